This is an optimization exercise on Yosys and OpenROAD, whose aim is small area, a short achievable clock period and few clock cycles per item, not a production implementation.
At most, simulation tests tie the RTL to the original design; equivalence was not proved.
The runs stand in the order in which they began. Some may have run side by side, so a run need not build on the results above it, and the first need not be the original design.
Not every run is shown, and edits may drop behaviour that the tests do not exercise.
For runs 2 to 9, 15, 16 and 20, only the layout was checked, not whether the RTL still works.

[flow/design.v]
typedef enum logic [1:0] {
	S_IDLE,
                S_M1,
                S_M2,
	S_UART_RX
} top_state_type;
typedef enum logic [1:0] {
	S_RXC_IDLE,
	S_RXC_SYNC,
	S_RXC_ASSEMBLE_DATA,
	S_RXC_STOP_BIT
} RX_Controller_state_type;
typedef enum logic [2:0] {
	S_US_IDLE,
	S_US_STRIP_FILE_HEADER_1,
	S_US_STRIP_FILE_HEADER_2,
	S_US_START_FIRST_BYTE_RECEIVE,
	S_US_WRITE_FIRST_BYTE,
	S_US_START_SECOND_BYTE_RECEIVE,
	S_US_WRITE_SECOND_BYTE
} UART_SRAM_state_type;
typedef enum logic [3:0] {
	S_VS_WAIT_NEW_PIXEL_ROW,
	S_VS_NEW_PIXEL_ROW_DELAY_1,
	S_VS_NEW_PIXEL_ROW_DELAY_2,
	S_VS_NEW_PIXEL_ROW_DELAY_3,
	S_VS_NEW_PIXEL_ROW_DELAY_4,
	S_VS_NEW_PIXEL_ROW_DELAY_5,
	S_VS_FETCH_PIXEL_DATA_0,
	S_VS_FETCH_PIXEL_DATA_1,
	S_VS_FETCH_PIXEL_DATA_2,
	S_VS_FETCH_PIXEL_DATA_3
} VGA_SRAM_state_type;
typedef enum logic [31:0] {
	S_M1_IDLE,
	S_LI_0,
	S_LI_1,
	S_LI_2,
	S_LI_3,
	S_LI_4,
	S_LI_5,
	S_LI_6,
	S_LI_7,
	S_LI_8,
	S_LI_9,
	S_LI_10,
	S_LI_11,
	S_LI_12,
	S_LI_13,
	S_LI_14,
	S_LI_15,
	S_LI_16,
	S_LI_17,
	S_LI_18,
	S_LI_19,
	S_LI_20,
	S_LI_21,
	S_LI_22,
	S_LI_23,
	S_LI_24,
	S_CC_0,
	S_CC_1,
	S_CC_2,
	S_CC_3,
	S_CC_4,
	S_CC_5,
	S_CC_6,
	S_CC_7,
	S_CC_8,
	S_CC_7_withbuff,
	S_CC_8_withbuff,
               S_LO_0,
	S_LO_1,
	S_LO_2,
	S_LO_3,
	S_LO_4,
	S_LO_5,
	S_LO_6,
	S_LO_7,
	S_LO_8,
                S_LO_9,
	S_LO_10,
	S_LO_11,
	S_LO_12,
	S_LO_13,
	S_LO_14,
	S_LO_15,
	S_LO_16,
	S_LO_17,
                S_LO_18,
	S_LO_19,
	S_LO_20,
	S_LO_21,
	S_LO_22,
	S_LO_23,
	S_LO_24,
	S_LO_25,
	S_LO_26,
                S_LO_27,
	S_LO_28,
	S_LO_29,
	S_LO_30,
	S_LO_31,
	S_LO_32,
	S_LO_33,
	S_LO_34,
	S_LO_35,
                S_LO_36,
	S_LO_37,
	S_LO_38,
                S_Done
} M1_state_type;
typedef enum logic [31:0] {
         S_M2_IDLE,
         LI_FS_0, 
         LI_FS_1,
         LI_FS_2,
         LI_FS_3,
         LI_FS_4,
         LI_FS_5,
         LI_FS_6,
         LI_CT_0,
         LI_CT_1,
         LI_CT_2,
         LI_CT_3,
         LI_CT_4,
         LI_CT_5,
	      LI_CT_6,
	      LI_CT_7,
         CC_CS_FS_0,
	      CC_CS_FS_0_1,
         CC_CS_FS_1,
	      CC_CS_FS_1_1,
         CC_CS_FS_2,
			CC_CS_FS_2_1,
         CC_CS_FS_3,
			CC_CS_FS_3_1,
			CC_CS_FS_3_noFS,
         CC_CS_FS_4,
			CC_CS_FS_4_1,
         CC_CS_FS_5,
			CC_CS_FS_5_1,
         CC_CS_FS_6,
			CC_CS_FS_6_1,
         CC_CS_FS_7,
			CC_CS_FS_8,
			CC_WS_CT_buff,
         CC_WS_CT_0,
			CC_WS_CT_0_1,
         CC_WS_CT_1,
			CC_WS_CT_1_1,
         CC_WS_CT_2,
			CC_WS_CT_2_1,
         CC_WS_CT_3,
         CC_WS_CT_4,
			CC_WS_CT_5_1,
			CC_WS_CT_3_1,
			CC_WS_CT_5_a,
         CC_WS_CT_5,
         CC_WS_CT_6,
         CC_WS_CT_7,
			CC_WS_CT_8,
         CC_WS_CT_last0,
         CC_WS_CT_last1,
         CC_WS_CT_end,
         LO_CS_0,
         LO_CS_1,
         LO_CS_2,
         LO_CS_3,
			LO_CS_0_1,
         LO_CS_1_1,
         LO_CS_2_1,
         LO_CS_3_1,
         LO_CS_4,
         LO_CS_5,
         LO_CS_6,
         LO_CS_7,
			LO_CS_8,
         LO_WS_0,
         LO_WS_1,
         LO_WS_2,
         LO_WS_3,
			LO_WS_1_1,
			LO_WS_2_last_1,
         LO_WS_last0,
         LO_WS_last1,
         M2_Done,
         M2_Done_all,
			S_test
} M2_state_type;
parameter 
   VIEW_AREA_LEFT = 160,
   VIEW_AREA_RIGHT = 480,
   VIEW_AREA_TOP = 120,
   VIEW_AREA_BOTTOM = 360;
`timescale 1ns/100ps
`default_nettype none
module milestone1 (
    input logic CLOCK_50_I,                   
    input logic resetn,                      
    input logic M1_start,
    input logic [15:0] SRAM_read_data,
    output logic [15:0] SRAM_write_data,
    output logic [17:0] SRAM_address,
    output logic SRAM_we_n,
	 output logic M1_done 
);
M1_state_type M1_state;
parameter 
          RGB_Y = 18'd76284,
          R_V = 18'd104595,
          G_U = 18'd25624,
			 G_V = 18'd53281,
          B_U = 18'd132251,
			 U_5 = 8'd21,
			 V_5 = 8'd21,
          U_3 = 8'd52,
			 V_3 = 8'd52,
          U_1 = 8'd159,
			 V_1 = 8'd159,
			 UV_plus = 8'd128,
			 Y_start = 18'd0,
          U_start = 18'd38400,
          V_start = 18'd57600,
			 Y_RGB_minus = 8'd16,
			 U_RGB_minus = 8'd128,
			 V_RGB_minus = 8'd128,
          RGB_start = 18'd146944,	 
			 RGB_base_address = 18'd146944;
logic [15:0] Y_value; 
logic [31:0] U_even_value;  
logic [31:0] U_odd_value;  
logic [7:0] U_buff;  
logic [31:0] V_even_value;  
logic [31:0] V_odd_value; 
logic [7:0] V_buff;  
logic [7:0] U_plus5;
logic [7:0] U_plus3;
logic [7:0] U_plus1;
logic [7:0] U_minus1;
logic [7:0] U_minus3;
logic [7:0] U_minus5;
logic [7:0] V_plus5;
logic [7:0] V_plus3;
logic [7:0] V_plus1;
logic [7:0] V_minus1;
logic [7:0] V_minus3;
logic [7:0] V_minus5;
logic [17:0] counter_Y, counter_U, counter_V, counter_RGB; 
logic [31:0] R_even, R_odd, G_even, G_odd, B_even, B_odd; 
logic [31:0] op1, op2, op3, op4;
logic [31:0] mult1, mult2; 
logic [1:0] state_pin;
logic [7:0] count_pos;
logic [7:0] count_row;
always @(posedge CLOCK_50_I or negedge resetn) begin
    if (~resetn) begin
        M1_state <= S_M1_IDLE;
        M1_done <= 1'b0;
        counter_Y <= 18'd0;
        counter_U <= 18'd0;
		  counter_V <= 18'd0;
        counter_RGB <= 18'd0;
        Y_value <= 16'd0;
        U_even_value <= 32'd0;
		  U_odd_value <= 32'd0;
		  U_buff <= 8'd0;
        V_even_value <= 32'd0;
		  V_odd_value <=32'd0;
		  V_buff <= 8'd0;
		  U_plus5 <= 8'd0;
        U_plus3 <= 8'd0;
        U_plus1 <= 8'd0;
        U_minus1 <= 8'd0;
        U_minus3 <= 8'd0;
        U_minus5 <= 8'd0;
        V_plus5 <= 8'd0;
        V_plus3 <= 8'd0;
        V_plus1 <= 8'd0;
        V_minus1 <= 8'd0;
        V_minus3 <= 8'd0;
        V_minus5 <= 8'd0;
        R_odd <=32'd0;
        G_odd <= 32'd0;
        B_odd <= 32'd0;
		  R_even <= 32'd0;
        G_even <= 32'd0;
        B_even <= 32'd0;
		  count_row <= 8'd0;
		  count_pos <= 8'd0;
		  state_pin <= 2'b0;
		  op1 <= 32'b0;
		  op2 <= 32'b0;
		  op3 <= 32'b0;
        op4 <= 32'b0;
        SRAM_address <= 18'd0;
        SRAM_write_data <= 16'd0;
        SRAM_we_n <= 1'b1;
		 end else begin
        case (M1_state)
        S_M1_IDLE: begin
		      M1_done <= 1'b0;
            if(M1_start) begin
				    counter_Y <= 18'd0;
                counter_U <= 18'd0;
		          counter_V <= 18'd0;
                counter_RGB <= 18'd0;
			 	    Y_value <= 16'd0;
                U_even_value <= 32'd0;
		          U_odd_value <= 32'd0;
		          U_buff <= 8'd0;
                V_even_value <= 32'd0;
		          V_odd_value <= 32'd0;
		          V_buff <= 8'd0;
		          U_plus5 <= 8'd0;
                U_plus3 <= 8'd0;
                U_plus1 <= 8'd0;
                U_minus1 <= 8'd0;
                U_minus3 <= 8'd0;
                U_minus5 <= 8'd0;
                V_plus5 <= 8'd0;
                V_plus3 <= 8'd0;
                V_plus1 <= 8'd0;
                V_minus1 <= 8'd0;
                V_minus3 <= 8'd0;
                V_minus5 <= 8'd0;
                R_odd <= 32'd0;
                G_odd <= 32'd0;
                B_odd <= 32'd0;
		          R_even <= 32'd0;
                G_even <= 32'd0;
                B_even <= 32'd0;
		         state_pin <= 2'b0;
					count_pos <= 8'd2;
					count_row <= 8'd0;
		         op1 <= 32'b0;
		         op2 <= 32'b0;
		         op3 <= 32'b0;
               op4 <= 32'b0;
               SRAM_we_n <= 1'b1;
               SRAM_address <= 18'd0;
               SRAM_write_data <= 16'd0;
               M1_state <= S_LI_0;
            end
        end
		  S_LI_0: begin
		      count_row <= count_row + 8'd1;
		      SRAM_we_n <= 1'b1;
		      SRAM_address <= Y_start + counter_Y;
				counter_Y <= counter_Y + 18'd1;  
            M1_state <= S_LI_1;
				end
		  S_LI_1: begin
		      SRAM_address <= U_start + counter_U;
				counter_U <= counter_U + 18'd1;  
				M1_state <= S_LI_2;
				end
		  S_LI_2: begin
				SRAM_address <= V_start + counter_V;
				counter_V <= counter_V + 18'd1;  
				M1_state <= S_LI_3;
				end
        S_LI_3: begin
		      SRAM_address <= U_start + counter_U;  
				counter_U <= counter_U + 18'd1;
				Y_value <= SRAM_read_data;
				M1_state <= S_LI_4;
			end
        S_LI_4: begin
		      SRAM_address <= V_start + counter_V;  
				counter_V <= counter_V + 18'd1;
		      U_even_value <= SRAM_read_data[15:8];  
				U_minus5 <= SRAM_read_data[15:8];  
				U_minus3 <= SRAM_read_data[15:8];  
				U_minus1 <= SRAM_read_data[15:8];  
				U_plus1 <= SRAM_read_data[7:0];  
            M1_state <= S_LI_5;
        end
       S_LI_5: begin
		      V_even_value <= SRAM_read_data[15:8];  
				V_minus5 <= SRAM_read_data[15:8];  
				V_minus3 <= SRAM_read_data[15:8];  
				V_minus1 <= SRAM_read_data[15:8];  
				V_plus1 <= SRAM_read_data[7:0];  
            M1_state <= S_LI_6;
			end
       S_LI_6: begin
		      U_plus3 <= SRAM_read_data[15:8];  
		      U_plus5 <= SRAM_read_data[7:0];  
				op1 <= Y_value[15:8] - Y_RGB_minus; 
				op2 <= RGB_Y;  
				op3 <= Y_value[7:0] - Y_RGB_minus; 
				op4 <= RGB_Y;  
				M1_state <= S_LI_7;
			end
       S_LI_7: begin
		      SRAM_address <= Y_start + counter_Y;  
				counter_Y <= counter_Y + 18'd1;
				V_plus3 <= SRAM_read_data[15:8];  
		      V_plus5 <= SRAM_read_data[7:0];  
				R_even <= mult1; 
				R_odd <= mult2;
				G_even <= mult1; 
				G_odd <= mult2;
				B_even <= mult1; 
				B_odd <= mult2;
				M1_state <= S_LI_8;
			end
       S_LI_8: begin
				SRAM_address <= U_start + counter_U;  
				counter_U <= counter_U + 18'd1;
				op1 <= U_plus5 + U_minus5;
				op2 <= U_5;
				op3 <= V_plus5 + V_minus5;
				op4 <= V_5;
				M1_state <= S_LI_9;
			end
       S_LI_9: begin
		     SRAM_address <= V_start + counter_V;  
			  counter_V <= counter_V + 18'd1;
		     U_odd_value <= mult1; 
			  V_odd_value <= mult2; 
		     op1 <= U_plus3 + U_minus3;
			  op2 <= U_3; 
			  op3 <= V_plus3 + V_minus3;
			  op4 <= V_3; 
			  M1_state <= S_LI_10;
			 end
       S_LI_10: begin
		     Y_value <= SRAM_read_data;  
		     U_odd_value <= U_odd_value - mult1; 
			  V_odd_value <= V_odd_value - mult2; 
		     op1 <= U_plus1 + U_minus1;
			  op2 <= U_1;
			  op3 <= V_plus1 + V_minus1;
			  op4 <= V_1;	
			  M1_state <= S_LI_11;
		end
       S_LI_11: begin
		     U_odd_value <= (U_odd_value + mult1 + UV_plus) >>> 8; 
			  V_odd_value <= (V_odd_value + mult2 + UV_plus) >>> 8; 
			  U_buff <= SRAM_read_data[7:0];  
			  U_minus5 <= U_minus3;  
			  U_minus3 <= U_minus1;  
			  U_minus1 <= U_plus1;  
			  U_plus1 <= U_plus3;  
			  U_plus3 <= U_plus5;  
			  U_plus5 <= SRAM_read_data[15:8];  
			  M1_state <= S_LI_12;
	   end
       S_LI_12: begin
		     V_buff <= SRAM_read_data[7:0];  
			  V_minus5 <= V_minus3;  
			  V_minus3 <= V_minus1;  
			  V_minus1 <= V_plus1;  
			  V_plus1 <= V_plus3;  
			  V_plus3 <= V_plus5;  
			  V_plus5 <= SRAM_read_data[15:8];  
		     op1 <= U_even_value - U_RGB_minus;
			  op2 <= G_U; 
			  op3 <= U_odd_value - U_RGB_minus;
		     op4 <= G_U; 
			  M1_state <= S_LI_13;
			end
       S_LI_13: begin
		     G_even <= G_even - mult1; 
			  G_odd <= G_odd - mult2; 
			  op1 <= U_even_value - U_RGB_minus;
			  op2 <= B_U;
			  op3 <= U_odd_value - U_RGB_minus;
			  op4 <= B_U;	
			  M1_state <= S_LI_14;
			end
       S_LI_14: begin
		     B_even <= B_even + mult1; 
			  B_odd <= B_odd + mult2;
			  op1 <= V_even_value - V_RGB_minus;
			  op2 <= R_V;
			  op3 <= V_odd_value - V_RGB_minus;
			  op4 <= R_V;		
			  M1_state <= S_LI_15;
			end
       S_LI_15: begin
		     R_even <= R_even + mult1; 
			  R_odd <= R_odd + mult2;
			  op1 <= V_even_value - V_RGB_minus;
			  op2 <= G_V; 
			  op3 <= V_odd_value - V_RGB_minus;
			  op4 <= G_V;	 
			  M1_state <= S_LI_16;
			end
       S_LI_16: begin
		     G_even <= G_even - mult1; 
			  G_odd <= G_odd - mult2; 
			  U_even_value <= U_minus1;  
			  V_even_value <= V_minus1;  
			  op1 <= U_plus5 + U_minus5;
			  op2 <= U_5;
			  op3 <= V_plus5 + V_minus5;
			  op4 <= V_5;
			  M1_state <= S_LI_17;
			end
       S_LI_17: begin
		     SRAM_address <= RGB_start + counter_RGB;
		     counter_RGB <= counter_RGB + 18'd1;
	        SRAM_we_n <= 1'b0; 
		     SRAM_write_data[15:8] <= (R_even[31] == 1'b1)?8'b0:((|R_even[30:24])?8'd255:R_even[23:16]);  
           SRAM_write_data[7:0] <= (G_even[31] == 1'b1)?8'b0:((|G_even[30:24])?8'd255:G_even[23:16]);  
			  U_odd_value <= mult1; 
			  V_odd_value <= mult2; 
		     op1 <= U_plus3 + U_minus3;
			  op2 <= U_3; 
			  op3 <= V_plus3 + V_minus3;
			  op4 <= V_3;	 
			  M1_state <= S_LI_18;
			end
       S_LI_18: begin
		     SRAM_address <= RGB_start + counter_RGB;
		     counter_RGB <= counter_RGB + 18'd1;
		     SRAM_write_data[15:8] <= (B_even[31] == 1'b1)?8'b0:((|B_even[30:24])?8'd255:B_even[23:16]);  
           SRAM_write_data[7:0] <= (R_odd[31] == 1'b1)?8'b0:((|R_odd[30:24])?8'd255:R_odd[23:16]);  
			  U_odd_value <= U_odd_value - mult1; 
			  V_odd_value <= V_odd_value - mult2; 
		     op1 <= U_plus1 + U_minus1;
			  op2 <= U_1;
			  op3 <= V_plus1 + V_minus1;
			  op4 <= V_1;
			  M1_state <= S_LI_19;
			end
       S_LI_19: begin
		     SRAM_address <= RGB_start + counter_RGB;
		     counter_RGB <= counter_RGB + 18'd1;
		     SRAM_write_data[15:8] <= (G_odd[31] == 1'b1)?8'b0:((|G_odd[30:24])?8'd255:G_odd[23:16]);  
           SRAM_write_data[7:0] <= (B_odd[31] == 1'b1)?8'b0:((|B_odd[30:24])?8'd255:B_odd[23:16]);  
			  U_odd_value <= (U_odd_value + mult1 + UV_plus) >>> 8; 
			  V_odd_value <= (V_odd_value + mult2 + UV_plus) >>> 8; 
		     op1 <= Y_value[15:8] - Y_RGB_minus;
			  op2 <= RGB_Y;  
			  op3 <= Y_value[7:0] - Y_RGB_minus;
			  op4 <= RGB_Y;  
			  M1_state <= S_LI_20;
			end
       S_LI_20: begin
		     SRAM_we_n <= 1'b1; 
		     SRAM_address <= Y_start + counter_Y;  
			  counter_Y <= counter_Y + 18'd1;	
	         R_even <= mult1; 
				R_odd <= mult2;
				G_even <= mult1; 
				G_odd <= mult2;
				B_even <= mult1; 
				B_odd <= mult2;
				op1 <= U_even_value - U_RGB_minus;
				op2 <= G_U; 
				op3 <= U_odd_value - U_RGB_minus;
				op4 <= G_U; 
			  M1_state <= S_LI_21;
			end
       S_LI_21: begin
	         G_even <= G_even - mult1; 
				G_odd <= G_odd - mult2; 
				op1 <= U_even_value - U_RGB_minus;
				op2 <= B_U;
				op3 <= U_odd_value - U_RGB_minus;
				op4 <= B_U;	
			  M1_state <= S_LI_22;
			end
       S_LI_22: begin
	         B_even <= B_even + mult1; 
				B_odd <= B_odd + mult2;  
				op1 <= V_even_value - V_RGB_minus;
				op2 <= R_V;
				op3 <= V_odd_value - V_RGB_minus;
				op4 <= R_V;	
			  M1_state <= S_LI_23;
			end
       S_LI_23: begin 
		      Y_value <= SRAM_read_data;  
	         R_even <= R_even + mult1; 
				R_odd <= R_odd + mult2;  
				op1 <= V_even_value - V_RGB_minus;
				op2 <= G_V; 
				op3 <= V_odd_value - V_RGB_minus;
				op4 <= G_V;	 
				U_minus5 <= U_minus3;  
				U_minus3 <= U_minus1;  
				U_minus1 <= U_plus1;  
				U_plus1 <= U_plus3;  
				U_plus3 <= U_plus5;  
				U_plus5 <= U_buff;  
			  M1_state <= S_LI_24;
			end
       S_LI_24: begin
	         G_even <= G_even - mult1; 
				G_odd <= G_odd - mult2;  
				V_minus5 <= V_minus3;  
				V_minus3 <= V_minus1;  
				V_minus1 <= V_plus1;  
				V_plus1 <= V_plus3;  
				V_plus3 <= V_plus5;  
				V_plus5 <= V_buff;  
			  M1_state <= S_CC_0;
			end
        S_CC_0: begin
		      count_pos <= count_pos + 8'd1;
		      SRAM_address <= RGB_start + counter_RGB;
		      counter_RGB <= counter_RGB + 18'd1;                                                                           
	         SRAM_we_n <= 1'b0; 
				SRAM_write_data[15:8] <= (R_even[31] == 1'b1)?8'b0:((|R_even[30:24])?8'd255:R_even[23:16]);  
            SRAM_write_data[7:0] <= (G_even[31] == 1'b1)?8'b0:((|G_even[30:24])?8'd255:G_even[23:16]);  
				op1 <= U_plus5 + U_minus5;
				op2 <= U_5;
				op3 <= V_plus5 + V_minus5;
				op4 <= V_5;
				M1_state <= S_CC_1;
			end
        S_CC_1: begin
		      SRAM_address <= RGB_start + counter_RGB;
				counter_RGB <= counter_RGB + 18'd1;
            SRAM_write_data[15:8] <= (B_even[31] == 1'b1)?8'b0:((|B_even[30:24])?8'd255:B_even[23:16]);  
            SRAM_write_data[7:0] <= (R_odd[31] == 1'b1)?8'b0:((|R_odd[30:24])?8'd255:R_odd[23:16]);  
				U_even_value <= U_minus1; 
				U_odd_value <= mult1; 
				V_odd_value <= mult2; 
			   op1 <= U_plus3 + U_minus3;
				op2 <= U_3;
				op3 <= V_plus3 + V_minus3;
				op4 <= V_3;	
				M1_state <= S_CC_2;
			end
        S_CC_2: begin
		      SRAM_address <= RGB_start + counter_RGB;
				counter_RGB <= counter_RGB + 18'd1;
            SRAM_write_data[15:8] <= (G_odd[31] == 1'b1)?8'b0:((|G_odd[30:24])?8'd255:G_odd[23:16]);  
            SRAM_write_data[7:0] <= (B_odd[31] == 1'b1)?8'b0:((|B_odd[30:24])?8'd255:B_odd[23:16]);  
				V_even_value <= V_minus1; 
				U_odd_value <= U_odd_value - mult1; 
				V_odd_value <= V_odd_value - mult2; 
				op1 <= U_plus1 + U_minus1;
				op2 <= U_1;
				op3 <= V_plus1 + V_minus1;
				op4 <= V_1;	
				M1_state <= S_CC_3;
			end
        S_CC_3: begin
		      SRAM_we_n <= 1'b1; 
	         SRAM_address <= Y_start + counter_Y;
				counter_Y <= counter_Y + 18'd1;
		      U_odd_value <= (U_odd_value + mult1 + UV_plus) >>> 8; 
				V_odd_value <= (V_odd_value + mult2 + UV_plus) >>> 8; 
				op1 <= Y_value[15:8] - Y_RGB_minus;  
				op2 <= RGB_Y;  
				op3 <= Y_value[7:0] - Y_RGB_minus;  
				op4 <= RGB_Y;  
				M1_state <= S_CC_4;
			end
        S_CC_4: begin
		      if(state_pin == 2'b0) begin 
				   SRAM_address <= U_start + counter_U;
				   counter_U <= counter_U + 18'd1;
				end
		      R_even <= mult1; 
				R_odd <= mult2;
				G_even <= mult1; 
				G_odd <= mult2;
				B_even <= mult1; 
				B_odd <= mult2;
				op1 <= U_even_value - U_RGB_minus;
				op2 <= G_U;
				op3 <= U_odd_value - U_RGB_minus;
				op4 <= G_U;	
				M1_state <= S_CC_5;
			end
        S_CC_5: begin
		      if(state_pin == 2'b0) begin 
	            SRAM_address <= V_start + counter_V;
				   counter_V = counter_V + 18'd1;
				end
				G_even <= G_even - mult1; 
				G_odd <= G_odd - mult2;
				op1 <= U_even_value - U_RGB_minus;
				op2 <= B_U;
				op3 <= U_odd_value - U_RGB_minus;
				op4 <= B_U;	
				M1_state <= S_CC_6;
			end
        S_CC_6: begin 	
		      Y_value <= SRAM_read_data;
				B_even <= B_even + mult1; 
				B_odd <= B_odd + mult2;
				op1 <= V_even_value - V_RGB_minus;
				op2 <= R_V;
				op3 <= V_odd_value - V_RGB_minus;
				op4 <= R_V;	
				if(state_pin == 2'b0) begin 
				   M1_state <= S_CC_7;
					end
				else begin
				   M1_state <= S_CC_7_withbuff;
			   end
			end
        S_CC_7: begin 	
				R_even <= R_even + mult1; 
				R_odd <= R_odd + mult2;
				op1 <= V_even_value - V_RGB_minus;
				op2 <= G_V;
				op3 <= V_odd_value - V_RGB_minus;
				op4 <= G_V;	
				U_buff <= SRAM_read_data[7:0];  
				U_minus5 <= U_minus3;  
				U_minus3 <= U_minus1;  
				U_minus1 <= U_plus1;  
				U_plus1 <= U_plus3;  
				U_plus3 <= U_plus5;  
				U_plus5 <= SRAM_read_data[15:8];  
				M1_state <= S_CC_8;
			end
        S_CC_8: begin 	
				G_even <= G_even - mult1; 
				G_odd <= G_odd - mult2;
				V_buff <= SRAM_read_data[7:0];  
				V_minus5 <= V_minus3;  
				V_minus3 <= V_minus1;  
				V_minus1 <= V_plus1;  
				V_plus1 <= V_plus3;  
				V_plus3 <= V_plus5;  
				V_plus5 <= SRAM_read_data[15:8];  
				state_pin <= 2'b1;
				M1_state <= S_CC_0;
			end
        S_CC_7_withbuff: begin 	
				R_even <= R_even + mult1; 
				R_odd <= R_odd + mult2;
				op1 <= V_even_value - V_RGB_minus;
				op2 <= G_V;
				op3 <= V_odd_value - V_RGB_minus;
				op4 <= G_V;	
				U_minus5 <= U_minus3;  
				U_minus3 <= U_minus1;  
				U_minus1 <= U_plus1;  
				U_plus1 <= U_plus3;  
				U_plus3 <= U_plus5;  
				U_plus5 <= U_buff;  
				  U_buff <= 8'b0;
				M1_state <= S_CC_8_withbuff;
			end
        S_CC_8_withbuff: begin 	
				G_even <= G_even - mult1; 
				G_odd <= G_odd - mult2;
				V_minus5 <= V_minus3;  
				V_minus3 <= V_minus1;  
				V_minus1 <= V_plus1;  
				V_plus1 <= V_plus3;  
				V_plus3 <= V_plus5;  
				V_plus5 <= V_buff;  
				state_pin <= 2'b0;
				if(count_pos == 8'd156) begin  
				   M1_state <= S_LO_0;
				end
				else begin
				   M1_state <= S_CC_0;
				end
			end
        S_LO_0: begin
		      SRAM_address <= RGB_start + counter_RGB;  
		      counter_RGB <= counter_RGB + 18'd1;
	         SRAM_we_n <= 1'b0; 
				SRAM_write_data[15:8] <= (R_even[31] == 1'b1)?8'b0:((|R_even[30:24])?8'd255:R_even[23:16]);  
           SRAM_write_data[7:0] <= (G_even[31] == 1'b1)?8'b0:((|G_even[30:24])?8'd255:G_even[23:16]);  
				op1 <= U_plus5 + U_minus5; 
				op2 <= U_5;
				op3 <= V_plus5 + V_minus5;
				op4 <= V_5;
				M1_state <= S_LO_1;
			end
		  S_LO_1: begin
				SRAM_address <= RGB_start + counter_RGB;  
				counter_RGB <= counter_RGB + 18'd1;
            SRAM_write_data[15:8] <= (B_even[31] == 1'b1)?8'b0:((|B_even[30:24])?8'd255:B_even[23:16]);  
            SRAM_write_data[7:0] <= (R_odd[31] == 1'b1)?8'b0:((|R_odd[30:24])?8'd255:R_odd[23:16]);  
				U_even_value <= U_minus1; 
				U_odd_value <= mult1; 
				V_odd_value <= mult2; 
			   op1 <= U_plus3 + U_minus3;
				op2 <= U_3;
				op3 <= V_plus3 + V_minus3;
				op4 <= V_3;	
				M1_state <= S_LO_2;
				end
        S_LO_2: begin
		      SRAM_address <= RGB_start + counter_RGB;
				counter_RGB <= counter_RGB + 18'd1;
            SRAM_write_data[15:8] <= (G_odd[31] == 1'b1)?8'b0:((|G_odd[30:24])?8'd255:G_odd[23:16]);  
            SRAM_write_data[7:0] <= (B_odd[31] == 1'b1)?8'b0:((|B_odd[30:24])?8'd255:B_odd[23:16]);  
				V_even_value <= V_minus1; 
				U_odd_value <= U_odd_value - mult1; 
				V_odd_value <= V_odd_value - mult2; 
				op1 <= U_plus1 + U_minus1;
				op2 <= U_1;
				op3 <= V_plus1 + V_minus1;
				op4 <= V_1;	
				M1_state <= S_LO_3;
			end
        S_LO_3: begin
		     SRAM_we_n <= 1'b1; 
		    SRAM_address <= Y_start + counter_Y; 
				counter_Y <= counter_Y + 18'd1;  
		      U_odd_value <= (U_odd_value + mult1 + UV_plus) >>> 8; 
				V_odd_value <= (V_odd_value + mult2 + UV_plus) >>> 8; 
				op1 <= Y_value[15:8] - Y_RGB_minus;  
				op2 <= RGB_Y;  
				op3 <= Y_value[7:0] - Y_RGB_minus;
				op4 <= RGB_Y;  
            M1_state <= S_LO_4;
        end
       S_LO_4: begin
		      R_even <= mult1; 
				R_odd <= mult2; 
				G_even <= mult1; 
				G_odd <= mult2;  
				B_even <= mult1; 
				B_odd <= mult2;  
				op1 <= U_even_value - U_RGB_minus;
				op2 <= G_U;
				op3 <= U_odd_value - U_RGB_minus;
				op4 <= G_U;	
            M1_state <= S_LO_5;
			end
       S_LO_5: begin
				G_even <= G_even - mult1; 
				G_odd <= G_odd - mult2;
				op1 <= U_even_value - U_RGB_minus;
				op2 <= B_U;
				op3 <= U_odd_value - U_RGB_minus;
				op4 <= B_U;	
				M1_state <= S_LO_6;
			end
       S_LO_6: begin
		      Y_value <= SRAM_read_data;  
				B_even <= B_even + mult1; 
				B_odd <= B_odd + mult2;  
				op1 <= V_even_value - V_RGB_minus;
				op2 <= R_V;
				op3 <= V_odd_value - V_RGB_minus;
				op4 <= R_V;	
				M1_state <= S_LO_7;
			end
       S_LO_7: begin
				R_even <= R_even + mult1; 
				R_odd <= R_odd + mult2;  
				op1 <= V_even_value - V_RGB_minus;
				op2 <= G_V;
				op3 <= V_odd_value - V_RGB_minus;
				op4 <= G_V;	
				U_minus5 <= U_minus3;  
				U_minus3 <= U_minus1;  
				U_minus1 <= U_plus1;  
				U_plus1 <= U_plus3;  
				U_plus3 <= U_plus5;  
				M1_state <= S_LO_8;
			end
       S_LO_8: begin
		     G_even <= G_even - mult1; 
			  G_odd <= G_odd - mult2;
			  V_minus5 <= V_minus3;  
			  V_minus3 <= V_minus1;  
			  V_minus1 <= V_plus1;  
			  V_plus1 <= V_plus3;  
			  V_plus3 <= V_plus5;  
			  M1_state <= S_LO_9;
			 end
       S_LO_9: begin
		    SRAM_address <= RGB_start + counter_RGB;
		    counter_RGB <= counter_RGB + 18'd1;
	       SRAM_we_n <= 1'b0; 
		    SRAM_write_data[15:8] <= (R_even[31] == 1'b1)?8'b0:((|R_even[30:24])?8'd255:R_even[23:16]);  
           SRAM_write_data[7:0] <= (G_even[31] == 1'b1)?8'b0:((|G_even[30:24])?8'd255:G_even[23:16]);  
		    op1 <= U_plus5 + U_minus5;
			 op2 <= U_5;
			 op3 <= V_plus5 + V_minus5;
			 op4 <= V_5;
			 M1_state <= S_LO_10;
		end
       S_LO_10: begin
		     SRAM_address <= RGB_start + counter_RGB;
		     counter_RGB <= counter_RGB + 18'd1;
           SRAM_write_data[15:8] <= (B_even[31] == 1'b1)?8'b0:((|B_even[30:24])?8'd255:B_even[23:16]);  
           SRAM_write_data[7:0] <= (R_odd[31] == 1'b1)?8'b0:((|R_odd[30:24])?8'd255:R_odd[23:16]);  
			  U_even_value <= U_minus1; 
			  U_odd_value <= mult1; 
		     V_odd_value <= mult2; 
			  op1 <= U_plus3 + U_minus3;
			  op2 <= U_3;
			  op3 <= V_plus3 + V_minus3;
			  op4 <= V_3;	
			  M1_state <= S_LO_11;
	   end
       S_LO_11: begin
		     SRAM_address <= RGB_start + counter_RGB;
		  	  counter_RGB <= counter_RGB + 18'd1;
           SRAM_write_data[15:8] <= (G_odd[31] == 1'b1)?8'b0:((|G_odd[30:24])?8'd255:G_odd[23:16]);  
           SRAM_write_data[7:0] <= (B_odd[31] == 1'b1)?8'b0:((|B_odd[30:24])?8'd255:B_odd[23:16]);  
			  V_even_value <= V_minus1; 
			  U_odd_value <= U_odd_value - mult1; 
			  V_odd_value <= V_odd_value - mult2; 
			  op1 <= U_plus1 + U_minus1;
			  op2 <= U_1;
			  op3 <= V_plus1 + V_minus1;
			  op4 <= V_1;	
			  M1_state <= S_LO_12;
			end
       S_LO_12: begin
		     SRAM_we_n <= 1'b1; 
		     SRAM_address <= Y_start + counter_Y; 
			  counter_Y <= counter_Y + 18'd1;
		     U_odd_value <= (U_odd_value + mult1 + UV_plus) >>> 8; 
		     V_odd_value <= (V_odd_value + mult2 + UV_plus) >>> 8; 
			  op1 <= Y_value[15:8] - Y_RGB_minus;  
			  op2 <= RGB_Y;  
			  op3 <= Y_value[7:0] - Y_RGB_minus;
			  op4 <= RGB_Y;  
			  M1_state <= S_LO_13;
			end
       S_LO_13: begin
		     R_even <= mult1; 
		     R_odd <= mult2; 
			  G_even <= mult1; 
			  G_odd <= mult2;  
			  B_even <= mult1; 
			  B_odd <= mult2;  
			  op1 <= U_even_value - U_RGB_minus;
			  op2 <= G_U;
			  op3 <= U_odd_value - U_RGB_minus;
			  op4 <= G_U;	
			  M1_state <= S_LO_14;
			end
       S_LO_14: begin
		    G_even <= G_even - mult1; 
		    G_odd <= G_odd - mult2;
			 op1 <= U_even_value - U_RGB_minus;
			 op2 <= B_U;
			 op3 <= U_odd_value - U_RGB_minus;
			 op4 <= B_U;	
			  M1_state <= S_LO_15;
			end
       S_LO_15: begin
           Y_value <= SRAM_read_data;  
			  B_even <= B_even + mult1; 
			  B_odd <= B_odd + mult2;  
			  op1 <= V_even_value - V_RGB_minus;
			  op2 <= R_V;
			  op3 <= V_odd_value - V_RGB_minus;
			  op4 <= R_V;	
			  M1_state <= S_LO_16;
			end
       S_LO_16: begin
		     R_even <= R_even + mult1; 
			  R_odd <= R_odd + mult2;  
			  op1 <= V_even_value - V_RGB_minus;
			  op2 <= G_V;
			  op3 <= V_odd_value - V_RGB_minus;
			  op4 <= G_V;	
			  U_minus5 <= U_minus3;  
			  U_minus3 <= U_minus1;  
			   U_minus1 <= U_plus1;  
			  U_plus1 <= U_plus3;  
			  M1_state <= S_LO_17;
			end
       S_LO_17: begin
		     G_even <= G_even - mult1; 
			  G_odd <= G_odd - mult2;
			  V_minus5 <= V_minus3;  
			  V_minus3 <= V_minus1;  
			  V_minus1 <= V_plus1;  
			  V_plus1 <= V_plus3;  
			  M1_state <= S_LO_18;
			end
       S_LO_18: begin
		    SRAM_address <= RGB_start + counter_RGB;
		    counter_RGB <= counter_RGB + 18'd1;
	       SRAM_we_n <= 1'b0; 
		    SRAM_write_data[15:8] <= (R_even[31] == 1'b1)?8'b0:((|R_even[30:24])?8'd255:R_even[23:16]);  
           SRAM_write_data[7:0] <= (G_even[31] == 1'b1)?8'b0:((|G_even[30:24])?8'd255:G_even[23:16]);  
		    op1 <= U_plus5 + U_minus5;
			 op2 <= U_5;
			 op3 <= V_plus5 + V_minus5;
			 op4 <= V_5;
			  M1_state <= S_LO_19;
			end
       S_LO_19: begin
		     SRAM_address <= RGB_start + counter_RGB;
		     counter_RGB <= counter_RGB + 18'd1;
           SRAM_write_data[15:8] <= (B_even[31] == 1'b1)?8'b0:((|B_even[30:24])?8'd255:B_even[23:16]);  
           SRAM_write_data[7:0] <= (R_odd[31] == 1'b1)?8'b0:((|R_odd[30:24])?8'd255:R_odd[23:16]);  
			  U_even_value <= U_minus1; 
			  U_odd_value <= mult1; 
		     V_odd_value <= mult2; 
			  op1 <= U_plus3 + U_minus3;
			  op2 <= U_3;
			  op3 <= V_plus3 + V_minus3;
			  op4 <= V_3;			
			  M1_state <= S_LO_20;
			end
       S_LO_20: begin
		     SRAM_address <= RGB_start + counter_RGB;
		  	  counter_RGB <= counter_RGB + 18'd1;
           SRAM_write_data[15:8] <= (G_odd[31] == 1'b1)?8'b0:((|G_odd[30:24])?8'd255:G_odd[23:16]);  
           SRAM_write_data[7:0] <= (B_odd[31] == 1'b1)?8'b0:((|B_odd[30:24])?8'd255:B_odd[23:16]);  
			  V_even_value <= V_minus1; 
			  U_odd_value <= U_odd_value - mult1; 
			  V_odd_value <= V_odd_value - mult2; 
			  op1 <= U_plus1 + U_minus1;
			  op2 <= U_1;
			  op3 <= V_plus1 + V_minus1;
			  op4 <= V_1;	
			  M1_state <= S_LO_21;
			end
       S_LO_21: begin
		     SRAM_we_n <= 1'b1; 
	        SRAM_address <= Y_start + counter_Y; 
			  counter_Y <= counter_Y + 18'd1;
		     U_odd_value <= (U_odd_value + mult1 + UV_plus) >>> 8; 
		     V_odd_value <= (V_odd_value + mult2 + UV_plus) >>> 8; 
			  op1 <= Y_value[15:8] - Y_RGB_minus;  
			  op2 <= RGB_Y;  
			  op3 <= Y_value[7:0] - Y_RGB_minus;
			  op4 <= RGB_Y;  
			  M1_state <= S_LO_22;
			end
       S_LO_22: begin
		     R_even <= mult1; 
		     R_odd <= mult2; 
			  G_even <= mult1; 
			  G_odd <= mult2;  
			  B_even <= mult1; 
			  B_odd <= mult2;  
			  op1 <= U_even_value - U_RGB_minus;
			  op2 <= G_U;
			  op3 <= U_odd_value - U_RGB_minus;
			  op4 <= G_U;	
			  M1_state <= S_LO_23;
			end
       S_LO_23: begin
	        G_even <= G_even - mult1; 
		     G_odd <= G_odd - mult2;
			  op1 <= U_even_value - U_RGB_minus;
			  op2 <= B_U;
			  op3 <= U_odd_value - U_RGB_minus;
			  op4 <= B_U;	
			  M1_state <= S_LO_24;
			end
       S_LO_24: begin
           Y_value <= SRAM_read_data;  
			  B_even <= B_even + mult1; 
			  B_odd <= B_odd + mult2;  
			  op1 <= V_even_value - V_RGB_minus;
			  op2 <= R_V;
			  op3 <= V_odd_value - V_RGB_minus;
			  op4 <= R_V;	
			  M1_state <= S_LO_25;
			end
       S_LO_25: begin
		     R_even <= R_even + mult1; 
			  R_odd <= R_odd + mult2;  
			  op1 <= V_even_value - V_RGB_minus;
			  op2 <= G_V;
			  op3 <= V_odd_value - V_RGB_minus;
			  op4 <= G_V;	
			  U_minus5 <= U_minus3;  
			  U_minus3 <= U_minus1;  
			  U_minus1 <= U_plus1;  
			  M1_state <= S_LO_26;
			end
       S_LO_26: begin
		     G_even <= G_even - mult1; 
			  G_odd <= G_odd - mult2;
			  V_minus5 <= V_minus3;  
			  V_minus3 <= V_minus1;  
			   V_minus1 <= V_plus1;  
			  M1_state <= S_LO_27;
			end			
       S_LO_27: begin
		    SRAM_address <= RGB_start + counter_RGB;
		    counter_RGB <= counter_RGB + 18'd1;
	       SRAM_we_n <= 1'b0; 
		   SRAM_write_data[15:8] <= (R_even[31] == 1'b1)?8'b0:((|R_even[30:24])?8'd255:R_even[23:16]);  
           SRAM_write_data[7:0] <= (G_even[31] == 1'b1)?8'b0:((|G_even[30:24])?8'd255:G_even[23:16]);  
		    op1 <= U_plus5 + U_minus5;
			 op2 <= U_5;
			 op3 <= V_plus5 + V_minus5;
			 op4 <= V_5;
			  M1_state <= S_LO_28;
			end
       S_LO_28: begin
		     SRAM_address <= RGB_start + counter_RGB;
		     counter_RGB <= counter_RGB + 18'd1;
           SRAM_write_data[15:8] <= (B_even[31] == 1'b1)?8'b0:((|B_even[30:24])?8'd255:B_even[23:16]);  
           SRAM_write_data[7:0] <= (R_odd[31] == 1'b1)?8'b0:((|R_odd[30:24])?8'd255:R_odd[23:16]);  
			  U_even_value <= U_minus1; 
			  U_odd_value <= mult1; 
		     V_odd_value <= mult2; 
			  op1 <= U_plus3 + U_minus3;
			  op2 <= U_3;
			  op3 <= V_plus3 + V_minus3;
			  op4 <= V_3;			
			  M1_state <= S_LO_29;
			end			
       S_LO_29: begin
		     SRAM_address <= RGB_start + counter_RGB;
		  	  counter_RGB <= counter_RGB + 18'd1;
           SRAM_write_data[15:8] <= (G_odd[31] == 1'b1)?8'b0:((|G_odd[30:24])?8'd255:G_odd[23:16]);  
           SRAM_write_data[7:0] <= (B_odd[31] == 1'b1)?8'b0:((|B_odd[30:24])?8'd255:B_odd[23:16]);  
			  V_even_value <= V_minus1; 
			  U_odd_value <= U_odd_value - mult1; 
			  V_odd_value <= V_odd_value - mult2; 
			  op1 <= U_plus1 + U_minus1;
			  op2 <= U_1;
			  op3 <= V_plus1 + V_minus1;
			  op4 <= V_1;	
			  M1_state <= S_LO_30;
			end
       S_LO_30: begin
			  SRAM_we_n <= 1'b1; 
		     U_odd_value <= (U_odd_value + mult1 + UV_plus) >>> 8; 
		     V_odd_value <= (V_odd_value + mult2 + UV_plus) >>> 8; 
			  op1 <= Y_value[15:8] - Y_RGB_minus;  
			  op2 <= RGB_Y;  
			  op3 <= Y_value[7:0] - Y_RGB_minus;
			  op4 <= RGB_Y;  
			  M1_state <= S_LO_31;
			end
       S_LO_31: begin
		     R_even <= mult1; 
		     R_odd <= mult2; 
			  G_even <= mult1; 
			  G_odd <= mult2;  
			  B_even <= mult1; 
			  B_odd <= mult2;  
			  op1 <= U_even_value - U_RGB_minus;
			  op2 <= G_U;
			  op3 <= U_odd_value - U_RGB_minus;
			  op4 <= G_U;	
			  M1_state <= S_LO_32;
			end			
       S_LO_32: begin
	        G_even <= G_even - mult1; 
		     G_odd <= G_odd - mult2;
			  op1 <= U_even_value - U_RGB_minus;
			  op2 <= B_U;
			  op3 <= U_odd_value - U_RGB_minus;
			  op4 <= B_U;	
			  M1_state <= S_LO_33;
			end
       S_LO_33: begin
			  B_even <= B_even + mult1; 
			  B_odd <= B_odd + mult2;  
			  op1 <= V_even_value - V_RGB_minus;
			  op2 <= R_V;
			  op3 <= V_odd_value - V_RGB_minus;
			  op4 <= R_V;	
			  M1_state <= S_LO_34;
			end
       S_LO_34: begin
		     R_even <= R_even + mult1; 
			  R_odd <= R_odd + mult2;  
			  op1 <= V_even_value - V_RGB_minus;
			  op2 <= G_V;
			  op3 <= V_odd_value - V_RGB_minus;
			  op4 <= G_V;	
			  M1_state <= S_LO_35;
			end			
       S_LO_35: begin
		     G_even <= G_even - mult1; 
			  G_odd <= G_odd - mult2;
			  M1_state <= S_LO_36;
			end	
       S_LO_36: begin
		     SRAM_address <= RGB_start + counter_RGB;
		     counter_RGB <= counter_RGB + 18'd1;
	        SRAM_we_n <= 1'b0; 
		     SRAM_write_data[15:8] <= (R_even[31] == 1'b1)?8'b0:((|R_even[30:24])?8'd255:R_even[23:16]);  
           SRAM_write_data[7:0] <= (G_even[31] == 1'b1)?8'b0:((|G_even[30:24])?8'd255:G_even[23:16]);  
			  M1_state <= S_LO_37;
			end
       S_LO_37: begin
		     SRAM_address <= RGB_start + counter_RGB;
		     counter_RGB <= counter_RGB + 18'd1;
           SRAM_write_data[15:8] <= (B_even[31] == 1'b1)?8'b0:((|B_even[30:24])?8'd255:B_even[23:16]);  
           SRAM_write_data[7:0] <= (R_odd[31] == 1'b1)?8'b0:((|R_odd[30:24])?8'd255:R_odd[23:16]);  
			  M1_state <= S_LO_38;
			end			
       S_LO_38: begin
		     SRAM_address <= RGB_start + counter_RGB;
		  	  counter_RGB <= counter_RGB + 18'd1;
           SRAM_write_data[15:8] <= (G_odd[31] == 1'b1)?8'b0:((|G_odd[30:24])?8'd255:G_odd[23:16]);  
           SRAM_write_data[7:0] <= (B_odd[31] == 1'b1)?8'b0:((|B_odd[30:24])?8'd255:B_odd[23:16]);  
			  if(count_row == 8'd240) begin
			     M1_state <= S_Done;
				 end
			  else begin
			     state_pin <= 2'b0;
				  count_pos <= 8'd2;
				  M1_state <= S_LI_0;
			end
		end	
       S_Done: begin
	       M1_done <= 1'b1;
		   end
			default: M1_state <= S_M1_IDLE;
         endcase
	 end
end
assign mult1 = op1 * op2; 
assign mult2 = op3 * op4;
endmodule
[flow/run.sh]
#!/bin/bash
# synth_recipe.tcl (not shown) runs the flow's synth.tcl, then flattens the netlist and writes it again
# the make line also repeats each setting of config.mk as NAME=value (left out here)
make -C /OpenROAD-flow-scripts/flow DESIGN_CONFIG=/design/flow/config.mk WORK_HOME=/design/flow/orfs CLKGATE_MAP_FILE= SYNTH_SCRIPT=/design/flow/synth_recipe.tcl finish
[flow/config.mk]
export PLATFORM = sky130hd
export DESIGN_NAME = milestone1
export DESIGN_NICKNAME = milestone1
export VERILOG_FILES = /design/flow/design.v
export SDC_FILE = /design/flow/constraint.sdc
export NUM_CORES = 4
export LEC_CHECK = 0
export CAP_MARGIN = 20
export CORE_MARGIN = 2
export CORE_UTILIZATION = 40
export SLEW_MARGIN = 20
[flow/constraint.sdc]
create_clock -name core_clock -period 10.5 [get_ports {CLOCK_50_I}]
set_input_delay 2.1000 -clock core_clock [delete_from_list [all_inputs] [get_ports {CLOCK_50_I}]]
set_output_delay 2.1000 -clock core_clock [all_outputs]
set_load 0.01 [all_outputs]
==> out/qor.yml, run 1 <==
outcome: "finished clean"
maxSlewViolCount: 0
synth-seq-cells: 588
grt-ovfl-total: 0
clock.fmax_mhz: 99.8
drc: 0
worstSetupPathType: "reg -> reg"
cp_max_fo: 11
ys_warn_count: 1
end_kind: "register"
antenna_found_initial: 8
max_slew_margin: 0.227
die_area_um2: 166000
critPathRequiredTime_ps: 11050
cts_tree: "yes"
arrival_ps: 10570
detail-route-antenna-nets: 0
cpPeakStageDelay_ps: 560
clkTransAtPathRegs_ps: 70
yosys_most_used_dff: "dfrtp_1"
reg2regPathDepth: 32
post-dp-hpwl_um: 162000
ff2ff_setup_slack_ps: 480
clock-sinks: 588
rows: 147
vias: 54402
wirelength_um: 210000
timing.final.crit_share: 0.954
skew_ps: 56.7
min_delay_path_depth: 2
cts.htree.levels: 3
clk_root_buffer_cell: "clkbuf_16"
pin_count: 55
dr.pass1.iters: 9
syn-instance-count: 7177
gp_congestion: 0.936
tns_ps: 0
die_w_um: 407
place_area_um2: 68400
grt_pass1_vias: 55433
worst_path_max_delay_cell: "fa_1"
drt-wirelength-per-cell_um: 22.4
preCtsSetupSlack_ps: 352
grt_pass1_wl_um: 327000
initial_utilization: 0.404
postLayoutCellArea_um2: 71100
start_kind: "register"
grt_usage: 0.250
tightest_slew_ps: 1150
clock_latency_ps: 710
hold_viol: 0
crit_top_cell: "fa_1"
viasPerCell: 5.79
min_path_type: "reg -> reg"
dpl.cell_count: 9254
portBuffers: 54
core_region_area_um2: 161000
drt_iter0_markers: 4665
fin_ws_ps: 482
die_y_um: 407
clk_path_buf_depth: 3
fin_cells: 9388
async_flop_share: 1.00
drv_cap: 0
avgSynthCellArea_um2: 9.06
synth-edff-count: 0
synthDistinctLibCells: 102
area_growth_pct: 9.22
numCtsBuffers: 75
ys_seq_area_frac: 0.226
ctsHoldBuffers: 0
layout-drive-gt1-share: 0.0475
finalNetCount: 8449
grt_max_degree: 158
syn-cell-area_um2: 65100
setup_violations: 0
fin_crit_ps: 10020
-- final timing paths --
kind                                 from         endpoint
worst max-delay path               op2[3]  U_odd_value[31]
worst min-delay path            SRAM_we_n        SRAM_we_n
worst max register to register     op2[3]  U_odd_value[31]
worst min register to register  SRAM_we_n        SRAM_we_n
max in group asynchronous          resetn       B_even[22]
min in group asynchronous          resetn      U_minus5[4]
-- cells by family (layout without fill, tap and decap cells) --
kind of cell,Yosys count,in the layout,share of synthesized area
flops,588,588,0.226
buf+inv,1101,1151,0.0652
other cells,0,1,0
compound gates,1820,1820,0.194
simple gates,1885,1885,0.141
fa+ha+maj,1258,1258,0.302
mux,25,25,0.00400
xor+xnor,500,500,0.0677
-- worst max-delay path, delay by kind of cell, from the launching register on --
family	cells	cell delay, ps
adders and majority gates	10	4810
AOI/OAI and AO/OA	8	2000
and+or+nand+nor	6	1260
buffers and inverters	6	870
DFF	1	490
xor gates and xnor gates	2	420
-- cells in the final DEF (no fill, tap or decap), types with 44 or more instances in the layout --
cell,count
nor3_1,84
xor2_1,194
clkdlybuf4s50_1,53
nand3_1,89
and3_1,48
a22oi_1,63
a221o_1,137
ha_1,742
nand2_1,608
o21ai_0,383
inv_1,814
dfrtp_1,584
nor2_1,407
fa_1,516
a21oi_1,404
o21a_1,55
nand2b_1,72
xnor2_1,301
a21o_1,154
a22o_1,47
nand4_1,44
o211ai_1,54
o21bai_1,52
clkbuf_16,76
or3_1,44
buf_4,143
a222oi_1,107
nor2b_1,63
and2_1,319
-- layout make-up --
cell class | instances | area, µm²
multi-input combinational | 5488 | 46300
timing repair buffer | 203 | 1720
inverter | 816 | 3060
sequential | 588 | 14700
clock buffer | 107 | 2100
fill | 15890 | 90100
clock inverter | 25 | 475
tap | 2160 | 2700
antenna | 1 | 2.50
-- sequential cells by signal, summed over array words and instances (netlist names), 16 cells and up --
signal           cells
B_even              32
B_odd               32
G_even              32
G_odd               32
R_even              32
R_odd               32
SRAM_address        18
SRAM_write_data     16
U_odd_value         32
V_odd_value         32
Y_value             16
counter_RGB         18
counter_U           18
counter_V           18
counter_Y           18
op3                 32
-- cells in the mapped netlist, types with 63 or more instances --
cell type | instances | area share
a21oi_1 | 405 | 0.031
nand2_1 | 609 | 0.035
xnor2_1 | 303 | 0.041
nor3_1 | 86 | 0.0066
fa_1 | 516 | 0.16
inv_1 | 814 | 0.047
a222oi_1 | 107 | 0.016
nor2b_1 | 63 | 0.0061
nand3_1 | 91 | 0.0070
nand2b_1 | 72 | 0.0069
clkbuf_1 | 215 | 0.012
nor2_1 | 409 | 0.024
a221o_1 | 137 | 0.021
dfrtp_1 | 587 | 0.23
xor2_1 | 195 | 0.026
o21ai_0 | 385 | 0.030
a21o_1 | 154 | 0.018
ha_1 | 742 | 0.14
a22oi_1 | 63 | 0.0073
and2_1 | 321 | 0.031
-- per-layer routing --
layer | track usage | up-vias | routed length (µm)
met1 | 0.329 | 27208 | 89500
met3 | 0.0353 | 400 | 12400
li1 | - | 24992 | -
met4 | 0.0907 | 2 | 8050
met5 | 0 | - | 13
met2 | 0.418 | 1800 | 100000
-- stage by stage --
stage | hold WS (ps) | utilization
finish | 465 | 0.441
global route | 493 | 0.441
CTS | 471 | 0.441
detailed placement | 458 | 0.425
global placement | 450 | 0.425
floorplan | 445 | -
-- timing repair --
action                                  CTS  global route
buffers inserted                          0             1
resized for setup                         0            10
endpoints found under the setup margin    0             6
Testbench counts, summed over its fixed seeds: cycles 2,088,018, pixels 460,800.
Power of run 1 is not shown: default switching activity piles up to over one toggle a cycle in this logic, so the estimate is an artifact.
==> inputs of run 2 (changes only) <==
==> flow/design.v (replaced) <==
`timescale 1ns/100ps
`default_nettype none
module milestone1 (
    input  logic        CLOCK_50_I,
    input  logic        resetn,
    input  logic        M1_start,
    input  logic [15:0] SRAM_read_data,
    output logic [15:0] SRAM_write_data,
    output logic [17:0] SRAM_address,
    output logic        SRAM_we_n,
    output logic        M1_done
);
localparam logic [17:0] U_BASE   = 18'd38400;
localparam logic [17:0] V_BASE   = 18'd57600;
localparam logic [17:0] RGB_BASE = 18'd146944;
logic [1:0]  st;           
logic [2:0]  ph;           
logic [2:0]  pro;          
logic        first;        
logic [7:0]  jc;           
logic [14:0] cw;           
logic [17:0] yc;           
logic [17:0] wa;           
localparam logic [1:0] ST_IDLE = 2'd0, ST_PRO = 2'd1, ST_RUN = 2'd2, ST_DONE = 2'd3;
wire running = (st == ST_PRO) || (st == ST_RUN);
wire odd_slot = jc[0];
logic [15:0] uw0, uw1, uw2, uw3;    
logic [15:0] vw0, vw1, vw2, vw3;    
logic [15:0] yw;                    
always_ff @(posedge CLOCK_50_I) begin
    if (running && ph == 3'd2) begin
        if (odd_slot) begin
            uw0 <= uw1; uw1 <= uw2; uw2 <= uw3; uw3 <= SRAM_read_data;
        end else begin
            vw0 <= vw1; vw1 <= vw2; vw2 <= vw3; vw3 <= SRAM_read_data;
        end
    end
    if (ph == 3'd1) yw <= SRAM_read_data;
end
wire use_v = (ph == 3'd3);
wire [63:0] sw = use_v ? {vw0, vw1, vw2, vw3} : {uw0, uw1, uw2, uw3};
wire [7:0] S0 = sw[63:56], S1 = sw[55:48], S2 = sw[47:40], S3 = sw[39:32];
wire [7:0] S4 = sw[31:24], S5 = sw[23:16], S6 = sw[15:8];
logic [7:0] x0, x1, x2, x3, x4, x5;
always_comb begin
    case (jc)
        8'd0:   begin x0 = S2; x1 = S2; x2 = S2; x3 = S3; x4 = S4; x5 = S5; end
        8'd1:   begin x0 = S2; x1 = S2; x2 = S3; x3 = S4; x4 = S5; x5 = S6; end
        8'd157: begin x0 = S1; x1 = S2; x2 = S3; x3 = S4; x4 = S5; x5 = S5; end
        8'd158: begin x0 = S0; x1 = S1; x2 = S2; x3 = S3; x4 = S3; x5 = S3; end
        8'd159: begin x0 = S1; x1 = S2; x2 = S3; x3 = S3; x4 = S3; x5 = S3; end
        default: begin
            if (jc[0]) begin x0 = S1; x1 = S2; x2 = S3; x3 = S4; x4 = S5; x5 = S6; end
            else       begin x0 = S0; x1 = S1; x2 = S2; x3 = S3; x4 = S4; x5 = S5; end
        end
    endcase
end
wire [8:0] a1 = x0 + x5;
wire [8:0] a2 = x1 + x4;
wire [8:0] a3 = x2 + x3;
wire [16:0] fsum = 17'(21 * a1) - 17'(52 * a2) + 17'(159 * a3) + 17'd32896;
wire [8:0] fw = fsum[16:8];         
logic [8:0] uo, vo;                 
always_ff @(posedge CLOCK_50_I) begin
    if (ph == 3'd2) uo <= fw;
    if (ph == 3'd3) vo <= fw;
end
wire even_px = (ph == 3'd2);
wire [7:0] ue = odd_slot ? uw1[7:0] : uw1[15:8];    
wire [7:0] ve = odd_slot ? vw1[7:0] : vw2[15:8];    
wire [7:0] py = even_px ? yw[15:8] : yw[7:0];
wire [8:0] pu = even_px ? {ue[7], ~ue[7], ue[6:0]} : uo;    
wire [8:0] pv = even_px ? {ve[7], ~ve[7], ve[6:0]} : vo;    
wire ku = ~pu[8] & ~pu[7];
wire kv = ~pv[8] & ~pv[7];
wire [26:0] tr = 27'(76284 * py) + 27'(104595 * pv) + 27'(67108864 - 1220544 - 104595*256);
wire [26:0] tg = 27'(76284 * py) - 27'(25624 * pu) - 27'(53281 * pv)
               + 27'(67108864 - 1220544 + 25624*256 + 53281*256);
wire [26:0] tb = 27'(76284 * py) + 27'(132251 * pu) + 27'(67108864 - 1220544 - 132251*256);
function automatic [7:0] clip(input [26:0] t, input kill);
    if (kill || !t[26]) clip = 8'd0;
    else if (t[25] || t[24]) clip = 8'd255;
    else clip = t[23:16];
endfunction
wire [7:0] cr = clip(tr, kv);
wire [7:0] cg = clip(tg, ku | kv);
wire [7:0] cb = clip(tb, ku);
logic [7:0] b0;
always_ff @(posedge CLOCK_50_I) begin
    if (ph == 3'd2) b0 <= cb;
    case (ph)
        3'd2: SRAM_write_data <= {cr, cg};
        3'd0: SRAM_write_data <= {b0, cr};
        3'd1: SRAM_write_data <= {cg, cb};
        default: ;
    endcase
end
always_ff @(posedge CLOCK_50_I or negedge resetn) begin
    if (!resetn) begin
        st <= ST_IDLE;
        ph <= 3'd0;
        pro <= 3'd0;
        first <= 1'b0;
        jc <= 8'd0;
        cw <= 15'd0;
        yc <= 18'd0;
        wa <= 18'd0;
        SRAM_address <= 18'd0;
        SRAM_we_n <= 1'b1;
        M1_done <= 1'b0;
    end else begin
        case (st)
        ST_IDLE: begin
            if (M1_start) begin
                st <= ST_PRO;
                ph <= 3'd0;
                pro <= 3'd4;
                first <= 1'b1;
                jc <= 8'd155;
                cw <= 15'd0;
                yc <= 18'd262140;      
                wa <= RGB_BASE;
                SRAM_address <= U_BASE;
                SRAM_we_n <= 1'b1;
            end
        end
        ST_PRO, ST_RUN: begin
            ph <= (ph == 3'd4) ? 3'd0 : ph + 3'd1;
            case (ph)
            3'd0: begin                            
                SRAM_address <= wa;
                SRAM_we_n <= !(st == ST_RUN && !first);
                if (st == ST_RUN && !first) wa <= wa + 18'd1;
            end
            3'd1: begin                            
                SRAM_address <= wa;
                SRAM_we_n <= !(st == ST_RUN && !first);
                if (st == ST_RUN && !first) wa <= wa + 18'd1;
            end
            3'd2: begin                            
                SRAM_address <= wa;
                if (st == ST_RUN && !first && wa == 18'd0) begin
                    st <= ST_DONE;
                    M1_done <= 1'b1;
                    SRAM_we_n <= 1'b1;
                end else begin
                    SRAM_we_n <= !(st == ST_RUN);
                    if (st == ST_RUN) wa <= wa + 18'd1;
                end
            end
            3'd3: begin                            
                SRAM_address <= yc;
                SRAM_we_n <= 1'b1;
                yc <= yc + 18'd1;
            end
            default: begin                         
                SRAM_we_n <= 1'b1;
                jc <= (jc == 8'd159) ? 8'd0 : jc + 8'd1;
                if (!jc[0]) begin                  
                    SRAM_address <= U_BASE + {3'd0, cw};
                end else begin                     
                    SRAM_address <= V_BASE + {3'd0, cw};
                    cw <= cw + 15'd1;
                end
                if (st == ST_PRO) begin
                    if (pro == 3'd0) st <= ST_RUN;
                    else pro <= pro - 3'd1;
                end else begin
                    first <= 1'b0;
                end
            end
            endcase
        end
        default: begin
            SRAM_we_n <= 1'b1;
            M1_done <= 1'b1;
        end
        endcase
    end
end
endmodule
==> out/qor.yml, run 2 <==
pin_count: 55  # unchanged
antenna_found_initial: 2  # -6
viasPerCell: 5.21  # -10%
layout_common_cells: "inv_1 (547), ha_1 (489), buf_4 (245)"
gp_congestion: 0.921  # -1.6%
critPathRequiredTime_ps: 10820  # -230 ps
min_path_type: "reg -> reg"
outcome: "finished clean"
fin_ws_ps: 330  # -152 ps
num-fill-cells: 6831  # -57%
cts.htree.levels: 1  # -2
yosysMostFrequentCell: "inv_1"
vias: 22098  # -59%
preCtsSetupSlack_ps: 37.2  # -315 ps
portBuffers: 54  # unchanged
fin_cells: 4240  # -55%
numCtsBuffers: 30  # -60%
worst_path_max_delay_cell: "or4_4"
fin_crit_ps: 10170  # +152 ps
tns_ps: 0  # unchanged
rows: 99  # -33%
synth-edff-count: 186  # +186
grt_pass1_wl_um: 120000  # -63%
synthDistinctLibCells: 92  # -9.8%
cts_tree: "yes"
ys_warn_count: 1  # unchanged
ff2ff_setup_slack_ps: 330  # -150 ps
fin_util: 0.470  # +0.0286
ys_seq_area_frac: 0.264  # +0.0382
finalNetCount: 3995  # -53%
area_growth_pct: 16.3
avgSynthCellArea_um2: 9.90  # +9.2%
start_kind: "register"
dr.pass1.iters: 5  # -4
grt_pass1_vias: 21659  # -61%
grt_usage: 0.204  # -0.0462
arrival_ps: 10490  # -80 ps
drt_iter0_markers: 1425  # -69%
clk_root_buffer_cell: "clkbuf_16"
grt-ovfl-total: 0  # unchanged
drv_cap: 0  # unchanged
worstReg2RegStart: "jc[5]"
syn-instance-count: 2975  # -59%
crit_top_cell: "fa_1"
synth-seq-cells: 274  # -53%
cp_max_fo: 3  # -8
synth_top_cell_by_area: "ha_1"
ctsHoldBuffers: 0  # unchanged
max_slew_margin: 0.252  # +0.0250
die_area_um2: 75800  # -54%
dpl.cell_count: 4176  # -55%
die_y_um: 275  # -32%
initial_utilization: 0.404  # about the same
clock-sinks: 274  # -53%
synth_commonest_cells: "inv_1 (552), ha_1 (497), fa_1 (222)"
yosys_most_used_dff: "edfxtp_1"
maxSlewViolCount: 0  # unchanged
clock.fmax_mhz: 98.3  # -1.5%
timing.final.crit_share: 0.969  # +0.0145
layout-drive-gt1-share: 0.134  # +0.0864
cpPeakStageDelay_ps: 550  # about the same
synth_top_area_frac: 0.211  # -0.0147
detail-route-antenna-nets: 0  # unchanged
core_region_area_um2: 73000  # -55%
drt-wirelength-per-cell_um: 18.1  # -19%
top_regs: "SRAM_address (18), wa (18), yc (18)"
crit_start: "jc[5]"
skew_ps: 14.1  # -42.6 ps
async_flop_share: 0.321  # -0.679
setup_violations: 0  # unchanged
clock_latency_ps: 580  # -130 ps
yosys-top-cells-area: "ha_1 (21%), edfxtp_1 (19%), fa_1 (15%), dfrtp_1 (7.4%), inv_1 (7.0%)"
tightest_slew_ps: 1110  # -36.2 ps
syn-cell-area_um2: 29500  # -55%
mostFrequentLayoutCell: "inv_1"
post-dp-hpwl_um: 63500  # -61%
clk_path_buf_depth: 3  # unchanged
worstSetupPathType: "reg -> reg"
drc: 0  # unchanged
wirelength_um: 76600  # -64%
die_w_um: 275  # -32%
hold_viol: 0  # unchanged
end_kind: "register"
clkTransAtPathRegs_ps: 60  # about the same
hp-start: "vw3[2]"
grt_max_degree: 71  # -55%
[run 2: changes by cell type after synthesis, sizes merged, moves of 126 or more]
cell and delta:
a21oi -270, a221o -136, and2 -312, clkbuf -171
dfrtp -500, edfxtp +186, fa -294, ha -245
inv -263, nand2 -400, nor2 -272, o21ai -312
xnor2 -213, xor2 -126
[run 2: final timing paths]
path | to | depth (start not counted)
worst max-delay path | uo[4] | 43
max in group asynchronous | jc[0] | 2
worst max register to register | uo[4] | 43
worst min-delay path | vw2[2] | 0
min in group asynchronous | SRAM_address[11] | 1
worst min register to register | vw2[2] | 0
[run 2: timing repair]
action | CTS | global route
pin swaps | 0 | 44
resized for setup | 2 | 81
buffers inserted | 0 | 8
hold endpoints to repair | 0 | 0
setup endpoints to repair | 2 | 34
[run 2: area by class of cell]
type	instances	area (µm²)	area share
multi-input combinational	2094	19800	0.577
sequential	274	7790	0.227
timing repair buffer	304	2450	0.0716
inverter	553	2080	0.0607
tap	959	1200	0.0350
clock buffer	35	769	0.0225
clock inverter	20	188	0.00548
antenna	1	2.50	0.0000730
[run 2: kinds of logic after synthesis]
| kind of cell | synth area share |
|---|---|
| compound gates | 0.125 |
| xor+xnor | 0.0479 |
| fa+ha+maj | 0.362 |
| buf+inv | 0.0779 |
| flops | 0.264 |
| mux | 0.0275 |
| simple gates | 0.0956 |
[run 2: metrics by stage]
step	cell area [µm²]	hold slack [ps]
floorplan	29500	400
global placement	32900	401
detailed placement	32900	405
CTS	33800	419
global route	34300	424
finish	34300	418
[run 2: critical path, delay by kind of cell (launching register included)]
family	cells	cell delay, ps
compound gates	5	830
simple gates	8	1430
buf+inv	12	860
xor+xnor	3	440
fa+ha+maj	15	5950
flops	1	390
[run 2: per-layer routing]
layer  GRT usage  wire [µm]
met5     0.00940        115
met4      0.0684       2670
met3      0.0309       4190
met2       0.308      33500
met1       0.298      36100
Power of run 2 is left out for the same reason.
==> inputs of run 3 (changes only) <==
--- a/flow/design.v
+++ b/flow/design.v
@@ -58,7 +58,8 @@
 wire [8:0] a1 = x0 + x5;
 wire [8:0] a2 = x1 + x4;
 wire [8:0] a3 = x2 + x3;
-wire [16:0] fsum = 17'(21 * a1) - 17'(52 * a2) + 17'(159 * a3) + 17'd32896;
+wire [16:0] fsum;
+m1_filter u_filter (.a1(a1), .a2(a2), .a3(a3), .fs(fsum));
 wire [8:0] fw = fsum[16:8];         
 logic [8:0] uo, vo;                 
 always_ff @(posedge CLOCK_50_I) begin
@@ -73,10 +74,8 @@
 wire [8:0] pv = even_px ? {ve[7], ~ve[7], ve[6:0]} : vo;    
 wire ku = ~pu[8] & ~pu[7];
 wire kv = ~pv[8] & ~pv[7];
-wire [26:0] tr = 27'(76284 * py) + 27'(104595 * pv) + 27'(67108864 - 1220544 - 104595*256);
-wire [26:0] tg = 27'(76284 * py) - 27'(25624 * pu) - 27'(53281 * pv)
-               + 27'(67108864 - 1220544 + 25624*256 + 53281*256);
-wire [26:0] tb = 27'(76284 * py) + 27'(132251 * pu) + 27'(67108864 - 1220544 - 132251*256);
+wire [26:0] tr, tg, tb;
+m1_engine u_engine (.py(py), .pu(pu), .pv(pv), .tr(tr), .tg(tg), .tb(tb));
 function automatic [7:0] clip(input [26:0] t, input kill);
     if (kill || !t[26]) clip = 8'd0;
     else if (t[25] || t[24]) clip = 8'd255;
@@ -179,3 +178,683 @@
     end
 end
 endmodule
+module m1_engine (
+    input  wire [7:0] py,
+    input  wire [8:0] pu,
+    input  wire [8:0] pv,
+    output wire [26:0] tr,
+    output wire [26:0] tg,
+    output wire [26:0] tb
+);
+wire e_n0 = ~(pv[2] ^ pv[1]);
+wire e_n1 = pv[2] | pv[1];
+wire e_n2 = pv[3] ^ pv[2] ^ ~py[1];
+wire e_n3 = (pv[3] & pv[2]) | (pv[3] & ~py[1]) | (pv[2] & ~py[1]);
+wire e_n4 = pv[4] ^ pv[3] ^ pv[0];
+wire e_n5 = (pv[4] & pv[3]) | (pv[4] & pv[0]) | (pv[3] & pv[0]);
+wire e_n6 = ~py[2] ^ e_n3 ^ e_n4;
+wire e_n7 = (~py[2] & e_n3) | (~py[2] & e_n4) | (e_n3 & e_n4);
+wire e_n8 = pv[5] ^ pv[4] ^ pv[1];
+wire e_n9 = (pv[5] & pv[4]) | (pv[5] & pv[1]) | (pv[4] & pv[1]);
+wire e_n10 = ~py[3] ^ e_n5 ^ e_n8;
+wire e_n11 = (~py[3] & e_n5) | (~py[3] & e_n8) | (e_n5 & e_n8);
+wire e_n12 = ~(pv[6] ^ pv[5]);
+wire e_n13 = pv[6] | pv[5];
+wire e_n14 = pv[2] ^ ~py[4] ^ e_n12;
+wire e_n15 = (pv[2] & ~py[4]) | (pv[2] & e_n12) | (~py[4] & e_n12);
+wire e_n16 = e_n9 ^ e_n14 ^ e_n11;
+wire e_n17 = (e_n9 & e_n14) | (e_n9 & e_n11) | (e_n14 & e_n11);
+wire e_n18 = pv[7] ^ pv[6] ^ pv[3];
+wire e_n19 = (pv[7] & pv[6]) | (pv[7] & pv[3]) | (pv[6] & pv[3]);
+wire e_n20 = pv[0] ^ ~py[5] ^ e_n13;
+wire e_n21 = (pv[0] & ~py[5]) | (pv[0] & e_n13) | (~py[5] & e_n13);
+wire e_n22 = e_n18 ^ e_n15 ^ e_n20;
+wire e_n23 = (e_n18 & e_n15) | (e_n18 & e_n20) | (e_n15 & e_n20);
+wire e_n24 = ~(pv[8] ^ pv[7]);
+wire e_n25 = pv[8] | pv[7];
+wire e_n26 = pv[4] ^ pv[1] ^ ~py[6];
+wire e_n27 = (pv[4] & pv[1]) | (pv[4] & ~py[6]) | (pv[1] & ~py[6]);
+wire e_n28 = e_n24 ^ e_n19 ^ e_n21;
+wire e_n29 = (e_n24 & e_n19) | (e_n24 & e_n21) | (e_n19 & e_n21);
+wire e_n30 = e_n26 ^ e_n23 ^ e_n28;
+wire e_n31 = (e_n26 & e_n23) | (e_n26 & e_n28) | (e_n23 & e_n28);
+wire e_n32 = py[0] ^ pv[8] ^ pv[5];
+wire e_n33 = (py[0] & pv[8]) | (py[0] & pv[5]) | (pv[8] & pv[5]);
+wire e_n34 = pv[2] ^ ~py[7] ^ e_n25;
+wire e_n35 = (pv[2] & ~py[7]) | (pv[2] & e_n25) | (~py[7] & e_n25);
+wire e_n36 = e_n27 ^ e_n32 ^ e_n34;
+wire e_n37 = (e_n27 & e_n32) | (e_n27 & e_n34) | (e_n32 & e_n34);
+wire e_n38 = e_n29 ^ e_n36 ^ e_n31;
+wire e_n39 = (e_n29 & e_n36) | (e_n29 & e_n31) | (e_n36 & e_n31);
+wire e_n40 = py[1] ^ pv[6] ^ pv[3];
+wire e_n41 = (py[1] & pv[6]) | (py[1] & pv[3]) | (pv[6] & pv[3]);
+wire e_n42 = e_n33 ^ e_n40 ^ e_n35;
+wire e_n43 = (e_n33 & e_n40) | (e_n33 & e_n35) | (e_n40 & e_n35);
+wire e_n44 = e_n37 ^ e_n42 ^ e_n39;
+wire e_n45 = (e_n37 & e_n42) | (e_n37 & e_n39) | (e_n42 & e_n39);
+wire e_n46 = ~(py[2] ^ py[0]);
+wire e_n47 = py[2] | py[0];
+wire e_n48 = pv[7] ^ pv[4] ^ pv[0];
+wire e_n49 = (pv[7] & pv[4]) | (pv[7] & pv[0]) | (pv[4] & pv[0]);
+wire e_n50 = e_n46 ^ e_n41 ^ e_n48;
+wire e_n51 = (e_n46 & e_n41) | (e_n46 & e_n48) | (e_n41 & e_n48);
+wire e_n52 = e_n43 ^ e_n50 ^ e_n45;
+wire e_n53 = (e_n43 & e_n50) | (e_n43 & e_n45) | (e_n50 & e_n45);
+wire e_n54 = py[3] ^ py[1] ^ pv[8];
+wire e_n55 = (py[3] & py[1]) | (py[3] & pv[8]) | (py[1] & pv[8]);
+wire e_n56 = pv[5] ^ pv[1] ^ pv[0];
+wire e_n57 = (pv[5] & pv[1]) | (pv[5] & pv[0]) | (pv[1] & pv[0]);
+wire e_n58 = e_n47 ^ e_n49 ^ e_n54;
+wire e_n59 = (e_n47 & e_n49) | (e_n47 & e_n54) | (e_n49 & e_n54);
+wire e_n60 = e_n56 ^ e_n51 ^ e_n58;
+wire e_n61 = (e_n56 & e_n51) | (e_n56 & e_n58) | (e_n51 & e_n58);
+wire e_n62 = py[4] ^ py[2] ^ py[0];
+wire e_n63 = (py[4] & py[2]) | (py[4] & py[0]) | (py[2] & py[0]);
+wire e_n64 = pv[6] ^ pv[2] ^ pv[1];
+wire e_n65 = (pv[6] & pv[2]) | (pv[6] & pv[1]) | (pv[2] & pv[1]);
+wire e_n66 = e_n55 ^ e_n57 ^ e_n62;
+wire e_n67 = (e_n55 & e_n57) | (e_n55 & e_n62) | (e_n57 & e_n62);
+wire e_n68 = e_n64 ^ e_n59 ^ e_n66;
+wire e_n69 = (e_n64 & e_n59) | (e_n64 & e_n66) | (e_n59 & e_n66);
+wire e_n70 = ~(py[5] ^ py[3]);
+wire e_n71 = py[5] | py[3];
+wire e_n72 = py[1] ^ pv[7] ^ pv[3];
+wire e_n73 = (py[1] & pv[7]) | (py[1] & pv[3]) | (pv[7] & pv[3]);
+wire e_n74 = pv[2] ^ e_n70 ^ e_n63;
+wire e_n75 = (pv[2] & e_n70) | (pv[2] & e_n63) | (e_n70 & e_n63);
+wire e_n76 = e_n65 ^ e_n72 ^ e_n67;
+wire e_n77 = (e_n65 & e_n72) | (e_n65 & e_n67) | (e_n72 & e_n67);
+wire e_n78 = e_n74 ^ e_n69 ^ e_n76;
+wire e_n79 = (e_n74 & e_n69) | (e_n74 & e_n76) | (e_n69 & e_n76);
+wire e_n80 = ~(py[6] ^ py[4]);
+wire e_n81 = py[6] | py[4];
+wire e_n82 = py[2] ^ pv[8] ^ pv[4];
+wire e_n83 = (py[2] & pv[8]) | (py[2] & pv[4]) | (pv[8] & pv[4]);
+wire e_n84 = pv[3] ^ pv[0] ^ e_n71;
+wire e_n85 = (pv[3] & pv[0]) | (pv[3] & e_n71) | (pv[0] & e_n71);
+wire e_n86 = e_n80 ^ e_n73 ^ e_n82;
+wire e_n87 = (e_n80 & e_n73) | (e_n80 & e_n82) | (e_n73 & e_n82);
+wire e_n88 = e_n84 ^ e_n75 ^ e_n86;
+wire e_n89 = (e_n84 & e_n75) | (e_n84 & e_n86) | (e_n75 & e_n86);
+wire e_n90 = e_n77 ^ e_n88 ^ e_n79;
+wire e_n91 = (e_n77 & e_n88) | (e_n77 & e_n79) | (e_n88 & e_n79);
+wire e_n92 = py[7] ^ py[5] ^ py[3];
+wire e_n93 = (py[7] & py[5]) | (py[7] & py[3]) | (py[5] & py[3]);
+wire e_n94 = py[0] ^ pv[5] ^ pv[4];
+wire e_n95 = (py[0] & pv[5]) | (py[0] & pv[4]) | (pv[5] & pv[4]);
+wire e_n96 = pv[1] ^ pv[0] ^ e_n81;
+wire e_n97 = (pv[1] & pv[0]) | (pv[1] & e_n81) | (pv[0] & e_n81);
+wire e_n98 = e_n83 ^ e_n92 ^ e_n94;
+wire e_n99 = (e_n83 & e_n92) | (e_n83 & e_n94) | (e_n92 & e_n94);
+wire e_n100 = e_n85 ^ e_n96 ^ e_n87;
+wire e_n101 = (e_n85 & e_n96) | (e_n85 & e_n87) | (e_n96 & e_n87);
+wire e_n102 = e_n98 ^ e_n89 ^ e_n100;
+wire e_n103 = (e_n98 & e_n89) | (e_n98 & e_n100) | (e_n89 & e_n100);
+wire e_n104 = py[6] ^ py[4] ^ py[1];
+wire e_n105 = (py[6] & py[4]) | (py[6] & py[1]) | (py[4] & py[1]);
+wire e_n106 = pv[6] ^ pv[5] ^ pv[2];
+wire e_n107 = (pv[6] & pv[5]) | (pv[6] & pv[2]) | (pv[5] & pv[2]);
+wire e_n108 = pv[1] ^ e_n93 ^ e_n95;
+wire e_n109 = (pv[1] & e_n93) | (pv[1] & e_n95) | (e_n93 & e_n95);
+wire e_n110 = e_n104 ^ e_n106 ^ e_n97;
+wire e_n111 = (e_n104 & e_n106) | (e_n104 & e_n97) | (e_n106 & e_n97);
+wire e_n112 = e_n99 ^ e_n108 ^ e_n110;
+wire e_n113 = (e_n99 & e_n108) | (e_n99 & e_n110) | (e_n108 & e_n110);
+wire e_n114 = e_n101 ^ e_n112 ^ e_n103;
+wire e_n115 = (e_n101 & e_n112) | (e_n101 & e_n103) | (e_n112 & e_n103);
+wire e_n116 = ~(py[7] ^ py[5]);
+wire e_n117 = py[7] | py[5];
+wire e_n118 = py[2] ^ pv[7] ^ pv[6];
+wire e_n119 = (py[2] & pv[7]) | (py[2] & pv[6]) | (pv[7] & pv[6]);
+wire e_n120 = pv[3] ^ pv[2] ^ e_n116;
+wire e_n121 = (pv[3] & pv[2]) | (pv[3] & e_n116) | (pv[2] & e_n116);
+wire e_n122 = e_n105 ^ e_n107 ^ e_n118;
+wire e_n123 = (e_n105 & e_n107) | (e_n105 & e_n118) | (e_n107 & e_n118);
+wire e_n124 = e_n120 ^ e_n109 ^ e_n111;
+wire e_n125 = (e_n120 & e_n109) | (e_n120 & e_n111) | (e_n109 & e_n111);
+wire e_n126 = e_n122 ^ e_n113 ^ e_n124;
+wire e_n127 = (e_n122 & e_n113) | (e_n122 & e_n124) | (e_n113 & e_n124);
+wire e_n128 = py[6] ^ py[3] ^ pv[8];
+wire e_n129 = (py[6] & py[3]) | (py[6] & pv[8]) | (py[3] & pv[8]);
+wire e_n130 = pv[7] ^ pv[4] ^ pv[3];
+wire e_n131 = (pv[7] & pv[4]) | (pv[7] & pv[3]) | (pv[4] & pv[3]);
+wire e_n132 = e_n117 ^ e_n119 ^ e_n128;
+wire e_n133 = (e_n117 & e_n119) | (e_n117 & e_n128) | (e_n119 & e_n128);
+wire e_n134 = e_n130 ^ e_n121 ^ e_n123;
+wire e_n135 = (e_n130 & e_n121) | (e_n130 & e_n123) | (e_n121 & e_n123);
+wire e_n136 = e_n132 ^ e_n125 ^ e_n134;
+wire e_n137 = (e_n132 & e_n125) | (e_n132 & e_n134) | (e_n125 & e_n134);
+wire e_n138 = ~(py[7] ^ py[4]);
+wire e_n139 = py[7] | py[4];
+wire e_n140 = pv[8] ^ pv[5] ^ pv[4];
+wire e_n141 = (pv[8] & pv[5]) | (pv[8] & pv[4]) | (pv[5] & pv[4]);
+wire e_n142 = e_n138 ^ e_n129 ^ e_n131;
+wire e_n143 = (e_n138 & e_n129) | (e_n138 & e_n131) | (e_n129 & e_n131);
+wire e_n144 = e_n140 ^ e_n133 ^ e_n142;
+wire e_n145 = (e_n140 & e_n133) | (e_n140 & e_n142) | (e_n133 & e_n142);
+wire e_n146 = e_n135 ^ e_n144 ^ e_n137;
+wire e_n147 = (e_n135 & e_n144) | (e_n135 & e_n137) | (e_n144 & e_n137);
+wire e_n148 = py[5] ^ pv[6] ^ pv[5];
+wire e_n149 = (py[5] & pv[6]) | (py[5] & pv[5]) | (pv[6] & pv[5]);
+wire e_n150 = e_n139 ^ e_n141 ^ e_n148;
+wire e_n151 = (e_n139 & e_n141) | (e_n139 & e_n148) | (e_n141 & e_n148);
+wire e_n152 = e_n143 ^ e_n150 ^ e_n145;
+wire e_n153 = (e_n143 & e_n150) | (e_n143 & e_n145) | (e_n150 & e_n145);
+wire e_n154 = ~(py[6] ^ pv[7]);
+wire e_n155 = py[6] | pv[7];
+wire e_n156 = pv[6] ^ e_n154 ^ e_n149;
+wire e_n157 = (pv[6] & e_n154) | (pv[6] & e_n149) | (e_n154 & e_n149);
+wire e_n158 = e_n151 ^ e_n156 ^ e_n153;
+wire e_n159 = (e_n151 & e_n156) | (e_n151 & e_n153) | (e_n156 & e_n153);
+wire e_n160 = py[7] ^ pv[8] ^ pv[7];
+wire e_n161 = (py[7] & pv[8]) | (py[7] & pv[7]) | (pv[8] & pv[7]);
+wire e_n162 = e_n155 ^ e_n160 ^ e_n157;
+wire e_n163 = (e_n155 & e_n160) | (e_n155 & e_n157) | (e_n160 & e_n157);
+wire e_n164 = pv[8] ^ e_n161 ^ e_n163;
+wire e_n165 = (pv[8] & e_n161) | (pv[8] & e_n163) | (e_n161 & e_n163);
+wire [26:0] tr_a = {1'b0, 1'b1, e_n164, e_n162, e_n158, e_n152, e_n146, e_n127, e_n126, e_n114, e_n102, e_n90, e_n78, e_n61, e_n60, e_n52, e_n44, e_n38, e_n30, e_n22, e_n16, e_n7, e_n6, e_n1, ~py[0], pv[1], pv[0]};
+wire [26:0] tr_b = {1'b0, e_n165, 1'b0, e_n159, 1'b0, e_n147, 1'b0, e_n136, e_n115, 1'b0, e_n91, 1'b0, 1'b0, e_n68, e_n53, 1'b0, 1'b0, 1'b0, 1'b0, e_n17, 1'b0, e_n10, 1'b0, e_n2, e_n0, pv[0], 1'b0};
+assign tr = tr_a + tr_b;
+wire e_n166 = ~(~py[0] ^ ~pv[2]);
+wire e_n167 = ~py[0] | ~pv[2];
+wire e_n168 = pu[0] ^ ~py[1] ^ ~pv[3];
+wire e_n169 = (pu[0] & ~py[1]) | (pu[0] & ~pv[3]) | (~py[1] & ~pv[3]);
+wire e_n170 = pu[1] ^ ~py[2] ^ ~pv[4];
+wire e_n171 = (pu[1] & ~py[2]) | (pu[1] & ~pv[4]) | (~py[2] & ~pv[4]);
+wire e_n172 = pu[2] ^ ~py[3] ^ ~pu[0];
+wire e_n173 = (pu[2] & ~py[3]) | (pu[2] & ~pu[0]) | (~py[3] & ~pu[0]);
+wire e_n174 = ~pv[5] ^ ~pv[0] ^ e_n171;
+wire e_n175 = (~pv[5] & ~pv[0]) | (~pv[5] & e_n171) | (~pv[0] & e_n171);
+wire e_n176 = pu[3] ^ ~py[4] ^ ~pu[1];
+wire e_n177 = (pu[3] & ~py[4]) | (pu[3] & ~pu[1]) | (~py[4] & ~pu[1]);
+wire e_n178 = ~pv[6] ^ ~pv[1] ^ e_n173;
+wire e_n179 = (~pv[6] & ~pv[1]) | (~pv[6] & e_n173) | (~pv[1] & e_n173);
+wire e_n180 = e_n176 ^ e_n175 ^ e_n178;
+wire e_n181 = (e_n176 & e_n175) | (e_n176 & e_n178) | (e_n175 & e_n178);
+wire e_n182 = ~(pu[4] ^ ~py[5]);
+wire e_n183 = pu[4] | ~py[5];
+wire e_n184 = ~pu[2] ^ ~pv[7] ^ ~pv[2];
+wire e_n185 = (~pu[2] & ~pv[7]) | (~pu[2] & ~pv[2]) | (~pv[7] & ~pv[2]);
+wire e_n186 = e_n182 ^ e_n177 ^ e_n184;
+wire e_n187 = (e_n182 & e_n177) | (e_n182 & e_n184) | (e_n177 & e_n184);
+wire e_n188 = e_n179 ^ e_n186 ^ e_n181;
+wire e_n189 = (e_n179 & e_n186) | (e_n179 & e_n181) | (e_n186 & e_n181);
+wire e_n190 = ~(pu[5] ^ ~py[6]);
+wire e_n191 = pu[5] | ~py[6];
+wire e_n192 = ~pu[3] ^ ~pv[8] ^ ~pv[3];
+wire e_n193 = (~pu[3] & ~pv[8]) | (~pu[3] & ~pv[3]) | (~pv[8] & ~pv[3]);
+wire e_n194 = e_n183 ^ e_n190 ^ e_n185;
+wire e_n195 = (e_n183 & e_n190) | (e_n183 & e_n185) | (e_n190 & e_n185);
+wire e_n196 = e_n192 ^ e_n194 ^ e_n187;
+wire e_n197 = (e_n192 & e_n194) | (e_n192 & e_n187) | (e_n194 & e_n187);
+wire e_n198 = ~(py[0] ^ pu[6]);
+wire e_n199 = py[0] | pu[6];
+wire e_n200 = ~py[7] ^ ~pu[4] ^ ~pv[4];
+wire e_n201 = (~py[7] & ~pu[4]) | (~py[7] & ~pv[4]) | (~pu[4] & ~pv[4]);
+wire e_n202 = e_n191 ^ e_n198 ^ e_n193;
+wire e_n203 = (e_n191 & e_n198) | (e_n191 & e_n193) | (e_n198 & e_n193);
+wire e_n204 = e_n200 ^ e_n195 ^ e_n202;
+wire e_n205 = (e_n200 & e_n195) | (e_n200 & e_n202) | (e_n195 & e_n202);
+wire e_n206 = ~(py[1] ^ pu[7]);
+wire e_n207 = py[1] | pu[7];
+wire e_n208 = ~pu[5] ^ ~pu[0] ^ ~pv[5];
+wire e_n209 = (~pu[5] & ~pu[0]) | (~pu[5] & ~pv[5]) | (~pu[0] & ~pv[5]);
+wire e_n210 = e_n199 ^ e_n206 ^ e_n201;
+wire e_n211 = (e_n199 & e_n206) | (e_n199 & e_n201) | (e_n206 & e_n201);
+wire e_n212 = e_n208 ^ e_n203 ^ e_n210;
+wire e_n213 = (e_n208 & e_n203) | (e_n208 & e_n210) | (e_n203 & e_n210);
+wire e_n214 = py[2] ^ py[0] ^ pu[8];
+wire e_n215 = (py[2] & py[0]) | (py[2] & pu[8]) | (py[0] & pu[8]);
+wire e_n216 = ~pu[6] ^ ~pu[1] ^ ~pv[6];
+wire e_n217 = (~pu[6] & ~pu[1]) | (~pu[6] & ~pv[6]) | (~pu[1] & ~pv[6]);
+wire e_n218 = e_n207 ^ e_n209 ^ e_n214;
+wire e_n219 = (e_n207 & e_n209) | (e_n207 & e_n214) | (e_n209 & e_n214);
+wire e_n220 = e_n216 ^ e_n211 ^ e_n218;
+wire e_n221 = (e_n216 & e_n211) | (e_n216 & e_n218) | (e_n211 & e_n218);
+wire e_n222 = py[3] ^ py[1] ^ ~pu[7];
+wire e_n223 = (py[3] & py[1]) | (py[3] & ~pu[7]) | (py[1] & ~pu[7]);
+wire e_n224 = ~pu[2] ^ ~pv[7] ^ ~pv[0];
+wire e_n225 = (~pu[2] & ~pv[7]) | (~pu[2] & ~pv[0]) | (~pv[7] & ~pv[0]);
+wire e_n226 = e_n215 ^ e_n217 ^ e_n222;
+wire e_n227 = (e_n215 & e_n217) | (e_n215 & e_n222) | (e_n217 & e_n222);
+wire e_n228 = e_n224 ^ e_n219 ^ e_n226;
+wire e_n229 = (e_n224 & e_n219) | (e_n224 & e_n226) | (e_n219 & e_n226);
+wire e_n230 = ~(py[4] ^ py[2]);
+wire e_n231 = py[4] | py[2];
+wire e_n232 = py[0] ^ pu[0] ^ ~pu[8];
+wire e_n233 = (py[0] & pu[0]) | (py[0] & ~pu[8]) | (pu[0] & ~pu[8]);
+wire e_n234 = ~pu[3] ^ ~pv[8] ^ ~pv[1];
+wire e_n235 = (~pu[3] & ~pv[8]) | (~pu[3] & ~pv[1]) | (~pv[8] & ~pv[1]);
+wire e_n236 = e_n230 ^ e_n223 ^ e_n225;
+wire e_n237 = (e_n230 & e_n223) | (e_n230 & e_n225) | (e_n223 & e_n225);
+wire e_n238 = e_n232 ^ e_n234 ^ e_n236;
+wire e_n239 = (e_n232 & e_n234) | (e_n232 & e_n236) | (e_n234 & e_n236);
+wire e_n240 = e_n227 ^ e_n238 ^ e_n229;
+wire e_n241 = (e_n227 & e_n238) | (e_n227 & e_n229) | (e_n238 & e_n229);
+wire e_n242 = py[5] ^ py[3] ^ py[1];
+wire e_n243 = (py[5] & py[3]) | (py[5] & py[1]) | (py[3] & py[1]);
+wire e_n244 = pu[1] ^ pv[0] ^ ~pu[4];
+wire e_n245 = (pu[1] & pv[0]) | (pu[1] & ~pu[4]) | (pv[0] & ~pu[4]);
+wire e_n246 = ~pv[2] ^ e_n231 ^ e_n233;
+wire e_n247 = (~pv[2] & e_n231) | (~pv[2] & e_n233) | (e_n231 & e_n233);
+wire e_n248 = e_n235 ^ e_n242 ^ e_n244;
+wire e_n249 = (e_n235 & e_n242) | (e_n235 & e_n244) | (e_n242 & e_n244);
+wire e_n250 = e_n237 ^ e_n246 ^ e_n248;
+wire e_n251 = (e_n237 & e_n246) | (e_n237 & e_n248) | (e_n246 & e_n248);
+wire e_n252 = e_n239 ^ e_n250 ^ e_n241;
+wire e_n253 = (e_n239 & e_n250) | (e_n239 & e_n241) | (e_n250 & e_n241);
+wire e_n254 = ~(py[6] ^ py[4]);
+wire e_n255 = py[6] | py[4];
+wire e_n256 = py[2] ^ pu[2] ^ pv[1];
+wire e_n257 = (py[2] & pu[2]) | (py[2] & pv[1]) | (pu[2] & pv[1]);
+wire e_n258 = ~pu[5] ^ ~pu[0] ^ ~pv[3];
+wire e_n259 = (~pu[5] & ~pu[0]) | (~pu[5] & ~pv[3]) | (~pu[0] & ~pv[3]);
+wire e_n260 = e_n254 ^ e_n243 ^ e_n245;
+wire e_n261 = (e_n254 & e_n243) | (e_n254 & e_n245) | (e_n243 & e_n245);
+wire e_n262 = e_n256 ^ e_n258 ^ e_n247;
+wire e_n263 = (e_n256 & e_n258) | (e_n256 & e_n247) | (e_n258 & e_n247);
+wire e_n264 = e_n260 ^ e_n249 ^ e_n262;
+wire e_n265 = (e_n260 & e_n249) | (e_n260 & e_n262) | (e_n249 & e_n262);
+wire e_n266 = e_n251 ^ e_n264 ^ e_n253;
+wire e_n267 = (e_n251 & e_n264) | (e_n251 & e_n253) | (e_n264 & e_n253);
+wire e_n268 = py[7] ^ py[5] ^ py[3];
+wire e_n269 = (py[7] & py[5]) | (py[7] & py[3]) | (py[5] & py[3]);
+wire e_n270 = py[0] ^ pu[3] ^ pv[2];
+wire e_n271 = (py[0] & pu[3]) | (py[0] & pv[2]) | (pu[3] & pv[2]);
+wire e_n272 = ~pu[6] ^ ~pu[1] ^ ~pv[4];
+wire e_n273 = (~pu[6] & ~pu[1]) | (~pu[6] & ~pv[4]) | (~pu[1] & ~pv[4]);
+wire e_n274 = ~pv[0] ^ e_n255 ^ e_n257;
+wire e_n275 = (~pv[0] & e_n255) | (~pv[0] & e_n257) | (e_n255 & e_n257);
+wire e_n276 = e_n259 ^ e_n268 ^ e_n270;
+wire e_n277 = (e_n259 & e_n268) | (e_n259 & e_n270) | (e_n268 & e_n270);
+wire e_n278 = e_n272 ^ e_n261 ^ e_n274;
+wire e_n279 = (e_n272 & e_n261) | (e_n272 & e_n274) | (e_n261 & e_n274);
+wire e_n280 = e_n276 ^ e_n263 ^ e_n278;
+wire e_n281 = (e_n276 & e_n263) | (e_n276 & e_n278) | (e_n263 & e_n278);
+wire e_n282 = e_n265 ^ e_n280 ^ e_n267;
+wire e_n283 = (e_n265 & e_n280) | (e_n265 & e_n267) | (e_n280 & e_n267);
+wire e_n284 = ~(py[6] ^ py[4]);
+wire e_n285 = py[6] | py[4];
+wire e_n286 = py[1] ^ pu[4] ^ pv[3];
+wire e_n287 = (py[1] & pu[4]) | (py[1] & pv[3]) | (pu[4] & pv[3]);
+wire e_n288 = ~pu[7] ^ ~pu[2] ^ ~pv[5];
+wire e_n289 = (~pu[7] & ~pu[2]) | (~pu[7] & ~pv[5]) | (~pu[2] & ~pv[5]);
+wire e_n290 = ~pv[1] ^ e_n284 ^ e_n269;
+wire e_n291 = (~pv[1] & e_n284) | (~pv[1] & e_n269) | (e_n284 & e_n269);
+wire e_n292 = e_n271 ^ e_n273 ^ e_n286;
+wire e_n293 = (e_n271 & e_n273) | (e_n271 & e_n286) | (e_n273 & e_n286);
+wire e_n294 = e_n288 ^ e_n275 ^ e_n277;
+wire e_n295 = (e_n288 & e_n275) | (e_n288 & e_n277) | (e_n275 & e_n277);
+wire e_n296 = e_n290 ^ e_n292 ^ e_n279;
+wire e_n297 = (e_n290 & e_n292) | (e_n290 & e_n279) | (e_n292 & e_n279);
+wire e_n298 = e_n294 ^ e_n281 ^ e_n296;
+wire e_n299 = (e_n294 & e_n281) | (e_n294 & e_n296) | (e_n281 & e_n296);
+wire e_n300 = py[7] ^ py[5] ^ py[2];
+wire e_n301 = (py[7] & py[5]) | (py[7] & py[2]) | (py[5] & py[2]);
+wire e_n302 = pu[5] ^ pv[4] ^ ~pu[8];
+wire e_n303 = (pu[5] & pv[4]) | (pu[5] & ~pu[8]) | (pv[4] & ~pu[8]);
+wire e_n304 = ~pu[3] ^ ~pv[6] ^ ~pv[2];
+wire e_n305 = (~pu[3] & ~pv[6]) | (~pu[3] & ~pv[2]) | (~pv[6] & ~pv[2]);
+wire e_n306 = e_n285 ^ e_n287 ^ e_n289;
+wire e_n307 = (e_n285 & e_n287) | (e_n285 & e_n289) | (e_n287 & e_n289);
+wire e_n308 = e_n300 ^ e_n302 ^ e_n304;
+wire e_n309 = (e_n300 & e_n302) | (e_n300 & e_n304) | (e_n302 & e_n304);
+wire e_n310 = e_n291 ^ e_n293 ^ e_n306;
+wire e_n311 = (e_n291 & e_n293) | (e_n291 & e_n306) | (e_n293 & e_n306);
+wire e_n312 = e_n308 ^ e_n295 ^ e_n310;
+wire e_n313 = (e_n308 & e_n295) | (e_n308 & e_n310) | (e_n295 & e_n310);
+wire e_n314 = e_n297 ^ e_n312 ^ e_n299;
+wire e_n315 = (e_n297 & e_n312) | (e_n297 & e_n299) | (e_n312 & e_n299);
+wire e_n316 = ~(py[6] ^ py[3]);
+wire e_n317 = py[6] | py[3];
+wire e_n318 = pu[6] ^ pv[5] ^ ~pu[4];
+wire e_n319 = (pu[6] & pv[5]) | (pu[6] & ~pu[4]) | (pv[5] & ~pu[4]);
+wire e_n320 = ~pv[7] ^ ~pv[3] ^ e_n316;
+wire e_n321 = (~pv[7] & ~pv[3]) | (~pv[7] & e_n316) | (~pv[3] & e_n316);
+wire e_n322 = e_n301 ^ e_n303 ^ e_n305;
+wire e_n323 = (e_n301 & e_n303) | (e_n301 & e_n305) | (e_n303 & e_n305);
+wire e_n324 = e_n318 ^ e_n320 ^ e_n307;
+wire e_n325 = (e_n318 & e_n320) | (e_n318 & e_n307) | (e_n320 & e_n307);
+wire e_n326 = e_n322 ^ e_n309 ^ e_n311;
+wire e_n327 = (e_n322 & e_n309) | (e_n322 & e_n311) | (e_n309 & e_n311);
+wire e_n328 = e_n324 ^ e_n313 ^ e_n326;
+wire e_n329 = (e_n324 & e_n313) | (e_n324 & e_n326) | (e_n313 & e_n326);
+wire e_n330 = ~(py[7] ^ py[4]);
+wire e_n331 = py[7] | py[4];
+wire e_n332 = pu[7] ^ pv[6] ^ ~pu[5];
+wire e_n333 = (pu[7] & pv[6]) | (pu[7] & ~pu[5]) | (pv[6] & ~pu[5]);
+wire e_n334 = ~pv[8] ^ ~pv[4] ^ e_n317;
+wire e_n335 = (~pv[8] & ~pv[4]) | (~pv[8] & e_n317) | (~pv[4] & e_n317);
+wire e_n336 = e_n330 ^ e_n319 ^ e_n332;
+wire e_n337 = (e_n330 & e_n319) | (e_n330 & e_n332) | (e_n319 & e_n332);
+wire e_n338 = e_n321 ^ e_n334 ^ e_n323;
+wire e_n339 = (e_n321 & e_n334) | (e_n321 & e_n323) | (e_n334 & e_n323);
+wire e_n340 = e_n336 ^ e_n325 ^ e_n338;
+wire e_n341 = (e_n336 & e_n325) | (e_n336 & e_n338) | (e_n325 & e_n338);
+wire e_n342 = e_n327 ^ e_n340 ^ e_n329;
+wire e_n343 = (e_n327 & e_n340) | (e_n327 & e_n329) | (e_n340 & e_n329);
+wire e_n344 = ~(py[5] ^ pu[8]);
+wire e_n345 = py[5] | pu[8];
+wire e_n346 = pv[7] ^ ~pu[6] ^ ~pv[5];
+wire e_n347 = (pv[7] & ~pu[6]) | (pv[7] & ~pv[5]) | (~pu[6] & ~pv[5]);
+wire e_n348 = e_n331 ^ e_n344 ^ e_n333;
+wire e_n349 = (e_n331 & e_n344) | (e_n331 & e_n333) | (e_n344 & e_n333);
+wire e_n350 = e_n335 ^ e_n346 ^ e_n348;
+wire e_n351 = (e_n335 & e_n346) | (e_n335 & e_n348) | (e_n346 & e_n348);
+wire e_n352 = e_n337 ^ e_n339 ^ e_n350;
+wire e_n353 = (e_n337 & e_n339) | (e_n337 & e_n350) | (e_n339 & e_n350);
+wire e_n354 = e_n341 ^ e_n352 ^ e_n343;
+wire e_n355 = (e_n341 & e_n352) | (e_n341 & e_n343) | (e_n352 & e_n343);
+wire e_n356 = ~(py[6] ^ pv[8]);
+wire e_n357 = py[6] | pv[8];
+wire e_n358 = ~pu[7] ^ ~pv[6] ^ e_n345;
+wire e_n359 = (~pu[7] & ~pv[6]) | (~pu[7] & e_n345) | (~pv[6] & e_n345);
+wire e_n360 = e_n356 ^ e_n347 ^ e_n358;
+wire e_n361 = (e_n356 & e_n347) | (e_n356 & e_n358) | (e_n347 & e_n358);
+wire e_n362 = e_n349 ^ e_n360 ^ e_n351;
+wire e_n363 = (e_n349 & e_n360) | (e_n349 & e_n351) | (e_n360 & e_n351);
+wire e_n364 = e_n353 ^ e_n362 ^ e_n355;
+wire e_n365 = (e_n353 & e_n362) | (e_n353 & e_n355) | (e_n362 & e_n355);
+wire e_n366 = ~(py[7] ^ ~pu[8]);
+wire e_n367 = py[7] | ~pu[8];
+wire e_n368 = ~pv[7] ^ e_n357 ^ e_n366;
+wire e_n369 = (~pv[7] & e_n357) | (~pv[7] & e_n366) | (e_n357 & e_n366);
+wire e_n370 = e_n359 ^ e_n368 ^ e_n361;
+wire e_n371 = (e_n359 & e_n368) | (e_n359 & e_n361) | (e_n368 & e_n361);
+wire e_n372 = e_n370 ^ e_n363 ^ e_n365;
+wire e_n373 = (e_n370 & e_n363) | (e_n370 & e_n365) | (e_n363 & e_n365);
+wire e_n374 = ~(~pv[8] ^ e_n367);
+wire e_n375 = ~pv[8] | e_n367;
+wire e_n376 = e_n374 ^ e_n369 ^ e_n371;
+wire e_n377 = (e_n374 & e_n369) | (e_n374 & e_n371) | (e_n369 & e_n371);
+wire [26:0] tg_a = {1'b0, e_n375, e_n376, e_n372, e_n364, e_n354, e_n342, e_n328, e_n314, e_n298, e_n282, e_n266, e_n252, e_n240, e_n221, e_n213, e_n205, e_n197, e_n196, e_n188, e_n180, e_n172, e_n169, e_n167, e_n166, ~pv[1], 1'b1};
+wire [26:0] tg_b = {1'b0, e_n377, e_n373, 1'b0, 1'b0, 1'b0, 1'b0, e_n315, 1'b0, e_n283, 1'b0, 1'b0, 1'b0, 1'b0, e_n228, e_n220, e_n212, e_n204, e_n189, 1'b0, 1'b0, e_n174, e_n170, e_n168, 1'b0, 1'b0, ~pv[0]};
+assign tg = tg_a + tg_b;
+wire e_n378 = ~py[0] ^ ~pu[2] ^ ~pu[0];
+wire e_n379 = (~py[0] & ~pu[2]) | (~py[0] & ~pu[0]) | (~pu[2] & ~pu[0]);
+wire e_n380 = ~(~py[1] ^ ~pu[3]);
+wire e_n381 = ~py[1] | ~pu[3];
+wire e_n382 = ~pu[1] ^ e_n380 ^ e_n379;
+wire e_n383 = (~pu[1] & e_n380) | (~pu[1] & e_n379) | (e_n380 & e_n379);
+wire e_n384 = ~py[2] ^ ~pu[4] ^ ~pu[2];
+wire e_n385 = (~py[2] & ~pu[4]) | (~py[2] & ~pu[2]) | (~pu[4] & ~pu[2]);
+wire e_n386 = e_n381 ^ e_n384 ^ e_n383;
+wire e_n387 = (e_n381 & e_n384) | (e_n381 & e_n383) | (e_n384 & e_n383);
+wire e_n388 = pu[0] ^ ~py[3] ^ ~pu[5];
+wire e_n389 = (pu[0] & ~py[3]) | (pu[0] & ~pu[5]) | (~py[3] & ~pu[5]);
+wire e_n390 = ~pu[3] ^ e_n385 ^ e_n388;
+wire e_n391 = (~pu[3] & e_n385) | (~pu[3] & e_n388) | (e_n385 & e_n388);
+wire e_n392 = ~(pu[1] ^ ~py[4]);
+wire e_n393 = pu[1] | ~py[4];
+wire e_n394 = ~pu[6] ^ ~pu[4] ^ e_n392;
+wire e_n395 = (~pu[6] & ~pu[4]) | (~pu[6] & e_n392) | (~pu[4] & e_n392);
+wire e_n396 = e_n389 ^ e_n394 ^ e_n391;
+wire e_n397 = (e_n389 & e_n394) | (e_n389 & e_n391) | (e_n394 & e_n391);
+wire e_n398 = pu[2] ^ pu[0] ^ ~py[5];
+wire e_n399 = (pu[2] & pu[0]) | (pu[2] & ~py[5]) | (pu[0] & ~py[5]);
+wire e_n400 = ~pu[7] ^ ~pu[5] ^ e_n393;
+wire e_n401 = (~pu[7] & ~pu[5]) | (~pu[7] & e_n393) | (~pu[5] & e_n393);
+wire e_n402 = e_n398 ^ e_n395 ^ e_n400;
+wire e_n403 = (e_n398 & e_n395) | (e_n398 & e_n400) | (e_n395 & e_n400);
+wire e_n404 = ~(pu[3] ^ pu[1]);
+wire e_n405 = pu[3] | pu[1];
+wire e_n406 = ~py[6] ^ ~pu[8] ^ ~pu[6];
+wire e_n407 = (~py[6] & ~pu[8]) | (~py[6] & ~pu[6]) | (~pu[8] & ~pu[6]);
+wire e_n408 = e_n404 ^ e_n399 ^ e_n406;
+wire e_n409 = (e_n404 & e_n399) | (e_n404 & e_n406) | (e_n399 & e_n406);
+wire e_n410 = e_n401 ^ e_n408 ^ e_n403;
+wire e_n411 = (e_n401 & e_n408) | (e_n401 & e_n403) | (e_n408 & e_n403);
+wire e_n412 = ~(py[0] ^ pu[4]);
+wire e_n413 = py[0] | pu[4];
+wire e_n414 = pu[2] ^ ~py[7] ^ ~pu[7];
+wire e_n415 = (pu[2] & ~py[7]) | (pu[2] & ~pu[7]) | (~py[7] & ~pu[7]);
+wire e_n416 = e_n405 ^ e_n412 ^ e_n407;
+wire e_n417 = (e_n405 & e_n412) | (e_n405 & e_n407) | (e_n412 & e_n407);
+wire e_n418 = e_n414 ^ e_n416 ^ e_n409;
+wire e_n419 = (e_n414 & e_n416) | (e_n414 & e_n409) | (e_n416 & e_n409);
+wire e_n420 = ~(py[1] ^ pu[5]);
+wire e_n421 = py[1] | pu[5];
+wire e_n422 = pu[3] ^ pu[0] ^ ~pu[8];
+wire e_n423 = (pu[3] & pu[0]) | (pu[3] & ~pu[8]) | (pu[0] & ~pu[8]);
+wire e_n424 = e_n413 ^ e_n420 ^ e_n415;
+wire e_n425 = (e_n413 & e_n420) | (e_n413 & e_n415) | (e_n420 & e_n415);
+wire e_n426 = e_n422 ^ e_n417 ^ e_n424;
+wire e_n427 = (e_n422 & e_n417) | (e_n422 & e_n424) | (e_n417 & e_n424);
+wire e_n428 = py[2] ^ py[0] ^ pu[6];
+wire e_n429 = (py[2] & py[0]) | (py[2] & pu[6]) | (py[0] & pu[6]);
+wire e_n430 = pu[4] ^ pu[1] ^ e_n421;
+wire e_n431 = (pu[4] & pu[1]) | (pu[4] & e_n421) | (pu[1] & e_n421);
+wire e_n432 = e_n423 ^ e_n428 ^ e_n430;
+wire e_n433 = (e_n423 & e_n428) | (e_n423 & e_n430) | (e_n428 & e_n430);
+wire e_n434 = e_n425 ^ e_n432 ^ e_n427;
+wire e_n435 = (e_n425 & e_n432) | (e_n425 & e_n427) | (e_n432 & e_n427);
+wire e_n436 = ~(py[3] ^ py[1]);
+wire e_n437 = py[3] | py[1];
+wire e_n438 = pu[7] ^ pu[5] ^ pu[2];
+wire e_n439 = (pu[7] & pu[5]) | (pu[7] & pu[2]) | (pu[5] & pu[2]);
+wire e_n440 = e_n436 ^ e_n429 ^ e_n438;
+wire e_n441 = (e_n436 & e_n429) | (e_n436 & e_n438) | (e_n429 & e_n438);
+wire e_n442 = e_n431 ^ e_n440 ^ e_n433;
+wire e_n443 = (e_n431 & e_n440) | (e_n431 & e_n433) | (e_n440 & e_n433);
+wire e_n444 = ~(py[4] ^ py[2]);
+wire e_n445 = py[4] | py[2];
+wire e_n446 = py[0] ^ pu[8] ^ pu[6];
+wire e_n447 = (py[0] & pu[8]) | (py[0] & pu[6]) | (pu[8] & pu[6]);
+wire e_n448 = pu[3] ^ e_n437 ^ e_n444;
+wire e_n449 = (pu[3] & e_n437) | (pu[3] & e_n444) | (e_n437 & e_n444);
+wire e_n450 = e_n439 ^ e_n446 ^ e_n448;
+wire e_n451 = (e_n439 & e_n446) | (e_n439 & e_n448) | (e_n446 & e_n448);
+wire e_n452 = e_n441 ^ e_n450 ^ e_n443;
+wire e_n453 = (e_n441 & e_n450) | (e_n441 & e_n443) | (e_n450 & e_n443);
+wire e_n454 = py[5] ^ py[3] ^ py[1];
+wire e_n455 = (py[5] & py[3]) | (py[5] & py[1]) | (py[3] & py[1]);
+wire e_n456 = pu[7] ^ pu[4] ^ e_n445;
+wire e_n457 = (pu[7] & pu[4]) | (pu[7] & e_n445) | (pu[4] & e_n445);
+wire e_n458 = e_n447 ^ e_n454 ^ e_n449;
+wire e_n459 = (e_n447 & e_n454) | (e_n447 & e_n449) | (e_n454 & e_n449);
+wire e_n460 = e_n456 ^ e_n451 ^ e_n458;
+wire e_n461 = (e_n456 & e_n451) | (e_n456 & e_n458) | (e_n451 & e_n458);
+wire e_n462 = ~(py[6] ^ py[4]);
+wire e_n463 = py[6] | py[4];
+wire e_n464 = py[2] ^ pu[8] ^ pu[5];
+wire e_n465 = (py[2] & pu[8]) | (py[2] & pu[5]) | (pu[8] & pu[5]);
+wire e_n466 = e_n462 ^ e_n455 ^ e_n464;
+wire e_n467 = (e_n462 & e_n455) | (e_n462 & e_n464) | (e_n455 & e_n464);
+wire e_n468 = e_n457 ^ e_n459 ^ e_n466;
+wire e_n469 = (e_n457 & e_n459) | (e_n457 & e_n466) | (e_n459 & e_n466);
+wire e_n470 = py[7] ^ py[5] ^ py[3];
+wire e_n471 = (py[7] & py[5]) | (py[7] & py[3]) | (py[5] & py[3]);
+wire e_n472 = py[0] ^ pu[6] ^ e_n463;
+wire e_n473 = (py[0] & pu[6]) | (py[0] & e_n463) | (pu[6] & e_n463);
+wire e_n474 = e_n465 ^ e_n470 ^ e_n472;
+wire e_n475 = (e_n465 & e_n470) | (e_n465 & e_n472) | (e_n470 & e_n472);
+wire e_n476 = e_n467 ^ e_n474 ^ e_n469;
+wire e_n477 = (e_n467 & e_n474) | (e_n467 & e_n469) | (e_n474 & e_n469);
+wire e_n478 = py[6] ^ py[4] ^ py[1];
+wire e_n479 = (py[6] & py[4]) | (py[6] & py[1]) | (py[4] & py[1]);
+wire e_n480 = pu[7] ^ pu[0] ^ e_n471;
+wire e_n481 = (pu[7] & pu[0]) | (pu[7] & e_n471) | (pu[0] & e_n471);
+wire e_n482 = e_n478 ^ e_n473 ^ e_n480;
+wire e_n483 = (e_n478 & e_n473) | (e_n478 & e_n480) | (e_n473 & e_n480);
+wire e_n484 = e_n475 ^ e_n482 ^ e_n477;
+wire e_n485 = (e_n475 & e_n482) | (e_n475 & e_n477) | (e_n482 & e_n477);
+wire e_n486 = py[7] ^ py[5] ^ py[2];
+wire e_n487 = (py[7] & py[5]) | (py[7] & py[2]) | (py[5] & py[2]);
+wire e_n488 = pu[8] ^ pu[1] ^ e_n479;
+wire e_n489 = (pu[8] & pu[1]) | (pu[8] & e_n479) | (pu[1] & e_n479);
+wire e_n490 = e_n486 ^ e_n481 ^ e_n488;
+wire e_n491 = (e_n486 & e_n481) | (e_n486 & e_n488) | (e_n481 & e_n488);
+wire e_n492 = e_n483 ^ e_n490 ^ e_n485;
+wire e_n493 = (e_n483 & e_n490) | (e_n483 & e_n485) | (e_n490 & e_n485);
+wire e_n494 = ~(py[6] ^ py[3]);
+wire e_n495 = py[6] | py[3];
+wire e_n496 = pu[2] ^ e_n494 ^ e_n487;
+wire e_n497 = (pu[2] & e_n494) | (pu[2] & e_n487) | (e_n494 & e_n487);
+wire e_n498 = e_n489 ^ e_n496 ^ e_n491;
+wire e_n499 = (e_n489 & e_n496) | (e_n489 & e_n491) | (e_n496 & e_n491);
+wire e_n500 = py[7] ^ py[4] ^ pu[3];
+wire e_n501 = (py[7] & py[4]) | (py[7] & pu[3]) | (py[4] & pu[3]);
+wire e_n502 = e_n495 ^ e_n500 ^ e_n497;
+wire e_n503 = (e_n495 & e_n500) | (e_n495 & e_n497) | (e_n500 & e_n497);
+wire e_n504 = ~(py[5] ^ pu[4]);
+wire e_n505 = py[5] | pu[4];
+wire e_n506 = e_n504 ^ e_n501 ^ e_n503;
+wire e_n507 = (e_n504 & e_n501) | (e_n504 & e_n503) | (e_n501 & e_n503);
+wire e_n508 = ~(py[6] ^ pu[5]);
+wire e_n509 = py[6] | pu[5];
+wire e_n510 = e_n505 ^ e_n508 ^ e_n507;
+wire e_n511 = (e_n505 & e_n508) | (e_n505 & e_n507) | (e_n508 & e_n507);
+wire e_n512 = ~(py[7] ^ pu[6]);
+wire e_n513 = py[7] | pu[6];
+wire e_n514 = e_n509 ^ e_n512 ^ e_n511;
+wire e_n515 = (e_n509 & e_n512) | (e_n509 & e_n511) | (e_n512 & e_n511);
+wire e_n516 = ~(pu[7] ^ e_n513);
+wire e_n517 = pu[7] | e_n513;
+wire [26:0] tb_a = {1'b0, pu[8], e_n516, e_n514, e_n510, e_n506, e_n502, e_n498, e_n492, e_n484, e_n476, e_n461, e_n460, e_n452, e_n442, e_n434, e_n419, e_n418, e_n410, e_n402, e_n396, e_n390, e_n386, e_n382, e_n378, ~pu[1], 1'b1};
+wire [26:0] tb_b = {1'b0, e_n517, e_n515, 1'b0, 1'b0, 1'b0, e_n499, e_n493, 1'b0, 1'b0, 1'b0, e_n468, e_n453, 1'b0, e_n435, 1'b0, e_n426, e_n411, 1'b0, e_n397, 1'b0, e_n387, 1'b0, 1'b0, 1'b0, 1'b0, ~pu[0]};
+assign tb = tb_a + tb_b;
+endmodule
+module m1_filter (
+    input  wire [8:0] a1,
+    input  wire [8:0] a2,
+    input  wire [8:0] a3,
+    output wire [16:0] fs
+);
+wire f_n0 = ~(a1[0] ^ ~a3[0]);
+wire f_n1 = a1[0] | ~a3[0];
+wire f_n2 = a1[1] ^ ~a3[1] ^ f_n1;
+wire f_n3 = (a1[1] & ~a3[1]) | (a1[1] & f_n1) | (~a3[1] & f_n1);
+wire f_n4 = ~(a1[2] ^ a1[0]);
+wire f_n5 = a1[2] | a1[0];
+wire f_n6 = ~a2[0] ^ ~a3[2] ^ f_n4;
+wire f_n7 = (~a2[0] & ~a3[2]) | (~a2[0] & f_n4) | (~a3[2] & f_n4);
+wire f_n8 = a1[3] ^ a1[1] ^ ~a2[1];
+wire f_n9 = (a1[3] & a1[1]) | (a1[3] & ~a2[1]) | (a1[1] & ~a2[1]);
+wire f_n10 = ~a3[3] ^ f_n5 ^ f_n8;
+wire f_n11 = (~a3[3] & f_n5) | (~a3[3] & f_n8) | (f_n5 & f_n8);
+wire f_n12 = a1[4] ^ a1[2] ^ a1[0];
+wire f_n13 = (a1[4] & a1[2]) | (a1[4] & a1[0]) | (a1[2] & a1[0]);
+wire f_n14 = a2[0] ^ ~a2[2] ^ ~a3[4];
+wire f_n15 = (a2[0] & ~a2[2]) | (a2[0] & ~a3[4]) | (~a2[2] & ~a3[4]);
+wire f_n16 = f_n9 ^ f_n12 ^ f_n14;
+wire f_n17 = (f_n9 & f_n12) | (f_n9 & f_n14) | (f_n12 & f_n14);
+wire f_n18 = a1[5] ^ a1[3] ^ a1[1];
+wire f_n19 = (a1[5] & a1[3]) | (a1[5] & a1[1]) | (a1[3] & a1[1]);
+wire f_n20 = a2[1] ^ a3[0] ^ ~a2[3];
+wire f_n21 = (a2[1] & a3[0]) | (a2[1] & ~a2[3]) | (a3[0] & ~a2[3]);
+wire f_n22 = ~a3[5] ^ f_n13 ^ f_n15;
+wire f_n23 = (~a3[5] & f_n13) | (~a3[5] & f_n15) | (f_n13 & f_n15);
+wire f_n24 = f_n18 ^ f_n20 ^ f_n22;
+wire f_n25 = (f_n18 & f_n20) | (f_n18 & f_n22) | (f_n20 & f_n22);
+wire f_n26 = ~(a1[6] ^ a1[4]);
+wire f_n27 = a1[6] | a1[4];
+wire f_n28 = a1[2] ^ a2[2] ^ a3[1];
+wire f_n29 = (a1[2] & a2[2]) | (a1[2] & a3[1]) | (a2[2] & a3[1]);
+wire f_n30 = ~a2[4] ^ ~a2[0] ^ ~a3[6];
+wire f_n31 = (~a2[4] & ~a2[0]) | (~a2[4] & ~a3[6]) | (~a2[0] & ~a3[6]);
+wire f_n32 = f_n26 ^ f_n19 ^ f_n21;
+wire f_n33 = (f_n26 & f_n19) | (f_n26 & f_n21) | (f_n19 & f_n21);
+wire f_n34 = f_n28 ^ f_n30 ^ f_n23;
+wire f_n35 = (f_n28 & f_n30) | (f_n28 & f_n23) | (f_n30 & f_n23);
+wire f_n36 = f_n32 ^ f_n25 ^ f_n34;
+wire f_n37 = (f_n32 & f_n25) | (f_n32 & f_n34) | (f_n25 & f_n34);
+wire f_n38 = ~(a1[7] ^ a1[5]);
+wire f_n39 = a1[7] | a1[5];
+wire f_n40 = a1[3] ^ a2[3] ^ a3[2];
+wire f_n41 = (a1[3] & a2[3]) | (a1[3] & a3[2]) | (a2[3] & a3[2]);
+wire f_n42 = a3[0] ^ ~a2[5] ^ ~a2[1];
+wire f_n43 = (a3[0] & ~a2[5]) | (a3[0] & ~a2[1]) | (~a2[5] & ~a2[1]);
+wire f_n44 = ~a3[7] ^ f_n27 ^ f_n38;
+wire f_n45 = (~a3[7] & f_n27) | (~a3[7] & f_n38) | (f_n27 & f_n38);
+wire f_n46 = f_n29 ^ f_n31 ^ f_n40;
+wire f_n47 = (f_n29 & f_n31) | (f_n29 & f_n40) | (f_n31 & f_n40);
+wire f_n48 = f_n42 ^ f_n44 ^ f_n33;
+wire f_n49 = (f_n42 & f_n44) | (f_n42 & f_n33) | (f_n44 & f_n33);
+wire f_n50 = f_n46 ^ f_n35 ^ f_n48;
+wire f_n51 = (f_n46 & f_n35) | (f_n46 & f_n48) | (f_n35 & f_n48);
+wire f_n52 = a1[8] ^ a1[6] ^ a1[4];
+wire f_n53 = (a1[8] & a1[6]) | (a1[8] & a1[4]) | (a1[6] & a1[4]);
+wire f_n54 = a2[4] ^ a3[3] ^ a3[1];
+wire f_n55 = (a2[4] & a3[3]) | (a2[4] & a3[1]) | (a3[3] & a3[1]);
+wire f_n56 = ~a2[6] ^ ~a2[2] ^ ~a3[8];
+wire f_n57 = (~a2[6] & ~a2[2]) | (~a2[6] & ~a3[8]) | (~a2[2] & ~a3[8]);
+wire f_n58 = f_n39 ^ f_n41 ^ f_n43;
+wire f_n59 = (f_n39 & f_n41) | (f_n39 & f_n43) | (f_n41 & f_n43);
+wire f_n60 = f_n52 ^ f_n54 ^ f_n56;
+wire f_n61 = (f_n52 & f_n54) | (f_n52 & f_n56) | (f_n54 & f_n56);
+wire f_n62 = f_n45 ^ f_n47 ^ f_n58;
+wire f_n63 = (f_n45 & f_n47) | (f_n45 & f_n58) | (f_n47 & f_n58);
+wire f_n64 = f_n60 ^ f_n49 ^ f_n62;
+wire f_n65 = (f_n60 & f_n49) | (f_n60 & f_n62) | (f_n49 & f_n62);
+wire f_n66 = ~(a1[7] ^ a1[5]);
+wire f_n67 = a1[7] | a1[5];
+wire f_n68 = a2[5] ^ a3[4] ^ a3[2];
+wire f_n69 = (a2[5] & a3[4]) | (a2[5] & a3[2]) | (a3[4] & a3[2]);
+wire f_n70 = ~a2[7] ^ ~a2[3] ^ f_n66;
+wire f_n71 = (~a2[7] & ~a2[3]) | (~a2[7] & f_n66) | (~a2[3] & f_n66);
+wire f_n72 = f_n53 ^ f_n55 ^ f_n57;
+wire f_n73 = (f_n53 & f_n55) | (f_n53 & f_n57) | (f_n55 & f_n57);
+wire f_n74 = f_n68 ^ f_n70 ^ f_n59;
+wire f_n75 = (f_n68 & f_n70) | (f_n68 & f_n59) | (f_n70 & f_n59);
+wire f_n76 = f_n72 ^ f_n61 ^ f_n63;
+wire f_n77 = (f_n72 & f_n61) | (f_n72 & f_n63) | (f_n61 & f_n63);
+wire f_n78 = f_n74 ^ f_n65 ^ f_n76;
+wire f_n79 = (f_n74 & f_n65) | (f_n74 & f_n76) | (f_n65 & f_n76);
+wire f_n80 = ~(a1[8] ^ a1[6]);
+wire f_n81 = a1[8] | a1[6];
+wire f_n82 = a2[6] ^ a3[5] ^ a3[3];
+wire f_n83 = (a2[6] & a3[5]) | (a2[6] & a3[3]) | (a3[5] & a3[3]);
+wire f_n84 = ~a2[8] ^ ~a2[4] ^ f_n67;
+wire f_n85 = (~a2[8] & ~a2[4]) | (~a2[8] & f_n67) | (~a2[4] & f_n67);
+wire f_n86 = f_n80 ^ f_n69 ^ f_n82;
+wire f_n87 = (f_n80 & f_n69) | (f_n80 & f_n82) | (f_n69 & f_n82);
+wire f_n88 = f_n71 ^ f_n84 ^ f_n73;
+wire f_n89 = (f_n71 & f_n84) | (f_n71 & f_n73) | (f_n84 & f_n73);
+wire f_n90 = f_n86 ^ f_n75 ^ f_n88;
+wire f_n91 = (f_n86 & f_n75) | (f_n86 & f_n88) | (f_n75 & f_n88);
+wire f_n92 = f_n77 ^ f_n90 ^ f_n79;
+wire f_n93 = (f_n77 & f_n90) | (f_n77 & f_n79) | (f_n90 & f_n79);
+wire f_n94 = a1[7] ^ a2[7] ^ a3[6];
+wire f_n95 = (a1[7] & a2[7]) | (a1[7] & a3[6]) | (a2[7] & a3[6]);
+wire f_n96 = a3[4] ^ ~a2[5] ^ f_n81;
+wire f_n97 = (a3[4] & ~a2[5]) | (a3[4] & f_n81) | (~a2[5] & f_n81);
+wire f_n98 = f_n83 ^ f_n94 ^ f_n85;
+wire f_n99 = (f_n83 & f_n94) | (f_n83 & f_n85) | (f_n94 & f_n85);
+wire f_n100 = f_n96 ^ f_n87 ^ f_n98;
+wire f_n101 = (f_n96 & f_n87) | (f_n96 & f_n98) | (f_n87 & f_n98);
+wire f_n102 = f_n89 ^ f_n100 ^ f_n91;
+wire f_n103 = (f_n89 & f_n100) | (f_n89 & f_n91) | (f_n100 & f_n91);
+wire f_n104 = ~(a1[8] ^ a2[8]);
+wire f_n105 = a1[8] | a2[8];
+wire f_n106 = a3[7] ^ a3[5] ^ ~a2[6];
+wire f_n107 = (a3[7] & a3[5]) | (a3[7] & ~a2[6]) | (a3[5] & ~a2[6]);
+wire f_n108 = f_n104 ^ f_n95 ^ f_n97;
+wire f_n109 = (f_n104 & f_n95) | (f_n104 & f_n97) | (f_n95 & f_n97);
+wire f_n110 = f_n106 ^ f_n99 ^ f_n108;
+wire f_n111 = (f_n106 & f_n99) | (f_n106 & f_n108) | (f_n99 & f_n108);
+wire f_n112 = f_n101 ^ f_n110 ^ f_n103;
+wire f_n113 = (f_n101 & f_n110) | (f_n101 & f_n103) | (f_n110 & f_n103);
+wire f_n114 = ~(a3[8] ^ a3[6]);
+wire f_n115 = a3[8] | a3[6];
+wire f_n116 = ~a2[7] ^ f_n105 ^ f_n114;
+wire f_n117 = (~a2[7] & f_n105) | (~a2[7] & f_n114) | (f_n105 & f_n114);
+wire f_n118 = f_n107 ^ f_n116 ^ f_n109;
+wire f_n119 = (f_n107 & f_n116) | (f_n107 & f_n109) | (f_n116 & f_n109);
+wire f_n120 = f_n111 ^ f_n118 ^ f_n113;
+wire f_n121 = (f_n111 & f_n118) | (f_n111 & f_n113) | (f_n118 & f_n113);
+wire f_n122 = ~(a3[7] ^ ~a2[8]);
+wire f_n123 = a3[7] | ~a2[8];
+wire f_n124 = f_n115 ^ f_n122 ^ f_n117;
+wire f_n125 = (f_n115 & f_n122) | (f_n115 & f_n117) | (f_n122 & f_n117);
+wire f_n126 = f_n124 ^ f_n119 ^ f_n121;
+wire f_n127 = (f_n124 & f_n119) | (f_n124 & f_n121) | (f_n119 & f_n121);
+wire f_n128 = ~(a3[8] ^ f_n123);
+wire f_n129 = a3[8] | f_n123;
+wire f_n130 = f_n128 ^ f_n125 ^ f_n127;
+wire f_n131 = (f_n128 & f_n125) | (f_n128 & f_n127) | (f_n125 & f_n127);
+wire f_n132 = ~(f_n129 ^ f_n131);
+wire f_n133 = f_n129 | f_n131;
+wire [16:0] fs_a = {f_n132, f_n130, f_n126, f_n120, f_n112, f_n102, f_n92, f_n78, f_n51, f_n37, f_n36, f_n17, f_n11, f_n7, f_n3, f_n2, f_n0};
+wire [16:0] fs_b = {1'b0, 1'b0, 1'b0, 1'b0, 1'b0, f_n93, 1'b0, 1'b0, f_n64, f_n50, 1'b0, f_n24, f_n16, f_n10, f_n6, 1'b0, 1'b0};
+assign fs = fs_a + fs_b;
+endmodule
==> out/qor.yml, run 3 <==
setup_violations: 0  # unchanged
outcome: "finished clean"
seq_area_um2: 7790  # unchanged
ff2ff_setup_slack_ps: 1030  # +700 ps
yosysMostFrequentCell: "inv_1"
fin_crit_ps: 9470  # -697 ps
clock-sinks: 274  # unchanged
finalNetCount: 2669  # -33%
die_w_um: 245  # -11%
fin_util: 0.449  # -0.0207
die_area_um2: 60100  # -21%
end_kind: "register"
syn-cell-area_um2: 23300  # -21%
initial_utilization: 0.404  # about the same
ys_seq_area_frac: 0.335  # +0.0705
worst_path_max_delay_cell: "dfrtp_2"
reg2reg_to: "uo[8]"
antenna_found_initial: 3  # +1
clock_latency_ps: 580  # about the same
crit_top_cell: "fa_1"
clk_root_buffer_cell: "clkbuf_16"
postLayoutCellArea_um2: 25800  # -25%
critPathRequiredTime_ps: 10820  # about the same
maxSlewViolCount: 0  # unchanged
synthDistinctLibCells: 85  # -7.6%
area_growth_pct: 11.1
ys_warn_count: 1  # unchanged
detail-route-antenna-nets: 0  # unchanged
drv_cap: 0  # unchanged
numCtsBuffers: 29  # -3.3%
ctsResizeCount: 0  # -2
async_flop_share: 0.321  # unchanged
tightest_slew_ps: 1030  # -84.6 ps
core_region_area_um2: 57600  # -21%
pin_count: 55  # unchanged
dr.pass1.iters: 6  # +1
critPathBufInv: 4  # -8
yosys_most_used_dff: "edfxtp_1"
layout-drive-gt1-share: 0.0610  # -0.0728
reg2regPathDepth: 30  # -30%
ctsHoldBuffers: 0  # unchanged
layout_common_cells: "inv_1 (411), fa_1 (273), edfxtp_1 (186)"
drt_iter0_markers: 1256  # -12%
synth_top_cell_by_area: "edfxtp_1"
hold_viol: 0  # unchanged
drc: 0  # unchanged
clock.fmax_mhz: 106  # +7.4%
worstSetupPathType: "reg -> reg"
timing.final.crit_share: 0.902  # -0.0664
syn-instance-count: 2176  # -27%
cts_tree: "yes"
grt_usage: 0.215  # +0.0109
synth-seq-cells: 274  # unchanged
vias: 16257  # -26%
tns_ps: 0  # unchanged
clk_path_buf_depth: 3  # unchanged
synth_commonest_cells: "inv_1 (411), fa_1 (273), edfxtp_1 (186)"
wirelength_um: 63400  # -17%
post-dp-hpwl_um: 49600  # -22%
crit_family: "adder cells"
grt_max_degree: 65  # -8.5%
die_y_um: 245  # -11%
avgSynthCellArea_um2: 10.7  # +8.0%
rsz0062_at_grt: "no"
cp_max_fo: 22  # +19
grt_pass1_wl_um: 99100  # -18%
hold_slack_ps: 418  # +0.376 ps
min_delay_path_depth: 0  # unchanged
num-fill-cells: 5378  # -21%
multi_input_area_um2: 13700  # -31%
grt-ovfl-total: 0  # unchanged
arrival_ps: 9790  # -700 ps
top_regs: "SRAM_address (18), wa (18), yc (18)"
min_path_type: "reg -> reg"
holdPathEnd: "vw2[6]"
yosys-top-cells-area: "edfxtp_1 (24%), fa_1 (23%), dfrtp_1 (9.4%), ha_1 (7.4%), inv_1 (6.6%)"
viasPerCell: 5.37  # +3.0%
mostFrequentLayoutCell: "inv_1"
place_area_um2: 24800  # -24%
grt_pass1_vias: 16737  # -23%
cts.htree.levels: 1  # unchanged
portBuffers: 54  # unchanged
drt-wirelength-per-cell_um: 21.0  # +16%
start_kind: "register"
worstReg2RegStart: "jc[0]"
cpPeakStageDelay_ps: 610  # +60 ps
synth-edff-count: 186  # unchanged
gp_congestion: 0.974  # +5.8%
hp-start: "vw3[6]"
clkTransAtPathRegs_ps: 60  # about the same
rows: 88  # -11%
max_slew_margin: 0.314  # +0.0621
postCtsSetupBuffers: 0  # unchanged
skew_ps: 35.9  # +21.7 ps
synth_top_area_frac: 0.240  # +0.0290
run 3: changes by cell type after synthesis, moves of 33 or more:
cell	before	now
ha_1	497	137
inv_1	552	411
nand2_1	209	134
a21oi_1	131	73
fa_1	222	273
xnor2_1	92	51
nor3_1	48	15
xor2_1	69	36
run 3: how the worst max path moves through the flow:
stage                     start  endpoint  slack [ps]  cells past startpoint
after global placement    jc[0]     uo[8]        1230                     30
after detailed placement  jc[0]     uo[8]        1050                     30
after CTS                 jc[0]     uo[8]        1050                     30
after global routing      jc[0]     uo[8]         370                     30
final                     jc[0]     uo[8]        1030                     30
after floorplan           jc[0]     uo[8]        1820                     36
run 3: cells by family after synthesis:
family          synth area share
compound gates             0.111
xor+xnor                  0.0328
fa+ha+maj                  0.309
buf+inv                   0.0769
flops                      0.335
mux                       0.0374
simple gates              0.0983
run 3: metrics by stage:
stage	worst slack, ps	instances
after floorplan	1820	2176
after global placement	1230	2974
after detailed placement	1050	2974
after CTS	1050	3027
after global routing	366	3027
final	1030	3028
run 3: final cells by class:
class,count,share of cell area
multi-input combinational,1432,0.531
sequential,274,0.301
inverter,413,0.0600
tap,765,0.0370
clock buffer,37,0.0321
timing repair buffer,90,0.0313
clock inverter,16,0.00697
antenna,1,0.0000968
run 3: per-layer routing:
metal,GRT usage,wire length (µm),up-vias
met1,0.305,28800,8248
met3,0.0336,3760,88
met5,0,13,-
met2,0.345,29400,495
met4,0.0531,1530,2
li1,-,-,7424
run 3: worst register-to-register path, delay by kind of cell, from the launching register on:
family                     cells  cell delay [ps]
AOI/OAI and AO/OA              8             1550
xor gates and xnor gates       2              390
adders and majority gates     11             4260
buffers and inverters          4              640
DFF                            1              610
and+or+nand+nor                5             1730
Power of run 3 is not shown: the default activity estimate is doubtful for this run.
## Run 4: large edit since run 3, in outline
flow/design.v: 860 -> 1309 lines; modules unchanged: 0
  milestone1: edited, 178 -> 171 lines, not shown
  m1_engine: edited, 536 -> 911 lines, shown in part
  m1_filter: edited, 144 -> 225 lines, not shown
==> module m1_engine as of run 4, first 51 of 911 lines <==
module m1_engine (
    input  wire [7:0] py,
    input  wire [8:0] pu,
    input  wire [8:0] pv,
    output wire [26:0] tr,
    output wire [26:0] tg,
    output wire [26:0] tb
);
wire e_n0 = 1'b1 ^ py[5];
wire e_n1 = 1'b1 & py[5];
wire e_n2 = ~(py[6] ^ py[4]);
wire e_n3 = py[6] | py[4];
wire e_n4 = py[2] ^ pv[8];
wire e_n5 = py[2] & pv[8];
wire e_n6 = py[7] ^ py[5] ^ py[3];
wire e_n7 = (py[7] & py[5]) | (py[7] & py[3]) | (py[5] & py[3]);
wire e_n8 = py[0] ^ pv[5] ^ pv[4];
wire e_n9 = (py[0] & pv[5]) | (py[0] & pv[4]) | (pv[5] & pv[4]);
wire e_n10 = py[6] ^ py[4] ^ py[1];
wire e_n11 = (py[6] & py[4]) | (py[6] & py[1]) | (py[4] & py[1]);
wire e_n12 = pv[6] ^ pv[5];
wire e_n13 = pv[6] & pv[5];
wire e_n14 = ~(py[7] ^ py[5]);
wire e_n15 = py[7] | py[5];
wire e_n16 = py[2] ^ pv[7] ^ pv[6];
wire e_n17 = (py[2] & pv[7]) | (py[2] & pv[6]) | (pv[7] & pv[6]);
wire e_n18 = py[6] ^ py[3] ^ pv[8];
wire e_n19 = (py[6] & py[3]) | (py[6] & pv[8]) | (py[3] & pv[8]);
wire e_n20 = 1'b1 ^ py[7];
wire e_n21 = 1'b1 & py[7];
wire e_n22 = 1'b1 ^ pv[6];
wire e_n23 = 1'b1 & pv[6];
wire e_n24 = pv[7] ^ pv[6] ^ pv[3];
wire e_n25 = (pv[7] & pv[6]) | (pv[7] & pv[3]) | (pv[6] & pv[3]);
wire e_n26 = ~(pv[8] ^ pv[7]);
wire e_n27 = pv[8] | pv[7];
wire e_n28 = pv[4] ^ pv[1];
wire e_n29 = pv[4] & pv[1];
wire e_n30 = py[0] ^ pv[8] ^ pv[5];
wire e_n31 = (py[0] & pv[8]) | (py[0] & pv[5]) | (pv[8] & pv[5]);
wire e_n32 = pv[2] ^ ~py[7];
wire e_n33 = pv[2] & ~py[7];
wire e_n34 = py[1] ^ pv[6];
wire e_n35 = py[1] & pv[6];
wire e_n36 = ~(py[2] ^ py[0]);
wire e_n37 = py[2] | py[0];
wire e_n38 = pv[7] ^ pv[4];
wire e_n39 = pv[7] & pv[4];
wire e_n40 = py[3] ^ py[1] ^ pv[8];
wire e_n41 = (py[3] & py[1]) | (py[3] & pv[8]) | (py[1] & pv[8]);
wire e_n42 = pv[5] ^ pv[1] ^ pv[0];
==> out/qor.yml, run 4 <==
ys_seq_area_frac: 0.347  # +0.0120
numCtsBuffers: 35  # +21%
clock.fmax_mhz: 140  # +32%
grt-ovfl-total: 0  # unchanged
postCtsSetupBuffers: 0  # unchanged
syn-cell-area_um2: 24000  # +3.3%
syn-instance-count: 2247  # +3.3%
core_region_area_um2: 59200  # +2.9%
crit_top_cell: "fa_1"
detail-route-antenna-nets: 0  # unchanged
ctsResizeCount: 0  # unchanged
n_antenna_cell: 0  # -1
clock-sinks: 309  # +13%
cts_tree: "yes"
antenna_found_initial: 1  # -2
clkTransAtPathRegs_ps: 60  # about the same
vias: 16549  # +1.8%
synth_top_cell_by_area: "edfxtp_1"
fin_crit_ps: 7150  # -2320 ps
layout-drive-gt1-share: 0.0629  # +0.00189
skew_ps: 11.1  # -24.7 ps
portBuffers: 54  # unchanged
viasPerCell: 5.29  # -1.4%
tightest_slew_ps: 1100  # +67.7 ps
dr.pass1.iters: 5  # -1
mostFrequentLayoutCell: "inv_1"
gp_congestion: 0.908  # -6.8%
async_flop_share: 0.285  # -0.0364
min_delay_path_depth: 0  # unchanged
grt_max_degree: 65  # unchanged
fin_util: 0.451  # +0.00234
layout_common_cells: "inv_1 (411), fa_1 (235), ha_1 (192)"
initial_utilization: 0.405  # +0.00153
reg2reg_to: "SRAM_write_data[0]"
die_w_um: 249  # +1.6%
reg2regPathDepth: 20  # -33%
die_y_um: 249  # +1.6%
ff2ff_setup_slack_ps: 3350  # +2320 ps
worstReg2RegStart: "even_px"
rsz0062_at_grt: "no"
timing.final.crit_share: 0.681  # -0.221
tns_ps: 0  # unchanged
critPathBufInv: 6  # +2
clock_latency_ps: 540  # -40 ps
die_area_um2: 62000  # +3.2%
crit_family: "adder cells"
ctsHoldBuffers: 0  # unchanged
yosys_most_used_dff: "edfxtp_1"
drt-wirelength-per-cell_um: 20.1  # -3.9%
grt_pass1_vias: 17418  # +4.1%
start_kind: "register"
critPathRequiredTime_ps: 10920  # +100 ps
end_kind: "register"
synth_top_area_frac: 0.213  # -0.0276
finalNetCount: 2772  # +3.9%
rows: 89  # +1.1%
ys_warn_count: 1  # unchanged
area_growth_pct: 11.3
cts.htree.levels: 2  # +1
worst_path_max_delay_cell: "a21oi_1"
drc: 0  # unchanged
yosysMostFrequentCell: "inv_1"
grt_usage: 0.206  # -0.00880
drt_iter0_markers: 1196  # -4.8%
outcome: "finished clean"
wirelength_um: 62900  # -0.79%
post-dp-hpwl_um: 49200  # -0.81%
cpPeakStageDelay_ps: 880  # +270 ps
maxSlewViolCount: 0  # unchanged
avgSynthCellArea_um2: 10.7  # about the same
arrival_ps: 7570  # -2220 ps
holdPathEnd: "uw2[2]"
clk_path_buf_depth: 3  # unchanged
hold_viol: 0  # unchanged
yosys-top-cells-area: "edfxtp_1 (21%), fa_1 (20%), ha_1 (10%), dfrtp_1 (9.0%), inv_1 (6.4%)"
synth_commonest_cells: "inv_1 (411), fa_1 (235), ha_1 (192)"
hp-start: "uw3[2]"
min_path_type: "reg -> reg"
worstSetupPathType: "reg -> reg"
synth-seq-cells: 309  # +13%
grt_pass1_wl_um: 99300  # +0.15%
synth-edff-count: 170  # -8.6%
max_slew_margin: 0.263  # -0.0508
pin_count: 55  # unchanged
drv_cap: 0  # unchanged
cp_max_fo: 28  # +27%
setup_violations: 0  # unchanged
synthDistinctLibCells: 83  # -2.4%
cp_cell_sequence: "buf_4 > clkinv_1 > a21oi_1 > inv_1 > fa_1 > inv_1 > fa_1 > fa_1 > inv_1 > fa_1 > ha_1 > a21o_1 > a21oi_1 > o211ai_1 > nand3_1 > a31oi_2 > o21ai_2 > or2_1 > inv_2 > a221o_1"
clk_root_buffer_cell: "clkbuf_16"
top_regs: "SRAM_address (18), wa (18)"
-- run 4: per-layer routing --
layer | vias up | routed length (µm) | GRT usage | share of wire
li1 | 7713 | - | - | -
met1 | 8227 | 27600 | 0.277 | 0.44
met2 | 488 | 29800 | 0.339 | 0.47
met3 | 119 | 3330 | 0.0331 | 0.053
met4 | 2 | 2190 | 0.0714 | 0.035
met5 | - | 14 | 0 | 0.00022
-- run 4: logic make-up (layout without fill, tap and decap cells) --
group | Yosys count | count (layout) | synth area share
AOI/OAI and AO/OA | 391 | 391 | 0.104
and+or+nand+nor | 451 | 451 | 0.0860
buffers and inverters | 458 | 564 | 0.0723
xor gates and xnor gates | 99 | 99 | 0.0361
DFF | 309 | 309 | 0.347
adders and majority gates | 429 | 429 | 0.297
muxes | 110 | 110 | 0.0581
-- run 4: stage by stage --
step | instances | setup slack, ps | hold slack, ps | instance area, µm²
floorplan | 2247 | 3840 | 400 | 24000
global placement | 3062 | 3630 | 401 | 25600
detailed placement | 3062 | 3440 | 405 | 25600
CTS | 3126 | 3430 | 415 | 26700
global route | 3126 | 2900 | 425 | 26700
finish | 3126 | 3350 | 417 | 26700
-- run 4: worst max-delay path by stage --
stage	from	end	cells after the start
after global routing	even_px	b0[7]	21
after floorplan	c_odd	SRAM_write_data[3]	23
after detailed placement	even_px	SRAM_write_data[0]	20
after CTS	even_px	SRAM_write_data[11]	20
after global placement	even_px	SRAM_write_data[0]	20
final	even_px	SRAM_write_data[0]	20
-- run 4: final cells by class --
cell class | instances | area, µm²
fillers | 5499 | 32500
multi-input cells | 1480 | 14000
flip-flops and latches | 309 | 8330
inverters | 415 | 1560
well taps | 773 | 967
clock buffers | 43 | 937
repair buffers | 85 | 771
clock inverters | 21 | 184
Power of run 4 is not shown: default switching activity piles up to over one toggle a cycle in this logic, so the estimate is an artifact.
==> inputs of run 5 (changes only) <==
--- a/flow/config.mk
+++ b/flow/config.mk
@@ -8,4 +8,5 @@
 export CAP_MARGIN = 20
 export CORE_MARGIN = 2
 export CORE_UTILIZATION = 40
+export SETUP_SLACK_MARGIN = 4.5
 export SLEW_MARGIN = 20
==> out/qor.yml, run 5 <==
critPathRequiredTime_ps: 10940  # +20 ps
arrival_ps: 6260  # -1310 ps
synth_top_cell_by_area: "edfxtp_1"
gp_congestion: 0.938  # +3.4%
core_region_area_um2: 59200  # unchanged
area_growth_pct: 16.7
clock_latency_ps: 560  # +20 ps
synth-xor-area-share: 0.0361  # unchanged
die_area_um2: 62000  # unchanged
grt_pass1_wl_um: 103000  # +3.3%
wl_met3_um: 3460  # +4.0%
clkTransAtPathRegs_ps: 60  # about the same
synth-edff-count: 170  # unchanged
yosys_most_used_dff: "edfxtp_1"
dr.pass1.iters: 5  # unchanged
wl_met2_um: 31000  # +3.9%
yosys.area_share.simple: 0.0860  # unchanged
synth_top_family_by_area: "adder cells"
clock-sinks: 309  # unchanged
antenna_found_initial: 0  # -1
cp_cell_sequence: "buf_12 > buf_12 > mux2i_4 > nor2_1 > a21oi_1 > buf_6 > inv_1 > fa_1 > fa_1 > fa_1 > inv_1 > ha_1 > and4_1 > and3_1 > a221o_2 > o31a_1 > nor3_4 > a211oi_4 > a2111oi_4 > nor2_1 > a211o_1"
rows: 89  # unchanged
initial_utilization: 0.405  # unchanged
drt_iter0_markers: 1046  # -13%
cts.htree.levels: 2  # unchanged
cp_max_fo: 10  # -64%
worst_path_max_delay_cell: "fa_1"
hold_viol: 0  # unchanged
top_layer: "met4"
synth-adder-area-share: 0.297  # unchanged
cpPeakStageDelay_ps: 500  # -380 ps
tightest_slew_ps: 1100  # +0.417 ps
tns_ps: 0  # unchanged
rsz0062_at_grt: "no"
setup_violations: 0  # unchanged
viasPerCell: 5.30  # about the same
numCtsBuffers: 35  # unchanged
finalNetCount: 2855  # +3.0%
preCtsSetupSlack_ps: 2940  # -505 ps
crit_top_cell: "fa_1"
clk_path_buf_depth: 3  # unchanged
post-dp-hpwl_um: 49300  # +0.35%
drt-wirelength-per-cell_um: 20.3  # +0.60%
fin_ws_ps: 4680  # +1330 ps
mostFrequentLayoutCell: "inv_1"
pin_count: 55  # unchanged
clk_root_buffer_cell: "clkbuf_16"
synth_commonest_cells: "inv_1 (411), fa_1 (235), ha_1 (192)"
die_w_um: 249  # unchanged
top_regs: "SRAM_address (18), wa (18)"
clock.fmax_mhz: 172  # +23%
crit_family: "adder cells"
async_flop_share: 0.285  # unchanged
drc: 0  # unchanged
max_slew_margin: 0.263  # -0.000280
wirelength_um: 65000  # +3.3%
avgSynthCellArea_um2: 10.7  # unchanged
synth_compound_area_frac: 0.104  # unchanged
grt_usage: 0.213  # +0.00701
grt-ovfl-total: 0  # unchanged
synth_top_area_frac: 0.213  # unchanged
drt-met1-wl_um: 28600  # +3.5%
drv_cap: 0  # unchanged
yosysMostFrequentCell: "inv_1"
synthMuxAreaShare: 0.0581  # unchanged
cts_tree: "yes"
syn-cell-area_um2: 24000  # unchanged
worstSetupPathType: "reg -> reg"
outcome: "finished clean"
layout_common_cells: "inv_1 (393), fa_1 (235), ha_1 (190)"
timing.final.crit_share: 0.554  # -0.127
yosys-top-cells-area: "edfxtp_1 (21%), fa_1 (20%), ha_1 (10%), dfrtp_1 (9.0%), inv_1 (6.4%)"
grt_pass1_vias: 17811  # +2.3%
ys_warn_count: 1  # unchanged
syn-instance-count: 2247  # unchanged
skew_ps: 13.5  # +2.35 ps
portBuffers: 54  # unchanged
grt_max_degree: 65  # unchanged
synthDistinctLibCells: 83  # unchanged
die_y_um: 249  # unchanged
ys_seq_area_frac: 0.347  # unchanged
fin_crit_ps: 5820  # -1330 ps
start_kind: "register"
critPathBufInv: 5  # -1
synth-seq-cells: 309  # unchanged
vias: 17001  # +2.7%
layout-drive-gt1-share: 0.119  # +0.0566
min_path_type: "reg -> reg"
detail-route-antenna-nets: 0  # unchanged
end_kind: "register"
maxSlewViolCount: 0  # unchanged
n_antenna_cell: 0  # unchanged
hold_slack_ps: 419  # +1.15 ps
[run 5: cells by family after synthesis]
group	after synthesis
AOI/OAI and AO/OA	391
xor gates and xnor gates	99
adders and majority gates	429
buffers and inverters	458
DFF	309
muxes	110
and+or+nand+nor	451
[run 5: through the flow]
| stage | cell area, µm² | utilization | instances |
|---|---|---|---|
| 6_report | 28000 | 0.473 | 3209 |
| 3_3_place_gp | 25700 | 0.433 | 3063 |
| 5_1_grt | 28000 | 0.473 | 3209 |
| 2_1_floorplan | 24100 | - | 2247 |
| 4_1_cts | 27300 | 0.462 | 3160 |
| 3_5_place_dp | 25700 | 0.433 | 3063 |
[run 5: worst register-to-register path: stages (launching register included)]
cell       delay (ps)
dfxtp_4           390
buf_12            150
buf_12            160
mux2i_4           300
nor2_1             80
a21oi_1           170
buf_6             220
inv_1             180
fa_1              440
fa_1              500
fa_1              490
inv_1              40
ha_1              300
and4_1            250
and3_1            200
a221o_2           450
o31a_1            380
nor3_4            220
a211oi_4          100
a2111oi_4         370
nor2_1             90
a211o_1           230
[run 5: metal layers]
layer  vias up  GRT usage
li1       7870          -
met1      8586      0.285
met2       435      0.355
met3       110     0.0358
met4         0     0.0649
met5         -          0
[run 5: path summary, 6_finish.rpt]
| kind | startpoint | endpoint | slack (ps) | depth (start not counted) |
|---|---|---|---|---|
| worst max-delay path | c_odd | SRAM_write_data[3] | 4680 | 21 |
| worst min-delay path | vw3[5] | vw2[5] | 420 | 0 |
| worst max register to register | c_odd | SRAM_write_data[3] | 4680 | 21 |
| worst min register to register | vw3[5] | vw2[5] | 420 | 0 |
| max in group asynchronous | resetn | jc[1] | 7920 | 2 |
| min in group asynchronous | resetn | SRAM_address[9] | 1450 | 1 |
[run 5: final cells by class]
type | count | area, µm²
clock buffers | 46 | 957
flip-flops and latches | 309 | 8340
repair buffers | 168 | 1520
inverters | 415 | 1630
fillers | 5440 | 31200
well taps | 773 | 967
clock inverters | 18 | 258
multi-input cells | 1480 | 14300
[run 5: timing repair]
action                     in CTS  in global routing
setup buffers                  33                 48
hold buffers                    0                  0
setup endpoints to repair      24                 24
gates resized for setup        48                 56
pin swaps                       2                 13
cloned                          0                  1
Power of run 5 is left out for the same reason.
## Run 6: large edit since run 5, in outline
flow/design.v: 1309 -> 1338 lines; modules unchanged: 0
  milestone1: edited, 171 -> 169 lines, not shown
  m1_engine: edited, 911 -> 932 lines, shown in part
  m1_filter: edited, 225 -> 235 lines, not shown
==> module m1_engine as of run 6, first 51 of 932 lines <==
module m1_engine (
    input  wire [7:0] py,
    input  wire [8:0] pu,
    input  wire [8:0] pv,
    output wire [10:0] tr,
    output wire [10:0] tg,
    output wire [10:0] tb
);
wire e_n0 = 1'b1 ^ py[5];
wire e_n1 = 1'b1 & py[5];
wire e_n2 = ~(py[6] ^ py[4]);
wire e_n3 = py[6] | py[4];
wire e_n4 = py[2] ^ pv[8];
wire e_n5 = py[2] & pv[8];
wire e_n6 = py[7] ^ py[5] ^ py[3];
wire e_n7 = (py[7] & py[5]) | (py[7] & py[3]) | (py[5] & py[3]);
wire e_n8 = py[0] ^ pv[5] ^ pv[4];
wire e_n9 = (py[0] & pv[5]) | (py[0] & pv[4]) | (pv[5] & pv[4]);
wire e_n10 = py[6] ^ py[4] ^ py[1];
wire e_n11 = (py[6] & py[4]) | (py[6] & py[1]) | (py[4] & py[1]);
wire e_n12 = pv[6] ^ pv[5];
wire e_n13 = pv[6] & pv[5];
wire e_n14 = ~(py[7] ^ py[5]);
wire e_n15 = py[7] | py[5];
wire e_n16 = py[2] ^ pv[7] ^ pv[6];
wire e_n17 = (py[2] & pv[7]) | (py[2] & pv[6]) | (pv[7] & pv[6]);
wire e_n18 = py[6] ^ py[3] ^ pv[8];
wire e_n19 = (py[6] & py[3]) | (py[6] & pv[8]) | (py[3] & pv[8]);
wire e_n20 = 1'b1 ^ py[7];
wire e_n21 = 1'b1 & py[7];
wire e_n22 = 1'b1 ^ pv[6];
wire e_n23 = 1'b1 & pv[6];
wire e_n24 = pv[7] ^ pv[6] ^ pv[3];
wire e_n25 = (pv[7] & pv[6]) | (pv[7] & pv[3]) | (pv[6] & pv[3]);
wire e_n26 = ~(pv[8] ^ pv[7]);
wire e_n27 = pv[8] | pv[7];
wire e_n28 = pv[4] ^ pv[1];
wire e_n29 = pv[4] & pv[1];
wire e_n30 = py[0] ^ pv[8] ^ pv[5];
wire e_n31 = (py[0] & pv[8]) | (py[0] & pv[5]) | (pv[8] & pv[5]);
wire e_n32 = pv[2] ^ ~py[7];
wire e_n33 = pv[2] & ~py[7];
wire e_n34 = py[1] ^ pv[6];
wire e_n35 = py[1] & pv[6];
wire e_n36 = ~(py[2] ^ py[0]);
wire e_n37 = py[2] | py[0];
wire e_n38 = pv[7] ^ pv[4];
wire e_n39 = pv[7] & pv[4];
wire e_n40 = py[3] ^ py[1] ^ pv[8];
wire e_n41 = (py[3] & py[1]) | (py[3] & pv[8]) | (py[1] & pv[8]);
wire e_n42 = pv[5] ^ pv[1] ^ pv[0];
--- a/flow/config.mk
+++ b/flow/config.mk
@@ -8,5 +8,5 @@
 export CAP_MARGIN = 20
 export CORE_MARGIN = 2
 export CORE_UTILIZATION = 40
-export SETUP_SLACK_MARGIN = 4.5
+export SETUP_SLACK_MARGIN = 5
 export SLEW_MARGIN = 20
==> out/qor.yml, run 6 <==
clk_path_buf_depth: 3  # unchanged
min_path_type: "reg -> reg"
yosysMostFrequentCell: "inv_1"
clock.fmax_mhz: 174  # +1.2%
synth_commonest_cells: "inv_1 (400), fa_1 (235), ha_1 (192)"
area_growth_pct: 19.1
synth_top_area_frac: 0.198  # -0.0145
die_w_um: 248  # -0.54%
layout_common_cells: "inv_1 (374), fa_1 (232), ha_1 (181)"
clock-sinks: 293  # -5.2%
rsz0062_at_grt: "yes"
initial_utilization: 0.403  # -0.00216
yosys_most_used_dff: "edfxtp_1"
ys_seq_area_frac: 0.318  # -0.0292
drt-wirelength-per-cell_um: 19.8  # -2.3%
critPathRequiredTime_ps: 11000  # +60 ps
grt_usage: 0.217  # +0.00408
rows: 89  # unchanged
synthMuxAreaShare: 0.0527  # -0.00541
pin_count: 55  # unchanged
wirelength_um: 65700  # +1.1%
post-dp-hpwl_um: 48600  # -1.4%
setup_violations: 0  # unchanged
synth-edff-count: 154  # -9.4%
drv_cap: 0  # unchanged
drt_iter0_markers: 1300  # +24%
skew_ps: 39.3  # +25.8 ps
synth_top_cell_by_area: "fa_1"
place_area_um2: 25300  # -1.3%
start_kind: "register"
core_region_area_um2: 58900  # -0.56%
avgSynthCellArea_um2: 10.2  # -4.7%
die_area_um2: 61400  # -1.1%
arrival_ps: 6250  # about the same
detail-route-antenna-nets: 0  # unchanged
top_regs: "us (56), vs (56)"
viasPerCell: 5.28  # -0.36%
outcome: "finished clean"
synthDistinctLibCells: 76  # -8.4%
max_slew_margin: 0.259  # -0.00407
vias: 17516  # +3.0%
fin_crit_ps: 5750  # -69.4 ps
synth-adder-area-share: 0.300  # +0.00328
tightest_slew_ps: 1110  # +12.3 ps
cts_tree: "yes"
layout-drive-gt1-share: 0.158  # +0.0389
synth_top_family_by_area: "adder cells"
postLayoutCellArea_um2: 28300  # +1.0%
n_antenna_cell: 0  # unchanged
async_flop_share: 0.0922  # -0.193
fin_cells: 3318  # +3.4%
numCtsBuffers: 31  # -11%
syn-cell-area_um2: 23800  # -1.1%
cp_max_fo: 8  # -2
yosys.area_share.simple: 0.0959  # +0.00985
worstSetupPathType: "reg -> reg"
dr.pass1.iters: 5  # unchanged
tns_ps: 0  # unchanged
grt-ovfl-total: 0  # unchanged
yosys-top-cells-area: "fa_1 (20%), edfxtp_1 (19%), ha_1 (10%), dfxtp_1 (9.4%), inv_1 (6.3%)"
synth-xor-area-share: 0.0435  # +0.00740
grt_pass1_wl_um: 104000  # +1.1%
gp_congestion: 0.918  # -2.2%
clk_root_buffer_cell: "clkbuf_16"
num-fill-cells: 5278  # -3.0%
die_y_um: 248  # -0.54%
clkTransAtPathRegs_ps: 80  # +20 ps
dpl.cell_count: 3116  # +1.7%
timing.final.crit_share: 0.548  # -0.00661
hold_viol: 0  # unchanged
clock_latency_ps: 610  # +50 ps
mostFrequentLayoutCell: "inv_1"
finalNetCount: 2966  # +3.9%
synth-seq-cells: 293  # -5.2%
synth_compound_area_frac: 0.116  # +0.0116
end_kind: "register"
ys_warn_count: 3  # +2
cts.htree.levels: 1  # -1
syn-instance-count: 2332  # +3.8%
grt_max_degree: 83  # +28%
maxSlewViolCount: 0  # unchanged
grt_pass1_vias: 18235  # +2.4%
drc: 0  # unchanged
portBuffers: 54  # unchanged
antenna_found_initial: 4  # +4
[run 6: changes by cell type after synthesis, sizes merged, moves of 17 or more]
| cell | before | now |
|---|---|---|
| dfxtp | 51 | 112 |
| and2 | 14 | 44 |
| nor2b | 5 | 22 |
| xnor2 | 63 | 93 |
| nor3 | 29 | 11 |
| o21ai | 110 | 129 |
| dfrtp | 86 | 25 |
| nor2 | 162 | 143 |
| clkbuf | 33 | 51 |
[run 6: path summary, 6_finish.rpt]
kind,startpoint,endpoint,slack [ps],depth (start not counted)
worst min register to register,vs[2][0],vs[0][0],450,0
min in group asynchronous,resetn,SRAM_address[15],1890,2
max in group asynchronous,resetn,ph[0],8300,2
worst max register to register,even_px,SRAM_write_data[6],4750,19
worst max-delay path,even_px,SRAM_write_data[6],4750,19
worst min-delay path,vs[2][0],vs[0][0],450,0
[run 6: what timing repair did]
item / 4_1_cts / 5_1_grt
buffers inserted: 75 / 67
hold buffers: 0 / 0
gates cloned: 1 / 1
setup endpoints to repair: 24 / 24
endpoints found under the hold margin: 0 / 0
pin swaps: 35 / 46
resized for setup: 104 / 79
[run 6: cell type report]
type                    instances  area, µm²  area share
clock inverters                12        140     0.00495
inverters                     401       1580      0.0558
multi-input cells            1572      15100       0.535
well taps                     773        967      0.0342
repair buffers                221       2000      0.0707
flip-flops and latches        293       7560       0.267
clock buffers                  46        918      0.0324
[run 6: critical path: stages, from the launching register on]
cell and delay [ps]:
dfxtp_4 480, mux2i_4 400, clkinvlp_4 160, buf_6 170, fa_1 530, inv_1 80, fa_1 390, fa_1 470
fa_1 490, inv_1 50, ha_1 350, and4_1 260, a221oi_4 340, o22ai_4 150, buf_6 160, buf_6 110
a211oi_4 230, a211oi_4 80, or4_4 440, a221o_1 320
[run 6: cells by family after synthesis]
family                     Yosys count
and+or+nand+nor                    478
adders and majority gates          429
DFF                                293
buffers and inverters              468
muxes                              113
AOI/OAI and AO/OA                  433
xor gates and xnor gates           118
[run 6: layer usage]
| layer | global-route usage | wire length, µm | vias to the layer above |
|---|---|---|---|
| li1 | - | - | 8163 |
| met3 | 0.0330 | 3440 | 111 |
| met2 | 0.354 | 30700 | 477 |
| met4 | 0.0476 | 1510 | 8 |
| met5 | 0 | 57 | - |
| met1 | 0.306 | 30000 | 8757 |
[run 6: stage by stage]
stage	worst slack, ps	hold slack, ps	utilization
4_1_cts	4780	447	0.466
6_report	4750	446	0.480
3_5_place_dp	3470	432	0.430
3_3_place_gp	3420	424	0.430
5_1_grt	4620	461	0.480
2_1_floorplan	4720	362	-
Power of run 6 is left out for the same reason.
==> inputs of run 7 (changes only) <==
--- a/flow/config.mk
+++ b/flow/config.mk
@@ -10,3 +10,5 @@
 export CORE_UTILIZATION = 40
 export SETUP_SLACK_MARGIN = 5
 export SLEW_MARGIN = 20
+export SYNTH_HIERARCHICAL = 1
+export SYNTH_MINIMUM_KEEP_SIZE = 0
==> out/qor.yml, run 7 <==
cp_max_fo: 11  # +3
numCtsBuffers: 30  # -3.2%
detail-route-antenna-nets: 0  # unchanged
post-dp-hpwl_um: 48500  # -0.36%
clock_latency_ps: 580  # -30 ps
yosys_most_used_dff: "edfxtp_1"
dr.pass1.iters: 5  # unchanged
avgSynthCellArea_um2: 10.3  # +0.83%
tns_ps: 0  # unchanged
layout-drive-gt1-share: 0.159  # +0.000260
grt_usage: 0.207  # -0.00973
num-fill-cells: 5488  # +4.0%
ys_seq_area_frac: 0.310  # -0.00780
antenna_found_initial: 3  # -1
clkTransAtPathRegs_ps: 60  # -20 ps
grt_pass1_wl_um: 101000  # -2.4%
min_path_type: "reg -> reg"
finalNetCount: 2936  # -1.0%
drv_cap: 0  # unchanged
grt-ovfl-total: 0  # unchanged
cts.htree.levels: 1  # unchanged
vias: 17208  # -1.8%
grt_pass1_vias: 17541  # -3.8%
outcome: "finished clean"
drt-wirelength-per-cell_um: 19.8  # about the same
tightest_slew_ps: 1060  # -53.8 ps
wirelength_um: 65000  # -1.0%
rows: 90  # +1.1%
start_kind: "register"
drc: 0  # unchanged
synth-seq-cells: 293  # unchanged
syn-instance-count: 2371  # +1.7%
initial_utilization: 0.404  # +0.000974
core_region_area_um2: 60200  # +2.3%
die_area_um2: 62900  # +2.5%
synth-edff-count: 154  # unchanged
critPathRequiredTime_ps: 10950  # -50 ps
clk_path_buf_depth: 3  # unchanged
pin_count: 55  # unchanged
area_growth_pct: 16.6
clock.fmax_mhz: 182  # +4.6%
hold_slack_ps: 447  # +0.708 ps
syn-cell-area_um2: 24400  # +2.5%
layout_common_cells: "inv_1 (396), fa_1 (234), ha_1 (173)"
end_kind: "register"
gp_congestion: 0.917  # about the same
grt_max_degree: 80  # -3.6%
portBuffers: 54  # unchanged
synth_top_cell_by_area: "fa_1"
arrival_ps: 5950  # -300 ps
mostFrequentLayoutCell: "inv_1"
skew_ps: 8.59  # -30.7 ps
clk_root_buffer_cell: "clkbuf_16"
maxSlewViolCount: 0  # unchanged
fin_crit_ps: 5500  # -252 ps
synth_commonest_cells: "inv_1 (429), fa_1 (246), ha_1 (192)"
async_flop_share: 0.0922  # unchanged
clock-sinks: 293  # unchanged
worstSetupPathType: "reg -> reg"
synth_top_area_frac: 0.202  # +0.00418
timing.final.crit_share: 0.524  # -0.0240
setup_violations: 0  # unchanged
cts_tree: "yes"
yosys-top-cells-area: "fa_1 (20%), edfxtp_1 (19%), ha_1 (9.9%), dfxtp_1 (9.2%), inv_1 (6.6%)"
die_w_um: 251  # +1.2%
die_y_um: 251  # +1.2%
hold_viol: 0  # unchanged
viasPerCell: 5.24  # -0.80%
yosysMostFrequentCell: "inv_1"
max_slew_margin: 0.296  # +0.0374
synthDistinctLibCells: 91  # +20%
ys_warn_count: 9  # +6
drt_iter0_markers: 1083  # -17%
rsz0062_at_grt: "yes"
top_regs: "us (56), vs (56)"
-- run 7: path summary, 6_finish.rpt --
check,endpoint,slack (ps),depth (start not counted),from
setup / recovery,SRAM_write_data[7],5000,22,even_px
hold / removal,us[4][4],450,0,us[6][4]
setup reg to reg,SRAM_write_data[7],5000,22,even_px
hold reg to reg,us[4][4],450,0,us[6][4]
max in group asynchronous,SRAM_we_n,8300,2,resetn
min in group asynchronous,M1_done,1900,2,resetn
-- run 7: final cells by class --
cell class	instances	area [µm²]	share of cell area
Multi-Input combinational cell	1540	15400	0.544
Sequential cell	293	7560	0.266
Clock buffer	38	781	0.0275
Timing Repair Buffer	185	1810	0.0638
Tap cell	782	978	0.0345
Antenna cell	1	2.50	0.0000881
Clock inverter	18	138	0.00485
Inverter	429	1680	0.0591
-- run 7: metrics by stage --
| step | setup slack, ps | util | instance area [µm²] | cells |
|---|---|---|---|---|
| after floorplan | 4940 | - | 24700 | 2371 |
| after global placement | 3610 | 0.426 | 25700 | 3114 |
| after detailed placement | 3590 | 0.426 | 25700 | 3114 |
| after CTS | 4970 | 0.461 | 27800 | 3252 |
| after global routing | 4810 | 0.471 | 28400 | 3285 |
| final | 5000 | 0.471 | 28400 | 3286 |
-- run 7: kinds of logic after synthesis --
family | count (synthesis) | synth area share
xor gates and xnor gates | 115 | 0.0414
buffers and inverters | 538 | 0.0919
muxes | 125 | 0.0527
DFF | 293 | 0.310
adders and majority gates | 439 | 0.301
and+or+nand+nor | 429 | 0.0895
AOI/OAI and AO/OA | 432 | 0.114
-- run 7: routing by layer --
metal	share of wire	up-vias	GRT usage
li1	-	8089	-
met1	0.44	8561	0.281
met2	0.47	451	0.342
met3	0.059	103	0.0411
met4	0.028	4	0.0515
met5	0.00046	-	0
-- run 7: repair_timing --
action,4_1_cts,5_1_grt
gates resized for setup,93,94
setup endpoints to repair,24,24
hold buffers,0,0
hold endpoints to repair,0,0
pin swaps,27,55
cloned,4,0
setup buffers,78,33
-- run 7: modules after synthesis, one instance, submodules excluded --
| module | cells | copies in the design |
|---|---|---|
| m1_engine | 843 | 1 |
| m1_filter | 238 | 1 |
| milestone1 | 1290 | 1 |
-- run 7: worst max-delay path, stage by stage (launching register included) --
cell and delay [ps]:
dfxtp_4 410, buf_8 160, buf_12 140, mux2_4 340, buf_4 150, fa_2 620
a21o_1 140, o21ai_0 110, fa_1 490, fa_1 510, inv_1 70, ha_4 250
a21o_1 200, a21oi_2 140, o211ai_1 150, a31o_2 350, nor4b_4 250, nor4bb_1 80
or2_4 340, o21ai_4 200, mux2i_1 100, nand2_1 90, o21ai_1 70
Power of run 7 is left out for the same reason.
==> inputs of run 8 (changes only) <==
--- a/flow/design.v
+++ b/flow/design.v
@@ -25,7 +25,6 @@
 wire odd_slot = jc[0];
 logic [7:0] us [0:6];
 logic [7:0] vs [0:6];
-logic [15:0] yw;                    
 always_ff @(posedge CLOCK_50_I) begin
     if (run && ph[2]) begin
         if (!odd_slot) begin
@@ -36,7 +35,6 @@
             vs[5] <= SRAM_read_data[15:8]; vs[6] <= SRAM_read_data[7:0];
         end
     end
-    if (ph[1]) yw <= SRAM_read_data;
 end
 logic use_v;                        
 logic c_j0, c_j1, c_j157, c_j158, c_j159, c_odd;    
@@ -74,18 +72,26 @@
 end
 wire [8:0] fw;                      
 m1_filter u_filter (.a1(a1), .a2(a2), .a3(a3), .fs(fw));
-logic [8:0] uo, vo;                 
-always_ff @(posedge CLOCK_50_I) begin
-    if (ph[3]) uo <= fw;
-    if (ph[4]) vo <= fw;
-end
-logic even_px;                      
-always_ff @(posedge CLOCK_50_I) even_px <= ph[1];
+logic [7:0] op_y, ylo;
+logic [8:0] op_u, op_v;             
 wire [7:0] ue = c_odd ? us[2] : us[3];    
 wire [7:0] ve = c_odd ? vs[4] : vs[3];    
-wire [7:0] py = even_px ? yw[15:8] : yw[7:0];
-wire [8:0] pu = even_px ? {ue[7], ~ue[7], ue[6:0]} : uo;    
-wire [8:0] pv = even_px ? {ve[7], ~ve[7], ve[6:0]} : vo;    
+always_ff @(posedge CLOCK_50_I) begin
+    if (ph[1]) begin
+        op_y <= SRAM_read_data[15:8];
+        ylo  <= SRAM_read_data[7:0];
+        op_u <= {ue[7], ~ue[7], ue[6:0]};
+        op_v <= {ve[7], ~ve[7], ve[6:0]};
+    end
+    if (ph[3]) op_u <= fw;
+    if (ph[4]) begin
+        op_y <= ylo;
+        op_v <= fw;
+    end
+end
+wire [7:0] py = op_y;
+wire [8:0] pu = op_u;
+wire [8:0] pv = op_v;
 wire ku = ~pu[8] & ~pu[7];
 wire kv = ~pv[8] & ~pv[7];
 wire [10:0] tr, tg, tb;             
==> out/qor.yml, run 8 <==
synth-xor-area-share: 0.0425  # +0.00110
yosys.area_share.simple: 0.0936  # +0.00410
drt-wirelength-per-cell_um: 19.4  # -2.2%
pin_count: 55  # unchanged
postLayoutCellArea_um2: 27300  # -3.8%
synthMuxAreaShare: 0.0499  # -0.00275
vias: 16950  # -1.5%
yosys-top-cells-area: "fa_1 (20%), edfxtp_1 (19%), ha_1 (9.9%), dfxtp_1 (9.1%), inv_1 (6.7%)"
clock_latency_ps: 580  # about the same
top_regs: "us (56), vs (56)"
finalNetCount: 2912  # -0.82%
synth_top_area_frac: 0.202  # about the same
mostFrequentLayoutCell: "inv_1"
cts_tree: "yes"
hold_viol: 0  # unchanged
synth-seq-cells: 292  # -0.34%
maxSlewViolCount: 0  # unchanged
cts.htree.levels: 2  # +1
layout_common_cells: "inv_1 (419), fa_1 (244), ha_1 (184)"
grt_usage: 0.205  # -0.00247
start_kind: "register"
clock.fmax_mhz: 188  # +3.3%
grt_max_degree: 81  # +1.3%
initial_utilization: 0.404  # about the same
cp_cell_sequence: "inv_1 > fa_1 > inv_1 > fa_1 > inv_1 > fa_1 > fa_1 > inv_1 > ha_4 > a21o_1 > a21o_1 > a21oi_1 > o21ai_0 > a31oi_2 > o22ai_1 > o311a_1 > or2_4 > o21ai_1 > nor2_1 > a21oi_1 > o21ai_0"
drv_cap: 0  # unchanged
skew_ps: 29.0  # +20.4 ps
min_path_type: "reg -> reg"
portBuffers: 54  # unchanged
layout-drive-gt1-share: 0.110  # -0.0489
synth_top_family_by_area: "adder cells"
setup_violations: 0  # unchanged
gp_congestion: 0.972  # +6.0%
synth_top_cell_by_area: "fa_1"
yosysMostFrequentCell: "inv_1"
synthDistinctLibCells: 90  # -1.1%
cpPeakStageDelay_ps: 560  # -60 ps
core_region_area_um2: 60200  # unchanged
fin_crit_ps: 5320  # -175 ps
timing.final.crit_share: 0.507  # -0.0167
avgSynthCellArea_um2: 10.2  # -0.97%
worstSetupPathType: "reg -> reg"
clock-sinks: 292  # -0.34%
async_flop_share: 0.0925  # +0.000316
n_antenna_cell: 0  # -1
viasPerCell: 5.20  # -0.74%
cp_max_fo: 8  # -3
post-dp-hpwl_um: 47600  # -1.9%
clk_root_buffer_cell: "clkbuf_16"
tns_ps: 0  # unchanged
max_slew_margin: 0.241  # -0.0546
num-fill-cells: 5644  # +2.8%
die_area_um2: 62800  # about the same
synth-edff-count: 154  # unchanged
place_area_um2: 25400  # -0.94%
end_kind: "register"
ys_seq_area_frac: 0.309  # -0.000679
grt_pass1_vias: 17469  # -0.41%
grt_pass1_wl_um: 99400  # -1.8%
rows: 90  # unchanged
synth_commonest_cells: "inv_1 (432), fa_1 (246), ha_1 (192)"
tightest_slew_ps: 1140  # +80.4 ps
synth_compound_area_frac: 0.111  # -0.00257
wirelength_um: 63100  # -3.0%
dr.pass1.iters: 5  # unchanged
drc: 0  # unchanged
yosys_most_used_dff: "edfxtp_1"
rsz0062_at_grt: "yes"
arrival_ps: 5760  # -190 ps
area_growth_pct: 12.3
numCtsBuffers: 35  # +17%
grt-ovfl-total: 0  # unchanged
clkTransAtPathRegs_ps: 80  # +20 ps
antenna_found_initial: 0  # -3
worst_path_max_delay_cell: "fa_1"
clk_path_buf_depth: 3  # unchanged
syn-instance-count: 2393  # +0.93%
syn-cell-area_um2: 24300  # about the same
detail-route-antenna-nets: 0  # unchanged
die_y_um: 251  # about the same
synth-adder-area-share: 0.301  # about the same
dpl.cell_count: 3134  # +0.64%
fin_cells: 3261  # -0.76%
critPathRequiredTime_ps: 10930  # -20 ps
die_w_um: 251  # about the same
ys_warn_count: 9  # unchanged
drt_iter0_markers: 1176  # +8.6%
outcome: "finished clean"
ctsHoldBuffers: 0  # unchanged
## run 8: cell type report
type                    count  area, µm²  area share
repair buffers            138       1230      0.0449
flip-flops and latches    292       7530       0.276
multi-input cells        1555      14800       0.541
clock buffers              46        961      0.0352
well taps                 782        978      0.0358
inverters                 433       1670      0.0609
clock inverters            15        175     0.00641
## run 8: worst paths after layout
path / from / endpoint / slack, ps / cells after the start
max reg2reg: op_v[2] / SRAM_write_data[9] / 5180 / 21
min: vs[5][0] / vs[3][0] / 430 / 0
min reg2reg: vs[5][0] / vs[3][0] / 430 / 0
max: op_v[2] / SRAM_write_data[9] / 5180 / 21
max in group asynchronous: resetn / ph[0] / 8280 / 2
min in group asynchronous: resetn / SRAM_address[8] / 1900 / 2
## run 8: kinds of logic after synthesis
logic type                 Yosys count
DFF                                292
muxes                              116
and+or+nand+nor                    459
adders and majority gates          439
AOI/OAI and AO/OA                  423
buffers and inverters              546
xor gates and xnor gates           118
## run 8: modules after synthesis (local to each module, per instance)
module | copies in the design | flops+latches | cells inside | cell area [µm²]
m1_engine | 1 | 0 | 860 | 8070
milestone1 | 1 | 292 | 1295 | 14100
m1_filter | 1 | 0 | 238 | 2190
## run 8: repair_timing
| action | 4_1_cts | 5_1_grt |
|---|---|---|
| endpoints found under the hold margin | 0 | 0 |
| pin swaps | 1 | 11 |
| resized for setup | 11 | 44 |
| setup endpoints to repair | 24 | 24 |
| setup buffers | 41 | 25 |
## run 8: worst max-delay path: cells and delay by family (launching register included)
kind	cells	cell delay (ps)
simple gates	2	380
fa+ha+maj	5	2130
flops	1	440
compound gates	10	1770
buf+inv	4	470
## run 8: routing by layer
metal	routed length, µm	global-route usage
met1	28500	0.275
met2	29700	0.343
met4	2120	0.0671
met3	2840	0.0273
met5	0	0
## run 8: per-stage QoR
stage / worst slack [ps] / utilization / hold slack, ps
after CTS: 5000 / 0.447 / 424
final: 5180 / 0.454 / 426
after global placement: 4530 / 0.422 / 424
after global routing: 4970 / 0.454 / 447
after floorplan: 5000 / - / 410
after detailed placement: 4390 / 0.422 / 428
Power of run 8 is left out for the same reason.
--- run 9: outline of the changes from run 8 ---
flow/design.v: 1344 -> 1287 lines; modules unchanged: 0
  milestone1: edited, 175 -> 187 lines, not shown
  m1_engine1: new, 643 lines, shown in part
  m1_final: new, 117 lines, not shown
  m1_pre: new, 176 lines, not shown
  m1_filter: edited, 235 -> 162 lines, not shown
  removed: m1_engine
==> module m1_engine1 as of run 9, first 48 of 643 lines <==
module m1_engine1 (
    input  wire [7:0] py,
    input  wire [8:0] pu,
    input  wire [8:0] pv,
    output wire [10:0] tr_ha,
    output wire [10:0] tr_hb,
    output wire [3:0] tr_gg,
    output wire [3:0] tr_gp,
    output wire [10:0] tg_ha,
    output wire [10:0] tg_hb,
    output wire [3:0] tg_gg,
    output wire [3:0] tg_gp,
    output wire [10:0] tb_ha,
    output wire [10:0] tb_hb,
    output wire [3:0] tb_gg,
    output wire [3:0] tb_gp
);
wire e_n0 = ~(pv[2] ^ pv[1]);
wire e_n1 = pv[2] | pv[1];
wire e_n2 = pv[3] ^ pv[2] ^ ~py[1];
wire e_n3 = (pv[3] & pv[2]) | (pv[3] & ~py[1]) | (pv[2] & ~py[1]);
wire e_n4 = pv[4] ^ pv[3] ^ pv[0];
wire e_n5 = (pv[4] & pv[3]) | (pv[4] & pv[0]) | (pv[3] & pv[0]);
wire e_n6 = ~py[2] ^ e_n3;
wire e_n7 = ~py[2] & e_n3;
wire e_n8 = pv[5] ^ pv[4] ^ pv[1];
wire e_n9 = (pv[5] & pv[4]) | (pv[5] & pv[1]) | (pv[4] & pv[1]);
wire e_n10 = ~py[3] ^ e_n5 ^ e_n8;
wire e_n11 = (~py[3] & e_n5) | (~py[3] & e_n8) | (e_n5 & e_n8);
wire e_n12 = ~(pv[6] ^ pv[5]);
wire e_n13 = pv[6] | pv[5];
wire e_n14 = pv[2] ^ ~py[4] ^ e_n12;
wire e_n15 = (pv[2] & ~py[4]) | (pv[2] & e_n12) | (~py[4] & e_n12);
wire e_n16 = e_n9 ^ e_n14;
wire e_n17 = e_n9 & e_n14;
wire e_n18 = pv[7] ^ pv[6] ^ pv[3];
wire e_n19 = (pv[7] & pv[6]) | (pv[7] & pv[3]) | (pv[6] & pv[3]);
wire e_n20 = pv[0] ^ ~py[5] ^ e_n13;
wire e_n21 = (pv[0] & ~py[5]) | (pv[0] & e_n13) | (~py[5] & e_n13);
wire e_n22 = e_n18 ^ e_n15 ^ e_n20;
wire e_n23 = (e_n18 & e_n15) | (e_n18 & e_n20) | (e_n15 & e_n20);
wire e_n24 = ~(pv[8] ^ pv[7]);
wire e_n25 = pv[8] | pv[7];
wire e_n26 = pv[4] ^ pv[1] ^ ~py[6];
wire e_n27 = (pv[4] & pv[1]) | (pv[4] & ~py[6]) | (pv[1] & ~py[6]);
wire e_n28 = e_n24 ^ e_n19 ^ e_n21;
wire e_n29 = (e_n24 & e_n19) | (e_n24 & e_n21) | (e_n19 & e_n21);
wire e_n30 = e_n26 ^ e_n23;
==> out/qor.yml, run 9 <==
grt_max_degree: 63  # -22%
grt_pass1_vias: 17383  # -0.49%
postCtsSetupBuffers: 0  # -100%
clock.fmax_mhz: 204  # +8.8%
layout-drive-gt1-share: 0.0691  # -0.0406
grt_usage: 0.182  # -0.0234
hp-start: "vs[3][6]"
end_kind: "register"
avgSynthCellArea_um2: 10.8  # +5.7%
min_delay_path_depth: 0  # unchanged
initial_utilization: 0.406  # +0.00163
post-dp-hpwl_um: 46100  # -3.0%
drt_iter0_markers: 1063  # -9.6%
drv_cap: 0  # unchanged
worstReg2RegStart: "c_j157"
reg2reg_to: "d1[8]"
max_slew_margin: 0.398  # +0.157
ys_warn_count: 9  # unchanged
syn-instance-count: 2436  # +1.8%
crit_start: "c_j157"
die_area_um2: 67600  # +7.5%
hold_viol: 0  # unchanged
antenna_found_initial: 2  # +2
core_region_area_um2: 64600  # +7.2%
pin_count: 55  # unchanged
clkTransAtPathRegs_ps: 60  # -20 ps
maxSlewViolCount: 0  # unchanged
area_growth_pct: 7.28
tightest_slew_ps: 903  # -234 ps
ff2ff_setup_slack_ps: 5610  # +430 ps
die_y_um: 260  # +3.7%
tns_ps: 0  # unchanged
dr.pass1.iters: 5  # unchanged
syn-cell-area_um2: 26200  # +7.6%
detail-route-antenna-nets: 0  # unchanged
clk_root_buffer_cell: "clkbuf_16"
reg2regPathDepth: 12  # -43%
cts_tree: "yes"
holdPathEnd: "vs[1][6]"
layout_common_cells: "inv_1 (435), fa_1 (253), ha_1 (203)"
clock-sinks: 376  # +29%
vias: 16462  # -2.9%
viasPerCell: 5.08  # -2.3%
wirelength_um: 59700  # -5.4%
portBuffers: 54  # unchanged
fin_crit_ps: 4890  # -431 ps
timing.final.crit_share: 0.466  # -0.0411
n_antenna_cell: 0  # unchanged
min_path_type: "reg -> reg"
cts.htree.levels: 2  # unchanged
arrival_ps: 5430  # -330 ps
cp_max_fo: 17  # +9
outcome: "finished clean"
grt_pass1_wl_um: 96000  # -3.5%
place_area_um2: 26700  # +4.8%
clock_latency_ps: 590  # about the same
worstSetupPathType: "reg -> reg"
drt-wirelength-per-cell_um: 18.4  # -4.9%
critPathRequiredTime_ps: 11030  # +100 ps
setup_violations: 0  # unchanged
clk_path_buf_depth: 3  # unchanged
die_w_um: 260  # +3.7%
rsz0062_at_grt: "no"
drc: 0  # unchanged
ctsHoldBuffers: 0  # unchanged
postLayoutCellArea_um2: 28100  # +2.9%
numCtsBuffers: 43  # +23%
top_regs: "us (56), vs (56)"
grt-ovfl-total: 0  # unchanged
skew_ps: 31.1  # +2.07 ps
finalNetCount: 2828  # -2.9%
mostFrequentLayoutCell: "inv_1"
gp_congestion: 0.928  # -4.5%
start_kind: "register"
rows: 93  # +3.3%
run 9: changes by cell type in the layout (fill, tap and decap cells not counted), sizes merged, moves of 14 or more:
| cell | before | now |
|---|---|---|
| a21oi | 137 | 93 |
| xnor2 | 74 | 40 |
| o211ai | 4 | 19 |
| buf | 84 | 12 |
| and2 | 45 | 13 |
| nand2 | 156 | 116 |
| mux2i | 73 | 58 |
| dfxtp | 111 | 186 |
| nor3 | 28 | 14 |
| o21a | 33 | 10 |
| clkbuf | 46 | 60 |
run 9: through the flow:
stage | std cells | setup slack, ps | hold slack [ps] | utilization
global route | 3242 | 5370 | 440 | 0.435
CTS | 3242 | 5340 | 428 | 0.435
finish | 3242 | 5610 | 431 | 0.435
floorplan | 2441 | 6250 | 411 | -
detailed placement | 3163 | 5340 | 429 | 0.413
global placement | 3163 | 5520 | 427 | 0.413
run 9: worst max path at each step:
stage,to,slack [ps],cells after the start
2_1_floorplan,d2[9],6250,15
3_3_place_gp,d1[8],5520,12
3_5_place_dp,d1[8],5340,12
4_1_cts,d1[8],5340,12
5_1_grt,d1[8],5370,12
6_report,d1[8],5610,12
run 9: per-layer routing:
metal	vias up	part of all wire	global-route usage
li1	7786	-	-
met1	8203	0.44	0.236
met2	373	0.49	0.311
met3	100	0.044	0.0262
met4	0	0.028	0.0586
met5	-	0	0
run 9: cell type report:
cell class / count / area (µm²)
clock buffer: 60 / 1240
clock inverter: 19 / 203
fill: 6017 / 36500
inverter: 436 / 1640
multi-input combinational: 1430 / 14000
sequential: 376 / 9300
tap: 855 / 1070
timing repair buffer: 66 / 631
run 9: timing repair:
action,4_1_cts,5_1_grt
endpoints found under the hold margin,0,0
resized for setup,0,1
setup endpoints to repair,0,1
run 9: critical path, cell delays in order, from the launching register on:
cell	delay (ps)
dfxtp_1	310
or3_1	650
nor2_2	620
o221ai_1	360
fa_1	560
fa_1	570
inv_1	60
ha_1	300
a211oi_1	440
o21ai_0	220
a31oi_1	270
fa_1	430
inv_1	50
Power of run 9 is left out for the same reason.
## Run 10: large edit since run 9, in outline
flow/design.v: 1287 -> 1340 lines; modules unchanged: 0
  milestone1: edited, 187 -> 171 lines, not shown
  m1_engine: new, 932 lines, shown in part
  m1_filter: edited, 162 -> 235 lines, not shown
  removed: m1_engine1, m1_final, m1_pre
==> module m1_engine as of run 10, first 51 of 932 lines <==
module m1_engine (
    input  wire [7:0] py,
    input  wire [8:0] pu,
    input  wire [8:0] pv,
    output wire [10:0] tr,
    output wire [10:0] tg,
    output wire [10:0] tb
);
wire e_n0 = 1'b1 ^ py[5];
wire e_n1 = 1'b1 & py[5];
wire e_n2 = ~(py[6] ^ py[4]);
wire e_n3 = py[6] | py[4];
wire e_n4 = py[2] ^ pv[8];
wire e_n5 = py[2] & pv[8];
wire e_n6 = py[7] ^ py[5] ^ py[3];
wire e_n7 = (py[7] & py[5]) | (py[7] & py[3]) | (py[5] & py[3]);
wire e_n8 = py[0] ^ pv[5] ^ pv[4];
wire e_n9 = (py[0] & pv[5]) | (py[0] & pv[4]) | (pv[5] & pv[4]);
wire e_n10 = py[6] ^ py[4] ^ py[1];
wire e_n11 = (py[6] & py[4]) | (py[6] & py[1]) | (py[4] & py[1]);
wire e_n12 = pv[6] ^ pv[5];
wire e_n13 = pv[6] & pv[5];
wire e_n14 = ~(py[7] ^ py[5]);
wire e_n15 = py[7] | py[5];
wire e_n16 = py[2] ^ pv[7] ^ pv[6];
wire e_n17 = (py[2] & pv[7]) | (py[2] & pv[6]) | (pv[7] & pv[6]);
wire e_n18 = py[6] ^ py[3] ^ pv[8];
wire e_n19 = (py[6] & py[3]) | (py[6] & pv[8]) | (py[3] & pv[8]);
wire e_n20 = 1'b1 ^ py[7];
wire e_n21 = 1'b1 & py[7];
wire e_n22 = 1'b1 ^ pv[6];
wire e_n23 = 1'b1 & pv[6];
wire e_n24 = pv[7] ^ pv[6] ^ pv[3];
wire e_n25 = (pv[7] & pv[6]) | (pv[7] & pv[3]) | (pv[6] & pv[3]);
wire e_n26 = ~(pv[8] ^ pv[7]);
wire e_n27 = pv[8] | pv[7];
wire e_n28 = pv[4] ^ pv[1];
wire e_n29 = pv[4] & pv[1];
wire e_n30 = py[0] ^ pv[8] ^ pv[5];
wire e_n31 = (py[0] & pv[8]) | (py[0] & pv[5]) | (pv[8] & pv[5]);
wire e_n32 = pv[2] ^ ~py[7];
wire e_n33 = pv[2] & ~py[7];
wire e_n34 = py[1] ^ pv[6];
wire e_n35 = py[1] & pv[6];
wire e_n36 = ~(py[2] ^ py[0]);
wire e_n37 = py[2] | py[0];
wire e_n38 = pv[7] ^ pv[4];
wire e_n39 = pv[7] & pv[4];
wire e_n40 = py[3] ^ py[1] ^ pv[8];
wire e_n41 = (py[3] & py[1]) | (py[3] & pv[8]) | (py[1] & pv[8]);
wire e_n42 = pv[5] ^ pv[1] ^ pv[0];
==> out/qor.yml, run 10 <==
outcome: "finished clean"
critPathRequiredTime_ps: 10950  # -80 ps
vias: 16478  # +0.097%
die_y_um: 247  # -4.8%
start_kind: "register"
syn-cell-area_um2: 23700  # -9.5%
drt-wirelength-per-cell_um: 19.3  # +4.9%
synth-edff-count: 154
core_region_area_um2: 58800  # -9.0%
die_area_um2: 61200  # -9.4%
clock.fmax_mhz: 189  # -7.7%
drv_cap: 0  # unchanged
drt_iter0_markers: 1178  # +11%
layout-drive-gt1-share: 0.0914  # +0.0222
crit_top_cell: "a21oi_1"
post-dp-hpwl_um: 46900  # +1.8%
worst_path_max_delay_cell: "fa_1"
crit_family: "compound AO/OA/AOI/OAI gates"
wirelength_um: 61400  # +2.9%
cp_max_fo: 8  # -9
synth_compound_area_frac: 0.116
min_path_type: "reg -> reg"
grt_usage: 0.206  # +0.0248
setup_violations: 0  # unchanged
layout_common_cells: "inv_1 (444), fa_1 (244), ha_1 (187)"
avgSynthCellArea_um2: 10.1  # -6.3%
clock_latency_ps: 600  # about the same
fin_crit_ps: 5300  # +410 ps
portBuffers: 54  # unchanged
yosys-top-cells-area: "fa_1 (21%), edfxtp_1 (20%), ha_1 (10%), dfxtp_1 (7.9%), inv_1 (7.2%)"
maxSlewViolCount: 0  # unchanged
cpPeakStageDelay_ps: 510  # -140 ps
skew_ps: 22.1  # -8.96 ps
worstSetupPathType: "reg -> reg"
area_growth_pct: 10.5
timing.final.crit_share: 0.505  # +0.0390
cp_cell_sequence: "buf_4 > buf_4 > fa_1 > fa_1 > inv_1 > fa_1 > inv_1 > ha_1 > a21oi_1 > o21ai_0 > a21oi_1 > a2111o_1 > a21oi_1 > a311o_1 > o21ba_1 > or2_2 > o21ai_0 > o21ai_0 > nor2_1 > a21oi_1"
synth_top_cell_by_area: "fa_1"
postLayoutCellArea_um2: 26200  # -6.8%
cts_tree: "yes"
place_area_um2: 24700  # -7.2%
synthDistinctLibCells: 86
clk_path_buf_depth: 3  # unchanged
drc: 0  # unchanged
synth-adder-area-share: 0.308
critPathBufInv: 4  # +2
rsz0062_at_grt: "yes"
clock-sinks: 274  # -27%
grt_pass1_vias: 17194  # -1.1%
arrival_ps: 5750  # +320 ps
viasPerCell: 5.18  # +2.0%
synthMuxAreaShare: 0.0516
mostFrequentLayoutCell: "inv_1"
ys_warn_count: 9  # unchanged
detail-route-antenna-nets: 0  # unchanged
synth-xor-area-share: 0.0387
finalNetCount: 2838  # +0.35%
grt_max_degree: 68  # +7.9%
synth-seq-cells: 274
ys_seq_area_frac: 0.302
antenna_found_initial: 2  # unchanged
hold_viol: 0  # unchanged
initial_utilization: 0.403  # -0.00239
rows: 89  # -4.3%
async_flop_share: 0.0985
n_antenna_cell: 0  # unchanged
ctsHoldBuffers: 0  # unchanged
yosys_most_used_dff: "edfxtp_1"
hold_slack_ps: 437  # +6.13 ps
end_kind: "register"
tightest_slew_ps: 1090  # +187 ps
clk_root_buffer_cell: "clkbuf_16"
numCtsBuffers: 30  # -30%
tns_ps: 0  # unchanged
syn-instance-count: 2354  # -3.4%
gp_congestion: 0.943  # +1.6%
clkTransAtPathRegs_ps: 80  # +20 ps
grt_pass1_wl_um: 98000  # +2.1%
die_w_um: 247  # -4.8%
dr.pass1.iters: 6  # +1
top_regs: "us (56), vs (56)"
pin_count: 55  # unchanged
yosysMostFrequentCell: "inv_1"
cts.htree.levels: 1  # -1
max_slew_margin: 0.272  # -0.126
synth_top_area_frac: 0.208
yosys.area_share.simple: 0.0851
synth_top_family_by_area: "adder cells"
grt-ovfl-total: 0  # unchanged
synth_commonest_cells: "inv_1 (453), fa_1 (246), ha_1 (189)"
[run 10: cell families (layout without fill, tap and decap cells)]
kind of cell / count (synthesis) / in the layout
muxes: 119 / 119
DFF: 274 / 274
and+or+nand+nor: 408 / 408
AOI/OAI and AO/OA: 438 / 438
xor gates and xnor gates: 104 / 104
buffers and inverters: 575 / 629
adders and majority gates: 436 / 436
[run 10: per-module statistics from Yosys (local to each module, per instance)]
module / cells / copies in the design
m1_filter: 238 / 1
milestone1: 1260 / 1
m1_engine: 856 / 1
[run 10: final timing paths]
path | from | end | slack (ps) | cells past startpoint
setup reg to reg | op_u[8] | SRAM_write_data[1] | 5200 | 20
max in group asynchronous | resetn | SRAM_we_n | 8320 | 2
min in group asynchronous | resetn | ph[4] | 1890 | 2
setup / recovery | op_u[8] | SRAM_write_data[1] | 5200 | 20
hold reg to reg | vs[5][5] | vs[3][5] | 440 | 0
hold / removal | vs[5][5] | vs[3][5] | 440 | 0
[run 10: final cells by class]
cell class              instances  area, µm²
fillers                      5658      32600
clock buffers                  41        867
inverters                     454       1720
clock inverters                15        140
multi-input cells            1505      14300
flip-flops and latches        274       7170
well taps                     773        967
repair buffers                119       1030
[run 10: timing repair]
action,in CTS,in global routing
resized for setup,12,22
pin swaps,1,2
setup buffers,46,2
cloned,0,0
setup endpoints to repair,24,15
[run 10: metrics by stage]
| stage | util | setup slack (ps) | cells |
|---|---|---|---|
| global route | 0.446 | 4990 | 3181 |
| finish | 0.446 | 5200 | 3181 |
| global placement | 0.421 | 4410 | 3077 |
| floorplan | - | 5060 | 2354 |
| detailed placement | 0.421 | 4260 | 3077 |
| CTS | 0.444 | 5050 | 3179 |
[run 10: routing by layer]
metal	vias to the layer above	wire, µm	part of all wire	track usage
li1	7809	-	-	-
met2	421	29000	0.47	0.342
met3	86	3330	0.054	0.0301
met5	-	0	0	0
met1	8162	27600	0.45	0.284
met4	0	1430	0.023	0.0525
Testbench counts for the RTL of run 10, summed over its fixed seeds: cycles 1,152,150, pixels 460,800.
Power of run 10 is left out for the same reason.
==> run 11: too many edits to list; what changed since run 10 <==
flow/design.v: 1340 -> 1307 lines; modules unchanged: 0
  milestone1: edited, 171 -> 197 lines, not shown
  m1_engine1: new, 643 lines, shown in part
  m1_final: new, 117 lines, not shown
  m1_pre: new, 176 lines, not shown
  m1_filter: edited, 235 -> 172 lines, not shown
  removed: m1_engine
==> module m1_engine1 as of run 11, first 48 of 643 lines <==
module m1_engine1 (
    input  wire [7:0] py,
    input  wire [8:0] pu,
    input  wire [8:0] pv,
    output wire [10:0] tr_ha,
    output wire [10:0] tr_hb,
    output wire [3:0] tr_gg,
    output wire [3:0] tr_gp,
    output wire [10:0] tg_ha,
    output wire [10:0] tg_hb,
    output wire [3:0] tg_gg,
    output wire [3:0] tg_gp,
    output wire [10:0] tb_ha,
    output wire [10:0] tb_hb,
    output wire [3:0] tb_gg,
    output wire [3:0] tb_gp
);
wire e_n0 = ~(pv[2] ^ pv[1]);
wire e_n1 = pv[2] | pv[1];
wire e_n2 = pv[3] ^ pv[2] ^ ~py[1];
wire e_n3 = (pv[3] & pv[2]) | (pv[3] & ~py[1]) | (pv[2] & ~py[1]);
wire e_n4 = pv[4] ^ pv[3] ^ pv[0];
wire e_n5 = (pv[4] & pv[3]) | (pv[4] & pv[0]) | (pv[3] & pv[0]);
wire e_n6 = ~py[2] ^ e_n3;
wire e_n7 = ~py[2] & e_n3;
wire e_n8 = pv[5] ^ pv[4] ^ pv[1];
wire e_n9 = (pv[5] & pv[4]) | (pv[5] & pv[1]) | (pv[4] & pv[1]);
wire e_n10 = ~py[3] ^ e_n5 ^ e_n8;
wire e_n11 = (~py[3] & e_n5) | (~py[3] & e_n8) | (e_n5 & e_n8);
wire e_n12 = ~(pv[6] ^ pv[5]);
wire e_n13 = pv[6] | pv[5];
wire e_n14 = pv[2] ^ ~py[4] ^ e_n12;
wire e_n15 = (pv[2] & ~py[4]) | (pv[2] & e_n12) | (~py[4] & e_n12);
wire e_n16 = e_n9 ^ e_n14;
wire e_n17 = e_n9 & e_n14;
wire e_n18 = pv[7] ^ pv[6] ^ pv[3];
wire e_n19 = (pv[7] & pv[6]) | (pv[7] & pv[3]) | (pv[6] & pv[3]);
wire e_n20 = pv[0] ^ ~py[5] ^ e_n13;
wire e_n21 = (pv[0] & ~py[5]) | (pv[0] & e_n13) | (~py[5] & e_n13);
wire e_n22 = e_n18 ^ e_n15 ^ e_n20;
wire e_n23 = (e_n18 & e_n15) | (e_n18 & e_n20) | (e_n15 & e_n20);
wire e_n24 = ~(pv[8] ^ pv[7]);
wire e_n25 = pv[8] | pv[7];
wire e_n26 = pv[4] ^ pv[1] ^ ~py[6];
wire e_n27 = (pv[4] & pv[1]) | (pv[4] & ~py[6]) | (pv[1] & ~py[6]);
wire e_n28 = e_n24 ^ e_n19 ^ e_n21;
wire e_n29 = (e_n24 & e_n19) | (e_n24 & e_n21) | (e_n19 & e_n21);
wire e_n30 = e_n26 ^ e_n23;
==> out/qor.yml, run 11 <==
avgSynthCellArea_um2: 11.1  # +9.8%
top_regs: "us (56), vs (56)"
arrival_ps: 5110  # -640 ps
fin_crit_ps: 4590  # -718 ps
drc: 0  # unchanged
initial_utilization: 0.405  # +0.00207
drv_cap: 0  # unchanged
skew_ps: 21.1  # -0.990 ps
gp_congestion: 0.903  # -4.3%
mostFrequentLayoutCell: "inv_1"
cp_cell_sequence: "buf_4 > mux2_2 > a222oi_1 > fa_1 > ha_1 > fa_1 > a211oi_1 > o21ai_1 > a31oi_1 > fa_1 > inv_1"
clk_path_buf_depth: 3  # unchanged
cpPeakStageDelay_ps: 650  # +140 ps
clock.fmax_mhz: 218  # +16%
ctsHoldBuffers: 0  # unchanged
syn-instance-count: 2371  # +0.72%
end_kind: "register"
die_w_um: 260  # +5.1%
dr.pass1.iters: 7  # +1
layout_common_cells: "inv_1 (396), fa_1 (253), ha_1 (206)"
worstReg2RegStart: "use_v"
drt-wirelength-per-cell_um: 19.1  # -0.91%
finalNetCount: 2763  # -2.6%
clkTransAtPathRegs_ps: 60  # -20 ps
crit_top_cell: "fa_1"
cts_tree: "yes"
hold_viol: 0  # unchanged
outcome: "finished clean"
n_antenna_cell: 0  # unchanged
maxSlewViolCount: 0  # unchanged
antenna_found_initial: 6  # +4
grt_max_degree: 91  # +34%
worstSetupPathType: "reg -> reg"
grt-ovfl-total: 0  # unchanged
pin_count: 55  # unchanged
worst_path_max_delay_cell: "a222oi_1"
rows: 93  # +4.5%
die_area_um2: 67600  # +10%
detail-route-antenna-nets: 0  # unchanged
portBuffers: 54  # unchanged
clock-sinks: 380  # +39%
timing.final.crit_share: 0.437  # -0.0684
wirelength_um: 60700  # -1.1%
setup_violations: 0  # unchanged
viasPerCell: 5.09  # -1.7%
hp-start: "vs[4][5]"
die_y_um: 260  # +5.1%
critPathRequiredTime_ps: 11020  # +70 ps
ff2ff_setup_slack_ps: 5910  # +720 ps
fin_util: 0.433  # -0.0122
tightest_slew_ps: 1070  # -24.2 ps
numCtsBuffers: 43  # +43%
clk_root_buffer_cell: "clkbuf_16"
tns_ps: 0  # unchanged
grt_pass1_wl_um: 96200  # -1.9%
crit_start: "use_v"
cp_max_fo: 56  # +48
vias: 16174  # -1.8%
area_growth_pct: 6.88
cts.htree.levels: 2  # +1
drt_iter0_markers: 1183  # +0.42%
ctsResizeCount: 0  # -12
syn-cell-area_um2: 26200  # +11%
grt_pass1_vias: 17172  # -0.13%
post-dp-hpwl_um: 46600  # -0.79%
grt_usage: 0.183  # -0.0229
min_path_type: "reg -> reg"
rsz0062_at_grt: "no"
ys_warn_count: 9  # unchanged
postCtsSetupBuffers: 0  # -100%
max_slew_margin: 0.289  # +0.0167
layout-drive-gt1-share: 0.0789  # -0.0125
clock_latency_ps: 590  # about the same
start_kind: "register"
core_region_area_um2: 64700  # +10%
run 11: worst max-delay path, delay by kind of cell (launching register included):
family                   cells  cell delay (ps)
multiplexers                 1              450
flip-flops                   1              310
AO/OA/AOI/OAI                4             1460
adder cells (fa/ha/maj)      4             1640
buffers and inverters        2              650
run 11: layer usage:
layer / part of all wire / up-vias / GRT usage
li1: - / 7651 / -
met1: 0.44 / 8014 / 0.241
met2: 0.48 / 392 / 0.305
met3: 0.052 / 107 / 0.0355
met4: 0.027 / 10 / 0.0571
met5: 0.00096 / - / 0
run 11: path summary, 6_finish.rpt:
kind	to	cells past startpoint
min in group asynchronous	ph[2]	2
max in group asynchronous	ph[4]	2
worst max-delay path	d1[8]	11
worst min register to register	vs[2][5]	0
worst max register to register	d1[8]	11
worst min-delay path	vs[2][5]	0
run 11: cell type report:
cell class	count	area, µm²
fillers	6080	36700
flip-flops and latches	380	9380
clock buffers	69	1250
repair buffers	68	646
clock inverters	11	146
well taps	855	1070
multi-input cells	1396	14100
inverters	396	1490
run 11: metrics by stage:
stage	hold slack, ps	std cells	instance area (µm²)	setup slack [ps]
floorplan	420	2376	26200	6240
global placement	426	3095	26600	6010
detailed placement	431	3095	26600	5940
CTS	441	3175	28000	5910
global route	450	3175	28000	5660
finish	438	3175	28000	5910
Testbench counts for the RTL of run 11, summed over its fixed seeds: cycles 1,152,162, pixels 460,800.
Power of run 11 is left out for the same reason.
==> inputs of run 12 (changes only) <==
==> flow/flow/run.sh (new file) <==
#!/bin/bash
set -euo pipefail
sed 's/SETUP_SLACK_MARGIN=5 /SETUP_SLACK_MARGIN=7.5 /' standard.sh > standard_m.sh
grep -q 'SETUP_SLACK_MARGIN=7.5 ' standard_m.sh
bash standard_m.sh > standard_m.log 2>&1
==> flow/standard.sh (new file) <==
#!/bin/bash
# synth_recipe.tcl (not shown) runs the flow's synth.tcl, then flattens the netlist and writes it again
# the make line also repeats each setting of config.mk as NAME=value (left out here)
make -C /OpenROAD-flow-scripts/flow DESIGN_CONFIG=/design/flow/config.mk WORK_HOME=/design/flow/orfs CLKGATE_MAP_FILE= SYNTH_SCRIPT=/design/flow/synth_recipe.tcl "${@:-finish}"
removed: flow/run.sh
==> out/qor.yml, run 12 <==
area_growth_pct: 17.4
viasPerCell: 5.14  # +0.84%
timing.final.crit_share: 0.384  # -0.0525
antenna_found_initial: 1  # -5
rows: 93  # unchanged
vias: 17188  # +6.3%
drv_cap: 0  # unchanged
cts_tree: "yes"
n_antenna_cell: 0  # unchanged
num-fill-cells: 5789  # -4.8%
ctsHoldBuffers: 0  # unchanged
ys_warn_count: 9  # unchanged
cp_max_fo: 5  # -91%
die_y_um: 260  # unchanged
fin_crit_ps: 4030  # -551 ps
worstSetupPathType: "reg -> reg"
wirelength_um: 64900  # +6.9%
start_kind: "register"
fin_util: 0.476  # +0.0427
cpPeakStageDelay_ps: 540  # -110 ps
syn-instance-count: 2371  # unchanged
grt_pass1_wl_um: 100000  # +4.4%
die_w_um: 260  # unchanged
cts.htree.levels: 2  # unchanged
avgSynthCellArea_um2: 11.1  # unchanged
skew_ps: 20.1  # -0.996 ps
multi_input_area_um2: 15200  # +8.3%
max_slew_margin: 0.340  # +0.0514
outcome: "finished clean"
layout_common_cells: "inv_1 (330), fa_1 (199), dfxtp_1 (173)"
tightest_slew_ps: 989  # -76.9 ps
seq_area_um2: 9410  # +0.31%
portBuffers: 54  # unchanged
clock-sinks: 380  # unchanged
min_path_type: "reg -> reg"
core_region_area_um2: 64700  # unchanged
critPathRequiredTime_ps: 10830  # -190 ps
hold_viol: 0  # unchanged
finalNetCount: 2934  # +6.2%
end_kind: "register"
arrival_ps: 4360  # -750 ps
grt_usage: 0.192  # +0.00835
detail-route-antenna-nets: 0  # unchanged
clock.fmax_mhz: 248  # +14%
gp_congestion: 0.939  # +4.0%
setup_violations: 0  # unchanged
maxSlewViolCount: 0  # unchanged
pin_count: 55  # unchanged
mostFrequentLayoutCell: "inv_1"
grt_pass1_vias: 17758  # +3.4%
grt_max_degree: 60  # -34%
drc: 0  # unchanged
grt-ovfl-total: 0  # unchanged
clk_path_buf_depth: 3  # unchanged
clock_latency_ps: 590  # about the same
syn-cell-area_um2: 26200  # unchanged
clk_root_buffer_cell: "clkbuf_16"
drt_iter0_markers: 1469  # +24%
numCtsBuffers: 43  # unchanged
crit_top_cell: "fa_1"
worst_path_max_delay_cell: "fa_1"
post-dp-hpwl_um: 45700  # -1.8%
layout-drive-gt1-share: 0.255  # +0.176
drt-wirelength-per-cell_um: 19.4  # +1.5%
tns_ps: 0  # unchanged
die_area_um2: 67600  # unchanged
ff2ff_setup_slack_ps: 6470  # +550 ps
cp_cell_sequence: "inv_2 > fa_1 > fa_1 > inv_1 > fa_2 > fa_1 > ha_4 > and3_4 > a221o_2 > a221o_1 > xor2_1 > a21o_1"
rsz0062_at_grt: "yes"
dr.pass1.iters: 9  # +2
initial_utilization: 0.405  # unchanged
top_regs: "us (56), vs (56)"
clkTransAtPathRegs_ps: 70  # about the same
## run 12: metal layers
layer  GRT usage  share of wire  vias to the layer above
met5           0              0                        -
met4      0.0603          0.031                        0
met3      0.0300          0.052                      137
met2       0.322           0.49                      494
met1       0.254           0.43                     8555
li1            -              -                     8002
## run 12: area by class of cell
type | instances | area share
timing repair buffer | 239 | 0.0689
clock inverter | 20 | 0.00764
tap | 855 | 0.0347
multi-input combinational | 1396 | 0.494
inverter | 396 | 0.0501
clock buffer | 60 | 0.0390
sequential | 380 | 0.305
## run 12: path summary, 6_finish.rpt
kind / startpoint / endpoint / cells after the start
worst max-delay path: d1[9] / op_u[7] / 12
worst min-delay path: vs[5][7] / vs[3][7] / 0
worst max register to register: d1[9] / op_u[7] / 12
worst min register to register: vs[5][7] / vs[3][7] / 0
max in group asynchronous: resetn / SRAM_we_n / 2
min in group asynchronous: resetn / SRAM_address[14] / 2
## run 12: repair_timing
item,4_1_cts,5_1_grt
gates resized for setup,309,132
cloned,5,0
setup buffers,132,35
endpoints found under the setup margin,160,122
pin swaps,88,62
## run 12: worst max-delay path, delay by kind of cell (launching register included)
family / cells / cell delay, ps
flops: 1 / 350
xor+xnor: 1 / 170
buf+inv: 2 / 90
compound gates: 3 / 950
simple gates: 1 / 140
fa+ha+maj: 5 / 2070
## run 12: per-stage QoR
stage	cells	instance area (µm²)	setup WS, ps	hold slack [ps]
final	3346	30800	6470	438
after global placement	3094	26900	6140	427
after global routing	3346	30800	6370	450
after detailed placement	3094	26900	6060	427
after CTS	3311	29900	6460	437
after floorplan	2376	26500	6460	420
Power of run 12 is left out for the same reason.
==> inputs of run 13 (changes only) <==
==> flow/flow/run.sh (replaced) <==
#!/bin/bash
set -euo pipefail
sed 's/SETUP_SLACK_MARGIN=5 /SETUP_SLACK_MARGIN=9 /' standard.sh > standard_m.sh
grep -q 'SETUP_SLACK_MARGIN=9 ' standard_m.sh
bash standard_m.sh > standard_m.log 2>&1
==> out/qor.yml, run 13 <==
detail-route-antenna-nets: 0  # unchanged
top_layer: "met5"
critPathBufInv: 2  # unchanged
cts.htree.levels: 2  # unchanged
tightest_slew_ps: 936  # -53.0 ps
max_slew_margin: 0.375  # +0.0354
multi_input_area_um2: 16600  # +8.8%
drt-wirelength-per-cell_um: 20.7  # +6.8%
wirelength_um: 72400  # +11%
clock-sinks: 380  # unchanged
wl_met2_um: 35000  # +11%
drt-met1-wl_um: 30500  # +8.7%
die_y_um: 260  # unchanged
tns_ps: 0  # unchanged
maxSlewViolCount: 0  # unchanged
cpPeakStageDelay_ps: 540  # about the same
grt_pass1_vias: 18719  # +5.4%
num-fill-cells: 5369  # -7.3%
top_regs: "us (56), vs (56)"
portBuffers: 54  # unchanged
crit_top_cell: "fa_1"
finalNetCount: 3077  # +4.9%
core_region_area_um2: 64700  # unchanged
drc: 0  # unchanged
hold_viol: 0  # unchanged
numCtsBuffers: 44  # +2.3%
setup_violations: 0  # unchanged
skew_ps: 19.6  # -0.516 ps
min_path_type: "reg -> reg"
timing.final.crit_share: 0.384  # about the same
layout_common_cells: "inv_1 (289), edfxtp_1 (163), fa_1 (160)"
vias: 18207  # +5.9%
antenna_found_initial: 2  # +1
clk_root_buffer_cell: "clkbuf_16"
gp_congestion: 0.895  # -4.7%
min_delay_path_depth: 0  # unchanged
ctsHoldBuffers: 0  # unchanged
clock.fmax_mhz: 248  # about the same
grt_max_degree: 62  # +3.3%
outcome: "finished clean"
clk_path_buf_depth: 3  # unchanged
layout-drive-gt1-share: 0.402  # +0.147
ys_warn_count: 9  # unchanged
grt_pass1_wl_um: 108000  # +7.9%
critPathRequiredTime_ps: 10840  # about the same
mostFrequentLayoutCell: "inv_1"
seq_area_um2: 9460  # +0.53%
end_kind: "register"
die_area_um2: 67600  # unchanged
clock_latency_ps: 600  # about the same
crit_family: "adder cells"
initial_utilization: 0.405  # unchanged
fin_crit_ps: 4040  # +1.42 ps
area_growth_pct: 31.5
drv_cap: 0  # unchanged
wl_met3_um: 3810  # +12%
worst_path_max_delay_cell: "fa_1"
dr.pass1.iters: 7  # -2
arrival_ps: 4380  # +20 ps
clkTransAtPathRegs_ps: 60  # about the same
syn-instance-count: 2371  # unchanged
die_w_um: 260  # unchanged
grt-ovfl-total: 0  # unchanged
cp_max_fo: 3  # -2
avgSynthCellArea_um2: 11.1  # unchanged
post-dp-hpwl_um: 46200  # +1.1%
reg2regPathDepth: 12  # unchanged
cp_cell_sequence: "inv_4 > fa_1 > fa_1 > inv_2 > fa_2 > fa_1 > ha_4 > and3_4 > a221o_2 > a221o_1 > xor2_1 > a21o_1"
syn-cell-area_um2: 26200  # unchanged
grt_usage: 0.209  # +0.0176
cts_tree: "yes"
cp.depth: 12  # unchanged
pin_count: 55  # unchanged
worstSetupPathType: "reg -> reg"
viasPerCell: 5.22  # +1.5%
start_kind: "register"
rsz0062_at_grt: "yes"
drt_iter0_markers: 1374  # -6.5%
rows: 93  # unchanged
==> run 13: layout make-up <==
cell class                      count  share of cell area
Multi-Input combinational cell   1401               0.480
Sequential cell                   380               0.274
Inverter                          396              0.0465
Clock inverter                     25             0.00874
Clock buffer                       57              0.0342
Timing Repair Buffer              376               0.125
Tap cell                          855              0.0310
Antenna cell                        1           0.0000725
==> run 13: per-layer routing <==
layer / up-vias / global-route usage
met5: - / 0
met4: 2 / 0.0827
met3: 163 / 0.0313
met2: 586 / 0.350
met1: 9163 / 0.273
li1: 8293 / -
==> run 13: worst reg2reg max path, stage by stage, from the launching register on <==
cell,delay [ps]
dfxtp_4,370
inv_4,40
fa_1,490
fa_1,510
inv_2,40
fa_2,350
fa_1,540
ha_4,220
and3_4,140
a221o_2,390
a221o_1,350
xor2_1,190
a21o_1,160
==> run 13: repair_timing <==
action	in CTS	in global routing
pin swaps	139	146
gates resized for setup	660	228
endpoints found under the setup margin	475	376
setup buffers	198	88
gates cloned	23	3
==> run 13: stage by stage <==
step	cells	utilization	hold slack, ps	cell area (µm²)	setup slack (ps)
final	3491	0.533	442	34500	6460
after global routing	3490	0.533	448	34500	6410
after CTS	3399	0.507	443	32800	6470
after detailed placement	3096	0.426	429	27600	5990
after global placement	3096	0.426	425	27600	6070
after floorplan	2376	-	420	27400	6460
==> run 13: final timing paths <==
| path | startpoint | end | slack [ps] |
|---|---|---|---|
| worst max register to register | d1[7] | op_u[7] | 6460 |
| worst min register to register | vs[6][7] | vs[4][7] | 440 |
| worst max-delay path | d1[7] | op_u[7] | 6460 |
| worst min-delay path | vs[6][7] | vs[4][7] | 440 |
| max in group asynchronous | resetn | SRAM_we_n | 8860 |
| min in group asynchronous | resetn | SRAM_address[13] | 1430 |
Power of run 13 is left out for the same reason.
==> inputs of run 14 (changes only) <==
==> flow/flow/run.sh (replaced) <==
#!/bin/bash
set -euo pipefail
sed 's/SETUP_SLACK_MARGIN=5 /SETUP_SLACK_MARGIN=6.5 /' standard.sh > standard_m.sh
grep -q 'SETUP_SLACK_MARGIN=6.5 ' standard_m.sh
bash standard_m.sh > standard_m.log 2>&1
==> out/qor.yml, run 14 <==
dr.pass1.iters: 6  # -1
pin_count: 55  # unchanged
critPathBufInv: 3  # +1
mostFrequentLayoutCell: "inv_1"
grt_pass1_wl_um: 95700  # -12%
initial_utilization: 0.405  # unchanged
skew_ps: 33.3  # +13.7 ps
grt_pass1_vias: 17113  # -8.6%
drt_iter0_markers: 1150  # -16%
crit_start: "d1[9]"
n_antenna_cell: 0  # -1
tns_ps: 0  # unchanged
timing.final.crit_share: 0.388  # +0.00316
crit_family: "adder cells"
numCtsBuffers: 44  # unchanged
maxSlewViolCount: 0  # unchanged
grt_usage: 0.182  # -0.0274
layout-drive-gt1-share: 0.0992  # -0.303
hold_slack_ps: 445  # +2.98 ps
max_slew_margin: 0.387  # +0.0113
drc: 0  # unchanged
avgSynthCellArea_um2: 11.1  # unchanged
wirelength_um: 60900  # -16%
gp_congestion: 0.924  # +3.2%
tightest_slew_ps: 907  # -28.4 ps
setup_violations: 0  # unchanged
min_path_type: "reg -> reg"
place_area_um2: 26700  # -3.3%
cts.htree.levels: 2  # unchanged
fin_util: 0.440  # -0.0927
worst_path_max_delay_cell: "fa_1"
die_y_um: 260  # unchanged
drv_cap: 0  # unchanged
cp_cell_sequence: "inv_2 > fa_1 > fa_1 > inv_2 > fa_2 > fa_1 > ha_4 > and3_4 > a221o_2 > a221o_1 > a21o_1 > inv_1 > a21oi_2"
seq_area_um2: 9390  # -0.73%
crit_top_cell: "fa_1"
multi_input_area_um2: 14200  # -14%
antenna_found_initial: 1  # -1
clk_root_buffer_cell: "clkbuf_16"
layout_common_cells: "inv_1 (392), fa_1 (249), ha_1 (200)"
end_kind: "register"
worstSetupPathType: "reg -> reg"
ys_warn_count: 9  # unchanged
detail-route-antenna-nets: 0  # unchanged
postLayoutCellArea_um2: 28500  # -17%
rows: 93  # unchanged
critPathRequiredTime_ps: 10790  # -50 ps
hp-start: "us[4][0]"
cp_max_fo: 4  # +1
worstReg2RegStart: "d1[9]"
cpPeakStageDelay_ps: 560  # +20 ps
ctsHoldBuffers: 0  # unchanged
start_kind: "register"
viasPerCell: 5.15  # -1.2%
portBuffers: 54  # unchanged
syn-cell-area_um2: 26200  # unchanged
ff2ff_setup_slack_ps: 6430  # -30 ps
clk_path_buf_depth: 3  # unchanged
hold_viol: 0  # unchanged
fin_crit_ps: 4070  # +33.1 ps
arrival_ps: 4360  # -20 ps
finalNetCount: 2780  # -9.7%
clock_latency_ps: 600  # about the same
core_region_area_um2: 64700  # unchanged
grt_max_degree: 72  # +16%
cts_tree: "yes"
top_regs: "us (56), vs (56)"
clock.fmax_mhz: 246  # -0.81%
die_w_um: 260  # unchanged
outcome: "finished clean"
grt-ovfl-total: 0  # unchanged
die_area_um2: 67600  # unchanged
drt-wirelength-per-cell_um: 19.1  # -8.0%
clock-sinks: 380  # unchanged
clkTransAtPathRegs_ps: 60  # about the same
syn-instance-count: 2371  # unchanged
post-dp-hpwl_um: 46000  # -0.61%
rsz0062_at_grt: "yes"
area_growth_pct: 8.65
num-fill-cells: 6081  # +13%
vias: 16455  # -9.6%
-- run 14: cell count changes in the layout (fill, tap and decap cells not counted), moves of 47 or more --
cell             previous run  this run
buf_4                     151        26
ha_1                      121       200
inv_2                      84         4
fa_2                       93         4
clkdlybuf4s50_1             0        54
fa_1                      160       249
inv_1                     289       392
ha_4                       77         5
buf_6                     141         0
o21ai_0                    51        98
-- run 14: cell type report --
class | instances | share of cell area
clock buffers | 63 | 0.0447
clock inverters | 19 | 0.00979
inverters | 396 | 0.0522
multi-input cells | 1396 | 0.497
flip-flops and latches | 380 | 0.329
well taps | 855 | 0.0375
repair buffers | 84 | 0.0291
-- run 14: per-layer routing --
metal  part of all wire  vias up  routed length, µm  global-route usage
met5            0.00015        -                  9                   0
met4              0.028        2               1720              0.0556
met3              0.046      110               2820              0.0276
met2               0.49      455              29800               0.311
met1               0.44     8199              26500               0.238
li1                   -     7689                  -                   -
-- run 14: timing repair --
action | CTS | global route
gates resized for setup | 14 | 14
setup buffers | 8 | 7
endpoints found under the hold margin | 0 | 0
setup endpoints to repair | 18 | 16
cloned | 1 | 1
pin swaps | 14 | 9
-- run 14: stage by stage --
stage               worst slack (ps)  std cells
floorplan                       6460       2376
global placement                5990       3094
detailed placement              5900       3094
CTS                             6410       3185
global route                    6330       3193
finish                          6430       3193
-- run 14: final timing paths --
kind,to,depth (start not counted)
setup / recovery,op_u[8],13
hold / removal,us[2][0],0
setup reg to reg,op_u[8],13
hold reg to reg,us[2][0],0
max in group asynchronous,SRAM_we_n,2
min in group asynchronous,SRAM_address[9],2
Power of run 14 is left out for the same reason.
--- run 15: outline of the changes from run 14 ---
flow/design.v: 1307 -> 1566 lines; modules unchanged: 0
  milestone1: edited, 197 -> 204 lines, not shown
  m1_engine1: edited, 643 -> 644 lines, shown in part
  m1_final10: new, 98 lines, not shown
  m1_final11: new, 117 lines, not shown
  m1_tap: new, 108 lines, not shown
  m1_pq: new, 263 lines, not shown
  m1_filter: edited, 172 -> 130 lines, not shown
  removed: m1_final, m1_pre
==> module m1_engine1, changes in run 15, first 33 of 343 lines <==
@@ -2,12 +2,12 @@
     input  wire [7:0] py,
     input  wire [8:0] pu,
     input  wire [8:0] pv,
-    output wire [10:0] tr_ha,
-    output wire [10:0] tr_hb,
+    output wire [9:0] tr_ha,
+    output wire [9:0] tr_hb,
     output wire [3:0] tr_gg,
     output wire [3:0] tr_gp,
-    output wire [10:0] tg_ha,
-    output wire [10:0] tg_hb,
+    output wire [9:0] tg_ha,
+    output wire [9:0] tg_hb,
     output wire [3:0] tg_gg,
     output wire [3:0] tg_gp,
     output wire [10:0] tb_ha,
@@ -179,12 +179,12 @@
 wire e_n161 = (py[7] & pv[8]) | (py[7] & pv[7]) | (pv[8] & pv[7]);
 wire e_n162 = e_n155 ^ e_n160 ^ e_n157;
 wire e_n163 = (e_n155 & e_n160) | (e_n155 & e_n157) | (e_n160 & e_n157);
-wire e_n164 = pv[8] ^ e_n161;
-wire e_n165 = pv[8] & e_n161;
-wire [26:0] tr_a = {1'b0, 1'b1, e_n164, e_n159, e_n158, e_n147, e_n146, e_n127, e_n115, e_n103, e_n91, e_n79, e_n76, e_n61, e_n53, e_n45, e_n44, e_n31, e_n28, e_n17, e_n11, e_n7, e_n4, e_n1, ~py[0], pv[1], pv[0]};
-wire [26:0] tr_b = {1'b0, e_n165, e_n163, e_n162, e_n153, e_n152, e_n137, e_n136, e_n126, e_n114, e_n102, e_n90, e_n78, e_n68, e_n60, e_n52, e_n39, e_n38, e_n30, e_n22, e_n16, e_n10, e_n6, e_n2, e_n0, pv[0], 1'b0};
-assign tr_ha = tr_a[26:16];
-assign tr_hb = tr_b[26:16];
+wire e_n164 = ~(pv[8] ^ e_n161);
+wire e_n165 = pv[8] | e_n161;
+wire [25:0] tr_a = {1'b1, e_n164, e_n159, e_n158, e_n147, e_n146, e_n127, e_n115, e_n103, e_n91, e_n79, e_n76, e_n61, e_n53, e_n45, e_n44, e_n31, e_n28, e_n17, e_n11, e_n7, e_n4, e_n1, ~py[0], pv[1], pv[0]};
+wire [25:0] tr_b = {e_n165, e_n163, e_n162, e_n153, e_n152, e_n137, e_n136, e_n126, e_n114, e_n102, e_n90, e_n78, e_n68, e_n60, e_n52, e_n39, e_n38, e_n30, e_n22, e_n16, e_n10, e_n6, e_n2, e_n0, pv[0], 1'b0};
+assign tr_ha = tr_a[25:16];
+assign tr_hb = tr_b[25:16];
==> flow/flow/run.sh (replaced) <==
#!/bin/bash
set -euo pipefail
sed 's/SETUP_SLACK_MARGIN=5 /SETUP_SLACK_MARGIN=7 /' standard.sh > standard_m.sh
grep -q 'SETUP_SLACK_MARGIN=7 ' standard_m.sh
bash standard_m.sh > standard_m.log 2>&1
==> out/qor.yml, run 15 <==
core_region_area_um2: 68800  # +6.4%
outcome: "finished clean"
syn-cell-area_um2: 27900  # +6.4%
timing.final.crit_share: 0.334  # -0.0534
grt-ovfl-total: 0  # unchanged
ctsHoldBuffers: 0  # unchanged
numCtsBuffers: 48  # +9.1%
start_kind: "register"
clock-sinks: 413  # +8.7%
top_layer: "met4"
wirelength_um: 68000  # +12%
drt_iter0_markers: 1363  # +19%
pin_count: 55  # unchanged
layout_common_cells: "inv_1 (444), ha_1 (250), fa_1 (239)"
die_area_um2: 71900  # +6.3%
critPathRequiredTime_ps: 10980  # +190 ps
drt-wirelength-per-cell_um: 19.0  # -0.37%
drt-met1-wl_um: 30600  # +15%
syn-instance-count: 2622  # +11%
tightest_slew_ps: 893  # -14.1 ps
die_w_um: 268  # +3.1%
viasPerCell: 5.05  # -2.0%
wl_met2_um: 32300  # +8.2%
wl_met3_um: 3630  # +29%
finalNetCount: 3126  # +12%
skew_ps: 18.1  # -15.2 ps
vias: 18069  # +9.8%
clk_path_buf_depth: 3  # unchanged
detail-route-antenna-nets: 0  # unchanged
clk_root_buffer_cell: "clkbuf_16"
die_y_um: 268  # +3.1%
end_kind: "register"
area_growth_pct: 10.0
dr.pass1.iters: 5  # -1
layout-drive-gt1-share: 0.120  # +0.0210
rsz0062_at_grt: "yes"
avgSynthCellArea_um2: 10.6  # -3.8%
post-dp-hpwl_um: 51200  # +11%
drv_cap: 0  # unchanged
max_slew_margin: 0.405  # +0.0180
maxSlewViolCount: 0  # unchanged
drc: 0  # unchanged
initial_utilization: 0.406  # about the same
setup_violations: 0  # unchanged
grt_pass1_wl_um: 107000  # +11%
grt_pass1_vias: 18715  # +9.4%
tns_ps: 0  # unchanged
rows: 96  # +3.2%
top_regs: "us (56), vs (56)"
clock.fmax_mhz: 285  # +16%
antenna_found_initial: 2  # +1
portBuffers: 54  # unchanged
fin_crit_ps: 3510  # -560 ps
gp_congestion: 0.947  # +2.5%
clock_latency_ps: 600  # about the same
hold_slack_ps: 390  # -55.3 ps
cts_tree: "yes"
min_path_type: "reg -> reg"
arrival_ps: 3990  # -370 ps
grt_usage: 0.192  # +0.0102
worstSetupPathType: "reg -> reg"
mostFrequentLayoutCell: "inv_1"
grt_max_degree: 57  # -21%
cts.htree.levels: 2  # unchanged
clkTransAtPathRegs_ps: 60  # about the same
ys_warn_count: 9  # unchanged
cp_max_fo: 3  # -1
n_antenna_cell: 0  # unchanged
hold_viol: 0  # unchanged
==> run 15: cell count changes in the layout (fill, tap and decap cells not counted), moves of 17 or more <==
cell and change:
clkdlybuf4s50_1 -36, buf_4 +48, nor3_1 +20, dlygate4sd2_1 +35, a22oi_1 +21, nor2_1 +32, inv_1 +52, a21oi_1 +17
dfxtp_1 +39, a222oi_1 -24, nand2_1 +44, ha_1 +50, xnor2_1 +20, and2_1 -22
==> run 15: layout make-up <==
type	count	area, µm²
inverters	465	1760
flip-flops and latches	413	9960
fillers	6455	38100
well taps	931	1160
clock inverters	26	340
clock buffers	62	1300
multi-input cells	1550	15100
repair buffers	129	1060
==> run 15: repair_timing <==
action	4_1_cts	5_1_grt
resized for setup	53	28
setup endpoints to repair	54	25
pin swaps	13	24
setup buffers	32	33
==> run 15: critical path, stage by stage, from the launching register on <==
cell and delay [ps]:
dfxtp_2 340, inv_2 50, ha_4 260, inv_2 30, fa_2 520, inv_2 40
fa_1 490, fa_1 530, inv_2 40, ha_4 210, a21o_1 170, a21o_1 200
fa_2 350, xor2_1 170
==> run 15: metrics by stage <==
| stage | utilization | instances | setup WS (ps) | cell area, µm² |
|---|---|---|---|---|
| 2_1_floorplan | - | 2623 | 6730 | 27900 |
| 3_3_place_gp | 0.414 | 3423 | 6600 | 28500 |
| 3_5_place_dp | 0.414 | 3423 | 6550 | 28500 |
| 4_1_cts | 0.442 | 3543 | 6950 | 30400 |
| 5_1_grt | 0.446 | 3576 | 6900 | 30700 |
| 6_report | 0.446 | 3576 | 6990 | 30700 |
==> run 15: worst paths after layout <==
check / startpoint / endpoint / slack (ps) / depth (start not counted)
min in group asynchronous: resetn / ph[2] / 1880 / 2
max in group asynchronous: resetn / ph[4] / 8320 / 2
worst max-delay path: a1[4] / fp[9] / 6990 / 13
worst max register to register: a1[4] / fp[9] / 6990 / 13
worst min register to register: a3[3] / fa3[3] / 390 / 0
worst min-delay path: a3[3] / fa3[3] / 390 / 0
==> run 15: layer usage <==
metal,vias to the layer above,global-route usage
met3,93,0.0285
met4,0,0.0457
met1,8934,0.263
met5,-,0
met2,472,0.321
li1,8570,-
Power of run 15 is not shown: the default activity estimate is doubtful for this run.
==> inputs of run 16 (changes only) <==
==> flow/flow/run.sh (replaced) <==
#!/bin/bash
set -euo pipefail
sed 's/SETUP_SLACK_MARGIN=5 /SETUP_SLACK_MARGIN=7.6 /' standard.sh > standard_m.sh
grep -q 'SETUP_SLACK_MARGIN=7.6 ' standard_m.sh
bash standard_m.sh > standard_m.log 2>&1
==> out/qor.yml, run 16 <==
die_area_um2: 71900  # unchanged
drt-wirelength-per-cell_um: 18.7  # -1.7%
min_path_type: "reg -> reg"
layout-drive-gt1-share: 0.248  # +0.128
cts.htree.levels: 2  # unchanged
grt_pass1_vias: 19025  # +1.7%
cp_max_fo: 3  # unchanged
n_antenna_cell: 0  # unchanged
tightest_slew_ps: 1030  # +132 ps
hold_viol: 0  # unchanged
clkTransAtPathRegs_ps: 60  # about the same
postLayoutCellArea_um2: 32700  # +6.5%
setup_violations: 0  # unchanged
clock-sinks: 413  # unchanged
area_growth_pct: 17.1
worst_path_max_delay_cell: "fa_2"
mostFrequentLayoutCell: "inv_1"
top_regs: "us (56), vs (56)"
critPathRequiredTime_ps: 10970  # about the same
cp_cell_sequence: "inv_4 > ha_4 > inv_2 > fa_1 > inv_1 > fa_2 > fa_1 > inv_2 > ha_4 > a21o_1 > a21o_1 > fa_2 > xor2_1"
detail-route-antenna-nets: 0  # unchanged
gp_congestion: 0.935  # -1.3%
grt_usage: 0.191  # -0.00102
viasPerCell: 4.99  # -1.2%
cpPeakStageDelay_ps: 520  # about the same
die_y_um: 268  # unchanged
antenna_found_initial: 4  # +2
avgSynthCellArea_um2: 10.6  # unchanged
rsz0062_at_grt: "yes"
portBuffers: 54  # unchanged
wirelength_um: 68300  # +0.54%
dr.pass1.iters: 6  # +1
post-dp-hpwl_um: 49900  # -2.5%
layout_common_cells: "inv_1 (383), dfxtp_1 (214), ha_1 (200)"
vias: 18269  # +1.1%
numCtsBuffers: 46  # -4.2%
fin_crit_ps: 3400  # -113 ps
die_w_um: 268  # unchanged
skew_ps: 41.6  # +23.5 ps
max_slew_margin: 0.311  # -0.0935
tns_ps: 0  # unchanged
grt-ovfl-total: 0  # unchanged
arrival_ps: 3860  # -130 ps
rows: 96  # unchanged
finalNetCount: 3209  # +2.7%
timing.final.crit_share: 0.323  # -0.0107
grt_pass1_wl_um: 106000  # -0.60%
initial_utilization: 0.406  # unchanged
pin_count: 55  # unchanged
start_kind: "register"
ctsHoldBuffers: 0  # unchanged
syn-cell-area_um2: 27900  # unchanged
outcome: "finished clean"
drc: 0  # unchanged
grt_max_degree: 58  # +1.8%
ys_warn_count: 9  # unchanged
clk_path_buf_depth: 3  # unchanged
core_region_area_um2: 68800  # unchanged
drv_cap: 0  # unchanged
end_kind: "register"
clk_root_buffer_cell: "clkbuf_16"
clock_latency_ps: 620  # +20 ps
maxSlewViolCount: 0  # unchanged
cts_tree: "yes"
drt_iter0_markers: 1063  # -22%
clock.fmax_mhz: 294  # +3.3%
syn-instance-count: 2622  # unchanged
worstSetupPathType: "reg -> reg"
place_area_um2: 28800  # +1.0%
## run 16: path summary, 6_finish.rpt
check | from | endpoint | slack [ps] | depth (start not counted)
setup / recovery | a1[4] | fp[9] | 7100 | 13
hold reg to reg | a3[3] | fa3[3] | 370 | 0
setup reg to reg | a1[4] | fp[9] | 7100 | 13
min in group asynchronous | resetn | SRAM_address[4] | 1890 | 2
max in group asynchronous | resetn | ph[4] | 8300 | 2
hold / removal | a3[3] | fa3[3] | 370 | 0
## run 16: routing by layer
layer  track usage  routed length (µm)  vias to the layer above
li1              -                   -                     8738
met1         0.251               29900                     8941
met2         0.320               32600                      473
met3        0.0388                3880                      113
met4        0.0535                1880                        4
met5             0                  27                        -
## run 16: timing repair
item | 4_1_cts | 5_1_grt
cloned | 2 | 2
endpoints found under the setup margin | 266 | 226
buffers inserted | 99 | 46
pin swaps | 89 | 71
gates resized for setup | 320 | 163
## run 16: critical path: cells and delay by family, from the launching register on
family	cells	cell delay (ps)
flops	1	350
compound gates	2	360
buf+inv	4	220
xor+xnor	1	140
fa+ha+maj	6	2200
## run 16: area by class of cell
type,count,area [µm²]
tap,931,1160
sequential,413,9980
multi-input combinational,1552,16300
fill,6201,36100
inverter,465,1830
timing repair buffer,212,1830
clock inverter,24,275
clock buffer,62,1280
## run 16: metrics by stage
stage	std cells	hold WS (ps)	worst slack (ps)	utilization
after floorplan	2623	331	6730	-
after global placement	3424	375	6700	0.418
after detailed placement	3424	374	6670	0.418
after CTS	3611	373	7080	0.461
after global routing	3659	375	6990	0.475
final	3659	366	7100	0.475
Power of run 16 is not shown: the default activity estimate is doubtful for this run.
==> inputs of run 17 (changes only) <==
--- a/flow/design.v
+++ b/flow/design.v
@@ -83,17 +83,18 @@
     a2 <= a2_n;
     a3 <= a3_n;
 end
-logic [14:0] fp, fq;
-logic [8:0]  fa3;
-wire [14:0] fp_n, fq_n;
-m1_pq u_pq (.a1(a1), .a2(a2), .a3(a3), .p(fp_n), .q(fq_n));
+logic [9:0] e1, e2, e3;
+logic [8:0] fa3;
+wire [9:0] e1_n, e2_n, e3_n;
+m1_dif u_dif (.a1(a1), .a2(a2), .a3(a3), .e1(e1_n), .e2(e2_n), .e3(e3_n));
 always_ff @(posedge CLOCK_50_I) begin
-    fp  <= fp_n;
-    fq  <= fq_n;
+    e1  <= e1_n;
+    e2  <= e2_n;
+    e3  <= e3_n;
     fa3 <= a3;
 end
 wire [8:0] fw;                      
-m1_filter u_filter (.p(fp), .q(fq), .a3(fa3), .fs(fw));
+m1_filter u_filter (.e1(e1), .e2(e2), .e3(e3), .a3(fa3), .fs(fw));
 logic [7:0] op_y, ylo;
 logic [8:0] op_u, op_v;             
 logic [8:0] fvr;                    
@@ -1171,318 +1172,203 @@
 wire [8:0] a3_c = {a3_G2_7, a3_G2_6, a3_G2_5, a3_G2_4, a3_G1_3, a3_G1_2, a3_G0_1, a3_g[0], 1'b0};
 assign a3 = a3_p ^ a3_c;
 endmodule
-module m1_pq (
+module m1_dif (
     input  wire [8:0] a1,
     input  wire [8:0] a2,
     input  wire [8:0] a3,
-    output wire [14:0] p,
-    output wire [14:0] q
+    output wire [9:0] e1,
+    output wire [9:0] e2,
+    output wire [9:0] e3
 );
-wire q_n0 = ~a1[0];
-wire q_n1 = ~(a1[1] ^ a1[0]);
-wire q_n2 = a1[1] | a1[0];
-wire q_n3 = a1[2] ^ a1[0] ^ ~a2[2];
-wire q_n4 = (a1[2] & a1[0]) | (a1[2] & ~a2[2]) | (a1[0] & ~a2[2]);
-wire q_n5 = ~a2[0] ^ q_n2;
-wire q_n6 = ~a2[0] & q_n2;
-wire q_n7 = ~(a1[3] ^ a1[1]);
-wire q_n8 = a1[3] | a1[1];
-wire q_n9 = ~a2[3] ^ ~a2[1] ^ q_n7;
-wire q_n10 = (~a2[3] & ~a2[1]) | (~a2[3] & q_n7) | (~a2[1] & q_n7);
-wire q_n11 = q_n6 ^ q_n4;
-wire q_n12 = q_n6 & q_n4;
-wire q_n13 = a1[4] ^ a1[2] ^ a1[0];
-wire q_n14 = (a1[4] & a1[2]) | (a1[4] & a1[0]) | (a1[2] & a1[0]);
-wire q_n15 = ~a2[4] ^ ~a2[2] ^ ~a2[0];
-wire q_n16 = (~a2[4] & ~a2[2]) | (~a2[4] & ~a2[0]) | (~a2[2] & ~a2[0]);
-wire q_n17 = q_n8 ^ q_n13 ^ q_n15;
-wire q_n18 = (q_n8 & q_n13) | (q_n8 & q_n15) | (q_n13 & q_n15);
-wire q_n19 = q_n10 ^ q_n12;
-wire q_n20 = q_n10 & q_n12;
-wire q_n21 = ~(a1[5] ^ a1[3]);
-wire q_n22 = a1[5] | a1[3];
-wire q_n23 = a1[1] ^ ~a2[5] ^ ~a2[3];
-wire q_n24 = (a1[1] & ~a2[5]) | (a1[1] & ~a2[3]) | (~a2[5] & ~a2[3]);
-wire q_n25 = ~a2[1] ^ q_n21 ^ q_n14;
-wire q_n26 = (~a2[1] & q_n21) | (~a2[1] & q_n14) | (q_n21 & q_n14);
-wire q_n27 = q_n16 ^ q_n23 ^ q_n25;
-wire q_n28 = (q_n16 & q_n23) | (q_n16 & q_n25) | (q_n23 & q_n25);
-wire q_n29 = q_n20 ^ q_n18;
-wire q_n30 = q_n20 & q_n18;
-wire q_n31 = ~(a1[6] ^ a1[4]);
-wire q_n32 = a1[6] | a1[4];
-wire q_n33 = a1[2] ^ ~a2[6] ^ ~a2[4];
-wire q_n34 = (a1[2] & ~a2[6]) | (a1[2] & ~a2[4]) | (~a2[6] & ~a2[4]);
-wire q_n35 = ~a2[2] ^ q_n22 ^ q_n31;
-wire q_n36 = (~a2[2] & q_n22) | (~a2[2] & q_n31) | (q_n22 & q_n31);
-wire q_n37 = q_n24 ^ q_n33 ^ q_n35;
-wire q_n38 = (q_n24 & q_n33) | (q_n24 & q_n35) | (q_n33 & q_n35);
-wire q_n39 = q_n26 ^ q_n37 ^ q_n30;
-wire q_n40 = (q_n26 & q_n37) | (q_n26 & q_n30) | (q_n37 & q_n30);
-wire q_n41 = ~(a1[7] ^ a1[5]);
-wire q_n42 = a1[7] | a1[5];
-wire q_n43 = a1[3] ^ ~a2[7] ^ ~a2[5];
-wire q_n44 = (a1[3] & ~a2[7]) | (a1[3] & ~a2[5]) | (~a2[7] & ~a2[5]);
-wire q_n45 = ~a2[3] ^ q_n32 ^ q_n41;
-wire q_n46 = (~a2[3] & q_n32) | (~a2[3] & q_n41) | (q_n32 & q_n41);
-wire q_n47 = q_n34 ^ q_n43 ^ q_n36;
-wire q_n48 = (q_n34 & q_n43) | (q_n34 & q_n36) | (q_n43 & q_n36);
-wire q_n49 = q_n45 ^ q_n38 ^ q_n47;
-wire q_n50 = (q_n45 & q_n38) | (q_n45 & q_n47) | (q_n38 & q_n47);
-wire q_n51 = ~(a1[8] ^ a1[6]);
-wire q_n52 = a1[8] | a1[6];
-wire q_n53 = a1[4] ^ ~a2[8] ^ ~a2[6];
-wire q_n54 = (a1[4] & ~a2[8]) | (a1[4] & ~a2[6]) | (~a2[8] & ~a2[6]);
-wire q_n55 = ~a2[4] ^ q_n42 ^ q_n51;
-wire q_n56 = (~a2[4] & q_n42) | (~a2[4] & q_n51) | (q_n42 & q_n51);
-wire q_n57 = q_n44 ^ q_n53 ^ q_n46;
-wire q_n58 = (q_n44 & q_n53) | (q_n44 & q_n46) | (q_n53 & q_n46);
-wire q_n59 = q_n55 ^ q_n48 ^ q_n57;
-wire q_n60 = (q_n55 & q_n48) | (q_n55 & q_n57) | (q_n48 & q_n57);
-wire q_n61 = ~(a1[7] ^ a1[5]);
-wire q_n62 = a1[7] | a1[5];
-wire q_n63 = ~a2[7] ^ ~a2[5] ^ q_n52;
-wire q_n64 = (~a2[7] & ~a2[5]) | (~a2[7] & q_n52) | (~a2[5] & q_n52);
-wire q_n65 = q_n61 ^ q_n54 ^ q_n56;
-wire q_n66 = (q_n61 & q_n54) | (q_n61 & q_n56) | (q_n54 & q_n56);
-wire q_n67 = q_n63 ^ q_n58 ^ q_n65;
-wire q_n68 = (q_n63 & q_n58) | (q_n63 & q_n65) | (q_n58 & q_n65);
-wire q_n69 = ~(a1[8] ^ a1[6]);
-wire q_n70 = a1[8] | a1[6];
-wire q_n71 = ~a2[8] ^ ~a2[6] ^ q_n62;
-wire q_n72 = (~a2[8] & ~a2[6]) | (~a2[8] & q_n62) | (~a2[6] & q_n62);
-wire q_n73 = q_n69 ^ q_n64 ^ q_n71;
-wire q_n74 = (q_n69 & q_n64) | (q_n69 & q_n71) | (q_n64 & q_n71);
-wire q_n75 = q_n66 ^ q_n73;
-wire q_n76 = q_n66 & q_n73;
-wire q_n77 = ~(a1[7] ^ ~a2[7]);
-wire q_n78 = a1[7] | ~a2[7];
-wire q_n79 = q_n70 ^ q_n77 ^ q_n72;
-wire q_n80 = (q_n70 & q_n77) | (q_n70 & q_n72) | (q_n77 & q_n72);
-wire q_n81 = q_n74 ^ q_n79;
-wire q_n82 = q_n74 & q_n79;
-wire q_n83 = ~(a1[8] ^ ~a2[8]);
-wire q_n84 = a1[8] | ~a2[8];
-wire q_n85 = q_n78 ^ q_n83 ^ q_n80;
-wire q_n86 = (q_n78 & q_n83) | (q_n78 & q_n80) | (q_n83 & q_n80);
-wire q_n87 = ~q_n84;
-wire [14:0] p_a = {1'b1, q_n87, q_n82, q_n81, q_n75, q_n60, q_n50, q_n40, q_n28, q_n29, q_n19, q_n9, q_n5, ~a2[1], ~a2[0]};
-wire [14:0] p_b = {q_n84, q_n86, q_n85, q_n76, q_n68, q_n67, q_n59, q_n49, q_n39, q_n27, q_n17, q_n11, q_n3, q_n1, q_n0};
-wire [14:0] p_g = p_a & p_b;
-wire [14:0] p_p = p_a ^ p_b;
-wire p_G0_1 = p_g[1] | (p_p[1] & p_g[0]);
-wire p_P0_1 = p_p[1] & p_p[0];
-wire p_G0_3 = p_g[3] | (p_p[3] & p_g[2]);
-wire p_P0_3 = p_p[3] & p_p[2];
-wire p_G0_5 = p_g[5] | (p_p[5] & p_g[4]);
-wire p_P0_5 = p_p[5] & p_p[4];
-wire p_G0_7 = p_g[7] | (p_p[7] & p_g[6]);
-wire p_P0_7 = p_p[7] & p_p[6];
-wire p_G0_9 = p_g[9] | (p_p[9] & p_g[8]);
-wire p_P0_9 = p_p[9] & p_p[8];
-wire p_G0_11 = p_g[11] | (p_p[11] & p_g[10]);
-wire p_P0_11 = p_p[11] & p_p[10];
-wire p_G0_13 = p_g[13] | (p_p[13] & p_g[12]);
-wire p_P0_13 = p_p[13] & p_p[12];
-wire p_G1_2 = p_g[2] | (p_p[2] & p_G0_1);
-wire p_P1_2 = p_p[2] & p_P0_1;
-wire p_G1_3 = p_G0_3 | (p_P0_3 & p_G0_1);
-wire p_P1_3 = p_P0_3 & p_P0_1;
-wire p_G1_6 = p_g[6] | (p_p[6] & p_G0_5);
-wire p_P1_6 = p_p[6] & p_P0_5;
-wire p_G1_7 = p_G0_7 | (p_P0_7 & p_G0_5);
-wire p_P1_7 = p_P0_7 & p_P0_5;
-wire p_G1_10 = p_g[10] | (p_p[10] & p_G0_9);
-wire p_P1_10 = p_p[10] & p_P0_9;
-wire p_G1_11 = p_G0_11 | (p_P0_11 & p_G0_9);
-wire p_P1_11 = p_P0_11 & p_P0_9;
-wire p_G1_14 = p_g[14] | (p_p[14] & p_G0_13);
-wire p_P1_14 = p_p[14] & p_P0_13;
-wire p_G2_4 = p_g[4] | (p_p[4] & p_G1_3);
-wire p_P2_4 = p_p[4] & p_P1_3;
-wire p_G2_5 = p_G0_5 | (p_P0_5 & p_G1_3);
-wire p_P2_5 = p_P0_5 & p_P1_3;
-wire p_G2_6 = p_G1_6 | (p_P1_6 & p_G1_3);
-wire p_P2_6 = p_P1_6 & p_P1_3;
-wire p_G2_7 = p_G1_7 | (p_P1_7 & p_G1_3);
-wire p_P2_7 = p_P1_7 & p_P1_3;
-wire p_G2_12 = p_g[12] | (p_p[12] & p_G1_11);
-wire p_P2_12 = p_p[12] & p_P1_11;
-wire p_G2_13 = p_G0_13 | (p_P0_13 & p_G1_11);
-wire p_P2_13 = p_P0_13 & p_P1_11;
-wire p_G2_14 = p_G1_14 | (p_P1_14 & p_G1_11);
-wire p_P2_14 = p_P1_14 & p_P1_11;
-wire p_G3_8 = p_g[8] | (p_p[8] & p_G2_7);
-wire p_P3_8 = p_p[8] & p_P2_7;
-wire p_G3_9 = p_G0_9 | (p_P0_9 & p_G2_7);
-wire p_P3_9 = p_P0_9 & p_P2_7;
-wire p_G3_10 = p_G1_10 | (p_P1_10 & p_G2_7);
-wire p_P3_10 = p_P1_10 & p_P2_7;
-wire p_G3_11 = p_G1_11 | (p_P1_11 & p_G2_7);
-wire p_P3_11 = p_P1_11 & p_P2_7;
-wire p_G3_12 = p_G2_12 | (p_P2_12 & p_G2_7);
-wire p_P3_12 = p_P2_12 & p_P2_7;
-wire p_G3_13 = p_G2_13 | (p_P2_13 & p_G2_7);
-wire p_P3_13 = p_P2_13 & p_P2_7;
-wire p_G3_14 = p_G2_14 | (p_P2_14 & p_G2_7);
-wire p_P3_14 = p_P2_14 & p_P2_7;
-wire [14:0] p_c = {p_G3_13, p_G3_12, p_G3_11, p_G3_10, p_G3_9, p_G3_8, p_G2_7, p_G2_6, p_G2_5, p_G2_4, p_G1_3, p_G1_2, p_G0_1, p_g[0], 1'b0};
-assign p = p_p ^ p_c;
-wire q_n88 = ~a2[0];
-wire q_n89 = ~(a2[1] ^ a2[0]);
-wire q_n90 = a2[1] | a2[0];
-wire q_n91 = a2[2] ^ ~a3[2];
-wire q_n92 = a2[2] & ~a3[2];
-wire q_n93 = a2[3] ^ ~a3[3];
-wire q_n94 = a2[3] & ~a3[3];
-wire q_n95 = a2[4] ^ ~a3[4];
-wire q_n96 = a2[4] & ~a3[4];
-wire q_n97 = ~(a3[0] ^ a2[5]);
-wire q_n98 = a3[0] | a2[5];
-wire q_n99 = ~a3[5] ^ ~a2[0] ^ q_n97;
-wire q_n100 = (~a3[5] & ~a2[0]) | (~a3[5] & q_n97) | (~a2[0] & q_n97);
-wire q_n101 = ~(a3[1] ^ a2[6]);
-wire q_n102 = a3[1] | a2[6];
-wire q_n103 = ~a3[6] ^ ~a2[1] ^ q_n98;
-wire q_n104 = (~a3[6] & ~a2[1]) | (~a3[6] & q_n98) | (~a2[1] & q_n98);
-wire q_n105 = q_n101 ^ q_n100;
-wire q_n106 = q_n101 & q_n100;
-wire q_n107 = ~(a3[2] ^ a2[7]);
-wire q_n108 = a3[2] | a2[7];
-wire q_n109 = ~a3[7] ^ ~a2[2] ^ q_n102;
-wire q_n110 = (~a3[7] & ~a2[2]) | (~a3[7] & q_n102) | (~a2[2] & q_n102);
-wire q_n111 = q_n107 ^ q_n104 ^ q_n109;
-wire q_n112 = (q_n107 & q_n104) | (q_n107 & q_n109) | (q_n104 & q_n109);
-wire q_n113 = ~(a3[3] ^ a2[8]);
-wire q_n114 = a3[3] | a2[8];
-wire q_n115 = ~a3[8] ^ ~a2[3] ^ q_n108;
-wire q_n116 = (~a3[8] & ~a2[3]) | (~a3[8] & q_n108) | (~a2[3] & q_n108);
-wire q_n117 = q_n113 ^ q_n110 ^ q_n115;
-wire q_n118 = (q_n113 & q_n110) | (q_n113 & q_n115) | (q_n110 & q_n115);
-wire q_n119 = ~(a3[4] ^ ~a2[4]);
-wire q_n120 = a3[4] | ~a2[4];
-wire q_n121 = q_n114 ^ q_n119 ^ q_n116;
-wire q_n122 = (q_n114 & q_n119) | (q_n114 & q_n116) | (q_n119 & q_n116);
-wire q_n123 = a3[5] ^ ~a2[5] ^ q_n120;
-wire q_n124 = (a3[5] & ~a2[5]) | (a3[5] & q_n120) | (~a2[5] & q_n120);
-wire q_n125 = ~(a3[6] ^ ~a2[6]);
-wire q_n126 = a3[6] | ~a2[6];
-wire q_n127 = ~(a3[7] ^ ~a2[7]);
-wire q_n128 = a3[7] | ~a2[7];
-wire q_n129 = ~(a3[8] ^ ~a2[8]);
-wire q_n130 = a3[8] | ~a2[8];
-wire [14:0] q_a = {1'b1, q_n128, q_n126, q_n125, q_n123, q_n118, q_n112, q_n106, q_n103, q_n96, q_n94, q_n92, q_n90, ~a3[1], ~a3[0]};
-wire [14:0] q_b = {q_n130, q_n129, q_n127, q_n124, q_n122, q_n121, q_n117, q_n111, q_n105, q_n99, q_n95, q_n93, q_n91, q_n89, q_n88};
-wire [14:0] q_g = q_a & q_b;
-wire [14:0] q_p = q_a ^ q_b;
-wire q_G0_1 = q_g[1] | (q_p[1] & q_g[0]);
-wire q_P0_1 = q_p[1] & q_p[0];
-wire q_G0_3 = q_g[3] | (q_p[3] & q_g[2]);
-wire q_P0_3 = q_p[3] & q_p[2];
-wire q_G0_5 = q_g[5] | (q_p[5] & q_g[4]);
-wire q_P0_5 = q_p[5] & q_p[4];
-wire q_G0_7 = q_g[7] | (q_p[7] & q_g[6]);
-wire q_P0_7 = q_p[7] & q_p[6];
-wire q_G0_9 = q_g[9] | (q_p[9] & q_g[8]);
-wire q_P0_9 = q_p[9] & q_p[8];
-wire q_G0_11 = q_g[11] | (q_p[11] & q_g[10]);
-wire q_P0_11 = q_p[11] & q_p[10];
-wire q_G0_13 = q_g[13] | (q_p[13] & q_g[12]);
-wire q_P0_13 = q_p[13] & q_p[12];
-wire q_G1_2 = q_g[2] | (q_p[2] & q_G0_1);
-wire q_P1_2 = q_p[2] & q_P0_1;
-wire q_G1_3 = q_G0_3 | (q_P0_3 & q_G0_1);
-wire q_P1_3 = q_P0_3 & q_P0_1;
-wire q_G1_6 = q_g[6] | (q_p[6] & q_G0_5);
-wire q_P1_6 = q_p[6] & q_P0_5;
-wire q_G1_7 = q_G0_7 | (q_P0_7 & q_G0_5);
-wire q_P1_7 = q_P0_7 & q_P0_5;
-wire q_G1_10 = q_g[10] | (q_p[10] & q_G0_9);
-wire q_P1_10 = q_p[10] & q_P0_9;
-wire q_G1_11 = q_G0_11 | (q_P0_11 & q_G0_9);
-wire q_P1_11 = q_P0_11 & q_P0_9;
-wire q_G1_14 = q_g[14] | (q_p[14] & q_G0_13);
-wire q_P1_14 = q_p[14] & q_P0_13;
-wire q_G2_4 = q_g[4] | (q_p[4] & q_G1_3);
-wire q_P2_4 = q_p[4] & q_P1_3;
-wire q_G2_5 = q_G0_5 | (q_P0_5 & q_G1_3);
-wire q_P2_5 = q_P0_5 & q_P1_3;
-wire q_G2_6 = q_G1_6 | (q_P1_6 & q_G1_3);
-wire q_P2_6 = q_P1_6 & q_P1_3;
-wire q_G2_7 = q_G1_7 | (q_P1_7 & q_G1_3);
-wire q_P2_7 = q_P1_7 & q_P1_3;
-wire q_G2_12 = q_g[12] | (q_p[12] & q_G1_11);
-wire q_P2_12 = q_p[12] & q_P1_11;
-wire q_G2_13 = q_G0_13 | (q_P0_13 & q_G1_11);
-wire q_P2_13 = q_P0_13 & q_P1_11;
-wire q_G2_14 = q_G1_14 | (q_P1_14 & q_G1_11);
-wire q_P2_14 = q_P1_14 & q_P1_11;
-wire q_G3_8 = q_g[8] | (q_p[8] & q_G2_7);
-wire q_P3_8 = q_p[8] & q_P2_7;
-wire q_G3_9 = q_G0_9 | (q_P0_9 & q_G2_7);
-wire q_P3_9 = q_P0_9 & q_P2_7;
-wire q_G3_10 = q_G1_10 | (q_P1_10 & q_G2_7);
-wire q_P3_10 = q_P1_10 & q_P2_7;
-wire q_G3_11 = q_G1_11 | (q_P1_11 & q_G2_7);
-wire q_P3_11 = q_P1_11 & q_P2_7;
-wire q_G3_12 = q_G2_12 | (q_P2_12 & q_G2_7);
-wire q_P3_12 = q_P2_12 & q_P2_7;
-wire q_G3_13 = q_G2_13 | (q_P2_13 & q_G2_7);
-wire q_P3_13 = q_P2_13 & q_P2_7;
-wire q_G3_14 = q_G2_14 | (q_P2_14 & q_G2_7);
-wire q_P3_14 = q_P2_14 & q_P2_7;
-wire [14:0] q_c = {q_G3_13, q_G3_12, q_G3_11, q_G3_10, q_G3_9, q_G3_8, q_G2_7, q_G2_6, q_G2_5, q_G2_4, q_G1_3, q_G1_2, q_G0_1, q_g[0], 1'b0};
-assign q = q_p ^ q_c;
+wire [8:0] a2n = ~a2;
+wire [8:0] a3n = ~a3;
+wire [9:0] e1_a = {1'b0, a1[8], a1[7], a1[6], a1[5], a1[4], a1[3], a1[2], a1[1], a1[0]};
+wire [9:0] e1_b = {1'b0, a2n[8], a2n[7], a2n[6], a2n[5], a2n[4], a2n[3], a2n[2], a2n[1], a2n[0]};
+wire [9:0] e1_g = e1_a & e1_b;
+wire [9:0] e1_p = e1_a ^ e1_b;
+wire e1_G0_1 = e1_g[1] | (e1_p[1] & e1_g[0]);
+wire e1_P0_1 = e1_p[1] & e1_p[0];
+wire e1_G0_3 = e1_g[3] | (e1_p[3] & e1_g[2]);
+wire e1_P0_3 = e1_p[3] & e1_p[2];
+wire e1_G0_5 = e1_g[5] | (e1_p[5] & e1_g[4]);
+wire e1_P0_5 = e1_p[5] & e1_p[4];
+wire e1_G0_7 = e1_g[7] | (e1_p[7] & e1_g[6]);
+wire e1_P0_7 = e1_p[7] & e1_p[6];
+wire e1_G0_9 = e1_g[9] | (e1_p[9] & e1_g[8]);
+wire e1_P0_9 = e1_p[9] & e1_p[8];
+wire e1_G1_2 = e1_g[2] | (e1_p[2] & e1_G0_1);
+wire e1_P1_2 = e1_p[2] & e1_P0_1;
+wire e1_G1_3 = e1_G0_3 | (e1_P0_3 & e1_G0_1);
+wire e1_P1_3 = e1_P0_3 & e1_P0_1;
+wire e1_G1_6 = e1_g[6] | (e1_p[6] & e1_G0_5);
+wire e1_P1_6 = e1_p[6] & e1_P0_5;
+wire e1_G1_7 = e1_G0_7 | (e1_P0_7 & e1_G0_5);
+wire e1_P1_7 = e1_P0_7 & e1_P0_5;
+wire e1_G2_4 = e1_g[4] | (e1_p[4] & e1_G1_3);
+wire e1_P2_4 = e1_p[4] & e1_P1_3;
+wire e1_G2_5 = e1_G0_5 | (e1_P0_5 & e1_G1_3);
+wire e1_P2_5 = e1_P0_5 & e1_P1_3;
+wire e1_G2_6 = e1_G1_6 | (e1_P1_6 & e1_G1_3);
+wire e1_P2_6 = e1_P1_6 & e1_P1_3;
+wire e1_G2_7 = e1_G1_7 | (e1_P1_7 & e1_G1_3);
+wire e1_P2_7 = e1_P1_7 & e1_P1_3;
+wire e1_G3_8 = e1_g[8] | (e1_p[8] & e1_G2_7);
+wire e1_P3_8 = e1_p[8] & e1_P2_7;
+wire e1_G3_9 = e1_G0_9 | (e1_P0_9 & e1_G2_7);
+wire e1_P3_9 = e1_P0_9 & e1_P2_7;
+wire [9:0] e1_c = {e1_G3_8, e1_G2_7, e1_G2_6, e1_G2_5, e1_G2_4, e1_G1_3, e1_G1_2, e1_G0_1, e1_g[0], 1'b0};
+assign e1 = e1_p ^ e1_c;
+wire [9:0] e2_a = {1'b0, a3[8], a3[7], a3[6], a3[5], a3[4], a3[3], a3[2], a3[1], a3[0]};
+wire [9:0] e2_b = {1'b0, a2n[8], a2n[7], a2n[6], a2n[5], a2n[4], a2n[3], a2n[2], a2n[1], a2n[0]};
+wire [9:0] e2_g = e2_a & e2_b;
+wire [9:0] e2_p = e2_a ^ e2_b;
+wire e2_G0_1 = e2_g[1] | (e2_p[1] & e2_g[0]);
+wire e2_P0_1 = e2_p[1] & e2_p[0];
+wire e2_G0_3 = e2_g[3] | (e2_p[3] & e2_g[2]);
+wire e2_P0_3 = e2_p[3] & e2_p[2];
+wire e2_G0_5 = e2_g[5] | (e2_p[5] & e2_g[4]);
+wire e2_P0_5 = e2_p[5] & e2_p[4];
+wire e2_G0_7 = e2_g[7] | (e2_p[7] & e2_g[6]);
+wire e2_P0_7 = e2_p[7] & e2_p[6];
+wire e2_G0_9 = e2_g[9] | (e2_p[9] & e2_g[8]);
+wire e2_P0_9 = e2_p[9] & e2_p[8];
+wire e2_G1_2 = e2_g[2] | (e2_p[2] & e2_G0_1);
+wire e2_P1_2 = e2_p[2] & e2_P0_1;
+wire e2_G1_3 = e2_G0_3 | (e2_P0_3 & e2_G0_1);
+wire e2_P1_3 = e2_P0_3 & e2_P0_1;
+wire e2_G1_6 = e2_g[6] | (e2_p[6] & e2_G0_5);
+wire e2_P1_6 = e2_p[6] & e2_P0_5;
+wire e2_G1_7 = e2_G0_7 | (e2_P0_7 & e2_G0_5);
+wire e2_P1_7 = e2_P0_7 & e2_P0_5;
+wire e2_G2_4 = e2_g[4] | (e2_p[4] & e2_G1_3);
+wire e2_P2_4 = e2_p[4] & e2_P1_3;
+wire e2_G2_5 = e2_G0_5 | (e2_P0_5 & e2_G1_3);
+wire e2_P2_5 = e2_P0_5 & e2_P1_3;
+wire e2_G2_6 = e2_G1_6 | (e2_P1_6 & e2_G1_3);
+wire e2_P2_6 = e2_P1_6 & e2_P1_3;
+wire e2_G2_7 = e2_G1_7 | (e2_P1_7 & e2_G1_3);
+wire e2_P2_7 = e2_P1_7 & e2_P1_3;
+wire e2_G3_8 = e2_g[8] | (e2_p[8] & e2_G2_7);
+wire e2_P3_8 = e2_p[8] & e2_P2_7;
+wire e2_G3_9 = e2_G0_9 | (e2_P0_9 & e2_G2_7);
+wire e2_P3_9 = e2_P0_9 & e2_P2_7;
+wire [9:0] e2_c = {e2_G3_8, e2_G2_7, e2_G2_6, e2_G2_5, e2_G2_4, e2_G1_3, e2_G1_2, e2_G0_1, e2_g[0], 1'b0};
+assign e2 = e2_p ^ e2_c;
+wire [9:0] e3_a = {1'b0, a1[8], a1[7], a1[6], a1[5], a1[4], a1[3], a1[2], a1[1], a1[0]};
+wire [9:0] e3_b = {1'b0, a3n[8], a3n[7], a3n[6], a3n[5], a3n[4], a3n[3], a3n[2], a3n[1], a3n[0]};
+wire [9:0] e3_g = e3_a & e3_b;
+wire [9:0] e3_p = e3_a ^ e3_b;
+wire e3_G0_1 = e3_g[1] | (e3_p[1] & e3_g[0]);
+wire e3_P0_1 = e3_p[1] & e3_p[0];
+wire e3_G0_3 = e3_g[3] | (e3_p[3] & e3_g[2]);
+wire e3_P0_3 = e3_p[3] & e3_p[2];
+wire e3_G0_5 = e3_g[5] | (e3_p[5] & e3_g[4]);
+wire e3_P0_5 = e3_p[5] & e3_p[4];
+wire e3_G0_7 = e3_g[7] | (e3_p[7] & e3_g[6]);
+wire e3_P0_7 = e3_p[7] & e3_p[6];
+wire e3_G0_9 = e3_g[9] | (e3_p[9] & e3_g[8]);
+wire e3_P0_9 = e3_p[9] & e3_p[8];
+wire e3_G1_2 = e3_g[2] | (e3_p[2] & e3_G0_1);
+wire e3_P1_2 = e3_p[2] & e3_P0_1;
+wire e3_G1_3 = e3_G0_3 | (e3_P0_3 & e3_G0_1);
+wire e3_P1_3 = e3_P0_3 & e3_P0_1;
+wire e3_G1_6 = e3_g[6] | (e3_p[6] & e3_G0_5);
+wire e3_P1_6 = e3_p[6] & e3_P0_5;
+wire e3_G1_7 = e3_G0_7 | (e3_P0_7 & e3_G0_5);
+wire e3_P1_7 = e3_P0_7 & e3_P0_5;
+wire e3_G2_4 = e3_g[4] | (e3_p[4] & e3_G1_3);
+wire e3_P2_4 = e3_p[4] & e3_P1_3;
+wire e3_G2_5 = e3_G0_5 | (e3_P0_5 & e3_G1_3);
+wire e3_P2_5 = e3_P0_5 & e3_P1_3;
+wire e3_G2_6 = e3_G1_6 | (e3_P1_6 & e3_G1_3);
+wire e3_P2_6 = e3_P1_6 & e3_P1_3;
+wire e3_G2_7 = e3_G1_7 | (e3_P1_7 & e3_G1_3);
+wire e3_P2_7 = e3_P1_7 & e3_P1_3;
+wire e3_G3_8 = e3_g[8] | (e3_p[8] & e3_G2_7);
+wire e3_P3_8 = e3_p[8] & e3_P2_7;
+wire e3_G3_9 = e3_G0_9 | (e3_P0_9 & e3_G2_7);
+wire e3_P3_9 = e3_P0_9 & e3_P2_7;
+wire [9:0] e3_c = {e3_G3_8, e3_G2_7, e3_G2_6, e3_G2_5, e3_G2_4, e3_G1_3, e3_G1_2, e3_G0_1, e3_g[0], 1'b0};
+assign e3 = e3_p ^ e3_c;
 endmodule
 module m1_filter (
-    input  wire [14:0] p,
-    input  wire [14:0] q,
+    input  wire [9:0] e1,
+    input  wire [9:0] e2,
+    input  wire [9:0] e3,
     input  wire [8:0] a3,
     output wire [8:0] fs
 );
-wire f_n0 = ~p[3];
-wire f_n1 = p[4] ^ q[4];
-wire f_n2 = p[4] & q[4];
-wire f_n3 = ~(p[5] ^ q[5]);
-wire f_n4 = p[5] | q[5];
-wire f_n5 = ~(p[6] ^ q[6]);
-wire f_n6 = p[6] | q[6];
-wire f_n7 = ~(p[7] ^ q[7]);
-wire f_n8 = p[7] | q[7];
-wire f_n9 = a3[0] ^ f_n6;
-wire f_n10 = a3[0] & f_n6;
-wire f_n11 = p[8] ^ q[8] ^ a3[1];
-wire f_n12 = (p[8] & q[8]) | (p[8] & a3[1]) | (q[8] & a3[1]);
-wire f_n13 = f_n8 ^ f_n10;
-wire f_n14 = f_n8 & f_n10;
-wire f_n15 = p[9] ^ q[9] ^ a3[2];
-wire f_n16 = (p[9] & q[9]) | (p[9] & a3[2]) | (q[9] & a3[2]);
-wire f_n17 = f_n12 ^ f_n15;
-wire f_n18 = f_n12 & f_n15;
-wire f_n19 = p[10] ^ q[10] ^ a3[3];
-wire f_n20 = (p[10] & q[10]) | (p[10] & a3[3]) | (q[10] & a3[3]);
-wire f_n21 = f_n16 ^ f_n19;
-wire f_n22 = f_n16 & f_n19;
-wire f_n23 = ~(p[11] ^ q[11]);
-wire f_n24 = p[11] | q[11];
-wire f_n25 = a3[4] ^ f_n23 ^ f_n20;
-wire f_n26 = (a3[4] & f_n23) | (a3[4] & f_n20) | (f_n23 & f_n20);
-wire f_n27 = ~(p[12] ^ q[12]);
-wire f_n28 = p[12] | q[12];
-wire f_n29 = a3[5] ^ f_n24 ^ f_n27;
-wire f_n30 = (a3[5] & f_n24) | (a3[5] & f_n27) | (f_n24 & f_n27);
-wire f_n31 = p[13] ^ q[13] ^ a3[6];
-wire f_n32 = (p[13] & q[13]) | (p[13] & a3[6]) | (q[13] & a3[6]);
-wire f_n33 = f_n28 ^ f_n31;
-wire f_n34 = f_n28 & f_n31;
-wire f_n35 = p[14] ^ q[14] ^ a3[7];
-wire f_n36 = (p[14] & q[14]) | (p[14] & a3[7]) | (q[14] & a3[7]);
-wire f_n37 = f_n32 ^ f_n35;
-wire f_n38 = f_n32 & f_n35;
-wire f_n39 = a3[8] ^ f_n36;
-wire f_n40 = a3[8] & f_n36;
-wire [16:0] fs_a = {f_n40, f_n39, f_n34, f_n30, f_n29, f_n22, f_n18, f_n14, f_n11, f_n7, f_n4, f_n3, p[3], q[3], p[2], p[1], p[0]};
-wire [16:0] fs_b = {1'b0, f_n38, f_n37, f_n33, f_n26, f_n25, f_n21, f_n17, f_n13, f_n9, f_n5, f_n2, f_n1, f_n0, q[2], q[1], q[0]};
+wire f_n0 = ~e1[0];
+wire f_n1 = e1[1] ^ e3[3];
+wire f_n2 = e1[1] & e3[3];
+wire f_n3 = ~(e1[0] ^ e1[2]);
+wire f_n4 = e1[0] | e1[2];
+wire f_n5 = e3[4] ^ f_n3;
+wire f_n6 = e3[4] & f_n3;
+wire f_n7 = ~(e1[1] ^ e1[3]);
+wire f_n8 = e1[1] | e1[3];
+wire f_n9 = e3[5] ^ e2[0] ^ f_n4;
+wire f_n10 = (e3[5] & e2[0]) | (e3[5] & f_n4) | (e2[0] & f_n4);
+wire f_n11 = f_n7 ^ f_n6;
+wire f_n12 = f_n7 & f_n6;
+wire f_n13 = e1[2] ^ e1[4] ^ e3[6];
+wire f_n14 = (e1[2] & e1[4]) | (e1[2] & e3[6]) | (e1[4] & e3[6]);
+wire f_n15 = e2[1] ^ f_n8 ^ f_n13;
+wire f_n16 = (e2[1] & f_n8) | (e2[1] & f_n13) | (f_n8 & f_n13);
+wire f_n17 = f_n10 ^ f_n12;
+wire f_n18 = f_n10 & f_n12;
+wire f_n19 = ~(e1[3] ^ e1[5]);
+wire f_n20 = e1[3] | e1[5];
+wire f_n21 = e3[7] ^ e2[2] ^ a3[0];
+wire f_n22 = (e3[7] & e2[2]) | (e3[7] & a3[0]) | (e2[2] & a3[0]);
+wire f_n23 = f_n19 ^ f_n14 ^ f_n21;
+wire f_n24 = (f_n19 & f_n14) | (f_n19 & f_n21) | (f_n14 & f_n21);
+wire f_n25 = f_n16 ^ f_n18;
+wire f_n26 = f_n16 & f_n18;
+wire f_n27 = e1[4] ^ e1[6] ^ e3[8];
+wire f_n28 = (e1[4] & e1[6]) | (e1[4] & e3[8]) | (e1[6] & e3[8]);
+wire f_n29 = e2[3] ^ a3[1] ^ f_n20;
+wire f_n30 = (e2[3] & a3[1]) | (e2[3] & f_n20) | (a3[1] & f_n20);
+wire f_n31 = f_n22 ^ f_n27 ^ f_n29;
+wire f_n32 = (f_n22 & f_n27) | (f_n22 & f_n29) | (f_n27 & f_n29);
+wire f_n33 = f_n24 ^ f_n31;
+wire f_n34 = f_n24 & f_n31;
+wire f_n35 = ~(e1[5] ^ e1[7]);
+wire f_n36 = e1[5] | e1[7];
+wire f_n37 = e3[9] ^ e2[4] ^ a3[2];
+wire f_n38 = (e3[9] & e2[4]) | (e3[9] & a3[2]) | (e2[4] & a3[2]);
+wire f_n39 = f_n35 ^ f_n28 ^ f_n37;
+wire f_n40 = (f_n35 & f_n28) | (f_n35 & f_n37) | (f_n28 & f_n37);
+wire f_n41 = f_n30 ^ f_n39 ^ f_n32;
+wire f_n42 = (f_n30 & f_n39) | (f_n30 & f_n32) | (f_n39 & f_n32);
+wire f_n43 = ~(e1[6] ^ e1[8]);
+wire f_n44 = e1[6] | e1[8];
+wire f_n45 = e2[5] ^ a3[3] ^ f_n36;
+wire f_n46 = (e2[5] & a3[3]) | (e2[5] & f_n36) | (a3[3] & f_n36);
+wire f_n47 = f_n43 ^ f_n38 ^ f_n45;
+wire f_n48 = (f_n43 & f_n38) | (f_n43 & f_n45) | (f_n38 & f_n45);
+wire f_n49 = f_n40 ^ f_n47;
+wire f_n50 = f_n40 & f_n47;
+wire f_n51 = e1[7] ^ e1[9] ^ e2[6];
+wire f_n52 = (e1[7] & e1[9]) | (e1[7] & e2[6]) | (e1[9] & e2[6]);
+wire f_n53 = a3[4] ^ f_n44 ^ f_n51;
+wire f_n54 = (a3[4] & f_n44) | (a3[4] & f_n51) | (f_n44 & f_n51);
+wire f_n55 = f_n46 ^ f_n53 ^ f_n48;
+wire f_n56 = (f_n46 & f_n53) | (f_n46 & f_n48) | (f_n53 & f_n48);
+wire f_n57 = ~(e1[8] ^ e2[7]);
+wire f_n58 = e1[8] | e2[7];
+wire f_n59 = a3[5] ^ f_n57 ^ f_n52;
+wire f_n60 = (a3[5] & f_n57) | (a3[5] & f_n52) | (f_n57 & f_n52);
+wire f_n61 = f_n54 ^ f_n59;
+wire f_n62 = f_n54 & f_n59;
+wire f_n63 = e1[9] ^ e2[8] ^ a3[6];
+wire f_n64 = (e1[9] & e2[8]) | (e1[9] & a3[6]) | (e2[8] & a3[6]);
+wire f_n65 = f_n58 ^ f_n63 ^ f_n60;
+wire f_n66 = (f_n58 & f_n63) | (f_n58 & f_n60) | (f_n63 & f_n60);
+wire f_n67 = e2[9] ^ a3[7] ^ f_n64;
+wire f_n68 = (e2[9] & a3[7]) | (e2[9] & f_n64) | (a3[7] & f_n64);
+wire [16:0] fs_a = {1'b0, a3[8], f_n67, f_n62, f_n61, f_n50, f_n49, f_n34, f_n26, f_n23, f_n15, f_n9, f_n2, e1[0], e3[2], e3[1], 1'b1};
+wire [16:0] fs_b = {1'b0, f_n68, f_n66, f_n65, f_n56, f_n55, f_n42, f_n41, f_n33, f_n25, f_n17, f_n11, f_n5, f_n1, f_n0, 1'b0, e3[0]};
 wire [16:0] fs_g = fs_a & fs_b;
 wire [16:0] fs_p = fs_a ^ fs_b;
 wire fs_lo_t0_0 = fs_g[1] | (fs_p[1] & fs_g[0]);
==> flow/flow/run.sh (replaced) <==
#!/bin/bash
set -euo pipefail
sed 's/SETUP_SLACK_MARGIN=5 /SETUP_SLACK_MARGIN=7 /' standard.sh > standard_m.sh
grep -q 'SETUP_SLACK_MARGIN=7 ' standard_m.sh
bash standard_m.sh > standard_m.log 2>&1
==> out/qor.yml, run 17 <==
ys_warn_count: 9  # unchanged
drv_cap: 0  # unchanged
reg2reg_to: "op_u[8]"
arrival_ps: 3810  # -50 ps
antenna_found_initial: 6  # +2
rows: 95  # -1.0%
detail-route-antenna-nets: 0  # unchanged
clk_root_buffer_cell: "clkbuf_16"
grt_pass1_wl_um: 97100  # -8.4%
drc: 0  # unchanged
avgSynthCellArea_um2: 10.7  # +0.71%
vias: 17084  # -6.5%
syn-cell-area_um2: 26900  # -3.6%
min_path_type: "reg -> reg"
core_region_area_um2: 66900  # -2.8%
area_growth_pct: 9.42
initial_utilization: 0.402  # -0.00343
worstReg2RegStart: "e1[5]"
crit_start: "e1[5]"
post-dp-hpwl_um: 47600  # -4.7%
n_antenna_cell: 0  # unchanged
start_kind: "register"
hold_viol: 0  # unchanged
gp_congestion: 1.01  # +7.7%
grt-ovfl-total: 0  # unchanged
tightest_slew_ps: 918  # -108 ps
drt-wirelength-per-cell_um: 18.3  # -1.8%
layout-drive-gt1-share: 0.119  # -0.129
top_regs: "us (56), vs (56)"
crit_end: "op_u[8]"
cpPeakStageDelay_ps: 430  # -90 ps
grt_usage: 0.179  # -0.0125
clkTransAtPathRegs_ps: 60  # about the same
skew_ps: 50.1  # +8.48 ps
portBuffers: 54  # unchanged
layout_common_cells: "inv_1 (405), dfxtp_1 (229), fa_1 (224)"
reg2regPathDepth: 15  # +2
worst_path_max_delay_cell: "fa_1"
clk_path_buf_depth: 3  # unchanged
fin_util: 0.440  # -0.0350
numCtsBuffers: 47  # +2.2%
pin_count: 55  # unchanged
cp_max_fo: 6  # +3
fin_crit_ps: 3530  # +135 ps
die_w_um: 263  # -1.8%
grt_max_degree: 61  # +5.2%
setup_violations: 0  # unchanged
dr.pass1.iters: 5  # -1
die_area_um2: 69400  # -3.5%
worstSetupPathType: "reg -> reg"
clock.fmax_mhz: 283  # -3.8%
drt_iter0_markers: 1078  # +1.4%
ff2ff_setup_slack_ps: 6970  # -140 ps
viasPerCell: 5.03  # +0.82%
grt_pass1_vias: 17625  # -7.4%
wirelength_um: 62200  # -8.9%
syn-instance-count: 2510  # -4.3%
clock-sinks: 413  # unchanged
tns_ps: 0  # unchanged
clock_latency_ps: 610  # about the same
die_y_um: 263  # -1.8%
outcome: "finished clean"
max_slew_margin: 0.387  # +0.0764
critPathRequiredTime_ps: 10780  # -190 ps
timing.final.crit_share: 0.336  # +0.0129
rsz0062_at_grt: "yes"
end_kind: "register"
mostFrequentLayoutCell: "inv_1"
finalNetCount: 2951  # -8.0%
maxSlewViolCount: 0  # unchanged
cts_tree: "yes"
cts.htree.levels: 2  # unchanged
ctsHoldBuffers: 0  # unchanged
cp_cell_sequence: "inv_2 > ha_1 > inv_1 > fa_1 > fa_1 > inv_1 > fa_1 > inv_2 > ha_4 > and4_1 > o21ai_2 > a21oi_2 > or3_4 > inv_1 > a21oi_1"
num-fill-cells: 6201  # unchanged
[run 17: area by class of cell]
| type | count | area, µm² | area share |
|---|---|---|---|
| inverter | 418 | 1600 | 0.0543 |
| timing repair buffer | 122 | 1010 | 0.0342 |
| clock buffer | 66 | 1340 | 0.0456 |
| clock inverter | 22 | 196 | 0.00667 |
| multi-input combinational | 1480 | 14300 | 0.484 |
| sequential | 413 | 9950 | 0.338 |
| tap | 873 | 1090 | 0.0371 |
[run 17: worst min-delay path by stage]
stage               start      to  slack, ps  cells past startpoint
finish              a3[5]  fa3[5]        400                      0
global route        a3[5]  fa3[5]        410                      0
CTS                 a3[5]  fa3[5]        410                      0
detailed placement  a3[5]  fa3[5]        400                      0
global placement    a3[5]  fa3[5]        400                      0
floorplan           a3[0]  fa3[0]        350                      0
[run 17: repair_timing]
| item | in CTS | in global routing |
|---|---|---|
| pin swaps | 9 | 9 |
| gates resized for setup | 54 | 17 |
| endpoints found under the setup margin | 52 | 26 |
| setup buffers | 19 | 38 |
[run 17: critical path: cells and delay by family, from the launching register on]
kind / cells / cell delay (ps)
buffers and inverters: 5 / 330
and+or+nand+nor: 2 / 600
DFF: 1 / 330
AOI/OAI and AO/OA: 3 / 290
adders and majority gates: 5 / 1660
[run 17: per-layer routing]
metal / vias to the layer above / global-route usage / part of all wire
met5: - / 0 / 0.00040
met4: 4 / 0.0815 / 0.043
met3: 148 / 0.0422 / 0.062
met2: 432 / 0.289 / 0.46
met1: 8339 / 0.227 / 0.43
li1: 8161 / - / -
[run 17: metrics by stage]
step,area (µm²),hold slack (ps),worst slack (ps),cells
final,29400,398,6970,3394
after detailed placement,27400,402,6720,3249
after global routing,29400,408,6810,3394
after CTS,29100,410,6950,3356
after floorplan,26900,355,7020,2511
after global placement,27400,403,6780,3249
Testbench counts for the RTL of run 17, summed over its fixed seeds: cycles 1,152,162, pixels 460,800.
Power of run 17 is not shown: default switching activity piles up to over one toggle a cycle in this logic, so the estimate is an artifact.
==> inputs of run 18 (changes only) <==
--- a/flow/config.mk
+++ b/flow/config.mk
@@ -8,6 +8,7 @@
 export CAP_MARGIN = 20
 export CORE_MARGIN = 2
 export CORE_UTILIZATION = 40
+export CTS_BUF_LIST = sky130_fd_sc_hd__clkbuf_4 sky130_fd_sc_hd__clkbuf_8
 export SETUP_SLACK_MARGIN = 5
 export SLEW_MARGIN = 20
 export SYNTH_HIERARCHICAL = 1
==> out/qor.yml, run 18 <==
grt_max_degree: 61  # unchanged
dr.pass1.iters: 7  # +2
worstSetupPathType: "reg -> reg"
syn-cell-area_um2: 26900  # unchanged
wirelength_um: 62500  # +0.44%
max_slew_margin: 0.377  # -0.0105
crit_start: "e1[3]"
drt-wirelength-per-cell_um: 18.1  # -1.1%
viasPerCell: 5.03  # about the same
drc: 0  # unchanged
die_area_um2: 69400  # unchanged
critPathRequiredTime_ps: 10920  # +140 ps
layout-drive-gt1-share: 0.142  # +0.0221
die_w_um: 263  # unchanged
skew_ps: 61.3  # +11.2 ps
start_kind: "register"
worstReg2RegStart: "e1[3]"
vias: 17349  # +1.6%
cpPeakStageDelay_ps: 550  # +120 ps
rows: 95  # unchanged
grt_pass1_vias: 17884  # +1.5%
clock.fmax_mhz: 285  # +0.63%
layout_common_cells: "inv_1 (403), dfxtp_1 (226), fa_1 (224)"
mostFrequentLayoutCell: "inv_1"
syn-instance-count: 2510  # unchanged
drv_cap: 0  # unchanged
clkTransAtPathRegs_ps: 60  # about the same
reg2reg_to: "op_u[7]"
maxSlewViolCount: 0  # unchanged
detail-route-antenna-nets: 0  # unchanged
clock_latency_ps: 710  # +100 ps
grt_pass1_wl_um: 98100  # +1.0%
portBuffers: 54  # unchanged
setup_violations: 0  # unchanged
area_growth_pct: 10.2
clk_root_buffer_cell: "clkbuf_8"
num-fill-cells: 6206  # +0.081%
cp_max_fo: 5  # -1
crit_top_cell: "inv_2"
antenna_found_initial: 4  # -2
worst_path_max_delay_cell: "fa_1"
core_region_area_um2: 66900  # unchanged
cp_cell_sequence: "inv_2 > ha_4 > inv_2 > fa_1 > inv_1 > fa_2 > fa_1 > inv_2 > ha_4 > a21oi_4 > o21ai_2 > a21oi_2 > buf_4 > and4b_1 > nor3_2 > a21o_1"
grt_usage: 0.181  # +0.00236
cp.depth: 16  # +1
arrival_ps: 3930  # +120 ps
avgSynthCellArea_um2: 10.7  # unchanged
grt-ovfl-total: 0  # unchanged
crit_family: "adder cells"
ff2ff_setup_slack_ps: 6990  # +20 ps
numCtsBuffers: 73  # +55%
initial_utilization: 0.402  # unchanged
gp_congestion: 1.01  # unchanged
pin_count: 55  # unchanged
cts_tree: "yes"
end_kind: "register"
die_y_um: 263  # unchanged
cts.htree.levels: 3  # +1
outcome: "finished clean"
timing.final.crit_share: 0.334  # -0.00211
drt_iter0_markers: 1116  # +3.5%
post-dp-hpwl_um: 47600  # unchanged
clk_path_buf_depth: 3  # unchanged
tns_ps: 0  # unchanged
hold_viol: 0  # unchanged
crit_end: "op_u[7]"
ys_warn_count: 9  # unchanged
critPathBufInv: 5  # unchanged
finalNetCount: 2983  # +1.1%
reg2regPathDepth: 16  # +1
top_regs: "us (56), vs (56)"
tightest_slew_ps: 933  # +15.7 ps
rsz0062_at_grt: "yes"
clock-sinks: 413  # unchanged
fin_crit_ps: 3510  # -22.1 ps
min_path_type: "reg -> reg"
run 18: layer usage:
metal / up-vias / GRT usage / share of wire
li1: 8232 / - / -
met1: 8459 / 0.232 / 0.43
met2: 506 / 0.296 / 0.47
met3: 152 / 0.0377 / 0.059
met4: 0 / 0.0823 / 0.040
met5: - / 0 / 0
run 18: how the worst min path moves through the flow:
| stage | depth (start not counted) | start | to | slack, ps |
|---|---|---|---|---|
| floorplan | 0 | a3[0] | fa3[0] | 350 |
| global placement | 0 | a3[5] | fa3[5] | 400 |
| detailed placement | 0 | a3[5] | fa3[5] | 400 |
| CTS | 0 | a3[8] | fa3[8] | 400 |
| global route | 0 | a3[5] | fa3[5] | 410 |
| finish | 0 | a3[5] | fa3[5] | 400 |
run 18: area by class of cell:
class	instances	area (µm²)	area share
multi-input cells	1480	14300	0.481
flip-flops and latches	413	9950	0.336
inverters	418	1600	0.0540
clock buffers	102	1300	0.0440
repair buffers	128	1110	0.0375
well taps	873	1090	0.0368
clock inverters	31	317	0.0107
diodes	1	2.50	0.0000844
run 18: repair_timing:
action | CTS | global route
pin swaps | 9 | 11
endpoints found under the setup margin | 50 | 27
buffers inserted | 27 | 36
gates resized for setup | 64 | 29
hold buffers | 0 | 0
hold endpoints to repair | 0 | 0
run 18: per-stage QoR:
| stage | cell area, µm² | cells | hold slack, ps | util | setup slack (ps) |
|---|---|---|---|---|---|
| 6_report | 29700 | 3446 | 399 | 0.443 | 6990 |
| 5_1_grt | 29700 | 3446 | 409 | 0.443 | 6840 |
| 4_1_cts | 29300 | 3409 | 402 | 0.437 | 6840 |
| 3_5_place_dp | 27400 | 3249 | 402 | 0.410 | 6720 |
| 3_3_place_gp | 27400 | 3249 | 403 | 0.410 | 6780 |
| 2_1_floorplan | 26900 | 2511 | 355 | - | 7020 |
Power of run 18 is left out for the same reason.
==> inputs of run 19 (changes only) <==
--- a/flow/config.mk
+++ b/flow/config.mk
@@ -8,7 +8,8 @@
 export CAP_MARGIN = 20
 export CORE_MARGIN = 2
 export CORE_UTILIZATION = 40
-export CTS_BUF_LIST = sky130_fd_sc_hd__clkbuf_4 sky130_fd_sc_hd__clkbuf_8
+export CTS_BUF_LIST = sky130_fd_sc_hd__clkbuf_8 sky130_fd_sc_hd__clkbuf_16
+export CTS_CLUSTER_SIZE = 16
 export SETUP_SLACK_MARGIN = 5
 export SLEW_MARGIN = 20
 export SYNTH_HIERARCHICAL = 1
==> out/qor.yml, run 19 <==
pin_count: 55  # unchanged
cpPeakStageDelay_ps: 430  # -120 ps
tightest_slew_ps: 921  # -12.4 ps
critPathBufInv: 5  # unchanged
worstSetupPathType: "reg -> reg"
clkTransAtPathRegs_ps: 60  # about the same
place_area_um2: 27400  # unchanged
min_path_type: "reg -> reg"
initial_utilization: 0.402  # unchanged
grt-ovfl-total: 0  # unchanged
clock.fmax_mhz: 282  # -1.1%
tns_ps: 0  # unchanged
clk_root_buffer_cell: "clkbuf_16"
fin_crit_ps: 3550  # +37.4 ps
wirelength_um: 62200  # -0.44%
core_region_area_um2: 66900  # unchanged
drv_cap: 0  # unchanged
arrival_ps: 3840  # -90 ps
worst_path_max_delay_cell: "fa_1"
antenna_found_initial: 3  # -1
cp_cell_sequence: "inv_2 > ha_1 > inv_1 > fa_1 > fa_1 > inv_1 > fa_1 > inv_2 > ha_4 > and4_1 > o21ai_4 > a21oi_2 > or3_4 > inv_1 > a21oi_1"
max_slew_margin: 0.385  # +0.00831
maxSlewViolCount: 0  # unchanged
grt_pass1_vias: 17631  # -1.4%
critPathRequiredTime_ps: 10790  # -130 ps
hold_viol: 0  # unchanged
cts_tree: "yes"
setup_violations: 0  # unchanged
post-dp-hpwl_um: 47600  # unchanged
min_delay_path_depth: 0  # unchanged
avgSynthCellArea_um2: 10.7  # unchanged
numCtsBuffers: 47  # -36%
start_kind: "register"
ys_warn_count: 9  # unchanged
area_growth_pct: 9.92
grt_usage: 0.179  # -0.00189
drc: 0  # unchanged
ctsHoldBuffers: 0  # unchanged
dr.pass1.iters: 5  # -2
layout_common_cells: "inv_1 (417), dfxtp_1 (227), fa_1 (225)"
grt_pass1_wl_um: 97600  # -0.54%
drt_iter0_markers: 1168  # +4.7%
rows: 95  # unchanged
reg2regPathDepth: 15  # -1
gp_congestion: 1.01  # unchanged
cp.depth: 15  # -1
outcome: "finished clean"
crit_family: "adder cells"
mostFrequentLayoutCell: "inv_1"
syn-instance-count: 2510  # unchanged
die_area_um2: 69400  # unchanged
skew_ps: 26.1  # -35.2 ps
ff2ff_setup_slack_ps: 6950  # -40 ps
drt-wirelength-per-cell_um: 18.3  # +0.97%
end_kind: "register"
rsz0062_at_grt: "yes"
finalNetCount: 2955  # -0.94%
clock_latency_ps: 600  # -110 ps
syn-cell-area_um2: 26900  # unchanged
top_regs: "us (56), vs (56)"
cts.htree.levels: 2  # -1
detail-route-antenna-nets: 0  # unchanged
grt_max_degree: 61  # unchanged
viasPerCell: 5.06  # +0.43%
clock-sinks: 413  # unchanged
cp_max_fo: 6  # +1
n_antenna_cell: 0  # -1
postLayoutCellArea_um2: 29600  # -0.25%
die_y_um: 263  # unchanged
timing.final.crit_share: 0.338  # +0.00357
clk_path_buf_depth: 3  # unchanged
layout-drive-gt1-share: 0.122  # -0.0199
die_w_um: 263  # unchanged
portBuffers: 54  # unchanged
vias: 17181  # -0.97%
## run 19: worst paths after layout
| kind | startpoint | end |
|---|---|---|
| worst min-delay path | a3[5] | fa3[5] |
| min in group asynchronous | resetn | SRAM_address[11] |
| worst max register to register | e1[5] | op_u[8] |
| max in group asynchronous | resetn | SRAM_we_n |
| worst max-delay path | e1[5] | op_u[8] |
| worst min register to register | a3[5] | fa3[5] |
## run 19: layout make-up
type | count | area (µm²)
well taps | 873 | 1090
flip-flops and latches | 413 | 9950
repair buffers | 126 | 1040
clock inverters | 30 | 228
multi-input cells | 1480 | 14300
inverters | 418 | 1600
fillers | 6198 | 37300
clock buffers | 58 | 1350
## run 19: layer usage
| layer | GRT usage | wire, µm | up-vias |
|---|---|---|---|
| met5 | 0 | 0 | - |
| met1 | 0.232 | 27100 | 8458 |
| met2 | 0.295 | 29400 | 431 |
| met4 | 0.0723 | 2300 | 0 |
| met3 | 0.0346 | 3460 | 128 |
| li1 | - | - | 8164 |
## run 19: metrics by stage
stage | std cells | utilization | setup WS (ps) | hold WS (ps)
6_report | 3398 | 0.442 | 6950 | 398
5_1_grt | 3398 | 0.442 | 6820 | 408
4_1_cts | 3357 | 0.435 | 6950 | 410
3_5_place_dp | 3249 | 0.410 | 6720 | 402
3_3_place_gp | 3249 | 0.410 | 6780 | 403
2_1_floorplan | 2511 | - | 7020 | 355
## run 19: what timing repair did
item	4_1_cts	5_1_grt
gates resized for setup	50	32
pin swaps	9	10
setup endpoints to repair	51	25
setup buffers	20	41
Power of run 19 is left out for the same reason.
## Run 20: large edit since run 19, in outline
flow/design.v: 1452 -> 1403 lines; modules unchanged: 5
  milestone1: edited, 205 -> 210 lines
  m1_engine1: edited, 644 -> 590 lines, shown in part
==> module milestone1, changes in run 20 <==
@@ -94,7 +94,11 @@
 wire [8:0] fw;                      
 m1_filter u_filter (.e1(e1), .e2(e2), .e3(e3), .a3(fa3), .fs(fw));
 logic [7:0] op_y, ylo;
+function automatic [10:0] times3(input [8:0] v);
+    times3 = {2'b0, v} + {1'b0, v, 1'b0};
+endfunction
 logic [8:0] op_u, op_v;             
+logic [10:0] op_v3;                 
 logic [8:0] fvr;                    
 wire [7:0] ue = c_odd ? us[2] : us[3];    
 wire [7:0] ve = c_odd ? vs[2] : vs[1];    
@@ -108,6 +112,7 @@
         op_u <= {ue[7], ~ue[7], ue[6:0]};
         op_v <= {ve[7], ~ve[7], ve[6:0]};
     end
+    if (ph[3] || ph[4]) op_v3 <= times3(ph[3] ? {ve[7], ~ve[7], ve[6:0]} : fvr);
     if (ph[4]) begin
         op_y <= ylo;
         op_u <= fw;
@@ -117,7 +122,7 @@
 wire [9:0]  r_ha, r_hb, g_ha, g_hb;
 wire [10:0] b_ha, b_hb;
 wire [3:0]  r_gg, r_gp, g_gg, g_gp, b_gg, b_gp;
-m1_engine1 u_e1 (.py(op_y), .pu(op_u), .pv(op_v),
+m1_engine1 u_e1 (.py(op_y), .pu(op_u), .pv(op_v), .pv3(op_v3),
     .tr_ha(r_ha), .tr_hb(r_hb), .tr_gg(r_gg), .tr_gp(r_gp),
     .tg_ha(g_ha), .tg_hb(g_hb), .tg_gg(g_gg), .tg_gp(g_gp),
     .tb_ha(b_ha), .tb_hb(b_hb), .tb_gg(b_gg), .tb_gp(b_gp));
@@ -142,7 +147,7 @@
 wire [7:0] cb = {8{~q_ku & tb[10]}} & ({8{tb[9] | tb[8]}} | tb[7:0]);              
 logic [7:0] b0;
 always_ff @(posedge CLOCK_50_I) begin
-    if (ph[0]) b0 <= cb;
+    b0 <= cb;                       
     if (ph[0])      SRAM_write_data <= {cr, cg};
     else if (ph[1]) SRAM_write_data <= {b0, cr};
     else            SRAM_write_data <= {cg, cb};
==> module m1_engine1 as of run 20, first 48 of 590 lines <==
module m1_engine1 (
    input  wire [7:0] py,
    input  wire [8:0] pu,
    input  wire [8:0] pv,
    input  wire [10:0] pv3,
    output wire [9:0] tr_ha,
    output wire [9:0] tr_hb,
    output wire [3:0] tr_gg,
    output wire [3:0] tr_gp,
    output wire [9:0] tg_ha,
    output wire [9:0] tg_hb,
    output wire [3:0] tg_gg,
    output wire [3:0] tg_gp,
    output wire [10:0] tb_ha,
    output wire [10:0] tb_hb,
    output wire [3:0] tb_gg,
    output wire [3:0] tb_gp
);
wire e_n0 = ~pv3[2];
wire e_n1 = pv3[3] ^ pv3[2];
wire e_n2 = pv3[3] & pv3[2];
wire e_n3 = pv3[4] ^ pv[0] ^ ~py[2];
wire e_n4 = (pv3[4] & pv[0]) | (pv3[4] & ~py[2]) | (pv[0] & ~py[2]);
wire e_n5 = pv3[5] ^ pv[1] ^ ~py[3];
wire e_n6 = (pv3[5] & pv[1]) | (pv3[5] & ~py[3]) | (pv[1] & ~py[3]);
wire e_n7 = ~(pv3[6] ^ pv[2]);
wire e_n8 = pv3[6] | pv[2];
wire e_n9 = ~py[4] ^ e_n7;
wire e_n10 = ~py[4] & e_n7;
wire e_n11 = pv3[7] ^ pv[3] ^ pv[0];
wire e_n12 = (pv3[7] & pv[3]) | (pv3[7] & pv[0]) | (pv[3] & pv[0]);
wire e_n13 = ~py[5] ^ e_n8 ^ e_n10;
wire e_n14 = (~py[5] & e_n8) | (~py[5] & e_n10) | (e_n8 & e_n10);
wire e_n15 = ~(pv3[8] ^ pv[4]);
wire e_n16 = pv3[8] | pv[4];
wire e_n17 = pv[1] ^ ~py[6] ^ e_n15;
wire e_n18 = (pv[1] & ~py[6]) | (pv[1] & e_n15) | (~py[6] & e_n15);
wire e_n19 = e_n12 ^ e_n17;
wire e_n20 = e_n12 & e_n17;
wire e_n21 = py[0] ^ pv3[9] ^ pv[5];
wire e_n22 = (py[0] & pv3[9]) | (py[0] & pv[5]) | (pv3[9] & pv[5]);
wire e_n23 = pv[2] ^ ~py[7] ^ e_n16;
wire e_n24 = (pv[2] & ~py[7]) | (pv[2] & e_n16) | (~py[7] & e_n16);
wire e_n25 = e_n21 ^ e_n18 ^ e_n23;
wire e_n26 = (e_n21 & e_n18) | (e_n21 & e_n23) | (e_n18 & e_n23);
wire e_n27 = py[1] ^ pv3[10] ^ pv[6];
wire e_n28 = (py[1] & pv3[10]) | (py[1] & pv[6]) | (pv3[10] & pv[6]);
wire e_n29 = pv[3] ^ e_n22 ^ e_n27;
--- a/flow/config.mk
+++ b/flow/config.mk
@@ -8,8 +8,9 @@
 export CAP_MARGIN = 20
 export CORE_MARGIN = 2
 export CORE_UTILIZATION = 40
-export CTS_BUF_LIST = sky130_fd_sc_hd__clkbuf_8 sky130_fd_sc_hd__clkbuf_16
-export CTS_CLUSTER_SIZE = 16
+export CTS_BUF_LIST = sky130_fd_sc_hd__clkbuf_16
+export CTS_CLUSTER_DIAMETER = 80
+export CTS_CLUSTER_SIZE = 24
 export SETUP_SLACK_MARGIN = 5
 export SLEW_MARGIN = 20
 export SYNTH_HIERARCHICAL = 1
==> out/qor.yml, run 20 <==
fin_cells: 3338  # -1.8%
clkTransAtPathRegs_ps: 90  # +30 ps
num-fill-cells: 6316  # +1.9%
clk_path_buf_depth: 3  # unchanged
vias: 16883  # -1.7%
grt_pass1_vias: 17519  # -0.64%
reg2regPathDepth: 17  # +2
maxSlewViolCount: 0  # unchanged
postLayoutCellArea_um2: 28800  # -2.5%
max_slew_margin: 0.391  # +0.00589
cp_max_fo: 5  # -1
fin_crit_ps: 3560  # +11.1 ps
tns_ps: 0  # unchanged
cp_cell_sequence: "inv_2 > ha_4 > inv_2 > fa_1 > inv_1 > fa_2 > fa_1 > inv_2 > ha_4 > a21oi_4 > o21ai_2 > a21oi_4 > buf_4 > a31oi_1 > xor2_1 > nand2_1 > o21ai_1"
fin_ws_ps: 6940  # -11.1 ps
post-dp-hpwl_um: 48500  # +2.1%
min_delay_path_depth: 0  # unchanged
dpl.cell_count: 3234  # -0.46%
rsz0062_at_grt: "yes"
drc: 0  # unchanged
die_y_um: 263  # about the same
start_kind: "register"
critPathRequiredTime_ps: 10940  # +150 ps
drv_cap: 0  # unchanged
gp_congestion: 0.948  # -5.8%
cts.htree.levels: 1  # -1
area_growth_pct: 7.26
place_area_um2: 27300  # -0.23%
hold_viol: 0  # unchanged
ctsHoldBuffers: 0  # unchanged
antenna_found_initial: 3  # unchanged
arrival_ps: 4000  # +160 ps
skew_ps: 46.0  # +19.9 ps
preCtsSetupSlack_ps: 6790  # +65.4 ps
portBuffers: 54  # unchanged
viasPerCell: 5.06  # about the same
timing.final.crit_share: 0.339  # +0.00106
clock-sinks: 424  # +2.7%
clk_root_buffer_cell: "clkbuf_16"
clock_latency_ps: 640  # +40 ps
layout_common_cells: "inv_1 (380), dfxtp_1 (235), ha_1 (220)"
detail-route-antenna-nets: 0  # unchanged
crit_family: "adder cells"
top_regs: "us (56), vs (56)"
critPathBufInv: 5  # unchanged
rows: 95  # unchanged
grt_usage: 0.181  # +0.00175
avgSynthCellArea_um2: 10.8  # +0.43%
drt-wirelength-per-cell_um: 18.8  # +2.5%
dr.pass1.iters: 5  # unchanged
setup_violations: 0  # unchanged
die_w_um: 263  # about the same
numCtsBuffers: 28  # -40%
worst_path_max_delay_cell: "fa_1"
pin_count: 55  # unchanged
drt_iter0_markers: 994  # -15%
end_kind: "register"
die_area_um2: 69300  # about the same
worstSetupPathType: "reg -> reg"
multi_input_area_um2: 14100  # -1.6%
mostFrequentLayoutCell: "inv_1"
clock.fmax_mhz: 281  # -0.31%
syn-cell-area_um2: 26900  # about the same
tightest_slew_ps: 913  # -7.58 ps
outcome: "finished clean"
layout-drive-gt1-share: 0.115  # -0.00678
seq_area_um2: 10200  # +2.5%
n_antenna_cell: 0  # unchanged
grt_pass1_wl_um: 98700  # +1.1%
core_region_area_um2: 66800  # -0.18%
ys_warn_count: 9  # unchanged
initial_utilization: 0.402  # about the same
cp.depth: 17  # +2
grt_max_degree: 62  # +1.6%
finalNetCount: 2889  # -2.2%
cpPeakStageDelay_ps: 490  # +60 ps
grt-ovfl-total: 0  # unchanged
min_path_type: "reg -> reg"
wirelength_um: 62700  # +0.68%
syn-instance-count: 2497  # -0.52%
cts_tree: "yes"
crit_top_cell: "inv_2"
[run 20: cell types whose count changed in the layout (fill, tap and decap cells not counted), sizes merged, moves of 6 or more]
cell    change
fa         -24
mux2        +7
nand2      -17
a21oi       +7
buf        -11
nor2       +16
dfxtp       +8
clkbuf     -27
xor2        +6
inv        -29
[run 20: worst register-to-register path: cells and delay by family (launching register included)]
kind	cells	cell delay, ps
simple gates	1	70
flops	1	330
buf+inv	5	330
xor+xnor	1	220
compound gates	5	690
fa+ha+maj	5	1740
[run 20: what timing repair did]
item	CTS	global route
pin swaps	8	7
buffers inserted	15	37
setup endpoints to repair	49	21
resized for setup	54	22
[run 20: worst paths after layout]
check	from	end	slack, ps
max	e1[3]	op_u[6]	6940
min reg2reg	op_v3[9]	q_r_ha[9]	380
min	op_v3[9]	q_r_ha[9]	380
max reg2reg	e1[3]	op_u[6]	6940
max in group asynchronous	resetn	ph[4]	8360
min in group asynchronous	resetn	pro_n	1830
[run 20: metal layers]
metal / vias to the layer above / track usage / wire, µm
met5: - / 0 / 0
met4: 0 / 0.0460 / 1610
met3: 87 / 0.0260 / 2860
met2: 351 / 0.314 / 30800
met1: 8299 / 0.237 / 27400
li1: 8146 / - / -
[run 20: cell type report]
cell class	instances	area share
Clock buffer	30	0.0260
Clock inverter	22	0.00876
Inverter	391	0.0521
Multi-Input combinational cell	1483	0.488
Sequential cell	424	0.354
Tap cell	873	0.0379
Timing Repair Buffer	115	0.0332
[run 20: per-stage QoR]
stage,hold WS [ps],util
after floorplan,355,-
after global placement,362,0.409
after detailed placement,363,0.409
after CTS,385,0.426
after global routing,397,0.432
final,381,0.432
Power of run 20 is left out for the same reason.
==> inputs of run 21 (changes only) <==
==> flow/design.v: back to that of run 17 <==
--- a/flow/config.mk
+++ b/flow/config.mk
@@ -9,8 +9,8 @@
 export CORE_MARGIN = 2
 export CORE_UTILIZATION = 40
 export CTS_BUF_LIST = sky130_fd_sc_hd__clkbuf_16
-export CTS_CLUSTER_DIAMETER = 80
-export CTS_CLUSTER_SIZE = 24
+export CTS_CLUSTER_DIAMETER = 60
+export CTS_CLUSTER_SIZE = 32
 export SETUP_SLACK_MARGIN = 5
 export SLEW_MARGIN = 20
 export SYNTH_HIERARCHICAL = 1
==> out/qor.yml, run 21 <==
outcome: "finished clean"
clk_path_buf_depth: 3  # unchanged
wl_met3_um: 3880  # +35%
tightest_slew_ps: 915  # +1.97 ps
clock-sinks: 413  # -2.6%
timing.final.crit_share: 0.332  # -0.00637
avgSynthCellArea_um2: 10.7  # -0.43%
grt_max_degree: 61  # -1.6%
tns_ps: 0  # unchanged
syn-cell-area_um2: 26900  # about the same
core_region_area_um2: 66900  # +0.18%
viasPerCell: 5.03  # -0.49%
reg2regPathDepth: 16  # -1
setup_violations: 0  # unchanged
start_kind: "register"
antenna_found_initial: 5  # +2
hold_viol: 0  # unchanged
fin_crit_ps: 3490  # -66.9 ps
post-dp-hpwl_um: 47600  # -2.0%
end_kind: "register"
grt-ovfl-total: 0  # unchanged
max_slew_margin: 0.389  # -0.00215
layout-drive-gt1-share: 0.116  # +0.00155
initial_utilization: 0.402  # about the same
drc: 0  # unchanged
crit_end: "op_u[8]"
top_layer: "met5"
drt_iter0_markers: 1093  # +10%
numCtsBuffers: 35  # +25%
area_growth_pct: 8.67
clock.fmax_mhz: 286  # +1.9%
clock_latency_ps: 610  # -30 ps
top_regs: "us (56), vs (56)"
drt-wirelength-per-cell_um: 18.4  # -2.2%
die_y_um: 263  # about the same
ys_warn_count: 9  # unchanged
grt_usage: 0.178  # -0.00273
cp_max_fo: 5  # unchanged
clk_root_buffer_cell: "clkbuf_16"
rows: 95  # unchanged
detail-route-antenna-nets: 0  # unchanged
grt_pass1_wl_um: 96400  # -2.3%
crit_start: "e1[3]"
cts_tree: "yes"
worstReg2RegStart: "e1[3]"
grt_pass1_vias: 17467  # -0.30%
hold_slack_ps: 404  # +22.3 ps
skew_ps: 55.9  # +9.93 ps
layout_common_cells: "inv_1 (405), dfxtp_1 (228), fa_1 (226)"
die_w_um: 263  # about the same
wirelength_um: 61900  # -1.2%
ff2ff_setup_slack_ps: 7010  # +70 ps
worstSetupPathType: "reg -> reg"
maxSlewViolCount: 0  # unchanged
wl_met2_um: 28700  # -6.8%
portBuffers: 54  # unchanged
cts.htree.levels: 2  # +1
drv_cap: 0  # unchanged
arrival_ps: 3810  # -190 ps
rsz0062_at_grt: "yes"
die_area_um2: 69400  # about the same
syn-instance-count: 2510  # +0.52%
min_path_type: "reg -> reg"
drt-met1-wl_um: 26700  # -2.6%
mostFrequentLayoutCell: "inv_1"
gp_congestion: 1.01  # +6.2%
reg2reg_to: "op_u[8]"
clkTransAtPathRegs_ps: 90  # about the same
critPathRequiredTime_ps: 10820  # -120 ps
vias: 16982  # +0.59%
dr.pass1.iters: 7  # +2
n_antenna_cell: 0  # unchanged
pin_count: 55  # unchanged
finalNetCount: 2944  # +1.9%
run 21: critical path, stage by stage, from the launching register on:
cell and delay (ps):
dfxtp_2 320, inv_2 50, ha_1 130, inv_1 40, fa_1 480, inv_2 40, fa_2 350, fa_1 500
inv_2 50, ha_4 250, a21oi_4 140, o21ai_2 70, a21oi_2 190, a21oi_2 80, or3_4 390, inv_1 70
a21oi_1 60
run 21: how the worst min path moves through the flow:
stage / startpoint / endpoint / depth (start not counted)
2_1_floorplan: a3[0] / fa3[0] / 0
3_3_place_gp: a3[5] / fa3[5] / 0
3_5_place_dp: a3[5] / fa3[5] / 0
4_1_cts: a3[5] / fa3[5] / 0
5_1_grt: a3[5] / fa3[5] / 0
6_report: a3[5] / fa3[5] / 0
run 21: per-stage QoR:
stage	worst slack [ps]	util	instances	area, µm²
after detailed placement	6720	0.410	3249	27400
after floorplan	7020	-	2511	26900
after global placement	6780	0.410	3249	27400
final	7010	0.437	3374	29200
after global routing	6850	0.437	3374	29200
after CTS	6950	0.431	3332	28800
run 21: cell type report:
class | count | area (µm²)
clock inverter | 27 | 390
tap | 873 | 1090
timing repair buffer | 127 | 1040
inverter | 418 | 1600
sequential | 413 | 9950
fill | 6216 | 37700
multi-input combinational | 1480 | 14300
clock buffer | 36 | 901
run 21: what timing repair did:
| action | CTS | global route |
|---|---|---|
| endpoints found under the hold margin | 0 | 0 |
| pin swaps | 8 | 7 |
| hold buffers | 0 | 0 |
| buffers inserted | 20 | 42 |
| setup endpoints to repair | 51 | 32 |
| gates resized for setup | 49 | 22 |
run 21: layer usage:
metal	vias up	track usage
li1	8127	-
met1	8283	0.227
met2	441	0.288
met3	129	0.0442
met4	2	0.0775
met5	-	0
Testbench counts for the RTL of run 21, summed over its fixed seeds: cycles 1,152,162, pixels 460,800.
Power of run 21 is left out for the same reason.
==> inputs of run 22 (changes only) <==
--- a/flow/config.mk
+++ b/flow/config.mk
@@ -9,8 +9,8 @@
 export CORE_MARGIN = 2
 export CORE_UTILIZATION = 40
 export CTS_BUF_LIST = sky130_fd_sc_hd__clkbuf_16
-export CTS_CLUSTER_DIAMETER = 60
-export CTS_CLUSTER_SIZE = 32
+export CTS_CLUSTER_DIAMETER = 80
+export CTS_CLUSTER_SIZE = 24
 export SETUP_SLACK_MARGIN = 5
 export SLEW_MARGIN = 20
 export SYNTH_HIERARCHICAL = 1
==> out/qor.yml, run 22 <==
outcome: "finished clean"
critPathBufInv: 5  # unchanged
fin_cells: 3357  # -0.50%
syn-cell-area_um2: 26900  # unchanged
cp_max_fo: 5  # unchanged
portBuffers: 54  # unchanged
start_kind: "register"
initial_utilization: 0.402  # unchanged
layout-drive-gt1-share: 0.111  # -0.00524
dr.pass1.iters: 4  # -3
cp.depth: 16  # unchanged
grt_pass1_wl_um: 96000  # -0.42%
clkTransAtPathRegs_ps: 90  # about the same
detail-route-antenna-nets: 0  # unchanged
ys_warn_count: 9  # unchanged
hold_viol: 0  # unchanged
crit_top_cell: "inv_2"
preCtsSetupSlack_ps: 6720  # unchanged
cts.htree.levels: 1  # -1
wirelength_um: 61600  # -0.63%
min_delay_path_depth: 0  # unchanged
pin_count: 55  # unchanged
drt_iter0_markers: 1096  # +0.27%
ctsHoldBuffers: 0  # unchanged
viasPerCell: 5.05  # +0.43%
arrival_ps: 3870  # +60 ps
seq_area_um2: 9950  # about the same
grt_usage: 0.176  # -0.00243
tightest_slew_ps: 927  # +11.7 ps
cpPeakStageDelay_ps: 550  # +50 ps
end_kind: "register"
clock.fmax_mhz: 283  # -1.2%
antenna_found_initial: 4  # -1
clock-sinks: 413  # unchanged
vias: 16969  # -0.077%
syn-instance-count: 2510  # unchanged
mostFrequentLayoutCell: "inv_1"
gp_congestion: 1.01  # unchanged
fin_crit_ps: 3530  # +43.7 ps
clk_path_buf_depth: 3  # unchanged
n_antenna_cell: 0  # unchanged
die_area_um2: 69400  # unchanged
dpl.cell_count: 3249  # unchanged
drt-wirelength-per-cell_um: 18.3  # -0.13%
critPathRequiredTime_ps: 10840  # +20 ps
place_area_um2: 27400  # unchanged
numCtsBuffers: 27  # -23%
crit_family: "adder cells"
die_y_um: 263  # unchanged
worstReg2RegStart: "e1[5]"
reg2regPathDepth: 16  # unchanged
grt_max_degree: 61  # unchanged
avgSynthCellArea_um2: 10.7  # unchanged
die_w_um: 263  # unchanged
grt_pass1_vias: 17351  # -0.66%
core_region_area_um2: 66900  # unchanged
timing.final.crit_share: 0.337  # +0.00416
max_slew_margin: 0.381  # -0.00784
rsz0062_at_grt: "yes"
multi_input_area_um2: 14300  # +0.43%
maxSlewViolCount: 0  # unchanged
tns_ps: 0  # unchanged
min_path_type: "reg -> reg"
setup_violations: 0  # unchanged
clock_latency_ps: 620  # about the same
skew_ps: 28.4  # -27.5 ps
layout_common_cells: "inv_1 (412), dfxtp_1 (226), fa_1 (226)"
worstSetupPathType: "reg -> reg"
num-fill-cells: 6237  # +0.34%
post-dp-hpwl_um: 47600  # unchanged
cp_cell_sequence: "inv_2 > ha_4 > inv_2 > fa_1 > inv_1 > fa_2 > fa_1 > inv_2 > ha_4 > a21oi_4 > o21ai_2 > a21oi_4 > a21oi_2 > or3_4 > inv_2 > a21oi_2"
worst_path_max_delay_cell: "fa_1"
crit_start: "e1[5]"
postLayoutCellArea_um2: 28900  # -1.2%
finalNetCount: 2932  # -0.41%
top_regs: "us (56), vs (56)"
rows: 95  # unchanged
drv_cap: 0  # unchanged
clk_root_buffer_cell: "clkbuf_16"
hp-start: "a3[5]"
drc: 0  # unchanged
grt-ovfl-total: 0  # unchanged
cts_tree: "yes"
fin_ws_ps: 6970  # -43.7 ps
area_growth_pct: 7.39
-- run 22: changes by cell type in the layout (fill, tap and decap cells not counted), moves of 3 or more --
cell	previous run	this run
clkinv_16	4	0
inv_1	405	412
clkbuf_16	36	27
inv_6	7	4
buf_4	72	67
-- run 22: through the flow --
step,hold slack (ps),util
6_report,402,0.432
5_1_grt,413,0.432
3_3_place_gp,403,0.410
2_1_floorplan,355,-
3_5_place_dp,402,0.410
4_1_cts,415,0.426
-- run 22: area by class of cell --
cell class / count / share of cell area
multi-input combinational: 1480 / 0.496
sequential: 413 / 0.344
inverter: 418 / 0.0554
tap: 873 / 0.0378
timing repair buffer: 123 / 0.0352
clock buffer: 27 / 0.0234
clock inverter: 23 / 0.00810
-- run 22: final timing paths --
check                                        end  slack (ps)
worst max-delay path                     op_u[8]        6970
worst min-delay path                      fa3[5]         400
worst max register to register           op_u[8]        6970
worst min register to register            fa3[5]         400
max in group asynchronous              SRAM_we_n        8310
min in group asynchronous       SRAM_address[14]        1870
-- run 22: repair_timing --
| item | in CTS | in global routing |
|---|---|---|
| pin swaps | 9 | 17 |
| setup buffers | 19 | 39 |
| gates resized for setup | 52 | 34 |
| setup endpoints to repair | 50 | 31 |
-- run 22: routing by layer --
| metal | track usage | vias up | share of wire |
|---|---|---|---|
| met5 | 0 | - | 0.00021 |
| met4 | 0.0647 | 2 | 0.040 |
| met3 | 0.0308 | 110 | 0.051 |
| met2 | 0.294 | 417 | 0.47 |
| met1 | 0.229 | 8336 | 0.44 |
| li1 | - | 8104 | - |
Power of run 22 is left out for the same reason.
--- run 23: outline of the changes from run 22 ---
flow/design.v: 1452 -> 1264 lines; modules unchanged: 5
  milestone1: edited, 205 -> 208 lines, not shown
  m1_engine1: edited, 644 -> 453 lines, shown in part
==> module m1_engine1, changes in run 23, first 50 of 1027 lines <==
@@ -2,435 +2,420 @@
     input  wire [7:0] py,
     input  wire [8:0] pu,
     input  wire [8:0] pv,
-    output wire [9:0] tr_ha,
-    output wire [9:0] tr_hb,
-    output wire [3:0] tr_gg,
-    output wire [3:0] tr_gp,
+    input  wire [8:0] w,
+    input  wire [10:0] w3,
+    input  wire [0:0] isb,
+    output wire [10:0] tx_ha,
+    output wire [10:0] tx_hb,
+    output wire [3:0] tx_gg,
+    output wire [3:0] tx_gp,
     output wire [9:0] tg_ha,
     output wire [9:0] tg_hb,
     output wire [3:0] tg_gg,
-    output wire [3:0] tg_gp,
-    output wire [10:0] tb_ha,
-    output wire [10:0] tb_hb,
-    output wire [3:0] tb_gg,
-    output wire [3:0] tb_gp
+    output wire [3:0] tg_gp
 );
-wire e_n0 = ~(pv[2] ^ pv[1]);
-wire e_n1 = pv[2] | pv[1];
-wire e_n2 = pv[3] ^ pv[2] ^ ~py[1];
-wire e_n3 = (pv[3] & pv[2]) | (pv[3] & ~py[1]) | (pv[2] & ~py[1]);
-wire e_n4 = pv[4] ^ pv[3] ^ pv[0];
-wire e_n5 = (pv[4] & pv[3]) | (pv[4] & pv[0]) | (pv[3] & pv[0]);
-wire e_n6 = ~py[2] ^ e_n3;
-wire e_n7 = ~py[2] & e_n3;
-wire e_n8 = pv[5] ^ pv[4] ^ pv[1];
-wire e_n9 = (pv[5] & pv[4]) | (pv[5] & pv[1]) | (pv[4] & pv[1]);
-wire e_n10 = ~py[3] ^ e_n5 ^ e_n8;
-wire e_n11 = (~py[3] & e_n5) | (~py[3] & e_n8) | (e_n5 & e_n8);
-wire e_n12 = ~(pv[6] ^ pv[5]);
-wire e_n13 = pv[6] | pv[5];
-wire e_n14 = pv[2] ^ ~py[4] ^ e_n12;
-wire e_n15 = (pv[2] & ~py[4]) | (pv[2] & e_n12) | (~py[4] & e_n12);
-wire e_n16 = e_n9 ^ e_n14;
-wire e_n17 = e_n9 & e_n14;
-wire e_n18 = pv[7] ^ pv[6] ^ pv[3];
-wire e_n19 = (pv[7] & pv[6]) | (pv[7] & pv[3]) | (pv[6] & pv[3]);
-wire e_n20 = pv[0] ^ ~py[5] ^ e_n13;
-wire e_n21 = (pv[0] & ~py[5]) | (pv[0] & e_n13) | (~py[5] & e_n13);
-wire e_n22 = e_n18 ^ e_n15 ^ e_n20;
-wire e_n23 = (e_n18 & e_n15) | (e_n18 & e_n20) | (e_n15 & e_n20);
-wire e_n24 = ~(pv[8] ^ pv[7]);
==> out/qor.yml, run 23 <==
ys_warn_count: 9  # unchanged
start_kind: "register"
drc: 0  # unchanged
numCtsBuffers: 28  # +3.7%
grt-ovfl-total: 0  # unchanged
drt-wirelength-per-cell_um: 18.1  # -1.5%
drt-met1-wl_um: 24600  # -8.9%
clock-sinks: 406  # -1.7%
ff2ff_setup_slack_ps: 6980  # +20 ps
n_antenna_cell: 0  # unchanged
reg2regPathDepth: 13  # -3
hold_viol: 0  # unchanged
cp_max_fo: 4  # -1
reg2reg_to: "op_u[7]"
skew_ps: 26.8  # -1.60 ps
area_growth_pct: 7.60
cts_tree: "yes"
preCtsSetupSlack_ps: 6500  # -220 ps
fin_ws_ps: 6980  # +18.5 ps
grt_pass1_wl_um: 88900  # -7.4%
wl_met2_um: 27600  # -4.9%
layout_common_cells: "inv_1 (355), dfxtp_1 (220), ha_1 (176)"
rsz0062_at_grt: "yes"
grt_pass1_vias: 16162  # -6.9%
syn-instance-count: 2319  # -7.6%
min_delay_path_depth: 0  # unchanged
end_kind: "register"
die_w_um: 253  # -4.0%
clock_latency_ps: 610  # about the same
clkTransAtPathRegs_ps: 90  # about the same
detail-route-antenna-nets: 0  # unchanged
grt_usage: 0.176  # +0.000626
drv_cap: 0  # unchanged
layout-drive-gt1-share: 0.104  # -0.00724
hp-start: "a3[6]"
drt_iter0_markers: 1074  # -2.0%
worstSetupPathType: "reg -> reg"
die_y_um: 253  # -4.0%
setup_violations: 0  # unchanged
pin_count: 55  # unchanged
dr.pass1.iters: 5  # +1
crit_top_cell: "fa_1"
arrival_ps: 3880  # about the same
syn-cell-area_um2: 24800  # -8.0%
tns_ps: 0  # unchanged
cts.htree.levels: 1  # unchanged
rows: 91  # -4.2%
min_path_type: "reg -> reg"
wl_met3_um: 2030  # -35%
vias: 15786  # -7.0%
worstReg2RegStart: "e1[7]"
viasPerCell: 5.11  # +1.0%
cpPeakStageDelay_ps: 530  # -20 ps
maxSlewViolCount: 0  # unchanged
clk_root_buffer_cell: "clkbuf_16"
fin_cells: 3091  # -7.9%
num-fill-cells: 5828  # -6.6%
timing.final.crit_share: 0.335  # -0.00176
ctsHoldBuffers: 0  # unchanged
critPathRequiredTime_ps: 10860  # +20 ps
portBuffers: 54  # unchanged
worst_path_max_delay_cell: "fa_1"
cp_cell_sequence: "fa_1 > inv_1 > fa_1 > fa_1 > inv_2 > ha_4 > nand2_1 > a21oi_4 > a211oi_2 > o21ai_2 > a41o_1 > xor2_2 > a21o_1"
fin_crit_ps: 3520  # -18.5 ps
finalNetCount: 2653  # -9.5%
core_region_area_um2: 61500  # -8.1%
wirelength_um: 55900  # -9.3%
gp_congestion: 0.929  # -7.7%
outcome: "finished clean"
clock.fmax_mhz: 284  # +0.53%
top_regs: "us (56), vs (56)"
post-dp-hpwl_um: 42600  # -11%
dpl.cell_count: 3011  # -7.3%
die_area_um2: 63900  # -7.9%
initial_utilization: 0.403  # +0.000575
max_slew_margin: 0.348  # -0.0337
top_layer: "met4"
holdPathEnd: "fa3[6]"
clk_path_buf_depth: 3  # unchanged
tightest_slew_ps: 968  # +41.6 ps
grt_max_degree: 57  # -6.6%
antenna_found_initial: 0  # -4
avgSynthCellArea_um2: 10.7  # -0.41%
mostFrequentLayoutCell: "inv_1"
[run 23: timing repair]
item / 4_1_cts / 5_1_grt
buffers inserted: 6 / 22
endpoints found under the setup margin: 44 / 20
resized for setup: 46 / 18
gates cloned: 0 / 0
pin swaps: 4 / 6
[run 23: final cells by class]
| class | count | area [µm²] | area share |
|---|---|---|---|
| timing repair buffer | 92 | 808 | 0.0303 |
| tap | 790 | 988 | 0.0371 |
| multi-input combinational | 1394 | 12700 | 0.477 |
| clock buffer | 28 | 701 | 0.0263 |
| inverter | 357 | 1350 | 0.0507 |
| sequential | 406 | 9820 | 0.369 |
| clock inverter | 24 | 274 | 0.0103 |
[run 23: how the worst max path moves through the flow]
stage	from	endpoint	slack [ps]
after CTS	SRAM_we_n	SRAM_we_n	6940
after global routing	e1[7]	op_u[6]	6840
after global placement	M1_start	SRAM_address[14]	6620
final	e1[7]	op_u[7]	6980
after floorplan	e1[3]	op_u[6]	7000
after detailed placement	M1_start	SRAM_address[14]	6500
[run 23: stage by stage]
stage | hold WS [ps] | utilization | instance area, µm²
final | 391 | 0.433 | 26600
after global routing | 399 | 0.433 | 26600
after CTS | 396 | 0.430 | 26400
after detailed placement | 395 | 0.413 | 25400
after global placement | 392 | 0.413 | 25400
after floorplan | 342 | - | 24800
[run 23: per-layer routing]
layer  vias to the layer above  global-route usage
li1                       7593                   -
met1                      7747               0.231
met2                       350               0.310
met3                        96              0.0190
met4                         0              0.0478
met5                         -                   0
[run 23: critical path, delay by kind of cell, from the launching register on]
family	cells	cell delay, ps
AOI/OAI and AO/OA	5	770
xor gates and xnor gates	1	190
adders and majority gates	4	1750
buffers and inverters	2	100
DFF	1	340
and+or+nand+nor	1	120
Testbench counts for the RTL of run 23, summed over its fixed seeds: cycles 1,152,162, pixels 460,800.
Power of run 23 is not shown: the default activity estimate is doubtful for this run.
==> inputs of run 24 (changes only) <==
==> flow/flow/run.sh (replaced) <==
#!/bin/bash
set -euo pipefail
sed 's/SETUP_SLACK_MARGIN=5 /SETUP_SLACK_MARGIN=6.7 /' standard.sh > standard_m.sh
grep -q 'SETUP_SLACK_MARGIN=6.7 ' standard_m.sh
bash standard_m.sh > standard_m.log 2>&1
==> out/qor.yml, run 24 <==
drc: 0  # unchanged
top_regs: "us (56), vs (56)"
arrival_ps: 1550  # -2330 ps
syn-cell-area_um2: 24800  # unchanged
worst_path_max_delay_cell: "clkdlybuf4s50_1"
drt-wirelength-per-cell_um: 18.1  # +0.22%
timing.final.crit_share: 0.347  # +0.0123
grt_pass1_vias: 15922  # -1.5%
crit_family: "buffers and inverters"
critPathBufInv: 1  # -1
clk_path_buf_depth: 3  # unchanged
detail-route-antenna-nets: 0  # unchanged
clock_latency_ps: 610  # about the same
avgSynthCellArea_um2: 10.7  # unchanged
cts.htree.levels: 1  # unchanged
setup_violations: 0  # unchanged
cp_cell_sequence: "clkdlybuf4s50_1"
worstSetupPathType: "reg -> out"
viasPerCell: 5.13  # +0.51%
clkTransAtPathRegs_ps: 90  # about the same
gp_congestion: 0.900  # -3.2%
min_path_type: "reg -> reg"
dr.pass1.iters: 6  # +1
die_area_um2: 63900  # unchanged
syn-instance-count: 2319  # unchanged
mostFrequentLayoutCell: "inv_1"
rsz0062_at_grt: "yes"
reg2regPathDepth: 16  # +3
rows: 91  # unchanged
drt_iter0_markers: 1158  # +7.8%
area_growth_pct: 6.32
clk_root_buffer_cell: "clkbuf_16"
grt-ovfl-total: 0  # unchanged
initial_utilization: 0.403  # unchanged
layout_common_cells: "inv_1 (361), dfxtp_1 (223), ha_1 (178)"
fin_crit_ps: 3650  # +130 ps
antenna_found_initial: 6  # +6
grt_usage: 0.176  # -0.000451
holdPathEnd: "fa3[5]"
min_delay_path_depth: 0  # unchanged
ys_warn_count: 9  # unchanged
pin_count: 55  # unchanged
outcome: "finished clean"
ctsHoldBuffers: 0  # unchanged
die_y_um: 253  # unchanged
cp_max_fo: 2  # -2
clock-sinks: 406  # unchanged
cpPeakStageDelay_ps: 550  # +20 ps
die_w_um: 253  # unchanged
start_kind: "register"
drv_cap: 0  # unchanged
maxSlewViolCount: 0  # unchanged
tns_ps: 0  # unchanged
finalNetCount: 2627  # -0.98%
ff2ff_setup_slack_ps: 6860  # -120 ps
hold_viol: 0  # unchanged
skew_ps: 37.9  # +11.1 ps
tightest_slew_ps: 878  # -90.3 ps
core_region_area_um2: 61500  # unchanged
cts_tree: "yes"
reg2reg_to: "op_u[6]"
end_kind: "output port"
layout-drive-gt1-share: 0.0836  # -0.0203
max_slew_margin: 0.415  # +0.0670
grt_max_degree: 57  # unchanged
vias: 15733  # -0.34%
wirelength_um: 55500  # -0.62%
clock.fmax_mhz: 274  # -3.6%
portBuffers: 54  # unchanged
post-dp-hpwl_um: 43000  # +0.98%
numCtsBuffers: 27  # -3.6%
worstReg2RegStart: "e1[3]"
critPathRequiredTime_ps: 8400  # -2460 ps
hp-start: "a3[5]"
grt_pass1_wl_um: 88300  # -0.68%
run 24: what timing repair did:
action / in CTS / in global routing
gates resized for setup: 2 / 3
setup buffers: 0 / 1
endpoints found under the setup margin: 3 / 6
pin swaps: 1 / 2
run 24: worst max path at each step:
stage	slack (ps)	from	cells after the start	end
floorplan	6880	e1[3]	17	op_u[7]
global placement	6610	M1_start	6	SRAM_address[14]
detailed placement	6510	M1_start	5	SRAM_address[11]
CTS	6730	e1[5]	16	op_u[7]
global route	6690	ph[4]	12	w3[10]
finish	6850	SRAM_address[14]	1	SRAM_address[14]
run 24: per-layer routing:
layer	vias up	track usage	share of wire
met1	7726	0.231	0.44
met3	97	0.0244	0.046
met4	4	0.0546	0.031
li1	7564	-	-
met2	342	0.301	0.48
met5	-	0	0.00058
run 24: stage by stage:
step,setup WS (ps),hold WS (ps),instances,area (µm²),util
3_5_place_dp,6510,403,3013,25400,0.413
2_1_floorplan,6880,342,2319,24800,-
3_3_place_gp,6610,406,3013,25400,0.413
4_1_cts,6730,416,3063,26300,0.428
6_report,6850,410,3065,26300,0.428
5_1_grt,6690,422,3065,26300,0.428
run 24: layout make-up:
cell class              instances  area [µm²]
fillers                      5820       35200
multi-input cells            1394       12600
flip-flops and latches        406        9820
inverters                     357        1340
well taps                     790         988
clock buffers                  27         676
repair buffers                 67         637
clock inverters                23         228
diodes                          1        2.50
Power of run 24 is not shown: the default activity estimate is doubtful for this run.
==> inputs of run 25 (changes only) <==
==> flow/flow/run.sh (replaced) <==
#!/bin/bash
set -euo pipefail
sed 's/SETUP_SLACK_MARGIN=5 /SETUP_SLACK_MARGIN=7 /' standard.sh > standard_m.sh
grep -q 'SETUP_SLACK_MARGIN=7 ' standard_m.sh
bash standard_m.sh > standard_m.log 2>&1
--- a/flow/config.mk
+++ b/flow/config.mk
@@ -7,10 +7,11 @@
 export LEC_CHECK = 0
 export CAP_MARGIN = 20
 export CORE_MARGIN = 2
-export CORE_UTILIZATION = 40
+export CORE_UTILIZATION = 55
 export CTS_BUF_LIST = sky130_fd_sc_hd__clkbuf_16
 export CTS_CLUSTER_DIAMETER = 80
 export CTS_CLUSTER_SIZE = 24
+export PLACE_DENSITY = 0.7
 export SETUP_SLACK_MARGIN = 5
 export SLEW_MARGIN = 20
 export SYNTH_HIERARCHICAL = 1
==> out/qor.yml, run 25 <==
core_region_area_um2: 44300  # -28%
arrival_ps: 3860  # +2310 ps
top_regs: "us (56), vs (56)"
post-dp-hpwl_um: 40900  # -4.9%
finalNetCount: 2653  # +0.99%
tns_ps: 0  # unchanged
hold_slack_ps: 379  # -31.8 ps
end_kind: "register"
initial_utilization: 0.559  # +0.156
syn-instance-count: 2319  # unchanged
grt_usage: 0.234  # +0.0583
place_area_um2: 25200  # -0.91%
timing.final.crit_share: 0.334  # -0.0130
vias: 16075  # +2.2%
min_path_type: "reg -> reg"
ys_warn_count: 9  # unchanged
die_w_um: 216  # -14%
viasPerCell: 5.56  # +8.4%
hp-start: "a3[0]"
ctsHoldBuffers: 0  # unchanged
die_y_um: 216  # -14%
avgSynthCellArea_um2: 10.7  # unchanged
max_slew_margin: 0.453  # +0.0387
mostFrequentLayoutCell: "inv_1"
clk_path_buf_depth: 3  # unchanged
crit_start: "e1[5]"
preCtsSetupSlack_ps: 6430  # -84.0 ps
area_growth_pct: 6.29  # about the same
cts_tree: "yes"
clock_latency_ps: 580  # -30 ps
drv_cap: 0  # unchanged
seq_area_um2: 9820  # about the same
cp_max_fo: 3  # +1
num-fill-cells: 3701  # -36%
clock-sinks: 406  # unchanged
dr.pass1.iters: 6  # unchanged
drt_iter0_markers: 1124  # -2.9%
syn-cell-area_um2: 24800  # unchanged
grt_max_degree: 73  # +28%
multi_input_area_um2: 12700  # +0.71%
grt_pass1_vias: 16059  # +0.86%
drc: 0  # unchanged
worstSetupPathType: "reg -> reg"
clock.fmax_mhz: 285  # +3.9%
postLayoutCellArea_um2: 26300  # about the same
detail-route-antenna-nets: 0  # unchanged
grt_pass1_wl_um: 86700  # -1.8%
layout-drive-gt1-share: 0.104  # +0.0205
fin_crit_ps: 3510  # -137 ps
critPathRequiredTime_ps: 10850  # +2450 ps
die_area_um2: 46700  # -27%
drt-wirelength-per-cell_um: 19.0  # +4.8%
outcome: "finished clean"
wirelength_um: 54800  # -1.3%
grt-ovfl-total: 0  # unchanged
worstReg2RegStart: "e1[5]"
pin_count: 55  # unchanged
cts.htree.levels: 1  # unchanged
clk_root_buffer_cell: "clkbuf_16"
tightest_slew_ps: 820  # -58.0 ps
setup_violations: 0  # unchanged
hold_viol: 0  # unchanged
skew_ps: 32.2  # -5.72 ps
layout_common_cells: "inv_1 (356), dfxtp_1 (219), ha_1 (175)"
n_antenna_cell: 0  # -1
start_kind: "register"
portBuffers: 54  # unchanged
rows: 77  # -15%
antenna_found_initial: 2  # -4
rsz0062_at_grt: "yes"
clkTransAtPathRegs_ps: 100  # about the same
fin_ws_ps: 6990  # +137 ps
gp_congestion: 0.892  # -0.87%
maxSlewViolCount: 0  # unchanged
numCtsBuffers: 24  # -11%
## run 25: worst paths after layout
kind	to	slack, ps	cells after the start
worst max-delay path	op_u[3]	6990	15
worst max register to register	op_u[3]	6990	15
max in group asynchronous	ph[4]	8300	2
worst min-delay path	fa3[0]	380	0
min in group asynchronous	SRAM_address[0]	1890	2
worst min register to register	fa3[0]	380	0
## run 25: critical path, stage by stage, from the launching register on
cell	delay (ps)
dfxtp_2	320
inv_2	60
ha_1	140
inv_1	50
fa_1	470
inv_1	50
fa_2	330
fa_1	500
inv_2	50
ha_4	280
buf_4	110
nand2_1	50
o211ai_1	250
a21oi_1	140
xnor2_1	210
mux2_2	290
## run 25: metrics by stage
step	std cells	util
floorplan	2319	-
global placement	2814	0.568
detailed placement	2814	0.568
CTS	2869	0.588
global route	2889	0.594
finish	2889	0.594
## run 25: what timing repair did
item	CTS	global route
gates resized for setup	51	23
buffers inserted	11	18
pin swaps	6	11
endpoints found under the setup margin	49	25
gates cloned	0	1
## run 25: area by class of cell
class                   count  area share
multi-input cells        1394       0.484
flip-flops and latches    406       0.373
inverters                 357      0.0512
repair buffers             96      0.0331
well taps                 592      0.0281
clock buffers              25      0.0238
clock inverters            19     0.00732
## run 25: per-layer routing
layer	part of all wire	track usage
met3	0.061	0.0291
met4	0.028	0.0658
met2	0.46	0.383
met1	0.45	0.330
met5	0.00024	0
Power of run 25 is not shown: the default activity estimate is doubtful for this run.
==> inputs of run 26 (changes only) <==
==> flow/flow/run.sh (replaced) <==
#!/bin/bash
set -euo pipefail
sed "s/SETUP_SLACK_MARGIN=5 /SETUP_SLACK_MARGIN=7 BUFFER_PORTS_ARGS='-buffer_cell sky130_fd_sc_hd__buf_2' /" standard.sh > standard_m.sh
grep -q 'SETUP_SLACK_MARGIN=7 ' standard_m.sh
bash standard_m.sh > standard_m.log 2>&1
--- a/flow/config.mk
+++ b/flow/config.mk
@@ -7,11 +7,10 @@
 export LEC_CHECK = 0
 export CAP_MARGIN = 20
 export CORE_MARGIN = 2
-export CORE_UTILIZATION = 55
+export CORE_UTILIZATION = 40
 export CTS_BUF_LIST = sky130_fd_sc_hd__clkbuf_16
 export CTS_CLUSTER_DIAMETER = 80
 export CTS_CLUSTER_SIZE = 24
-export PLACE_DENSITY = 0.7
 export SETUP_SLACK_MARGIN = 5
 export SLEW_MARGIN = 20
 export SYNTH_HIERARCHICAL = 1
==> out/qor.yml, run 26 <==
multi_input_area_um2: 12700  # about the same
tns_ps: 0  # unchanged
seq_area_um2: 9820  # unchanged
wirelength_um: 55300  # +0.85%
tightest_slew_ps: 853  # +32.6 ps
layout_common_cells: "inv_1 (354), dfxtp_1 (219), nand2_1 (174), ha_1 (174), fa_1 (173)"
fin_cells: 3074  # +6.4%
detail-route-antenna-nets: 0  # unchanged
gp_congestion: 0.912  # +2.3%
num-fill-cells: 5791  # +56%
crit_top_cell: "fa_1"
rsz0062_at_grt: "yes"
critPathRequiredTime_ps: 10870  # +20 ps
dr.pass1.iters: 5  # -1
antenna_found_initial: 4  # +2
clock.fmax_mhz: 284  # -0.29%
skew_ps: 44.3  # +12.1 ps
cts_tree: "yes"
pin_count: 55  # unchanged
grt_max_degree: 72  # -1.4%
portBuffers: 54  # unchanged
worstSetupPathType: "reg -> reg"
grt_usage: 0.174  # -0.0608
worst_path_max_delay_cell: "fa_1"
n_antenna_cell: 0  # unchanged
end_kind: "register"
grt_pass1_wl_um: 87400  # +0.78%
start_kind: "register"
grt-ovfl-total: 0  # unchanged
cpPeakStageDelay_ps: 530  # +30 ps
clkTransAtPathRegs_ps: 90  # about the same
ys_warn_count: 9  # unchanged
core_region_area_um2: 61500  # +39%
cts.htree.levels: 1  # unchanged
cp_cell_sequence: "fa_1 > inv_1 > fa_1 > fa_1 > inv_2 > ha_4 > nand2_2 > a21oi_2 > a211oi_2 > o21ai_2 > a41o_1 > xor2_1 > a21o_1"
avgSynthCellArea_um2: 10.7  # unchanged
ctsHoldBuffers: 0  # unchanged
outcome: "finished clean"
place_area_um2: 25100  # -0.12%
viasPerCell: 5.09  # -8.5%
drt_iter0_markers: 942  # -16%
post-dp-hpwl_um: 42100  # +3.1%
dpl.cell_count: 3011  # +7.0%
initial_utilization: 0.403  # -0.156
clk_path_buf_depth: 3  # unchanged
hold_slack_ps: 416  # +37.1 ps
grt_pass1_vias: 15878  # -1.1%
syn-instance-count: 2319  # unchanged
critPathBufInv: 2  # -3
crit_family: "adder cells"
drt-wirelength-per-cell_um: 18.0  # -5.2%
arrival_ps: 3880  # +20 ps
mostFrequentLayoutCell: "inv_1"
die_area_um2: 63900  # +37%
clock-sinks: 406  # unchanged
cp_max_fo: 4  # +1
layout-drive-gt1-share: 0.123  # +0.0185
max_slew_margin: 0.431  # -0.0218
postLayoutCellArea_um2: 26300  # -0.18%
vias: 15645  # -2.7%
timing.final.crit_share: 0.335  # +0.000973
clock_latency_ps: 620  # +40 ps
die_w_um: 253  # +17%
top_regs: "us (56), vs (56)"
numCtsBuffers: 28  # +17%
min_path_type: "reg -> reg"
drv_cap: 0  # unchanged
syn-cell-area_um2: 24800  # unchanged
die_y_um: 253  # +17%
maxSlewViolCount: 0  # unchanged
drc: 0  # unchanged
finalNetCount: 2636  # -0.64%
setup_violations: 0  # unchanged
hold_viol: 0  # unchanged
fin_crit_ps: 3520  # +10.2 ps
area_growth_pct: 6.10
rows: 91  # +18%
clk_root_buffer_cell: "clkbuf_16"
-- run 26: final timing paths --
check	cells past startpoint	to	startpoint	slack, ps
worst max-delay path	13	op_u[7]	e1[7]	6980
worst min-delay path	0	fa3[1]	a3[1]	420
worst max register to register	13	op_u[7]	e1[7]	6980
worst min register to register	0	fa3[1]	a3[1]	420
max in group asynchronous	1	SRAM_address[14]	resetn	8600
min in group asynchronous	1	SRAM_address[3]	resetn	1490
-- run 26: worst reg2reg max path, cell delays in order (launching register included) --
cell and delay (ps):
dfxtp_2 340, fa_1 520, inv_1 50, fa_1 510, fa_1 530, inv_2 50, ha_4 230, nand2_2 70
a21oi_2 40, a211oi_2 170, o21ai_2 130, a41o_1 280, xor2_1 180, a21o_1 170
-- run 26: timing repair --
action                     in CTS  in global routing
resized for setup              11                 22
buffers inserted                0                 11
pin swaps                       4                  7
setup endpoints to repair      11                 21
hold endpoints to repair        0                  0
-- run 26: area by class of cell --
cell class | instances | area share
inverter | 357 | 0.0512
timing repair buffer | 75 | 0.0171
sequential | 406 | 0.374
tap | 790 | 0.0376
clock buffer | 28 | 0.0267
clock inverter | 24 | 0.00957
multi-input combinational | 1394 | 0.484
-- run 26: per-stage QoR --
step | util | setup slack [ps]
floorplan | - | 7000
global placement | 0.409 | 6760
detailed placement | 0.409 | 6710
CTS | 0.425 | 7010
global route | 0.427 | 6860
finish | 0.427 | 6980
-- run 26: per-layer routing --
layer	wire (µm)	part of all wire	global-route usage	vias up
li1	-	-	-	7573
met1	24500	0.44	0.227	7678
met2	27000	0.49	0.300	314
met3	2220	0.040	0.0240	80
met4	1590	0.029	0.0487	0
met5	0	0	0	-
Power of run 26 is not shown: the default activity estimate is doubtful for this run.
==> inputs of run 27 (changes only) <==
==> flow/flow/run.sh (replaced) <==
#!/bin/bash
set -euo pipefail
sed "s/SETUP_SLACK_MARGIN=5 /SETUP_SLACK_MARGIN=7 BUFFER_PORTS_ARGS='-buffer_cell sky130_fd_sc_hd__buf_1' /" standard.sh > standard_m.sh
grep -q 'SETUP_SLACK_MARGIN=7 ' standard_m.sh
bash standard_m.sh > standard_m.log 2>&1
==> out/qor.yml, run 27 <==
setup_violations: 0  # unchanged
clock-sinks: 406  # unchanged
rows: 91  # unchanged
avgSynthCellArea_um2: 10.7  # unchanged
end_kind: "register"
drt_iter0_markers: 1078  # +14%
initial_utilization: 0.403  # unchanged
skew_ps: 37.7  # -6.58 ps
dpl.cell_count: 3011  # unchanged
layout_common_cells: "inv_1 (355), dfxtp_1 (218), nand2_1 (174), fa_1 (174), ha_1 (173)"
antenna_found_initial: 1  # -3
grt-ovfl-total: 0  # unchanged
top_regs: "us (56), vs (56)"
syn-cell-area_um2: 24800  # unchanged
outcome: "finished clean"
min_delay_path_depth: 0  # unchanged
layout-drive-gt1-share: 0.102  # -0.0203
cts_tree: "yes"
viasPerCell: 5.09  # about the same
grt_max_degree: 72  # unchanged
clock.fmax_mhz: 287  # +0.89%
tightest_slew_ps: 816  # -37.2 ps
critPathRequiredTime_ps: 10870  # about the same
finalNetCount: 2640  # +0.15%
cts.htree.levels: 1  # unchanged
fin_util: 0.428  # +0.000936
start_kind: "register"
drc: 0  # unchanged
max_slew_margin: 0.456  # +0.0248
syn-instance-count: 2319  # unchanged
pin_count: 55  # unchanged
ys_warn_count: 9  # unchanged
mostFrequentLayoutCell: "inv_1"
clock_latency_ps: 620  # about the same
hold_viol: 0  # unchanged
clk_root_buffer_cell: "clkbuf_16"
post-dp-hpwl_um: 42600  # +1.1%
detail-route-antenna-nets: 0  # unchanged
cp_max_fo: 4  # unchanged
ctsHoldBuffers: 0  # unchanged
maxSlewViolCount: 0  # unchanged
clkTransAtPathRegs_ps: 90  # about the same
wirelength_um: 55900  # +1.1%
worstSetupPathType: "reg -> reg"
drt-met1-wl_um: 25000  # +2.0%
drt-wirelength-per-cell_um: 18.1  # +0.93%
fin_cells: 3079  # +0.16%
top_layer: "met4"
wl_met3_um: 1880  # -15%
drv_cap: 0  # unchanged
grt_pass1_wl_um: 88400  # +1.2%
core_region_area_um2: 61500  # unchanged
rsz0062_at_grt: "yes"
dr.pass1.iters: 5  # unchanged
vias: 15672  # +0.17%
wl_met2_um: 27600  # +2.4%
die_area_um2: 63900  # unchanged
area_growth_pct: 6.34
grt_pass1_vias: 16091  # +1.3%
portBuffers: 54  # unchanged
tns_ps: 0  # unchanged
min_path_type: "reg -> reg"
numCtsBuffers: 28  # unchanged
die_w_um: 253  # unchanged
reg2regPathDepth: 16  # +3
timing.final.crit_share: 0.332  # -0.00295
arrival_ps: 3860  # -20 ps
die_y_um: 253  # unchanged
grt_usage: 0.175  # +0.00152
gp_congestion: 0.913  # +0.11%
clk_path_buf_depth: 3  # unchanged
fin_crit_ps: 3490  # -31.0 ps
run 27: worst max-delay path, stage by stage (launching register included):
cell and delay [ps]:
dfxtp_2 330, inv_2 90, ha_4 140, inv_2 30
fa_1 460, inv_1 50, fa_2 330, fa_1 500
inv_2 50, ha_4 290, nand2_4 60, a21oi_2 150
a211oi_2 60, o21ai_4 100, mux2i_1 240, xnor2_1 100
mux2_4 270
run 27: repair_timing:
action / 4_1_cts / 5_1_grt
endpoints found under the setup margin: 11 / 22
setup buffers: 0 / 15
gates cloned: 0 / 0
gates resized for setup: 6 / 31
pin swaps: 3 / 9
run 27: cell type report:
| type | instances | area (µm²) |
|---|---|---|
| fillers | 5850 | 35200 |
| multi-input cells | 1394 | 12700 |
| repair buffers | 79 | 414 |
| inverters | 357 | 1340 |
| diodes | 1 | 2.50 |
| clock inverters | 22 | 263 |
| flip-flops and latches | 406 | 9820 |
| clock buffers | 30 | 751 |
| well taps | 790 | 988 |
run 27: worst paths after layout:
kind                        start              end  slack (ps)
hold reg to reg             a3[3]           fa3[3]         410
setup reg to reg            e1[5]          op_u[6]        7010
setup / recovery            e1[5]          op_u[6]        7010
min in group asynchronous  resetn  SRAM_address[5]        1510
hold / removal              a3[3]           fa3[3]         410
max in group asynchronous  resetn            ph[1]        8540
run 27: stage by stage:
stage	hold WS (ps)	cell area [µm²]	setup slack, ps
3_3_place_gp	404	25100	6750
3_5_place_dp	405	25100	6770
5_1_grt	418	26300	6900
2_1_floorplan	342	24800	7000
6_report	412	26300	7010
4_1_cts	421	26100	7010
run 27: per-layer routing:
layer,up-vias,track usage
li1,7589,-
met3,77,0.0185
met1,7722,0.229
met4,0,0.0468
met2,284,0.308
met5,-,0
Power of run 27 is not shown: the default activity estimate is doubtful for this run.
==> inputs of run 28 (changes only) <==
--- a/flow/config.mk
+++ b/flow/config.mk
@@ -13,5 +13,4 @@
 export CTS_CLUSTER_SIZE = 24
 export SETUP_SLACK_MARGIN = 5
 export SLEW_MARGIN = 20
-export SYNTH_HIERARCHICAL = 1
-export SYNTH_MINIMUM_KEEP_SIZE = 0
+export SYNTH_HIERARCHICAL = 0
==> out/qor.yml, run 28 <==
drc: 0  # unchanged
setup_violations: 0  # unchanged
ys_seq_area_frac: 0.420
dr.pass1.iters: 7  # +2
syn-instance-count: 2137  # -7.8%
core_region_area_um2: 57700  # -6.2%
die_area_um2: 60300  # -5.6%
drt-wirelength-per-cell_um: 18.1  # about the same
min_path_type: "reg -> reg"
critPathRequiredTime_ps: 10840  # -30 ps
die_y_um: 246  # -2.9%
layout-drive-gt1-share: 0.0895  # -0.0128
synthDistinctLibCells: 69
detail-route-antenna-nets: 0  # unchanged
synth-seq-cells: 406
drv_cap: 0  # unchanged
postLayoutCellArea_um2: 25500  # -3.1%
grt-ovfl-total: 0  # unchanged
ctsHoldBuffers: 0  # unchanged
clkTransAtPathRegs_ps: 90  # about the same
max_slew_margin: 0.333  # -0.123
finalNetCount: 2546  # -3.6%
viasPerCell: 5.03  # -1.2%
pin_count: 55  # unchanged
clock_latency_ps: 590  # -30 ps
ys_warn_count: 3  # -6
maxSlewViolCount: 0  # unchanged
yosysMostFrequentCell: "inv_1"
syn-cell-area_um2: 23300  # -5.7%
n_antenna_cell: 0  # -1
yosys_most_used_dff: "dfxtp_1"
yosys-top-cells-area: "edfxtp_1 (20%), dfxtp_1 (19%), fa_1 (15%), ha_1 (9.6%), inv_1 (5.2%)"
clock-sinks: 406  # unchanged
timing.final.crit_share: 0.349  # +0.0166
mostFrequentLayoutCell: "inv_1"
outcome: "finished clean"
die_w_um: 246  # -2.9%
top_regs: "us (56), vs (56)"
clk_path_buf_depth: 3  # unchanged
clock.fmax_mhz: 273  # -4.8%
cts.htree.levels: 1  # unchanged
synth_commonest_cells: "inv_1 (325), dfxtp_1 (225), ha_1 (180)"
synth_top_cell_by_area: "edfxtp_1"
rows: 88  # -3.3%
wirelength_um: 53600  # -4.1%
cts_tree: "yes"
crit_start: "e1[3]"
drt_iter0_markers: 851  # -21%
antenna_found_initial: 4  # +3
grt_usage: 0.179  # +0.00363
fin_ws_ps: 6840  # -175 ps
worstSetupPathType: "reg -> reg"
place_area_um2: 24300  # -2.9%
gp_congestion: 0.896  # -1.9%
portBuffers: 54  # unchanged
initial_utilization: 0.405  # +0.00190
clk_root_buffer_cell: "clkbuf_16"
synth-edff-count: 154
preCtsSetupSlack_ps: 6220  # -554 ps
arrival_ps: 4000  # +140 ps
hold_viol: 0  # unchanged
cp_max_fo: 3  # -1
end_kind: "register"
skew_ps: 41.5  # +3.80 ps
layout_common_cells: "inv_1 (324), dfxtp_1 (222), ha_1 (175)"
numCtsBuffers: 25  # -11%
rsz0062_at_grt: "yes"
hp-start: "a3[6]"
async_flop_share: 0.0665
grt_pass1_vias: 15267  # -5.1%
post-dp-hpwl_um: 40600  # -4.6%
tns_ps: 0  # unchanged
synth_top_area_frac: 0.198
avgSynthCellArea_um2: 10.9  # +2.3%
vias: 14859  # -5.2%
grt_pass1_wl_um: 84500  # -4.4%
grt_max_degree: 57  # -21%
area_growth_pct: 9.24
tightest_slew_ps: 990  # +175 ps
fin_crit_ps: 3660  # +175 ps
worstReg2RegStart: "e1[3]"
start_kind: "register"
-- run 28: cell type report --
cell class,count,area (µm²)
fillers,5393,32200
multi-input cells,1332,12200
flip-flops and latches,406,9820
inverters,326,1240
well taps,765,957
clock buffers,26,651
repair buffers,81,465
clock inverters,20,174
-- run 28: layer usage --
layer	GRT usage	routed length, µm	vias up
met2	0.305	25900	310
met1	0.235	23600	7268
met4	0.0554	1660	0
li1	-	-	7193
met3	0.0242	2500	88
met5	0	0	-
-- run 28: per-stage QoR --
stage	hold WS, ps	std cells	util
final	390	2956	0.442
after global routing	396	2956	0.442
after CTS	391	2946	0.439
after detailed placement	378	2894	0.422
after global placement	381	2894	0.422
after floorplan	355	2137	-
-- run 28: worst max-delay path: stages, from the launching register on --
cell      delay, ps
dfxtp_2         330
inv_2            80
ha_4            130
inv_2            30
fa_1            470
inv_1            50
fa_2            520
inv_2            40
ha_4            270
ha_4            200
a21o_1          160
a21oi_2         130
nand2b_4        140
o211ai_1         70
buf_4           160
a31oi_4         170
o21bai_4        100
xor2_2          160
a21o_1          180
-- run 28: timing repair --
| item | 4_1_cts | 5_1_grt |
|---|---|---|
| pin swaps | 6 | 4 |
| buffers inserted | 6 | 10 |
| gates resized for setup | 23 | 15 |
| setup endpoints to repair | 27 | 24 |
-- run 28: worst paths after layout --
path | endpoint | slack [ps] | cells after the start
setup / recovery | op_u[7] | 6840 | 18
hold / removal | fa3[6] | 390 | 0
setup reg to reg | op_u[7] | 6840 | 18
hold reg to reg | fa3[6] | 390 | 0
max in group asynchronous | ph[2] | 8440 | 1
min in group asynchronous | SRAM_address[3] | 1540 | 1
-- run 28: cell families after synthesis --
logic type | share of synthesized area
xor+xnor | 0.0386
fa+ha+maj | 0.247
buf+inv | 0.0652
compound gates | 0.0908
simple gates | 0.0887
mux | 0.0501
flops | 0.420
Power of run 28 is not shown: default switching activity piles up to over one toggle a cycle in this logic, so the estimate is an artifact.
==> inputs of run 29 (changes only) <==
==> flow/flow/run.sh (replaced) <==
#!/bin/bash
set -euo pipefail
sed "s/SETUP_SLACK_MARGIN=5 /SETUP_SLACK_MARGIN=7.4 BUFFER_PORTS_ARGS='-buffer_cell sky130_fd_sc_hd__buf_1' /" standard.sh > standard_m.sh
grep -q 'SETUP_SLACK_MARGIN=7.4 ' standard_m.sh
bash standard_m.sh > standard_m.log 2>&1
==> out/qor.yml, run 29 <==
cts.htree.levels: 1  # unchanged
holdPathEnd: "fa3[6]"
core_region_area_um2: 57700  # unchanged
yosysMostFrequentCell: "inv_1"
clk_root_buffer_cell: "clkbuf_16"
numCtsBuffers: 24  # -4.0%
worst_path_max_delay_cell: "fa_2"
die_y_um: 246  # unchanged
grt-ovfl-total: 0  # unchanged
synth_commonest_cells: "inv_1 (325), dfxtp_1 (225), ha_1 (180)"
grt_usage: 0.185  # +0.00649
rows: 88  # unchanged
die_area_um2: 60300  # unchanged
dr.pass1.iters: 5  # -2
worstSetupPathType: "reg -> reg"
viasPerCell: 5.08  # +1.0%
drc: 0  # unchanged
antenna_found_initial: 5  # +1
start_kind: "register"
portBuffers: 54  # unchanged
maxSlewViolCount: 0  # unchanged
async_flop_share: 0.0665  # unchanged
reg2regPathDepth: 18  # unchanged
die_w_um: 246  # unchanged
synth_top_area_frac: 0.198  # unchanged
wirelength_um: 56500  # +5.4%
clock_latency_ps: 590  # about the same
max_slew_margin: 0.452  # +0.119
n_antenna_cell: 0  # unchanged
yosys_most_used_dff: "dfxtp_1"
cp_cell_sequence: "inv_2 > ha_4 > inv_2 > fa_1 > inv_1 > fa_2 > inv_2 > ha_4 > ha_4 > a21o_1 > a21oi_2 > nand2b_4 > o211ai_1 > buf_4 > a31oi_4 > o21bai_4 > xor2_2 > a21o_1"
synth-edff-count: 154  # unchanged
met1_usage: 0.238  # +0.00289
grt_max_degree: 57  # unchanged
detail-route-antenna-nets: 0  # unchanged
critPathRequiredTime_ps: 10850  # about the same
drv_cap: 0  # unchanged
min_path_type: "reg -> reg"
clkTransAtPathRegs_ps: 100  # about the same
area_growth_pct: 14.1
arrival_ps: 4010  # about the same
initial_utilization: 0.405  # unchanged
layout_common_cells: "inv_1 (299), dfxtp_1 (215), nand2_1 (163)"
fin_ws_ps: 6840  # -2.04 ps
post-dp-hpwl_um: 41200  # +1.3%
reg2reg_to: "op_u[7]"
hold_viol: 0  # unchanged
end_kind: "register"
grt_pass1_wl_um: 87400  # +3.5%
gp_congestion: 0.913  # +1.9%
syn-instance-count: 2137  # unchanged
hp-start: "a3[6]"
tns_ps: 0  # unchanged
mostFrequentLayoutCell: "inv_1"
ys_warn_count: 3  # unchanged
fin_crit_ps: 3660  # +2.04 ps
pin_count: 55  # unchanged
avgSynthCellArea_um2: 10.9  # unchanged
synth-seq-cells: 406  # unchanged
outcome: "finished clean"
drt-wirelength-per-cell_um: 18.6  # +2.8%
cts_tree: "yes"
min_delay_path_depth: 0  # unchanged
grt_pass1_vias: 15865  # +3.9%
num-fill-cells: 5288  # -1.9%
yosys-top-cells-area: "edfxtp_1 (20%), dfxtp_1 (19%), fa_1 (15%), ha_1 (9.6%), inv_1 (5.2%)"
ys_seq_area_frac: 0.420  # unchanged
rsz0062_at_grt: "yes"
tightest_slew_ps: 822  # -169 ps
preCtsSetupSlack_ps: 6420  # +203 ps
layout-drive-gt1-share: 0.176  # +0.0866
clock-sinks: 406  # unchanged
synthDistinctLibCells: 69  # unchanged
timing.final.crit_share: 0.349  # about the same
top_regs: "us (56), vs (56)"
drt_iter0_markers: 926  # +8.8%
cp_max_fo: 2  # -1
syn-cell-area_um2: 23300  # unchanged
gr-usage-met3: 0.0258  # +0.00153
vias: 15393  # +3.6%
crit_start: "e1[5]"
setup_violations: 0  # unchanged
synth_top_cell_by_area: "edfxtp_1"
finalNetCount: 2622  # +3.0%
ff2ff_setup_slack_ps: 6840  # about the same
clk_path_buf_depth: 3  # unchanged
met2_usage: 0.320  # +0.0146
skew_ps: 29.5  # -12.0 ps
grt.busiest_layer: "met2"
cpPeakStageDelay_ps: 520  # about the same
worstReg2RegStart: "e1[5]"
clock.fmax_mhz: 273  # about the same
[run 29: cell counts after synthesis]
Identical to the previous run, type by type.
[run 29: kinds of logic after synthesis]
kind of cell,count (synthesis),share of synthesized area
AND/OR/NAND/NOR,441,0.0887
adder cells (fa/ha/maj),355,0.247
AO/OA/AOI/OAI,327,0.0908
buffers and inverters,399,0.0652
flip-flops,406,0.420
multiplexers,107,0.0501
XOR/XNOR,102,0.0386
[run 29: worst max path at each step]
stage	cells after the start	endpoint
after floorplan	17	op_u[7]
after global routing	18	op_u[7]
after CTS	17	op_u[7]
after detailed placement	14	w3[9]
after global placement	16	w3[9]
final	18	op_u[7]
[run 29: per-layer routing]
layer  wire length [µm]  vias up
met3               2830      110
met2              27600      383
met1              23900     7547
met5                 13        -
met4               2140        2
li1                   -     7351
[run 29: per-stage QoR]
step / instances / hold slack (ps) / utilization / cell area [µm²]
floorplan: 2137 / 355 / - / 23500
global placement: 2892 / 376 / 0.422 / 24400
detailed placement: 2892 / 375 / 0.422 / 24400
CTS: 2991 / 388 / 0.450 / 26000
global route: 3031 / 391 / 0.462 / 26600
finish: 3031 / 385 / 0.462 / 26600
[run 29: what timing repair did]
action	4_1_cts	5_1_grt
resized for setup	109	85
endpoints found under the hold margin	0	0
setup buffers	55	37
pin swaps	25	43
gates cloned	0	3
hold buffers	0	0
setup endpoints to repair	148	91
[run 29: layout make-up]
type,count,area (µm²),share of cell area
clock buffers,24,601,0.0225
clock inverters,20,169,0.00634
inverters,326,1260,0.0475
multi-input cells,1332,12500,0.471
flip-flops and latches,406,9830,0.369
well taps,765,957,0.0359
repair buffers,158,1270,0.0478
[run 29: critical path, delay by kind of cell (launching register included)]
kind            cells  cell delay [ps]
xor+xnor            1              160
simple gates        1              150
compound gates      6              840
flops               1              330
buf+inv             5              360
fa+ha+maj           5             1580
Power of run 29 is left out for the same reason.
==> inputs of run 30 (changes only) <==
--- a/flow/design.v
+++ b/flow/design.v
@@ -20,60 +20,51 @@
 logic [15:0] k;            
 logic [7:0]  jc;           
 logic [17:0] wa;           
-logic [7:0] us [0:6];
-logic [7:0] vs [0:6];
+logic [7:0] us [0:5];
+logic [7:0] vs [0:5];
+logic [7:0] ubuf, vbuf;
+wire u_in = !k[0];                  
 always_ff @(posedge CLOCK_50_I) begin
     if (ph[1]) begin
-        if (!k[0]) begin
-            us[0] <= us[2]; us[1] <= us[3]; us[2] <= us[4]; us[3] <= us[5]; us[4] <= us[6];
-            us[5] <= SRAM_read_data[15:8]; us[6] <= SRAM_read_data[7:0];
-        end else begin
-            vs[0] <= vs[2]; vs[1] <= vs[3]; vs[2] <= vs[4]; vs[3] <= vs[5]; vs[4] <= vs[6];
-            vs[5] <= SRAM_read_data[15:8]; vs[6] <= SRAM_read_data[7:0];
-        end
+        us[0] <= us[1]; us[1] <= us[2]; us[2] <= us[3]; us[3] <= us[4]; us[4] <= us[5];
+        us[5] <= u_in ? SRAM_read_data[15:8] : ubuf;
+        if (u_in) ubuf <= SRAM_read_data[7:0];
+        vs[0] <= vs[1]; vs[1] <= vs[2]; vs[2] <= vs[3]; vs[3] <= vs[4]; vs[4] <= vs[5];
+        vs[5] <= !u_in ? SRAM_read_data[15:8] : vbuf;
+        if (!u_in) vbuf <= SRAM_read_data[7:0];
     end
 end
 logic use_v;                        
-logic c_odd;
-logic sA, sB, sC, sD, sE, sF, sG, sH, sI, sJ, sK, sL;
+logic c_j0, c_j1, c_j157, c_j158, c_j159, c_n01, c_n89, c_n789;    
 wire j0 = (jc == 8'd0), j1 = (jc == 8'd1), j157 = (jc == 8'd157);
 wire j158 = (jc == 8'd158), j159 = (jc == 8'd159);
-wire ne = !jc[0] && !j0 && !j158;
-wire no = jc[0] && !j1 && !j157 && !j159;
 always_ff @(posedge CLOCK_50_I) begin
-    use_v <= ph[0];
-    c_odd <= jc[0];
-    sA <= j157 | j159 | no;
-    sB <= j1 | j158 | ne;
-    sC <= j0;
-    sD <= jc[0];
-    sE <= j158 | ne;
-    sF <= !jc[0];
-    sG <= j159;
-    sH <= j1 | j157 | no;
-    sI <= j1 | j157 | j158 | no;
-    sJ <= j0 | ne;
-    sK <= j157 | j158;
-    sL <= j1 | no;
+    use_v  <= ph[0];
+    c_j0   <= j0;
+    c_j1   <= j1;
+    c_j157 <= j157;
+    c_j158 <= j158;
+    c_j159 <= j159;
+    c_n01  <= !(j0 | j1);
+    c_n89  <= !(j158 | j159);
+    c_n789 <= !(j157 | j158 | j159);
 end
-wire c_j159 = sG;
 wire [7:0] S0 = use_v ? vs[0] : us[0];
 wire [7:0] S1 = use_v ? vs[1] : us[1];
 wire [7:0] S2 = use_v ? vs[2] : us[2];
 wire [7:0] S3 = use_v ? vs[3] : us[3];
 wire [7:0] S4 = use_v ? vs[4] : us[4];
 wire [7:0] S5 = use_v ? vs[5] : us[5];
-wire [7:0] S6 = use_v ? vs[6] : us[6];
 function automatic [7:0] pick(input [3:0] sel, input [7:0] a, input [7:0] b,
                               input [7:0] c, input [7:0] d);
     pick = ({8{sel[0]}} & a) | ({8{sel[1]}} & b) | ({8{sel[2]}} & c) | ({8{sel[3]}} & d);
 endfunction
-wire [7:0] x0 = pick({1'b0, sC, sB, sA}, S0, S1, S3, 8'd0);
-wire [7:0] x1 = pick({1'b0, sC, sE, sD}, S1, S2, S3, 8'd0);
-wire [7:0] x2 = pick({2'b0, sF, sD}, S2, S3, 8'd0, 8'd0);
-wire [7:0] x3 = pick({1'b0, sF, sH, sG}, S2, S3, S4, 8'd0);
-wire [7:0] x4 = pick({1'b0, sJ, sI, sG}, S2, S4, S5, 8'd0);
-wire [7:0] x5 = pick({sJ, sL, sK, sG}, S2, S4, S5, S6);
+wire [7:0] x0 = pick({1'b0, c_j0, c_j1, c_n01}, S0, S1, S2, 8'd0);
+wire [7:0] x1 = c_j0 ? S2 : S1;
+wire [7:0] x2 = S2;
+wire [7:0] x3 = c_j159 ? S2 : S3;
+wire [7:0] x4 = pick({1'b0, c_j159, c_j158, c_n89}, S4, S3, S2, 8'd0);
+wire [7:0] x5 = pick({c_j159, c_j158, c_j157, c_n789}, S5, S4, S3, S2);
 logic [8:0] a1, a2, a3;
 wire [8:0] a1_n, a2_n, a3_n;
 m1_tap u_tap (.x0(x0), .x1(x1), .x2(x2), .x3(x3), .x4(x4), .x5(x5),
@@ -101,8 +92,8 @@
 logic [8:0] w;
 logic [10:0] w3;
 logic isb;                          
-wire [7:0] ue = c_odd ? us[2] : us[3];    
-wire [7:0] ve = c_odd ? vs[2] : vs[1];    
+wire [7:0] ue = us[2];              
+wire [7:0] ve = vs[1];              
 wire [8:0] ue_w = {ue[7], ~ue[7], ue[6:0]};
 wire [8:0] ve_w = {ve[7], ~ve[7], ve[6:0]};
 wire [8:0] w_n = ph[2] ? ue_w : ph[3] ? op_v : ph[4] ? fvr : op_u;
==> flow/flow/run.sh (replaced) <==
#!/bin/bash
set -euo pipefail
sed "s/SETUP_SLACK_MARGIN=5 /SETUP_SLACK_MARGIN=7 BUFFER_PORTS_ARGS='-buffer_cell sky130_fd_sc_hd__buf_1' /" standard.sh > standard_m.sh
grep -q 'SETUP_SLACK_MARGIN=7 ' standard_m.sh
bash standard_m.sh > standard_m.log 2>&1
--- a/flow/config.mk
+++ b/flow/config.mk
@@ -13,4 +13,5 @@
 export CTS_CLUSTER_SIZE = 24
 export SETUP_SLACK_MARGIN = 5
 export SLEW_MARGIN = 20
-export SYNTH_HIERARCHICAL = 0
+export SYNTH_HIERARCHICAL = 1
+export SYNTH_MINIMUM_KEEP_SIZE = 0
==> out/qor.yml, run 30 <==
ctsHoldBuffers: 0  # unchanged
drt-wirelength-per-cell_um: 17.8  # -4.5%
cts_tree: "yes"
grt_pass1_wl_um: 85400  # -2.4%
reg2regPathDepth: 16  # -2
critPathBufInv: 4  # -1
vias: 15310  # -0.54%
arrival_ps: 3890  # -120 ps
end_kind: "register"
tightest_slew_ps: 934  # +113 ps
initial_utilization: 0.405  # +0.000467
dr.pass1.iters: 6  # +1
maxSlewViolCount: 0  # unchanged
numCtsBuffers: 27  # +13%
drc: 0  # unchanged
hold_slack_ps: 405  # +19.6 ps
syn-cell-area_um2: 24500  # +4.9%
grt_max_degree: 90  # +58%
outcome: "finished clean"
ys_warn_count: 9  # +6
die_y_um: 251  # +2.4%
fin_util: 0.429  # -0.0329
timing.final.crit_share: 0.335  # -0.0139
drv_cap: 0  # unchanged
rsz0062_at_grt: "yes"
critPathRequiredTime_ps: 10880  # +30 ps
avgSynthCellArea_um2: 10.8  # -1.1%
drt_iter0_markers: 1066  # +15%
rows: 90  # +2.3%
worstSetupPathType: "reg -> reg"
die_area_um2: 63200  # +4.9%
hold_viol: 0  # unchanged
clk_path_buf_depth: 3  # unchanged
post-dp-hpwl_um: 42000  # +2.0%
cp_max_fo: 4  # +2
worst_path_max_delay_cell: "fa_1"
grt-ovfl-total: 0  # unchanged
wirelength_um: 53800  # -4.8%
clkTransAtPathRegs_ps: 100  # about the same
reg2reg_to: "op_u[8]"
clk_root_buffer_cell: "clkbuf_16"
crit_top_cell: "inv_1"
worstReg2RegStart: "e1[5]"
finalNetCount: 2593  # -1.1%
layout_common_cells: "inv_1 (370), dfxtp_1 (217), ha_1 (176)"
pin_count: 55  # unchanged
num-fill-cells: 5728  # +8.3%
start_kind: "register"
mostFrequentLayoutCell: "inv_1"
clock.fmax_mhz: 284  # +4.1%
area_growth_pct: 5.88
min_delay_path_depth: 0  # unchanged
cpPeakStageDelay_ps: 480  # -40 ps
layout-drive-gt1-share: 0.0978  # -0.0783
grt_usage: 0.171  # -0.0146
clock_latency_ps: 610  # +20 ps
gp_congestion: 0.941  # +3.0%
die_w_um: 251  # +2.4%
holdPathEnd: "fa3[5]"
viasPerCell: 5.07  # -0.24%
skew_ps: 29.2  # -0.297 ps
cts.htree.levels: 1  # unchanged
top_regs: "us (48), vs (48)"
ff2ff_setup_slack_ps: 6980  # +150 ps
clock-sinks: 402  # -0.99%
grt_pass1_vias: 15615  # -1.6%
max_slew_margin: 0.377  # -0.0751
n_antenna_cell: 0  # unchanged
detail-route-antenna-nets: 0  # unchanged
hp-start: "a3[5]"
cp_cell_sequence: "inv_2 > ha_1 > inv_1 > fa_1 > inv_1 > fa_2 > fa_1 > inv_1 > ha_4 > nand2_2 > a21oi_1 > a211oi_2 > o21ai_2 > a41o_1 > a21o_1 > mux2_2"
syn-instance-count: 2268  # +6.1%
antenna_found_initial: 5  # unchanged
fin_crit_ps: 3520  # -146 ps
core_region_area_um2: 60500  # +4.8%
portBuffers: 54  # unchanged
crit_family: "adder cells"
min_path_type: "reg -> reg"
tns_ps: 0  # unchanged
setup_violations: 0  # unchanged
-- run 30: cell types whose count changed in the layout (fill, tap and decap cells not counted), sizes merged, moves of 9 or more --
cell	previous run	this run
a21oi	83	103
a22oi	37	19
buf	141	79
clkbuf	41	29
inv	331	385
mux2i	29	46
nand2	165	120
nand3	34	21
nor2	111	123
o211ai	7	16
o21a	13	4
o21ai	74	93
xor2	42	33
-- run 30: area by class of cell --
cell class,instances,area (µm²),area share
Clock buffer,28,701,0.0270
Clock inverter,22,249,0.00960
Inverter,369,1390,0.0535
Multi-Input combinational cell,1339,12400,0.480
Sequential cell,402,9740,0.376
Tap cell,782,978,0.0377
Timing Repair Buffer,80,432,0.0166
-- run 30: routing by layer --
metal  GRT usage  routed length, µm  vias to the layer above
met1       0.228              24100                     7491
met4      0.0519               1670                        2
met2       0.289              25700                      349
li1            -                  -                     7394
met3      0.0220               2390                       74
met5           0                 13                        -
-- run 30: through the flow --
| step | worst slack, ps | cells | area (µm²) |
|---|---|---|---|
| 6_report | 6980 | 3022 | 25900 |
| 5_1_grt | 6860 | 3022 | 25900 |
| 4_1_cts | 6960 | 3007 | 25800 |
| 3_5_place_dp | 6690 | 2955 | 24800 |
| 3_3_place_gp | 6750 | 2955 | 24800 |
| 2_1_floorplan | 7000 | 2268 | 24500 |
-- run 30: repair_timing --
action | 4_1_cts | 5_1_grt
resized for setup | 10 | 6
setup buffers | 2 | 15
setup endpoints to repair | 6 | 17
cloned | 0 | 0
pin swaps | 0 | 5
-- run 30: how the worst max path moves through the flow --
stage | start | end | slack, ps | cells after the start
after floorplan | e1[3] | op_u[8] | 7000 | 17
after global placement | isb | q_x_gg[3] | 6750 | 10
after detailed placement | isb | q_x_gg[3] | 6690 | 10
after CTS | isb | q_x_gg[3] | 6960 | 10
after global routing | e1[3] | op_u[8] | 6860 | 16
final | e1[5] | op_u[8] | 6980 | 16
-- run 30: worst register-to-register path: cells and delay by family, from the launching register on --
kind            cells  cell delay, ps
simple gates        1              80
fa+ha+maj           5            1650
mux                 1             260
buf+inv             4             220
compound gates      5             780
flops               1             310
Testbench counts for the RTL of run 30, summed over its fixed seeds: cycles 1,152,162, pixels 460,800.
Power of run 30 is not shown: the default activity estimate is doubtful for this run.
==> inputs of run 31 (changes only) <==
--- a/flow/config.mk
+++ b/flow/config.mk
@@ -5,6 +5,7 @@
 export SDC_FILE = /design/flow/constraint.sdc
 export NUM_CORES = 4
 export LEC_CHECK = 0
+export ABC_AREA = 1
 export CAP_MARGIN = 20
 export CORE_MARGIN = 2
 export CORE_UTILIZATION = 40
==> out/qor.yml, run 31 <==
outcome: "finished clean"
detail-route-antenna-nets: 0  # unchanged
area_growth_pct: 6.40
ctsHoldBuffers: 0  # unchanged
clock-sinks: 402  # unchanged
grt_pass1_vias: 17743  # +14%
drc: 0  # unchanged
ys_warn_count: 9  # unchanged
vias: 17562  # +15%
crit_family: "flip-flops"
grt_pass1_wl_um: 94000  # +10%
antenna_found_initial: 1  # -4
top_regs: "us (48), vs (48)"
grt-ovfl-total: 0  # unchanged
post-dp-hpwl_um: 46500  # +11%
ff2ff_setup_slack_ps: 7140  # +160 ps
viasPerCell: 4.84  # -4.4%
drv_cap: 0  # unchanged
portBuffers: 54  # unchanged
core_region_area_um2: 61700  # +2.1%
worst_path_max_delay_cell: "dfstp_2"
clk_path_buf_depth: 3  # unchanged
die_w_um: 254  # +0.86%
dr.pass1.iters: 5  # -1
gp_congestion: 0.921  # -2.1%
fin_crit_ps: 3390  # -125 ps
cts.htree.levels: 1  # unchanged
clock.fmax_mhz: 295  # +3.7%
numCtsBuffers: 28  # +3.7%
cp_cell_sequence: "buf_1"
drt_iter0_markers: 1159  # +8.7%
clock_latency_ps: 600  # about the same
clkTransAtPathRegs_ps: 90  # about the same
layout-drive-gt1-share: 0.0614  # -0.0364
clk_root_buffer_cell: "clkbuf_16"
timing.final.crit_share: 0.323  # -0.0119
die_y_um: 254  # +0.86%
pin_count: 55  # unchanged
max_slew_margin: 0.296  # -0.0813
skew_ps: 28.7  # -0.523 ps
mostFrequentLayoutCell: "nand2_1"
avgSynthCellArea_um2: 8.90  # -18%
wirelength_um: 58400  # +8.6%
initial_utilization: 0.404  # -0.00117
rows: 91  # +1.1%
critPathBufInv: 1  # -3
arrival_ps: 1290  # -2600 ps
grt_max_degree: 67  # -26%
worstSetupPathType: "reg -> out"
syn-instance-count: 2802  # +24%
syn-cell-area_um2: 24900  # +1.8%
setup_violations: 0  # unchanged
tns_ps: 0  # unchanged
tightest_slew_ps: 1060  # +122 ps
cp_max_fo: 2  # -2
grt_usage: 0.184  # +0.0138
end_kind: "output port"
min_path_type: "reg -> reg"
layout_common_cells: "nand2_1 (564), inv_1 (547), dfxtp_1 (219)"
die_area_um2: 64300  # +1.7%
maxSlewViolCount: 0  # unchanged
critPathRequiredTime_ps: 8400  # -2480 ps
hold_viol: 0  # unchanged
finalNetCount: 3138  # +21%
start_kind: "register"
rsz0062_at_grt: "yes"
cts_tree: "yes"
cpPeakStageDelay_ps: 550  # +70 ps
drt-wirelength-per-cell_um: 16.1  # -9.5%
-- run 31: stage by stage --
step                      utilization  setup slack, ps  hold slack [ps]  std cells  area (µm²)
after global routing            0.430             6950              419       3623       26500
after global placement          0.409             6700              395       3548       25200
after detailed placement        0.409             6630              406       3548       25200
after floorplan                     -             7040              355       2802       24900
final                           0.430             7110              412       3625       26500
after CTS                       0.426             7010              414       3604       26300
-- run 31: worst paths after layout --
kind / cells after the start / to / from
setup / recovery: 1 / SRAM_we_n / SRAM_we_n
hold / removal: 0 / fa3[7] / a3[7]
setup reg to reg: 7 / q_g_hb[1] / op_y[6]
hold reg to reg: 0 / fa3[7] / a3[7]
max in group asynchronous: 1 / ph[1] / resetn
min in group asynchronous: 1 / SRAM_address[3] / resetn
-- run 31: what timing repair did --
item,in CTS,in global routing
gates cloned,1,0
endpoints found under the setup margin,12,21
setup buffers,3,19
hold endpoints to repair,0,0
resized for setup,6,29
pin swaps,0,5
-- run 31: worst reg2reg max path, cell delays in order (launching register included) --
cell and delay, ps:
edfxtp_1 550, inv_1 370, ha_1 400, fa_1 490, fa_1 440, fa_1 500
inv_1 50, fa_1 430
-- run 31: final cells by class --
| type | instances | area [µm²] |
|---|---|---|
| flip-flops and latches | 402 | 9740 |
| clock buffers | 29 | 726 |
| repair buffers | 83 | 447 |
| diodes | 2 | 5.00 |
| multi-input cells | 1681 | 12100 |
| well taps | 837 | 1050 |
| clock inverters | 23 | 258 |
| inverters | 567 | 2150 |
| repair inverters | 1 | 7.51 |
| fillers | 6158 | 35200 |
-- run 31: layer usage --
| metal | up-vias | track usage | wire length (µm) |
|---|---|---|---|
| li1 | 8657 | - | - |
| met1 | 8445 | 0.249 | 26600 |
| met2 | 377 | 0.316 | 28000 |
| met3 | 83 | 0.0172 | 2350 |
| met4 | 0 | 0.0496 | 1510 |
| met5 | - | 0 | 0 |
Power of run 31 is not shown: the default activity estimate is doubtful for this run.
==> inputs of run 32 (changes only) <==
==> flow/flow/run.sh (replaced) <==
#!/bin/bash
set -euo pipefail
sed "s/SETUP_SLACK_MARGIN=5 /SETUP_SLACK_MARGIN=7.2 BUFFER_PORTS_ARGS='-buffer_cell sky130_fd_sc_hd__buf_1' /" standard.sh > standard_m.sh
grep -q 'SETUP_SLACK_MARGIN=7.2 ' standard_m.sh
bash standard_m.sh > standard_m.log 2>&1
==> out/qor.yml, run 32 <==
ys_warn_count: 9  # unchanged
drt_iter0_markers: 1288  # +11%
avgSynthCellArea_um2: 8.90  # unchanged
post-dp-hpwl_um: 46500  # about the same
timing.final.crit_share: 0.322  # -0.00138
grt_usage: 0.188  # +0.00311
cp.depth: 1  # unchanged
layout_common_cells: "nand2_1 (560), inv_1 (538), dfxtp_1 (213)"
rsz0062_at_grt: "yes"
crit_family: "flip-flops"
grt_pass1_wl_um: 94400  # +0.48%
numCtsBuffers: 28  # unchanged
cts_tree: "yes"
clock_latency_ps: 630  # +30 ps
cp_max_fo: 2  # unchanged
critPathBufInv: 1  # unchanged
clock.fmax_mhz: 296  # +0.43%
skew_ps: 49.6  # +20.9 ps
fin_util: 0.436  # +0.00612
hold_viol: 0  # unchanged
clkTransAtPathRegs_ps: 90  # about the same
grt_pass1_vias: 17587  # -0.88%
multi_input_area_um2: 12300  # +1.3%
worstReg2RegStart: "e2[6]"
die_w_um: 254  # unchanged
core_region_area_um2: 61700  # unchanged
preCtsSetupSlack_ps: 6900  # +265 ps
top_regs: "us (48), vs (48)"
reg2reg_to: "op_u[7]"
setup_violations: 0  # unchanged
min_path_type: "reg -> reg"
mostFrequentLayoutCell: "nand2_1"
drt-wirelength-per-cell_um: 16.5  # +2.3%
syn-cell-area_um2: 24900  # unchanged
wirelength_um: 60000  # +2.8%
ctsHoldBuffers: 0  # unchanged
cpPeakStageDelay_ps: 560  # about the same
n_antenna_cell: 0  # -2
reg2regPathDepth: 14  # +7
antenna_found_initial: 6  # +5
hp-start: "a3[6]"
area_growth_pct: 7.92
ff2ff_setup_slack_ps: 7200  # +60 ps
max_slew_margin: 0.296  # about the same
clk_path_buf_depth: 3  # unchanged
rows: 91  # unchanged
vias: 17708  # +0.83%
fin_ws_ps: 7120  # +14.5 ps
min_delay_path_depth: 0  # unchanged
portBuffers: 54  # unchanged
clock-sinks: 402  # unchanged
cp_cell_sequence: "buf_6"
tightest_slew_ps: 1050  # -4.26 ps
critPathRequiredTime_ps: 8400  # about the same
dr.pass1.iters: 5  # unchanged
pin_count: 55  # unchanged
end_kind: "output port"
drc: 0  # unchanged
outcome: "finished clean"
seq_area_um2: 9750  # about the same
cts.htree.levels: 1  # unchanged
start_kind: "register"
layout-drive-gt1-share: 0.0834  # +0.0220
finalNetCount: 3158  # +0.64%
viasPerCell: 4.86  # +0.33%
die_y_um: 254  # unchanged
detail-route-antenna-nets: 0  # unchanged
grt_max_degree: 82  # +22%
arrival_ps: 1280  # about the same
maxSlewViolCount: 0  # unchanged
initial_utilization: 0.404  # unchanged
gp_congestion: 0.932  # +1.2%
worstSetupPathType: "reg -> out"
syn-instance-count: 2802  # unchanged
tns_ps: 0  # unchanged
drv_cap: 0  # unchanged
fin_crit_ps: 3380  # -14.5 ps
grt-ovfl-total: 0  # unchanged
worst_path_max_delay_cell: "dfstp_2"
die_area_um2: 64300  # unchanged
clk_root_buffer_cell: "clkbuf_16"
holdPathEnd: "fa3[6]"
num-fill-cells: 6094  # -1.0%
run 32: metal layers:
layer,up-vias,track usage,wire [µm]
li1,8677,-,-
met1,8561,0.252,27100
met2,367,0.315,28400
met3,97,0.0276,2770
met4,6,0.0526,1740
met5,-,0,46
run 32: worst register-to-register path, stage by stage (launching register included):
cell and delay (ps):
dfxtp_2 340, fa_1 550, inv_2 40, fa_1 490, fa_1 530, inv_2 50, ha_4 260, a21oi_4 200
nand2_8 110, a21oi_4 160, nand2_1 70, nand2_1 80, nand2_2 70, nand2_1 60, o21ai_1 60
run 32: what timing repair did:
action                                  4_1_cts  5_1_grt
resized for setup                            26       62
gates cloned                                  1        0
pin swaps                                     1       23
buffers inserted                             24       20
endpoints found under the setup margin       32       38
run 32: worst max-delay path by stage:
stage	startpoint	end	slack, ps
finish	SRAM_we_n	SRAM_we_n	7120
global route	e1[5]	op_u[7]	7020
CTS	SRAM_we_n	SRAM_we_n	7080
detailed placement	use_v	a1[4]	6900
global placement	use_v	a1[4]	6920
floorplan	isb	q_x_gg[3]	7230
run 32: cell type report:
| class | count | area share |
|---|---|---|
| multi-input cells | 1681 | 0.457 |
| flip-flops and latches | 402 | 0.362 |
| inverters | 567 | 0.0805 |
| well taps | 837 | 0.0389 |
| clock buffers | 28 | 0.0260 |
| repair buffers | 103 | 0.0230 |
| clock inverters | 24 | 0.0117 |
| repair inverters | 1 | 0.000279 |
run 32: stage by stage:
stage	cells	instance area [µm²]	hold WS [ps]
4_1_cts	3623	26500	411
5_1_grt	3643	26900	417
2_1_floorplan	2802	24900	355
3_5_place_dp	3546	25200	394
6_report	3643	26900	404
3_3_place_gp	3546	25200	398
Power of run 32 is not shown: the default activity estimate is doubtful for this run.
==> inputs of run 33 (changes only) <==
==> flow/flow/run.sh (replaced) <==
#!/bin/bash
set -euo pipefail
sed "s/SETUP_SLACK_MARGIN=5 /SETUP_SLACK_MARGIN=7 BUFFER_PORTS_ARGS='-buffer_cell sky130_fd_sc_hd__buf_1' /" standard.sh > standard_m.sh
grep -q 'SETUP_SLACK_MARGIN=7 ' standard_m.sh
bash standard_m.sh > standard_m.log 2>&1
--- a/flow/config.mk
+++ b/flow/config.mk
@@ -14,5 +14,4 @@
 export CTS_CLUSTER_SIZE = 24
 export SETUP_SLACK_MARGIN = 5
 export SLEW_MARGIN = 20
-export SYNTH_HIERARCHICAL = 1
-export SYNTH_MINIMUM_KEEP_SIZE = 0
+export SYNTH_HIERARCHICAL = 0
==> out/qor.yml, run 33 <==
drt-wirelength-per-cell_um: 16.7  # +1.4%
portBuffers: 54  # unchanged
worstReg2RegStart: "e1[2]"
detail-route-antenna-nets: 0  # unchanged
rows: 88  # -3.3%
cp_max_fo: 2  # unchanged
grt_usage: 0.186  # -0.00141
clk_path_buf_depth: 3  # unchanged
outcome: "finished clean"
cts.htree.levels: 1  # unchanged
min_path_type: "reg -> reg"
end_kind: "register"
grt_pass1_wl_um: 89100  # -5.6%
wirelength_um: 55600  # -7.5%
syn-instance-count: 2473  # -12%
initial_utilization: 0.406  # +0.00162
synth_top_cell_by_area: "edfxtp_1"
numCtsBuffers: 27  # -3.6%
post-dp-hpwl_um: 43800  # -5.8%
worstSetupPathType: "reg -> reg"
reg2reg_to: "op_u[0]"
cts_tree: "yes"
drt_iter0_markers: 1299  # +0.85%
async_flop_share: 0.0672
finalNetCount: 2911  # -7.8%
ys_seq_area_frac: 0.415
reg2regPathDepth: 12  # -2
n_antenna_cell: 0  # unchanged
setup_violations: 0  # unchanged
drv_cap: 0  # unchanged
layout-drive-gt1-share: 0.0637  # -0.0197
yosysMostFrequentCell: "inv_1"
drc: 0  # unchanged
crit_end: "op_u[0]"
start_kind: "register"
syn-cell-area_um2: 23400  # -6.0%
synth-seq-cells: 402
mostFrequentLayoutCell: "inv_1"
clock.fmax_mhz: 294  # -0.59%
synthDistinctLibCells: 58
ctsHoldBuffers: 0  # unchanged
num-fill-cells: 5565  # -8.7%
clock-sinks: 402  # unchanged
hold_viol: 0  # unchanged
dr.pass1.iters: 6  # +1
timing.final.crit_share: 0.324  # +0.00190
die_y_um: 246  # -3.0%
top_regs: "us (48), vs (48)"
core_region_area_um2: 57800  # -6.3%
die_area_um2: 60600  # -5.9%
max_slew_margin: 0.303  # +0.00723
clock_latency_ps: 600  # -30 ps
clk_root_buffer_cell: "clkbuf_16"
vias: 16399  # -7.4%
ys_warn_count: 3  # -6
pin_count: 55  # unchanged
synth-edff-count: 154
yosys-top-cells-area: "edfxtp_1 (20%), dfxtp_1 (19%), fa_1 (15%), ha_1 (9.6%), inv_1 (7.6%)"
skew_ps: 26.7  # -22.8 ps
grt_pass1_vias: 16548  # -5.9%
clkTransAtPathRegs_ps: 100  # about the same
synth_top_area_frac: 0.197
tns_ps: 0  # unchanged
crit_start: "e1[2]"
layout_common_cells: "inv_1 (473), nand2_1 (396), dfxtp_1 (217)"
arrival_ps: 3740  # +2460 ps
avgSynthCellArea_um2: 9.48  # +6.6%
fin_crit_ps: 3400  # +19.9 ps
critPathRequiredTime_ps: 10840  # +2440 ps
area_growth_pct: 9.87
ff2ff_setup_slack_ps: 7100  # -100 ps
antenna_found_initial: 0  # -6
gp_congestion: 0.927  # -0.53%
tightest_slew_ps: 1050  # -6.96 ps
die_w_um: 246  # -3.0%
synth_commonest_cells: "inv_1 (474), nand2_1 (397), dfxtp_1 (221)"
viasPerCell: 4.93  # +1.5%
grt_max_degree: 84  # +2.4%
grt-ovfl-total: 0  # unchanged
rsz0062_at_grt: "yes"
yosys_most_used_dff: "dfxtp_1"
maxSlewViolCount: 0  # unchanged
## run 33: final cells by class
| class | count | area, µm² | share of cell area |
|---|---|---|---|
| Inverter | 483 | 1830 | 0.0710 |
| Timing Repair Buffer | 91 | 549 | 0.0213 |
| Sequential cell | 402 | 9740 | 0.378 |
| Tap cell | 765 | 957 | 0.0372 |
| Multi-Input combinational cell | 1532 | 11800 | 0.457 |
| Clock inverter | 22 | 218 | 0.00845 |
| Clock buffer | 28 | 701 | 0.0272 |
## run 33: worst min-delay path by stage
stage,cells after the start,slack [ps],to,from
2_1_floorplan,0,350,use_v,ph[0]
3_3_place_gp,0,380,fa3[5],a3[5]
3_5_place_dp,0,380,fa3[5],a3[5]
4_1_cts,0,410,fa3[3],a3[3]
5_1_grt,0,420,fa3[7],a3[7]
6_report,0,400,fa3[5],a3[5]
## run 33: per-layer routing
layer  global-route usage  part of all wire
met3               0.0265             0.052
met5                    0                 0
met4               0.0414             0.023
met2                0.314              0.47
met1                0.253              0.45
## run 33: per-stage QoR
step | util | setup WS [ps] | instances | hold WS (ps) | area [µm²]
final | 0.446 | 7100 | 3323 | 404 | 25800
after global placement | 0.422 | 6460 | 3244 | 377 | 24400
after CTS | 0.440 | 6970 | 3301 | 408 | 25500
after detailed placement | 0.423 | 6370 | 3245 | 380 | 24400
after floorplan | - | 7100 | 2473 | 348 | 23400
after global routing | 0.446 | 6950 | 3323 | 419 | 25800
## run 33: critical path, cell delays in order (launching register included)
cell and delay (ps):
dfxtp_2 340, fa_1 530, inv_1 50, fa_1 360
inv_1 70, ha_1 230, ha_1 290, nand2_1 60
or2_2 320, o2111ai_4 120, inv_2 70, fa_2 620
o21ai_0 110
## run 33: timing repair
item / 4_1_cts / 5_1_grt
endpoints found under the setup margin: 33 / 27
buffers inserted: 6 / 21
cloned: 0 / 1
resized for setup: 16 / 27
pin swaps: 3 / 7
## run 33: logic make-up after synthesis
family	after synthesis	synth area share
AO/OA/AOI/OAI	392	0.0928
XOR/XNOR	56	0.0209
adder cells (fa/ha/maj)	355	0.246
buffers and inverters	539	0.0882
flip-flops	402	0.415
multiplexers	13	0.00555
AND/OR/NAND/NOR	716	0.132
Power of run 33 is not shown: the default activity estimate is doubtful for this run.
==> inputs of run 34 (changes only) <==
==> flow/flow/run.sh (replaced) <==
#!/bin/bash
set -euo pipefail
sed "s/SETUP_SLACK_MARGIN=5 /SETUP_SLACK_MARGIN=7.2 BUFFER_PORTS_ARGS='-buffer_cell sky130_fd_sc_hd__buf_1' /" standard.sh > standard_m.sh
grep -q 'SETUP_SLACK_MARGIN=7.2 ' standard_m.sh
bash standard_m.sh > standard_m.log 2>&1
==> out/qor.yml, run 34 <==
dr.pass1.iters: 5  # -1
hold_slack_ps: 384  # -20.4 ps
drt_iter0_markers: 1186  # -8.7%
wl_met3_um: 3010  # +3.5%
maxSlewViolCount: 0  # unchanged
synth-edff-count: 154  # unchanged
clk_path_buf_depth: 3  # unchanged
cpPeakStageDelay_ps: 550  # -70 ps
syn-instance-count: 2473  # unchanged
rsz0062_at_grt: "yes"
syn-cell-area_um2: 23400  # unchanged
drc: 0  # unchanged
yosys_most_used_dff: "dfxtp_1"
skew_ps: 24.9  # -1.85 ps
cts.htree.levels: 1  # unchanged
ff2ff_setup_slack_ps: 7250  # +150 ps
min_delay_path_depth: 0  # unchanged
finalNetCount: 2939  # +0.96%
hold_viol: 0  # unchanged
fin_crit_ps: 3350  # -53.6 ps
synth_top_cell_by_area: "edfxtp_1"
synth-seq-cells: 402  # unchanged
top_regs: "us (48), vs (48)"
die_w_um: 246  # unchanged
wirelength_um: 56800  # +2.2%
yosys-top-cells-area: "edfxtp_1 (20%), dfxtp_1 (19%), fa_1 (15%), ha_1 (9.6%), inv_1 (7.6%)"
grt_max_degree: 67  # -20%
end_kind: "output port"
drt-met1-wl_um: 25700  # +1.8%
cp_cell_sequence: "buf_6"
synthDistinctLibCells: 58  # unchanged
core_region_area_um2: 57800  # unchanged
async_flop_share: 0.0672  # unchanged
clock_latency_ps: 600  # about the same
grt_usage: 0.189  # +0.00255
start_kind: "register"
cp_max_fo: 2  # unchanged
synth_commonest_cells: "inv_1 (474), nand2_1 (397), dfxtp_1 (221)"
pin_count: 55  # unchanged
post-dp-hpwl_um: 44300  # +1.2%
ys_seq_area_frac: 0.415  # unchanged
worst_path_max_delay_cell: "dfstp_2"
cts_tree: "yes"
die_area_um2: 60600  # unchanged
critPathBufInv: 1  # -2
viasPerCell: 4.94  # about the same
clk_root_buffer_cell: "clkbuf_16"
crit_family: "flip-flops"
antenna_found_initial: 1  # +1
tightest_slew_ps: 1090  # +47.9 ps
ys_warn_count: 3  # unchanged
yosysMostFrequentCell: "inv_1"
max_slew_margin: 0.271  # -0.0319
holdPathEnd: "fa3[3]"
drt-wirelength-per-cell_um: 17.0  # +1.4%
numCtsBuffers: 27  # unchanged
portBuffers: 54  # unchanged
rows: 88  # unchanged
avgSynthCellArea_um2: 9.48  # unchanged
layout-drive-gt1-share: 0.0909  # +0.0272
wl_met2_um: 26900  # +3.1%
fin_ws_ps: 7150  # +53.6 ps
ctsHoldBuffers: 0  # unchanged
clock-sinks: 402  # unchanged
top_layer: "met5"
arrival_ps: 1250  # -2490 ps
reg2regPathDepth: 14  # +2
grt_pass1_wl_um: 90500  # +1.5%
tns_ps: 0  # unchanged
area_growth_pct: 11.6
timing.final.crit_share: 0.319  # -0.00510
n_antenna_cell: 0  # unchanged
grt_pass1_vias: 16623  # +0.45%
reg2reg_to: "op_u[1]"
worstSetupPathType: "reg -> out"
critPathRequiredTime_ps: 8400  # -2440 ps
detail-route-antenna-nets: 0  # unchanged
min_path_type: "reg -> reg"
initial_utilization: 0.406  # unchanged
outcome: "finished clean"
setup_violations: 0  # unchanged
fin_util: 0.452  # +0.00690
vias: 16535  # +0.83%
clock.fmax_mhz: 299  # +1.6%
gp_congestion: 0.914  # -1.4%
grt-ovfl-total: 0  # unchanged
synth_top_area_frac: 0.197  # unchanged
drv_cap: 0  # unchanged
die_y_um: 246  # unchanged
worstReg2RegStart: "e3[6]"
preCtsSetupSlack_ps: 6570  # +200 ps
hp-start: "a3[3]"
layout_common_cells: "inv_1 (461), nand2_1 (393), dfxtp_1 (214)"
num-fill-cells: 5556  # -0.16%
mostFrequentLayoutCell: "inv_1"
clkTransAtPathRegs_ps: 80  # -20 ps
## run 34: changes by cell type in the layout (fill, tap and decap cells not counted), sizes merged
cell / before / now
bufbuf: 0 / 1
clkinv: 7 / 6
clkbuf: 31 / 33
clkinvlp: 4 / 6
buf: 88 / 111
## run 34: timing repair
action                                 4_1_cts  5_1_grt
resized for setup                           46       52
endpoints found under the hold margin        0        0
cloned                                       2        1
setup endpoints to repair                   49       37
buffers inserted                            25       28
pin swaps                                    9       18
## run 34: cell families (layout without fill, tap and decap cells)
kind of cell / count (synthesis) / after routing / share of synthesized area
and+or+nand+nor: 716 / 716 / 0.132
adders and majority gates: 355 / 355 / 0.246
DFF: 402 / 402 / 0.415
buffers and inverters: 539 / 651 / 0.0882
muxes: 13 / 13 / 0.00555
AOI/OAI and AO/OA: 392 / 392 / 0.0928
xor gates and xnor gates: 56 / 56 / 0.0209
## run 34: area by class of cell
class	count	area, µm²	share of cell area
tap	765	957	0.0366
timing repair buffer	118	796	0.0304
sequential	402	9750	0.373
multi-input combinational	1532	11900	0.455
inverter	483	1840	0.0703
timing repair inverter	1	5.00	0.000191
clock inverter	22	239	0.00914
clock buffer	27	676	0.0258
## run 34: metal layers
metal  global-route usage  vias to the layer above
li1                     -                     8130
met1                0.259                     7929
met2                0.318                      399
met3               0.0233                       75
met4               0.0428                        2
met5                    0                        -
## run 34: worst max-delay path by stage
stage | slack [ps] | end | from | depth (start not counted)
5_1_grt | 7060 | op_u[7] | e1[5] | 17
4_1_cts | 7120 | SRAM_we_n | SRAM_we_n | 1
3_3_place_gp | 6710 | SRAM_address[6] | M1_start | 5
6_report | 7150 | SRAM_we_n | SRAM_we_n | 1
3_5_place_dp | 6570 | SRAM_address[6] | M1_start | 5
2_1_floorplan | 7230 | q_x_gg[3] | isb | 13
## run 34: through the flow
step / area (µm²) / cells
final: 26200 / 3350
after global placement: 24400 / 3245
after CTS: 25800 / 3321
after global routing: 26200 / 3350
after floorplan: 23500 / 2473
after detailed placement: 24400 / 3245
Power of run 34 is not shown: the default activity estimate is doubtful for this run.

-- separate check: timing with driven ports --
Ports are ideal in the flow. The routed layouts listed here were re-timed in OpenROAD. Step 1, drivers: a clkbuf_16 drives CLOCK_50_I and a buf_2 each remaining input, both assumed. Step 2 adds t to the input delays and takes it off the output delays; t is the mean of the earliest and latest rising clock arrival at the registers after step 1. Input paths then give back, and output paths get back, about the clock's delay inside the block. a / b / c = ideal / step 1 / step 2; a / b = the first two.
| run | shift t [ns] | setup slack, ns | clock arrival spread, ns |
|---|---|---|---|
| run 1 | 0.760 | 0.482 / 0.482 / 0.482 | 0.056 / 0.057 |
| run 2 | 0.637 | 0.330 / 0.330 / 0.330 | 0.016 / 0.015 |
| run 3 | 0.616 | 1.027 / 1.027 / 1.027 | 0.036 / 0.036 |
| run 4 | 0.591 | 3.349 / 3.349 / 3.349 | 0.011 / 0.011 |
| run 5 | 0.608 | 4.679 / 4.679 / 4.679 | 0.014 / 0.014 |
| run 6 | 0.643 | 4.748 / 4.748 / 4.748 | 0.039 / 0.039 |
| run 7 | 0.629 | 5.000 / 5.000 / 5.000 | 0.009 / 0.010 |
| run 8 | 0.624 | 5.175 / 5.175 / 5.175 | 0.029 / 0.030 |
| run 9 | 0.631 | 5.606 / 5.606 / 5.606 | 0.031 / 0.031 |
| run 10 | 0.643 | 5.197 / 5.197 / 5.197 | 0.026 / 0.025 |
| run 11 | 0.637 | 5.914 / 5.914 / 5.914 | 0.022 / 0.022 |
| run 12 | 0.636 | 6.465 / 6.465 / 6.465 | 0.020 / 0.020 |
| run 13 | 0.653 | 6.464 / 6.464 / 6.464 | 0.021 / 0.021 |
| run 14 | 0.649 | 6.431 / 6.431 / 6.431 | 0.033 / 0.033 |
| run 15 | 0.655 | 6.991 / 6.991 / 6.686 | 0.022 / 0.023 |
| run 16 | 0.659 | 7.104 / 7.071 / 6.981 | 0.048 / 0.047 |
| run 17 | 0.649 | 6.969 / 6.969 / 6.692 | 0.055 / 0.054 |
| run 18 | 0.742 | 6.991 / 6.991 / 6.694 | 0.067 / 0.067 |
| run 19 | 0.645 | 6.954 / 6.954 / 6.700 | 0.030 / 0.030 |
| run 20 | 0.675 | 6.943 / 6.943 / 6.839 | 0.047 / 0.046 |
| run 21 | 0.642 | 7.009 / 7.009 / 6.732 | 0.061 / 0.062 |
| run 22 | 0.669 | 6.966 / 6.966 / 6.718 | 0.029 / 0.029 |
| run 23 | 0.657 | 6.984 / 6.984 / 6.586 | 0.028 / 0.027 |
| run 24 | 0.659 | 6.855 / 6.794 / 6.472 | 0.047 / 0.047 |
| run 25 | 0.625 | 6.991 / 6.991 / 6.564 | 0.032 / 0.033 |
| run 26 | 0.659 | 6.981 / 6.981 / 6.866 | 0.047 / 0.047 |
| run 27 | 0.663 | 7.012 / 7.012 / 6.790 | 0.039 / 0.039 |
| run 28 | 0.631 | 6.838 / 6.838 / 6.675 | 0.044 / 0.044 |
| run 29 | 0.635 | 6.835 / 6.835 / 6.835 | 0.033 / 0.033 |
| run 30 | 0.656 | 6.981 / 6.981 / 6.788 | 0.030 / 0.030 |
| run 31 | 0.643 | 7.106 / 7.046 / 7.140 | 0.032 / 0.032 |
| run 32 | 0.662 | 7.121 / 7.061 / 7.168 | 0.053 / 0.052 |
| run 33 | 0.646 | 7.101 / 7.044 / 6.899 | 0.027 / 0.028 |
| run 34 | 0.641 | 7.154 / 7.099 / 6.885 | 0.025 / 0.025 |
After both steps every run listed still meets setup and hold. The setup slack of run 25, which loses most, moves by 0.000 ns with the drivers and by -0.427 ns with both steps.
